This design comes from an exercise in tuning for small area, a short achievable clock period and few clock cycles on the open sky130 flow, not from production work. Only simulation tests tie the RTL to the original design; equivalence was not proved. The runs stand in the order in which they began. Some may have run side by side, so a run need not build on the results above it, and the first need not be the original design. Not every run is shown, and edits may drop behaviour that the tests do not exercise. No activity file was given, so power comes from the tool's default toggle rates.

File: design.v
module Tape_module (
    input working_clock,
    input [3:0]tape_new_symbol,
    input tape_set_symbol,
    input tape_move_dir,
    input tape_move,
    output [3:0]tape_symbol,
    input reset,
    input roll_back,
    input tape_delete,
    output reg available,
    output [6:0]tape_address
    );
    reg available_next;
    reg [0:511]tape,tape_next;  
    assign tape_symbol = tape[0:3];
    reg [6:0]counter,counter_next;
    reg [6:0]mov_counter,mov_counter_next;
    assign tape_address = counter;
    parameter hat = 4'b0000,
              add = 4'b0001,
              sub = 4'b0010,
              mol = 4'b0011,
              mor = 4'b0100,
              inp = 4'b0101,
              oup = 4'b0110,
              lol = 4'b0111,
              lor = 4'b1000,
              ceo = 4'b1001,
              zer = 4'b1010,
              pas = 4'b1011;
    parameter INIT = 2'd0,
              WAIT = 2'd1,
              MOVL = 2'd2,
              MOVR = 2'd3;
    reg [1:0]_state;
    reg [1:0]_state_next;
    always@(posedge working_clock) begin
        if(reset) begin
            _state <= INIT;
            available <= 1'b0;
            counter <= 7'd0;
            mov_counter <= 7'd0;
        end else begin
            _state <= _state_next;
            available <= available_next;
            counter <= counter_next;
            mov_counter <= mov_counter_next;
        end
        tape <= tape_next;
    end
    always@(*) begin
        tape_next = tape;
        available_next = 1'b0;
        mov_counter_next = mov_counter;
        counter_next = counter;
        case(_state) 
            INIT: begin
                tape_next = 512'd0;
                _state_next = WAIT;
                available_next = 1'b1;
                counter_next = 7'd0;
                mov_counter_next = 7'd0;
            end
            WAIT: begin
                if(tape_set_symbol) begin
                    tape_next = {tape_new_symbol,tape[4:511]};
                    _state_next = WAIT;
                    available_next = 1'b1;
                end else if(tape_move &&
                            tape_move_dir==1'b1 &&
                            counter<7'd127) begin
                    mov_counter_next = 7'd1;
                    _state_next = MOVR;
                end else if(tape_move &&
                            tape_move_dir==1'b0 &&
                            counter>7'd0) begin
                    mov_counter_next = 7'd1;
                    _state_next = MOVL;
                end else if(roll_back && counter>7'd0) begin
                    _state_next = MOVL;
                    mov_counter_next = counter;
                end else if(tape_delete) begin
                    tape_next = {hat,tape[4:511]};
                    _state_next = WAIT;
                    available_next = 1'b1;
                end else begin
                    _state_next = WAIT;
                    available_next = 1'b1;
                end
            end
            MOVL: begin
                tape_next = {tape[508:511],tape[0:507]};
                if(mov_counter == 7'd1) begin
                    mov_counter_next = 7'd0;
                    _state_next = WAIT;
                    available_next = 1'b1;
                    counter_next = counter - 1;
                end else begin
                    mov_counter_next = mov_counter - 1;
                    counter_next = counter - 1;
                    _state_next = MOVL;
                end
            end
            MOVR: begin
                tape_next = {tape[4:511],tape[0:3]};
                if(mov_counter == 7'd1) begin
                    mov_counter_next = 7'd0;
                    _state_next = WAIT;
                    available_next = 1'b1;
                    counter_next = counter + 1;
                end else begin
                    mov_counter_next = mov_counter - 1;
                    counter_next = counter + 1;
                    _state_next = MOVR;
                end
            end
            default:
                _state_next = INIT;
        endcase
    end
endmodule
module Memory_module (
    input working_clock,
    output [7:0]ptr_value,
    input [7:0]ptr_new_value,
    input ptr_move_dir,
    input ptr_set_value,  
    input ptr_move,  
    input reset,
    input roll_back,
    output [13:0]mem_monitor2,
    output reg available
    );
    reg available_next;
    reg [0:511]memory,memory_next;  
    assign ptr_value = memory[0:7];
    reg [5:0]address;
    reg [5:0]address_next;
    reg [5:0]mov_counter,mov_counter_next;
    assign mem_monitor2 = {address,ptr_value};
    parameter INIT = 2'd0,
              WAIT = 2'd1,
              MOVL = 2'd2,
              MOVR = 2'd3;
    reg [1:0]_state;
    reg [1:0]_state_next;
    always@(posedge working_clock) begin
        if(reset) begin
            _state <= INIT;
            available <= 1'b0;
            address <= 6'd0;
            mov_counter <= 6'd0;
        end else begin
            _state <= _state_next;
            address <= address_next;
            available <= available_next;
            mov_counter <= mov_counter_next;
        end
        memory <= memory_next;
    end
    always@(*) begin
        memory_next = memory;
        address_next = address;
        available_next = 1'b0;
        mov_counter_next = mov_counter;
        case(_state) 
            INIT: begin
                memory_next = 512'd0;
                _state_next = WAIT;
                address_next = 6'd0;
                available_next = 1'b1;
                mov_counter_next = 6'b0;
            end
            WAIT: begin
                if(ptr_set_value) begin
                    memory_next = {ptr_new_value,memory[8:511]};
                    _state_next = WAIT;
                    available_next = 1'b1;
                end else if(ptr_move &&
                        ptr_move_dir==1'b1 &&
                        address < 6'd63) begin
                    mov_counter_next = 6'd1;
                    _state_next = MOVR;
                end else if(ptr_move &&
                        ptr_move_dir==1'b0 &&
                        address > 6'd0) begin
                    mov_counter_next = 6'd1;
                    _state_next = MOVL;
                end else if(roll_back && address>6'd0) begin
                    _state_next = MOVL;
                    mov_counter_next = address;
                end else begin
                    _state_next = WAIT;
                    available_next = 1'b1;
                end
            end
            MOVL: begin
                memory_next = {memory[504:511],memory[0:503]};
                if(mov_counter == 6'd1) begin
                    mov_counter_next = 6'd0;
                    _state_next = WAIT;
                    available_next = 1'b1;
                    address_next = address - 1;
                end else begin
                    mov_counter_next = mov_counter - 1;
                    address_next = address - 1;
                    _state_next = MOVL;
                end
            end
            MOVR: begin
                memory_next = {memory[8:511],memory[0:7]};
                if(mov_counter == 6'd1) begin
                    mov_counter_next = 6'd0;
                    _state_next = WAIT;
                    available_next = 1'b1;
                    address_next = address + 1;
                end else begin
                    mov_counter_next = mov_counter - 1;
                    address_next = address + 1;
                    _state_next = MOVR;
                end
            end
            default:
                _state_next = INIT;
        endcase
    end
endmodule
module Controller_module (
    input working_clock,
    input reset_machine,
    input controller_change_mode,
    input key_valid,
    input [3:0]key_code,
    output key_ack,
    output reg out_valid,
    output reg out_device,
    output reg [7:0]out_char,
    output editing,
    output halted
    );
    reg controller_mode,controller_mode_next;
    parameter hat = 4'b0000,
              add = 4'b0001,
              sub = 4'b0010,
              mol = 4'b0011,
              mor = 4'b0100,
              inp = 4'b0101,
              oup = 4'b0110,
              lol = 4'b0111,
              lor = 4'b1000,
              ceo = 4'b1001,
              zer = 4'b1010,
              pas = 4'b1011;
    reg aux_tape_reset,aux_tape_reset_next;
    reg aux_mem_reset,aux_mem_reset_next;
    wire tape_reset = reset_machine | aux_tape_reset;
    wire mem_reset = reset_machine | aux_mem_reset;
    wire tape_available;
    wire [3:0]tape_symbol;
    wire [6:0]tape_address;
    reg [3:0]tape_new_symbol,   tape_new_symbol_next;
    reg tape_move_dir,      tape_move_dir_next;
    reg tape_set_symbol,    tape_set_symbol_next;
    reg tape_move,          tape_move_next;
    reg tape_roll_back,     tape_roll_back_next;
    reg tape_delete,        tape_delete_next;
    Tape_module tape(
        .working_clock(working_clock),
        .tape_new_symbol(tape_new_symbol),
        .tape_set_symbol(tape_set_symbol),
        .tape_move_dir(tape_move_dir),
        .tape_move(tape_move),
        .tape_symbol(tape_symbol),
        .reset(tape_reset),
        .roll_back(tape_roll_back),
        .tape_delete(tape_delete),
        .available(tape_available),
        .tape_address(tape_address)
        );
    wire tape_ready = tape_available & ~tape_set_symbol & ~tape_move &
                      ~tape_roll_back & ~tape_delete;
    wire mem_available;
    wire [7:0]ptr_value;
    wire [13:0]mem_monitor2;
    reg [7:0]ptr_new_value,     ptr_new_value_next;
    reg ptr_move_dir,       ptr_move_dir_next;
    reg ptr_set_value,      ptr_set_value_next;
    reg ptr_move,           ptr_move_next;
    Memory_module memory(
        .working_clock(working_clock),
        .ptr_value(ptr_value),
        .ptr_new_value(ptr_new_value),
        .ptr_move_dir(ptr_move_dir),
        .ptr_set_value(ptr_set_value),
        .ptr_move(ptr_move),
        .reset(mem_reset),
        .roll_back(1'b0),
        .mem_monitor2(mem_monitor2),
        .available(mem_available)
        );
    wire mem_ready = mem_available & ~ptr_set_value & ~ptr_move;
    reg keypad_available;
    reg [3:0]keypad_key;
    reg keypad_pull_key,        keypad_pull_key_next;
    assign key_ack = keypad_pull_key;
    wire key_ready = keypad_available & ~keypad_pull_key;
    reg edit_symbol_valid;
    reg [3:0]edit_symbol;
    always@(*) begin
        edit_symbol_valid = 1'b1;
        edit_symbol = hat;
        case(keypad_key)
            4'h0: edit_symbol = zer;
            4'h1: edit_symbol = inp;
            4'h2: edit_symbol = oup;
            4'h3: edit_symbol = pas;
            4'h4: edit_symbol = mol;
            4'h5: edit_symbol = sub;
            4'h6: edit_symbol = lol;
            4'h7: edit_symbol = mor;
            4'h8: edit_symbol = add;
            4'h9: edit_symbol = lor;
            4'ha: edit_symbol = ceo;
            4'hb: edit_symbol = hat;
            default: edit_symbol_valid = 1'b0;
        endcase
    end
    reg out_valid_next;
    reg [7:0]out_char_next;
    reg [6:0]tape_address_to_recover,tape_address_to_recover_next;
    reg output_device;
    reg output_device_next;
    reg [3:0]pause_counter;
    reg [3:0]pause_counter_next;
    reg [4:0]search_stack;
    reg [4:0]search_stack_next;
    reg [5:0]_state,_state_next;
    parameter LOR_AUX_MOVE = 6'd0,
              LOR_SUB_SEARCH_STACK = 6'd1,
              LOR_ADD_SEARCH_STACK = 6'd2,
              LOR_SEARCH_NOT_DESIRED = 6'd3,
              LOR_SEARCH_LOL = 6'd4,
              LOR_AUX_TRANS = 6'd5,
              WAIT_TO_LOR_AUX_MOVE = 6'd6,
              WAIT_BACK_TO_LOR = 6'd7,
              BEFORE_LOR_SEARCH_LOL_S3 = 6'd8,
              BEFORE_LOR_MOV_S2 = 6'd9,
              BEFORE_LOR_SEARCH_LOL_S2 = 6'd10,
              BEFORE_LOR_MOV_S1 = 6'd11,
              BEFORE_LOR_SEARCH_LOL_S1 = 6'd12,
              LOL_SUB_SEARCH_STACK = 6'd13,
              LOL_ADD_SEARCH_STACK = 6'd14,
              LOL_SEARCH_NOT_DESIRED = 6'd15,
              LOL_SEARCH_LOR = 6'd16,
              EXE_ADD_LOOP_STACK = 6'd17,
              WAIT_BACK_TO_LOL = 6'd18,
              EXE_WAIT_FOR_ALL = 6'd19,
              EXE_PAUSE = 6'd20,
              EXE_ZER = 6'd21,
              EXE_CEO = 6'd22,
              EXE_OUP = 6'd23,
              EXE_INP = 6'd24,
              EXE_MOR = 6'd25,
              EXE_MOL = 6'd26,
              EXE_SUB = 6'd27,
              EXE_ADD = 6'd28,
              EXE_HALT = 6'd29,
              EXE = 6'd30,
              EXE_TO_EDIT_CHECK = 6'd31,
              EXE_TO_EDIT_RECOVER_TAPE = 6'd32,
              EXE_TO_EDIT = 6'd33,
              EDIT_TO_EXE_S2 = 6'd34,
              EDIT_TO_EXE = 6'd35,
              EDIT_WAIT_ALL = 6'd36,
              EDIT_MOVE_TAPEL = 6'd37,
              EDIT_MOVE_TAPER = 6'd38,
              EDIT_DELETE_SYMBOL = 6'd39,
              EDIT_INSERT_SYMBOL = 6'd40,
              EDIT = 6'd41,
              INIT = 6'd42,
              CHANGE_MODE_AUX = 6'd43;
    assign editing = (_state == EDIT);
    assign halted = (_state == EXE_HALT);
    always@(posedge working_clock) begin
        if(reset_machine)begin
            _state <= INIT;
            keypad_available <= 1'b0;
            keypad_pull_key <= 1'b0;
            tape_set_symbol <= 1'b0;
            tape_move <= 1'b0;
            tape_roll_back <= 1'b0;
            tape_delete <= 1'b0;
            ptr_set_value <= 1'b0;
            ptr_move <= 1'b0;
            out_valid <= 1'b0;
            aux_tape_reset <= 1'b0;
            aux_mem_reset <= 1'b0;
        end else begin
            if(controller_change_mode)
                _state <= CHANGE_MODE_AUX;
            else
                _state <= _state_next;
            keypad_available <= key_valid & ~keypad_pull_key;
            keypad_pull_key <= keypad_pull_key_next;
            tape_set_symbol <= tape_set_symbol_next;
            tape_move <= tape_move_next;
            tape_roll_back <= tape_roll_back_next;
            tape_delete <= tape_delete_next;
            ptr_set_value <= ptr_set_value_next;
            ptr_move <= ptr_move_next;
            out_valid <= out_valid_next;
            aux_tape_reset <= aux_tape_reset_next;
            aux_mem_reset <= aux_mem_reset_next;
        end
        keypad_key <= key_code;
        tape_new_symbol <= tape_new_symbol_next;
        tape_move_dir <= tape_move_dir_next;
        ptr_new_value <= ptr_new_value_next;
        ptr_move_dir <= ptr_move_dir_next;
        out_char <= out_char_next;
        out_device <= output_device;
        tape_address_to_recover <= tape_address_to_recover_next;
        controller_mode <= controller_mode_next;
        output_device <= output_device_next;
        pause_counter <= pause_counter_next;
        search_stack <= search_stack_next;
    end
    always@(*) begin
        aux_tape_reset_next = 1'b0;
        aux_mem_reset_next = 1'b0;
        _state_next = INIT;
        tape_set_symbol_next = 1'b0;
        tape_move_next = 1'b0;
        tape_roll_back_next = 1'b0;
        tape_delete_next = 1'b0;
        ptr_set_value_next = 1'b0;
        ptr_move_next = 1'b0;
        out_valid_next = 1'b0;
        out_char_next = out_char;
        output_device_next = output_device;
        pause_counter_next = pause_counter;
        search_stack_next = search_stack;
        keypad_pull_key_next = 1'b0;
        tape_move_dir_next = tape_move_dir;
        tape_new_symbol_next = tape_new_symbol;
        ptr_move_dir_next = ptr_move_dir;
        ptr_new_value_next = ptr_new_value;
        tape_address_to_recover_next = tape_address_to_recover;
        controller_mode_next = controller_mode;
        case (_state)
            LOR_AUX_MOVE: begin
                tape_move_next = 1'b1;
                tape_move_dir_next = 1'b1;
                _state_next = LOR_AUX_TRANS;
                end
            LOR_SUB_SEARCH_STACK: begin
                search_stack_next = search_stack-1;
                if((search_stack==5'd0)) begin
                    _state_next = WAIT_TO_LOR_AUX_MOVE;
                end else begin
                    _state_next = WAIT_BACK_TO_LOR;
                end
                end
            LOR_ADD_SEARCH_STACK: begin
                search_stack_next = search_stack+1;
                _state_next = WAIT_BACK_TO_LOR;
                end
            LOR_SEARCH_NOT_DESIRED: begin
                _state_next = WAIT_BACK_TO_LOR;
                end
            LOR_SEARCH_LOL: begin
                tape_move_next = 1'b1;
                tape_move_dir_next = 1'b0;
                if((tape_symbol==lor)) begin
                    _state_next = LOR_ADD_SEARCH_STACK;
                end else if((tape_symbol==lol)) begin
                    _state_next = LOR_SUB_SEARCH_STACK;
                end else begin
                    _state_next = LOR_SEARCH_NOT_DESIRED;
                end
                end
            LOR_AUX_TRANS: begin
                if(tape_ready) begin
                    _state_next = EXE;
                end else begin
                    _state_next = LOR_AUX_TRANS;
                end
                end
            WAIT_TO_LOR_AUX_MOVE: begin
                if(tape_ready) begin
                    _state_next = LOR_AUX_MOVE;
                end else begin
                    _state_next = WAIT_TO_LOR_AUX_MOVE;
                end
                end
            WAIT_BACK_TO_LOR: begin
                if(tape_ready) begin
                    _state_next = LOR_SEARCH_LOL;
                end else begin
                    _state_next = WAIT_BACK_TO_LOR;
                end
                end
            BEFORE_LOR_SEARCH_LOL_S3: begin
                if(tape_ready) begin
                    _state_next = LOR_SEARCH_LOL;
                end else begin
                    _state_next = BEFORE_LOR_SEARCH_LOL_S3;
                end
                end
            BEFORE_LOR_MOV_S2: begin
                tape_move_next = 1'b1;
                tape_move_dir_next = 1'b0;
                _state_next = BEFORE_LOR_SEARCH_LOL_S3;
                end
            BEFORE_LOR_SEARCH_LOL_S2: begin
                if(tape_ready) begin
                    _state_next = BEFORE_LOR_MOV_S2;
                end else begin
                    _state_next = BEFORE_LOR_SEARCH_LOL_S2;
                end
                end
            BEFORE_LOR_MOV_S1: begin
                tape_move_next = 1'b1;
                tape_move_dir_next = 1'b0;
                _state_next = BEFORE_LOR_SEARCH_LOL_S2;
                end
            BEFORE_LOR_SEARCH_LOL_S1: begin
                if(tape_ready) begin
                    _state_next = BEFORE_LOR_MOV_S1;
                end else begin
                    _state_next = BEFORE_LOR_SEARCH_LOL_S1;
                end
                end
            LOL_SUB_SEARCH_STACK: begin
                search_stack_next = search_stack-1;
                if((search_stack==5'd0)) begin
                    _state_next = EXE_WAIT_FOR_ALL;
                end else begin
                    _state_next = WAIT_BACK_TO_LOL;
                end
                end
            LOL_ADD_SEARCH_STACK: begin
                search_stack_next = search_stack+1;
                _state_next = WAIT_BACK_TO_LOL;
                end
            LOL_SEARCH_NOT_DESIRED: begin
                _state_next = WAIT_BACK_TO_LOL;
                end
            LOL_SEARCH_LOR: begin
                tape_move_next = 1'b1;
                tape_move_dir_next = 1'b1;
                if((tape_symbol==lor)) begin
                    _state_next = LOL_SUB_SEARCH_STACK;
                end else if((tape_symbol==lol)) begin
                    _state_next = LOL_ADD_SEARCH_STACK;
                end else begin
                    _state_next = LOL_SEARCH_NOT_DESIRED;
                end
                end
            EXE_ADD_LOOP_STACK: begin
                if((ptr_value==8'd0)) begin
                    _state_next = WAIT_BACK_TO_LOL;
                end else begin
                    _state_next = EXE_WAIT_FOR_ALL;
                end
                end
            WAIT_BACK_TO_LOL: begin
                if(tape_ready) begin
                    _state_next = LOL_SEARCH_LOR;
                end else begin
                    _state_next = WAIT_BACK_TO_LOL;
                end
                end
            EXE_WAIT_FOR_ALL: begin
                if(tape_ready && mem_ready) begin
                    _state_next = EXE;
                end else begin
                    _state_next = EXE_WAIT_FOR_ALL;
                end
                end
            EXE_PAUSE: begin
                pause_counter_next = pause_counter+1;
                if((pause_counter==4'b1111)) begin
                    _state_next = EXE_WAIT_FOR_ALL;
                end else begin
                    _state_next = EXE_PAUSE;
                end
                end
            EXE_ZER: begin
                ptr_set_value_next = 1'b1;
                ptr_new_value_next = 8'd0;
                _state_next = EXE_WAIT_FOR_ALL;
                end
            EXE_CEO: begin
                output_device_next = ~output_device;
                _state_next = EXE_WAIT_FOR_ALL;
                end
            EXE_OUP: begin
                out_valid_next = 1'b1;
                out_char_next = ptr_value;
                _state_next = EXE_WAIT_FOR_ALL;
                end
            EXE_INP: begin
                ptr_new_value_next = {4'd0,keypad_key};
                if(key_ready) begin
                    ptr_set_value_next = 1'b1;
                    keypad_pull_key_next = 1'b1;
                    _state_next = EXE_WAIT_FOR_ALL;
                end else begin
                    _state_next = EXE_INP;
                end
                end
            EXE_MOR: begin
                ptr_move_next = 1'b1;
                ptr_move_dir_next = 1'b1;
                _state_next = EXE_WAIT_FOR_ALL;
                end
            EXE_MOL: begin
                ptr_move_next = 1'b1;
                ptr_move_dir_next = 1'b0;
                _state_next = EXE_WAIT_FOR_ALL;
                end
            EXE_SUB: begin
                ptr_set_value_next = 1'b1;
                ptr_new_value_next = ptr_value-1;
                _state_next = EXE_WAIT_FOR_ALL;
                end
            EXE_ADD: begin
                ptr_set_value_next = 1'b1;
                ptr_new_value_next = ptr_value+1;
                _state_next = EXE_WAIT_FOR_ALL;
                end
            EXE_HALT: begin
                _state_next = EXE_HALT;
                end
            EXE: begin
                tape_move_next = 1'b1;
                search_stack_next = 5'd0;
                tape_move_dir_next = 1'b1;
                if((tape_symbol==pas)) begin
                    _state_next = EXE_PAUSE;
                end else if((tape_symbol==zer)) begin
                    _state_next = EXE_ZER;
                end else if((tape_symbol==ceo)) begin
                    _state_next = EXE_CEO;
                end else if((tape_symbol==lor)) begin
                    _state_next = BEFORE_LOR_SEARCH_LOL_S1;
                end else if((tape_symbol==lol)) begin
                    _state_next = EXE_ADD_LOOP_STACK;
                end else if((tape_symbol==oup)) begin
                    _state_next = EXE_OUP;
                end else if((tape_symbol==inp)) begin
                    _state_next = EXE_INP;
                end else if((tape_symbol==mor)) begin
                    _state_next = EXE_MOR;
                end else if((tape_symbol==mol)) begin
                    _state_next = EXE_MOL;
                end else if((tape_symbol==sub)) begin
                    _state_next = EXE_SUB;
                end else if((tape_symbol==add)) begin
                    _state_next = EXE_ADD;
                end else begin
                    _state_next = EXE_HALT;
                end
                end
            EXE_TO_EDIT_CHECK: begin
                if((tape_ready && (tape_address==tape_address_to_recover))) begin
                    _state_next = EDIT;
                    aux_mem_reset_next = 1'b1;
                end else if(!tape_ready) begin
                    _state_next = EXE_TO_EDIT_CHECK;
                end else if((tape_address<tape_address_to_recover)) begin
                    _state_next = EXE_TO_EDIT_RECOVER_TAPE;
                end
                end
            EXE_TO_EDIT_RECOVER_TAPE: begin
                tape_move_next = 1'b1;
                tape_move_dir_next = 1'b1;
                _state_next = EXE_TO_EDIT_CHECK;
                end
            EXE_TO_EDIT: begin
                controller_mode_next = 1'b0;
                _state_next = EXE_TO_EDIT_CHECK;
                end
            EDIT_TO_EXE_S2: begin
                if(tape_ready) begin
                    _state_next = EXE;
                end else begin
                    _state_next = EDIT_TO_EXE_S2;
                end
                end
            EDIT_TO_EXE: begin
                tape_address_to_recover_next = tape_address;
                tape_roll_back_next = 1'b1;
                controller_mode_next = 1'b1;
                _state_next = EDIT_TO_EXE_S2;
                end
            EDIT_WAIT_ALL: begin
                if(tape_ready) begin
                    _state_next = EDIT;
                end else begin
                    _state_next = EDIT_WAIT_ALL;
                end
                end
            EDIT_MOVE_TAPEL: begin
                tape_move_next = 1'b1;
                keypad_pull_key_next = 1'b1;
                tape_move_dir_next = 1'b0;
                _state_next = EDIT_WAIT_ALL;
                end
            EDIT_MOVE_TAPER: begin
                tape_move_next = 1'b1;
                keypad_pull_key_next = 1'b1;
                tape_move_dir_next = 1'b1;
                _state_next = EDIT_WAIT_ALL;
                end
            EDIT_DELETE_SYMBOL: begin
                tape_delete_next = 1'b1;
                _state_next = EDIT_MOVE_TAPEL;
                end
            EDIT_INSERT_SYMBOL: begin
                tape_set_symbol_next = 1'b1;
                tape_new_symbol_next = edit_symbol;
                _state_next = EDIT_MOVE_TAPER;
                end
            EDIT: begin
                if(key_ready && edit_symbol_valid && keypad_key==4'hb) begin
                    _state_next = EDIT_DELETE_SYMBOL;
                end else if(key_ready && edit_symbol_valid) begin
                    _state_next = EDIT_INSERT_SYMBOL;
                end else if(key_ready) begin
                    keypad_pull_key_next = 1'b1;
                    _state_next = EDIT;
                end else begin
                    _state_next = EDIT;
                end
                end
            INIT: begin
                output_device_next = 1'b0;
                pause_counter_next = 4'd0;
                search_stack_next = 5'd0;
                controller_mode_next = 1'b0;
                _state_next = EDIT;
                aux_tape_reset_next = 1'b1;
                aux_mem_reset_next = 1'b1;
                end
            CHANGE_MODE_AUX: begin
                if((controller_mode==1'b1)) begin
                    _state_next = EXE_TO_EDIT;
                end else begin
                    _state_next = EDIT_TO_EXE;
                end
                end
            default: begin
                _state_next = INIT;
                end
        endcase
    end
endmodule
File: run.sh
#!/bin/bash
# synth_recipe.tcl (not shown) runs the flow's synth.tcl, then flattens the netlist and writes it again
# the make line also repeats each setting of config.mk as NAME=value (left out here)
make -C /OpenROAD-flow-scripts/flow DESIGN_CONFIG=/design/flow/config.mk WORK_HOME=/design/flow/orfs CLKGATE_MAP_FILE= SYNTH_SCRIPT=/design/flow/synth_recipe.tcl finish
File: config.mk
export PLATFORM = sky130hd
export DESIGN_NAME = Controller_module
export DESIGN_NICKNAME = Controller_module
export VERILOG_FILES = /design/flow/design.v
export SDC_FILE = /design/flow/constraint.sdc
export NUM_CORES = 4
export LEC_CHECK = 0
export CAP_MARGIN = 20
export CORE_MARGIN = 2
export CORE_UTILIZATION = 40
export SLEW_MARGIN = 20
File: constraint.sdc
create_clock -name core_clock -period 6.0 [get_ports {working_clock}]
set_input_delay 1.2000 -clock core_clock [delete_from_list [all_inputs] [get_ports {working_clock}]]
set_output_delay 1.2000 -clock core_clock [all_outputs]
set_load 0.01 [all_outputs]
==> summary.txt, run 1 <==
Pwr
  • PwrDens: 318 nW/µm²
  • P_leak: approximately 21 nW
  • Pwr Total: approximately 19 mW
  • Worst VDD drop: between 0.2 and 0.3 mV

Setup path
  • Reg2reg start: tape._state[0]$_SDFF_PP0_
  • Buf/Inv on CP: 1
  • Setup crit end kind: output port
  • Reg2Reg Depth: 4
  • Slowest stage cell, crit path: dfxtp_1
  • RR Endpoint: tape.tape[263]$_DFFE_PN_
  • Largest delay share family, worst path: simple AND/OR/NAND/NOR gates
  • Critical Path, Cell by Cell: nand2b_1, nor3_1, clkdlybuf4s50_1
  • Critical path class: reg -> out
  • Req. time, crit path: 4.80 ns
  • R2R setup slack: approximately 2.5 ns
  • Crit path largest cell delay: roughly 0.72 ns
  • Worst setup SP type: flop
  • Arrival time worst endpoint: about 2.9 ns
  • Peak fanout along the critical path: 20

Drt
  • Routed Antenna Nets: 0
  • Total vias in the final route: roughly 29k
  • DR iter-0 viols: between 2k and 2.5k
  • Drt total wl: a little under 90000 µm
  • WL/cell: about 15 µm
  • Routed vias/inst: between 4 and 5
  • # DRC: 0
  • DRT Pass-1 Iters: 5

Die
  • Die footprint: around 140000 µm²
  • Placeable Area: 131000 µm²
  • Initial Util: 40.3%
  • Die Ht: ~370 µm
  • Boundary Pins: 21
  • Row count: 133
  • Die width: between 300 and 400 µm

Global route
  • GRT Util Overall: about 13%
  • GR Overflow Total: 0
  • Global-route wire length before repair: around 150000 µm
  • Pin count of the biggest net entering global routing: between 150 and 200
  • Initial antenna violation count: 0
  • Vias in the first global route: around 28k

CTS
  • H-Tree Depth: 3
  • CTS-repair resized insts: 0
  • Clock sink total: 1123
  • Post-CTS Setup Inserts: 0
  • CTS Buf Count: 121
  • CTS clk-pin slew, worst paths: around 0.06 ns
  • Root Buffer: clkbuf_16
  • Worst skew pair latency: 0.77 ns
  • Bufs on Longest Clock Path: 3
  • # hold bufs at CTS: 0
  • TritonCTS clock tree: done

STA
  • Layout Skew: between 0.07 and 0.08 ns
  • Max-slew violations: 0
  • Slew @ Worst Pin: ~1.1 ns
  • RSZ-0062 raised after global routing: no
  • Final setup violation count: 0
  • Min Hold Slack: between 0.3 and 0.4 ns
  • Rel. slew slack: between 20 and 30%
  • Final setup margin: 1.93 ns
  • Fmax: approximately 250 MHz
  • Final worst path period need: 4.07 ns
  • Setup tns final: 0 ns
  • Final Hold Vio Count: 0
  • Period utilization: 67.9%

Synthesis
  • Post-synth top area share: 60.2%
  • Synthesized area per cell: between 10 and 15 µm²
  • Area contributors post-synth: edfxtp_1 (60%), mux2i_1 (19%), nor2b_1 (6.2%), nor2_1 (4.2%), dfxtp_1 (2.2%)
  • YS warnings: 3
  • Post-synth top cells: edfxtp_1 (1064), mux2i_1 (1026), nor2_1 (596), nor2b_1 (522), clkbuf_1 (176)
  • Asr flop ratio synth: 0%
  • Register bit count reported by yosys: between 1k and 1.5k
  • Cell count after synthesis: roughly 4.0k
  • Dominant cell by count in the synthesized netlist: edfxtp_1
  • Synth area leader: edfxtp_1
  • Synth Cell Area: 53000 µm²
  • Netlist cell types: 76
  • Sequential fraction of the synthesis area: about 62%
  • Post-synth EDFFs: roughly 1.1k
  • Synth Flop Type: edfxtp_1

Placed design
  • IO Port Bufs: 20
  • Cell area after placement: around 55000 µm²
  • HPWL after detailed placement: between 40000 and 50000 µm
  • Pre-CTS setup slack: roughly 2.5 ns
  • Placer Congestion: roughly 0.81
  • Placed insts: around 5.6k

Min path
  • Hold path depth: 0
  • Worst min-delay path startpoint: output_device$_SDFFCE_PP0P_
  • Hold crit path type: reg -> reg
  • Hold Path Sink: out_device$_DFF_P_

Cells and area
  • Non-Filler Instances: around 5.8k
  • Final nets: roughly 4k
  • Finished Core Util: between 40% and 50%
  • Layout cells sized above 1: 5.92%
  • Fillers: 11.9k
  • Layout area overhead: 10.6%
  • Post-route cell area: 58700 µm²

Status
  • Status: no timing/DRC/antenna violations

Job
  • Max-cap violations: 0
-- how the worst max path moves through the flow --
stage	start	end	cells after the start
floorplan	tape._state[0]$_SDFF_PP0_	tape.available$_SDFF_PP0_	5
finish	_state[0]$_SDFF_PP0_	halted	3
global placement	reset_machine	tape.counter[6]$_SDFFE_PP0N_	5
global route	_state[0]$_SDFF_PP0_	halted	3
CTS	_state[0]$_SDFF_PP0_	halted	3
detailed placement	reset_machine	tape.counter[6]$_SDFFE_PP0N_	5
-- power breakdown --
group	switching [mW]	leakage, nW	total, mW	internal, mW
registers	0.429	11.8	9.76	9.33
clock network	3.08	1.85	7.05	3.97
logic	1.07	7.76	1.88	0.805
total	4.58	21.4	18.7	14.1
-- sequential cells by signal (all words and copies together), names as in the netlist, 5 cells and up --
| signal | flops |
|---|---|
| _state | 6 |
| memory.address | 6 |
| memory.memory | 512 |
| memory.mov_counter | 6 |
| out_char | 8 |
| ptr_new_value | 8 |
| search_stack | 5 |
| tape.counter | 7 |
| tape.mov_counter | 7 |
| tape.tape | 512 |
| tape_address_to_recover | 7 |
-- final cells by class --
| type | count | area, µm² | share of cell area, % |
|---|---|---|---|
| Antenna cell | 1 | 2.50 | 0.00427 |
| Clock buffer | 161 | 3280 | 5.59 |
| Clock inverter | 61 | 518 | 0.883 |
| Inverter | 37 | 154 | 0.262 |
| Multi-Input combinational cell | 2574 | 18700 | 31.9 |
| Sequential cell | 1123 | 33100 | 56.5 |
| Tap cell | 1755 | 2200 | 3.74 |
| Timing Repair Buffer | 64 | 638 | 1.09 |
-- per-layer routing --
metal  vias up  global-route usage, %  wire length (µm)
met3       135                   2.40              3060
met5         -                      0                 0
met4         0                   4.10              2000
met2       349                   18.4             37700
met1     13800                   19.2             45900
li1      14300                      -                 -
-- cells by family after synthesis --
kind of cell / Yosys count / synth area share [%]
DFF: 1123 / 62.5
adders and majority gates: 38 / 0.953
AOI/OAI and AO/OA: 183 / 2.22
buffers and inverters: 303 / 2.24
and+or+nand+nor: 1298 / 12.2
xor gates and xnor gates: 25 / 0.427
muxes: 1030 / 19.4
-- cells in the final DEF, fill, tap and decap left out, types with 5 or more instances in the layout --
cell and count:
nor4_1 7, edfxtp_1 1064, xor2_1 11, ha_1 34
mux2i_1 1026, o21ai_1 5, nor3b_1 6, nor2b_1 521
a31oi_1 8, o21ai_0 45, a211oi_1 14, dfxtp_1 56
clkinv_2 22, clkinv_1 26, o21a_1 7, a21oi_1 44
clkbuf_8 10, buf_4 36, nand2_1 52, clkdlybuf4s50_1 20
xnor2_1 13, clkbuf_16 121, clkbuf_1 30, a21o_1 9
nand2b_1 13, clkinv_16 6, buf_12 7, nor3_1 35
nand3_1 24, nand4_1 9, nor2_1 595, inv_1 33
Testbench counts, summed over its fixed seeds: cycles 661,476.
==> run 2, diff against run 1 <==
==> design.v (replaced) <==
module Controller_module (
    input working_clock,
    input reset_machine,
    input controller_change_mode,
    input key_valid,
    input [3:0]key_code,
    output key_ack,
    output reg out_valid,
    output out_device,
    output [7:0]out_char,
    output editing,
    output halted
    );
    localparam [3:0] S_ZER = 4'h0, S_INP = 4'h1, S_OUP = 4'h2, S_PAS = 4'h3,
                     S_MOL = 4'h4, S_SUB = 4'h5, S_LOL = 4'h6, S_MOR = 4'h7,
                     S_ADD = 4'h8, S_LOR = 4'h9, S_CEO = 4'ha, S_END = 4'hb;
    localparam [2:0] M_EDIT = 3'd0, M_RUN = 3'd1, M_HALT = 3'd2,
                     M_FSCAN = 3'd3, M_BSCAN = 3'd4;
    reg [2:0] mode;
    reg [3:0] tape [0:126];
    reg [6:0] cursor;
    reg [6:0] hw;             
    reg [3:0] kreg;           
    reg kv;
    reg [6:0] pc;
    wire [3:0] rd = (pc < hw) ? tape[pc] : S_END;
    wire edit_we = kv && kreg <= 4'hb && cursor != 7'd127;
    always @(posedge working_clock)
        if (edit_we) tape[cursor] <= kreg;
    reg [7:0] mem [0:63];    
    reg [5:0] ptr;
    wire [7:0] cur = mem[0];
    wire cur_zero = (cur == 8'd0);
    reg dev;
    reg [3:0] ir;             
    reg pred;                 
    reg [6:0] ft;             
    reg [6:0] s0, s1;         
    reg [6:0] d;              
    reg [6:0] cnt;            
    wire run = (mode == M_RUN);
    wire e_inp  = run && ir == S_INP;
    wire stall  = e_inp && !key_valid;
    wire e_push = run && ir == S_LOL && !cur_zero;
    wire e_skip = run && ir == S_LOL && cur_zero;
    wire e_miss = run && ir == S_LOR && pred && cur_zero;
    wire e_pop_u = run && ir == S_LOR && !pred && cur_zero;
    wire e_back = run && ir == S_LOR && !pred && !cur_zero;
    wire e_end  = run && ir == S_END;
    wire e_mor  = run && ir == S_MOR && ptr != 6'd63;
    wire e_mol  = run && ir == S_MOL && ptr != 6'd0;
    wire [6:0] d_eff = e_push ? d + 7'd1 : e_pop_u ? d - 7'd1 : d;
    wire [6:0] top_eff = e_push ? pc : (d_eff == 7'd1) ? s0 : s1;
    wire has_top = (d_eff == 7'd1) || (d_eff == 7'd2);
    assign key_ack = key_valid && (mode == M_EDIT || e_inp);
    assign editing = (mode == M_EDIT) && !kv;
    assign halted = (mode == M_HALT);
    assign out_device = dev;
    assign out_char = cur;
    always @(posedge working_clock) begin
        if (reset_machine) begin
            mode <= M_EDIT;
            cursor <= 7'd0;
            hw <= 7'd0;
            kv <= 1'b0;
            ptr <= 6'd0;
            dev <= 1'b0;
            out_valid <= 1'b0;
            d <= 7'd0;
        end else begin
            out_valid <= run && ir == S_OUP;
            kv <= key_valid && mode == M_EDIT;
            kreg <= key_code;
            if (kv) begin
                if (kreg <= 4'ha) begin
                    if (cursor != 7'd127) cursor <= cursor + 7'd1;
                    if (cursor == hw && cursor != 7'd127) hw <= hw + 7'd1;
                end else if (kreg == 4'hb) begin
                    if (cursor != 7'd0) cursor <= cursor - 7'd1;
                end
            end
            case (mode)
            M_EDIT: if (controller_change_mode) begin
                mode <= M_RUN;
                pc <= 7'd1;
                ir <= rd;    
                pred <= 1'b0;
            end else begin
                pc <= 7'd0;
            end
            M_RUN: begin
                if (e_inp && key_valid) ;
                if (e_mor) ptr <= ptr + 6'd1;
                if (e_mol) ptr <= ptr - 6'd1;
                if (run && ir == S_CEO) dev <= ~dev;
                if (e_push) begin
                    d <= d + 7'd1;
                    if (d == 7'd0) s0 <= pc;
                    if (d == 7'd1) s1 <= pc;
                end
                if (e_miss || e_pop_u) d <= d - 7'd1;
                if (e_end) mode <= M_HALT;
                else if (e_skip) begin
                    mode <= M_FSCAN;
                    cnt <= 7'd0;
                    ir <= S_PAS;
                end else if (e_back) begin
                    mode <= M_BSCAN;
                    cnt <= 7'd0;
                    pc <= pc - 7'd2;
                    ir <= S_PAS;
                end else if (e_miss) begin
                    pc <= ft;
                    ir <= S_PAS;
                    pred <= 1'b0;
                end else if (!stall) begin
                    ir <= rd;
                    if (rd == S_LOR && has_top) begin
                        pc <= top_eff;
                        ft <= pc + 7'd1;
                        pred <= 1'b1;
                    end else begin
                        pc <= pc + 7'd1;
                        pred <= 1'b0;
                    end
                end
            end
            M_FSCAN: begin
                pc <= pc + 7'd1;
                if (rd == S_LOL) cnt <= cnt + 7'd1;
                if (rd == S_LOR) begin
                    cnt <= cnt - 7'd1;
                    if (cnt == 7'd0) mode <= M_RUN;
                end
            end
            M_BSCAN: begin
                pc <= pc - 7'd1;
                if (rd == S_LOR) cnt <= cnt + 7'd1;
                if (rd == S_LOL) begin
                    cnt <= cnt - 7'd1;
                    if (cnt == 7'd0) begin
                        mode <= M_RUN;
                        pc <= pc + 7'd1;
                    end
                end
            end
            default: ;
            endcase
        end
    end
    integer i;
    always @(posedge working_clock) begin
        if (reset_machine) begin
            for (i = 0; i < 64; i = i + 1) mem[i] <= 8'd0;
        end else if (e_mor) begin
            for (i = 0; i < 64; i = i + 1) mem[i] <= mem[(i + 1) % 64];
        end else if (e_mol) begin
            for (i = 0; i < 64; i = i + 1) mem[i] <= mem[(i + 63) % 64];
        end else if (run) begin
            case (ir)
            S_ADD: mem[0] <= cur + 8'd1;
            S_SUB: mem[0] <= cur - 8'd1;
            S_ZER: mem[0] <= 8'd0;
            S_INP: if (key_valid) mem[0] <= {4'd0, key_code};
            default: ;
            endcase
        end
    end
endmodule
==> summary.txt, run 2 <==
Synthesis
  • Post-synth top cells: nand2_1 (1116), nor2_1 (735), dfxtp_1 (552), edfxtp_1 (552), a311oi_1 (506)
  • Synthesized area per cell: 10.3 µm² (-23%)
  • Synth area leader: edfxtp_1
  • Netlist cell types: 74 (-2.6%)
  • Synth Cell Area: 48100 µm² (-9.3%)
  • Cell count after synthesis: 4683 (+17%)
  • YS warnings: 2 (-1)
  • Post-synth EDFFs: 552 (-48%)
  • Post-synth top area share: 34.5% (-26 points)
  • Dominant cell by count in the synthesized netlist: nand2_1
  • Asr flop ratio synth: 0% (unchanged)
  • Area contributors post-synth: edfxtp_1 (34%), dfxtp_1 (23%), a311oi_1 (9.2%), nand2_1 (8.7%), nor2_1 (5.7%)
  • Synth Flop Type: edfxtp_1
  • Sequential fraction of the synthesis area: 57.4% (-5.0 points)
  • Register bit count reported by yosys: 1104 (-1.7%)

Global route
  • Initial antenna violation count: 0 (unchanged)
  • Pin count of the biggest net entering global routing: 253 (+38%)
  • Global-route wire length before repair: 186000 µm (+26%)
  • GRT Util Overall: 18.6% (+5.9 points)
  • GR Overflow Total: 0 (unchanged)
  • Vias in the first global route: 32.8k (+15%)

Setup path
  • Top cell by count, worst path: buf_4
  • Critical path class: reg -> reg
  • Crit path largest cell delay: 0.88 ns (+0.16 ns)
  • Arrival time worst endpoint: 5.22 ns (+2.35 ns)
  • Largest delay share family, worst path: simple AND/OR/NAND/NOR gates
  • Reg2Reg Depth: 11 (+7)
  • Critical Path, Cell by Cell: buf_4, mux4_2, or2_2, a21oi_1, o21ai_0, a31oi_1, nor3_1, nor4_1, a211oi_1, a2111oi_2, buf_4
  • Setup crit end kind: flop
  • Peak fanout along the critical path: 38 (+90%)
  • Buf/Inv on CP: 2 (+1)
  • Slowest stage cell, crit path: dfxtp_4
  • R2R setup slack: 1.22 ns (-1.25 ns)
  • RR Endpoint: cnt[6]$_DFFE_PP_
  • Req. time, crit path: 6.44 ns (+1.64 ns)
  • Worst setup SP type: flop

CTS
  • CTS Buf Count: 114 (-5.8%)
  • Bufs on Longest Clock Path: 3 (unchanged)
  • Post-CTS Setup Inserts: 0 (unchanged)
  • TritonCTS clock tree: done
  • # hold bufs at CTS: 0 (unchanged)
  • Clock sink total: 1104 (-1.7%)
  • H-Tree Depth: 3 (unchanged)
  • CTS-repair resized insts: 0 (unchanged)
  • Root Buffer: clkbuf_16
  • Worst skew pair latency: 0.73 ns (-0.04 ns)
  • CTS clk-pin slew, worst paths: 0.06 ns (about the same)

Cells and area
  • Layout area overhead: 10.8%
  • Final nets: 4545 (+15%)
  • Fillers: 11.1k (-6.4%)
  • Layout cells sized above 1: 8.04% (+2.1 points)
  • Most common cell after layout, fill and taps aside: nand2_1
  • Most frequent cells in the layout: nand2_1 (1115), nor2_1 (734), edfxtp_1 (552), dfxtp_1 (549), a311oi_1 (506)
  • Non-Filler Instances: 6213 (+7.6%)
  • Max reg flops: 512
  • Finished Core Util: 44.5% (-0.079 points)
  • Top Registers: mem: 512 flops, tape: 508 flops
  • Inserted Diodes: 0 (-1)
  • Largest register by flop count: mem

STA
  • Period utilization: 79.6% (+12 points)
  • Setup tns final: 0 ns (unchanged)
  • Final setup violation count: 0 (unchanged)
  • Fmax: 209 MHz (-15%)
  • RSZ-0062 raised after global routing: no
  • Min Hold Slack: 0.466 ns (+0.0782 ns)
  • Rel. slew slack: 20.2% (-7.9 points)
  • Slew @ Worst Pin: 1.19 ns (+0.116 ns)
  • Max-slew violations: 0 (unchanged)
  • Final worst path period need: 4.78 ns (+0.704 ns)
  • Layout Skew: 0.0441 ns (-0.0328 ns)
  • Final Hold Vio Count: 0 (unchanged)

Min path
  • Hold crit path type: reg -> reg
  • Worst min-delay path startpoint: mem[14][1]$_SDFFE_PP0P_
  • Hold Path Sink: mem[15][1]$_SDFFE_PP0P_
  • Hold path depth: 2 (+2)

Placed design
  • Placer Congestion: 0.899 (+11%)
  • Placed insts: 5997 (+8.0%)
  • HPWL after detailed placement: 70400 µm (+44%)
  • IO Port Bufs: 20 (unchanged)

Die
  • Initial Util: 40.2% (-0.15 points)
  • Row count: 127 (-4.5%)
  • Die footprint: 123000 µm² (-9.2%)
  • Placeable Area: 120000 µm² (-9.0%)
  • Boundary Pins: 21 (unchanged)
  • Die width: 351 µm (-4.7%)
  • Die Ht: 351 µm (-4.7%)

Drt
  • # DRC: 0 (unchanged)
  • DRT Pass-1 Iters: 7 (+2)
  • WL/cell: 18.8 µm (+23%)
  • Routed vias/inst: 5.62 (+14%)
  • Drt total wl: 117000 µm (+32%)
  • Total vias in the final route: 34.9k (+22%)
  • Routed Antenna Nets: 0 (unchanged)
  • DR iter-0 viols: 3535 (+46%)

Pwr
  • Pwr Total: 20.2 mW (+8.2%)
  • PwrDens: 379 nW/µm² (+19%)
  • P_leak: 17.8 nW (-17%)
  • Worst VDD drop: 0.282 mV (+6.7%)

Status
  • Status: no timing/DRC/antenna violations

Job
  • Max-cap violations: 0 (unchanged)
run 2: metal layers:
| metal | wire length [µm] | global-route usage (%) | share of wire (%) | vias up |
|---|---|---|---|---|
| met5 | 0 | 0 | 0 | - |
| met1 | 53600 | 26.5 | 46 | 17200 |
| met2 | 53300 | 29.3 | 46 | 934 |
| met3 | 7290 | 3.35 | 6.2 | 179 |
| met4 | 2830 | 5.04 | 2.4 | 0 |
| li1 | - | - | - | 16600 |
run 2: where the power goes:
| part | total, mW | leakage [nW] | internal (mW) | switching, mW |
|---|---|---|---|---|
| Sequential | 8.87 | 9.43 | 8.31 | 0.556 |
| Combinational | 3.89 | 6.46 | 1.56 | 2.33 |
| Clock | 7.45 | 1.93 | 4.35 | 3.10 |
run 2: layout make-up:
class,count,area [µm²],share of cell area [%]
flip-flops and latches,1104,27600,51.8
multi-input cells,3155,18700,35.0
clock buffers,141,3060,5.75
well taps,1612,2020,3.78
clock inverters,74,922,1.73
repair buffers,89,851,1.60
inverters,38,150,0.282
run 2: metrics by stage:
stage	setup WS (ns)	area (µm²)
floorplan	1.98	48100
global placement	1.31	49300
detailed placement	1.29	49300
CTS	1.19	53300
global route	0.986	53300
finish	1.22	53300
run 2: kinds of logic after synthesis:
kind of cell,Yosys count,synth area share (%)
XOR/XNOR,59,1.07
AO/OA/AOI/OAI,763,12.9
adder cells (fa/ha/maj),35,0.957
flip-flops,1104,57.4
buffers and inverters,424,3.81
AND/OR/NAND/NOR,2064,17.2
multiplexers,234,6.59
run 2: worst max-delay path by stage:
stage                     depth (start not counted)  slack, ns                endpoint
after global placement                           11       1.31        cnt[4]$_DFFE_PP_
after floorplan                                  11       1.98  cursor[6]$_SDFFE_PP0P_
after global routing                             11       0.99        cnt[4]$_DFFE_PP_
after detailed placement                         11       1.29        cnt[4]$_DFFE_PP_
final                                            11       1.22        cnt[6]$_DFFE_PP_
after CTS                                        11       1.19        cnt[6]$_DFFE_PP_
run 2: worst register-to-register path, delay by kind of cell (launching register included):
family	cells	cell delay, ns
buf+inv	2	0.67
simple gates	3	1.28
flops	1	0.88
compound gates	5	1.12
mux	1	0.54
Testbench counts for the RTL of run 2, summed over its fixed seeds: cycles 60,167.
==> run 3, diff against run 2 <==
--- a/config.mk
+++ b/config.mk
@@ -6,6 +6,8 @@
 export NUM_CORES = 4
 export LEC_CHECK = 0
+export ABC_CLOCK_PERIOD_IN_PS = 3000
 export CAP_MARGIN = 20
 export CORE_MARGIN = 2
 export CORE_UTILIZATION = 40
+export SETUP_SLACK_MARGIN = 2.5
 export SLEW_MARGIN = 20
==> summary.txt, run 3 <==
Pwr
  • Pwr Total: 21.3 mW (+5.4%)
  • Power share of the clock group: 34.9% (-2.0 points)
  • P_sw: 6.36 mW (+6.2%)
  • P_leak: 18.7 nW (+4.8%)
  • PwrDens: 386 nW/µm² (+1.8%)
  • Internal: 14.9 mW (+5.1%)
  • Combinational share of power: 24.5% (+5.3 points)
  • Worst VDD drop: 0.270 mV (-4.4%)
  • Register share of total power: 40.6% (-3.3 points)
  • Switching share of total power: 29.9% (+0.23 points)

Synthesis
  • Synth area leader: edfxtp_1
  • Register bit count reported by yosys: 1104 (unchanged)
  • Synthesized area per cell: 10.3 µm² (unchanged)
  • Sequential fraction of the synthesis area: 57.4% (unchanged)
  • YS warnings: 2 (unchanged)
  • Netlist cell types: 74 (unchanged)
  • Post-synth top area share: 34.5% (unchanged)
  • Cell count after synthesis: 4683 (unchanged)
  • Post-synth top cells: nand2_1 (1116), nor2_1 (735), dfxtp_1 (552), edfxtp_1 (552), a311oi_1 (506)
  • Dominant cell by count in the synthesized netlist: nand2_1
  • Post-synth EDFFs: 552 (unchanged)
  • Synth Cell Area: 48100 µm² (unchanged)
  • Synth Flop Type: edfxtp_1
  • Area contributors post-synth: edfxtp_1 (34%), dfxtp_1 (23%), a311oi_1 (9.2%), nand2_1 (8.7%), nor2_1 (5.7%)
  • Asr flop ratio synth: 0% (unchanged)

CTS
  • CTS clk-pin slew, worst paths: 0.06 ns (about the same)
  • Clock sink total: 1104 (unchanged)
  • TritonCTS clock tree: done
  • Root Buffer: clkbuf_16
  • # hold bufs at CTS: 0 (unchanged)
  • Bufs on Longest Clock Path: 3 (unchanged)
  • Worst skew pair latency: 0.72 ns (about the same)
  • CTS Buf Count: 114 (unchanged)
  • H-Tree Depth: 3 (unchanged)

Cells and area
  • Max reg flops: 512 (unchanged)
  • Top Registers: mem: 512 flops, tape: 508 flops
  • Most frequent cells in the layout: nand2_1 (1116), nor2_1 (729), edfxtp_1 (552), dfxtp_1 (541), a311oi_1 (506)
  • Largest register by flop count: mem
  • Inserted Diodes: 0 (unchanged)
  • Final nets: 4657 (+2.5%)
  • Most common cell after layout, fill and taps aside: nand2_1
  • Layout area overhead: 14.7%
  • Non-Filler Instances: 6326 (+1.8%)
  • Layout cells sized above 1: 11.9% (+3.8 points)

Global route
  • GRT Util Overall: 19.7% (+1.0 points)
  • GR Overflow Total: 0 (unchanged)
  • Global-route wire length before repair: 194000 µm (+4.2%)
  • Initial antenna violation count: 2 (+2)
  • Vias in the first global route: 33.5k (+2.0%)
  • Pin count of the biggest net entering global routing: 245 (-3.2%)

STA
  • Final worst path period need: 3.74 ns (-1.03 ns)
  • Fmax: 267 MHz (+28%)
  • Final setup violation count: 0 (unchanged)
  • Min Hold Slack: 0.465 ns (-0.000471 ns)
  • Final setup margin: 2.26 ns (+1.03 ns)
  • RSZ-0062 raised after global routing: yes
  • Setup tns final: 0 ns (unchanged)
  • Layout Skew: 0.0569 ns (+0.0128 ns)
  • Period utilization: 62.4% (-17 points)
  • Rel. slew slack: 29.8% (+9.6 points)
  • Slew @ Worst Pin: 1.05 ns (-0.141 ns)
  • Max-slew violations: 0 (unchanged)
  • Final Hold Vio Count: 0 (unchanged)

Min path
  • Hold crit path type: reg -> reg

Die
  • Initial Util: 40.2% (unchanged)
  • Die width: 351 µm (unchanged)
  • Placeable Area: 120000 µm² (unchanged)
  • Die Ht: 351 µm (unchanged)
  • Die footprint: 123000 µm² (unchanged)
  • Boundary Pins: 21 (unchanged)
  • Row count: 127 (unchanged)

Status
  • Status: no timing/DRC/antenna violations

Drt
  • DR iter-0 viols: 3674 (+3.9%)
  • Metal3 WL: 7710 µm (+5.7%)
  • Routed vias/inst: 5.69 (+1.3%)
  • Total vias in the final route: 36.0k (+3.1%)
  • DRT Pass-1 Iters: 6 (-1)
  • # DRC: 0 (unchanged)
  • WL/cell: 19.9 µm (+5.7%)
  • M1 WL: 56800 µm (+6.0%)
  • Routed Antenna Nets: 0 (unchanged)
  • Drt total wl: 126000 µm (+7.6%)
  • Top sig layer: met4
  • Metal2 WL: 58700 µm (+10%)

Placed design
  • Pre-CTS setup slack: 1.19 ns (-0.0927 ns)
  • IO Port Bufs: 20 (unchanged)
  • Placed insts: 5999 (+0.033%)
  • Placer Congestion: 0.875 (-2.6%)
  • HPWL after detailed placement: 69200 µm (-1.8%)

Setup path
  • Peak fanout along the critical path: 16 (-58%)
  • Worst setup SP type: flop
  • Req. time, crit path: 6.44 ns (about the same)
  • Setup crit end kind: flop
  • Critical path class: reg -> reg
  • Arrival time worst endpoint: 4.18 ns (-1.04 ns)

Job
  • Max-cap violations: 0 (unchanged)
-- run 3: cells by family after synthesis --
kind of cell | share of synthesized area (%)
flops | 57.4
buf+inv | 3.81
xor+xnor | 1.07
simple gates | 17.2
compound gates | 12.9
mux | 6.59
fa+ha+maj | 0.957
-- run 3: path summary, 6_finish.rpt --
| check | start | endpoint | slack, ns | cells after the start |
|---|---|---|---|---|
| worst max-delay path | flop | cnt[2]$_DFFE_PP_ | 2.26 | 14 |
| worst min-delay path | mem[23][7]$_SDFFE_PP0P_ | mem[24][7]$_SDFFE_PP0P_ | 0.47 | 2 |
| worst max register to register | flop | cnt[2]$_DFFE_PP_ | 2.26 | 14 |
| worst min register to register | mem[23][7]$_SDFFE_PP0P_ | mem[24][7]$_SDFFE_PP0P_ | 0.47 | 2 |
-- run 3: area by class of cell --
class	instances	area [µm²]
Sequential cell	1104	27600
Fill cell	11100	64500
Multi-Input combinational cell	3158	19200
Inverter	38	159
Timing Repair Buffer	197	2200
Timing Repair inverter	1	8.76
Tap cell	1612	2020
Clock buffer	145	3150
Clock inverter	71	800
-- run 3: worst max-delay path, stage by stage (launching register included) --
cell,delay [ns]
dfxtp_1,0.31
buf_4,0.21
nand2b_1,0.39
nor2_1,0.48
nand3_1,0.18
o311ai_2,0.15
nor4_4,0.06
buf_4,0.17
or3_4,0.40
nor4_4,0.32
buf_6,0.18
buf_12,0.11
mux2i_2,0.22
xor2_1,0.18
o22ai_1,0.10
-- run 3: metal layers --
metal  global-route usage (%)  up-vias
li1                         -    16900
met4                     5.09        0
met5                        0        -
met1                     28.2    17900
met2                     31.2     1057
met3                     2.96      186
-- run 3: stage by stage --
stage / utilization, % / instance area (µm²)
4_1_cts: 45.6 / 54500
3_3_place_gp: 41.2 / 49300
3_5_place_dp: 41.2 / 49300
2_1_floorplan: - / 48100
6_report: 46.1 / 55200
5_1_grt: 46.1 / 55200
-- run 3: power groups by stage --
stage / sequential, mW / combinational, mW / clock (mW)
final: 8.65 / 5.21 / 7.43
after global placement: 9.00 / 3.81 / 0
after global routing: 8.69 / 5.52 / 7.86
after floorplan: 8.71 / 3.03 / 0
after detailed placement: 9.01 / 3.86 / 0
after CTS: 8.65 / 4.83 / 7.55
-- run 3: what timing repair did --
action,4_1_cts,5_1_grt
setup buffers,65,34
resized for setup,115,59
cloned,9,3
pin swaps,24,34
endpoints found under the setup margin,471,329
==> run 4, diff against run 3 <==
==> design.v (replaced) <==
module Controller_module (
    input working_clock,
    input reset_machine,
    input controller_change_mode,
    input key_valid,
    input [3:0]key_code,
    output key_ack,
    output reg out_valid,
    output reg out_device,
    output reg [7:0]out_char,
    output editing,
    output halted
    );
    localparam [3:0] S_ZER = 4'h0, S_INP = 4'h1, S_OUP = 4'h2, S_PAS = 4'h3,
                     S_MOL = 4'h4, S_SUB = 4'h5, S_LOL = 4'h6, S_MOR = 4'h7,
                     S_ADD = 4'h8, S_LOR = 4'h9, S_CEO = 4'ha, S_END = 4'hb;
    localparam [2:0] M_EDIT = 3'd0, M_RUN = 3'd1, M_HALT = 3'd2,
                     M_FSCAN = 3'd3, M_BSCAN = 3'd4;
    localparam [2:0] O_ID = 3'd0, O_INC = 3'd1, O_DEC = 3'd2, O_ZER = 3'd3, O_KEY = 3'd4;
    localparam [1:0] K_NOP = 2'd0, K_OPS = 2'd1, K_LOL = 2'd2, K_END = 2'd3;
    reg [2:0] mode;
    wire run = (mode == M_RUN);
    reg [3:0] bank0 [0:31];
    reg [3:0] bank1 [0:31];
    reg [3:0] bank2 [0:31];
    reg [3:0] bank3 [0:30];   
    reg [6:0] cursor;
    reg [6:0] hw;             
    reg [3:0] kreg;           
    reg kv;
    wire [6:0] waddr = kv ? cursor : hw;
    wire [3:0] wdata = kv ? kreg : S_END;
    wire we = (mode == M_EDIT) && (kv ? (kreg <= 4'hb) : 1'b1) && waddr != 7'd127;
    always @(posedge working_clock) begin
        if (we && waddr[1:0] == 2'd0) bank0[waddr[6:2]] <= wdata;
        if (we && waddr[1:0] == 2'd1) bank1[waddr[6:2]] <= wdata;
        if (we && waddr[1:0] == 2'd2) bank2[waddr[6:2]] <= wdata;
        if (we && waddr[1:0] == 2'd3) bank3[waddr[6:2]] <= wdata;
    end
    reg [6:0] pc;
    wire [4:0] q0 = pc[6:2];
    wire [4:0] q1 = pc[6:2] + 5'd1;
    wire [3:0] r0 = bank0[(pc[1:0] > 2'd0) ? q1 : q0];
    wire [3:0] r1 = bank1[(pc[1:0] > 2'd1) ? q1 : q0];
    wire [3:0] r2 = bank2[(pc[1:0] > 2'd2) ? q1 : q0];
    wire [4:0] i3 = q0;
    wire [3:0] r3 = (i3 == 5'd31) ? S_END : bank3[i3];
    reg [3:0] w0, w1, w2, w3;    
    always @(*) begin
        case (pc[1:0])
        2'd0: begin w0 = r0; w1 = r1; w2 = r2; w3 = r3; end
        2'd1: begin w0 = r1; w1 = r2; w2 = r3; w3 = r0; end
        2'd2: begin w0 = r2; w1 = r3; w2 = r0; w3 = r1; end
        default: begin w0 = r3; w1 = r0; w2 = r1; w3 = r2; end
        endcase
    end
    function is_op(input [3:0] s);
        is_op = (s == S_ADD) || (s == S_SUB) || (s == S_ZER) || (s == S_INP) ||
                (s == S_OUP) || (s == S_CEO) || (s == S_PAS);
    endfunction
    function is_mv(input [3:0] s);
        is_mv = (s == S_MOL) || (s == S_MOR);
    endfunction
    function [2:0] op_of(input [3:0] s);
        case (s)
        S_ADD: op_of = O_INC;
        S_SUB: op_of = O_DEC;
        S_ZER: op_of = O_ZER;
        S_INP: op_of = O_KEY;
        default: op_of = O_ID;
        endcase
    endfunction
    reg [3:0] sa, sm, sb, sr;
    reg has_a, has_m, has_b, has_r;
    reg [2:0] f_len;
    reg [1:0] f_kind;
    always @(*) begin
        has_a = is_op(w0);
        sa = w0;
        sm = has_a ? w1 : w0;
        has_m = is_mv(sm);
        case ({has_a, has_m})
        2'b00: sb = w0;
        2'b01, 2'b10: sb = w1;
        default: sb = w2;
        endcase
        has_b = (has_a || has_m) && is_op(sb) &&
                !(has_a && sa == S_INP && sb == S_INP) &&
                !(has_a && sa == S_OUP && sb == S_OUP);
        case ({1'b0, has_a} + {1'b0, has_m} + {1'b0, has_b})
        2'd0: sr = w0;
        2'd1: sr = w1;
        2'd2: sr = w2;
        default: sr = w3;
        endcase
        has_r = (sr == S_LOR);
        f_len = {2'b0, has_a} + {2'b0, has_m} + {2'b0, has_b} + {2'b0, has_r};
        if (w0 == S_LOL) begin
            f_kind = K_LOL;
            f_len = 3'd1;
        end else if (f_len == 3'd0) begin
            f_kind = K_END;
        end else begin
            f_kind = K_OPS;
        end
    end
    wire [2:0] f_aop = has_a ? op_of(sa) : O_ID;
    wire [2:0] f_bop = has_b ? op_of(sb) : O_ID;
    wire f_aout = has_a && sa == S_OUP;
    wire f_bout = has_b && sb == S_OUP;
    wire f_asw = has_a && sa == S_CEO;
    wire f_bsw = has_b && sb == S_CEO;
    wire f_inp = (has_a && sa == S_INP) || (has_b && sb == S_INP);
    wire [1:0] f_mv = !has_m ? 2'd0 : (sm == S_MOR) ? 2'd2 : 2'd1;
    reg [1:0] f_csrc;         
    reg [2:0] f_cdel;         
    always @(*) begin
        if (f_bop == O_ZER || f_bop == O_KEY) begin
            f_csrc = (f_bop == O_ZER) ? 2'd1 : 2'd2;
            f_cdel = 3'd0;
        end else begin
            f_cdel = (f_bop == O_INC) ? 3'd1 : (f_bop == O_DEC) ? 3'b111 : 3'd0;
            if (f_aop == O_ZER || f_aop == O_KEY)
                f_csrc = (f_aop == O_ZER) ? 2'd1 : 2'd2;
            else begin
                f_csrc = 2'd0;
                f_cdel = f_cdel + ((f_aop == O_INC) ? 3'd1 : (f_aop == O_DEC) ? 3'b111 : 3'd0);
            end
        end
    end
    reg [1:0] u_kind;
    reg [2:0] u_aop, u_bop;
    reg [1:0] u_mv;
    reg u_aout, u_bout, u_asw, u_bsw, u_inp, u_br, u_pred;
    reg [1:0] u_csrc;
    reg [2:0] u_cdel;
    reg [6:0] ft;             
    reg [6:0] s0, s1;         
    reg [6:0] d;              
    reg [6:0] cnt;            
    reg [7:0] mem [0:63];    
    reg [5:0] ptr;
    reg dev;
    wire [7:0] cur = mem[0];
    wire active = run && u_kind == K_OPS;
    wire stall = active && u_inp && !key_valid;
    wire go = active && !stall;
    wire [7:0] key8 = {4'd0, key_code};
    function [7:0] apply(input [2:0] op, input [7:0] x);
        case (op)
        O_INC: apply = x + 8'd1;
        O_DEC: apply = x - 8'd1;
        O_ZER: apply = 8'd0;
        O_KEY: apply = key8;
        default: apply = x;
        endcase
    endfunction
    wire moved = (u_mv == 2'd2 && ptr != 6'd63) || (u_mv == 2'd1 && ptr != 6'd0);
    wire [7:0] nb = (u_mv == 2'd2) ? mem[1] : mem[63];
    wire [7:0] v0 = apply(u_aop, cur);
    wire [7:0] vb = apply(u_bop, nb);
    wire [7:0] csrc = (u_csrc == 2'd0) ? cur : (u_csrc == 2'd2) ? key8 : 8'd0;
    wire [7:0] vc = csrc + {{5{u_cdel[2]}}, u_cdel};
    wire [7:0] v1 = moved ? vb : vc;
    wire z1 = (v1 == 8'd0);
    wire cur_zero = (cur == 8'd0);
    wire e_push = run && u_kind == K_LOL && !cur_zero;
    wire e_skip = run && u_kind == K_LOL && cur_zero;
    wire e_miss = go && u_br && u_pred && z1;
    wire e_pop_u = go && u_br && !u_pred && z1;
    wire e_back = go && u_br && !u_pred && !z1;
    wire e_end = run && u_kind == K_END;
    wire [6:0] d_eff = e_push ? d + 7'd1 : e_pop_u ? d - 7'd1 : d;
    wire [6:0] top_eff = e_push ? pc : (d_eff == 7'd1) ? s0 : s1;
    wire has_top = (d_eff == 7'd1) || (d_eff == 7'd2);
    assign key_ack = key_valid && (mode == M_EDIT || (active && u_inp));
    assign editing = (mode == M_EDIT) && !kv;
    assign halted = (mode == M_HALT);
    task load_bundle;
        begin
            u_kind <= f_kind;
            u_aop <= f_aop; u_bop <= f_bop; u_mv <= f_mv;
            u_aout <= f_aout; u_bout <= f_bout; u_asw <= f_asw; u_bsw <= f_bsw;
            u_inp <= f_inp; u_br <= has_r && f_kind == K_OPS;
            u_csrc <= f_csrc; u_cdel <= f_cdel;
        end
    endtask
    always @(posedge working_clock) begin
        if (reset_machine) begin
            mode <= M_EDIT;
            cursor <= 7'd0;
            hw <= 7'd0;
            kv <= 1'b0;
            ptr <= 6'd0;
            dev <= 1'b0;
            out_valid <= 1'b0;
            d <= 7'd0;
            u_kind <= K_NOP;
        end else begin
            out_valid <= go && (u_aout || u_bout);
            kv <= key_valid && mode == M_EDIT;
            kreg <= key_code;
            if (kv) begin
                if (kreg <= 4'ha) begin
                    if (cursor != 7'd127) cursor <= cursor + 7'd1;
                    if (cursor == hw && cursor != 7'd127) hw <= hw + 7'd1;
                end else if (kreg == 4'hb) begin
                    if (cursor != 7'd0) cursor <= cursor - 7'd1;
                end
            end
            if (go) begin
                if (moved && u_mv == 2'd2) ptr <= ptr + 6'd1;
                if (moved && u_mv == 2'd1) ptr <= ptr - 6'd1;
                dev <= dev ^ u_asw ^ u_bsw;
            end
            if (e_push) begin
                d <= d + 7'd1;
                if (d == 7'd0) s0 <= pc;
                if (d == 7'd1) s1 <= pc;
            end
            if (e_miss || e_pop_u) d <= d - 7'd1;
            case (mode)
            M_EDIT: if (controller_change_mode) begin
                mode <= M_RUN;
                load_bundle;
                u_pred <= 1'b0;
                pc <= {4'd0, f_len};    
            end else begin
                pc <= 7'd0;
            end
            M_RUN: begin
                if (e_end) mode <= M_HALT;
                else if (e_skip) begin
                    mode <= M_FSCAN;
                    cnt <= 7'd0;
                    u_kind <= K_NOP;
                end else if (e_back) begin
                    mode <= M_BSCAN;
                    cnt <= 7'd0;
                    pc <= pc - 7'd2;
                    u_kind <= K_NOP;
                end else if (e_miss) begin
                    pc <= ft;
                    u_kind <= K_NOP;
                end else if (!stall) begin
                    load_bundle;
                    if (f_kind == K_OPS && has_r && has_top) begin
                        pc <= top_eff;
                        ft <= pc + {4'd0, f_len};
                        u_pred <= 1'b1;
                    end else begin
                        pc <= pc + {4'd0, f_len};
                        u_pred <= 1'b0;
                    end
                end
            end
            M_FSCAN: begin
                pc <= pc + 7'd1;
                if (w0 == S_LOL) cnt <= cnt + 7'd1;
                if (w0 == S_LOR) begin
                    cnt <= cnt - 7'd1;
                    if (cnt == 7'd0) mode <= M_RUN;
                end
            end
            M_BSCAN: begin
                pc <= pc - 7'd1;
                if (w0 == S_LOR) cnt <= cnt + 7'd1;
                if (w0 == S_LOL) begin
                    cnt <= cnt - 7'd1;
                    if (cnt == 7'd0) begin
                        mode <= M_RUN;
                        pc <= pc + 7'd1;
                    end
                end
            end
            default: ;
            endcase
        end
        if (go && (u_aout || u_bout)) begin
            out_char <= u_aout ? cur : moved ? nb : v0;
            out_device <= u_aout ? dev : dev ^ u_asw;
        end
    end
    integer i;
    always @(posedge working_clock) begin
        if (reset_machine) begin
            for (i = 0; i < 64; i = i + 1) mem[i] <= 8'd0;
        end else if (go && moved && u_mv == 2'd2) begin
            for (i = 0; i < 63; i = i + 1) mem[i] <= mem[i + 1];
            mem[0] <= v1;
            mem[63] <= v0;
        end else if (go && moved) begin
            for (i = 2; i < 64; i = i + 1) mem[i] <= mem[i - 1];
            mem[0] <= v1;
            mem[1] <= v0;
        end else if (go) begin
            mem[0] <= v1;
        end
    end
endmodule
==> summary.txt, run 4 <==
Status
  • Status: finished with violations
  • SO Faults: setup timing

Die
  • Boundary Pins: 21 (unchanged)
  • Initial Util: 40.4% (+0.20 points)
  • Die width: 377 µm (+7.4%)
  • Row count: 136 (+7.1%)
  • Placeable Area: 138000 µm² (+15%)
  • Die Ht: 377 µm (+7.4%)
  • Die footprint: 142000 µm² (+15%)

CTS
  • TritonCTS clock tree: done
  • CTS Buf Count: 118 (+3.5%)
  • H-Tree Depth: 3 (unchanged)
  • Root Buffer: clkbuf_16
  • CTS clk-pin slew, worst paths: 0.06 ns (about the same)
  • Bufs on Longest Clock Path: 3 (unchanged)
  • Clock sink total: 1128 (+2.2%)
  • Worst skew pair latency: 0.78 ns (+0.06 ns)
  • # hold bufs at CTS: 0 (unchanged)

Cells and area
  • Final nets: 5959 (+28%)
  • Layout cells sized above 1: 17.8% (+5.9 points)
  • Max reg flops: 512 (unchanged)
  • Post-route cell area: 66200 µm² (+20%)
  • Register area: 28300 µm² (+2.5%)
  • Most common cell after layout, fill and taps aside: nand2_1
  • Layout area overhead: 19.1%
  • Multi-input logic area: 26300 µm² (+37%)
  • Fillers: 12.6k (+13%)
  • Most frequent cells in the layout: nand2_1 (1170), nor2_1 (739), edfxtp_1 (576), dfxtp_1 (550), a311oi_1 (499)
  • Largest register by flop count: mem

Synthesis
  • YS warnings: 2 (unchanged)
  • Post-synth top area share: 31.1% (-3.4 points)
  • Dominant cell by count in the synthesized netlist: nand2_1
  • Synth Cell Area: 55600 µm² (+16%)
  • Netlist cell types: 110 (+49%)
  • Post-synth top cells: nand2_1 (1187), nor2_1 (750), edfxtp_1 (576), dfxtp_1 (552), a311oi_1 (499)
  • Synth area leader: edfxtp_1
  • Register bit count reported by yosys: 1128 (+2.2%)
  • Asr flop ratio synth: 0% (unchanged)
  • Sequential fraction of the synthesis area: 51.0% (-6.5 points)
  • Synthesized area per cell: 9.75 µm² (-5.1%)
  • Area contributors post-synth: edfxtp_1 (31%), dfxtp_1 (20%), nand2_1 (8.0%), a311oi_1 (7.9%), mux2i_1 (5.4%)
  • Post-synth EDFFs: 576 (+4.3%)
  • Cell count after synthesis: 5704 (+22%)
  • Synth Flop Type: edfxtp_1

STA
  • Layout Skew: 0.0465 ns (-0.0104 ns)
  • Final worst path period need: 8.39 ns (+4.64 ns)
  • Fmax: 119 MHz (-55%)
  • Period utilization: 140% (+77 points)
  • Rel. slew slack: 12.7% (-17 points)
  • Final setup margin: -2.39 ns (-4.64 ns)
  • Slew @ Worst Pin: 1.31 ns (+0.257 ns)
  • Final Hold Vio Count: 0 (unchanged)
  • Final setup violation count: 41 (+41)
  • Max-slew violations: 0 (unchanged)
  • RSZ-0062 raised after global routing: yes

Drt
  • Routed Antenna Nets: 0 (unchanged)
  • Drt total wl: 156000 µm (+24%)
  • Total vias in the final route: 44.7k (+24%)
  • WL/cell: 20.0 µm (+0.60%)
  • DR iter-0 viols: 4598 (+25%)
  • Routed vias/inst: 5.75 (+1.1%)
  • DRT Pass-1 Iters: 6 (unchanged)
  • # DRC: 0 (unchanged)

Pwr
  • P_sw: 18.8 mW (+200%)
  • Worst VDD drop: 1.35 mV (+400%)
  • PwrDens: 693 nW/µm² (+79%)
  • Combinational share of power: 63.3% (+39 points)
  • Internal: 27.1 mW (+82%)
  • Power share of the clock group: 16.3% (-19 points)
  • P_leak: 21.4 nW (+15%)
  • Register share of total power: 20.4% (-20 points)
  • Switching share of total power: 40.9% (+11 points)
  • Pwr Total: 45.9 mW (+120%)

Global route
  • GRT Util Overall: 21.4% (+1.7 points)
  • Vias in the first global route: 42.1k (+26%)
  • Pin count of the biggest net entering global routing: 229 (-6.5%)
  • Global-route wire length before repair: 244000 µm (+26%)
  • Initial antenna violation count: 2 (unchanged)
  • GR Overflow Total: 0 (unchanged)

Placed design
  • HPWL after detailed placement: 102000 µm (+48%)
  • Placer Congestion: 0.939 (+7.3%)
  • Cell area after placement: 60100 µm² (+22%)
  • IO Port Bufs: 20 (unchanged)

Setup path
  • Reg2Reg Depth: 42 (+28)
  • Critical path class: reg -> reg
  • Slowest stage cell, crit path: mux4_2
  • Crit path largest cell delay: 0.55 ns (+0.07 ns)
  • Arrival time worst endpoint: 9.01 ns (+4.83 ns)
  • Top cell by count, worst path: ha_4
  • Req. time, crit path: 6.63 ns (+0.19 ns)
  • Peak fanout along the critical path: 13 (-3)
  • Setup crit end kind: flop
  • Worst setup SP type: flop

Min path
  • Hold crit path type: reg -> reg
  • Hold path depth: 2 (unchanged)

Job
  • Max-cap violations: 0 (unchanged)
run 4: cell types whose count changed in the layout (fill, tap and decap cells not counted), moves of 26 or more:
cell	change
o21ai_0	+49
nand2_1	+54
a22oi_1	+54
buf_4	+300
nand3_1	+26
nor3_1	+48
mux2i_1	+153
a211oi_1	+27
a21oi_1	+61
run 4: final cells by class:
type,count,share of cell area (%)
Clock buffer,143,4.72
Antenna cell,1,0.00378
Tap cell,1794,3.39
Sequential cell,1128,42.8
Timing Repair Buffer,538,7.65
Clock inverter,72,1.29
Inverter,65,0.408
Multi-Input combinational cell,4035,39.7
run 4: through the flow:
| step | TNS, ns | instances | hold slack, ns | util, % | worst slack (ns) |
|---|---|---|---|---|---|
| 2_1_floorplan | -78.47 | 5704 | 0.457 | - | -2.55 |
| 3_5_place_dp | -89.68 | 7461 | 0.482 | 43.7 | -2.88 |
| 6_report | -72.37 | 7776 | 0.471 | 48.1 | -2.39 |
| 4_1_cts | -66.90 | 7753 | 0.468 | 47.6 | -2.22 |
| 5_1_grt | -85.82 | 7775 | 0.488 | 48.1 | -2.73 |
| 3_3_place_gp | -84.53 | 7461 | 0.476 | 43.7 | -2.75 |
run 4: worst paths after layout:
path | startpoint | to | slack [ns]
worst max-delay path | pc[2]$_DFFE_PN_ | flop | -2.39
worst min-delay path | mem[29][4]$_SDFFE_PP0P_ | mem[30][4]$_SDFFE_PP0P_ | 0.47
worst max register to register | pc[2]$_DFFE_PN_ | flop | -2.39
worst min register to register | mem[29][4]$_SDFFE_PP0P_ | mem[30][4]$_SDFFE_PP0P_ | 0.47
run 4: critical path, delay by kind of cell, from the launching register on:
kind | cells | cell delay (ns)
AOI/OAI and AO/OA | 12 | 1.96
adders and majority gates | 6 | 1.30
buffers and inverters | 7 | 0.99
xor gates and xnor gates | 1 | 0.17
DFF | 1 | 0.38
and+or+nand+nor | 13 | 2.16
muxes | 3 | 1.30
run 4: repair_timing:
item,in CTS,in global routing
gates cloned,5,2
endpoints found under the setup margin,303,457
setup buffers,72,20
pin swaps,64,36
gates resized for setup,159,108
run 4: cells by family after synthesis:
family	share of synthesized area [%]
and+or+nand+nor	17.5
AOI/OAI and AO/OA	16.3
DFF	51.0
buffers and inverters	4.13
muxes	8.26
xor gates and xnor gates	1.29
adders and majority gates	1.57
run 4: routing by layer:
| metal | GRT usage, % | routed length, µm | vias to the layer above |
|---|---|---|---|
| met4 | 6.76 | 4240 | 2 |
| met3 | 3.66 | 10700 | 239 |
| met5 | 0 | 16 | - |
| met1 | 31.1 | 72300 | 21800 |
| li1 | - | - | 21300 |
| met2 | 32.4 | 68400 | 1375 |
run 4: power by group through the flow:
stage,combinational [mW],clock (mW),sequential [mW]
after detailed placement,23.9,0,9.53
after global placement,23.8,0,9.53
after floorplan,15.0,0,9.34
after CTS,27.2,7.64,9.38
final,29.0,7.48,9.38
after global routing,31.1,7.96,9.44
Testbench counts for the RTL of run 4, summed over its fixed seeds: cycles 34,830.
==> run 5, diff against run 4 <==
==> design.v (replaced) <==
module Controller_module (
    input working_clock,
    input reset_machine,
    input controller_change_mode,
    input key_valid,
    input [3:0]key_code,
    output key_ack,
    output reg out_valid,
    output reg out_device,
    output reg [7:0]out_char,
    output editing,
    output halted
    );
    localparam [3:0] S_PAS = 4'b1000, S_CEO = 4'b1001, S_OUP = 4'b1010, S_INP = 4'b1011,
                     S_ADD = 4'b1100, S_SUB = 4'b1101, S_ZER = 4'b1110,
                     S_MOL = 4'b0100, S_MOR = 4'b0101, S_LOL = 4'b0010, S_LOR = 4'b0011,
                     S_END = 4'b0000;
    localparam [2:0] M_EDIT = 3'd0, M_RUN = 3'd1, M_HALT = 3'd2,
                     M_FSCAN = 3'd3, M_BSCAN = 3'd4;
    localparam [2:0] O_ID = 3'd0, O_INC = 3'd1, O_DEC = 3'd2, O_ZER = 3'd3, O_KEY = 3'd4;
    localparam [1:0] K_NOP = 2'd0, K_OPS = 2'd1, K_END = 2'd3;
    reg [2:0] mode;
    wire run = (mode == M_RUN);
    reg [3:0] bank0 [0:31];
    reg [3:0] bank1 [0:31];
    reg [3:0] bank2 [0:31];
    reg [3:0] bank3 [0:30];   
    reg [6:0] cursor;
    reg [6:0] hw;             
    reg [3:0] kreg;           
    reg kv;
    wire [6:0] waddr = kv ? cursor : hw;
    reg [3:0] ksym;
    always @(*) begin
        case (kreg)
        4'h0: ksym = S_ZER;
        4'h1: ksym = S_INP;
        4'h2: ksym = S_OUP;
        4'h3: ksym = S_PAS;
        4'h4: ksym = S_MOL;
        4'h5: ksym = S_SUB;
        4'h6: ksym = S_LOL;
        4'h7: ksym = S_MOR;
        4'h8: ksym = S_ADD;
        4'h9: ksym = S_LOR;
        4'ha: ksym = S_CEO;
        default: ksym = S_END;
        endcase
    end
    wire [3:0] wdata = kv ? ksym : S_END;
    wire we = (mode == M_EDIT) && (kv ? (kreg <= 4'hb) : 1'b1) && waddr != 7'd127;
    always @(posedge working_clock) begin
        if (we && waddr[1:0] == 2'd0) bank0[waddr[6:2]] <= wdata;
        if (we && waddr[1:0] == 2'd1) bank1[waddr[6:2]] <= wdata;
        if (we && waddr[1:0] == 2'd2) bank2[waddr[6:2]] <= wdata;
        if (we && waddr[1:0] == 2'd3) bank3[waddr[6:2]] <= wdata;
    end
    reg [6:0] pc;
    reg [19:0] ib;
    wire [3:0] r0 = bank0[ib[19:15]];
    wire [3:0] r1 = bank1[ib[14:10]];
    wire [3:0] r2 = bank2[ib[9:5]];
    wire [3:0] r3 = (ib[4:0] == 5'd31) ? S_END : bank3[ib[4:0]];
    wire [7:0] pcx = {1'b0, pc};
    wire [4:0] qm2 = (pcx - 8'd2) >> 2, qm1 = (pcx - 8'd1) >> 2, qp0 = pcx >> 2,
               qp1 = (pcx + 8'd1) >> 2, qp2 = (pcx + 8'd2) >> 2, qp3 = (pcx + 8'd3) >> 2,
               qp4 = (pcx + 8'd4) >> 2, qp5 = (pcx + 8'd5) >> 2, qp6 = (pcx + 8'd6) >> 2,
               qp7 = (pcx + 8'd7) >> 2;
    wire [19:0] ib_m2 = {qp1, qp0, qm1, qm2};
    wire [19:0] ib_m1 = {qp2, qp1, qp0, qm1};
    wire [19:0] ib_p1 = {qp4, qp3, qp2, qp1};
    wire [19:0] ib_p2 = {qp5, qp4, qp3, qp2};
    wire [19:0] ib_p3 = {qp6, qp5, qp4, qp3};
    wire [19:0] ib_p4 = {qp7, qp6, qp5, qp4};
    reg [3:0] w0, w1, w2, w3;    
    always @(*) begin
        case (pc[1:0])
        2'd0: begin w0 = r0; w1 = r1; w2 = r2; w3 = r3; end
        2'd1: begin w0 = r1; w1 = r2; w2 = r3; w3 = r0; end
        2'd2: begin w0 = r2; w1 = r3; w2 = r0; w3 = r1; end
        default: begin w0 = r3; w1 = r0; w2 = r1; w3 = r2; end
        endcase
    end
    function is_op(input [3:0] s);
        is_op = s[3];
    endfunction
    function is_mv(input [3:0] s);
        is_mv = !s[3] && s[2];
    endfunction
    function is_lor(input [3:0] s);
        is_lor = !s[3] && !s[2] && s[1] && s[0];
    endfunction
    function is_lol(input [3:0] s);
        is_lol = !s[3] && !s[2] && s[1] && !s[0];
    endfunction
    function [2:0] op_of(input [3:0] s);
        case (s[2:0])
        3'b100: op_of = O_INC;
        3'b101: op_of = O_DEC;
        3'b110, 3'b111: op_of = O_ZER;
        3'b011: op_of = O_KEY;
        default: op_of = O_ID;
        endcase
    endfunction
    wire op0 = is_op(w0), op1 = is_op(w1), op2 = is_op(w2);
    wire mv0 = is_mv(w0), mv1 = is_mv(w1);
    wire ok01 = !(w0[2:1] == 2'b01 && w1[2:1] == 2'b01 && w0[0] == w1[0]);
    wire ok02 = !(w0[2:1] == 2'b01 && w2[2:1] == 2'b01 && w0[0] == w2[0]);
    wire m_at0 = mv0;
    wire m_at1 = op0 && mv1;
    wire b_at1 = (op0 && op1 && ok01) || (mv0 && op1);
    wire b_at2 = op0 && mv1 && op2 && ok02;
    wire e3 = b_at2;
    wire e2 = (m_at1 && !b_at2) || b_at1;
    wire e1 = (op0 && !mv1 && !b_at1) || (mv0 && !op1);
    wire e0 = !op0 && !mv0;
    wire [3:0] we_ = e0 ? w0 : e1 ? w1 : e2 ? w2 : w3;
    wire has_r = is_lor(we_);
    wire has_l = is_lol(we_);
    wire has_br = has_r || has_l;
    wire f_end = e0 && !has_br;
    wire l1 = (e0 && has_br) || (e1 && !has_br);
    wire l2 = (e1 && has_br) || (e2 && !has_br);
    wire l3 = (e2 && has_br) || (e3 && !has_br);
    wire l4 = e3 && has_br;
    wire [1:0] f_kind = f_end ? K_END : K_OPS;
    wire [6:0] pc1 = pc + 7'd1, pc2 = pc + 7'd2, pc3 = pc + 7'd3, pc4 = pc + 7'd4;
    wire [6:0] pc_seq = l1 ? pc1 : l2 ? pc2 : l3 ? pc3 : l4 ? pc4 : pc;
    wire [19:0] ib_seq = l1 ? ib_p1 : l2 ? ib_p2 : l3 ? ib_p3 : l4 ? ib_p4 : ib;
    wire [2:0] f_aop = op0 ? op_of(w0) : O_ID;
    wire [2:0] f_bop = b_at1 ? op_of(w1) : b_at2 ? op_of(w2) : O_ID;
    wire f_aout = op0 && w0[2:0] == 3'b010;
    wire f_bout = (b_at1 && w1[2:0] == 3'b010) || (b_at2 && w2[2:0] == 3'b010);
    wire f_asw = op0 && w0[2:0] == 3'b001;
    wire f_bsw = (b_at1 && w1[2:0] == 3'b001) || (b_at2 && w2[2:0] == 3'b001);
    wire f_inp = (op0 && w0[2:0] == 3'b011) || (b_at1 && w1[2:0] == 3'b011) ||
                 (b_at2 && w2[2:0] == 3'b011);
    wire [1:0] f_mv = m_at0 ? (w0[0] ? 2'd2 : 2'd1) :
                      m_at1 ? (w1[0] ? 2'd2 : 2'd1) : 2'd0;
    reg [1:0] f_csrc;         
    reg [2:0] f_cdel;         
    always @(*) begin
        case (f_bop)
        O_ZER: begin f_csrc = 2'd1; f_cdel = 3'd0; end
        O_KEY: begin f_csrc = 2'd2; f_cdel = 3'd0; end
        default: begin
            case (f_aop)
            O_ZER: f_csrc = 2'd1;
            O_KEY: f_csrc = 2'd2;
            default: f_csrc = 2'd0;
            endcase
            case ({f_aop, f_bop})
            {O_INC, O_INC}: f_cdel = 3'd2;
            {O_DEC, O_DEC}: f_cdel = 3'b110;
            {O_INC, O_ID}, {O_ID, O_INC}, {O_ZER, O_INC}, {O_KEY, O_INC}: f_cdel = 3'd1;
            {O_DEC, O_ID}, {O_ID, O_DEC}, {O_ZER, O_DEC}, {O_KEY, O_DEC}: f_cdel = 3'b111;
            default: f_cdel = 3'd0;
            endcase
        end
        endcase
    end
    reg [1:0] u_kind;
    reg [2:0] u_aop, u_bop;
    reg [1:0] u_mv;
    reg u_aout, u_bout, u_asw, u_bsw, u_inp, u_br, u_lol, u_pred;
    reg [1:0] u_csrc;
    reg [2:0] u_cdel;
    reg [6:0] ft;             
    reg [19:0] ft_ib;
    reg [6:0] s0, s1;         
    reg [19:0] s0_ib, s1_ib;
    reg [6:0] d;              
    reg [6:0] cnt;            
    reg [7:0] mem [0:63];    
    reg [5:0] ptr;
    reg dev;
    wire [7:0] cur = mem[0];
    wire active = run && u_kind == K_OPS;
    wire stall = active && u_inp && !key_valid;
    wire go = active && !stall;
    wire [7:0] key8 = {4'd0, key_code};
    function [7:0] apply(input [2:0] op, input [7:0] x);
        case (op)
        O_INC: apply = x + 8'd1;
        O_DEC: apply = x - 8'd1;
        O_ZER: apply = 8'd0;
        O_KEY: apply = key8;
        default: apply = x;
        endcase
    endfunction
    wire moved = (u_mv == 2'd2 && ptr != 6'd63) || (u_mv == 2'd1 && ptr != 6'd0);
    wire [7:0] nb = (u_mv == 2'd2) ? mem[1] : mem[63];
    wire [7:0] v0 = apply(u_aop, cur);
    wire [7:0] vb = apply(u_bop, nb);
    wire [7:0] csrc = (u_csrc == 2'd0) ? cur : (u_csrc == 2'd2) ? key8 : 8'd0;
    wire [7:0] vc = csrc + {{5{u_cdel[2]}}, u_cdel};
    wire [7:0] v1 = moved ? vb : vc;
    reg zb, zc;
    always @(*) begin
        case (u_bop)
        O_INC: zb = (nb == 8'd255);
        O_DEC: zb = (nb == 8'd1);
        O_ZER: zb = 1'b1;
        O_KEY: zb = (key_code == 4'd0);
        default: zb = (nb == 8'd0);
        endcase
        case (u_csrc)
        2'd0: case (u_cdel)
              3'd1: zc = (cur == 8'd255);
              3'd2: zc = (cur == 8'd254);
              3'b111: zc = (cur == 8'd1);
              3'b110: zc = (cur == 8'd2);
              default: zc = (cur == 8'd0);
              endcase
        2'd2: case (u_cdel)
              3'd0: zc = (key_code == 4'd0);
              3'b111: zc = (key_code == 4'd1);
              default: zc = 1'b0;
              endcase
        default: zc = (u_cdel == 3'd0);
        endcase
    end
    wire z1 = moved ? zb : zc;
    wire e_lol = active && u_lol;    
    wire e_push = go && u_lol && !z1;
    wire e_skip = go && u_lol && z1;
    wire e_miss = go && u_br && u_pred && z1;
    wire e_pop_u = go && u_br && !u_pred && z1;
    wire e_back = go && u_br && !u_pred && !z1;
    wire e_end = run && u_kind == K_END;
    wire e_ubr = active && u_br && !u_pred;
    wire top1 = e_lol ? (d == 7'd0) : (d == 7'd1);
    wire top2 = e_lol ? (d == 7'd1) : (d == 7'd2);
    wire has_top = !e_ubr && (top1 || top2);
    wire [6:0] top_eff = e_lol ? pc : top1 ? s0 : s1;
    wire [19:0] top_ib = e_lol ? ib : top1 ? s0_ib : s1_ib;
    assign key_ack = key_valid && (mode == M_EDIT || (active && u_inp));
    assign editing = (mode == M_EDIT) && !kv;
    assign halted = (mode == M_HALT);
    always @(posedge working_clock) begin
        if (!stall) begin
            u_aop <= f_aop; u_bop <= f_bop; u_mv <= f_mv;
            u_aout <= f_aout; u_bout <= f_bout; u_asw <= f_asw; u_bsw <= f_bsw;
            u_inp <= f_inp; u_br <= has_r; u_lol <= has_l;
            u_csrc <= f_csrc; u_cdel <= f_cdel;
            u_pred <= has_r && has_top && mode == M_RUN;
            ft <= pc_seq;
            ft_ib <= ib_seq;
        end
    end
    always @(posedge working_clock) begin
        if (reset_machine) begin
            mode <= M_EDIT;
            cursor <= 7'd0;
            hw <= 7'd0;
            kv <= 1'b0;
            ptr <= 6'd0;
            dev <= 1'b0;
            out_valid <= 1'b0;
            d <= 7'd0;
            u_kind <= K_NOP;
        end else begin
            out_valid <= go && (u_aout || u_bout);
            kv <= key_valid && mode == M_EDIT;
            kreg <= key_code;
            if (kv) begin
                if (kreg <= 4'ha) begin
                    if (cursor != 7'd127) cursor <= cursor + 7'd1;
                    if (cursor == hw && cursor != 7'd127) hw <= hw + 7'd1;
                end else if (kreg == 4'hb) begin
                    if (cursor != 7'd0) cursor <= cursor - 7'd1;
                end
            end
            if (go) begin
                if (moved && u_mv == 2'd2) ptr <= ptr + 6'd1;
                if (moved && u_mv == 2'd1) ptr <= ptr - 6'd1;
                dev <= dev ^ u_asw ^ u_bsw;
            end
            if (e_push) begin
                d <= d + 7'd1;
                if (d == 7'd0) begin s0 <= pc; s0_ib <= ib; end
                if (d == 7'd1) begin s1 <= pc; s1_ib <= ib; end
            end
            if (e_miss || e_pop_u) d <= d - 7'd1;
            case (mode)
            M_EDIT: if (controller_change_mode) begin
                mode <= M_RUN;
                u_kind <= f_kind;
                pc <= pc_seq;    
                ib <= ib_seq;
            end else begin
                pc <= 7'd0;
                ib <= 20'd0;
            end
            M_RUN: begin
                if (e_end) mode <= M_HALT;
                else if (e_skip) begin
                    mode <= M_FSCAN;
                    cnt <= 7'd0;
                    u_kind <= K_NOP;
                end else if (e_back) begin
                    mode <= M_BSCAN;
                    cnt <= 7'd0;
                    pc <= pc - 7'd2;
                    ib <= ib_m2;
                    u_kind <= K_NOP;
                end else if (e_miss) begin
                    pc <= ft;
                    ib <= ft_ib;
                    u_kind <= K_NOP;
                end else if (!stall) begin
                    u_kind <= f_kind;
                    if (has_r && has_top) begin
                        pc <= top_eff;
                        ib <= top_ib;
                    end else begin
                        pc <= pc_seq;
                        ib <= ib_seq;
                    end
                end
            end
            M_FSCAN: begin
                pc <= pc + 7'd1;
                ib <= ib_p1;
                if (is_lol(w0)) cnt <= cnt + 7'd1;
                if (is_lor(w0)) begin
                    cnt <= cnt - 7'd1;
                    if (cnt == 7'd0) mode <= M_RUN;
                end
            end
            M_BSCAN: begin
                pc <= pc - 7'd1;
                ib <= ib_m1;
                if (is_lor(w0)) cnt <= cnt + 7'd1;
                if (is_lol(w0)) begin
                    cnt <= cnt - 7'd1;
                    if (cnt == 7'd0) begin
                        mode <= M_RUN;
                        pc <= pc + 7'd1;
                        ib <= ib_p1;
                    end
                end
            end
            default: ;
            endcase
        end
        if (go && (u_aout || u_bout)) begin
            out_char <= u_aout ? cur : moved ? nb : v0;
            out_device <= u_aout ? dev : dev ^ u_asw;
        end
    end
    integer i;
    always @(posedge working_clock) begin
        if (reset_machine) begin
            for (i = 0; i < 64; i = i + 1) mem[i] <= 8'd0;
        end else if (go && moved && u_mv == 2'd2) begin
            for (i = 0; i < 63; i = i + 1) mem[i] <= mem[i + 1];
            mem[0] <= v1;
            mem[63] <= v0;
        end else if (go && moved) begin
            for (i = 2; i < 64; i = i + 1) mem[i] <= mem[i - 1];
            mem[0] <= v1;
            mem[1] <= v0;
        end else if (go) begin
            mem[0] <= v1;
        end
    end
endmodule
==> summary.txt, run 5 <==
Status
  • Status: no timing/DRC/antenna violations

Die
  • Die width: 382 µm (+1.5%)
  • Initial Util: 40.4% (about the same)
  • Die footprint: 146000 µm² (+3.0%)
  • Row count: 138 (+1.5%)
  • Boundary Pins: 21 (unchanged)
  • Die Ht: 382 µm (+1.5%)
  • Placeable Area: 142000 µm² (+3.1%)

CTS
  • H-Tree Depth: 4 (+1)
  • Worst skew pair latency: 0.78 ns (about the same)
  • Root Buffer: clkbuf_16
  • Bufs on Longest Clock Path: 3 (unchanged)
  • CTS clk-pin slew, worst paths: 0.06 ns (about the same)
  • CTS Buf Count: 137 (+16%)
  • Clock sink total: 1228 (+8.9%)
  • TritonCTS clock tree: done

STA
  • Setup tns final: 0 ns (+72.37 ns)
  • Final setup margin: 1.11 ns (+3.49 ns)
  • Fmax: 204 MHz (+71%)
  • Max-slew violations: 0 (unchanged)
  • Final setup violation count: 0 (-100%)
  • Layout Skew: 0.0312 ns (-0.0153 ns)
  • Slew @ Worst Pin: 1.12 ns (-0.193 ns)
  • Final worst path period need: 4.89 ns (-3.49 ns)
  • Period utilization: 81.6% (-58 points)
  • RSZ-0062 raised after global routing: yes
  • Rel. slew slack: 25.6% (+13 points)
  • Final Hold Vio Count: 0 (unchanged)

Synthesis
  • YS warnings: 2 (unchanged)
  • Dominant cell by count in the synthesized netlist: nand2_1
  • Asr flop ratio synth: 0% (unchanged)
  • Post-synth top area share: 34.4% (+3.3 points)
  • Register bit count reported by yosys: 1228 (+8.9%)
  • Cell count after synthesis: 5758 (+0.95%)
  • Netlist cell types: 105 (-4.5%)
  • Sequential fraction of the synthesis area: 54.4% (+3.4 points)
  • Post-synth top cells: nand2_1 (1218), nor2_1 (743), edfxtp_1 (657), dfxtp_1 (571), a311oi_1 (498)
  • Synth Cell Area: 57300 µm² (+3.0%)
  • Post-synth EDFFs: 657 (+14%)
  • Synthesized area per cell: 9.95 µm² (+2.1%)
  • Synth area leader: edfxtp_1
  • Area contributors post-synth: edfxtp_1 (34%), dfxtp_1 (20%), nand2_1 (8.0%), a311oi_1 (7.6%), nor2_1 (4.9%)
  • Synth Flop Type: edfxtp_1

Pwr
  • Worst VDD drop: 0.738 mV (-45%)
  • P_leak: 21.5 nW (+0.47%)
  • Pwr Total: 41.5 mW (-9.7%)
  • PwrDens: 608 nW/µm² (-12%)

Job
  • Max-cap violations: 0 (unchanged)

Setup path
  • Req. time, crit path: 6.68 ns (+0.05 ns)
  • Peak fanout along the critical path: 7 (-6)
  • Arrival time worst endpoint: 5.58 ns (-3.43 ns)
  • R2R setup slack: 1.11 ns (+3.49 ns)
  • Critical path class: reg -> reg
  • Worst setup SP type: flop
  • Setup crit end kind: flop
  • Reg2Reg Depth: 17 (-60%)

Drt
  • DR iter-0 viols: 4178 (-9.1%)
  • Drt total wl: 161000 µm (+3.3%)
  • Total vias in the final route: 44.9k (+0.42%)
  • Routed Antenna Nets: 0 (unchanged)
  • Routed vias/inst: 5.78 (+0.54%)
  • DRT Pass-1 Iters: 6 (unchanged)
  • WL/cell: 20.7 µm (+3.5%)
  • # DRC: 0 (unchanged)

Global route
  • GR Overflow Total: 0 (unchanged)
  • GRT Util Overall: 21.3% (-0.079 points)
  • Pin count of the biggest net entering global routing: 224 (-2.2%)
  • Initial antenna violation count: 5 (+3)
  • Global-route wire length before repair: 249000 µm (+2.1%)
  • Vias in the first global route: 42.6k (+1.1%)

Min path
  • Hold crit path type: reg -> reg

Placed design
  • Pre-CTS setup slack: 0.387 ns (+3.27 ns)
  • IO Port Bufs: 20 (unchanged)
  • HPWL after detailed placement: 97900 µm (-4.4%)
  • Cell area after placement: 59600 µm² (-0.81%)
  • Placer Congestion: 0.940 (about the same)

Cells and area
  • Largest register by flop count: mem
  • Final nets: 5820 (-2.3%)
  • Post-route cell area: 68200 µm² (+3.0%)
  • Layout area overhead: 19.1% (about the same)
  • Register area: 31200 µm² (+10%)
  • Fillers: 12.9k (+3.0%)
  • Layout cells sized above 1: 15.9% (-1.8 points)
  • Multi-input logic area: 26000 µm² (-1.4%)
  • Most frequent cells in the layout: nand2_1 (1201), nor2_1 (721), edfxtp_1 (657), dfxtp_1 (555), a311oi_1 (498)
  • Max reg flops: 512 (unchanged)
  • Most common cell after layout, fill and taps aside: nand2_1
==> run 5: per-layer routing <==
layer / vias to the layer above / global-route usage (%) / part of all wire, %
met4: 2 / 7.28 / 3.2
met5: - / 0 / 0.0081
met2: 1290 / 33.5 / 46
li1: 21200 / - / -
met1: 22200 / 29.8 / 45
met3: 292 / 3.66 / 6.2
==> run 5: area by class of cell <==
cell class,instances,share of cell area (%)
flip-flops and latches,1228,45.7
multi-input cells,3995,38.0
clock buffers,182,5.57
repair buffers,341,5.39
well taps,1890,3.47
clock inverters,68,1.40
inverters,58,0.376
repair inverters,2,0.0257
diodes,3,0.0110
==> run 5: worst min-delay path by stage <==
stage	end	startpoint	depth (start not counted)	slack, ns
after floorplan	s0[5]$_DFFE_PP_	pc[5]$_DFFE_PP_	0	0.44
after global placement	mem[63][4]$_SDFFE_PP0P_	mem[63][4]$_SDFFE_PP0P_	2	0.46
after detailed placement	mem[63][4]$_SDFFE_PP0P_	mem[63][4]$_SDFFE_PP0P_	2	0.46
after CTS	mem[1][4]$_SDFFE_PP0P_	mem[1][4]$_SDFFE_PP0P_	2	0.48
after global routing	mem[36][1]$_SDFFE_PP0P_	mem[37][1]$_SDFFE_PP0P_	2	0.50
final	mem[63][4]$_SDFFE_PP0P_	mem[63][4]$_SDFFE_PP0P_	2	0.47
==> run 5: stage by stage <==
stage / hold slack [ns] / util (%) / std cells
final: 0.475 / 48.1 / 7767
after global placement: 0.461 / 42.0 / 7338
after global routing: 0.504 / 48.1 / 7765
after detailed placement: 0.464 / 42.0 / 7338
after floorplan: 0.443 / - / 5758
after CTS: 0.476 / 47.3 / 7718
==> run 5: kinds of logic after synthesis <==
kind of cell / Yosys count / synth area share [%]
AOI/OAI and AO/OA: 1176 / 15.6
xor gates and xnor gates: 89 / 1.36
adders and majority gates: 49 / 1.11
buffers and inverters: 539 / 3.78
DFF: 1228 / 54.4
muxes: 311 / 6.72
and+or+nand+nor: 2366 / 17.0
==> run 5: repair_timing <==
item,CTS,global route
hold buffers,0,0
buffers inserted,119,42
setup endpoints to repair,749,379
resized for setup,327,135
pin swaps,114,81
cloned,11,4
==> run 5: power by group <==
group	internal (mW)	switching (mW)	total [mW]
sequential	10.1	0.793	10.9
combinational	9.53	12.3	21.8
clock	5.27	3.54	8.81
total	24.9	16.6	41.5
==> run 5: critical path: stages, from the launching register on <==
cell	delay (ns)
dfxtp_4	0.36
buf_12	0.13
mux4_2	0.51
mux4_2	0.50
mux2_4	0.33
a21oi_4	0.15
a31oi_4	0.11
or4b_4	0.53
o21a_4	0.26
o211ai_4	0.24
a31o_4	0.27
buf_12	0.13
nor3_4	0.06
buf_4	0.15
a311oi_4	0.29
nor2_2	0.09
or4b_4	0.54
a31oi_1	0.16
Testbench counts for the RTL of run 5, summed over its fixed seeds: cycles 33,395.
==> run 6, diff against run 5 <==
--- a/design.v
+++ b/design.v
@@ -350,19 +350,15 @@
         end
     end
+    wire rot_r = !reset_machine && go && moved && u_mv == 2'd2;
+    wire rot_l = !reset_machine && go && moved && u_mv == 2'd1;
+    wire keep = !reset_machine && !(go && moved);
+    wire set0 = !reset_machine && go;
     integer i;
     always @(posedge working_clock) begin
-        if (reset_machine) begin
-            for (i = 0; i < 64; i = i + 1) mem[i] <= 8'd0;
-        end else if (go && moved && u_mv == 2'd2) begin
-            for (i = 0; i < 63; i = i + 1) mem[i] <= mem[i + 1];
-            mem[0] <= v1;
-            mem[63] <= v0;
-        end else if (go && moved) begin
-            for (i = 2; i < 64; i = i + 1) mem[i] <= mem[i - 1];
-            mem[0] <= v1;
-            mem[1] <= v0;
-        end else if (go) begin
-            mem[0] <= v1;
-        end
+        for (i = 2; i < 63; i = i + 1)
+            mem[i] <= ({8{rot_r}} & mem[i + 1]) | ({8{rot_l}} & mem[i - 1]) | ({8{keep}} & mem[i]);
+        mem[63] <= ({8{rot_r}} & v0) | ({8{rot_l}} & mem[62]) | ({8{keep}} & mem[63]);
+        mem[1] <= ({8{rot_r}} & mem[2]) | ({8{rot_l}} & v0) | ({8{keep}} & mem[1]);
+        mem[0] <= set0 ? v1 : reset_machine ? 8'd0 : mem[0];
     end
 endmodule
==> summary.txt, run 6 <==
Status
  • Status: no timing/DRC/antenna violations

CTS
  • CTS Buf Count: 132 (-3.6%)
  • Bufs on Longest Clock Path: 3 (unchanged)
  • Worst skew pair latency: 0.76 ns (-0.02 ns)
  • H-Tree Depth: 4 (unchanged)
  • CTS clk-pin slew, worst paths: 0.06 ns (about the same)
  • TritonCTS clock tree: done
  • Clock sink total: 1228 (unchanged)
  • Root Buffer: clkbuf_16

Drt
  • Total vias in the final route: 39.6k (-12%)
  • DR iter-0 viols: 5832 (+40%)
  • Routed Antenna Nets: 0 (unchanged)
  • Routed vias/inst: 6.04 (+4.6%)
  • DRT Pass-1 Iters: 14 (+8)
  • # DRC: 0 (unchanged)
  • WL/cell: 22.3 µm (+7.8%)
  • Drt total wl: 146000 µm (-9.0%)

STA
  • Period utilization: 89.3% (+7.7 points)
  • Fmax: 187 MHz (-8.7%)
  • Layout Skew: 0.0267 ns (-0.00448 ns)
  • Min Hold Slack: 0.479 ns (+0.00432 ns)
  • RSZ-0062 raised after global routing: yes
  • Final worst path period need: 5.36 ns (+0.465 ns)
  • Slew @ Worst Pin: 1.18 ns (+0.0680 ns)
  • Final setup violation count: 0 (unchanged)
  • Rel. slew slack: 20.8% (-4.8 points)
  • Final Hold Vio Count: 0 (unchanged)
  • Final setup margin: 0.641 ns (-0.465 ns)
  • Setup tns final: 0 ns (unchanged)
  • Max-slew violations: 0 (unchanged)

Cells and area
  • Final nets: 4748 (-18%)
  • Post-route cell area: 63700 µm² (-6.7%)
  • Most frequent cells in the layout: edfxtp_1 (665), dfxtp_1 (550), inv_1 (545), a222oi_1 (500), mux2i_1 (219)
  • Max reg flops: 512 (unchanged)
  • Layout area overhead: 18.4%
  • Layout cells sized above 1: 18.0% (+2.1 points)
  • Most common cell after layout, fill and taps aside: edfxtp_1
  • Largest register by flop count: mem

Synthesis
  • Synth area leader: edfxtp_1
  • Post-synth top cells: edfxtp_1 (665), dfxtp_1 (563), inv_1 (552), a222oi_1 (500), clkbuf_1 (290)
  • Post-synth top area share: 37.1% (+2.7 points)
  • Synth Flop Type: edfxtp_1
  • Post-synth EDFFs: 665 (+1.2%)
  • Asr flop ratio synth: 0% (unchanged)
  • Dominant cell by count in the synthesized netlist: edfxtp_1
  • Cell count after synthesis: 4593 (-20%)
  • YS warnings: 2 (unchanged)
  • Sequential fraction of the synthesis area: 58.1% (+3.7 points)
  • Synthesized area per cell: 11.7 µm² (+18%)
  • Register bit count reported by yosys: 1228 (unchanged)
  • Area contributors post-synth: edfxtp_1 (37%), dfxtp_1 (21%), a222oi_1 (9.3%), mux2i_1 (4.1%), inv_1 (3.9%)
  • Synth Cell Area: 53800 µm² (-6.1%)
  • Netlist cell types: 108 (+2.9%)

Global route
  • Pin count of the biggest net entering global routing: 272 (+21%)
  • Vias in the first global route: 37.4k (-12%)
  • Global-route wire length before repair: 222000 µm (-11%)
  • Initial antenna violation count: 6 (+1)
  • GRT Util Overall: 20.5% (-0.81 points)
  • GR Overflow Total: 0 (unchanged)

Pwr
  • Pwr Total: 37.6 mW (-9.2%)
  • Worst VDD drop: 0.631 mV (-15%)
  • PwrDens: 591 nW/µm² (-2.7%)
  • P_leak: 25.6 nW (+19%)

Setup path
  • Req. time, crit path: 6.49 ns (-0.19 ns)
  • Critical path class: reg -> reg
  • Crit path largest cell delay: 0.56 ns (+0.02 ns)
  • Peak fanout along the critical path: 15 (+8)
  • Buf/Inv on CP: 3 (unchanged)
  • Worst setup SP type: flop
  • Slowest stage cell, crit path: or4_4
  • Largest delay share family, worst path: simple AND/OR/NAND/NOR gates
  • Arrival time worst endpoint: 5.85 ns (+0.27 ns)
  • Critical Path, Cell by Cell: buf_8, mux2i_1, a22oi_1, a21oi_1, nor4_4, a222oi_1, buf_4, buf_4, o21a_1, or4_4, or4_4, and3_4, o31a_4, o211ai_4, a211oi_4, o311a_1, or3_1
  • Setup crit end kind: flop

Placed design
  • IO Port Bufs: 20 (unchanged)
  • HPWL after detailed placement: 88000 µm (-10%)
  • Pre-CTS setup slack: 0.0210 ns (-0.366 ns)
  • Placer Congestion: 0.937 (-0.22%)
  • Cell area after placement: 56300 µm² (-5.7%)

Job
  • Max-cap violations: 0 (unchanged)

Die
  • Row count: 134 (-2.9%)
  • Die Ht: 371 µm (-3.1%)
  • Die footprint: 137000 µm² (-6.1%)
  • Initial Util: 40.3% (-0.067 points)
  • Boundary Pins: 21 (unchanged)
  • Placeable Area: 133000 µm² (-6.0%)
  • Die width: 371 µm (-3.1%)

Min path
  • Hold crit path type: reg -> reg
## run 6: logic make-up after synthesis
family / Yosys count / share of synthesized area (%)
flip-flops: 1228 / 58.1
AO/OA/AOI/OAI: 1167 / 17.9
buffers and inverters: 913 / 6.60
AND/OR/NAND/NOR: 820 / 7.45
multiplexers: 316 / 7.17
XOR/XNOR: 100 / 1.63
adder cells (fa/ha/maj): 49 / 1.18
## run 6: final timing paths
path                           start                 end  slack, ns  cells past startpoint
setup / recovery                flop     ib[8]$_DFFE_PP_       0.64                     17
hold / removal    mem[26][7]$_DFF_P_  mem[25][7]$_DFF_P_       0.48                      2
setup reg to reg                flop     ib[8]$_DFFE_PP_       0.64                     17
hold reg to reg   mem[26][7]$_DFF_P_  mem[25][7]$_DFF_P_       0.48                      2
## run 6: metal layers
layer	vias up	part of all wire (%)	GRT usage, %
met3	341	7.7	4.31
met4	4	3.6	7.92
met2	1629	45	31.5
li1	18000	-	-
met5	-	0.020	0
met1	19700	44	28.4
## run 6: worst register-to-register path, stage by stage, from the launching register on
cell and delay [ns]:
dfxtp_4 0.47, buf_8 0.24, mux2i_1 0.11, a22oi_1 0.25, a21oi_1 0.16, nor4_4 0.37
a222oi_1 0.17, buf_4 0.19, buf_4 0.13, o21a_1 0.18, or4_4 0.56, or4_4 0.55
and3_4 0.22, o31a_4 0.34, o211ai_4 0.42, a211oi_4 0.07, o311a_1 0.33, or3_1 0.34
## run 6: cell type report
type	instances	area [µm²]
Fill cell	12000	69800
Sequential cell	1228	31300
Multi-Input combinational cell	2459	20600
Clock buffer	176	3680
Timing Repair Buffer	314	3300
Tap cell	1768	2210
Inverter	556	2100
Clock inverter	55	546
Antenna cell	2	5.00
## run 6: repair_timing
item | 4_1_cts | 5_1_grt
pin swaps | 58 | 79
cloned | 12 | 4
gates resized for setup | 177 | 178
buffers inserted | 99 | 46
endpoints found under the setup margin | 768 | 695
hold buffers | 0 | 0
## run 6: power breakdown
group          internal, mW  switching [mW]
registers              9.75           0.647
logic                  8.46            10.8
clock network          4.63            3.35
total                  22.8            14.8
## run 6: stage by stage
step           instances  util [%]
2_1_floorplan       4593         -
3_3_place_gp        6162      42.2
3_5_place_dp        6162      42.2
4_1_cts             6504      46.7
5_1_grt             6556      47.7
6_report            6558      47.7
Testbench counts for the RTL of run 6, summed over its fixed seeds: cycles 33,395.
==> run 7, diff against run 6 <==
==> design.v (replaced) <==
module Controller_module (
    input working_clock,
    input reset_machine,
    input controller_change_mode,
    input key_valid,
    input [3:0]key_code,
    output key_ack,
    output reg out_valid,
    output reg out_device,
    output reg [7:0]out_char,
    output editing,
    output halted
    );
    localparam [3:0] S_PAS = 4'b1000, S_CEO = 4'b1001, S_OUP = 4'b1010, S_INP = 4'b1011,
                     S_ADD = 4'b1100, S_SUB = 4'b1101, S_ZER = 4'b1110,
                     S_MOL = 4'b0100, S_MOR = 4'b0101, S_LOL = 4'b0010, S_LOR = 4'b0011,
                     S_END = 4'b0000;
    localparam [2:0] M_EDIT = 3'd0, M_RUN = 3'd1, M_HALT = 3'd2,
                     M_FSCAN = 3'd3, M_BSCAN = 3'd4, M_LOAD0 = 3'd5, M_LOAD1 = 3'd6;
    localparam [2:0] O_ID = 3'd0, O_INC = 3'd1, O_DEC = 3'd2, O_ZER = 3'd3, O_KEY = 3'd4;
    localparam [1:0] K_NOP = 2'd0, K_OPS = 2'd1, K_END = 2'd3;
    reg [2:0] mode;
    wire run = (mode == M_RUN);
    reg [3:0] bank0 [0:31];
    reg [3:0] bank1 [0:31];
    reg [3:0] bank2 [0:31];
    reg [3:0] bank3 [0:31];   
    reg [6:0] cursor;
    reg [6:0] hw;             
    reg [3:0] kreg;           
    reg kv;
    reg [3:0] ksym;
    always @(*) begin
        case (kreg)
        4'h0: ksym = S_ZER;
        4'h1: ksym = S_INP;
        4'h2: ksym = S_OUP;
        4'h3: ksym = S_PAS;
        4'h4: ksym = S_MOL;
        4'h5: ksym = S_SUB;
        4'h6: ksym = S_LOL;
        4'h7: ksym = S_MOR;
        4'h8: ksym = S_ADD;
        4'h9: ksym = S_LOR;
        4'ha: ksym = S_CEO;
        default: ksym = S_END;
        endcase
    end
    wire we = kv && kreg <= 4'hb && cursor != 7'd127;
    always @(posedge working_clock) begin
        if (we && cursor[1:0] == 2'd0) bank0[cursor[6:2]] <= ksym;
        if (we && cursor[1:0] == 2'd1) bank1[cursor[6:2]] <= ksym;
        if (we && cursor[1:0] == 2'd2) bank2[cursor[6:2]] <= ksym;
        if (we && cursor[1:0] == 2'd3) bank3[cursor[6:2]] <= ksym;
    end
    reg [4:0] ri;
    wire [6:0] rp = {ri, 2'b00};
    wire [3:0] gr0 = (rp < hw) ? bank0[ri] : S_END;
    wire [3:0] gr1 = (rp + 7'd1 < hw) ? bank1[ri] : S_END;
    wire [3:0] gr2 = (rp + 7'd2 < hw) ? bank2[ri] : S_END;
    wire [3:0] gr3 = (rp + 7'd3 < hw) ? bank3[ri] : S_END;
    wire [15:0] grp = {gr3, gr2, gr1, gr0};
    reg [31:0] q;
    reg [4:0] g;
    reg [1:0] o;
    wire [6:0] pc = {g, o};
    reg [3:0] w0, w1, w2, w3, w4;    
    always @(*) begin
        case (o)
        2'd0: {w4, w3, w2, w1, w0} = q[19:0];
        2'd1: {w4, w3, w2, w1, w0} = q[23:4];
        2'd2: {w4, w3, w2, w1, w0} = q[27:8];
        default: {w4, w3, w2, w1, w0} = {S_END, q[27:12]};   
        endcase
    end
    function is_op(input [3:0] s);
        is_op = s[3];
    endfunction
    function is_mv(input [3:0] s);
        is_mv = !s[3] && s[2];
    endfunction
    function is_lor(input [3:0] s);
        is_lor = !s[3] && !s[2] && s[1] && s[0];
    endfunction
    function is_lol(input [3:0] s);
        is_lol = !s[3] && !s[2] && s[1] && !s[0];
    endfunction
    function [2:0] op_of(input [3:0] s);
        case (s[2:0])
        3'b100: op_of = O_INC;
        3'b101: op_of = O_DEC;
        3'b110, 3'b111: op_of = O_ZER;
        3'b011: op_of = O_KEY;
        default: op_of = O_ID;
        endcase
    endfunction
    wire op0 = is_op(w0), op1 = is_op(w1), op2 = is_op(w2), op3 = is_op(w3);
    wire mv0 = is_mv(w0), mv1 = is_mv(w1), mv2 = is_mv(w2);
    function ok(input [3:0] a, input [3:0] b);
        ok = !(a[2:1] == 2'b01 && b[2:1] == 2'b01 && a[0] == b[0]);
    endfunction
    wire m_at0 = mv0;
    wire m_at1 = op0 && mv1;
    wire mm0 = mv0 && mv1 && (w0[0] == w1[0]);
    wire mm1 = op0 && mv1 && mv2 && (w1[0] == w2[0]);
    wire p1 = (op0 && !mv1) || (mv0 && !mm0);
    wire p2 = (m_at1 && !mm1) || mm0;
    wire p3 = mm1;
    wire b_at1 = (p1 && op1 && (!op0 || ok(w0, w1)));
    wire b_at2 = (p2 && op2 && (!op0 || ok(w0, w2)));
    wire b_at3 = (p3 && op3 && ok(w0, w3));
    wire e4 = b_at3;
    wire e3 = (p3 && !b_at3) || b_at2;
    wire e2 = (p2 && !b_at2) || b_at1;
    wire e1 = p1 && !b_at1;
    wire e0 = !op0 && !mv0;
    wire [3:0] we_ = e0 ? w0 : e1 ? w1 : e2 ? w2 : e3 ? w3 : w4;
    wire has_r = is_lor(we_);
    wire has_l = is_lol(we_);
    wire has_br = has_r || has_l;
    wire f_end = e0 && !has_br;
    wire [1:0] f_kind = f_end ? K_END : K_OPS;
    wire ln1 = (e0 && has_br) || (e1 && !has_br);
    wire ln2 = (e1 && has_br) || (e2 && !has_br);
    wire ln3 = (e2 && has_br) || (e3 && !has_br);
    wire ln4 = (e3 && has_br) || (e4 && !has_br);
    wire ln5 = e4 && has_br;
    wire [2:0] os1 = {1'b0, o} + 3'd1, os2 = {1'b0, o} + 3'd2, os3 = {1'b0, o} + 3'd3,
               os4 = {1'b0, o} + 3'd4, os5 = {1'b0, o} + 3'd5;
    wire [2:0] osum = ({3{ln1}} & os1) | ({3{ln2}} & os2) | ({3{ln3}} & os3) |
                      ({3{ln4}} & os4) | ({3{ln5}} & os5) | ({3{f_end}} & {1'b0, o});
    wire sh = osum[2];
    wire [4:0] g1 = g + 5'd1, g2 = g + 5'd2, g3 = g + 5'd3;
    wire [38:0] qs_seq = sh ? {g1, osum[1:0], grp, q[31:16]} : {g, osum[1:0], q};
    wire [4:0] ri_seq = sh ? g3 : g2;
    wire [38:0] qs_cur = {g, o, q};
    wire [3:0] sb = b_at1 ? w1 : b_at2 ? w2 : w3;
    wire has_b = b_at1 || b_at2 || b_at3;
    wire [2:0] f_aop = op0 ? op_of(w0) : O_ID;
    wire [2:0] f_bop = has_b ? op_of(sb) : O_ID;
    wire f_aout = op0 && w0[2:0] == 3'b010;
    wire f_bout = has_b && sb[2:0] == 3'b010;
    wire f_asw = op0 && w0[2:0] == 3'b001;
    wire f_bsw = has_b && sb[2:0] == 3'b001;
    wire f_inp = (op0 && w0[2:0] == 3'b011) || (has_b && sb[2:0] == 3'b011);
    wire [2:0] f_mv = m_at0 ? {mm0, w0[0], 1'b1} :
                      m_at1 ? {mm1, w1[0], 1'b1} : 3'd0;
    reg [1:0] f_csrc;         
    reg [2:0] f_cdel;         
    always @(*) begin
        case (f_bop)
        O_ZER: begin f_csrc = 2'd1; f_cdel = 3'd0; end
        O_KEY: begin f_csrc = 2'd2; f_cdel = 3'd0; end
        default: begin
            case (f_aop)
            O_ZER: f_csrc = 2'd1;
            O_KEY: f_csrc = 2'd2;
            default: f_csrc = 2'd0;
            endcase
            case ({f_aop, f_bop})
            {O_INC, O_INC}: f_cdel = 3'd2;
            {O_DEC, O_DEC}: f_cdel = 3'b110;
            {O_INC, O_ID}, {O_ID, O_INC}, {O_ZER, O_INC}, {O_KEY, O_INC}: f_cdel = 3'd1;
            {O_DEC, O_ID}, {O_ID, O_DEC}, {O_ZER, O_DEC}, {O_KEY, O_DEC}: f_cdel = 3'b111;
            default: f_cdel = 3'd0;
            endcase
        end
        endcase
    end
    reg [1:0] u_kind;
    reg [2:0] u_aop, u_bop;
    reg [2:0] u_mv;
    reg u_aout, u_bout, u_asw, u_bsw, u_inp, u_br, u_lol, u_pred;
    reg [1:0] u_csrc;
    reg [2:0] u_cdel;
    reg [38:0] ft;            
    reg [38:0] s0, s1;        
    reg [4:0] ft_ri, s0_ri, s1_ri;    
    reg [6:0] sp;             
    reg [6:0] d;              
    reg [6:0] cnt;            
    reg [15:0] pr [0:31];     
    reg [5:0] ptr;
    wire h = ptr[0];
    reg dev;
    wire [7:0] cur = h ? pr[0][15:8] : pr[0][7:0];
    wire active = run && u_kind == K_OPS;
    wire stall = active && u_inp && !key_valid;
    wire go = active && !stall;
    wire [7:0] key8 = {4'd0, key_code};
    function [7:0] apply(input [2:0] op, input [7:0] x);
        case (op)
        O_INC: apply = x + 8'd1;
        O_DEC: apply = x - 8'd1;
        O_ZER: apply = 8'd0;
        O_KEY: apply = key8;
        default: apply = x;
        endcase
    endfunction
    reg at0, at1, at62, at63;           
    wire mv_r = u_mv[0] && u_mv[1], mv_l = u_mv[0] && !u_mv[1];
    wire r2 = mv_r && u_mv[2] && !at62 && !at63;
    wire r1 = mv_r && !at63 && !r2;
    wire l2 = mv_l && u_mv[2] && !at0 && !at1;
    wire l1 = mv_l && !at0 && !l2;
    wire moved = r2 || r1 || l2 || l1;
    wire tm2 = l2 && !h;
    wire tm1 = (l2 && h) || (l1 && !h);
    wire t0 = (!moved && !h) || (l1 && h);
    wire t1 = (!moved && h) || (r1 && !h);
    wire t2 = (r1 && h) || (r2 && !h);
    wire t3 = r2 && h;
    wire [7:0] nb = ({8{tm2}} & pr[31][7:0]) | ({8{tm1}} & pr[31][15:8]) |
                    ({8{t0}} & pr[0][7:0]) | ({8{t1}} & pr[0][15:8]) |
                    ({8{t2}} & pr[1][7:0]) | ({8{t3}} & pr[1][15:8]);
    function [2:0] eqs(input [7:0] x);
        eqs = {x == 8'd255, x == 8'd1, x == 8'd0};
    endfunction
    wire [2:0] nbeq = ({3{tm2}} & eqs(pr[31][7:0])) | ({3{tm1}} & eqs(pr[31][15:8])) |
                      ({3{t0}} & eqs(pr[0][7:0])) | ({3{t1}} & eqs(pr[0][15:8])) |
                      ({3{t2}} & eqs(pr[1][7:0])) | ({3{t3}} & eqs(pr[1][15:8]));
    wire [7:0] v0 = apply(u_aop, cur);
    wire [7:0] vb = apply(u_bop, nb);
    wire [7:0] csrc = (u_csrc == 2'd0) ? cur : (u_csrc == 2'd2) ? key8 : 8'd0;
    wire [7:0] vc = csrc + {{5{u_cdel[2]}}, u_cdel};
    wire [7:0] v1 = moved ? vb : vc;
    reg zb, zc;
    always @(*) begin
        case (u_bop)
        O_INC: zb = nbeq[2];
        O_DEC: zb = nbeq[1];
        O_ZER: zb = 1'b1;
        O_KEY: zb = (key_code == 4'd0);
        default: zb = nbeq[0];
        endcase
        case (u_csrc)
        2'd0: case (u_cdel)
              3'd1: zc = (cur == 8'd255);
              3'd2: zc = (cur == 8'd254);
              3'b111: zc = (cur == 8'd1);
              3'b110: zc = (cur == 8'd2);
              default: zc = (cur == 8'd0);
              endcase
        2'd2: case (u_cdel)
              3'd0: zc = (key_code == 4'd0);
              3'b111: zc = (key_code == 4'd1);
              default: zc = 1'b0;
              endcase
        default: zc = (u_cdel == 3'd0);
        endcase
    end
    wire z1 = moved ? zb : zc;
    wire e_lol = active && u_lol;    
    wire e_push = go && u_lol && !z1;
    wire e_skip = go && u_lol && z1;
    wire e_miss = go && u_br && u_pred && z1;
    wire e_pop_u = go && u_br && !u_pred && z1;
    wire e_back = go && u_br && !u_pred && !z1;
    wire e_end = run && u_kind == K_END;
    wire e_ubr = active && u_br && !u_pred;
    wire top1 = e_lol ? (d == 7'd0) : (d == 7'd1);
    wire top2 = e_lol ? (d == 7'd1) : (d == 7'd2);
    wire has_top = !e_ubr && (top1 || top2);
    wire [38:0] top_eff = e_lol ? qs_cur : top1 ? s0 : s1;
    wire [4:0] top_ri = e_lol ? g2 : top1 ? s0_ri : s1_ri;
    wire [6:0] pc_m2 = pc - 7'd2;
    wire [6:0] sp_p1 = sp + 7'd1, sp_m1 = sp - 7'd1;
    reg [3:0] sw;             
    always @(*) begin
        case (sp[1:0])
        2'd0: sw = gr0;
        2'd1: sw = gr1;
        2'd2: sw = gr2;
        default: sw = gr3;
        endcase
    end
    assign key_ack = key_valid && (mode == M_EDIT || (active && u_inp));
    assign editing = (mode == M_EDIT) && !kv;
    assign halted = (mode == M_HALT);
    always @(posedge working_clock) begin
        if (!stall) begin
            u_aop <= f_aop; u_bop <= f_bop; u_mv <= f_mv;
            u_aout <= f_aout; u_bout <= f_bout; u_asw <= f_asw; u_bsw <= f_bsw;
            u_inp <= f_inp; u_br <= has_r; u_lol <= has_l;
            u_csrc <= f_csrc; u_cdel <= f_cdel;
            u_pred <= has_r && has_top && mode == M_RUN;
            ft <= qs_seq;
            ft_ri <= ri_seq;
        end
    end
    always @(posedge working_clock) begin
        if (reset_machine) begin
            mode <= M_EDIT;
            cursor <= 7'd0;
            hw <= 7'd0;
            kv <= 1'b0;
            ptr <= 6'd0;
            {at0, at1, at62, at63} <= 4'b1000;
            dev <= 1'b0;
            out_valid <= 1'b0;
            d <= 7'd0;
            u_kind <= K_NOP;
            ri <= 5'd0;
        end else begin
            out_valid <= go && (u_aout || u_bout);
            kv <= key_valid && mode == M_EDIT;
            kreg <= key_code;
            if (kv) begin
                if (kreg <= 4'ha) begin
                    if (cursor != 7'd127) cursor <= cursor + 7'd1;
                    if (cursor == hw && cursor != 7'd127) hw <= hw + 7'd1;
                end else if (kreg == 4'hb) begin
                    if (cursor != 7'd0) cursor <= cursor - 7'd1;
                end
            end
            if (go) begin
                ptr <= ptr_n;
                {at0, at1, at62, at63} <= {ptr_n == 6'd0, ptr_n == 6'd1, ptr_n == 6'd62, ptr_n == 6'd63};
                dev <= dev ^ u_asw ^ u_bsw;
            end
            if (e_push) begin
                d <= d + 7'd1;
                if (d == 7'd0) begin s0 <= qs_cur; s0_ri <= g2; end
                if (d == 7'd1) begin s1 <= qs_cur; s1_ri <= g2; end
            end
            if (e_miss || e_pop_u) d <= d - 7'd1;
            case (mode)
            M_EDIT: begin
                ri <= {4'd0, ~ri[0]};
                if (ri[0]) q[31:16] <= grp; else q[15:0] <= grp;
                g <= 5'd0;
                o <= 2'd0;
                if (controller_change_mode) begin
                    mode <= M_RUN;
                    ri <= 5'd2;
                end
            end
            M_RUN: begin
                if (e_end) mode <= M_HALT;
                else if (e_skip) begin
                    mode <= M_FSCAN;
                    cnt <= 7'd0;
                    sp <= pc;
                    ri <= pc[6:2];
                    u_kind <= K_NOP;
                end else if (e_back) begin
                    mode <= M_BSCAN;
                    cnt <= 7'd0;
                    sp <= pc - 7'd2;
                    ri <= pc_m2[6:2];
                    u_kind <= K_NOP;
                end else if (e_miss) begin
                    {g, o, q} <= ft;
                    ri <= ft_ri;
                    u_kind <= K_NOP;
                end else if (!stall) begin
                    u_kind <= f_kind;
                    if (has_r && has_top) begin
                        {g, o, q} <= top_eff;
                        ri <= top_ri;
                    end else begin
                        {g, o, q} <= qs_seq;
                        ri <= ri_seq;
                    end
                end
            end
            M_FSCAN: begin
                sp <= sp + 7'd1;
                ri <= sp_p1[6:2];
                if (is_lol(sw)) cnt <= cnt + 7'd1;
                if (is_lor(sw)) begin
                    cnt <= cnt - 7'd1;
                    if (cnt == 7'd0) mode <= M_LOAD0;
                end
            end
            M_BSCAN: begin
                sp <= sp - 7'd1;
                ri <= sp_m1[6:2];
                if (is_lor(sw)) cnt <= cnt + 7'd1;
                if (is_lol(sw)) begin
                    cnt <= cnt - 7'd1;
                    if (cnt == 7'd0) begin
                        mode <= M_LOAD0;
                        sp <= sp + 7'd1;
                        ri <= sp_p1[6:2];
                    end
                end
            end
            M_LOAD0: begin
                q[15:0] <= grp;
                ri <= ri + 5'd1;
                mode <= M_LOAD1;
            end
            M_LOAD1: begin
                q[31:16] <= grp;
                g <= sp[6:2];
                o <= sp[1:0];
                ri <= ri + 5'd1;
                mode <= M_RUN;
            end
            default: ;
            endcase
        end
        if (go && (u_aout || u_bout)) begin
            out_char <= u_aout ? cur : moved ? nb : v0;
            out_device <= u_aout ? dev : dev ^ u_asw;
        end
    end
    wire [5:0] ptr_n = r2 ? ptr + 6'd2 : r1 ? ptr + 6'd1 : l1 ? ptr - 6'd1 : l2 ? ptr - 6'd2 : ptr;
    wire wr = !reset_machine && go;
    wire rot_r = wr && (t2 || t3);
    wire rot_l = wr && (tm2 || tm1);
    wire keep = !reset_machine && !rot_r && !rot_l;
    wire [7:0] vcur = moved ? v0 : v1;
    wire [15:0] x31 = {(go && tm1) ? v1 : pr[31][15:8],
                       (go && tm2) ? v1 : pr[31][7:0]};
    wire [15:0] x0 = {!go ? pr[0][15:8] : h ? vcur : t1 ? v1 : pr[0][15:8],
                      !go ? pr[0][7:0] : !h ? vcur : t0 ? v1 : pr[0][7:0]};
    wire [15:0] x1 = {(go && t3) ? v1 : pr[1][15:8],
                      (go && t2) ? v1 : pr[1][7:0]};
    integer i;
    always @(posedge working_clock) begin
        for (i = 3; i < 30; i = i + 1)
            pr[i] <= ({16{rot_r}} & pr[i + 1]) | ({16{rot_l}} & pr[i - 1]) | ({16{keep}} & pr[i]);
        pr[30] <= ({16{rot_r}} & x31) | ({16{rot_l}} & pr[29]) | ({16{keep}} & pr[30]);
        pr[31] <= ({16{rot_r}} & x0) | ({16{rot_l}} & pr[30]) | ({16{keep}} & x31);
        pr[0] <= ({16{rot_r}} & x1) | ({16{rot_l}} & x31) | ({16{keep}} & x0);
        pr[1] <= ({16{rot_r}} & pr[2]) | ({16{rot_l}} & x0) | ({16{keep}} & x1);
        pr[2] <= ({16{rot_r}} & pr[3]) | ({16{rot_l}} & x1) | ({16{keep}} & pr[2]);
    end
endmodule
--- a/config.mk
+++ b/config.mk
@@ -6,8 +6,9 @@
 export NUM_CORES = 4
 export LEC_CHECK = 0
+export ABC_AREA = 1
 export ABC_CLOCK_PERIOD_IN_PS = 3000
 export CAP_MARGIN = 20
 export CORE_MARGIN = 2
 export CORE_UTILIZATION = 40
-export SETUP_SLACK_MARGIN = 2.5
+export SETUP_SLACK_MARGIN = 1.0
 export SLEW_MARGIN = 20
==> summary.txt, run 7 <==
Min path
  • Hold Path Sink: pr[8][3]$_DFF_P_
  • Hold crit path type: reg -> reg
  • Worst min-delay path startpoint: pr[8][3]$_DFF_P_
  • Hold path depth: 2 (unchanged)

CTS
  • H-Tree Depth: 4 (unchanged)
  • Worst skew pair latency: 0.79 ns (+0.03 ns)
  • Root Buffer: clkbuf_16
  • Clock sink total: 1294 (+5.4%)
  • Bufs on Longest Clock Path: 3 (unchanged)
  • CTS clk-pin slew, worst paths: 0.06 ns (about the same)
  • CTS Buf Count: 141 (+6.8%)
  • # hold bufs at CTS: 0 (unchanged)
  • TritonCTS clock tree: done

Cells and area
  • Most frequent cells in the layout: nand2_1 (1561), edfxtp_1 (729), inv_1 (722), dfxtp_1 (558), o221ai_1 (479)
  • Final nets: 6338 (+33%)
  • Layout area overhead: 11.7%
  • Max reg flops: 512 (unchanged)
  • Finished Core Util: 44.9% (-2.8 points)
  • Largest register by flop count: pr
  • Most common cell after layout, fill and taps aside: nand2_1
  • Fillers: 13.8k (+15%)
  • Layout cells sized above 1: 6.88% (-11 points)
  • Inserted Diodes: 0 (-2)

Die
  • Die width: 386 µm (+4.2%)
  • Die footprint: 149000 µm² (+8.6%)
  • Boundary Pins: 21 (unchanged)
  • Placeable Area: 145000 µm² (+8.9%)
  • Initial Util: 40.2% (-0.11 points)
  • Die Ht: 386 µm (+4.2%)
  • Row count: 140 (+4.5%)

STA
  • Period utilization: 78.1% (-11 points)
  • Min Hold Slack: 0.463 ns (-0.0163 ns)
  • Final worst path period need: 4.69 ns (-0.672 ns)
  • Max-slew violations: 0 (unchanged)
  • Final setup violation count: 0 (unchanged)
  • RSZ-0062 raised after global routing: no
  • Setup tns final: 0 ns (unchanged)
  • Final setup margin: 1.31 ns (+0.672 ns)
  • Rel. slew slack: 18.7% (-2.1 points)
  • Layout Skew: 0.0524 ns (+0.0256 ns)
  • Final Hold Vio Count: 0 (unchanged)
  • Slew @ Worst Pin: 1.21 ns (+0.0298 ns)
  • Fmax: 213 MHz (+14%)

Synthesis
  • Synth Flop Type: edfxtp_1
  • YS warnings: 2 (unchanged)
  • Post-synth EDFFs: 729 (+9.6%)
  • Cell count after synthesis: 6385 (+39%)
  • Netlist cell types: 69 (-36%)
  • Synth area leader: edfxtp_1
  • Post-synth top cells: nand2_1 (1565), edfxtp_1 (729), inv_1 (726), dfxtp_1 (565), o221ai_1 (480)
  • Register bit count reported by yosys: 1294 (+5.4%)
  • Dominant cell by count in the synthesized netlist: nand2_1
  • Synth Cell Area: 58400 µm² (+8.6%)
  • Sequential fraction of the synthesis area: 56.8% (-1.3 points)
  • Area contributors post-synth: edfxtp_1 (37%), dfxtp_1 (19%), nand2_1 (10%), o221ai_1 (7.2%), inv_1 (4.7%)
  • Asr flop ratio synth: 0% (unchanged)
  • Synthesized area per cell: 9.15 µm² (-22%)
  • Post-synth top area share: 37.5% (+0.33 points)

Setup path
  • R2R setup slack: 1.31 ns (+0.67 ns)
  • Peak fanout along the critical path: 61 (+46)
  • Worst setup SP type: flop
  • Reg2Reg Depth: 20 (+3)
  • Req. time, crit path: 6.70 ns (+0.21 ns)
  • Arrival time worst endpoint: 5.39 ns (-0.46 ns)
  • Setup crit end kind: flop
  • Critical path class: reg -> reg
  • RR Endpoint: ri[3]$_SDFFE_PP0P_

Global route
  • Pin count of the biggest net entering global routing: 224 (-18%)
  • Vias in the first global route: 43.5k (+16%)
  • GRT Util Overall: 20.9% (+0.37 points)
  • GR Overflow Total: 0 (unchanged)
  • Global-route wire length before repair: 249000 µm (+12%)
  • Initial antenna violation count: 3 (-3)

Pwr
  • PwrDens: 453 nW/µm² (-23%)
  • Worst VDD drop: 0.497 mV (-21%)
  • P_leak: 22.9 nW (-11%)

Drt
  • WL/cell: 19.1 µm (-14%)
  • Total vias in the final route: 45.8k (+16%)
  • DR iter-0 viols: 4656 (-20%)
  • Drt total wl: 159000 µm (+8.5%)
  • Routed Antenna Nets: 0 (unchanged)
  • Routed vias/inst: 5.52 (-8.7%)
  • DRT Pass-1 Iters: 7 (-7)
  • # DRC: 0 (unchanged)

Placed design
  • IO Port Bufs: 20 (unchanged)
  • Pre-CTS setup slack: 0.609 ns (+0.588 ns)
  • HPWL after detailed placement: 100000 µm (+14%)
  • Placer Congestion: 0.923 (-1.5%)

Job
  • Max-cap violations: 0 (unchanged)

Status
  • Status: no timing/DRC/antenna violations
[run 7: how the worst max path moves through the flow]
stage	start	to	slack (ns)	cells past startpoint
after CTS	u_mv[1]$_DFFE_PN_	pr[31][6]$_DFF_P_	1.04	28
after floorplan	ptr[0]$_SDFFE_PP0P_	s0[0]$_DFFE_PP_	0.37	16
after detailed placement	o[1]$_DFFE_PP_	q[1]$_DFFE_PP_	0.61	29
after global routing	u_mv[1]$_DFFE_PN_	pr[2][6]$_DFF_P_	0.98	27
after global placement	o[1]$_DFFE_PP_	q[1]$_DFFE_PP_	0.59	29
final	flop	ri[3]$_SDFFE_PP0P_	1.31	20
[run 7: kinds of logic (layout without fill, tap and decap cells)]
| kind of cell | count (synthesis) | count (layout) | synth area share (%) |
|---|---|---|---|
| and+or+nand+nor | 2439 | 2439 | 17.0 |
| AOI/OAI and AO/OA | 1406 | 1406 | 16.5 |
| DFF | 1294 | 1294 | 56.8 |
| buffers and inverters | 1129 | 1126 | 7.45 |
| adders and majority gates | 62 | 62 | 1.37 |
| xor gates and xnor gates | 53 | 53 | 0.794 |
| other | 1 | 4 | 0.00642 |
| muxes | 1 | 1 | 0.0171 |
[run 7: cell type report]
cell class	count	area (µm²)	share of cell area, %
inverter	754	2900	4.44
clock inverter	66	741	1.13
timing repair buffer	112	1060	1.62
sequential	1294	33200	50.9
clock buffer	194	3860	5.91
multi-input combinational	3965	21100	32.3
tap	1917	2400	3.68
[run 7: critical path, stage by stage, from the launching register on]
cell	delay, ns
dfxtp_4	0.48
inv_4	0.66
buf_4	0.42
a21oi_1	0.08
a22oi_1	0.33
nand2_1	0.09
nand3_1	0.08
a21oi_1	0.10
nor3b_1	0.72
o21ai_0	0.15
nand3_1	0.12
o21ai_1	0.16
nand2_1	0.22
inv_1	0.16
nand2_1	0.09
nand3_1	0.06
o21ai_0	0.24
nor2_1	0.07
nand2_1	0.08
nand2_1	0.05
a21oi_1	0.19
[run 7: metal layers]
| layer | track usage, % | vias up | wire, µm |
|---|---|---|---|
| met5 | 0 | - | 26 |
| met4 | 6.00 | 4 | 3870 |
| met3 | 3.90 | 259 | 11300 |
| met2 | 31.9 | 1525 | 70400 |
| met1 | 30.2 | 22100 | 73400 |
| li1 | - | 22000 | - |
[run 7: metrics by stage]
step	total power, mW	cell area [µm²]	instances
floorplan	18.1	58400	6388
global placement	20.8	60400	8036
detailed placement	20.9	60400	8036
CTS	29.5	65100	8296
global route	31.3	65300	8302
finish	29.6	65300	8302
[run 7: what timing repair did]
item	4_1_cts	5_1_grt
buffers inserted	0	6
resized for setup	14	40
setup endpoints to repair	192	167
pin swaps	0	1
[run 7: power by group]
group | leakage, nW | switching (mW) | internal (mW)
registers | 11.4 | 0.665 | 10.5
logic | 9.29 | 6.97 | 2.93
clock network | 2.21 | 3.74 | 4.81
Testbench counts for the RTL of run 7, summed over its fixed seeds: cycles 29,576.
==> run 8, diff against run 7 <==
--- a/design.v
+++ b/design.v
@@ -171,5 +171,5 @@
     reg [2:0] u_aop, u_bop;
     reg [2:0] u_mv;
-    reg u_aout, u_bout, u_asw, u_bsw, u_inp, u_br, u_lol, u_pred;
+    reg u_aout, u_bout, u_asw, u_bsw, u_inp, u_br, u_lol, u_pred, u_pex;
     reg [1:0] u_csrc;
     reg [2:0] u_cdel;
@@ -177,4 +177,5 @@
     reg [38:0] s0, s1;        
     reg [4:0] ft_ri, s0_ri, s1_ri;    
+    reg [7:0] rem0, rem1;     
     reg [6:0] sp;             
     reg [6:0] d;              
@@ -199,16 +200,23 @@
     endfunction
     reg at0, at1, at62, at63;           
-    wire mv_r = u_mv[0] && u_mv[1], mv_l = u_mv[0] && !u_mv[1];
-    wire r2 = mv_r && u_mv[2] && !at62 && !at63;
-    wire r1 = mv_r && !at63 && !r2;
-    wire l2 = mv_l && u_mv[2] && !at0 && !at1;
-    wire l1 = mv_l && !at0 && !l2;
-    wire moved = r2 || r1 || l2 || l1;
-    wire tm2 = l2 && !h;
-    wire tm1 = (l2 && h) || (l1 && !h);
-    wire t0 = (!moved && !h) || (l1 && h);
-    wire t1 = (!moved && h) || (r1 && !h);
-    wire t2 = (r1 && h) || (r2 && !h);
-    wire t3 = r2 && h;
+    function [9:0] msel(input [2:0] mv, input hh, input a0, input a1, input a62, input a63);
+        reg mr, ml, rr2, rr1, ll2, ll1, mvd;
+        begin
+            mr = mv[0] && mv[1];
+            ml = mv[0] && !mv[1];
+            rr2 = mr && mv[2] && !a62 && !a63;
+            rr1 = mr && !a63 && !rr2;
+            ll2 = ml && mv[2] && !a0 && !a1;
+            ll1 = ml && !a0 && !ll2;
+            mvd = rr2 || rr1 || ll2 || ll1;
+            msel = {rr2, rr1, ll1, ll2,
+                    ll2 && !hh, (ll2 && hh) || (ll1 && !hh), (!mvd && !hh) || (ll1 && hh),
+                    (!mvd && hh) || (rr1 && !hh), (rr1 && hh) || (rr2 && !hh), rr2 && hh};
+        end
+    endfunction
+    reg [9:0] u_sel;
+    wire r2 = u_sel[9], r1 = u_sel[8], l1 = u_sel[7], l2 = u_sel[6];
+    wire tm2 = u_sel[5], tm1 = u_sel[4], t0 = u_sel[3], t1 = u_sel[2], t2 = u_sel[1], t3 = u_sel[0];
+    wire moved = !(t0 && !h) && !(t1 && h);
     wire [7:0] nb = ({8{tm2}} & pr[31][7:0]) | ({8{tm1}} & pr[31][15:8]) |
                     ({8{t0}} & pr[0][7:0]) | ({8{t1}} & pr[0][15:8]) |
@@ -254,12 +262,23 @@
     wire e_push = go && u_lol && !z1;
     wire e_skip = go && u_lol && z1;
-    wire e_miss = go && u_br && u_pred && z1;
-    wire e_pop_u = go && u_br && !u_pred && z1;
-    wire e_back = go && u_br && !u_pred && !z1;
+    wire e_miss = go && u_br && u_pred && z1;        
+    wire e_taken = go && u_br && u_pred && !z1;
+    wire e_xok = go && u_br && u_pex && z1;          
+    wire e_xmiss = go && u_br && u_pex && !z1;       
+    wire e_pop_u = go && u_br && !u_pred && !u_pex && z1;
+    wire e_back = go && u_br && !u_pred && !u_pex && !z1;
     wire e_end = run && u_kind == K_END;
-    wire e_ubr = active && u_br && !u_pred;
-    wire top1 = e_lol ? (d == 7'd0) : (d == 7'd1);
-    wire top2 = e_lol ? (d == 7'd1) : (d == 7'd2);
+    wire e_ubr = active && u_br && !u_pred && !u_pex;
+    wire e_tbr = active && u_br && u_pred;
+    wire e_xbr = active && u_br && u_pex;
+    wire top1 = e_lol ? (d == 7'd0) : e_xbr ? (d == 7'd2) : (d == 7'd1);
+    wire top2 = e_lol ? (d == 7'd1) : e_xbr ? (d == 7'd3) : (d == 7'd2);
     wire has_top = !e_ubr && (top1 || top2);
+    wire [7:0] rem_top = top1 ? rem0 : rem1;
+    wire last = !e_lol && (e_tbr ? (rem_top == 8'd2) : (rem_top == 8'd1));
+    wire f_pt = has_r && has_top && !last;
+    wire f_pex = has_r && has_top && last;
+    wire [38:0] cur_top = (d == 7'd1) ? s0 : s1;
+    wire [4:0] cur_top_ri = (d == 7'd1) ? s0_ri : s1_ri;
     wire [38:0] top_eff = e_lol ? qs_cur : top1 ? s0 : s1;
     wire [4:0] top_ri = e_lol ? g2 : top1 ? s0_ri : s1_ri;
@@ -281,8 +300,11 @@
         if (!stall) begin
             u_aop <= f_aop; u_bop <= f_bop; u_mv <= f_mv;
+            u_sel <= go ? msel(f_mv, ptr_n[0], ptr_n == 6'd0, ptr_n == 6'd1, ptr_n == 6'd62, ptr_n == 6'd63)
+                        : msel(f_mv, h, at0, at1, at62, at63);
             u_aout <= f_aout; u_bout <= f_bout; u_asw <= f_asw; u_bsw <= f_bsw;
             u_inp <= f_inp; u_br <= has_r; u_lol <= has_l;
             u_csrc <= f_csrc; u_cdel <= f_cdel;
-            u_pred <= has_r && has_top && mode == M_RUN;
+            u_pred <= f_pt && mode == M_RUN;
+            u_pex <= f_pex && mode == M_RUN;
             ft <= qs_seq;
             ft_ri <= ri_seq;
@@ -321,8 +343,12 @@
             if (e_push) begin
                 d <= d + 7'd1;
-                if (d == 7'd0) begin s0 <= qs_cur; s0_ri <= g2; end
-                if (d == 7'd1) begin s1 <= qs_cur; s1_ri <= g2; end
+                if (d == 7'd0) begin s0 <= qs_cur; s0_ri <= g2; rem0 <= v1; end
+                if (d == 7'd1) begin s1 <= qs_cur; s1_ri <= g2; rem1 <= v1; end
             end
-            if (e_miss || e_pop_u) d <= d - 7'd1;
+            if (e_taken || e_xmiss) begin
+                if (d == 7'd1) rem0 <= rem0 - 8'd1;
+                if (d == 7'd2) rem1 <= rem1 - 8'd1;
+            end
+            if (e_miss || e_xok || e_pop_u) d <= d - 7'd1;
             case (mode)
             M_EDIT: begin
@@ -354,7 +380,11 @@
                     ri <= ft_ri;
                     u_kind <= K_NOP;
+                end else if (e_xmiss) begin
+                    {g, o, q} <= cur_top;
+                    ri <= cur_top_ri;
+                    u_kind <= K_NOP;
                 end else if (!stall) begin
                     u_kind <= f_kind;
-                    if (has_r && has_top) begin
+                    if (f_pt) begin
                         {g, o, q} <= top_eff;
                         ri <= top_ri;
==> summary.txt, run 8 <==
Setup path
  • Worst setup SP type: flop
  • Top cell by count, worst path: nand2_4
  • Critical path class: reg -> reg
  • Crit path largest cell delay: 0.56 ns (-0.16 ns)
  • Peak fanout along the critical path: 27 (-56%)
  • Slowest stage cell, crit path: edfxtp_1
  • R2R setup slack: 1.27 ns (-0.04 ns)
  • Req. time, crit path: 6.51 ns (-0.19 ns)
  • Arrival time worst endpoint: 5.24 ns (-0.15 ns)
  • Setup crit end kind: flop

Placed design
  • IO Port Bufs: 20 (unchanged)
  • Pre-CTS setup slack: 0.730 ns (+0.121 ns)
  • HPWL after detailed placement: 106000 µm (+5.6%)
  • Cell area after placement: 62500 µm² (+3.4%)
  • Placer Congestion: 0.921 (-0.18%)

Global route
  • GRT Util Overall: 21.6% (+0.66 points)
  • Global-route wire length before repair: 264000 µm (+6.2%)
  • GR Overflow Total: 0 (unchanged)
  • Initial antenna violation count: 3 (unchanged)
  • Pin count of the biggest net entering global routing: 238 (+6.3%)
  • Vias in the first global route: 44.5k (+2.3%)

Cells and area
  • Most frequent cells in the layout: nand2_1 (1317), edfxtp_1 (753), inv_1 (595), dfxtp_1 (557), o21ai_0 (541)
  • Finished Core Util: 45.0% (+0.15 points)
  • Fillers: 14.2k (+2.6%)
  • Most common cell after layout, fill and taps aside: nand2_1
  • Layout cells sized above 1: 6.89% (+0.015 points)
  • Post-route cell area: 67500 µm² (+3.4%)
  • Layout area overhead: 11.7% (about the same)
  • Largest register by flop count: pr
  • Max reg flops: 512 (unchanged)
  • Final nets: 6459 (+1.9%)
  • Inserted Diodes: 0 (unchanged)

CTS
  • Bufs on Longest Clock Path: 3 (unchanged)
  • Root Buffer: clkbuf_16
  • Clock sink total: 1318 (+1.9%)
  • H-Tree Depth: 4 (unchanged)
  • # hold bufs at CTS: 0 (unchanged)
  • Worst skew pair latency: 0.80 ns (about the same)
  • TritonCTS clock tree: done
  • CTS clk-pin slew, worst paths: 0.06 ns (about the same)
  • CTS Buf Count: 143 (+1.4%)

Synthesis
  • YS warnings: 2 (unchanged)
  • Register bit count reported by yosys: 1318 (+1.9%)
  • Synth Cell Area: 60400 µm² (+3.3%)
  • Synth Flop Type: edfxtp_1
  • Asr flop ratio synth: 0% (unchanged)
  • Netlist cell types: 76 (+10%)
  • Dominant cell by count in the synthesized netlist: nand2_1
  • Largest family of logic cells by synthesized area: compound AO/OA/AOI/OAI gates
  • Synthesized area per cell: 9.27 µm² (+1.3%)
  • Cell count after synthesis: 6512 (+2.0%)
  • Synthesized-area fraction occupied by and/or/nand/nor cells: 14.6% (-2.4 points)
  • Area contributors post-synth: edfxtp_1 (37%), dfxtp_1 (19%), nand2_1 (8.2%), o21ai_0 (4.5%), o221ai_1 (3.8%)
  • Compound-Gate Fraction of Synth Area: 20.2% (+3.6 points)
  • Post-synth top area share: 37.5% (about the same)
  • Sequential fraction of the synthesis area: 56.2% (-0.63 points)
  • Post-synth EDFFs: 753 (+3.3%)
  • Synth area leader: edfxtp_1
  • Post-synthesis xor/xnor area fraction: 0.943% (+0.15 points)
  • Post-synthesis mux area share: 0.0166% (-0.00055 points)
  • Post-synth top cells: nand2_1 (1319), edfxtp_1 (753), inv_1 (601), dfxtp_1 (565), o21ai_0 (546)
  • Synthesized-area fraction occupied by adder cells: 1.36% (-0.0024 points)

STA
  • Final setup margin: 1.27 ns (-0.0402 ns)
  • Fmax: 212 MHz (-0.85%)
  • Setup tns final: 0 ns (unchanged)
  • Final Hold Vio Count: 0 (unchanged)
  • Final setup violation count: 0 (unchanged)
  • Rel. slew slack: 3.61% (-15 points)
  • Final worst path period need: 4.73 ns (+0.0402 ns)
  • Max-slew violations: 0 (unchanged)
  • Layout Skew: 0.0406 ns (-0.0118 ns)
  • Slew @ Worst Pin: 1.45 ns (+0.232 ns)
  • Period utilization: 78.8% (+0.67 points)
  • RSZ-0062 raised after global routing: no

Job
  • Max-cap violations: 0 (unchanged)

Drt
  • DR iter-0 viols: 4846 (+4.1%)
  • WL/cell: 19.9 µm (+3.8%)
  • # DRC: 0 (unchanged)
  • DRT Pass-1 Iters: 6 (-1)
  • Total vias in the final route: 47.9k (+4.5%)
  • Routed Antenna Nets: 0 (unchanged)
  • Routed vias/inst: 5.62 (+1.8%)
  • Drt total wl: 169000 µm (+6.5%)

Die
  • Boundary Pins: 21 (unchanged)
  • Row count: 142 (+1.4%)
  • Die footprint: 154000 µm² (+3.3%)
  • Initial Util: 40.3% (+0.12 points)
  • Die Ht: 392 µm (+1.6%)
  • Placeable Area: 150000 µm² (+3.0%)
  • Die width: 392 µm (+1.6%)

Status
  • Status: no timing/DRC/antenna violations

Pwr
  • Pwr Total: 30.6 mW (+3.4%)
  • Worst VDD drop: 0.884 mV (+78%)
  • PwrDens: 453 nW/µm² (about the same)
  • P_leak: 23.7 nW (+3.5%)

Min path
  • Hold crit path type: reg -> reg
[run 8: cell count changes in the layout (fill, tap and decap cells not counted), sizes merged, moves of 31 or more]
cell | previous run | this run
o21ai | 355 | 642
nand3 | 257 | 180
o211ai | 36 | 112
inv | 756 | 616
a21oi | 255 | 403
o21bai | 39 | 8
o221ai | 480 | 262
nand2 | 1600 | 1344
a22oi | 68 | 292
[run 8: cell type report]
class,instances,area (µm²),share of cell area (%)
well taps,2016,2520,3.74
inverters,619,2380,3.53
repair buffers,124,1260,1.86
clock buffers,191,3980,5.90
flip-flops and latches,1318,34000,50.3
multi-input cells,4181,22600,33.5
clock inverters,69,777,1.15
[run 8: cell families after synthesis]
family                     count (synthesis)
AOI/OAI and AO/OA                       1904
muxes                                      1
adders and majority gates                 64
xor gates and xnor gates                  65
other                                      1
buffers and inverters                   1016
DFF                                     1318
and+or+nand+nor                         2143
[run 8: through the flow]
step           hold slack, ns  std cells
2_1_floorplan           0.441       6515
3_3_place_gp            0.456       8248
3_5_place_dp            0.463       8248
4_1_cts                 0.472       8508
5_1_grt                 0.494       8518
6_report                0.470       8518
[run 8: final timing paths]
| kind | from | end | cells after the start |
|---|---|---|---|
| worst max-delay path | o[0]$_DFFE_PP_ | q[19]$_DFFE_PP_ | 25 |
| worst min-delay path | pr[28][12]$_DFF_P_ | pr[28][12]$_DFF_P_ | 2 |
| worst max register to register | o[0]$_DFFE_PP_ | q[19]$_DFFE_PP_ | 25 |
| worst min register to register | pr[28][12]$_DFF_P_ | pr[28][12]$_DFF_P_ | 2 |
[run 8: critical path, delay by kind of cell, from the launching register on]
family | cells | cell delay [ns]
and+or+nand+nor | 19 | 2.30
AOI/OAI and AO/OA | 3 | 0.74
buffers and inverters | 2 | 0.36
DFF | 1 | 0.56
adders and majority gates | 1 | 0.45
[run 8: what timing repair did]
action	4_1_cts	5_1_grt
resized for setup	7	23
setup buffers	0	8
pin swaps	0	1
setup endpoints to repair	57	100
[run 8: power by group]
| group | internal, mW | switching (mW) |
|---|---|---|
| Clock | 5.11 | 3.77 |
| Sequential | 10.6 | 0.641 |
| Combinational | 3.23 | 7.20 |
| Total | 19.0 | 11.6 |
[run 8: routing by layer]
layer  global-route usage (%)  share of wire [%]
met1                     30.9                 46
met2                     33.0                 45
met3                     3.99                7.0
met4                     6.44                2.4
met5                        0             0.0077
Testbench counts for the RTL of run 8, summed over its fixed seeds: cycles 28,171.
==> run 9, diff against run 8 <==
--- a/design.v
+++ b/design.v
@@ -95,39 +95,64 @@
         endcase
     endfunction
-    wire op0 = is_op(w0), op1 = is_op(w1), op2 = is_op(w2), op3 = is_op(w3);
-    wire mv0 = is_mv(w0), mv1 = is_mv(w1), mv2 = is_mv(w2);
-    function ok(input [3:0] a, input [3:0] b);
-        ok = !(a[2:1] == 2'b01 && b[2:1] == 2'b01 && a[0] == b[0]);
+    wire [4:0] op = {is_op(w4), is_op(w3), is_op(w2), is_op(w1), is_op(w0)};
+    wire [4:0] mv = {is_mv(w4), is_mv(w3), is_mv(w2), is_mv(w1), is_mv(w0)};
+    wire [4:0] dr = {w4[0], w3[0], w2[0], w1[0], w0[0]};
+    wire [4:0] lr = {is_lor(w4), is_lor(w3), is_lor(w2), is_lor(w1), is_lor(w0)};
+    wire [4:0] ll = {is_lol(w4), is_lol(w3), is_lol(w2), is_lol(w1), is_lol(w0)};
+    wire [4:0] ki = {w4[2:0] == 3'b011, w3[2:0] == 3'b011, w2[2:0] == 3'b011, w1[2:0] == 3'b011, w0[2:0] == 3'b011};
+    wire [4:0] ko = {w4[2:0] == 3'b010, w3[2:0] == 3'b010, w2[2:0] == 3'b010, w1[2:0] == 3'b010, w0[2:0] == 3'b010};
+    function okp(input integer i, input integer j);
+        okp = !(ki[i] && ki[j]) && !(ko[i] && ko[j]);
     endfunction
-    wire m_at0 = mv0;
-    wire m_at1 = op0 && mv1;
-    wire mm0 = mv0 && mv1 && (w0[0] == w1[0]);
-    wire mm1 = op0 && mv1 && mv2 && (w1[0] == w2[0]);
-    wire p1 = (op0 && !mv1) || (mv0 && !mm0);
-    wire p2 = (m_at1 && !mm1) || mm0;
-    wire p3 = mm1;
-    wire b_at1 = (p1 && op1 && (!op0 || ok(w0, w1)));
-    wire b_at2 = (p2 && op2 && (!op0 || ok(w0, w2)));
-    wire b_at3 = (p3 && op3 && ok(w0, w3));
-    wire e4 = b_at3;
-    wire e3 = (p3 && !b_at3) || b_at2;
-    wire e2 = (p2 && !b_at2) || b_at1;
-    wire e1 = p1 && !b_at1;
-    wire e0 = !op0 && !mv0;
-    wire [3:0] we_ = e0 ? w0 : e1 ? w1 : e2 ? w2 : e3 ? w3 : w4;
-    wire has_r = is_lor(we_);
-    wire has_l = is_lol(we_);
+    wire a2 = op[0] && op[1] && okp(0, 1);
+    wire ca0 = !op[0], ca1 = op[0] && !a2, ca2 = a2;
+    wire m1_0 = mv[0], m2_0 = mv[0] && mv[1] && dr[0] == dr[1];
+    wire m1_1 = mv[1], m2_1 = mv[1] && mv[2] && dr[1] == dr[2];
+    wire m1_2 = mv[2], m2_2 = mv[2] && mv[3] && dr[2] == dr[3];
+    wire [4:0] kk;
+    assign kk[0] = ca0 && !m1_0;
+    assign kk[1] = (ca0 && m1_0 && !m2_0) || (ca1 && !m1_1);
+    assign kk[2] = (ca0 && m2_0) || (ca1 && m1_1 && !m2_1) || (ca2 && !m1_2);
+    assign kk[3] = (ca1 && m2_1) || (ca2 && m1_2 && !m2_2);
+    assign kk[4] = ca2 && m2_2;
+    wire [4:0] oka;
+    genvar gj;
+    generate for (gj = 1; gj < 5; gj = gj + 1) begin : g_oka
+        assign oka[gj] = ca0 || (okp(0, gj) && (!ca2 || okp(1, gj)));
+    end endgenerate
+    assign oka[0] = 1'b0;
+    wire [4:0] b1k, b2k;        
+    generate for (gj = 0; gj < 5; gj = gj + 1) begin : g_b
+        assign b1k[gj] = kk[gj] && op[gj] && oka[gj];
+        if (gj < 4) begin : g_b2
+            assign b2k[gj] = b1k[gj] && op[gj + 1] && oka[gj + 1] && okp(gj, gj + 1);
+        end else begin : g_b2n
+            assign b2k[gj] = 1'b0;
+        end
+    end endgenerate
+    wire [4:0] e;
+    assign e[0] = kk[0];
+    assign e[1] = (kk[1] && !b1k[1]);
+    assign e[2] = (kk[2] && !b1k[2]) || (b1k[1] && !b2k[1]);
+    assign e[3] = (kk[3] && !b1k[3]) || (b1k[2] && !b2k[2]) || b2k[1];
+    assign e[4] = (kk[4] && !b1k[4]) || (b1k[3] && !b2k[3]) || b2k[2];
+    wire e5 = (b1k[4] && !b2k[4]) || b2k[3];     
+    wire has_r = |(e & lr);
+    wire has_l = |(e & ll);
     wire has_br = has_r || has_l;
-    wire f_end = e0 && !has_br;
+    wire [5:0] lenh = {(e[4] && has_br) || e5, (e[3] && has_br) || (e[4] && !has_br),
+                       (e[2] && has_br) || (e[3] && !has_br), (e[1] && has_br) || (e[2] && !has_br),
+                       (e[0] && has_br) || (e[1] && !has_br), e[0] && !has_br};
+    wire [3:0] a1 = op[0] ? w0 : S_PAS;
+    wire [3:0] a2s = a2 ? w1 : S_PAS;
+    wire [2:0] f_mv = ca0 ? {m2_0, dr[0], m1_0} : ca1 ? {m2_1, dr[1], m1_1} : {m2_2, dr[2], m1_2};
+    wire [3:0] b1 = b1k[1] ? w1 : b1k[2] ? w2 : b1k[3] ? w3 : b1k[4] ? w4 : S_PAS;
+    wire [3:0] b2 = b2k[1] ? w2 : b2k[2] ? w3 : b2k[3] ? w4 : S_PAS;
+    wire f_end = lenh[0];
     wire [1:0] f_kind = f_end ? K_END : K_OPS;
-    wire ln1 = (e0 && has_br) || (e1 && !has_br);
-    wire ln2 = (e1 && has_br) || (e2 && !has_br);
-    wire ln3 = (e2 && has_br) || (e3 && !has_br);
-    wire ln4 = (e3 && has_br) || (e4 && !has_br);
-    wire ln5 = e4 && has_br;
     wire [2:0] os1 = {1'b0, o} + 3'd1, os2 = {1'b0, o} + 3'd2, os3 = {1'b0, o} + 3'd3,
                os4 = {1'b0, o} + 3'd4, os5 = {1'b0, o} + 3'd5;
-    wire [2:0] osum = ({3{ln1}} & os1) | ({3{ln2}} & os2) | ({3{ln3}} & os3) |
-                      ({3{ln4}} & os4) | ({3{ln5}} & os5) | ({3{f_end}} & {1'b0, o});
+    wire [2:0] osum = ({3{lenh[1]}} & os1) | ({3{lenh[2]}} & os2) | ({3{lenh[3]}} & os3) |
+                      ({3{lenh[4]}} & os4) | ({3{lenh[5]}} & os5) | ({3{f_end}} & {1'b0, o});
     wire sh = osum[2];
     wire [4:0] g1 = g + 5'd1, g2 = g + 5'd2, g3 = g + 5'd3;
@@ -135,43 +160,43 @@
     wire [4:0] ri_seq = sh ? g3 : g2;
     wire [38:0] qs_cur = {g, o, q};
-    wire [3:0] sb = b_at1 ? w1 : b_at2 ? w2 : w3;
-    wire has_b = b_at1 || b_at2 || b_at3;
-    wire [2:0] f_aop = op0 ? op_of(w0) : O_ID;
-    wire [2:0] f_bop = has_b ? op_of(sb) : O_ID;
-    wire f_aout = op0 && w0[2:0] == 3'b010;
-    wire f_bout = has_b && sb[2:0] == 3'b010;
-    wire f_asw = op0 && w0[2:0] == 3'b001;
-    wire f_bsw = has_b && sb[2:0] == 3'b001;
-    wire f_inp = (op0 && w0[2:0] == 3'b011) || (has_b && sb[2:0] == 3'b011);
-    wire [2:0] f_mv = m_at0 ? {mm0, w0[0], 1'b1} :
-                      m_at1 ? {mm1, w1[0], 1'b1} : 3'd0;
-    reg [1:0] f_csrc;         
-    reg [2:0] f_cdel;         
-    always @(*) begin
-        case (f_bop)
-        O_ZER: begin f_csrc = 2'd1; f_cdel = 3'd0; end
-        O_KEY: begin f_csrc = 2'd2; f_cdel = 3'd0; end
-        default: begin
-            case (f_aop)
-            O_ZER: f_csrc = 2'd1;
-            O_KEY: f_csrc = 2'd2;
-            default: f_csrc = 2'd0;
+    function [4:0] comp2(input [3:0] x1, input [3:0] x2);    
+        reg [1:0] s1;
+        reg [2:0] d1;
+        begin
+            case (x1[2:0])
+            3'b100: begin s1 = 2'd0; d1 = 3'd1; end
+            3'b101: begin s1 = 2'd0; d1 = 3'b111; end
+            3'b110, 3'b111: begin s1 = 2'd1; d1 = 3'd0; end
+            3'b011: begin s1 = 2'd2; d1 = 3'd0; end
+            default: begin s1 = 2'd0; d1 = 3'd0; end
             endcase
-            case ({f_aop, f_bop})
-            {O_INC, O_INC}: f_cdel = 3'd2;
-            {O_DEC, O_DEC}: f_cdel = 3'b110;
-            {O_INC, O_ID}, {O_ID, O_INC}, {O_ZER, O_INC}, {O_KEY, O_INC}: f_cdel = 3'd1;
-            {O_DEC, O_ID}, {O_ID, O_DEC}, {O_ZER, O_DEC}, {O_KEY, O_DEC}: f_cdel = 3'b111;
-            default: f_cdel = 3'd0;
+            case (x2[2:0])
+            3'b100: comp2 = {s1, d1 + 3'd1};
+            3'b101: comp2 = {s1, d1 - 3'd1};
+            3'b110, 3'b111: comp2 = {2'd1, 3'd0};
+            3'b011: comp2 = {2'd2, 3'd0};
+            default: comp2 = {s1, d1};
             endcase
         end
-        endcase
-    end
+    endfunction
+    wire [4:0] f_a5 = comp2(a1, a2s);
+    wire [4:0] f_b5 = comp2(b1, b2);
+    wire [5:0] f_a = {f_a5[4:3], {f_a5[2], f_a5[2:0]}};
+    wire [5:0] f_b = {f_b5[4:3], {f_b5[2], f_b5[2:0]}};
+    wire [5:0] f_c = (f_b[5:4] != 2'd0) ? f_b : {f_a[5:4], f_a[3:0] + f_b[3:0]};
+    function [7:0] neg(input [3:0] dl);
+        neg = 8'd0 - {{4{dl[3]}}, dl};
+    endfunction
+    wire f_inp = a1 == S_INP || a2s == S_INP || b1 == S_INP || b2 == S_INP;
+    wire [3:0] f_out = {b2 == S_OUP, b1 == S_OUP, a2s == S_OUP, a1 == S_OUP};
+    wire f_sw_all = (a1 == S_CEO) ^ (a2s == S_CEO) ^ (b1 == S_CEO) ^ (b2 == S_CEO);
+    wire f_sw_out = (a1 == S_CEO && (f_out[1] || f_out[2] || f_out[3])) ^
+                    (a2s == S_CEO && (f_out[2] || f_out[3])) ^ (b1 == S_CEO && f_out[3]);
     reg [1:0] u_kind;
-    reg [2:0] u_aop, u_bop;
+    reg [5:0] u_a, u_b, u_c;
+    reg [7:0] u_bneg, u_cneg;
     reg [2:0] u_mv;
-    reg u_aout, u_bout, u_asw, u_bsw, u_inp, u_br, u_lol, u_pred, u_pex;
-    reg [1:0] u_csrc;
-    reg [2:0] u_cdel;
+    reg [3:0] u_out;
+    reg u_swa, u_swo, u_inp, u_br, u_lol, u_pred, u_pex;
     reg [38:0] ft;            
     reg [38:0] s0, s1;        
@@ -190,12 +215,6 @@
     wire go = active && !stall;
     wire [7:0] key8 = {4'd0, key_code};
-    function [7:0] apply(input [2:0] op, input [7:0] x);
-        case (op)
-        O_INC: apply = x + 8'd1;
-        O_DEC: apply = x - 8'd1;
-        O_ZER: apply = 8'd0;
-        O_KEY: apply = key8;
-        default: apply = x;
-        endcase
+    function [7:0] apply(input [5:0] c, input [7:0] x);
+        apply = ((c[5:4] == 2'd0) ? x : (c[5:4] == 2'd2) ? key8 : 8'd0) + {{4{c[3]}}, c[3:0]};
     endfunction
     reg at0, at1, at62, at63;           
@@ -222,40 +241,13 @@
                     ({8{t0}} & pr[0][7:0]) | ({8{t1}} & pr[0][15:8]) |
                     ({8{t2}} & pr[1][7:0]) | ({8{t3}} & pr[1][15:8]);
-    function [2:0] eqs(input [7:0] x);
-        eqs = {x == 8'd255, x == 8'd1, x == 8'd0};
-    endfunction
-    wire [2:0] nbeq = ({3{tm2}} & eqs(pr[31][7:0])) | ({3{tm1}} & eqs(pr[31][15:8])) |
-                      ({3{t0}} & eqs(pr[0][7:0])) | ({3{t1}} & eqs(pr[0][15:8])) |
-                      ({3{t2}} & eqs(pr[1][7:0])) | ({3{t3}} & eqs(pr[1][15:8]));
-    wire [7:0] v0 = apply(u_aop, cur);
-    wire [7:0] vb = apply(u_bop, nb);
-    wire [7:0] csrc = (u_csrc == 2'd0) ? cur : (u_csrc == 2'd2) ? key8 : 8'd0;
-    wire [7:0] vc = csrc + {{5{u_cdel[2]}}, u_cdel};
+    wire nbeq = (tm2 && pr[31][7:0] == u_bneg) || (tm1 && pr[31][15:8] == u_bneg) ||
+                (t0 && pr[0][7:0] == u_bneg) || (t1 && pr[0][15:8] == u_bneg) ||
+                (t2 && pr[1][7:0] == u_bneg) || (t3 && pr[1][15:8] == u_bneg);
+    wire [7:0] v0 = apply(u_a, cur);
+    wire [7:0] vb = apply(u_b, nb);
+    wire [7:0] vc = apply(u_c, cur);
     wire [7:0] v1 = moved ? vb : vc;
-    reg zb, zc;
-    always @(*) begin
-        case (u_bop)
-        O_INC: zb = nbeq[2];
-        O_DEC: zb = nbeq[1];
-        O_ZER: zb = 1'b1;
-        O_KEY: zb = (key_code == 4'd0);
-        default: zb = nbeq[0];
-        endcase
-        case (u_csrc)
-        2'd0: case (u_cdel)
-              3'd1: zc = (cur == 8'd255);
-              3'd2: zc = (cur == 8'd254);
-              3'b111: zc = (cur == 8'd1);
-              3'b110: zc = (cur == 8'd2);
-              default: zc = (cur == 8'd0);
-              endcase
-        2'd2: case (u_cdel)
-              3'd0: zc = (key_code == 4'd0);
-              3'b111: zc = (key_code == 4'd1);
-              default: zc = 1'b0;
-              endcase
-        default: zc = (u_cdel == 3'd0);
-        endcase
-    end
+    wire zb = (u_b[5:4] == 2'd0) ? nbeq : (u_b[5:4] == 2'd2) ? (key8 == u_bneg) : (u_bneg == 8'd0);
+    wire zc = (u_c[5:4] == 2'd0) ? (cur == u_cneg) : (u_c[5:4] == 2'd2) ? (key8 == u_cneg) : (u_cneg == 8'd0);
     wire z1 = moved ? zb : zc;
     wire e_lol = active && u_lol;    
@@ -299,10 +291,10 @@
     always @(posedge working_clock) begin
         if (!stall) begin
-            u_aop <= f_aop; u_bop <= f_bop; u_mv <= f_mv;
+            u_a <= f_a; u_b <= f_b; u_c <= f_c; u_mv <= f_mv;
+            u_bneg <= neg(f_b[3:0]); u_cneg <= neg(f_c[3:0]);
             u_sel <= go ? msel(f_mv, ptr_n[0], ptr_n == 6'd0, ptr_n == 6'd1, ptr_n == 6'd62, ptr_n == 6'd63)
                         : msel(f_mv, h, at0, at1, at62, at63);
-            u_aout <= f_aout; u_bout <= f_bout; u_asw <= f_asw; u_bsw <= f_bsw;
+            u_out <= f_out; u_swa <= f_sw_all; u_swo <= f_sw_out;
             u_inp <= f_inp; u_br <= has_r; u_lol <= has_l;
-            u_csrc <= f_csrc; u_cdel <= f_cdel;
             u_pred <= f_pt && mode == M_RUN;
             u_pex <= f_pex && mode == M_RUN;
@@ -325,5 +317,5 @@
             ri <= 5'd0;
         end else begin
-            out_valid <= go && (u_aout || u_bout);
+            out_valid <= go && u_out != 4'd0;
             kv <= key_valid && mode == M_EDIT;
             kreg <= key_code;
@@ -339,5 +331,5 @@
                 ptr <= ptr_n;
                 {at0, at1, at62, at63} <= {ptr_n == 6'd0, ptr_n == 6'd1, ptr_n == 6'd62, ptr_n == 6'd63};
-                dev <= dev ^ u_asw ^ u_bsw;
+                dev <= dev ^ u_swa;
             end
             if (e_push) begin
@@ -432,7 +424,7 @@
             endcase
         end
-        if (go && (u_aout || u_bout)) begin
-            out_char <= u_aout ? cur : moved ? nb : v0;
-            out_device <= u_aout ? dev : dev ^ u_asw;
+        if (go && u_out != 4'd0) begin
+            out_char <= u_out[0] ? cur : u_out[1] ? v0 : u_out[2] ? (moved ? nb : v0) : v1;
+            out_device <= dev ^ u_swo;
         end
     end
==> summary.txt, run 9 <==
Status
  • Status: no timing/DRC/antenna violations

Synthesis
  • Synth Cell Area: 61200 µm² (+1.3%)
  • Synth Flop Type: edfxtp_1
  • YS warnings: 2 (unchanged)
  • Post-synth top cells: nand2_1 (1462), edfxtp_1 (767), inv_1 (608), dfxtp_1 (565), o21ai_0 (498)
  • Cell count after synthesis: 6554 (+0.64%)
  • Area contributors post-synth: edfxtp_1 (38%), dfxtp_1 (18%), nand2_1 (9.0%), o21ai_0 (4.1%), inv_1 (3.7%)
  • Post-synth EDFFs: 767 (+1.9%)
  • Dominant cell by count in the synthesized netlist: nand2_1
  • Sequential fraction of the synthesis area: 56.2% (about the same)
  • Post-synth top area share: 37.7% (+0.20 points)
  • Register bit count reported by yosys: 1332 (+1.1%)
  • Synthesized area per cell: 9.33 µm² (+0.66%)
  • Netlist cell types: 71 (-6.6%)
  • Asr flop ratio synth: 0% (unchanged)
  • Synth area leader: edfxtp_1

Setup path
  • Reg2reg start: o[1]$_DFFE_PP_
  • RR Endpoint: u_cneg[6]$_DFFE_PN_
  • Worst setup SP type: flop
  • Setup crit end kind: flop
  • Arrival time worst endpoint: 5.50 ns (+0.26 ns)
  • Critical path class: reg -> reg
  • Peak fanout along the critical path: 7 (-74%)
  • Top cell by count, worst path: nand2_1
  • Crit path largest cell delay: 0.51 ns (-0.05 ns)
  • Req. time, crit path: 6.54 ns (+0.03 ns)
  • R2R setup slack: 1.04 ns (-0.23 ns)
  • Slowest stage cell, crit path: fa_1
  • Reg2Reg Depth: 32 (+28%)

Drt
  • Metal2 WL: 79700 µm (+4.9%)
  • M1 WL: 76400 µm (-1.2%)
  • WL/cell: 19.7 µm (-0.67%)
  • Routed Antenna Nets: 0 (unchanged)
  • # DRC: 0 (unchanged)
  • Routed vias/inst: 5.60 (-0.40%)
  • DR iter-0 viols: 4744 (-2.1%)
  • Top sig layer: met5
  • DRT Pass-1 Iters: 6 (unchanged)
  • Metal3 WL: 9920 µm (-17%)
  • Total vias in the final route: 48.4k (+1.1%)
  • Drt total wl: 171000 µm (+0.77%)

STA
  • Max-slew violations: 0 (unchanged)
  • Rel. slew slack: 28.3% (+25 points)
  • Slew @ Worst Pin: 1.08 ns (-0.371 ns)
  • Period utilization: 82.6% (+3.8 points)
  • Final worst path period need: 4.96 ns (+0.228 ns)
  • Final Hold Vio Count: 0 (unchanged)
  • Layout Skew: 0.0634 ns (+0.0228 ns)
  • Fmax: 202 MHz (-4.6%)
  • RSZ-0062 raised after global routing: yes
  • Setup tns final: 0 ns (unchanged)
  • Final setup margin: 1.04 ns (-0.228 ns)
  • Final setup violation count: 0 (unchanged)

Cells and area
  • Fillers: 14.3k (+0.90%)
  • Layout area overhead: 13.7%
  • Most common cell after layout, fill and taps aside: nand2_1
  • Non-Filler Instances: 8642 (+1.5%)
  • Final nets: 6581 (+1.9%)
  • Multi-input logic area: 23400 µm² (+3.7%)
  • Largest register by flop count: pr
  • Max reg flops: 512 (unchanged)
  • Most frequent cells in the layout: nand2_1 (1432), edfxtp_1 (767), inv_1 (588), dfxtp_1 (558), o21ai_0 (493)
  • Layout cells sized above 1: 9.32% (+2.4 points)
  • Register area: 34400 µm² (+1.2%)

Min path
  • Worst min-delay path startpoint: pr[10][13]$_DFF_P_
  • Hold path depth: 2 (unchanged)
  • Hold Path Sink: pr[10][13]$_DFF_P_
  • Hold crit path type: reg -> reg

Global route
  • Vias in the first global route: 46.4k (+4.3%)
  • Pin count of the biggest net entering global routing: 196 (-18%)
  • GR Overflow Total: 0 (unchanged)
  • Initial antenna violation count: 2 (-1)
  • Global-route wire length before repair: 267000 µm (+1.2%)
  • GRT Util Overall: 21.1% (-0.42 points)

Placed design
  • Pre-CTS setup slack: 0.291 ns (-0.439 ns)
  • Placed insts: 8316 (+0.82%)
  • IO Port Bufs: 20 (unchanged)
  • HPWL after detailed placement: 106000 µm (about the same)
  • Placer Congestion: 0.891 (-3.3%)

CTS
  • CTS clk-pin slew, worst paths: 0.05 ns (about the same)
  • Clock sink total: 1332 (+1.1%)
  • H-Tree Depth: 4 (unchanged)
  • TritonCTS clock tree: done
  • CTS Buf Count: 146 (+2.1%)
  • Worst skew pair latency: 0.80 ns (about the same)
  • # hold bufs at CTS: 0 (unchanged)
  • Bufs on Longest Clock Path: 3 (unchanged)
  • Root Buffer: clkbuf_16

Die
  • Boundary Pins: 21 (unchanged)
  • Die Ht: 395 µm (+0.64%)
  • Initial Util: 40.3% (-0.046 points)
  • Row count: 143 (+0.70%)
  • Placeable Area: 152000 µm² (+1.4%)
  • Die width: 395 µm (+0.64%)
  • Die footprint: 156000 µm² (+1.3%)

Pwr
  • P_leak: 25.1 nW (+6.0%)
  • Worst VDD drop: 0.731 mV (-17%)
  • PwrDens: 496 nW/µm² (+9.4%)

Job
  • Max-cap violations: 0 (unchanged)
## run 9: through the flow
step / total power [mW] / hold WS (ns) / area [µm²] / utilization (%)
finish: 34.5 / 0.465 / 69500 / 45.8
global route: 36.4 / 0.483 / 69500 / 45.8
detailed placement: 23.5 / 0.456 / 63300 / 41.7
global placement: 23.4 / 0.453 / 63300 / 41.7
CTS: 33.2 / 0.463 / 68800 / 45.3
floorplan: 20.0 / 0.439 / 61200 / -
## run 9: critical path: cells and delay by family (launching register included)
kind / cells / cell delay (ns)
simple gates: 13 / 1.19
compound gates: 5 / 0.74
fa+ha+maj: 4 / 1.35
flops: 1 / 0.44
buf+inv: 10 / 0.99
## run 9: kinds of logic (layout without fill, tap and decap cells)
family          count (synthesis)  after routing  synth area share [%]
other cells                     1              5               0.00613
simple gates                 2230           2230                  14.8
xor+xnor                       77             77                  1.10
buf+inv                      1032           1086                  6.58
fa+ha+maj                      79             79                  1.71
compound gates               1803           1803                  19.6
flops                        1332           1332                  56.2
## run 9: power by group
| part | total (mW) | switching [mW] | internal, mW |
|---|---|---|---|
| registers | 11.6 | 0.652 | 10.9 |
| logic | 13.7 | 9.03 | 4.67 |
| clock network | 9.21 | 3.88 | 5.32 |
| total | 34.5 | 13.6 | 20.9 |
## run 9: repair_timing
action	CTS	global route
gates resized for setup	66	126
setup buffers	18	39
setup endpoints to repair	60	97
pin swaps	21	52
gates cloned	1	2
## run 9: layout make-up
cell class | instances | area share (%)
Multi-Input combinational cell | 4193 | 33.7
Timing Repair inverter | 2 | 0.0252
Inverter | 639 | 3.58
Clock buffer | 189 | 5.78
Timing Repair Buffer | 180 | 2.44
Tap cell | 2030 | 3.65
Clock inverter | 76 | 1.39
Sequential cell | 1332 | 49.4
Antenna cell | 1 | 0.00360
## run 9: worst max-delay path by stage
stage / startpoint / to / cells past startpoint
after CTS: o[0]$_DFFE_PP_ / u_cneg[6]$_DFFE_PN_ / 33
after floorplan: key_valid / q[16]$_DFFE_PP_ / 8
after detailed placement: o[0]$_DFFE_PP_ / u_cneg[3]$_DFFE_PN_ / 33
final: o[1]$_DFFE_PP_ / u_cneg[6]$_DFFE_PN_ / 32
after global routing: o[0]$_DFFE_PP_ / u_cneg[3]$_DFFE_PN_ / 33
after global placement: o[0]$_DFFE_PP_ / u_cneg[3]$_DFFE_PN_ / 29
## run 9: per-layer routing
layer	vias to the layer above	GRT usage [%]
met3	270	3.14
met4	2	6.60
met2	1493	34.3
met1	23500	29.1
met5	-	0
li1	23100	-
Testbench counts for the RTL of run 9, summed over its fixed seeds: cycles 24,989.
==> run 10, diff against run 9 <==
--- a/design.v
+++ b/design.v
@@ -288,5 +288,5 @@
     assign key_ack = key_valid && (mode == M_EDIT || (active && u_inp));
     assign editing = (mode == M_EDIT) && !kv;
-    assign halted = (mode == M_HALT);
+    assign halted = (mode == M_HALT) || (run && u_kind == K_END && !out_valid);
     always @(posedge working_clock) begin
         if (!stall) begin
--- a/config.mk
+++ b/config.mk
@@ -11,4 +11,4 @@
 export CORE_MARGIN = 2
 export CORE_UTILIZATION = 40
-export SETUP_SLACK_MARGIN = 1.0
+export SETUP_SLACK_MARGIN = 1.5
 export SLEW_MARGIN = 20
==> summary.txt, run 10 <==
CTS
  • CTS clk-pin slew, worst paths: 0.06 ns (about the same)
  • Worst skew pair latency: 0.78 ns (-0.02 ns)
  • Bufs on Longest Clock Path: 3 (unchanged)
  • H-Tree Depth: 4 (unchanged)
  • Root Buffer: clkbuf_16
  • TritonCTS clock tree: done
  • Clock sink total: 1332 (unchanged)
  • CTS Buf Count: 145 (-0.68%)
  • # hold bufs at CTS: 0 (unchanged)

Global route
  • Vias in the first global route: 47.3k (+1.9%)
  • Initial antenna violation count: 1 (-1)
  • GRT Util Overall: 21.8% (+0.68 points)
  • Pin count of the biggest net entering global routing: 192 (-2.0%)
  • Global-route wire length before repair: 273000 µm (+2.3%)
  • GR Overflow Total: 0 (unchanged)

Synthesis
  • Synth area leader: edfxtp_1
  • Netlist cell types: 70 (-1.4%)
  • Synth Flop Type: edfxtp_1
  • YS warnings: 2 (unchanged)
  • Post-synth top area share: 37.7% (about the same)
  • Post-synth top cells: nand2_1 (1412), edfxtp_1 (767), inv_1 (652), dfxtp_1 (565), o21ai_0 (553)
  • Synthesized area per cell: 9.31 µm² (-0.19%)
  • Register bit count reported by yosys: 1332 (unchanged)
  • Area contributors post-synth: edfxtp_1 (38%), dfxtp_1 (19%), nand2_1 (8.7%), o21ai_0 (4.5%), inv_1 (4.0%)
  • Post-synth EDFFs: 767 (unchanged)
  • Synth Cell Area: 61100 µm² (about the same)
  • Cell count after synthesis: 6561 (+0.11%)
  • Dominant cell by count in the synthesized netlist: nand2_1
  • Asr flop ratio synth: 0% (unchanged)
  • Sequential fraction of the synthesis area: 56.2% (about the same)

Setup path
  • Req. time, crit path: 6.51 ns (-0.03 ns)
  • Largest delay share family, worst path: adder cells
  • Critical path class: reg -> reg
  • Slowest stage cell, crit path: fa_1
  • CP Launch Point: o[0]$_DFFE_PP_
  • Peak fanout along the critical path: 7 (unchanged)
  • Setup crit end kind: flop
  • Reg2reg start: o[0]$_DFFE_PP_
  • Top cell by count, worst path: nand2_1
  • Worst setup SP type: flop
  • Arrival time worst endpoint: 5.48 ns (-0.02 ns)
  • Buf/Inv on CP: 8 (-2)
  • Crit path largest cell delay: 0.54 ns (+0.03 ns)

Cells and area
  • Multi-input logic area: 23600 µm² (+0.85%)
  • Register area: 34400 µm² (about the same)
  • Finished Core Util: 46.5% (+0.70 points)
  • Fillers: 14.4k (+0.65%)
  • Layout cells sized above 1: 10.8% (+1.5 points)
  • Post-route cell area: 70500 µm² (+1.4%)
  • Inserted Diodes: 0 (-1)
  • Max reg flops: 512 (unchanged)
  • Final nets: 6662 (+1.2%)
  • Most common cell after layout, fill and taps aside: nand2_1
  • Most frequent cells in the layout: nand2_1 (1359), edfxtp_1 (767), inv_1 (623), dfxtp_1 (557), o21ai_0 (538)
  • Largest register by flop count: pr
  • Layout area overhead: 15.4%

STA
  • RSZ-0062 raised after global routing: yes
  • Layout Skew: 0.0401 ns (-0.0233 ns)
  • Setup tns final: 0 ns (unchanged)
  • Final setup margin: 1.03 ns (-0.0141 ns)
  • Final setup violation count: 0 (unchanged)
  • Final worst path period need: 4.97 ns (+0.0141 ns)
  • Period utilization: 82.8% (+0.24 points)
  • Final Hold Vio Count: 0 (unchanged)
  • Slew @ Worst Pin: 1.23 ns (+0.153 ns)
  • Max-slew violations: 0 (unchanged)
  • Fmax: 201 MHz (-0.28%)
  • Rel. slew slack: 17.5% (-11 points)

Drt
  • Drt total wl: 178000 µm (+4.4%)
  • Total vias in the final route: 49.5k (+2.4%)
  • DRT Pass-1 Iters: 6 (unchanged)
  • # DRC: 0 (unchanged)
  • WL/cell: 20.4 µm (+3.5%)
  • DR iter-0 viols: 4752 (+0.17%)
  • Routed Antenna Nets: 0 (unchanged)
  • Routed vias/inst: 5.68 (+1.5%)

Die
  • Placeable Area: 152000 µm² (-0.12%)
  • Row count: 143 (unchanged)
  • Boundary Pins: 21 (unchanged)
  • Die width: 395 µm (about the same)
  • Initial Util: 40.3% (about the same)
  • Die footprint: 156000 µm² (about the same)
  • Die Ht: 395 µm (about the same)

Pwr
  • PwrDens: 525 nW/µm² (+5.8%)
  • Pwr Total: 37.0 mW (+7.3%)
  • Worst VDD drop: 0.895 mV (+22%)
  • P_leak: 25.3 nW (+0.90%)

Min path
  • Worst min-delay path startpoint: at0$_SDFFE_PP1P_
  • Hold crit path type: reg -> reg

Status
  • Status: no timing/DRC/antenna violations

Placed design
  • Cell area after placement: 63500 µm² (+0.31%)
  • Placer Congestion: 0.938 (+5.2%)
  • Pre-CTS setup slack: 0.379 ns (+0.0876 ns)
  • HPWL after detailed placement: 107000 µm (+1.3%)
  • IO Port Bufs: 20 (unchanged)

Job
  • Max-cap violations: 0 (unchanged)
==> run 10: cell types whose count changed after synthesis, sizes merged, moves of 25 or more <==
cell	delta
a22oi	-25
buf	-26
clkbuf	+25
inv	+34
nand2	-50
o21ai	+55
==> run 10: metrics by stage <==
stage | hold WS (ns) | cells
floorplan | 0.443 | 6564
global placement | 0.456 | 8335
detailed placement | 0.460 | 8335
CTS | 0.474 | 8682
global route | 0.501 | 8718
finish | 0.468 | 8718
==> run 10: cells by family (layout without fill, tap and decap cells) <==
| family | after synthesis | after routing | share of synthesized area (%) |
|---|---|---|---|
| AND/OR/NAND/NOR | 2163 | 2164 | 14.3 |
| AO/OA/AOI/OAI | 1851 | 1851 | 20.0 |
| flip-flops | 1332 | 1332 | 56.2 |
| buffers and inverters | 1062 | 1185 | 6.66 |
| adder cells (fa/ha/maj) | 79 | 79 | 1.72 |
| XOR/XNOR | 72 | 72 | 1.03 |
| other | 1 | 4 | 0.00614 |
| multiplexers | 1 | 1 | 0.0184 |
==> run 10: worst paths after layout <==
check | end | slack [ns] | cells after the start
worst max-delay path | u_cneg[6]$_DFFE_PN_ | 1.03 | 30
worst min-delay path | at0$_SDFFE_PP1P_ | 0.47 | 2
worst max register to register | u_cneg[6]$_DFFE_PN_ | 1.03 | 30
worst min register to register | at0$_SDFFE_PP1P_ | 0.47 | 2
==> run 10: tightest hold or removal path: cells and delay by family (launching register included) <==
| family | cells | cell delay (ns) |
|---|---|---|
| compound gates | 2 | 0.11 |
| flops | 1 | 0.32 |
==> run 10: area by class of cell <==
| type | count | area share [%] |
|---|---|---|
| flip-flops and latches | 1332 | 48.8 |
| multi-input cells | 4171 | 33.5 |
| clock buffers | 192 | 5.59 |
| inverters | 670 | 3.74 |
| repair buffers | 253 | 3.71 |
| well taps | 2030 | 3.60 |
| clock inverters | 68 | 1.06 |
| repair inverters | 2 | 0.0284 |
==> run 10: what timing repair did <==
| item | in CTS | in global routing |
|---|---|---|
| buffers inserted | 77 | 30 |
| gates resized for setup | 217 | 88 |
| pin swaps | 75 | 49 |
| gates cloned | 10 | 6 |
| setup endpoints to repair | 341 | 500 |
==> run 10: layer usage <==
metal,global-route usage (%),vias up,share of wire (%)
met2,35.1,1821,47
li1,-,23300,-
met1,29.9,24100,44
met5,0,-,0
met4,7.24,0,2.9
met3,3.54,335,6.9
==> run 10: where the power goes <==
| part | leakage [nW] | internal [mW] | switching (mW) | total [mW] |
|---|---|---|---|---|
| Clock | 2.28 | 5.13 | 3.75 | 8.87 |
| Combinational | 11.2 | 6.56 | 9.95 | 16.5 |
| Sequential | 11.8 | 10.9 | 0.683 | 11.6 |
Testbench counts for the RTL of run 10, summed over its fixed seeds: cycles 24,921.
==> run 11, diff against run 10 <==
--- a/design.v
+++ b/design.v
@@ -184,5 +184,38 @@
     wire [5:0] f_a = {f_a5[4:3], {f_a5[2], f_a5[2:0]}};
     wire [5:0] f_b = {f_b5[4:3], {f_b5[2], f_b5[2:0]}};
-    wire [5:0] f_c = (f_b[5:4] != 2'd0) ? f_b : {f_a[5:4], f_a[3:0] + f_b[3:0]};
+    wire [4:0] sinc, sdec, srst, skey;
+    generate for (gj = 0; gj < 5; gj = gj + 1) begin : g_sf
+        wire [3:0] sy = (gj == 0) ? w0 : (gj == 1) ? w1 : (gj == 2) ? w2 : (gj == 3) ? w3 : w4;
+        assign sinc[gj] = sy[3] && sy[2:0] == 3'b100;
+        assign sdec[gj] = sy[3] && sy[2:0] == 3'b101;
+        assign srst[gj] = sy[3] && (sy[2:1] == 2'b11 || sy[2:0] == 3'b011);
+        assign skey[gj] = sy[3] && sy[2:0] == 3'b011;
+    end endgenerate
+    function [9:0] pre(input integer n);
+        integer i;
+        reg [4:0] live;
+        reg after;
+        reg [1:0] sr;
+        reg [2:0] ci, cd;
+        begin
+            after = 1'b1;
+            sr = 2'd0;
+            for (i = 4; i >= 0; i = i - 1) begin
+                live[i] = (i < n) && after;
+                if (i < n && srst[i] && after) sr = skey[i] ? 2'd2 : 2'd1;
+                if (i < n && srst[i]) after = 1'b0;
+            end
+            ci = {2'b0, sinc[0] & live[0]} + {2'b0, sinc[1] & live[1]} + {2'b0, sinc[2] & live[2]} +
+                 {2'b0, sinc[3] & live[3]} + {2'b0, sinc[4] & live[4]};
+            cd = {2'b0, sdec[0] & live[0]} + {2'b0, sdec[1] & live[1]} + {2'b0, sdec[2] & live[2]} +
+                 {2'b0, sdec[3] & live[3]} + {2'b0, sdec[4] & live[4]};
+            pre = {sr, {1'b0, ci} - {1'b0, cd}, {1'b0, cd} - {1'b0, ci}};
+        end
+    endfunction
+    wire [9:0] pc1_ = pre(1), pc2_ = pre(2), pc3_ = pre(3), pc4_ = pre(4), pc5_ = pre(5);
+    wire [9:0] f_cx = ({10{e[1]}} & pc1_) | ({10{e[2]}} & pc2_) | ({10{e[3]}} & pc3_) |
+                      ({10{e[4]}} & pc4_) | ({10{e5}} & pc5_);
+    wire [5:0] f_c = f_cx[9:4];
+    wire [3:0] f_cn = f_cx[3:0];
     function [7:0] neg(input [3:0] dl);
         neg = 8'd0 - {{4{dl[3]}}, dl};
@@ -292,5 +325,5 @@
         if (!stall) begin
             u_a <= f_a; u_b <= f_b; u_c <= f_c; u_mv <= f_mv;
-            u_bneg <= neg(f_b[3:0]); u_cneg <= neg(f_c[3:0]);
+            u_bneg <= neg(f_b[3:0]); u_cneg <= {{4{f_cn[3]}}, f_cn};
             u_sel <= go ? msel(f_mv, ptr_n[0], ptr_n == 6'd0, ptr_n == 6'd1, ptr_n == 6'd62, ptr_n == 6'd63)
                         : msel(f_mv, h, at0, at1, at62, at63);
--- a/config.mk
+++ b/config.mk
@@ -11,4 +11,4 @@
 export CORE_MARGIN = 2
 export CORE_UTILIZATION = 40
-export SETUP_SLACK_MARGIN = 1.5
+export SETUP_SLACK_MARGIN = 1.0
 export SLEW_MARGIN = 20
==> summary.txt, run 11 <==
Setup path
  • Req. time, crit path: 4.80 ns (-1.71 ns)
  • Crit path largest cell delay: 0.71 ns (+0.17 ns)
  • Critical Path, Cell by Cell: inv_1, nor2_1, inv_1, nor2_2, buf_4, nand3_1, o32ai_1, clkdlybuf4s50_1
  • Peak fanout along the critical path: 33 (+26)
  • Worst setup SP type: flop
  • Setup crit end kind: output port
  • Largest delay share family, worst path: buffers and inverters
  • Top cell by count, worst path: inv_1
  • Critical path class: reg -> out
  • Slowest stage cell, crit path: clkdlybuf4s50_1
  • Buf/Inv on CP: 4 (-4)
  • Arrival time worst endpoint: 3.67 ns (-1.81 ns)

STA
  • Fmax: 205 MHz (+1.9%)
  • Rel. slew slack: 29.5% (+12 points)
  • Layout Skew: 0.0594 ns (+0.0193 ns)
  • Final setup margin: 1.13 ns (+0.0948 ns)
  • Final worst path period need: 4.87 ns (-0.0948 ns)
  • Setup tns final: 0 ns (unchanged)
  • Final Hold Vio Count: 0 (unchanged)
  • Max-slew violations: 0 (unchanged)
  • Period utilization: 81.2% (-1.6 points)
  • Slew @ Worst Pin: 1.05 ns (-0.174 ns)
  • RSZ-0062 raised after global routing: no
  • Final setup violation count: 0 (unchanged)

Global route
  • Pin count of the biggest net entering global routing: 153 (-20%)
  • GR Overflow Total: 0 (unchanged)
  • GRT Util Overall: 21.4% (-0.45 points)
  • Initial antenna violation count: 2 (+1)
  • Vias in the first global route: 46.4k (-2.0%)
  • Global-route wire length before repair: 272000 µm (-0.40%)

Drt
  • WL/cell: 20.0 µm (-2.0%)
  • # DRC: 0 (unchanged)
  • Drt total wl: 176000 µm (-1.1%)
  • DRT Pass-1 Iters: 6 (unchanged)
  • Total vias in the final route: 49.8k (+0.51%)
  • Routed Antenna Nets: 0 (unchanged)
  • DR iter-0 viols: 4589 (-3.4%)
  • Routed vias/inst: 5.66 (-0.37%)

Synthesis
  • Cell count after synthesis: 6729 (+2.6%)
  • Sequential fraction of the synthesis area: 54.8% (-1.4 points)
  • Asr flop ratio synth: 0% (unchanged)
  • YS warnings: 2 (unchanged)
  • Synthesized area per cell: 9.30 µm² (-0.13%)
  • Synth Flop Type: edfxtp_1
  • Register bit count reported by yosys: 1331 (-0.075%)
  • Post-synth EDFFs: 766 (-0.13%)
  • Area contributors post-synth: edfxtp_1 (37%), dfxtp_1 (18%), nand2_1 (8.3%), o21ai_0 (5.0%), o221ai_1 (4.1%)
  • Dominant cell by count in the synthesized netlist: nand2_1
  • Post-synth top cells: nand2_1 (1383), edfxtp_1 (766), inv_1 (671), o21ai_0 (628), dfxtp_1 (565)
  • Netlist cell types: 81 (+16%)
  • Synth area leader: edfxtp_1
  • Synth Cell Area: 62600 µm² (+2.4%)
  • Post-synth top area share: 36.8% (-0.94 points)

CTS
  • Clock sink total: 1331 (-0.075%)
  • CTS clk-pin slew, worst paths: 0.06 ns (about the same)
  • # hold bufs at CTS: 0 (unchanged)
  • H-Tree Depth: 4 (unchanged)
  • Bufs on Longest Clock Path: 3 (unchanged)
  • TritonCTS clock tree: done
  • Worst skew pair latency: 0.78 ns (about the same)
  • Root Buffer: clkbuf_16
  • CTS Buf Count: 146 (+0.69%)

Pwr
  • PwrDens: 499 nW/µm² (-5.0%)
  • P_leak: 24.9 nW (-1.7%)
  • Worst VDD drop: 0.507 mV (-43%)

Cells and area
  • Max reg flops: 512 (unchanged)
  • Fillers: 14.7k (+2.2%)
  • Most frequent cells in the layout: nand2_1 (1375), edfxtp_1 (766), inv_1 (659), o21ai_0 (624), dfxtp_1 (558)
  • Layout cells sized above 1: 7.76% (-3.1 points)
  • Most common cell after layout, fill and taps aside: nand2_1
  • Finished Core Util: 44.9% (-1.5 points)
  • Largest register by flop count: pr
  • Layout area overhead: 11.9%
  • Post-route cell area: 70000 µm² (-0.67%)
  • Final nets: 6749 (+1.3%)
  • Non-Filler Instances: 8795 (+0.88%)

Die
  • Row count: 145 (+1.4%)
  • Placeable Area: 156000 µm² (+2.7%)
  • Die footprint: 160000 µm² (+2.4%)
  • Boundary Pins: 21 (unchanged)
  • Initial Util: 40.2% (-0.11 points)
  • Die width: 400 µm (+1.2%)
  • Die Ht: 400 µm (+1.2%)

Placed design
  • Pre-CTS setup slack: 0.529 ns (+0.150 ns)
  • Placer Congestion: 0.918 (-2.1%)
  • Cell area after placement: 64700 µm² (+1.9%)
  • HPWL after detailed placement: 110000 µm (+2.8%)
  • Placed insts: 8508 (+2.1%)
  • IO Port Bufs: 20 (unchanged)

Min path
  • Hold crit path type: reg -> reg

Job
  • Max-cap violations: 0 (unchanged)

Status
  • Status: no timing/DRC/antenna violations
-- run 11: cell count changes after synthesis, sizes merged, moves of 27 or more --
| cell | before | now |
|---|---|---|
| buf | 62 | 92 |
| a21oi | 306 | 342 |
| nand2 | 1427 | 1400 |
| o21ai | 591 | 660 |
| o211ai | 191 | 130 |
| nand3 | 192 | 142 |
| nor2 | 432 | 495 |
-- run 11: per-stage QoR --
| step | hold slack (ns) | total power [mW] |
|---|---|---|
| finish | 0.471 | 34.9 |
| global route | 0.499 | 36.9 |
| CTS | 0.470 | 33.7 |
| detailed placement | 0.463 | 24.7 |
| global placement | 0.454 | 24.6 |
| floorplan | 0.441 | 21.1 |
-- run 11: layout make-up --
cell class	count	area [µm²]	area share [%]
Timing Repair Buffer	142	1310	1.88
Antenna cell	1	2.50	0.00357
Tap cell	2058	2570	3.68
Multi-Input combinational cell	4310	24300	34.7
Sequential cell	1331	34300	49.0
Clock inverter	67	737	1.05
Clock buffer	192	4100	5.85
Timing Repair inverter	1	11.3	0.0161
Inverter	693	2670	3.81
-- run 11: power by group --
part	switching, mW	internal [mW]
combinational	9.72	4.68
sequential	0.737	10.9
clock	3.86	5.05
total	14.3	20.6
-- run 11: logic make-up after synthesis --
logic type	after synthesis	synth area share (%)
DFF	1331	54.8
other	1	0.00599
adders and majority gates	116	2.60
xor gates and xnor gates	79	1.11
and+or+nand+nor	2159	14.1
muxes	5	0.0880
buffers and inverters	1092	6.80
AOI/OAI and AO/OA	1946	20.5
-- run 11: timing repair --
action | in CTS | in global routing
setup buffers | 4 | 21
cloned | 0 | 2
gates resized for setup | 8 | 51
setup endpoints to repair | 96 | 250
pin swaps | 0 | 11
-- run 11: worst min-delay path, delay by kind of cell (launching register included) --
family / cells / cell delay [ns]
flops: 1 / 0.33
compound gates: 1 / 0.05
buf+inv: 1 / 0.05
-- run 11: path summary, 6_finish.rpt --
check	start	to	slack [ns]	depth (start not counted)
max reg2reg	o[0]$_DFFE_PP_	q[18]$_DFFE_PP_	1.24	35
min reg2reg	dev$_SDFFE_PP0P_	dev$_SDFFE_PP0P_	0.47	2
min	dev$_SDFFE_PP0P_	dev$_SDFFE_PP0P_	0.47	2
max	mode[0]$_SDFFE_PP0P_	halted	1.13	8
-- run 11: per-layer routing --
metal | wire length (µm) | share of wire, % | vias to the layer above | GRT usage, %
met5 | 0 | 0 | - | 0
met4 | 4190 | 2.4 | 0 | 6.18
met3 | 11500 | 6.5 | 270 | 2.98
met2 | 80500 | 46 | 1664 | 33.4
met1 | 79900 | 45 | 24300 | 30.8
li1 | - | - | 23600 | -
Testbench counts for the RTL of run 11, summed over its fixed seeds: cycles 24,921.
==> run 12, diff against run 11 <==
--- a/config.mk
+++ b/config.mk
@@ -10,5 +10,6 @@
 export CAP_MARGIN = 20
 export CORE_MARGIN = 2
-export CORE_UTILIZATION = 40
+export CORE_UTILIZATION = 60
+export PLACE_DENSITY = 0.75
 export SETUP_SLACK_MARGIN = 1.0
 export SLEW_MARGIN = 20
==> summary.txt, run 12 <==
Status
  • Status: no timing/DRC/antenna violations

CTS
  • TritonCTS clock tree: done
  • Root Buffer: clkbuf_16
  • Worst skew pair latency: 0.77 ns (about the same)
  • H-Tree Depth: 4 (unchanged)
  • Clock sink total: 1331 (unchanged)
  • CTS clk-pin slew, worst paths: 0.06 ns (about the same)
  • CTS Buf Count: 138 (-5.5%)
  • Bufs on Longest Clock Path: 3 (unchanged)

Synthesis
  • YS warnings: 2 (unchanged)
  • Synth Cell Area: 62600 µm² (unchanged)
  • Netlist cell types: 81 (unchanged)
  • Cell count after synthesis: 6729 (unchanged)
  • Synth Flop Type: edfxtp_1
  • Synthesized-area fraction occupied by and/or/nand/nor cells: 14.1% (unchanged)
  • Synthesized area per cell: 9.30 µm² (unchanged)
  • Asr flop ratio synth: 0% (unchanged)
  • Area contributors post-synth: edfxtp_1 (37%), dfxtp_1 (18%), nand2_1 (8.3%), o21ai_0 (5.0%), o221ai_1 (4.1%)
  • Dominant cell by count in the synthesized netlist: nand2_1
  • Synthesized-area fraction occupied by adder cells: 2.60% (unchanged)
  • Post-synth top area share: 36.8% (unchanged)
  • Post-synth EDFFs: 766 (unchanged)
  • Compound-Gate Fraction of Synth Area: 20.5% (unchanged)
  • Sequential fraction of the synthesis area: 54.8% (unchanged)
  • Post-synthesis mux area share: 0.0880% (unchanged)
  • Post-synth top cells: nand2_1 (1383), edfxtp_1 (766), inv_1 (671), o21ai_0 (628), dfxtp_1 (565)
  • Largest family of logic cells by synthesized area: compound AO/OA/AOI/OAI gates
  • Post-synthesis xor/xnor area fraction: 1.11% (unchanged)
  • Synth area leader: edfxtp_1
  • Register bit count reported by yosys: 1331 (unchanged)

Drt
  • # DRC: 0 (unchanged)
  • DR iter-0 viols: 6702 (+46%)
  • Routed vias/inst: 6.32 (+12%)
  • DRT Pass-1 Iters: 6 (unchanged)
  • Drt total wl: 172000 µm (-2.5%)
  • Routed Antenna Nets: 0 (unchanged)
  • WL/cell: 21.2 µm (+6.0%)
  • Total vias in the final route: 51.2k (+2.7%)

Setup path
  • Arrival time worst endpoint: 5.35 ns (+1.68 ns)
  • Top cell by count, worst path: nand2_1
  • RR Endpoint: u_bneg[2]$_DFFE_PN_
  • Req. time, crit path: 6.51 ns (+1.71 ns)
  • Peak fanout along the critical path: 11 (-67%)
  • Slowest stage cell, crit path: edfxtp_1
  • Largest delay share family, worst path: simple AND/OR/NAND/NOR gates
  • Setup crit end kind: flop
  • Critical path class: reg -> reg
  • Buf/Inv on CP: 4 (unchanged)
  • Reg2reg start: o[1]$_DFFE_PP_
  • Crit path largest cell delay: 0.49 ns (-0.22 ns)
  • R2R setup slack: 1.16 ns (-0.08 ns)
  • Reg2Reg Depth: 27 (-23%)
  • Worst setup SP type: flop

STA
  • Slew @ Worst Pin: 1.16 ns (+0.104 ns)
  • RSZ-0062 raised after global routing: yes
  • Setup tns final: 0 ns (unchanged)
  • Period utilization: 80.6% (-0.62 points)
  • Fmax: 207 MHz (+0.77%)
  • Max-slew violations: 0 (unchanged)
  • Final setup violation count: 0 (unchanged)
  • Layout Skew: 0.0198 ns (-0.0397 ns)
  • Rel. slew slack: 22.8% (-6.7 points)
  • Final Hold Vio Count: 0 (unchanged)
  • Final worst path period need: 4.84 ns (-0.0373 ns)
  • Min Hold Slack: 0.469 ns (-0.00175 ns)
  • Final setup margin: 1.16 ns (+0.0373 ns)

Pwr
  • PwrDens: 500 nW/µm² (+0.35%)
  • Pwr Total: 34.4 mW (-1.5%)
  • P_leak: 24.7 nW (-0.90%)
  • Worst VDD drop: 0.901 mV (+78%)

Min path
  • Hold path depth: 2 (unchanged)
  • Hold Path Sink: dev$_SDFFE_PP0P_
  • Hold crit path type: reg -> reg
  • Worst min-delay path startpoint: dev$_SDFFE_PP0P_

Cells and area
  • Final nets: 6730 (-0.28%)
  • Max reg flops: 512 (unchanged)
  • Layout cells sized above 1: 7.35% (-0.42 points)
  • Most common cell after layout, fill and taps aside: nand2_1
  • Layout area overhead: 9.79%
  • Inserted Diodes: 0 (-1)
  • Post-route cell area: 68700 µm² (-1.9%)
  • Finished Core Util: 66.4% (+21 points)
  • Most frequent cells in the layout: nand2_1 (1374), edfxtp_1 (766), inv_1 (660), o21ai_0 (619), dfxtp_1 (558)
  • Largest register by flop count: pr
  • Non-Filler Instances: 8091 (-8.0%)

Global route
  • GRT Util Overall: 31.2% (+9.8 points)
  • Vias in the first global route: 47.5k (+2.3%)
  • Global-route wire length before repair: 267000 µm (-1.7%)
  • GR Overflow Total: 0 (unchanged)
  • Initial antenna violation count: 2 (unchanged)
  • Pin count of the biggest net entering global routing: 240 (+57%)

Die
  • Die Ht: 327 µm (-18%)
  • Boundary Pins: 21 (unchanged)
  • Placeable Area: 103000 µm² (-34%)
  • Row count: 118 (-19%)
  • Die width: 327 µm (-18%)
  • Initial Util: 60.5% (+20 points)
  • Die footprint: 107000 µm² (-33%)

Placed design
  • HPWL after detailed placement: 109000 µm (-1.1%)
  • Pre-CTS setup slack: 0.521 ns (-0.00837 ns)
  • Placer Congestion: 0.952 (+3.7%)
  • Cell area after placement: 63800 µm² (-1.5%)
  • Placed insts: 7823 (-8.1%)
  • IO Port Bufs: 20 (unchanged)

Job
  • Max-cap violations: 0 (unchanged)
## run 12: cell count changes in the layout (fill, tap and decap cells not counted), moves of 3 or more
cell	previous run	this run
clkinv_2	25	18
clkinv_16	11	3
bufinv_16	4	10
o21ai_0	624	619
clkbuf_16	148	141
clkbuf_1	21	30
clkbuf_8	23	15
clkinv_1	26	29
buf_12	15	10
o21ai_1	26	29
buf_4	103	95
## run 12: cell families (layout without fill, tap and decap cells)
| logic type | Yosys count | count (layout) |
|---|---|---|
| DFF | 1331 | 1331 |
| and+or+nand+nor | 2159 | 2160 |
| buffers and inverters | 1092 | 1070 |
| adders and majority gates | 116 | 116 |
| muxes | 5 | 5 |
| AOI/OAI and AO/OA | 1946 | 1946 |
| xor gates and xnor gates | 79 | 79 |
| other | 1 | 4 |
## run 12: repair_timing
item | 4_1_cts | 5_1_grt
pin swaps | 1 | 12
buffers inserted | 6 | 15
setup endpoints to repair | 103 | 435
hold buffers | 0 | 0
gates cloned | 0 | 2
resized for setup | 13 | 72
## run 12: worst max-delay path by stage
stage,cells after the start,endpoint,from
finish,27,u_bneg[2]$_DFFE_PN_,o[1]$_DFFE_PP_
detailed placement,31,q[18]$_DFFE_PP_,o[1]$_DFFE_PP_
CTS,22,u_bneg[2]$_DFFE_PN_,o[1]$_DFFE_PP_
floorplan,5,q[16]$_DFFE_PP_,key_valid
global placement,35,flop,o[1]$_DFFE_PP_
global route,27,u_bneg[2]$_DFFE_PN_,o[1]$_DFFE_PP_
## run 12: layer usage
layer	global-route usage (%)	wire length [µm]	up-vias
li1	-	-	23600
met1	44.9	72500	24700
met2	47.7	77300	2502
met3	4.75	15600	372
met4	12.3	6230	2
met5	0	10	-
## run 12: where the power goes
group	total [mW]	switching [mW]	internal (mW)
Sequential	11.6	0.707	10.9
Clock	8.40	3.60	4.80
Combinational	14.4	9.78	4.64
Total	34.4	14.1	20.3
## run 12: final cells by class
cell class	count	area, µm²
timing repair buffer	132	1200
tap	1380	1730
multi-input combinational	4310	24300
clock inverter	60	602
sequential	1331	34300
fill	8155	34800
clock buffer	185	3820
inverter	693	2720
## run 12: worst reg2reg max path, cell delays in order, from the launching register on
cell      delay [ns]
edfxtp_1        0.49
buf_4           0.19
ha_4            0.20
buf_4           0.19
nand2_1         0.07
nand2_1         0.10
o21ai_4         0.29
nand2_2         0.13
nor2_4          0.16
nand2_1         0.13
nand2_1         0.09
o21ai_0         0.08
nand2_1         0.09
nand2_1         0.06
nand2_1         0.10
nand4_1         0.17
o221ai_1        0.19
o21ai_0         0.22
o21ai_1         0.33
inv_1           0.12
nand2_1         0.11
nor2_2          0.07
fa_1            0.48
nand2_1         0.08
nand2_1         0.10
inv_1           0.05
ha_1            0.19
xnor2_1         0.12
==> run 13, diff against run 12 <==
--- a/config.mk
+++ b/config.mk
@@ -10,6 +10,7 @@
 export CAP_MARGIN = 20
 export CORE_MARGIN = 2
-export CORE_UTILIZATION = 60
-export PLACE_DENSITY = 0.75
+export CORE_UTILIZATION = 40
+export CTS_BUF_LIST = sky130_fd_sc_hd__clkbuf_8
+export CTS_CLUSTER_SIZE = 20
 export SETUP_SLACK_MARGIN = 1.0
 export SLEW_MARGIN = 20
==> summary.txt, run 13 <==
Global route
  • GRT busiest layer: met2
  • Pin count of the biggest net entering global routing: 153 (-36%)
  • GR Util met1: 30.6% (-14 points)
  • GRT Util Overall: 21.5% (-9.7 points)
  • GR Layer Usage met3: 3.38% (-1.4 points)
  • M2 GR Usage: 33.6% (-14 points)
  • Initial antenna violation count: 4 (+2)
  • Vias in the first global route: 47.1k (-0.67%)
  • GR Overflow Total: 0 (unchanged)
  • Global-route wire length before repair: 274000 µm (+2.3%)

Setup path
  • Setup crit end kind: flop
  • Largest delay share family, worst path: adder cells
  • Critical Path, Cell by Cell: buf_4, ha_4, buf_4, nand2_1, nand2_1, nor2_1, nor2_4, inv_2, nand2_1, nor2_1, inv_1, nor2_1, nand2_1, nor2_1, fa_1, inv_1, fa_1, inv_1, ha_1, inv_1, fa_1, xnor2_1, o211ai_1
  • Slowest stage cell, crit path: edfxtp_1
  • Worst setup SP type: flop
  • Peak fanout along the critical path: 10 (-1)
  • Arrival time worst endpoint: 5.44 ns (+0.09 ns)
  • Crit path largest cell delay: 0.48 ns (about the same)
  • Req. time, crit path: 6.62 ns (+0.11 ns)
  • R2R setup slack: 1.19 ns (+0.02 ns)
  • Critical path class: reg -> reg
  • Buf/Inv on CP: 7 (+3)

Synthesis
  • Synthesized-area fraction occupied by adder cells: 2.60% (unchanged)
  • Synthesized area per cell: 9.30 µm² (unchanged)
  • Dominant cell by count in the synthesized netlist: nand2_1
  • Register bit count reported by yosys: 1331 (unchanged)
  • Area contributors post-synth: edfxtp_1 (37%), dfxtp_1 (18%), nand2_1 (8.3%), o21ai_0 (5.0%), o221ai_1 (4.1%)
  • Asr flop ratio synth: 0% (unchanged)
  • Post-synthesis xor/xnor area fraction: 1.11% (unchanged)
  • Compound-Gate Fraction of Synth Area: 20.5% (unchanged)
  • Synth Cell Area: 62600 µm² (unchanged)
  • YS warnings: 2 (unchanged)
  • Cell count after synthesis: 6729 (unchanged)
  • Post-synth EDFFs: 766 (unchanged)
  • Netlist cell types: 81 (unchanged)
  • Synth Flop Type: edfxtp_1
  • Largest family of logic cells by synthesized area: compound AO/OA/AOI/OAI gates
  • Post-synth top area share: 36.8% (unchanged)
  • Synth area leader: edfxtp_1
  • Post-synthesis mux area share: 0.0880% (unchanged)
  • Sequential fraction of the synthesis area: 54.8% (unchanged)
  • Post-synth top cells: nand2_1 (1383), edfxtp_1 (766), inv_1 (671), o21ai_0 (628), dfxtp_1 (565)
  • Synthesized-area fraction occupied by and/or/nand/nor cells: 14.1% (unchanged)

CTS
  • Root Buffer: clkbuf_8
  • H-Tree Depth: 4 (unchanged)
  • # hold bufs at CTS: 0 (unchanged)
  • CTS Buf Count: 218 (+58%)
  • Bufs on Longest Clock Path: 3 (unchanged)
  • Clock sink total: 1331 (unchanged)
  • Worst skew pair latency: 0.94 ns (+0.17 ns)
  • CTS clk-pin slew, worst paths: 0.07 ns (about the same)
  • TritonCTS clock tree: done

Die
  • Initial Util: 40.2% (-20 points)
  • Die footprint: 160000 µm² (+49%)
  • Placeable Area: 156000 µm² (+51%)
  • Boundary Pins: 21 (unchanged)
  • Die Ht: 400 µm (+22%)
  • Die width: 400 µm (+22%)
  • Row count: 145 (+23%)

Drt
  • DRT Pass-1 Iters: 6 (unchanged)
  • WL/cell: 19.8 µm (-6.6%)
  • Total vias in the final route: 50.3k (-1.7%)
  • Routed Antenna Nets: 0 (unchanged)
  • # DRC: 0 (unchanged)
  • Drt total wl: 177000 µm (+3.3%)
  • DR iter-0 viols: 4611 (-31%)
  • Routed vias/inst: 5.62 (-11%)

STA
  • Max-slew violations: 0 (unchanged)
  • Fmax: 208 MHz (+0.49%)
  • Final worst path period need: 4.81 ns (-0.0235 ns)
  • Layout Skew: 0.0809 ns (+0.0611 ns)
  • Setup tns final: 0 ns (unchanged)
  • Final Hold Vio Count: 0 (unchanged)
  • Rel. slew slack: 33.0% (+10 points)
  • Period utilization: 80.2% (-0.39 points)
  • RSZ-0062 raised after global routing: yes
  • Slew @ Worst Pin: 1.00 ns (-0.157 ns)
  • Min Hold Slack: 0.472 ns (+0.00245 ns)
  • Final setup violation count: 0 (unchanged)

Pwr
  • PwrDens: 481 nW/µm² (-3.8%)
  • Internal: 19.4 mW (-4.4%)
  • P_sw: 14.1 mW (about the same)
  • Worst VDD drop: 0.684 mV (-24%)
  • Power share of the clock group: 23.6% (-0.8 points)
  • Combinational share of power: 41.8% (-0.2 points)
  • Register share of total power: 34.6% (+1.0 points)
  • P_leak: 25.1 nW (+1.6%)
  • Switching share of total power: 42.1% (+1.1 points)

Cells and area
  • Max reg flops: 512 (unchanged)
  • Layout area overhead: 11.1%
  • Final nets: 6824 (+1.4%)
  • Most common cell after layout, fill and taps aside: nand2_1
  • Most frequent cells in the layout: nand2_1 (1373), edfxtp_1 (766), inv_1 (733), o21ai_0 (624), dfxtp_1 (558)
  • Largest register by flop count: pr
  • Layout cells sized above 1: 8.78% (+1.4 points)
  • Fillers: 14.9k (+82%)

Job
  • Max-cap violations: 0 (unchanged)

Placed design
  • Placer Congestion: 0.918 (-3.6%)
  • IO Port Bufs: 20 (unchanged)
  • HPWL after detailed placement: 110000 µm (+1.2%)

Min path
  • Hold crit path type: reg -> reg

Status
  • Status: no timing/DRC/antenna violations
-- run 13: layer usage --
layer  up-vias  part of all wire (%)
met1     24500                    45
met2      1736                    46
met3       298                   6.7
met5         -                     0
li1      23800                     -
met4         0                   2.4
-- run 13: cells by family (layout without fill, tap and decap cells) --
group / count (synthesis) / in the layout
other: 1 / 7
buffers and inverters: 1092 / 1240
and+or+nand+nor: 2159 / 2160
AOI/OAI and AO/OA: 1946 / 1946
xor gates and xnor gates: 79 / 79
DFF: 1331 / 1331
muxes: 5 / 5
adders and majority gates: 116 / 116
-- run 13: worst paths after layout --
| path | cells past startpoint | endpoint | startpoint |
|---|---|---|---|
| max | 23 | u_c[2]$_DFFE_PN_ | o[0]$_DFFE_PP_ |
| min | 2 | pr[9][1]$_DFF_P_ | pr[10][1]$_DFF_P_ |
| max reg2reg | 23 | u_c[2]$_DFFE_PN_ | o[0]$_DFFE_PP_ |
| min reg2reg | 2 | pr[9][1]$_DFF_P_ | pr[10][1]$_DFF_P_ |
-- run 13: area by class of cell --
class                           instances  area, µm²  area share [%]
Tap cell                             2058       2570            3.70
Clock inverter                        154        951            1.37
Clock buffer                          247       3400            4.89
Timing Repair Buffer                  146       1340            1.92
Sequential cell                      1331      34300            49.4
Antenna cell                            3       7.51          0.0108
Inverter                              693       2680            3.85
Multi-Input combinational cell       4310      24300            34.9
-- run 13: through the flow --
step / worst slack, ns / power (mW) / cell area (µm²) / std cells / util [%]
6_report: 1.19 / 33.5 / 69600 / 8942 / 44.6
5_1_grt: 0.919 / 35.5 / 69600 / 8942 / 44.6
4_1_cts: 1.03 / 32.7 / 69100 / 8913 / 44.4
3_5_place_dp: 0.529 / 24.7 / 64700 / 8508 / 41.5
3_3_place_gp: 0.470 / 24.6 / 64700 / 8508 / 41.5
2_1_floorplan: 1.40 / 21.1 / 62600 / 6732 / -
-- run 13: timing repair --
action | 4_1_cts | 5_1_grt
cloned | 0 | 1
pin swaps | 0 | 12
resized for setup | 9 | 50
setup buffers | 4 | 25
setup endpoints to repair | 96 | 262
-- run 13: power groups by stage --
stage | registers (mW) | clock network (mW) | logic, mW
after floorplan | 11.4 | 0 | 9.73
after global placement | 11.8 | 0 | 12.9
after detailed placement | 11.8 | 0 | 12.9
after CTS | 11.6 | 8.08 | 13.1
after global routing | 11.6 | 8.47 | 15.4
final | 11.6 | 7.91 | 14.0
-- run 13: worst register-to-register path, cell delays in order, from the launching register on --
cell and delay [ns]:
edfxtp_1 0.48, buf_4 0.19, ha_4 0.15, buf_4 0.17, nand2_1 0.09, nand2_1 0.05
nor2_1 0.17, nor2_4 0.09, inv_2 0.12, nand2_1 0.11, nor2_1 0.23, inv_1 0.19
nor2_1 0.20, nand2_1 0.15, nor2_1 0.16, fa_1 0.42, inv_1 0.07, fa_1 0.43
inv_1 0.08, ha_1 0.14, inv_1 0.06, fa_1 0.43, xnor2_1 0.21, o211ai_1 0.13
==> run 14, diff against run 13 <==
--- a/design.v
+++ b/design.v
@@ -321,5 +321,8 @@
     assign key_ack = key_valid && (mode == M_EDIT || (active && u_inp));
     assign editing = (mode == M_EDIT) && !kv;
-    assign halted = (mode == M_HALT) || (run && u_kind == K_END && !out_valid);
+    reg halted_r;
+    assign halted = halted_r;
+    wire end_next = run && !(e_end || e_skip || e_back || e_miss || e_xmiss) && !stall &&
+                    f_kind == K_END && !(go && u_out != 4'd0);
     always @(posedge working_clock) begin
         if (!stall) begin
@@ -346,4 +349,5 @@
             dev <= 1'b0;
             out_valid <= 1'b0;
+            halted_r <= 1'b0;
             d <= 7'd0;
             u_kind <= K_NOP;
@@ -351,4 +355,5 @@
         end else begin
             out_valid <= go && u_out != 4'd0;
+            if (e_end || end_next) halted_r <= 1'b1;
             kv <= key_valid && mode == M_EDIT;
             kreg <= key_code;
--- a/config.mk
+++ b/config.mk
@@ -11,6 +11,4 @@
 export CORE_MARGIN = 2
 export CORE_UTILIZATION = 40
-export CTS_BUF_LIST = sky130_fd_sc_hd__clkbuf_8
-export CTS_CLUSTER_SIZE = 20
 export SETUP_SLACK_MARGIN = 1.0
 export SLEW_MARGIN = 20
==> summary.txt, run 14 <==
Setup path
  • Arrival time worst endpoint: 5.25 ns (-0.19 ns)
  • Setup crit end kind: flop
  • Critical Path, Cell by Cell: inv_2, ha_4, buf_4, a21oi_1, nand2_1, nand2_1, inv_2, nand2_1, nor2_1, inv_1, nor2_1, nand2_1, nor2_1, fa_1, inv_1, fa_1, inv_1, ha_1, inv_1, fa_1, xnor2_1, o221ai_1
  • Slowest stage cell, crit path: edfxtp_1
  • Critical path class: reg -> reg
  • Crit path largest cell delay: 0.44 ns (-0.04 ns)
  • Peak fanout along the critical path: 12 (+2)
  • Req. time, crit path: 6.48 ns (-0.14 ns)
  • Worst setup SP type: flop

Placed design
  • Cell area after placement: 64500 µm² (-0.37%)
  • IO Port Bufs: 20 (unchanged)
  • Pre-CTS setup slack: 0.569 ns (+0.0395 ns)
  • Placer Congestion: 0.928 (+1.1%)
  • HPWL after detailed placement: 112000 µm (+1.3%)

Synthesis
  • Dominant cell by count in the synthesized netlist: nand2_1
  • Synth Flop Type: edfxtp_1
  • Cell count after synthesis: 6711 (-0.27%)
  • Netlist cell types: 73 (-9.9%)
  • Sequential fraction of the synthesis area: 55.2% (+0.37 points)
  • Area contributors post-synth: edfxtp_1 (37%), dfxtp_1 (18%), nand2_1 (8.3%), o21ai_0 (4.5%), inv_1 (4.2%)
  • Post-synth top cells: nand2_1 (1367), edfxtp_1 (766), inv_1 (689), dfxtp_1 (566), o21ai_0 (563)
  • Synth area leader: edfxtp_1
  • Synthesized area per cell: 9.27 µm² (-0.35%)
  • Synth Cell Area: 62200 µm² (-0.62%)
  • YS warnings: 2 (unchanged)
  • Post-synth EDFFs: 766 (unchanged)
  • Post-synth top area share: 37.0% (+0.23 points)
  • Asr flop ratio synth: 0% (unchanged)
  • Register bit count reported by yosys: 1332 (+0.075%)

STA
  • Slew @ Worst Pin: 1.12 ns (+0.120 ns)
  • Max-slew violations: 0 (unchanged)
  • Setup tns final: 0 ns (unchanged)
  • Layout Skew: 0.0449 ns (-0.0360 ns)
  • Rel. slew slack: 24.3% (-8.7 points)
  • Final setup margin: 1.23 ns (+0.0416 ns)
  • RSZ-0062 raised after global routing: yes
  • Period utilization: 79.5% (-0.69 points)
  • Final setup violation count: 0 (unchanged)
  • Final Hold Vio Count: 0 (unchanged)
  • Fmax: 210 MHz (+0.87%)
  • Final worst path period need: 4.77 ns (-0.0417 ns)

Cells and area
  • Most common cell after layout, fill and taps aside: nand2_1
  • Layout area overhead: 11.9%
  • Post-route cell area: 69600 µm² (about the same)
  • Fillers: 14.8k (-0.40%)
  • Max reg flops: 512 (unchanged)
  • Most frequent cells in the layout: nand2_1 (1361), edfxtp_1 (766), inv_1 (680), o21ai_0 (561), dfxtp_1 (558)
  • Layout cells sized above 1: 6.92% (-1.9 points)
  • Final nets: 6729 (-1.4%)
  • Register area: 34400 µm² (about the same)
  • Multi-input logic area: 23800 µm² (-1.9%)
  • Largest register by flop count: pr

Die
  • Die footprint: 159000 µm² (-0.61%)
  • Row count: 144 (-0.69%)
  • Initial Util: 40.3% (+0.17 points)
  • Die Ht: 398 µm (-0.31%)
  • Die width: 398 µm (-0.31%)
  • Placeable Area: 154000 µm² (-1.0%)
  • Boundary Pins: 21 (unchanged)

Drt
  • DRT Pass-1 Iters: 8 (+2)
  • Routed vias/inst: 5.69 (+1.2%)
  • DR iter-0 viols: 5116 (+11%)
  • Drt total wl: 177000 µm (-0.37%)
  • WL/cell: 20.1 µm (+1.7%)
  • Routed Antenna Nets: 0 (unchanged)
  • # DRC: 0 (unchanged)
  • Total vias in the final route: 49.9k (-0.79%)

CTS
  • TritonCTS clock tree: done
  • H-Tree Depth: 4 (unchanged)
  • Worst skew pair latency: 0.78 ns (-0.16 ns)
  • Bufs on Longest Clock Path: 3 (unchanged)
  • Root Buffer: clkbuf_16
  • Clock sink total: 1332 (+0.075%)
  • CTS Buf Count: 145 (-33%)
  • CTS clk-pin slew, worst paths: 0.06 ns (about the same)
  • # hold bufs at CTS: 0 (unchanged)

Pwr
  • P_sw: 14.1 mW (about the same)
  • Switching share of total power: 40.7% (-1.3 points)
  • P_leak: 24.8 nW (-1.1%)
  • Combinational share of power: 41.1% (-0.7 points)
  • Power share of the clock group: 25.4% (+1.8 points)
  • Internal: 20.5 mW (+5.5%)
  • Worst VDD drop: 1.07 mV (+56%)
  • PwrDens: 497 nW/µm² (+3.2%)
  • Register share of total power: 33.5% (-1.1 points)

Global route
  • Pin count of the biggest net entering global routing: 211 (+38%)
  • Initial antenna violation count: 1 (-3)
  • Global-route wire length before repair: 276000 µm (+0.81%)
  • GR Overflow Total: 0 (unchanged)
  • GRT Util Overall: 21.7% (+0.27 points)
  • Vias in the first global route: 47.1k (-0.042%)

Status
  • Status: no timing/DRC/antenna violations

Min path
  • Hold crit path type: reg -> reg

Job
  • Max-cap violations: 0 (unchanged)
==> run 14: cell types whose count changed after synthesis, moves of 13 or more <==
| cell | before | now |
|---|---|---|
| o21ai_0 | 628 | 563 |
| o211ai_1 | 125 | 171 |
| clkbuf_1 | 307 | 346 |
| buf_2 | 47 | 11 |
| a21oi_1 | 337 | 303 |
| nand3_1 | 136 | 166 |
| o21ai_1 | 24 | 46 |
| inv_1 | 671 | 689 |
| nand2_1 | 1383 | 1367 |
| inv_2 | 12 | 25 |
| o21bai_1 | 16 | 3 |
==> run 14: what timing repair did <==
action                     4_1_cts  5_1_grt
setup endpoints to repair      107      113
setup buffers                    5       16
pin swaps                        0        9
gates cloned                     0        1
resized for setup               12       39
==> run 14: cell families after synthesis <==
kind of cell	after synthesis	share of synthesized area [%]
multiplexers	1	0.0161
AND/OR/NAND/NOR	2166	14.1
other	1	0.00603
AO/OA/AOI/OAI	1899	20.1
flip-flops	1332	55.2
buffers and inverters	1120	6.93
XOR/XNOR	76	1.07
adder cells (fa/ha/maj)	116	2.61
==> run 14: metal layers <==
metal	up-vias	part of all wire [%]	global-route usage (%)
met3	343	6.5	3.11
met1	24200	45	31.3
li1	23500	-	-
met2	1779	45	33.5
met5	-	0	0
met4	0	3.1	7.39
==> run 14: final cells by class <==
cell class                 count  area share [%]
sequential                  1332            49.4
multi-input combinational   4262            34.2
clock buffer                 197            5.69
inverter                     718            3.96
tap                         2044            3.68
timing repair buffer         146            2.04
clock inverter                64            1.03
antenna                        1         0.00360
==> run 14: power by group through the flow <==
stage	Combinational (mW)	Clock, mW	Sequential (mW)
3_5_place_dp	13.3	0	11.8
2_1_floorplan	9.66	0	11.4
5_1_grt	15.6	9.33	11.6
3_3_place_gp	13.1	0	11.7
4_1_cts	13.5	8.95	11.6
6_report	14.2	8.78	11.6
==> run 14: worst paths after layout <==
path,startpoint,to,slack [ns],depth (start not counted)
hold / removal,pr[29][5]$_DFF_P_,pr[29][5]$_DFF_P_,0.47,2
hold reg to reg,pr[29][5]$_DFF_P_,pr[29][5]$_DFF_P_,0.47,2
setup reg to reg,o[0]$_DFFE_PP_,u_cneg[2]$_DFFE_PN_,1.23,22
setup / recovery,o[0]$_DFFE_PP_,u_cneg[2]$_DFFE_PN_,1.23,22
==> run 14: through the flow <==
stage          power [mW]  cells  hold slack, ns  utilization, %
2_1_floorplan        21.1   6714           0.439               -
3_3_place_gp         24.9   8480           0.455            41.8
3_5_place_dp         25.1   8480           0.464            41.8
4_1_cts              34.0   8746           0.472            44.9
5_1_grt              36.5   8763           0.500            45.1
6_report             34.6   8764           0.469            45.1
==> run 14: worst max-delay path: cells and delay by family (launching register included) <==
kind,cells,cell delay (ns)
compound gates,2,0.24
fa+ha+maj,5,1.65
flops,1,0.44
simple gates,7,1.08
xor+xnor,1,0.17
buf+inv,7,0.88
Testbench counts for the RTL of run 14, summed over its fixed seeds: cycles 24,921.
==> run 15, diff against run 14 <==
--- a/design.v
+++ b/design.v
@@ -64,13 +64,10 @@
     reg [4:0] g;
     reg [1:0] o;
+    reg [3:0] oh;             
     wire [6:0] pc = {g, o};
     reg [3:0] w0, w1, w2, w3, w4;    
     always @(*) begin
-        case (o)
-        2'd0: {w4, w3, w2, w1, w0} = q[19:0];
-        2'd1: {w4, w3, w2, w1, w0} = q[23:4];
-        2'd2: {w4, w3, w2, w1, w0} = q[27:8];
-        default: {w4, w3, w2, w1, w0} = {S_END, q[27:12]};   
-        endcase
+        {w4, w3, w2, w1, w0} = ({20{oh[0]}} & q[19:0]) | ({20{oh[1]}} & q[23:4]) |
+                               ({20{oh[2]}} & q[27:8]) | ({20{oh[3]}} & {S_END, q[27:12]});
     end
     function is_op(input [3:0] s);
@@ -151,9 +148,18 @@
     wire f_end = lenh[0];
     wire [1:0] f_kind = f_end ? K_END : K_OPS;
-    wire [2:0] os1 = {1'b0, o} + 3'd1, os2 = {1'b0, o} + 3'd2, os3 = {1'b0, o} + 3'd3,
-               os4 = {1'b0, o} + 3'd4, os5 = {1'b0, o} + 3'd5;
-    wire [2:0] osum = ({3{lenh[1]}} & os1) | ({3{lenh[2]}} & os2) | ({3{lenh[3]}} & os3) |
-                      ({3{lenh[4]}} & os4) | ({3{lenh[5]}} & os5) | ({3{f_end}} & {1'b0, o});
-    wire sh = osum[2];
+    reg [3:0] nxh;
+    reg sh;
+    integer ok_, ol_;
+    always @(*) begin
+        nxh = 4'd0;
+        sh = 1'b0;
+        for (ok_ = 0; ok_ < 4; ok_ = ok_ + 1)
+            for (ol_ = 0; ol_ < 6; ol_ = ol_ + 1)
+                if (ok_ + ol_ <= 7) begin
+                    nxh[(ok_ + ol_) % 4] = nxh[(ok_ + ol_) % 4] | (oh[ok_] & lenh[ol_]);
+                    if (ok_ + ol_ >= 4) sh = sh | (oh[ok_] & lenh[ol_]);
+                end
+    end
+    wire [2:0] osum = {sh, nxh[3] | nxh[2], nxh[3] | nxh[1]};
     wire [4:0] g1 = g + 5'd1, g2 = g + 5'd2, g3 = g + 5'd3;
     wire [38:0] qs_seq = sh ? {g1, osum[1:0], grp, q[31:16]} : {g, osum[1:0], q};
@@ -387,4 +393,5 @@
                 g <= 5'd0;
                 o <= 2'd0;
+                oh <= 4'b0001;
                 if (controller_change_mode) begin
                     mode <= M_RUN;
@@ -408,8 +415,10 @@
                 end else if (e_miss) begin
                     {g, o, q} <= ft;
+                    oh <= 4'b0001 << ft[33:32];
                     ri <= ft_ri;
                     u_kind <= K_NOP;
                 end else if (e_xmiss) begin
                     {g, o, q} <= cur_top;
+                    oh <= 4'b0001 << cur_top[33:32];
                     ri <= cur_top_ri;
                     u_kind <= K_NOP;
@@ -418,7 +427,9 @@
                     if (f_pt) begin
                         {g, o, q} <= top_eff;
+                        oh <= 4'b0001 << top_eff[33:32];
                         ri <= top_ri;
                     end else begin
                         {g, o, q} <= qs_seq;
+                        oh <= nxh;
                         ri <= ri_seq;
                     end
@@ -456,4 +467,5 @@
                 g <= sp[6:2];
                 o <= sp[1:0];
+                oh <= 4'b0001 << sp[1:0];
                 ri <= ri + 5'd1;
                 mode <= M_RUN;
--- a/config.mk
+++ b/config.mk
@@ -11,4 +11,6 @@
 export CORE_MARGIN = 2
 export CORE_UTILIZATION = 40
+export CTS_BUF_LIST = sky130_fd_sc_hd__clkbuf_8
+export CTS_CLUSTER_SIZE = 20
 export SETUP_SLACK_MARGIN = 1.0
 export SLEW_MARGIN = 20
==> summary.txt, run 15 <==
Drt
  • Routed vias/inst: 5.68 (-0.25%)
  • Drt total wl: 185000 µm (+4.8%)
  • DR iter-0 viols: 5299 (+3.6%)
  • Metal3 WL: 13200 µm (+15%)
  • M1 WL: 79900 µm (+0.18%)
  • Routed Antenna Nets: 0 (unchanged)
  • Top sig layer: met4
  • Metal2 WL: 85400 µm (+6.9%)
  • # DRC: 0 (unchanged)
  • DRT Pass-1 Iters: 6 (-2)
  • WL/cell: 20.4 µm (+1.2%)
  • Total vias in the final route: 51.5k (+3.3%)

Synthesis
  • Sequential fraction of the synthesis area: 54.7% (-0.51 points)
  • Netlist cell types: 74 (+1.4%)
  • Asr flop ratio synth: 0% (unchanged)
  • Synth Flop Type: edfxtp_1
  • Dominant cell by count in the synthesized netlist: nand2_1
  • Register bit count reported by yosys: 1336 (+0.30%)
  • YS warnings: 2 (unchanged)
  • Post-synth EDFFs: 770 (+0.52%)
  • Synthesized area per cell: 9.19 µm² (-0.86%)
  • Synth Cell Area: 63000 µm² (+1.3%)
  • Post-synth top area share: 36.7% (-0.28 points)
  • Synth area leader: edfxtp_1
  • Cell count after synthesis: 6856 (+2.2%)
  • Area contributors post-synth: edfxtp_1 (37%), dfxtp_1 (18%), nand2_1 (8.1%), o21ai_0 (5.1%), inv_1 (4.2%)
  • Post-synth top cells: nand2_1 (1361), edfxtp_1 (770), inv_1 (699), o21ai_0 (643), dfxtp_1 (566)

CTS
  • Clock sink total: 1336 (+0.30%)
  • TritonCTS clock tree: done
  • H-Tree Depth: 4 (unchanged)
  • Worst skew pair latency: 0.95 ns (+0.17 ns)
  • CTS Buf Count: 216 (+49%)
  • CTS clk-pin slew, worst paths: 0.06 ns (about the same)
  • Bufs on Longest Clock Path: 3 (unchanged)
  • Root Buffer: clkbuf_8

Cells and area
  • Layout cells sized above 1: 8.43% (+1.5 points)
  • Layout area overhead: 11.1%
  • Most frequent cells in the layout: nand2_1 (1356), edfxtp_1 (770), inv_1 (757), o21ai_0 (641), dfxtp_1 (557)
  • Max reg flops: 512 (unchanged)
  • Largest register by flop count: pr
  • Most common cell after layout, fill and taps aside: nand2_1
  • Post-route cell area: 70000 µm² (+0.57%)
  • Fillers: 15.1k (+1.7%)
  • Final nets: 6947 (+3.2%)

Die
  • Die width: 401 µm (+0.63%)
  • Die footprint: 161000 µm² (+1.3%)
  • Placeable Area: 156000 µm² (+1.4%)
  • Initial Util: 40.3% (-0.048 points)
  • Boundary Pins: 21 (unchanged)
  • Die Ht: 401 µm (+0.63%)
  • Row count: 145 (+0.69%)

STA
  • Final setup violation count: 0 (unchanged)
  • Final setup margin: 1.24 ns (+0.00783 ns)
  • Max-slew violations: 0 (unchanged)
  • Setup tns final: 0 ns (unchanged)
  • Layout Skew: 0.0835 ns (+0.0386 ns)
  • Fmax: 210 MHz (+0.16%)
  • RSZ-0062 raised after global routing: no
  • Final Hold Vio Count: 0 (unchanged)
  • Slew @ Worst Pin: 1.12 ns (-0.00277 ns)
  • Rel. slew slack: 25.4% (+1.1 points)
  • Final worst path period need: 4.76 ns (-0.00783 ns)
  • Period utilization: 79.4% (-0.13 points)

Global route
  • Initial antenna violation count: 3 (+2)
  • Vias in the first global route: 49.7k (+5.4%)
  • GR Overflow Total: 0 (unchanged)
  • Global-route wire length before repair: 287000 µm (+4.0%)
  • Pin count of the biggest net entering global routing: 180 (-15%)
  • GRT Util Overall: 22.2% (+0.46 points)

Status
  • Status: no timing/DRC/antenna violations

Setup path
  • Slowest stage cell, crit path: edfxtp_1
  • Arrival time worst endpoint: 5.46 ns (+0.21 ns)
  • Setup crit end kind: flop
  • Worst setup SP type: flop
  • Crit path largest cell delay: 0.39 ns (-0.05 ns)
  • Top cell by count, worst path: nand2_1
  • Req. time, crit path: 6.70 ns (+0.22 ns)
  • Peak fanout along the critical path: 14 (+2)
  • Reg2reg start: oh[0]$_DFFE_PP_
  • Critical path class: reg -> reg
  • CP Launch Point: oh[0]$_DFFE_PP_

Placed design
  • IO Port Bufs: 20 (unchanged)
  • Pre-CTS setup slack: 0.629 ns (+0.0606 ns)
  • Placer Congestion: 0.952 (+2.5%)
  • HPWL after detailed placement: 116000 µm (+3.6%)
  • Cell area after placement: 65200 µm² (+1.0%)

Pwr
  • P_leak: 25.3 nW (+2.0%)
  • Worst VDD drop: 0.582 mV (-45%)
  • Power share of the clock group: 22.0% (-3.4 points)
  • P_sw: 15.7 mW (+11%)
  • Register share of total power: 33.1% (-0.4 points)
  • Combinational share of power: 45.0% (+3.9 points)
  • Switching share of total power: 44.1% (+3.4 points)
  • PwrDens: 507 nW/µm² (+2.2%)
  • Internal: 19.8 mW (-3.2%)

Min path
  • Hold crit path type: reg -> reg
  • Worst min-delay path startpoint: dev$_SDFFE_PP0P_

Job
  • Max-cap violations: 0 (unchanged)
## run 15: critical path: cells and delay by family, from the launching register on
kind | cells | cell delay (ns)
AO/OA/AOI/OAI | 5 | 0.85
AND/OR/NAND/NOR | 22 | 2.66
buffers and inverters | 5 | 0.61
flip-flops | 1 | 0.39
## run 15: layout make-up
type,instances,area (µm²),share of cell area (%)
Multi-Input combinational cell,4384,24400,34.9
Clock inverter,162,952,1.36
Clock buffer,242,3330,4.76
Inverter,737,2820,4.03
Tap cell,2058,2570,3.68
Antenna cell,3,7.51,0.0107
Timing Repair Buffer,153,1390,1.99
Sequential cell,1336,34500,49.3
## run 15: final timing paths
| path | to | slack (ns) | cells after the start |
|---|---|---|---|
| worst max-delay path | q[13]$_DFFE_PP_ | 1.24 | 32 |
| worst max register to register | q[13]$_DFFE_PP_ | 1.24 | 32 |
| worst min register to register | dev$_SDFFE_PP0P_ | 0.47 | 2 |
| worst min-delay path | dev$_SDFFE_PP0P_ | 0.47 | 2 |
## run 15: power groups by stage
stage / clock [mW] / sequential, mW / combinational, mW
finish: 7.80 / 11.7 / 16.0
floorplan: 0 / 11.5 / 10.6
CTS: 7.99 / 11.7 / 14.9
detailed placement: 0 / 12.0 / 14.6
global placement: 0 / 12.0 / 14.5
global route: 8.40 / 11.8 / 17.5
## run 15: metrics by stage
step / instances / total power, mW / hold slack [ns] / util (%)
2_1_floorplan: 6859 / 22.1 / 0.441 / -
3_3_place_gp: 8635 / 26.5 / 0.452 / 41.7
3_5_place_dp: 8635 / 26.6 / 0.462 / 41.7
4_1_cts: 9049 / 34.6 / 0.474 / 44.5
5_1_grt: 9074 / 37.7 / 0.499 / 44.7
6_report: 9075 / 35.5 / 0.472 / 44.7
## run 15: per-layer routing
layer	track usage (%)	vias to the layer above
li1	-	24200
met4	8.30	0
met1	29.8	24900
met5	0	-
met2	35.7	1951
met3	3.97	445
## run 15: kinds of logic after synthesis
| kind of cell | share of synthesized area (%) |
|---|---|
| AO/OA/AOI/OAI | 20.2 |
| XOR/XNOR | 1.06 |
| adder cells (fa/ha/maj) | 2.48 |
| buffers and inverters | 7.00 |
| flip-flops | 54.7 |
| multiplexers | 0.0795 |
| other | 0.00595 |
| AND/OR/NAND/NOR | 14.5 |
## run 15: what timing repair did
item                                    in CTS  in global routing
endpoints found under the setup margin      61                196
pin swaps                                    0                 12
setup buffers                               10                 21
cloned                                       0                  1
hold buffers                                 0                  0
resized for setup                            6                 47
Testbench counts for the RTL of run 15, summed over its fixed seeds: cycles 24,921.
==> run 16, diff against run 15 <==
--- a/design.v
+++ b/design.v
@@ -288,5 +288,6 @@
     wire [7:0] v1 = moved ? vb : vc;
     wire zb = (u_b[5:4] == 2'd0) ? nbeq : (u_b[5:4] == 2'd2) ? (key8 == u_bneg) : (u_bneg == 8'd0);
-    wire zc = (u_c[5:4] == 2'd0) ? (cur == u_cneg) : (u_c[5:4] == 2'd2) ? (key8 == u_cneg) : (u_cneg == 8'd0);
+    wire zc = (u_c[5:4] == 2'd0) ? (h ? pr[0][15:8] == u_cneg : pr[0][7:0] == u_cneg) :
+              (u_c[5:4] == 2'd2) ? (key8 == u_cneg) : (u_cneg == 8'd0);
     wire z1 = moved ? zb : zc;
     wire e_lol = active && u_lol;    
@@ -315,4 +316,12 @@
     wire [4:0] top_ri = e_lol ? g2 : top1 ? s0_ri : s1_ri;
     wire [6:0] pc_m2 = pc - 7'd2;
+    wire [47:0] st_norm = f_pt ? {top_eff, 4'b0001 << top_eff[33:32], top_ri}
+                               : {qs_seq, nxh, ri_seq};
+    wire [47:0] st_z = u_lol ? {qs_cur, oh, pc[6:2]} :
+                       (u_br && u_pred) ? {ft, 4'b0001 << ft[33:32], ft_ri} : st_norm;
+    wire [47:0] st_nz = (u_br && u_pex) ? {cur_top, 4'b0001 << cur_top[33:32], cur_top_ri} :
+                        (u_br && !u_pred && !u_pex) ? {qs_cur, oh, pc_m2[6:2]} : st_norm;
+    wire [1:0] uk_z = (u_lol || (u_br && u_pred)) ? K_NOP : f_kind;
+    wire [1:0] uk_nz = (u_br && !u_pred) ? K_NOP : f_kind;
     wire [6:0] sp_p1 = sp + 7'd1, sp_m1 = sp - 7'd1;
     reg [3:0] sw;             
@@ -400,38 +409,16 @@
             end
             M_RUN: begin
+                if (go || !stall) {g, o, q, oh, ri} <= go ? (z1 ? st_z : st_nz) : st_norm;
+                if (go || !stall) u_kind <= go ? (z1 ? uk_z : uk_nz) : f_kind;
                 if (e_end) mode <= M_HALT;
-                else if (e_skip) begin
+                if (e_skip) begin
                     mode <= M_FSCAN;
                     cnt <= 7'd0;
                     sp <= pc;
-                    ri <= pc[6:2];
-                    u_kind <= K_NOP;
-                end else if (e_back) begin
+                end
+                if (e_back) begin
                     mode <= M_BSCAN;
                     cnt <= 7'd0;
                     sp <= pc - 7'd2;
-                    ri <= pc_m2[6:2];
-                    u_kind <= K_NOP;
-                end else if (e_miss) begin
-                    {g, o, q} <= ft;
-                    oh <= 4'b0001 << ft[33:32];
-                    ri <= ft_ri;
-                    u_kind <= K_NOP;
-                end else if (e_xmiss) begin
-                    {g, o, q} <= cur_top;
-                    oh <= 4'b0001 << cur_top[33:32];
-                    ri <= cur_top_ri;
-                    u_kind <= K_NOP;
-                end else if (!stall) begin
-                    u_kind <= f_kind;
-                    if (f_pt) begin
-                        {g, o, q} <= top_eff;
-                        oh <= 4'b0001 << top_eff[33:32];
-                        ri <= top_ri;
-                    end else begin
-                        {g, o, q} <= qs_seq;
-                        oh <= nxh;
-                        ri <= ri_seq;
-                    end
                 end
             end
==> summary.txt, run 16 <==
Synthesis
  • Synth Flop Type: edfxtp_1
  • Register bit count reported by yosys: 1336 (unchanged)
  • Synth Cell Area: 63500 µm² (+0.75%)
  • Area contributors post-synth: edfxtp_1 (36%), dfxtp_1 (18%), nand2_1 (8.7%), o21ai_0 (5.1%), inv_1 (4.1%)
  • Dominant cell by count in the synthesized netlist: nand2_1
  • Asr flop ratio synth: 0% (unchanged)
  • Synthesized area per cell: 9.11 µm² (-0.89%)
  • Post-synth EDFFs: 770 (unchanged)
  • YS warnings: 2 (unchanged)
  • Post-synth top cells: nand2_1 (1465), edfxtp_1 (770), inv_1 (691), o21ai_0 (648), dfxtp_1 (566)
  • Cell count after synthesis: 6970 (+1.7%)
  • Netlist cell types: 69 (-6.8%)
  • Post-synth top area share: 36.4% (-0.27 points)
  • Synth area leader: edfxtp_1
  • Sequential fraction of the synthesis area: 54.3% (-0.41 points)

Cells and area
  • Largest register by flop count: pr
  • Layout area overhead: 10.9%
  • Max reg flops: 512 (unchanged)
  • Non-Filler Instances: 9169 (+1.0%)
  • Finished Core Util: 44.5% (-0.21 points)
  • Most common cell after layout, fill and taps aside: nand2_1
  • Final nets: 7036 (+1.3%)
  • Most frequent cells in the layout: nand2_1 (1460), edfxtp_1 (770), inv_1 (762), o21ai_0 (645), dfxtp_1 (558)
  • Layout cells sized above 1: 7.89% (-0.53 points)

Pwr
  • PwrDens: 494 nW/µm² (-2.7%)
  • Worst VDD drop: 0.837 mV (+44%)
  • P_leak: 25.2 nW (-0.28%)

Global route
  • GR Overflow Total: 0 (unchanged)
  • Global-route wire length before repair: 289000 µm (+0.72%)
  • GRT Util Overall: 22.3% (+0.10 points)
  • Initial antenna violation count: 5 (+2)
  • Pin count of the biggest net entering global routing: 199 (+11%)
  • Vias in the first global route: 49.5k (-0.44%)

Setup path
  • Setup crit end kind: flop
  • CP Launch Point: q[15]$_DFFE_PP_
  • Worst setup SP type: flop
  • Crit path largest cell delay: 0.60 ns (+0.21 ns)
  • Peak fanout along the critical path: 11 (-3)
  • Critical path class: reg -> reg
  • Req. time, crit path: 6.85 ns (+0.15 ns)
  • Arrival time worst endpoint: 5.66 ns (+0.20 ns)
  • Top cell by count, worst path: nand2_1
  • Reg2Reg Depth: 30 (-6.3%)
  • R2R setup slack: 1.19 ns (-0.05 ns)
  • Slowest stage cell, crit path: edfxtp_1
  • Reg2reg start: q[15]$_DFFE_PP_

Drt
  • DRT Pass-1 Iters: 7 (+1)
  • Routed Antenna Nets: 0 (unchanged)
  • WL/cell: 20.4 µm (+0.22%)
  • Routed vias/inst: 5.71 (+0.50%)
  • DR iter-0 viols: 5552 (+4.8%)
  • # DRC: 0 (unchanged)
  • Drt total wl: 187000 µm (+1.3%)
  • Total vias in the final route: 52.3k (+1.5%)

Status
  • Status: no timing/DRC/antenna violations

Min path
  • Hold crit path type: reg -> reg

CTS
  • # hold bufs at CTS: 0 (unchanged)
  • CTS clk-pin slew, worst paths: 0.06 ns (about the same)
  • CTS Buf Count: 220 (+1.9%)
  • TritonCTS clock tree: done
  • H-Tree Depth: 4 (unchanged)
  • Clock sink total: 1336 (unchanged)
  • Worst skew pair latency: 0.97 ns (+0.02 ns)
  • Root Buffer: clkbuf_8
  • Bufs on Longest Clock Path: 3 (unchanged)

Job
  • Max-cap violations: 0 (unchanged)

Placed design
  • IO Port Bufs: 20 (unchanged)
  • Placed insts: 8740 (+1.2%)
  • HPWL after detailed placement: 114000 µm (-1.3%)
  • Placer Congestion: 0.919 (-3.4%)

Die
  • Die footprint: 162000 µm² (+0.75%)
  • Die Ht: 402 µm (+0.37%)
  • Initial Util: 40.2% (-0.11 points)
  • Boundary Pins: 21 (unchanged)
  • Die width: 402 µm (+0.37%)
  • Placeable Area: 158000 µm² (+1.0%)
  • Row count: 146 (+0.69%)

STA
  • Setup tns final: 0 ns (unchanged)
  • Final Hold Vio Count: 0 (unchanged)
  • Final setup violation count: 0 (unchanged)
  • Fmax: 208 MHz (-0.94%)
  • Period utilization: 80.2% (+0.76 points)
  • Max-slew violations: 0 (unchanged)
  • Final worst path period need: 4.81 ns (+0.0453 ns)
  • Layout Skew: 0.0986 ns (+0.0151 ns)
  • Slew @ Worst Pin: 1.14 ns (+0.0233 ns)
  • RSZ-0062 raised after global routing: no
  • Rel. slew slack: 21.9% (-3.5 points)
-- run 16: worst min path at each step --
stage	slack [ns]	start	to	depth (start not counted)
after CTS	0.47	pr[14][2]$_DFF_P_	pr[13][2]$_DFF_P_	2
after detailed placement	0.46	pr[29][13]$_DFF_P_	pr[29][13]$_DFF_P_	2
final	0.47	dev$_SDFFE_PP0P_	dev$_SDFFE_PP0P_	2
after global routing	0.48	pr[29][13]$_DFF_P_	pr[29][13]$_DFF_P_	2
after floorplan	0.44	pr[29][15]$_DFF_P_	pr[29][15]$_DFF_P_	2
after global placement	0.45	q[28]$_DFFE_PP_	s1[28]$_DFFE_PP_	0
-- run 16: critical path: cells and delay by family (launching register included) --
| kind | cells | cell delay (ns) |
|---|---|---|
| buf+inv | 5 | 0.77 |
| simple gates | 22 | 2.81 |
| flops | 1 | 0.60 |
| compound gates | 3 | 0.51 |
-- run 16: final cells by class --
class	instances	area, µm²
Timing Repair inverter	1	6.26
Antenna cell	3	7.51
Tap cell	2072	2590
Timing Repair Buffer	144	1440
Multi-Input combinational cell	4494	24700
Sequential cell	1336	34500
Inverter	721	2770
Clock inverter	151	936
Fill cell	15200	87700
Clock buffer	247	3400
-- run 16: power by group --
part	internal, mW	switching [mW]	total [mW]
Combinational	4.53	10.6	15.1
Clock	4.06	3.81	7.87
Sequential	11.0	0.747	11.8
-- run 16: what timing repair did --
item                       CTS  global route
setup buffers                6            20
gates resized for setup      6            23
gates cloned                 1             1
setup endpoints to repair   59           493
pin swaps                    1             6
-- run 16: logic make-up after synthesis --
family          count (synthesis)  share of synthesized area, %
compound gates               2002                          20.3
xor+xnor                       78                          1.08
fa+ha+maj                     110                          2.44
buf+inv                      1143                          7.00
flops                        1336                          54.3
other cells                     1                       0.00591
simple gates                 2300                          14.9
-- run 16: per-stage QoR --
step                cell area, µm²  setup slack, ns  total power [mW]  hold WS [ns]
floorplan                    63500             1.11              21.7         0.441
global placement             65600            0.786              25.9         0.454
finish                       70400             1.19              34.7         0.473
global route                 70400            0.984              36.8         0.484
detailed placement           65600            0.728              26.0         0.462
CTS                          70000             1.00              34.2         0.468
-- run 16: layer usage --
layer,vias to the layer above,GRT usage (%),wire length [µm]
met2,2002,34.3,84000
met5,-,0,21
li1,24500,-,-
met1,25400,31.5,83700
met4,4,7.91,5690
met3,367,3.99,14000
Testbench counts for the RTL of run 16, summed over its fixed seeds: cycles 24,921.
==> run 17, diff against run 16 <==
--- a/design.v
+++ b/design.v
@@ -104,13 +104,17 @@
     wire a2 = op[0] && op[1] && okp(0, 1);
     wire ca0 = !op[0], ca1 = op[0] && !a2, ca2 = a2;
-    wire m1_0 = mv[0], m2_0 = mv[0] && mv[1] && dr[0] == dr[1];
-    wire m1_1 = mv[1], m2_1 = mv[1] && mv[2] && dr[1] == dr[2];
-    wire m1_2 = mv[2], m2_2 = mv[2] && mv[3] && dr[2] == dr[3];
+    wire m3_0 = mv[0] && mv[1] && mv[2] && !(dr[0] == dr[1] && dr[1] == dr[2]);
+    wire m3_1 = mv[1] && mv[2] && mv[3] && !(dr[1] == dr[2] && dr[2] == dr[3]);
+    wire m3_2 = mv[2] && mv[3] && mv[4] && !(dr[2] == dr[3] && dr[3] == dr[4]);
+    wire m2_0 = mv[0] && mv[1] && !m3_0, m1_0 = mv[0] && !mv[1];
+    wire m2_1 = mv[1] && mv[2] && !m3_1, m1_1 = mv[1] && !mv[2];
+    wire m2_2 = mv[2] && mv[3] && !m3_2, m1_2 = mv[2] && !mv[3];
     wire [4:0] kk;
-    assign kk[0] = ca0 && !m1_0;
-    assign kk[1] = (ca0 && m1_0 && !m2_0) || (ca1 && !m1_1);
-    assign kk[2] = (ca0 && m2_0) || (ca1 && m1_1 && !m2_1) || (ca2 && !m1_2);
-    assign kk[3] = (ca1 && m2_1) || (ca2 && m1_2 && !m2_2);
-    assign kk[4] = ca2 && m2_2;
+    assign kk[0] = ca0 && !mv[0];
+    assign kk[1] = (ca0 && m1_0) || (ca1 && !mv[1]);
+    assign kk[2] = (ca0 && m2_0) || (ca1 && m1_1) || (ca2 && !mv[2]);
+    assign kk[3] = (ca0 && m3_0) || (ca1 && m2_1) || (ca2 && m1_2);
+    assign kk[4] = (ca1 && m3_1) || (ca2 && m2_2);
+    wire kk5 = ca2 && m3_2;      
     wire [4:0] oka;
     genvar gj;
@@ -134,5 +138,5 @@
     assign e[3] = (kk[3] && !b1k[3]) || (b1k[2] && !b2k[2]) || b2k[1];
     assign e[4] = (kk[4] && !b1k[4]) || (b1k[3] && !b2k[3]) || b2k[2];
-    wire e5 = (b1k[4] && !b2k[4]) || b2k[3];     
+    wire e5 = (b1k[4] && !b2k[4]) || b2k[3] || kk5;     
     wire has_r = |(e & lr);
     wire has_l = |(e & ll);
@@ -143,5 +147,7 @@
     wire [3:0] a1 = op[0] ? w0 : S_PAS;
     wire [3:0] a2s = a2 ? w1 : S_PAS;
-    wire [2:0] f_mv = ca0 ? {m2_0, dr[0], m1_0} : ca1 ? {m2_1, dr[1], m1_1} : {m2_2, dr[2], m1_2};
+    wire [4:0] f_mv = ca0 ? {m3_0 ? 2'd3 : m2_0 ? 2'd2 : m1_0 ? 2'd1 : 2'd0, dr[2:0]} :
+                      ca1 ? {m3_1 ? 2'd3 : m2_1 ? 2'd2 : m1_1 ? 2'd1 : 2'd0, dr[3:1]} :
+                            {m3_2 ? 2'd3 : m2_2 ? 2'd2 : m1_2 ? 2'd1 : 2'd0, dr[4:2]};
     wire [3:0] b1 = b1k[1] ? w1 : b1k[2] ? w2 : b1k[3] ? w3 : b1k[4] ? w4 : S_PAS;
     wire [3:0] b2 = b2k[1] ? w2 : b2k[2] ? w3 : b2k[3] ? w4 : S_PAS;
@@ -235,5 +241,5 @@
     reg [5:0] u_a, u_b, u_c;
     reg [7:0] u_bneg, u_cneg;
-    reg [2:0] u_mv;
+    reg [4:0] u_mv;
     reg [3:0] u_out;
     reg u_swa, u_swo, u_inp, u_br, u_lol, u_pred, u_pex;
@@ -258,13 +264,24 @@
     endfunction
     reg at0, at1, at62, at63;           
-    function [9:0] msel(input [2:0] mv, input hh, input a0, input a1, input a62, input a63);
-        reg mr, ml, rr2, rr1, ll2, ll1, mvd;
+    function [2:0] step(input [2:0] x, input rt, input a0, input a1, input a62, input a63);
         begin
-            mr = mv[0] && mv[1];
-            ml = mv[0] && !mv[1];
-            rr2 = mr && mv[2] && !a62 && !a63;
-            rr1 = mr && !a63 && !rr2;
-            ll2 = ml && mv[2] && !a0 && !a1;
-            ll1 = ml && !a0 && !ll2;
+            if (rt) step = (x == 3'd2 || (x == 3'd1 && a62) || (x == 3'd0 && a63) ||
+                            (x == 3'b111 && a62 && a63)) ? x : x + 3'd1;
+            else step = (x == 3'b110 || (x == 3'b111 && a1) || (x == 3'd0 && a0) ||
+                         (x == 3'd1 && a1 && a0)) ? x : x - 3'd1;
+        end
+    endfunction
+    function [9:0] msel(input [4:0] mv, input hh, input a0, input a1, input a62, input a63);
+        reg rr2, rr1, ll2, ll1, mvd;
+        reg [2:0] x;
+        begin
+            x = 3'd0;
+            if (mv[4:3] != 2'd0) x = step(x, mv[0], a0, a1, a62, a63);
+            if (mv[4:3] >= 2'd2) x = step(x, mv[1], a0, a1, a62, a63);
+            if (mv[4:3] == 2'd3) x = step(x, mv[2], a0, a1, a62, a63);
+            rr2 = x == 3'd2;
+            rr1 = x == 3'd1;
+            ll1 = x == 3'b111;
+            ll2 = x == 3'b110;
             mvd = rr2 || rr1 || ll2 || ll1;
             msel = {rr2, rr1, ll1, ll2,
@@ -273,4 +290,21 @@
         end
     endfunction
+    wire [9:0] ms_n = msel(f_mv, 1'b0, 1'b0, 1'b0, 1'b0, 1'b0);
+    wire [9:0] ms_0 = msel(f_mv, 1'b0, 1'b1, 1'b0, 1'b0, 1'b0);
+    wire [9:0] ms_1 = msel(f_mv, 1'b0, 1'b0, 1'b1, 1'b0, 1'b0);
+    wire [9:0] ms_62 = msel(f_mv, 1'b0, 1'b0, 1'b0, 1'b1, 1'b0);
+    wire [9:0] ms_63 = msel(f_mv, 1'b0, 1'b0, 1'b0, 1'b0, 1'b1);
+    function [9:0] msel2(input hh, input a0, input a1, input a62, input a63);
+        reg [3:0] rl;     
+        reg rr2, rr1, ll1, ll2, mvd;
+        begin
+            rl = a0 ? ms_0[9:6] : a1 ? ms_1[9:6] : a62 ? ms_62[9:6] : a63 ? ms_63[9:6] : ms_n[9:6];
+            {rr2, rr1, ll1, ll2} = rl;
+            mvd = |rl;
+            msel2 = {rr2, rr1, ll1, ll2,
+                     ll2 && !hh, (ll2 && hh) || (ll1 && !hh), (!mvd && !hh) || (ll1 && hh),
+                     (!mvd && hh) || (rr1 && !hh), (rr1 && hh) || (rr2 && !hh), rr2 && hh};
+        end
+    endfunction
     reg [9:0] u_sel;
     wire r2 = u_sel[9], r1 = u_sel[8], l1 = u_sel[7], l2 = u_sel[6];
@@ -344,6 +378,6 @@
             u_a <= f_a; u_b <= f_b; u_c <= f_c; u_mv <= f_mv;
             u_bneg <= neg(f_b[3:0]); u_cneg <= {{4{f_cn[3]}}, f_cn};
-            u_sel <= go ? msel(f_mv, ptr_n[0], ptr_n == 6'd0, ptr_n == 6'd1, ptr_n == 6'd62, ptr_n == 6'd63)
-                        : msel(f_mv, h, at0, at1, at62, at63);
+            u_sel <= go ? msel2(ptr_n[0], ptr_n == 6'd0, ptr_n == 6'd1, ptr_n == 6'd62, ptr_n == 6'd63)
+                        : msel2(h, at0, at1, at62, at63);
             u_out <= f_out; u_swa <= f_sw_all; u_swo <= f_sw_out;
             u_inp <= f_inp; u_br <= has_r; u_lol <= has_l;
==> summary.txt, run 17 <==
Status
  • Status: no timing/DRC/antenna violations

Setup path
  • Arrival time worst endpoint: 5.44 ns (-0.22 ns)
  • Crit path largest cell delay: 0.59 ns (about the same)
  • Slowest stage cell, crit path: o211ai_1
  • Critical path class: reg -> reg
  • Worst setup SP type: flop
  • Peak fanout along the critical path: 13 (+2)
  • Req. time, crit path: 6.66 ns (-0.19 ns)
  • Setup crit end kind: flop
  • Critical Path, Cell by Cell: buf_4, buf_6, nand2_1, nand2_1, nor2_4, nand2_1, inv_1, nor3_1, buf_4, inv_1, nand2_2, inv_1, nand2_1, nor2_1, fa_1, ha_1, ha_1, inv_1, ha_1, a21oi_1, o21ai_0, o211ai_1

Die
  • Placeable Area: 161000 µm² (+1.7%)
  • Row count: 147 (+0.68%)
  • Initial Util: 40.4% (+0.19 points)
  • Die Ht: 407 µm (+1.1%)
  • Die footprint: 165000 µm² (+2.2%)
  • Boundary Pins: 21 (unchanged)
  • Die width: 407 µm (+1.1%)

Cells and area
  • Final nets: 7397 (+5.1%)
  • Layout area overhead: 11.5%
  • Most common cell after layout, fill and taps aside: nand2_1
  • Most frequent cells in the layout: nand2_1 (1469), inv_1 (828), edfxtp_1 (770), o21ai_0 (747), dfxtp_1 (559)
  • Fillers: 15.6k (+2.3%)
  • Post-route cell area: 72300 µm² (+2.8%)
  • Layout cells sized above 1: 8.80% (+0.91 points)
  • Max reg flops: 512 (unchanged)
  • Largest register by flop count: pr

Drt
  • Top sig layer: met5
  • # DRC: 0 (unchanged)
  • Metal2 WL: 86800 µm (+3.3%)
  • Routed vias/inst: 5.66 (-0.81%)
  • Drt total wl: 194000 µm (+3.4%)
  • Total vias in the final route: 54.4k (+3.9%)
  • M1 WL: 86300 µm (+3.1%)
  • Metal3 WL: 14200 µm (+1.5%)
  • Routed Antenna Nets: 0 (unchanged)
  • DR iter-0 viols: 5651 (+1.8%)
  • DRT Pass-1 Iters: 6 (-1)
  • WL/cell: 20.2 µm (-1.3%)

Placed design
  • Placer Congestion: 0.951 (+3.5%)
  • Cell area after placement: 67400 µm² (+2.7%)
  • IO Port Bufs: 20 (unchanged)
  • HPWL after detailed placement: 122000 µm (+6.5%)

Min path
  • Hold crit path type: reg -> reg

CTS
  • Bufs on Longest Clock Path: 3 (unchanged)
  • TritonCTS clock tree: done
  • Root Buffer: clkbuf_8
  • CTS clk-pin slew, worst paths: 0.06 ns (about the same)
  • Clock sink total: 1336 (unchanged)
  • CTS Buf Count: 222 (+0.91%)
  • H-Tree Depth: 4 (unchanged)
  • Worst skew pair latency: 0.98 ns (about the same)

STA
  • Layout Skew: 0.0862 ns (-0.0123 ns)
  • Min Hold Slack: 0.468 ns (-0.00484 ns)
  • Slew @ Worst Pin: 1.19 ns (+0.0491 ns)
  • Period utilization: 79.8% (-0.35 points)
  • Fmax: 209 MHz (+0.44%)
  • Max-slew violations: 0 (unchanged)
  • Final setup violation count: 0 (unchanged)
  • RSZ-0062 raised after global routing: yes
  • Final worst path period need: 4.79 ns (-0.0212 ns)
  • Final Hold Vio Count: 0 (unchanged)
  • Setup tns final: 0 ns (unchanged)
  • Rel. slew slack: 20.3% (-1.6 points)

Pwr
  • Power share of the clock group: 20.3% (-2.3 points)
  • Worst VDD drop: 0.571 mV (-32%)
  • Register share of total power: 30.2% (-3.6 points)
  • PwrDens: 544 nW/µm² (+10%)
  • P_leak: 26.2 nW (+4.1%)
  • Internal: 21.3 mW (+8.6%)
  • Combinational share of power: 49.5% (+6.0 points)
  • Switching share of total power: 45.9% (+2.3 points)
  • P_sw: 18.1 mW (+19%)

Global route
  • GR Overflow Total: 0 (unchanged)
  • Global-route wire length before repair: 298000 µm (+3.3%)
  • Vias in the first global route: 51.4k (+3.8%)
  • Pin count of the biggest net entering global routing: 204 (+2.5%)
  • GRT Util Overall: 22.7% (+0.40 points)
  • Initial antenna violation count: 8 (+3)

Synthesis
  • Synthesized-area fraction occupied by adder cells: 2.75% (+0.31 points)
  • Synth area leader: edfxtp_1
  • Register bit count reported by yosys: 1336 (unchanged)
  • Compound-Gate Fraction of Synth Area: 20.8% (+0.49 points)
  • Synthesized area per cell: 8.93 µm² (-1.9%)
  • YS warnings: 2 (unchanged)
  • Post-synthesis xor/xnor area fraction: 0.999% (-0.077 points)
  • Sequential fraction of the synthesis area: 53.1% (-1.2 points)
  • Post-synthesis mux area share: 0.0154% (+0.015 points)
  • Dominant cell by count in the synthesized netlist: nand2_1
  • Post-synth top cells: nand2_1 (1478), edfxtp_1 (770), inv_1 (760), o21ai_0 (753), dfxtp_1 (566)
  • Asr flop ratio synth: 0% (unchanged)
  • Largest family of logic cells by synthesized area: compound AO/OA/AOI/OAI gates
  • Synth Flop Type: edfxtp_1
  • Synth Cell Area: 64900 µm² (+2.2%)
  • Cell count after synthesis: 7262 (+4.2%)
  • Post-synth EDFFs: 770 (unchanged)
  • Synthesized-area fraction occupied by and/or/nand/nor cells: 15.1% (+0.22 points)
  • Netlist cell types: 72 (+4.3%)
  • Area contributors post-synth: edfxtp_1 (36%), dfxtp_1 (17%), nand2_1 (8.6%), o21ai_0 (5.8%), inv_1 (4.4%)
  • Post-synth top area share: 35.6% (-0.79 points)

Job
  • Max-cap violations: 0 (unchanged)
run 17: changes by cell type in the layout (fill, tap and decap cells not counted), moves of 23 or more:
cell,previous run,this run
a21oi_1,360,383
a22oi_1,279,305
nor2_1,449,485
buf_4,99,147
inv_1,762,828
o22ai_1,57,83
o21ai_0,645,747
run 17: layer usage:
metal,track usage [%],vias to the layer above
li1,-,25600
met1,32.1,26300
met2,35.2,2121
met3,3.41,376
met4,8.15,2
met5,0,-
run 17: cell type report:
cell class	instances	area [µm²]	share of cell area, %
sequential	1336	34500	47.7
multi-input combinational	4717	26000	36.0
inverter	794	3020	4.17
antenna	4	10.0	0.0138
clock buffer	246	3390	4.68
timing repair buffer	189	1720	2.37
clock inverter	158	1010	1.40
tap	2160	2700	3.74
run 17: final timing paths:
kind | from | to | slack [ns] | depth (start not counted)
worst max-delay path | oh[2]$_DFFE_PP_ | u_cneg[3]$_DFFE_PN_ | 1.21 | 22
worst min-delay path | dev$_SDFFE_PP0P_ | dev$_SDFFE_PP0P_ | 0.47 | 1
worst max register to register | oh[2]$_DFFE_PP_ | u_cneg[3]$_DFFE_PN_ | 1.21 | 22
worst min register to register | dev$_SDFFE_PP0P_ | dev$_SDFFE_PP0P_ | 0.47 | 1
run 17: logic make-up after synthesis:
family | Yosys count
multiplexers | 1
XOR/XNOR | 74
other | 1
flip-flops | 1336
AO/OA/AOI/OAI | 2130
adder cells (fa/ha/maj) | 129
buffers and inverters | 1214
AND/OR/NAND/NOR | 2377
run 17: power groups by stage:
| stage | clock network [mW] | logic (mW) | registers (mW) |
|---|---|---|---|
| floorplan | 0 | 12.8 | 11.6 |
| global placement | 0 | 17.5 | 12.1 |
| detailed placement | 0 | 17.6 | 12.1 |
| CTS | 8.16 | 17.8 | 11.9 |
| global route | 8.55 | 21.4 | 11.9 |
| finish | 7.98 | 19.5 | 11.9 |
run 17: worst max-delay path: cells and delay by family, from the launching register on:
kind,cells,cell delay [ns]
adder cells (fa/ha/maj),4,1.28
buffers and inverters,7,1.00
AND/OR/NAND/NOR,8,0.99
AO/OA/AOI/OAI,3,0.82
flip-flops,1,0.37
run 17: through the flow:
stage | std cells | utilization, % | total power, mW | setup WS, ns
after floorplan | 7265 | - | 24.4 | 1.08
final | 9604 | 45.0 | 39.3 | 1.21
after CTS | 9560 | 44.7 | 37.8 | 1.01
after detailed placement | 9149 | 41.9 | 29.7 | 0.814
after global placement | 9149 | 41.9 | 29.6 | 0.863
after global routing | 9603 | 45.0 | 41.9 | 0.940
run 17: what timing repair did:
item	CTS	global route
pin swaps	0	16
setup buffers	7	38
cloned	0	2
setup endpoints to repair	51	90
resized for setup	1	45
hold buffers	0	0
Testbench counts for the RTL of run 17, summed over its fixed seeds: cycles 24,079.
==> run 18, diff against run 17 <==
--- a/config.mk
+++ b/config.mk
@@ -13,4 +13,4 @@
 export CTS_BUF_LIST = sky130_fd_sc_hd__clkbuf_8
 export CTS_CLUSTER_SIZE = 20
-export SETUP_SLACK_MARGIN = 1.0
+export SETUP_SLACK_MARGIN = 1.3
 export SLEW_MARGIN = 20
==> summary.txt, run 18 <==
STA
  • Final setup margin: 1.40 ns (+0.185 ns)
  • Period utilization: 76.7% (-3.1 points)
  • Fmax: 217 MHz (+4.0%)
  • Final Hold Vio Count: 0 (unchanged)
  • Setup tns final: 0 ns (unchanged)
  • Min Hold Slack: 0.470 ns (+0.00199 ns)
  • Layout Skew: 0.0829 ns (-0.00334 ns)
  • Final setup violation count: 0 (unchanged)
  • Slew @ Worst Pin: 1.06 ns (-0.127 ns)
  • RSZ-0062 raised after global routing: yes
  • Max-slew violations: 0 (unchanged)
  • Rel. slew slack: 28.8% (+8.5 points)
  • Final worst path period need: 4.60 ns (-0.185 ns)

Placed design
  • IO Port Bufs: 20 (unchanged)
  • Pre-CTS setup slack: 0.685 ns (-0.129 ns)
  • Cell area after placement: 67300 µm² (-0.14%)
  • Placed insts: 9146 (-0.033%)
  • Placer Congestion: 0.926 (-2.6%)
  • HPWL after detailed placement: 122000 µm (+0.12%)

Setup path
  • Crit path largest cell delay: 0.40 ns (-0.19 ns)
  • Top cell by count, worst path: nand2_2
  • Critical path class: reg -> reg
  • Buf/Inv on CP: 8 (+1)
  • RR Endpoint: u_sel[3]$_DFFE_PN_
  • Arrival time worst endpoint: 5.25 ns (-0.19 ns)
  • R2R setup slack: 1.40 ns (+0.18 ns)
  • Setup crit end kind: flop
  • Peak fanout along the critical path: 7 (-6)
  • CP endpoint: u_sel[3]$_DFFE_PN_
  • Crit path depth: 35 (+59%)
  • Req. time, crit path: 6.65 ns (about the same)
  • CP Launch Point: oh[0]$_DFFE_PP_
  • Reg2reg start: oh[0]$_DFFE_PP_
  • Worst setup SP type: flop
  • Slowest stage cell, crit path: edfxtp_1
  • Reg2Reg Depth: 35 (+59%)
  • Largest delay share family, worst path: simple AND/OR/NAND/NOR gates

Synthesis
  • Post-synth top area share: 35.6% (unchanged)
  • Sequential fraction of the synthesis area: 53.1% (unchanged)
  • Synth area leader: edfxtp_1
  • Asr flop ratio synth: 0% (unchanged)
  • Post-synth top cells: nand2_1 (1478), edfxtp_1 (770), inv_1 (760), o21ai_0 (753), dfxtp_1 (566)
  • Cell count after synthesis: 7262 (unchanged)
  • Area contributors post-synth: edfxtp_1 (36%), dfxtp_1 (17%), nand2_1 (8.6%), o21ai_0 (5.8%), inv_1 (4.4%)
  • Synth Flop Type: edfxtp_1
  • Dominant cell by count in the synthesized netlist: nand2_1
  • Netlist cell types: 72 (unchanged)
  • Register bit count reported by yosys: 1336 (unchanged)
  • Synthesized area per cell: 8.93 µm² (unchanged)
  • Post-synth EDFFs: 770 (unchanged)
  • YS warnings: 2 (unchanged)
  • Synth Cell Area: 64900 µm² (unchanged)

Global route
  • GR Overflow Total: 0 (unchanged)
  • Initial antenna violation count: 4 (-4)
  • Global-route wire length before repair: 300000 µm (+0.47%)
  • Pin count of the biggest net entering global routing: 202 (-0.98%)
  • Vias in the first global route: 51.3k (-0.021%)
  • GRT Util Overall: 22.9% (+0.17 points)

Cells and area
  • Layout cells sized above 1: 10.9% (+2.1 points)
  • Non-Filler Instances: 9660 (+0.58%)
  • Final nets: 7450 (+0.72%)
  • Most frequent cells in the layout: nand2_1 (1441), inv_1 (811), edfxtp_1 (770), o21ai_0 (735), dfxtp_1 (558)
  • Fillers: 15.5k (-0.40%)
  • Most common cell after layout, fill and taps aside: nand2_1
  • Max reg flops: 512 (unchanged)
  • Largest register by flop count: pr
  • Layout area overhead: 13.3%
  • Post-route cell area: 73500 µm² (+1.6%)

CTS
  • Worst skew pair latency: 0.97 ns (about the same)
  • CTS clk-pin slew, worst paths: 0.06 ns (about the same)
  • Clock sink total: 1336 (unchanged)
  • TritonCTS clock tree: done
  • Bufs on Longest Clock Path: 3 (unchanged)
  • CTS Buf Count: 223 (+0.45%)
  • # hold bufs at CTS: 0 (unchanged)
  • Root Buffer: clkbuf_8
  • H-Tree Depth: 4 (unchanged)

Die
  • Boundary Pins: 21 (unchanged)
  • Row count: 147 (unchanged)
  • Placeable Area: 161000 µm² (unchanged)
  • Die footprint: 165000 µm² (unchanged)
  • Die Ht: 407 µm (unchanged)
  • Initial Util: 40.4% (unchanged)
  • Die width: 407 µm (unchanged)

Drt
  • WL/cell: 20.4 µm (+1.0%)
  • # DRC: 0 (unchanged)
  • Routed vias/inst: 5.63 (-0.51%)
  • DRT Pass-1 Iters: 6 (unchanged)
  • Drt total wl: 197000 µm (+1.6%)
  • Total vias in the final route: 54.4k (+0.074%)
  • DR iter-0 viols: 5393 (-4.6%)
  • Routed Antenna Nets: 0 (unchanged)

Pwr
  • PwrDens: 569 nW/µm² (+4.7%)
  • P_leak: 26.7 nW (+1.7%)
  • Worst VDD drop: 0.693 mV (+21%)

Min path
  • Hold crit path type: reg -> reg

Job
  • Max-cap violations: 0 (unchanged)

Status
  • Status: no timing/DRC/antenna violations
run 18: cell counts after synthesis:
No cell type changed its count.
run 18: kinds of logic after synthesis:
| family | count (synthesis) | share of synthesized area, % |
|---|---|---|
| muxes | 1 | 0.0154 |
| buffers and inverters | 1214 | 7.22 |
| DFF | 1336 | 53.1 |
| xor gates and xnor gates | 74 | 0.999 |
| and+or+nand+nor | 2377 | 15.1 |
| adders and majority gates | 129 | 2.75 |
| other | 1 | 0.00578 |
| AOI/OAI and AO/OA | 2130 | 20.8 |
run 18: worst min path at each step:
| stage | slack [ns] | cells past startpoint | startpoint | to |
|---|---|---|---|---|
| 2_1_floorplan | 0.44 | 2 | pr[26][14]$_DFF_P_ | pr[26][14]$_DFF_P_ |
| 3_3_place_gp | 0.45 | 0 | o[0]$_DFFE_PP_ | s0[32]$_DFFE_PP_ |
| 3_5_place_dp | 0.46 | 0 | o[0]$_DFFE_PP_ | s0[32]$_DFFE_PP_ |
| 4_1_cts | 0.47 | 0 | o[0]$_DFFE_PP_ | s1[32]$_DFFE_PP_ |
| 5_1_grt | 0.48 | 0 | q[0]$_DFFE_PP_ | s1[0]$_DFFE_PP_ |
| 6_report | 0.47 | 2 | pr[15][1]$_DFF_P_ | pr[16][1]$_DFF_P_ |
run 18: routing by layer:
metal / up-vias / wire [µm] / global-route usage, %
met3: 394 / 14200 / 3.89
met1: 26200 / 86900 / 31.9
met4: 2 / 6050 / 7.54
li1: 25700 / - / -
met2: 2100 / 89700 / 35.9
met5: - / 14 / 0
run 18: tightest hold or removal path: cells and delay by family, from the launching register on:
family	cells	cell delay [ns]
AOI/OAI and AO/OA	2	0.12
DFF	1	0.33
run 18: where the power goes:
group / switching (mW) / internal, mW / leakage (nW)
Combinational: 14.5 / 7.38 / 12.3
Clock: 3.87 / 4.29 / 2.57
Sequential: 0.769 / 11.0 / 11.8
Total: 19.1 / 22.7 / 26.7
run 18: stage by stage:
step	utilization, %	power (mW)
finish	45.7	41.8
global route	45.7	44.3
CTS	44.9	38.8
detailed placement	41.9	29.7
global placement	41.9	29.6
floorplan	-	24.4
run 18: cell type report:
type / instances / area, µm² / area share (%)
flip-flops and latches: 1336 / 34500 / 46.9
multi-input cells: 4718 / 26500 / 36.1
clock buffers: 247 / 3400 / 4.62
inverters: 794 / 3060 / 4.17
well taps: 2160 / 2700 / 3.68
repair buffers: 240 / 2230 / 3.04
clock inverters: 161 / 1100 / 1.49
diodes: 4 / 10.0 / 0.0136
run 18: repair_timing:
item / 4_1_cts / 5_1_grt
resized for setup: 45 / 167
setup endpoints to repair: 138 / 388
pin swaps: 13 / 58
setup buffers: 31 / 66
cloned: 1 / 4
==> run 19, diff against run 18 <==
--- a/config.mk
+++ b/config.mk
@@ -13,4 +13,4 @@
 export CTS_BUF_LIST = sky130_fd_sc_hd__clkbuf_8
 export CTS_CLUSTER_SIZE = 20
-export SETUP_SLACK_MARGIN = 1.3
+export SETUP_SLACK_MARGIN = 1.6
 export SLEW_MARGIN = 20
==> summary.txt, run 19 <==
Drt
  • Routed vias/inst: 5.66 (+0.44%)
  • Drt total wl: 201000 µm (+2.1%)
  • WL/cell: 20.6 µm (+1.3%)
  • Routed Antenna Nets: 0 (unchanged)
  • DRT Pass-1 Iters: 6 (unchanged)
  • DR iter-0 viols: 5450 (+1.1%)
  • # DRC: 0 (unchanged)
  • Total vias in the final route: 55.1k (+1.2%)

Die
  • Die Ht: 407 µm (unchanged)
  • Die width: 407 µm (unchanged)
  • Placeable Area: 161000 µm² (unchanged)
  • Initial Util: 40.4% (unchanged)
  • Boundary Pins: 21 (unchanged)
  • Die footprint: 165000 µm² (unchanged)
  • Row count: 147 (unchanged)

CTS
  • TritonCTS clock tree: done
  • Worst skew pair latency: 0.98 ns (about the same)
  • Root Buffer: clkbuf_8
  • H-Tree Depth: 4 (unchanged)
  • CTS clk-pin slew, worst paths: 0.07 ns (about the same)
  • Bufs on Longest Clock Path: 3 (unchanged)
  • Clock sink total: 1336 (unchanged)
  • CTS Buf Count: 223 (unchanged)

Min path
  • Worst min-delay path startpoint: pr[15][1]$_DFF_P_
  • Hold crit path type: reg -> reg

Setup path
  • Reg2Reg Depth: 31 (-11%)
  • Buf/Inv on CP: 10 (+2)
  • Reg2reg start: oh[0]$_DFFE_PP_
  • R2R setup slack: 1.52 ns (+0.12 ns)
  • Crit path depth: 31 (-11%)
  • Critical path class: reg -> reg
  • Worst setup SP type: flop
  • Top cell by count, worst path: buf_4
  • Peak fanout along the critical path: 6 (-1)
  • Arrival time worst endpoint: 5.26 ns (about the same)
  • Slowest stage cell, crit path: edfxtp_1
  • Setup crit end kind: flop
  • CP endpoint: u_sel[3]$_DFFE_PN_
  • CP Launch Point: oh[0]$_DFFE_PP_
  • Largest delay share family, worst path: simple AND/OR/NAND/NOR gates
  • RR Endpoint: u_sel[3]$_DFFE_PN_
  • Crit path largest cell delay: 0.41 ns (about the same)
  • Req. time, crit path: 6.77 ns (+0.12 ns)

Synthesis
  • Synthesized area per cell: 8.93 µm² (unchanged)
  • Cell count after synthesis: 7262 (unchanged)
  • Netlist cell types: 72 (unchanged)
  • Register bit count reported by yosys: 1336 (unchanged)
  • Synth Flop Type: edfxtp_1
  • Post-synth top area share: 35.6% (unchanged)
  • Post-synth top cells: nand2_1 (1478), edfxtp_1 (770), inv_1 (760), o21ai_0 (753), dfxtp_1 (566)
  • Post-synth EDFFs: 770 (unchanged)
  • Dominant cell by count in the synthesized netlist: nand2_1
  • YS warnings: 2 (unchanged)
  • Synth area leader: edfxtp_1
  • Asr flop ratio synth: 0% (unchanged)
  • Synth Cell Area: 64900 µm² (unchanged)
  • Area contributors post-synth: edfxtp_1 (36%), dfxtp_1 (17%), nand2_1 (8.6%), o21ai_0 (5.8%), inv_1 (4.4%)
  • Sequential fraction of the synthesis area: 53.1% (unchanged)

Placed design
  • HPWL after detailed placement: 122000 µm (unchanged)
  • Placer Congestion: 0.926 (unchanged)
  • Placed insts: 9146 (unchanged)
  • IO Port Bufs: 20 (unchanged)

STA
  • Slew @ Worst Pin: 1.07 ns (+0.00229 ns)
  • RSZ-0062 raised after global routing: yes
  • Rel. slew slack: 28.9% (+0.11 points)
  • Min Hold Slack: 0.472 ns (+0.00182 ns)
  • Setup tns final: 0 ns (unchanged)
  • Fmax: 223 MHz (+2.7%)
  • Period utilization: 74.7% (-2.0 points)
  • Final Hold Vio Count: 0 (unchanged)
  • Max-slew violations: 0 (unchanged)
  • Final worst path period need: 4.48 ns (-0.122 ns)
  • Layout Skew: 0.0794 ns (-0.00349 ns)
  • Final setup violation count: 0 (unchanged)

Cells and area
  • Non-Filler Instances: 9737 (+0.80%)
  • Max reg flops: 512 (unchanged)
  • Layout cells sized above 1: 13.7% (+2.9 points)
  • Layout area overhead: 15.6%
  • Most common cell after layout, fill and taps aside: nand2_1
  • Largest register by flop count: pr
  • Final nets: 7528 (+1.0%)
  • Most frequent cells in the layout: nand2_1 (1398), inv_1 (791), edfxtp_1 (770), o21ai_0 (712), dfxtp_1 (558)

Global route
  • Global-route wire length before repair: 303000 µm (+1.0%)
  • Initial antenna violation count: 4 (unchanged)
  • GR Overflow Total: 0 (unchanged)
  • GRT Util Overall: 23.1% (+0.25 points)
  • Pin count of the biggest net entering global routing: 202 (unchanged)
  • Vias in the first global route: 51.7k (+0.75%)

Pwr
  • P_leak: 27.2 nW (+2.1%)
  • Worst VDD drop: 0.791 mV (+14%)
  • PwrDens: 595 nW/µm² (+4.6%)

Job
  • Max-cap violations: 0 (unchanged)

Status
  • Status: no timing/DRC/antenna violations
==> run 19: cell counts after synthesis <==
Identical to the previous run, type by type.
==> run 19: per-stage QoR <==
step	cell area, µm²	total power, mW	worst slack, ns	utilization [%]
after global routing	75000	47.1	1.26	46.6
after CTS	72900	40.4	1.55	45.4
after detailed placement	67300	29.7	0.685	41.9
after floorplan	64900	24.4	1.80	-
final	75000	44.6	1.52	46.6
after global placement	67300	29.6	0.677	41.9
==> run 19: layout make-up <==
cell class	count	area (µm²)
clock buffers	247	3400
diodes	3	7.51
repair buffers	315	2940
well taps	2160	2700
fillers	15300	85800
inverters	794	3110
repair inverters	1	11.3
flip-flops and latches	1336	34500
clock inverters	161	1100
multi-input cells	4720	27200
==> run 19: worst min-delay path by stage <==
stage	depth (start not counted)	to	slack, ns
after floorplan	2	pr[26][14]$_DFF_P_	0.44
after global placement	0	s0[32]$_DFFE_PP_	0.45
after detailed placement	0	s0[32]$_DFFE_PP_	0.46
after CTS	0	s1[32]$_DFFE_PP_	0.47
after global routing	0	s1[32]$_DFFE_PP_	0.49
final	2	pr[16][1]$_DFF_P_	0.47
==> run 19: worst reg2reg max path: cells and delay by family, from the launching register on <==
kind / cells / cell delay (ns)
buffers and inverters: 10 / 1.28
flip-flops: 1 / 0.41
adder cells (fa/ha/maj): 1 / 0.23
AO/OA/AOI/OAI: 4 / 0.57
AND/OR/NAND/NOR: 16 / 1.82
==> run 19: cells by family after synthesis <==
family                   count (synthesis)  share of synthesized area, %
other                                    1                       0.00578
multiplexers                             1                        0.0154
flip-flops                            1336                          53.1
AND/OR/NAND/NOR                       2377                          15.1
XOR/XNOR                                74                         0.999
adder cells (fa/ha/maj)                129                          2.75
buffers and inverters                 1214                          7.22
AO/OA/AOI/OAI                         2130                          20.8
==> run 19: power by group <==
group          switching (mW)  internal (mW)  total [mW]  leakage [nW]
combinational            15.9           8.80        24.7          12.9
clock                    3.87           4.29        8.16          2.57
sequential              0.756           11.0        11.8          11.8
==> run 19: routing by layer <==
| layer | GRT usage [%] | part of all wire [%] |
|---|---|---|
| met3 | 4.01 | 7.4 |
| met2 | 36.2 | 46 |
| met1 | 32.2 | 44 |
| met5 | 0 | 0.0065 |
| met4 | 8.04 | 3.1 |
==> run 19: timing repair <==
action / 4_1_cts / 5_1_grt
hold buffers: 0 / 0
endpoints found under the setup margin: 305 / 554
resized for setup: 134 / 330
pin swaps: 34 / 120
setup buffers: 72 / 97
cloned: 3 / 8
==> run 20, diff against run 19 <==
==> design.v: back to that of run 14 <==
--- a/config.mk
+++ b/config.mk
@@ -13,4 +13,4 @@
 export CTS_BUF_LIST = sky130_fd_sc_hd__clkbuf_8
 export CTS_CLUSTER_SIZE = 20
-export SETUP_SLACK_MARGIN = 1.6
+export SETUP_SLACK_MARGIN = 1.3
 export SLEW_MARGIN = 20
==> summary.txt, run 20 <==
Global route
  • Initial antenna violation count: 2 (-2)
  • GRT Util Overall: 21.9% (-1.2 points)
  • Pin count of the biggest net entering global routing: 211 (+4.5%)
  • Global-route wire length before repair: 278000 µm (-8.1%)
  • Vias in the first global route: 47.9k (-7.3%)
  • GR Overflow Total: 0 (unchanged)

STA
  • Min Hold Slack: 0.450 ns (-0.0211 ns)
  • Final Hold Vio Count: 0 (unchanged)
  • Slew @ Worst Pin: 1.09 ns (+0.0258 ns)
  • Setup tns final: 0 ns (unchanged)
  • Final worst path period need: 4.58 ns (+0.102 ns)
  • Max-slew violations: 0 (unchanged)
  • RSZ-0062 raised after global routing: yes
  • Layout Skew: 0.0797 ns (+0.000317 ns)
  • Rel. slew slack: 26.7% (-2.2 points)
  • Period utilization: 76.4% (+1.7 points)
  • Fmax: 218 MHz (-2.2%)
  • Final setup violation count: 0 (unchanged)
  • Final setup margin: 1.42 ns (-0.102 ns)

Cells and area
  • Max reg flops: 512 (unchanged)
  • Largest register by flop count: pr
  • Most common cell after layout, fill and taps aside: nand2_1
  • Layout area overhead: 13.8%
  • Most frequent cells in the layout: nand2_1 (1310), edfxtp_1 (766), inv_1 (738), dfxtp_1 (557), o21ai_0 (556)
  • Final nets: 6880 (-8.6%)
  • Layout cells sized above 1: 11.0% (-2.7 points)

Drt
  • Metal3 WL: 12300 µm (-17%)
  • DRT Pass-1 Iters: 6 (unchanged)
  • Metal2 WL: 81900 µm (-11%)
  • Total vias in the final route: 50.8k (-7.8%)
  • Routed Antenna Nets: 0 (unchanged)
  • WL/cell: 20.1 µm (-2.5%)
  • Top sig layer: met4
  • M1 WL: 80700 µm (-7.9%)
  • Routed vias/inst: 5.66 (about the same)
  • Drt total wl: 181000 µm (-10%)
  • DR iter-0 viols: 5190 (-4.8%)
  • # DRC: 0 (unchanged)

Setup path
  • Top cell by count, worst path: nand2_4
  • Peak fanout along the critical path: 10 (+4)
  • Req. time, crit path: 6.64 ns (-0.13 ns)
  • Reg2Reg Depth: 33 (+6.5%)
  • Slowest stage cell, crit path: edfxtp_1
  • Reg2reg start: o[1]$_DFFE_PP_
  • RR Endpoint: q[0]$_DFFE_PP_
  • Arrival time worst endpoint: 5.22 ns (-0.04 ns)
  • Crit path largest cell delay: 0.47 ns (+0.06 ns)
  • Critical path class: reg -> reg
  • R2R setup slack: 1.42 ns (-0.10 ns)
  • Setup crit end kind: flop
  • Worst setup SP type: flop

Synthesis
  • Area contributors post-synth: edfxtp_1 (37%), dfxtp_1 (18%), nand2_1 (8.3%), o21ai_0 (4.5%), inv_1 (4.2%)
  • Synthesized area per cell: 9.27 µm² (+3.8%)
  • Dominant cell by count in the synthesized netlist: nand2_1
  • Post-synth top area share: 37.0% (+1.3 points)
  • Synth Flop Type: edfxtp_1
  • Netlist cell types: 73 (+1.4%)
  • Post-synth top cells: nand2_1 (1367), edfxtp_1 (766), inv_1 (689), dfxtp_1 (566), o21ai_0 (563)
  • Cell count after synthesis: 6711 (-7.6%)
  • YS warnings: 2 (unchanged)
  • Synth area leader: edfxtp_1
  • Post-synth EDFFs: 766 (-0.52%)
  • Asr flop ratio synth: 0% (unchanged)
  • Synth Cell Area: 62200 µm² (-4.1%)
  • Sequential fraction of the synthesis area: 55.2% (+2.1 points)
  • Register bit count reported by yosys: 1332 (-0.30%)

Die
  • Boundary Pins: 21 (unchanged)
  • Placeable Area: 154000 µm² (-4.1%)
  • Initial Util: 40.3% (about the same)
  • Die width: 398 µm (-2.1%)
  • Row count: 144 (-2.0%)
  • Die footprint: 159000 µm² (-4.1%)
  • Die Ht: 398 µm (-2.1%)

Placed design
  • Pre-CTS setup slack: 0.569 ns (-0.117 ns)
  • IO Port Bufs: 20 (unchanged)
  • HPWL after detailed placement: 112000 µm (-8.3%)
  • Placer Congestion: 0.928 (+0.23%)

CTS
  • Bufs on Longest Clock Path: 3 (unchanged)
  • Root Buffer: clkbuf_8
  • Clock sink total: 1332 (-0.30%)
  • CTS Buf Count: 216 (-3.1%)
  • TritonCTS clock tree: done
  • CTS clk-pin slew, worst paths: 0.06 ns (about the same)
  • # hold bufs at CTS: 0 (unchanged)
  • H-Tree Depth: 4 (unchanged)
  • Worst skew pair latency: 0.95 ns (-0.03 ns)

Min path
  • Worst min-delay path startpoint: pr[19][6]$_DFF_P_
  • Hold Path Sink: pr[18][6]$_DFF_P_
  • Hold crit path type: reg -> reg
  • Hold path depth: 2 (unchanged)

Status
  • Status: no timing/DRC/antenna violations

Job
  • Max-cap violations: 0 (unchanged)

Pwr
  • P_leak: 25.7 nW (-5.6%)
  • PwrDens: 527 nW/µm² (-12%)
  • Worst VDD drop: 0.725 mV (-8.3%)
[run 20: cell types whose count changed in the layout (fill, tap and decap cells not counted), moves of 33 or more]
cell      before   now
o211ai_1      94   171
o21ai_0      712   556
buf_4        228   158
inv_1        791   738
a21oi_1      361   294
nand2_1     1398  1310
a22oi_1      303   270
o21ai_2       46    13
[run 20: kinds of logic after synthesis]
logic type	share of synthesized area, %
AND/OR/NAND/NOR	14.1
AO/OA/AOI/OAI	20.1
flip-flops	55.2
buffers and inverters	6.93
adder cells (fa/ha/maj)	2.61
XOR/XNOR	1.07
other	0.00603
multiplexers	0.0161
[run 20: final cells by class]
type                            count  area [µm²]
Clock buffer                      252        3470
Fill cell                       14900       83400
Clock inverter                    140         980
Sequential cell                  1332       34400
Timing Repair Buffer              225        2230
Multi-Input combinational cell   4262       24400
Inverter                          718        2790
Tap cell                         2044        2560
Antenna cell                        1        2.50
Timing Repair inverter              1        11.3
[run 20: where the power goes]
group	total (mW)	switching [mW]	internal (mW)	leakage, nW
Combinational	17.6	11.1	6.54	11.4
Clock	8.05	3.79	4.25	2.55
Sequential	11.6	0.698	10.9	11.8
[run 20: stage by stage]
stage / utilization, % / area [µm²] / power (mW) / instances
4_1_cts: 45.0 / 69400 / 34.0 / 8904
3_3_place_gp: 41.8 / 64500 / 24.9 / 8480
3_5_place_dp: 41.8 / 64500 / 25.1 / 8480
6_report: 45.9 / 70800 / 37.3 / 8975
2_1_floorplan: - / 62200 / 21.1 / 6714
5_1_grt: 45.9 / 70800 / 39.3 / 8975
[run 20: metal layers]
metal  vias up  global-route usage, %
met5         -                      0
met2      1824                   33.9
met4         0                   7.70
met3       342                   3.48
met1     24800                   31.1
li1      23900                      -
[run 20: worst max-delay path: cells and delay by family (launching register included)]
| family | cells | cell delay [ns] |
|---|---|---|
| AND/OR/NAND/NOR | 24 | 2.58 |
| buffers and inverters | 5 | 0.62 |
| flip-flops | 1 | 0.47 |
| AO/OA/AOI/OAI | 3 | 0.36 |
| adder cells (fa/ha/maj) | 1 | 0.22 |
[run 20: worst max-delay path by stage]
stage / startpoint / end / slack [ns] / depth (start not counted)
final: o[1]$_DFFE_PP_ / q[0]$_DFFE_PP_ / 1.42 / 33
after global routing: o[0]$_DFFE_PP_ / q[0]$_DFFE_PP_ / 1.16 / 34
after CTS: o[1]$_DFFE_PP_ / q[0]$_DFFE_PP_ / 1.32 / 31
after detailed placement: o[1]$_DFFE_PP_ / q[16]$_DFFE_PP_ / 0.57 / 32
after global placement: o[1]$_DFFE_PP_ / flop / 0.59 / 37
after floorplan: o[1]$_DFFE_PP_ / q[16]$_DFFE_PP_ / 1.35 / 27
[run 20: what timing repair did]
action,4_1_cts,5_1_grt
buffers inserted,30,62
cloned,2,8
pin swaps,9,77
gates resized for setup,58,197
setup endpoints to repair,145,235
Testbench counts for the RTL of run 20, summed over its fixed seeds: cycles 24,921.
==> run 21, diff against run 20 <==
==> design.v: back to that of run 17 <==
--- a/config.mk
+++ b/config.mk
@@ -13,4 +13,4 @@
 export CTS_BUF_LIST = sky130_fd_sc_hd__clkbuf_8
 export CTS_CLUSTER_SIZE = 20
-export SETUP_SLACK_MARGIN = 1.3
+export SETUP_SLACK_MARGIN = 2.0
 export SLEW_MARGIN = 20
==> summary.txt, run 21 <==
Status
  • Status: no timing/DRC/antenna violations

Setup path
  • Setup crit end kind: flop
  • Peak fanout along the critical path: 8 (-2)
  • Req. time, crit path: 6.65 ns (about the same)
  • R2R setup slack: 1.58 ns (+0.17 ns)
  • Critical path class: reg -> reg
  • Crit path largest cell delay: 0.43 ns (-0.04 ns)
  • Worst setup SP type: flop
  • Slowest stage cell, crit path: edfxtp_1
  • Arrival time worst endpoint: 5.07 ns (-0.15 ns)

Placed design
  • Placer Congestion: 0.953 (+2.6%)
  • IO Port Bufs: 20 (unchanged)
  • Placed insts: 9147 (+7.9%)
  • HPWL after detailed placement: 121000 µm (+8.5%)

Die
  • Die Ht: 407 µm (+2.1%)
  • Die footprint: 165000 µm² (+4.3%)
  • Placeable Area: 161000 µm² (+4.2%)
  • Row count: 147 (+2.1%)
  • Initial Util: 40.4% (about the same)
  • Die width: 407 µm (+2.1%)
  • Boundary Pins: 21 (unchanged)

Drt
  • # DRC: 0 (unchanged)
  • DRT Pass-1 Iters: 8 (+2)
  • Routed Antenna Nets: 0 (unchanged)
  • Total vias in the final route: 56.2k (+11%)
  • Drt total wl: 204000 µm (+13%)
  • Routed vias/inst: 5.70 (+0.75%)
  • DR iter-0 viols: 5805 (+12%)
  • WL/cell: 20.7 µm (+3.2%)

Synthesis
  • Post-synth top cells: nand2_1 (1478), edfxtp_1 (770), inv_1 (760), o21ai_0 (753), dfxtp_1 (566)
  • Compound-Gate Fraction of Synth Area: 20.8% (+0.74 points)
  • Asr flop ratio synth: 0% (unchanged)
  • Post-synth EDFFs: 770 (+0.52%)
  • Register bit count reported by yosys: 1336 (+0.30%)
  • Sequential fraction of the synthesis area: 53.1% (-2.1 points)
  • Synthesized-area fraction occupied by adder cells: 2.75% (+0.14 points)
  • Dominant cell by count in the synthesized netlist: nand2_1
  • Synth Flop Type: edfxtp_1
  • YS warnings: 2 (unchanged)
  • Synthesized area per cell: 8.93 µm² (-3.6%)
  • Netlist cell types: 72 (-1.4%)
  • Post-synth top area share: 35.6% (-1.3 points)
  • Synthesized-area fraction occupied by and/or/nand/nor cells: 15.1% (+0.99 points)
  • Cell count after synthesis: 7262 (+8.2%)
  • Post-synthesis mux area share: 0.0154% (-0.00066 points)
  • Largest family of logic cells by synthesized area: compound AO/OA/AOI/OAI gates
  • Post-synthesis xor/xnor area fraction: 0.999% (-0.071 points)
  • Synth area leader: edfxtp_1
  • Synth Cell Area: 64900 µm² (+4.3%)
  • Area contributors post-synth: edfxtp_1 (36%), dfxtp_1 (17%), nand2_1 (8.6%), o21ai_0 (5.8%), inv_1 (4.4%)

CTS
  • H-Tree Depth: 4 (unchanged)
  • CTS Buf Count: 221 (+2.3%)
  • # hold bufs at CTS: 0 (unchanged)
  • CTS clk-pin slew, worst paths: 0.06 ns (about the same)
  • Worst skew pair latency: 0.98 ns (+0.03 ns)
  • Clock sink total: 1336 (+0.30%)
  • Root Buffer: clkbuf_8
  • TritonCTS clock tree: done
  • Bufs on Longest Clock Path: 3 (unchanged)

Global route
  • Initial antenna violation count: 9 (+7)
  • GR Overflow Total: 0 (unchanged)
  • Pin count of the biggest net entering global routing: 166 (-21%)
  • GRT Util Overall: 24.0% (+2.1 points)
  • Vias in the first global route: 54.0k (+13%)
  • Global-route wire length before repair: 313000 µm (+12%)

Cells and area
  • Most frequent cells in the layout: nand2_1 (1366), inv_1 (771), edfxtp_1 (770), o21ai_0 (685), dfxtp_1 (557)
  • Max reg flops: 512 (unchanged)
  • Non-Filler Instances: 9856 (+9.8%)
  • Most common cell after layout, fill and taps aside: nand2_1
  • Fillers: 15.1k (+1.8%)
  • Final nets: 7636 (+11%)
  • Layout cells sized above 1: 16.4% (+5.4 points)
  • Layout area overhead: 18.3%
  • Largest register by flop count: pr

STA
  • Rel. slew slack: 24.9% (-1.9 points)
  • RSZ-0062 raised after global routing: yes
  • Layout Skew: 0.0991 ns (+0.0193 ns)
  • Slew @ Worst Pin: 1.12 ns (+0.0302 ns)
  • Setup tns final: 0 ns (unchanged)
  • Final Hold Vio Count: 0 (unchanged)
  • Period utilization: 73.6% (-2.8 points)
  • Max-slew violations: 0 (unchanged)
  • Final setup violation count: 0 (unchanged)
  • Fmax: 226 MHz (+3.8%)
  • Final worst path period need: 4.42 ns (-0.168 ns)

Pwr
  • Pwr Total: 47.3 mW (+27%)
  • PwrDens: 617 nW/µm² (+17%)
  • Worst VDD drop: 0.605 mV (-17%)
  • P_leak: 28.0 nW (+8.8%)

Job
  • Max-cap violations: 0 (unchanged)

Min path
  • Hold crit path type: reg -> reg
==> run 21: cell types whose count changed in the layout (fill, tap and decap cells not counted), moves of 30 or more <==
| cell | before | now |
|---|---|---|
| buf_4 | 158 | 293 |
| o21ai_0 | 556 | 685 |
| o211ai_1 | 171 | 94 |
| a21oi_1 | 294 | 362 |
| nand2_1 | 1310 | 1366 |
| nand2_2 | 46 | 92 |
| a22oi_1 | 270 | 304 |
| buf_6 | 14 | 48 |
| o21ai_2 | 13 | 47 |
| inv_1 | 738 | 771 |
| nor2_4 | 22 | 52 |
==> run 21: repair_timing <==
| item | 4_1_cts | 5_1_grt |
|---|---|---|
| setup endpoints to repair | 761 | 784 |
| pin swaps | 130 | 124 |
| endpoints found under the hold margin | 0 | 0 |
| cloned | 17 | 5 |
| setup buffers | 186 | 81 |
| resized for setup | 471 | 251 |
==> run 21: cell type report <==
cell class	count	area [µm²]	area share, %
diodes	6	15.0	0.0196
clock buffers	247	3400	4.43
clock inverters	167	941	1.23
inverters	794	3180	4.14
multi-input cells	4723	27900	36.3
flip-flops and latches	1336	34500	44.9
well taps	2160	2700	3.52
repair buffers	418	4110	5.35
repair inverters	5	40.0	0.0522
==> run 21: power by group <==
group	total [mW]	internal [mW]	switching [mW]
clock	7.86	3.99	3.87
sequential	11.8	11.0	0.753
combinational	27.7	10.6	17.1
==> run 21: critical path, delay by kind of cell (launching register included) <==
family	cells	cell delay [ns]
AOI/OAI and AO/OA	6	0.72
adders and majority gates	1	0.17
buffers and inverters	10	1.24
DFF	1	0.43
and+or+nand+nor	15	1.51
==> run 21: path summary, 6_finish.rpt <==
check / cells after the start / start / endpoint
max: 32 / oh[1]$_DFFE_PP_ / u_sel[6]$_DFFE_PN_
min reg2reg: 2 / pr[8][2]$_DFF_P_ / pr[9][2]$_DFF_P_
min: 2 / pr[8][2]$_DFF_P_ / pr[9][2]$_DFF_P_
max reg2reg: 32 / oh[1]$_DFFE_PP_ / u_sel[6]$_DFFE_PN_
==> run 21: cell families after synthesis <==
family / count (synthesis)
xor+xnor: 74
simple gates: 2377
compound gates: 2130
mux: 1
fa+ha+maj: 129
other cells: 1
flops: 1336
buf+inv: 1214
==> run 21: through the flow <==
step           utilization [%]  instance area (µm²)  hold slack, ns  setup WS (ns)
2_1_floorplan                -                64900           0.441           2.04
3_3_place_gp              41.9                67300           0.456          0.732
3_5_place_dp              41.9                67300           0.464          0.730
4_1_cts                   46.7                75100           0.453           1.72
5_1_grt                   47.8                76800           0.471           1.30
6_report                  47.8                76800           0.452           1.58
==> run 21: layer usage <==
metal  wire, µm  GRT usage, %  vias to the layer above  part of all wire [%]
met5         13             0                        -                0.0064
met2      93700          38.1                     2422                    46
met3      15700          4.14                      474                   7.7
met4       7220          9.08                        2                   3.5
li1           -             -                    26100                     -
met1      87900          32.6                    27200                    43
Testbench counts for the RTL of run 21, summed over its fixed seeds: cycles 24,079.
==> run 22, diff against run 21 <==
==> design.v: back to that of run 14 <==
--- a/config.mk
+++ b/config.mk
@@ -13,4 +13,4 @@
 export CTS_BUF_LIST = sky130_fd_sc_hd__clkbuf_8
 export CTS_CLUSTER_SIZE = 20
-export SETUP_SLACK_MARGIN = 2.0
+export SETUP_SLACK_MARGIN = 1.6
 export SLEW_MARGIN = 20
==> summary.txt, run 22 <==
Cells and area
  • Most common cell after layout, fill and taps aside: nand2_1
  • Largest register by flop count: pr
  • Multi-input logic area: 24800 µm² (-11%)
  • Layout area overhead: 14.8%
  • Max reg flops: 512 (unchanged)
  • Register area: 34400 µm² (-0.35%)
  • Fillers: 14.7k (-2.5%)
  • Final nets: 6903 (-9.6%)
  • Most frequent cells in the layout: nand2_1 (1276), edfxtp_1 (766), inv_1 (739), dfxtp_1 (558), o21ai_0 (549)
  • Layout cells sized above 1: 12.4% (-4.0 points)

Setup path
  • Critical path class: reg -> reg
  • Arrival time worst endpoint: 5.18 ns (+0.11 ns)
  • Slowest stage cell, crit path: fa_1
  • Req. time, crit path: 6.65 ns (about the same)
  • Peak fanout along the critical path: 7 (-1)
  • Crit path largest cell delay: 0.50 ns (+0.07 ns)
  • Worst setup SP type: flop
  • Setup crit end kind: flop

Synthesis
  • Dominant cell by count in the synthesized netlist: nand2_1
  • Cell count after synthesis: 6711 (-7.6%)
  • Synth Flop Type: edfxtp_1
  • Post-synth EDFFs: 766 (-0.52%)
  • Post-synth top area share: 37.0% (+1.3 points)
  • Register bit count reported by yosys: 1332 (-0.30%)
  • Sequential fraction of the synthesis area: 55.2% (+2.1 points)
  • Post-synth top cells: nand2_1 (1367), edfxtp_1 (766), inv_1 (689), dfxtp_1 (566), o21ai_0 (563)
  • Area contributors post-synth: edfxtp_1 (37%), dfxtp_1 (18%), nand2_1 (8.3%), o21ai_0 (4.5%), inv_1 (4.2%)
  • Synthesized area per cell: 9.27 µm² (+3.8%)
  • YS warnings: 2 (unchanged)
  • Netlist cell types: 73 (+1.4%)
  • Synth Cell Area: 62200 µm² (-4.1%)
  • Synth area leader: edfxtp_1
  • Asr flop ratio synth: 0% (unchanged)

Drt
  • Routed vias/inst: 5.67 (-0.59%)
  • Drt total wl: 183000 µm (-11%)
  • WL/cell: 20.3 µm (-2.2%)
  • # DRC: 0 (unchanged)
  • Total vias in the final route: 51.1k (-9.1%)
  • DR iter-0 viols: 5267 (-9.3%)
  • DRT Pass-1 Iters: 6 (-2)
  • Routed Antenna Nets: 0 (unchanged)

Die
  • Initial Util: 40.3% (about the same)
  • Boundary Pins: 21 (unchanged)
  • Placeable Area: 154000 µm² (-4.1%)
  • Die width: 398 µm (-2.1%)
  • Die Ht: 398 µm (-2.1%)
  • Die footprint: 159000 µm² (-4.1%)
  • Row count: 144 (-2.0%)

Global route
  • Pin count of the biggest net entering global routing: 187 (+13%)
  • Vias in the first global route: 48.6k (-10%)
  • Initial antenna violation count: 2 (-7)
  • GR Overflow Total: 0 (unchanged)
  • Global-route wire length before repair: 283000 µm (-9.4%)
  • GRT Util Overall: 22.4% (-1.6 points)

Pwr
  • Switching share of total power: 41.8% (-4.1 points)
  • Power share of the clock group: 20.7% (+4.1 points)
  • P_sw: 16.1 mW (-26%)
  • P_leak: 26.0 nW (-7.2%)
  • Internal: 22.4 mW (-12%)
  • PwrDens: 539 nW/µm² (-13%)
  • Register share of total power: 30.2% (+5.3 points)
  • Combinational share of power: 49.1% (-9.4 points)
  • Worst VDD drop: 0.754 mV (+25%)
  • Pwr Total: 38.5 mW (-19%)

CTS
  • H-Tree Depth: 4 (unchanged)
  • Bufs on Longest Clock Path: 3 (unchanged)
  • Root Buffer: clkbuf_8
  • # hold bufs at CTS: 0 (unchanged)
  • Clock sink total: 1332 (-0.30%)
  • TritonCTS clock tree: done
  • CTS clk-pin slew, worst paths: 0.06 ns (about the same)
  • Worst skew pair latency: 0.95 ns (-0.03 ns)
  • CTS Buf Count: 220 (-0.45%)

Job
  • Max-cap violations: 0 (unchanged)

STA
  • Max-slew violations: 0 (unchanged)
  • Slew @ Worst Pin: 1.16 ns (+0.0376 ns)
  • Final setup violation count: 0 (unchanged)
  • Final Hold Vio Count: 0 (unchanged)
  • Min Hold Slack: 0.453 ns (+0.000619 ns)
  • Layout Skew: 0.0779 ns (-0.0211 ns)
  • Setup tns final: 0 ns (unchanged)
  • Final worst path period need: 4.53 ns (+0.115 ns)
  • Rel. slew slack: 22.6% (-2.3 points)
  • RSZ-0062 raised after global routing: yes
  • Fmax: 221 MHz (-2.5%)
  • Period utilization: 75.5% (+1.9 points)

Min path
  • Hold crit path type: reg -> reg

Status
  • Status: no timing/DRC/antenna violations

Placed design
  • IO Port Bufs: 20 (unchanged)
  • HPWL after detailed placement: 113000 µm (-6.6%)
  • Placer Congestion: 0.936 (-1.7%)
==> run 22: changes by cell type after synthesis, moves of 23 or more <==
cell and delta:
nand3_1 -39, a22oi_1 -35, o21ai_2 -25, a21oi_1 -85, o21ai_0 -190, o22ai_1 -26, o221ai_1 +24, nand2_1 -111
nor2_1 -23, inv_1 -71, o211ai_1 +77
==> run 22: layout make-up <==
class / count / share of cell area, %
inverter: 718 / 3.93
multi-input combinational: 4263 / 34.7
clock buffer: 251 / 4.84
timing repair inverter: 1 / 0.0123
tap: 2044 / 3.58
timing repair buffer: 243 / 3.41
clock inverter: 156 / 1.38
antenna: 2 / 0.00701
sequential: 1332 / 48.1
==> run 22: power groups by stage <==
stage / Sequential, mW / Clock, mW / Combinational, mW
finish: 11.6 / 7.97 / 18.9
CTS: 11.6 / 8.14 / 16.6
global route: 11.7 / 8.56 / 20.4
floorplan: 11.4 / 0 / 9.67
global placement: 11.8 / 0 / 13.2
detailed placement: 11.8 / 0 / 13.4
==> run 22: worst max-delay path: cells and delay by family (launching register included) <==
| kind | cells | cell delay [ns] |
|---|---|---|
| flops | 1 | 0.48 |
| simple gates | 13 | 1.33 |
| fa+ha+maj | 3 | 0.87 |
| compound gates | 4 | 0.54 |
| xor+xnor | 1 | 0.12 |
| buf+inv | 9 | 0.88 |
==> run 22: kinds of logic (layout without fill, tap and decap cells) <==
kind of cell,Yosys count,count (layout),share of synthesized area (%)
AND/OR/NAND/NOR,2166,2166,14.1
flip-flops,1332,1332,55.2
multiplexers,1,1,0.0161
buffers and inverters,1120,1369,6.93
AO/OA/AOI/OAI,1899,1900,20.1
XOR/XNOR,76,76,1.07
other,1,6,0.00603
adder cells (fa/ha/maj),116,116,2.61
==> run 22: path summary, 6_finish.rpt <==
kind | slack (ns) | depth (start not counted) | end | from
min reg2reg | 0.45 | 2 | pr[15][5]$_DFF_P_ | pr[16][5]$_DFF_P_
max reg2reg | 1.47 | 30 | u_bneg[2]$_DFFE_PN_ | o[0]$_DFFE_PP_
max | 1.47 | 30 | u_bneg[2]$_DFFE_PN_ | o[0]$_DFFE_PP_
min | 0.45 | 2 | pr[15][5]$_DFF_P_ | pr[16][5]$_DFF_P_
==> run 22: layer usage <==
| layer | global-route usage, % | wire length [µm] |
|---|---|---|
| met2 | 35.5 | 84700 |
| met3 | 3.35 | 12100 |
| met5 | 0 | 0 |
| met4 | 7.30 | 5060 |
| met1 | 31.3 | 81000 |
==> run 22: through the flow <==
step	cells	utilization (%)	setup slack, ns	instance area, µm²
floorplan	6714	-	1.61	62200
global placement	8481	41.8	0.748	64500
detailed placement	8481	41.8	0.611	64500
CTS	8970	45.6	1.56	70300
global route	9010	46.3	1.21	71400
finish	9010	46.3	1.47	71400
==> run 22: repair_timing <==
| action | CTS | global route |
|---|---|---|
| cloned | 6 | 6 |
| setup buffers | 76 | 32 |
| endpoints found under the hold margin | 0 | 0 |
| pin swaps | 72 | 87 |
| setup endpoints to repair | 159 | 559 |
| gates resized for setup | 202 | 188 |
Testbench counts for the RTL of run 22, summed over its fixed seeds: cycles 24,921.
==> run 23, diff against run 22 <==
--- a/config.mk
+++ b/config.mk
@@ -13,4 +13,4 @@
 export CTS_BUF_LIST = sky130_fd_sc_hd__clkbuf_8
 export CTS_CLUSTER_SIZE = 20
-export SETUP_SLACK_MARGIN = 1.6
+export SETUP_SLACK_MARGIN = 1.8
 export SLEW_MARGIN = 20
==> summary.txt, run 23 <==
Placed design
  • HPWL after detailed placement: 113000 µm (-0.67%)
  • Placer Congestion: 0.898 (-4.1%)
  • IO Port Bufs: 20 (unchanged)

STA
  • Layout Skew: 0.113 ns (+0.0346 ns)
  • Setup tns final: 0 ns (unchanged)
  • Final Hold Vio Count: 0 (unchanged)
  • Rel. slew slack: 27.7% (+5.1 points)
  • Period utilization: 75.8% (+0.26 points)
  • Max-slew violations: 0 (unchanged)
  • Final setup violation count: 0 (unchanged)
  • Slew @ Worst Pin: 1.08 ns (-0.0794 ns)
  • RSZ-0062 raised after global routing: yes
  • Fmax: 220 MHz (-0.34%)
  • Final worst path period need: 4.55 ns (+0.0154 ns)

Pwr
  • P_leak: 26.4 nW (+1.6%)
  • PwrDens: 558 nW/µm² (+3.5%)
  • Worst VDD drop: 1.06 mV (+41%)
  • P_sw: 16.9 mW (+4.8%)
  • Switching share of total power: 41.7% (-0.18 points)
  • Combinational share of power: 52.1% (+3.0 points)
  • Power share of the clock group: 19.2% (-1.5 points)
  • Register share of total power: 28.8% (-1.4 points)
  • Internal: 23.6 mW (+5.5%)

Die
  • Row count: 144 (unchanged)
  • Die Ht: 398 µm (unchanged)
  • Placeable Area: 154000 µm² (unchanged)
  • Die width: 398 µm (unchanged)
  • Boundary Pins: 21 (unchanged)
  • Die footprint: 159000 µm² (unchanged)
  • Initial Util: 40.3% (unchanged)

Drt
  • # DRC: 0 (unchanged)
  • Routed Antenna Nets: 0 (unchanged)
  • Drt total wl: 186000 µm (+1.6%)
  • WL/cell: 20.5 µm (+1.0%)
  • DR iter-0 viols: 5185 (-1.6%)
  • Routed vias/inst: 5.70 (+0.59%)
  • DRT Pass-1 Iters: 8 (+2)
  • Total vias in the final route: 51.7k (+1.2%)

Setup path
  • Req. time, crit path: 6.66 ns (about the same)
  • Buf/Inv on CP: 10 (+1)
  • Peak fanout along the critical path: 6 (-1)
  • Setup crit end kind: flop
  • Arrival time worst endpoint: 5.20 ns (+0.02 ns)
  • Worst setup SP type: flop
  • Largest delay share family, worst path: simple AND/OR/NAND/NOR gates
  • Slowest stage cell, crit path: edfxtp_1
  • Crit path largest cell delay: 0.47 ns (-0.03 ns)
  • Critical path class: reg -> reg

Global route
  • GRT Util Overall: 22.5% (+0.12 points)
  • GR Overflow Total: 0 (unchanged)
  • Pin count of the biggest net entering global routing: 193 (+3.2%)
  • Global-route wire length before repair: 285000 µm (+0.43%)
  • Initial antenna violation count: 1 (-1)
  • Vias in the first global route: 49.1k (+1.1%)

CTS
  • Bufs on Longest Clock Path: 3 (unchanged)
  • Root Buffer: clkbuf_8
  • H-Tree Depth: 4 (unchanged)
  • CTS Buf Count: 218 (-0.91%)
  • Clock sink total: 1332 (unchanged)
  • Worst skew pair latency: 0.99 ns (+0.04 ns)
  • # hold bufs at CTS: 0 (unchanged)
  • TritonCTS clock tree: done
  • CTS clk-pin slew, worst paths: 0.07 ns (about the same)

Synthesis
  • Register bit count reported by yosys: 1332 (unchanged)
  • Area contributors post-synth: edfxtp_1 (37%), dfxtp_1 (18%), nand2_1 (8.3%), o21ai_0 (4.5%), inv_1 (4.2%)
  • YS warnings: 2 (unchanged)
  • Synth area leader: edfxtp_1
  • Synth Cell Area: 62200 µm² (unchanged)
  • Post-synth top cells: nand2_1 (1367), edfxtp_1 (766), inv_1 (689), dfxtp_1 (566), o21ai_0 (563)
  • Synth Flop Type: edfxtp_1
  • Synthesized area per cell: 9.27 µm² (unchanged)
  • Netlist cell types: 73 (unchanged)
  • Post-synth top area share: 37.0% (unchanged)
  • Sequential fraction of the synthesis area: 55.2% (unchanged)
  • Cell count after synthesis: 6711 (unchanged)
  • Asr flop ratio synth: 0% (unchanged)
  • Dominant cell by count in the synthesized netlist: nand2_1
  • Post-synth EDFFs: 766 (unchanged)

Cells and area
  • Most frequent cells in the layout: nand2_1 (1262), edfxtp_1 (766), inv_1 (721), dfxtp_1 (558), o21ai_0 (538)
  • Most common cell after layout, fill and taps aside: nand2_1
  • Max reg flops: 512 (unchanged)
  • Layout cells sized above 1: 14.0% (+1.6 points)
  • Largest register by flop count: pr
  • Finished Core Util: 47.0% (+0.75 points)
  • Final nets: 6977 (+1.1%)
  • Layout area overhead: 16.7%

Status
  • Status: no timing/DRC/antenna violations

Min path
  • Hold crit path type: reg -> reg

Job
  • Max-cap violations: 0 (unchanged)
==> run 23: final cells by class <==
class,instances,area [µm²]
Clock buffer,239,3290
Fill cell,14600,81700
Sequential cell,1332,34400
Clock inverter,148,967
Inverter,718,2870
Multi-Input combinational cell,4262,25200
Timing Repair inverter,1,11.3
Tap cell,2044,2560
Antenna cell,1,2.50
Timing Repair Buffer,320,3320
==> run 23: logic make-up after synthesis <==
family,count (synthesis),synth area share [%]
AOI/OAI and AO/OA,1899,20.1
xor gates and xnor gates,76,1.07
adders and majority gates,116,2.61
buffers and inverters,1120,6.93
DFF,1332,55.2
muxes,1,0.0161
other,1,0.00603
and+or+nand+nor,2166,14.1
==> run 23: final timing paths <==
path / from / end / slack (ns) / cells past startpoint
max: o[1]$_DFFE_PP_ / u_bneg[2]$_DFFE_PN_ / 1.45 / 27
min: pr[30][1]$_DFF_P_ / pr[29][1]$_DFF_P_ / 0.45 / 2
max reg2reg: o[1]$_DFFE_PP_ / u_bneg[2]$_DFFE_PN_ / 1.45 / 27
min reg2reg: pr[30][1]$_DFF_P_ / pr[29][1]$_DFF_P_ / 0.45 / 2
==> run 23: what timing repair did <==
item                                    in CTS  in global routing
endpoints found under the setup margin     280                660
endpoints found under the hold margin        0                  0
gates resized for setup                    364                182
pin swaps                                  120                 84
cloned                                      10                  5
setup buffers                              132                 53
==> run 23: stage by stage <==
stage / hold WS [ns] / std cells / cell area, µm² / power [mW] / setup slack (ns)
2_1_floorplan: 0.439 / 6714 / 62200 / 21.1 / 1.76
3_3_place_gp: 0.453 / 8477 / 64500 / 24.9 / 0.652
3_5_place_dp: 0.462 / 8477 / 64500 / 25.0 / 0.492
4_1_cts: 0.446 / 9006 / 71400 / 39.0 / 1.58
5_1_grt: 0.488 / 9065 / 72600 / 42.6 / 1.22
6_report: 0.452 / 9065 / 72600 / 40.5 / 1.45
==> run 23: power by group through the flow <==
stage / clock network [mW] / registers (mW) / logic (mW)
detailed placement: 0 / 11.8 / 13.2
floorplan: 0 / 11.4 / 9.68
global placement: 0 / 11.8 / 13.0
global route: 8.33 / 11.7 / 22.6
finish: 7.76 / 11.7 / 21.1
CTS: 7.91 / 11.6 / 19.4
==> run 23: worst reg2reg max path, stage by stage, from the launching register on <==
cell,delay (ns)
edfxtp_1,0.47
buf_6,0.17
ha_4,0.19
buf_6,0.14
nand2_1,0.07
nand2_2,0.07
o21ai_4,0.22
nand2_4,0.11
nor2_4,0.17
nand2_4,0.11
nand3_4,0.12
nand3_4,0.09
nand2_4,0.10
nand4_1,0.17
buf_4,0.19
buf_4,0.13
buf_6,0.12
inv_4,0.07
nand2_1,0.06
nand2_2,0.13
buf_4,0.14
inv_1,0.05
nor2_1,0.21
inv_1,0.13
o21ai_0,0.35
inv_1,0.12
ha_2,0.20
xnor2_1,0.12
==> run 23: per-layer routing <==
metal / vias to the layer above / part of all wire [%] / global-route usage, %
met5: - / 0 / 0
met4: 0 / 3.2 / 7.65
met1: 25200 / 44 / 31.3
met3: 391 / 6.9 / 3.59
li1: 24100 / - / -
met2: 1989 / 46 / 35.6

[static timing again, ports no longer ideal]
How much do the figures lean on ideal ports? The routed layouts below were timed once more, with nothing changed but the port constraints. Step 1, drivers: a clkbuf_16 drives working_clock and a buf_2 each remaining input, both assumed. Step 2 adds t to the input delays and takes it off the output delays; t is the mean of the earliest and latest rising clock arrival at the registers after step 1. Input paths then give back, and output paths get back, about the clock's delay inside the block. Three values: ideal ports, drivers, drivers and shift; two values: the first two.
run | t, ns | slack for setup (ns) | worst setup path at the end | latest minus earliest clock arrival (ns) | worst data-port slew with drivers (ns)
run 1 | 0.797 | 1.926 / 1.858 / 2.389 | input to register | 0.090 / 0.089 | 0.05
run 2 | 0.774 | 1.223 / 1.223 / 1.223 | register to register | 0.044 / 0.044 | 0.06
run 3 | 0.770 | 2.257 / 2.257 / 2.257 | register to register | 0.067 / 0.067 | 0.06
run 4 | 0.831 | -2.387 / -2.387 / -2.387 | register to register | 0.052 / 0.052 | 0.05
run 5 | 0.833 | 1.106 / 1.106 / 0.734 | input to register | 0.032 / 0.032 | 0.16
run 6 | 0.831 | 0.641 / 0.641 / 0.641 | register to register | 0.028 / 0.028 | 0.13
run 7 | 0.849 | 1.313 / 1.313 / 1.133 | input to register | 0.053 / 0.054 | 0.08
run 8 | 0.848 | 1.273 / 1.273 / 0.840 | input to register | 0.043 / 0.044 | 0.12
run 9 | 0.841 | 1.045 / 1.045 / 0.663 | input to register | 0.063 / 0.064 | 0.18
run 10 | 0.834 | 1.031 / 1.031 / 0.849 | input to register | 0.042 / 0.042 | 0.07
run 11 | 0.840 | 1.126 / 1.045 / 0.531 | input to register | 0.078 / 0.078 | 0.04
run 12 | 0.828 | 1.163 / 1.163 / 0.782 | input to register | 0.022 / 0.022 | 0.03
run 13 | 0.969 | 1.186 / 1.131 / 0.443 | input to register | 0.090 / 0.090 | 0.04
run 14 | 0.833 | 1.228 / 1.228 / 0.793 | input to register | 0.046 / 0.045 | 0.13
run 15 | 0.990 | 1.236 / 1.236 / 0.664 | input to register | 0.085 / 0.084 | 0.05
run 16 | 0.997 | 1.191 / 1.191 / 0.678 | input to register | 0.104 / 0.103 | 0.18
run 17 | 1.007 | 1.212 / 1.212 / 0.825 | input to register | 0.099 / 0.099 | 0.20
run 18 | 1.000 | 1.396 / 1.396 / 0.874 | input to register | 0.092 / 0.091 | 0.17
run 19 | 1.004 | 1.519 / 1.519 / 0.953 | input to register | 0.088 / 0.088 | 0.17
run 20 | 0.980 | 1.416 / 1.416 / 0.728 | input to register | 0.087 / 0.087 | 0.14
run 21 | 1.010 | 1.585 / 1.585 / 0.990 | input to register | 0.102 / 0.102 | 0.19
run 22 | 0.996 | 1.469 / 1.469 / 0.905 | input to register | 0.082 / 0.082 | 0.08
run 23 | 1.000 | 1.454 / 1.454 / 1.066 | input to register | 0.117 / 0.117 | 0.07
For run 13, which loses most, drivers alone change the setup slack by -0.055 ns; drivers and shift together by -0.743 ns.
